From an optimization exercise on the open Yosys and OpenROAD flow, aimed at small area, a short achievable clock period and few clock cycles; shortcuts taken in it are not production practice.
At most, simulation tests tie the RTL to the original design; equivalence was not proved.
Order is by start time. A run may have started before the one above it ended, and the first run may already hold edits.
The series may have gaps, and a smaller design here may also do less where the tests do not look.
Function not checked in runs 5 to 8, 13 and 22: the RTL went through the layout flow alone.

[config.mk]
export PLATFORM = sky130hd
export DESIGN_NAME = neural
export DESIGN_NICKNAME = neural
export VERILOG_FILES = /design/flow/design.v
export SDC_FILE = /design/flow/constraint.sdc
export NUM_CORES = 4
export LEC_CHECK = 0
export CAP_MARGIN = 20
export CORE_MARGIN = 2
export CORE_UTILIZATION = 40
export SLEW_MARGIN = 20
[constraint.sdc]
create_clock -name core_clock -period 20.0 [get_ports {clk}]
set_input_delay 4.0000 -clock core_clock [delete_from_list [all_inputs] [get_ports {clk}]]
set_output_delay 4.0000 -clock core_clock [all_outputs]
set_load 0.01 [all_outputs]
[design.v]
module neural_control (input logic clk, reset, run_inference, registers_initialized, data_loaded, data_processed, output_written,
                        input logic [7:0] totalLayerNumber,
                        output logic ready, begin_initialize_registers, begin_load_data, begin_process_data, begin_write_output, 
                        output logic [7:0] stage);
logic n_ready, n_begin_initialize_registers, n_begin_load_data, n_begin_process_data, n_begin_write_output;
logic [7:0] n_stage;
typedef enum logic [2:0] {s0 = 3'b000, 
        s1 = 3'b001, 
        s2 = 3'b010,
        s3 = 3'b011,
        s4 = 3'b100, 
          XX = 3'bxxx} state_1;
state_1 present_state, next_state;
always_ff @ (posedge clk, posedge reset)  
  begin
    if (reset)
      present_state <= s0;
    else
      present_state <= next_state;
  end
always_comb begin  
  next_state = XX;
  case (present_state)
    s0 : begin
      if(run_inference)
        next_state = s1;
      else
        next_state = s0;  
    end
    s1 : begin
      if(registers_initialized)
        next_state = s2;
      else
        next_state = s1;  
    end
    s2 : begin
      if(data_loaded)
        next_state = s3;
      else
        next_state = s2;  
    end
    s3 : begin
      if(data_processed)
        if(stage >= totalLayerNumber - 1)
          next_state = s4;
        else
          next_state = s2;
      else
        next_state = s3;  
    end
    s4 : begin
      if(output_written)
        next_state = s0;
      else
        next_state = s4;  
    end
  endcase
end
always_comb begin  
  n_stage = stage;
  n_ready = ready;
  n_begin_initialize_registers = begin_initialize_registers;
  n_begin_load_data = begin_load_data;
  n_begin_process_data = begin_process_data;
  n_begin_write_output = begin_write_output;
  case (next_state)
    s0 : begin
      n_ready = 1;
      n_stage = 0;
      n_begin_write_output = 0;
    end
    s1 : begin
      n_begin_initialize_registers = 1;
      n_ready = 0;
    end
    s2 : begin
      if(registers_initialized || data_processed)
        n_stage = stage + 1;
      n_begin_load_data = 1;
      n_begin_initialize_registers = 0;
      n_begin_process_data = 0;
    end
    s3 : begin
      n_begin_process_data = 1;
      n_begin_load_data = 0;
    end
    s4 : begin
      n_begin_write_output = 1;  
      n_begin_process_data = 0;
		end
  endcase
end
always_ff @ (posedge clk, posedge reset)  
  begin
    if (reset) begin
      stage <= 0;
      ready <= 1;
      begin_initialize_registers <= 0;
      begin_load_data <= 0;
      begin_process_data <= 0;
      begin_write_output <= 0;
    end else begin
      stage <= n_stage;
      ready <= n_ready;
      begin_initialize_registers <= n_begin_initialize_registers;
      begin_load_data <= n_begin_load_data;
      begin_process_data <= n_begin_process_data;
      begin_write_output <= n_begin_write_output;
    end
  end
endmodule
module complete_aux (input logic clk, reset, begin_initialize_registers, begin_load_data, begin_process_data, begin_write_output,
                      input logic [7:0] RAM_rd, stage,
                      output logic registers_initialized, data_loaded, data_processed, output_written, RAM_we, fifo_wr, input_fifo_wr, input_fifo_rd, input_mux, bias, reset_accumulators, output_layer, 
                      output logic [9:0] RAM_address,
                      output logic [7:0] totalLayerNumber, output_mux, fifo_wr_demux,
                      output logic [15:0] fifo_rd,
							 output logic [3:0] shift,
							 output logic [7:0] nodeNumberB);
logic n_registers_initialized, n_data_loaded, n_data_processed, n_output_written, n_RAM_we, n_reset_accumulators, n_output_layer;
logic n_input_mux, n_fifo_wr, n_input_fifo_rd, n_input_fifo_wr, n_bias;
logic [3:0] n_shift;
logic [7:0] n_totalLayerNumber, n_nodeNumberA, nodeNumberA, n_nodeNumberB;
logic [7:0] n_input_counter, input_counter, n_progress_counter, progress_counter;
logic [7:0] n_fifo_wr_ptr, fifo_wr_ptr, n_fifo_wr_demux, n_output_mux;
logic [15:0] n_fifo_rd;
logic [31:0] n_input_ptr, input_ptr, n_data_ptr, data_ptr, n_result_ptr, result_ptr, n_layer_ptr, layer_ptr, n_RAM_address, n_counter, counter;
typedef enum logic [4:0] {s0 = 5'b00000,
        s1 = 5'b00001, 
        s2 = 5'b00010,
        s3 = 5'b00011,
        s4 = 5'b00100, 
        s5 = 5'b00101, 
        s6 = 5'b00110, 
        s7 = 5'b00111, 
        s8 = 5'b01000, 
        s9 = 5'b01001, 
        s10 = 5'b01010, 
        s11 = 5'b01011, 
        s12 = 5'b01100, 
        s13 = 5'b01101, 
        s14 = 5'b01110,
        s15 = 5'b01111,
        s16 = 5'b10000,
        XX = 5'bxxxxx} state_2;
state_2 present_state, next_state;
always_ff @ (posedge clk, posedge reset)  
  begin
    if (reset)
      present_state <= s0;
    else
      present_state <= next_state;
  end
always_comb begin  
  next_state = XX;
  case (present_state)
    s0 : begin
      if(begin_initialize_registers)
        next_state = s1;
      else if(begin_load_data)
        next_state = s3;
      else if(begin_process_data)
        next_state = s12;
      else if(begin_write_output)
        next_state = s15;
      else
        next_state = s0;  
    end
    s1 : begin
      next_state = s2;
    end
    s2 : begin
      next_state = s0;
    end
    s3 : begin
      next_state = s4;
    end
    s4 : begin
      next_state = s5;
    end
    s5 : begin
      next_state = s6;
    end
    s6 : begin
      next_state = s7;
    end
    s7 : begin
      if(counter >= nodeNumberA * nodeNumberB + nodeNumberB)
        if(stage == 1)
          next_state = s8;
        else
          next_state = s9;
      else
        next_state = s7;  
    end
    s8 : begin
      if(input_counter >= nodeNumberA)
        next_state = s10;
      else
        next_state = s8;  
    end
    s9 : begin
      if(input_counter >= nodeNumberA)
        next_state = s10;
      else
        next_state = s9;  
    end
    s10 : begin
      next_state = s11;
    end
	 s11 : begin
      next_state = s0;
    end
    s12 : begin
      if(progress_counter >= nodeNumberB)
        next_state = s13;
      else
        next_state = s12;  
    end
    s13 : begin
      if(progress_counter >= nodeNumberA + nodeNumberB + 2)
        next_state = s14;
      else
        next_state = s13;  
    end
    s14 : begin
      next_state = s0;
    end
    s15 : begin
      next_state = s16;
    end
    s16 : begin
      next_state = s0;
    end
  endcase
end
always_comb begin  
  n_registers_initialized = registers_initialized;
  n_data_loaded = data_loaded;
  n_data_processed = data_processed;
  n_output_written = output_written;
  n_layer_ptr = layer_ptr;
  n_input_ptr = input_ptr;
  n_data_ptr = data_ptr;
  n_result_ptr = result_ptr;
  n_totalLayerNumber = totalLayerNumber;
  n_nodeNumberA = nodeNumberA;
  n_nodeNumberB = nodeNumberB;
  n_shift = shift;
  n_RAM_address = RAM_address;
  n_RAM_we = RAM_we;
  n_counter = counter;
  n_input_counter = input_counter;
  n_progress_counter = progress_counter;
  n_fifo_wr = fifo_wr;
  n_fifo_wr_ptr = fifo_wr_ptr;
  n_input_fifo_wr = input_fifo_wr;
  n_input_mux = input_mux;
  n_bias = bias;
  n_fifo_wr_demux = fifo_wr_demux;
  n_output_mux = output_mux;
  n_fifo_rd = fifo_rd;
  n_input_fifo_rd = input_fifo_rd;
  n_reset_accumulators = reset_accumulators;
  n_output_layer = output_layer;
  case (next_state)
    s0 : begin
      n_registers_initialized = 0;
      n_data_loaded = 0;
      n_data_processed = 0;
      n_output_written = 0;
      n_counter = 0;
      n_progress_counter = 0;
      n_input_counter = 0;
      n_fifo_wr_ptr = 0;
      n_bias = 0;
    end
    s1 : begin
      n_layer_ptr = 32'd0000;
      n_input_ptr = 32'd1015;
      n_result_ptr = 32'd1023;
      n_RAM_address = layer_ptr;
    end
    s2 : begin
      n_totalLayerNumber = RAM_rd;
      n_RAM_address = layer_ptr + 1;
      n_layer_ptr = layer_ptr + 1;
      n_data_ptr = layer_ptr + RAM_rd + 1;
      n_registers_initialized = 1;
    end
    s3 : begin
      n_RAM_address = layer_ptr + 1;
      n_layer_ptr = layer_ptr + 1;
      n_nodeNumberA = RAM_rd;
    end
    s4 : begin
      n_RAM_address = data_ptr;
    end
    s5 : begin
      n_nodeNumberB = RAM_rd;
      n_RAM_address = data_ptr;
      n_data_ptr = data_ptr + 1;
    end
    s6 : begin
      n_data_ptr = data_ptr + 1;
      n_shift = RAM_rd[3:0];
      n_RAM_address = data_ptr;
    end
    s7 : begin
      n_fifo_wr = 1;
      n_RAM_address = data_ptr;
      n_fifo_wr_demux = fifo_wr_ptr;
      n_counter = counter + 1;
      if(fifo_wr_ptr >= nodeNumberB - 1)
        n_fifo_wr_ptr = 0;
      else
        n_fifo_wr_ptr = fifo_wr_ptr + 1;
      if(counter < nodeNumberA * nodeNumberB + nodeNumberB - 1)
        n_data_ptr = data_ptr + 1;
      if(stage == 1 && counter >= nodeNumberA * nodeNumberB + nodeNumberB - 1)
        n_RAM_address = input_ptr;
    end
    s8 : begin
      n_fifo_wr = 0;
      n_input_fifo_wr = 1;
      n_input_mux = 0;
      n_RAM_address = input_ptr + 4;
      n_input_ptr = input_ptr + 4;
      n_input_counter = input_counter + 1;
    end
    s9 : begin
      n_fifo_wr = 0;
      n_input_fifo_wr = 1;
      n_input_mux = 1;
      n_output_mux = input_counter;
      n_input_counter = input_counter + 1;
    end
	 s10 : begin
      n_bias = 1;
    end
    s11 : begin
      n_input_fifo_wr = 0;
      n_data_loaded = 1;
      n_reset_accumulators = 1;
    end
    s12 : begin
	 	n_reset_accumulators = 0;
      n_input_fifo_rd = 1;
      n_fifo_rd = fifo_rd * 2 + 1;
      n_progress_counter = progress_counter + 1;
    end
    s13 : begin
      n_progress_counter = progress_counter + 1;
    end
    s14 : begin
      n_input_fifo_rd = 0;
      n_fifo_rd = 0;
      n_data_processed = 1;
      if(stage < totalLayerNumber - 1)
        n_RAM_address = layer_ptr;
    end
    s15 : begin
	   n_output_layer = 1;
      n_RAM_address = result_ptr;
      n_RAM_we = 1;
    end
    s16 : begin
      n_output_layer = 0;
      n_output_written = 1;
      n_RAM_we = 0;
      n_RAM_address = 32'h0000;
    end
  endcase
end
always_ff @ (posedge clk, posedge reset)  
  begin
    if (reset) begin
      registers_initialized <= 0;
      data_loaded <= 0;
      data_processed <= 0;
      output_written <= 0;
      layer_ptr <= 0;
      input_ptr <= 0;
      data_ptr <= 0;
      result_ptr <= 0;
      totalLayerNumber <= 0;
      nodeNumberA <= 0;
      nodeNumberB <= 0;
      shift <= 0;
      RAM_address <= 0;
      RAM_we <= 0;
      counter <= 0;
      input_counter <= 0;
      progress_counter <= 0;
      fifo_wr <= 0;
      fifo_wr_ptr <= 0;
      input_fifo_wr <= 0;
      input_mux <= 0;
      bias <= 0;
      fifo_wr_demux <= 0;
      output_mux <= 0;
      fifo_rd <= 0;
      input_fifo_rd <= 0;
      reset_accumulators <= 0;
      output_layer <= 0;
    end else begin
      registers_initialized <= n_registers_initialized;
      data_loaded <= n_data_loaded;
      data_processed <= n_data_processed;
      output_written <= n_output_written;
      layer_ptr <= n_layer_ptr;
      input_ptr <= n_input_ptr;
      data_ptr <= n_data_ptr;
      result_ptr <= n_result_ptr;
      totalLayerNumber <= n_totalLayerNumber;
      nodeNumberA <= n_nodeNumberA;
      nodeNumberB <= n_nodeNumberB;
      shift <= n_shift;
      RAM_address <= n_RAM_address;
      RAM_we <= n_RAM_we;
      counter <= n_counter;
      input_counter <= n_input_counter;
      progress_counter <= n_progress_counter;
      fifo_wr <= n_fifo_wr;
      fifo_wr_ptr <= n_fifo_wr_ptr;
      input_fifo_wr <= n_input_fifo_wr;
      input_mux <= n_input_mux;
      bias <= n_bias;
      fifo_wr_demux <= n_fifo_wr_demux;
      output_mux <= n_output_mux;
      fifo_rd <= n_fifo_rd;
      input_fifo_rd <= n_input_fifo_rd;
      reset_accumulators <= n_reset_accumulators;
      output_layer <= n_output_layer;
    end
  end
endmodule
module control_unit(input logic clk, reset, run_inference,
            input logic [7:0] RAM_rd,
            output logic ready,
            output logic RAM_we, fifo_wr, input_fifo_wr, input_fifo_rd, input_mux, bias, reset_accumulators, output_layer, 
            output logic [7:0] output_mux, fifo_wr_demux,
				output logic [3:0] shift,
            output logic [15:0] fifo_rd,
            output logic [9:0] RAM_address,
				output logic [7:0] outputNodeNumber);
  logic begin_initialize_registers, begin_load_data, begin_process_data, begin_write_output, registers_initialized, data_loaded, data_processed, output_written;
  logic [7:0] stage, totalLayerNumber;
  neural_control main(clk, reset, run_inference, registers_initialized, data_loaded, data_processed, output_written, totalLayerNumber,
                        ready, begin_initialize_registers, begin_load_data, begin_process_data, begin_write_output, 
                        stage);
  complete_aux secondary(clk, reset, begin_initialize_registers, begin_load_data, begin_process_data, begin_write_output, RAM_rd, stage,
                        registers_initialized, data_loaded, data_processed, output_written, RAM_we, fifo_wr, input_fifo_wr, input_fifo_rd, input_mux, bias, reset_accumulators, output_layer, 
                        RAM_address, totalLayerNumber, output_mux, fifo_wr_demux, fifo_rd, shift, outputNodeNumber);
endmodule
module fifo (input logic [7:0] data_in,  
              input logic clk, rst, rd, wr,
              output logic empty, full,
              output logic [7:0] fifo_cnt,  
              output logic [7:0] data_out);
  logic [7:0] fifo_ram[31:0];  
  logic [3:0] rd_ptr, wr_ptr;  
  assign empty = (fifo_cnt == 8'h0);
  assign full = (fifo_cnt == 8'h20);
  always @( posedge clk )
    if( rst )
      begin
        wr_ptr <= 0;  
        rd_ptr <= 0;  
        fifo_cnt <= 0;  
        data_out <= 0;
      end
    else
      begin
        if((wr && !full)||(wr && rd && !empty))  
          begin
            fifo_ram[wr_ptr] <= data_in;  
            wr_ptr <= wr_ptr + 1'b1;  
            if (!(rd && !empty)) fifo_cnt <= fifo_cnt + 1'b1;  
          end
        if(rd && !empty)  
          begin
            data_out <= fifo_ram[rd_ptr];
            rd_ptr <= rd_ptr + 1'b1;
            if (!wr) fifo_cnt <= fifo_cnt - 1'b1;
          end
        if(rd && empty)  
          begin
            data_out <= 0;
          end
      end
endmodule
module weight_fifos_16(input logic clk, reset, 
                      input logic [15:0] rd, wr,
                      input logic [7:0] data_in,
                      output logic [15:0] empty, full,
                      output logic [7:0] q0, q1, q2, q3, q4, q5, q6, q7, q8, q9, q10, q11, q12, q13, q14, q15);
	logic fifo_cnt1, fifo_cnt2, fifo_cnt3, fifo_cnt4, fifo_cnt5, fifo_cnt6, fifo_cnt7, fifo_cnt8,
	      fifo_cnt9, fifo_cnt10, fifo_cnt11, fifo_cnt12, fifo_cnt13, fifo_cnt14, fifo_cnt15, fifo_cnt16;
	fifo f1(data_in, clk, reset, rd[0], wr[0], empty[0], full[0], fifo_cnt1, q0);
	fifo f2(data_in, clk, reset, rd[1], wr[1], empty[1], full[1], fifo_cnt2, q1);
	fifo f3(data_in, clk, reset, rd[2], wr[2], empty[2], full[2], fifo_cnt3, q2);
	fifo f4(data_in, clk, reset, rd[3], wr[3], empty[3], full[3], fifo_cnt4, q3);
	fifo f5(data_in, clk, reset, rd[4], wr[4], empty[4], full[4], fifo_cnt5, q4);
	fifo f6(data_in, clk, reset, rd[5], wr[5], empty[5], full[5], fifo_cnt6, q5);
	fifo f7(data_in, clk, reset, rd[6], wr[6], empty[6], full[6], fifo_cnt7, q6);
	fifo f8(data_in, clk, reset, rd[7], wr[7], empty[7], full[7], fifo_cnt8, q7);
	fifo f9(data_in, clk, reset, rd[8], wr[8], empty[8], full[8], fifo_cnt9, q8);
	fifo f10(data_in, clk, reset, rd[9], wr[9], empty[9], full[9], fifo_cnt10, q9);
	fifo f11(data_in, clk, reset, rd[10], wr[10], empty[10], full[10], fifo_cnt11, q10);
	fifo f12(data_in, clk, reset, rd[11], wr[11], empty[11], full[11], fifo_cnt12, q11);
	fifo f13(data_in, clk, reset, rd[12], wr[12], empty[12], full[12], fifo_cnt13, q12);
	fifo f14(data_in, clk, reset, rd[13], wr[13], empty[13], full[13], fifo_cnt14, q13);
	fifo f15(data_in, clk, reset, rd[14], wr[14], empty[14], full[14], fifo_cnt15, q14);
	fifo f16(data_in, clk, reset, rd[15], wr[15], empty[15], full[15], fifo_cnt16, q15);
endmodule
module mult8bitmodule(input logic signed [7:0] xin, w,
                      input logic clk, rst,
                      output logic signed [15:0] result,
                      output logic signed [7:0] xout);
always @(posedge clk)
  if (rst)
    begin
      result <= 0;
      xout <= 0;
    end
  else
    begin
      result <= xin * w;
      xout <= xin;
    end
endmodule
module acc32bitmodule(input logic signed [15:0] zin, 
                      input logic clk, rst, 
                      output logic signed [31:0] accum);
always @(posedge clk)
  begin
    if (rst) accum <= 32'b0;
    else accum <= accum + zin;
  end
endmodule
module vector_unit(input logic signed [7:0] xin, w,
                    input logic clk, rst,
                    output logic signed [31:0] accum,
                    output logic signed [7:0] xout);
  logic [15:0] multOut, accIn;
  mult8bitmodule multiplier1(xin, w, clk, rst, multOut, xout);
  acc32bitmodule accumulator1(accIn, clk, rst, accum);
  assign accIn = multOut;
endmodule
module activation_module(input logic signed [31:0] accumulator,
                          input logic [3:0] shift,
                          input logic output_layer,
                          output logic signed [7:0] result);	
	logic signed [31:0] temp;
	assign temp = (accumulator >>> shift) > -128 ? ((accumulator >>> shift) < 127 ? (accumulator >>> shift) : 127) : -128;
	assign result = (!output_layer) ? ((temp < 0) ? 0 : temp) : temp;
endmodule
module vu_activation(input logic signed [7:0] xin, w,
                      input logic clk, rst,
                      input logic [3:0] shift,
                      input logic output_layer,
                      output logic signed [7:0] xout, 
                      output logic signed [7:0] result);
  logic [31:0] accum_o, accum_i;
  vector_unit single_vector_unit(xin, w, clk, rst, accum_o, xout);
  activation_module single_activation_module(accum_i, shift, output_layer, result);
  assign accum_i = accum_o;
endmodule
module systolic_array(input logic signed [7:0] xin, w1, w2, w3, w4, w5, w6, w7, w8, w9, w10, w11, w12, w13, w14, w15, w16, 
                input logic clk, reset, output_layer,
                input logic [3:0] shift,
                output logic signed [7:0] result0, result1, result2, result3, result4, result5, result6, result7, result8, result9, result10, result11, result12, result13, result14, result15,
                output logic signed [7:0] xout);
  logic [7:0]	x1_2, x2_3, x3_4, x4_5, x5_6, x6_7, x7_8, x8_9, x9_10, x10_11, x11_12, x12_13, x13_14, x14_15, x15_16;
  vu_activation vu1(xin, w1, clk, reset, shift, output_layer, x1_2, result0);
  vu_activation vu2(x1_2, w2, clk, reset, shift, output_layer, x2_3, result1);
  vu_activation vu3(x2_3, w3, clk, reset, shift, output_layer, x3_4, result2);
  vu_activation vu4(x3_4, w4, clk, reset, shift, output_layer, x4_5, result3);
  vu_activation vu5(x4_5, w5, clk, reset, shift, output_layer, x5_6, result4);
  vu_activation vu6(x5_6, w6, clk, reset, shift, output_layer, x6_7, result5);
  vu_activation vu7(x6_7, w7, clk, reset, shift, output_layer, x7_8, result6);
  vu_activation vu8(x7_8, w8, clk, reset, shift, output_layer, x8_9, result7);
  vu_activation vu9(x8_9, w9, clk, reset, shift, output_layer, x9_10, result8);
  vu_activation vu10(x9_10, w10, clk, reset, shift, output_layer, x10_11, result9);
  vu_activation vu11(x10_11, w11, clk, reset, shift, output_layer, x11_12, result10);
  vu_activation vu12(x11_12, w12, clk, reset, shift, output_layer, x12_13, result11);
  vu_activation vu13(x12_13, w13, clk, reset, shift, output_layer, x13_14, result12);
  vu_activation vu14(x13_14, w14, clk, reset, shift, output_layer, x14_15, result13);
  vu_activation vu15(x14_15, w15, clk, reset, shift, output_layer, x15_16, result14);
  vu_activation vu16(x15_16, w16, clk, reset, shift, output_layer, xout, result15);
endmodule
module classifier(input logic signed [7:0] result0, result1, result2, result3, result4, result5, result6, result7, result8, result9, result10, result11, result12, result13, result14, result15,
                  input logic [3:0] outputNodeNumber,
                  output logic [7:0] classification);	
  logic [7:0] result0_en, result1_en, result2_en, result3_en, result4_en, result5_en, result6_en, result7_en, result8_en, result9_en, result10_en, result11_en, result12_en, result13_en, result14_en, result15_en;
  logic [7:0] d1_y, d2_y, d3_y, d4_y, d5_y, d6_y, d7_y, d8_y, c1_y, c2_y, c3_y, c4_y, b1_y, b2_y, a1_y;
  logic [15:0] enabled;
  logic d1_winner, d2_winner, d3_winner, d4_winner, d5_winner, d6_winner, d7_winner, d8_winner, c1_winner, c2_winner, c3_winner, c4_winner, b1_winner, b2_winner;
  logic a, b, c, d;
  decode_enable_nodes decode_enable(outputNodeNumber-1, enabled);
  enable_mux_2 en1(result0, -8'd128, enabled[0], result0_en);
  enable_mux_2 en2(result1, -8'd128, enabled[1], result1_en);
  enable_mux_2 en3(result2, -8'd128, enabled[2], result2_en);
  enable_mux_2 en4(result3, -8'd128, enabled[3], result3_en);
  enable_mux_2 en5(result4, -8'd128, enabled[4], result4_en);
  enable_mux_2 en6(result5, -8'd128, enabled[5], result5_en);
  enable_mux_2 en7(result6, -8'd128, enabled[6], result6_en);
  enable_mux_2 en8(result7, -8'd128, enabled[7], result7_en);
  enable_mux_2 en9(result8, -8'd128, enabled[8], result8_en);
  enable_mux_2 en10(result9, -8'd128, enabled[9], result9_en);
  enable_mux_2 en11(result10, -8'd128, enabled[10], result10_en);
  enable_mux_2 en12(result11, -8'd128, enabled[11], result11_en);
  enable_mux_2 en13(result12, -8'd128, enabled[12], result12_en);
  enable_mux_2 en14(result13, -8'd128, enabled[13], result13_en);
  enable_mux_2 en15(result14, -8'd128, enabled[14], result14_en);
  enable_mux_2 en16(result15, -8'd128, enabled[15], result15_en);
  comparator d1(result0_en, result1_en, d1_y, d1_winner);
  comparator d2(result2_en, result3_en, d2_y, d2_winner);
  comparator d3(result4_en, result5_en, d3_y, d3_winner);
  comparator d4(result6_en, result7_en, d4_y, d4_winner);
  comparator d5(result8_en, result9_en, d5_y, d5_winner);
  comparator d6(result10_en, result11_en, d6_y, d6_winner);
  comparator d7(result12_en, result13_en, d7_y, d7_winner);
  comparator d8(result14_en, result15_en, d8_y, d8_winner);
  comparator c1(d1_y, d2_y, c1_y, c1_winner);
  comparator c2(d3_y, d4_y, c2_y, c2_winner);
  comparator c3(d5_y, d6_y, c3_y, c3_winner);
  comparator c4(d7_y, d8_y, c4_y, c4_winner);
  comparator b1(c1_y, c2_y, b1_y, b1_winner);
  comparator b2(c3_y, c4_y, b2_y, b2_winner);
  comparator a1(b1_y, b2_y, a1_y, a);
  class_mux_2 outputmux2(b1_winner, b2_winner, a, b);
  class_mux_4 outputmux4(c1_winner, c2_winner, c3_winner, c4_winner, {a, b}, c);
  class_mux_8 outputmux8(d1_winner, d2_winner, d3_winner, d4_winner, d5_winner, d6_winner, d7_winner, d8_winner, {a, b, c}, d);
  assign classification = {4'b0, a, b, c, d};
endmodule
module comparator(input logic signed [7:0] a, b,
						output logic signed [7:0] y,
						output logic winner);
	assign y = (a > b) ? a : b;
	assign winner = (a > b) ? 0 : 1;
endmodule
module class_mux_2(input logic a, b, s,
                    output logic y);
	assign y = s ? b : a;
endmodule
module enable_mux_2(input logic signed [7:0] a, b, 
                    input logic s,
                    output logic signed [7:0] y);
	assign y = s ? a : b;
endmodule
module class_mux_4(input logic a, b, c, d,
                    input logic [1:0] s,
						  output logic y);
	always_comb
	begin
		case(s)
			2'b00: y = a;
			2'b01: y = b;
			2'b10: y = c;
			2'b11: y = d;
			default: y = 0;
		endcase
	end
endmodule
module class_mux_8(input logic a, b, c, d, e, f, g, h,
                    input logic [2:0] s,
						        output logic y);
	always_comb
	begin
		case(s)
			3'b000: y = a;
			3'b001: y = b;
			3'b010: y = c;
			3'b011: y = d;
         3'b100: y = e;
			3'b101: y = f;
			3'b110: y = g;
			3'b111: y = h;
			default: y = 0;
		endcase
	end
endmodule
module decode_enable_nodes(input logic [3:0] s,
                    output logic [15:0] enabled);
	always_comb
	begin
		case(s)
			4'b0000: enabled = 16'b0000000000000001;
			4'b0001: enabled = 16'b0000000000000011;
			4'b0010: enabled = 16'b0000000000000111;
			4'b0011: enabled = 16'b0000000000001111;
			4'b0100: enabled = 16'b0000000000011111;
			4'b0101: enabled = 16'b0000000000111111;
			4'b0110: enabled = 16'b0000000001111111;
			4'b0111: enabled = 16'b0000000011111111;
         4'b1000: enabled = 16'b0000000111111111;
			4'b1001: enabled = 16'b0000001111111111;
			4'b1010: enabled = 16'b0000011111111111;
			4'b1011: enabled = 16'b0000111111111111;
			4'b1100: enabled = 16'b0001111111111111;
			4'b1101: enabled = 16'b0011111111111111;
			4'b1110: enabled = 16'b0111111111111111;
			4'b1111: enabled = 16'b1111111111111111;
			default: enabled = 16'b1111111111111111;
		endcase
	end
endmodule
module nn_mux_2(input logic s,
              input logic [7:0] a, b, 
              output logic [7:0] y);
  assign y = s ? b : a;
endmodule
module nn_mux_16(input logic [7:0] d0, d1, d2, d3, d4, d5, d6, d7, d8, d9, d10, d11, d12, d13, d14, d15,
              input logic [3:0] s,
              output logic  [7:0] y);
always_comb
  begin
    case(s)
      4'b0000 : y = d0;
      4'b0001 : y = d1;
      4'b0010 : y = d2;
      4'b0011 : y = d3;
      4'b0100 : y = d4;
      4'b0101 : y = d5;
      4'b0110 : y = d6;
      4'b0111 : y = d7;
      4'b1000 : y = d8;
      4'b1001 : y = d9;
      4'b1010 : y = d10;
      4'b1011 : y = d11;
      4'b1100 : y = d12;
      4'b1101 : y = d13;
      4'b1110 : y = d14;
      default : y = d15;
    endcase
  end
endmodule
module nn_demux_16(output logic [15:0] dout,
                input logic din,
                input logic  [3:0] s);
always_comb 
  begin
  dout = 16'b0;
    case(s)
      4'b0000 : dout[0] = din;
      4'b0001 : dout[1] = din;
      4'b0010 : dout[2] = din;
      4'b0011 : dout[3] = din;
      4'b0100 : dout[4] = din;
      4'b0101 : dout[5] = din;
      4'b0110 : dout[6] = din;
      4'b0111 : dout[7] = din;
      4'b1000 : dout[8] = din;
      4'b1001 : dout[9] = din;
      4'b1010 : dout[10] = din;
      4'b1011 : dout[11] = din;
      4'b1100 : dout[12] = din;
      4'b1101 : dout[13] = din;
      4'b1110 : dout[14] = din;
      default : dout[15] = din;
    endcase
  end
endmodule
module neural(input  logic clk, reset, run_inference,
              output logic ready,
              output logic [9:0] RAM_address, 
              output logic [7:0] RAM_wd,
              output logic RAM_we,
              input  logic [7:0] RAM_rd);
  logic fifo_wr, reset_accumulators;	
  logic [7:0] bias_data, input_data, output_data, input_mux, output_mux, y, fifo_wr_demux, xin;
  logic [3:0] shift;
  logic [7:0] w1, w2, w3, w4, w5, w6, w7, w8, w9, w10, w11, w12, w13, w14, w15, w16;
  logic [7:0] d0, d1, d2, d3, d4, d5, d6, d7, d8, d9, d10, d11, d12, d13, d14, d15;
  logic [15:0] fifo_rd, dout;
  logic [7:0] partial_classification, outputNodeNumber;
  logic input_fifo_wr, input_fifo_rd, bias, output_layer, empty_w, full_w, empty, full, fifo_cnt, xout;
  control_unit control(clk, reset, run_inference, RAM_rd, ready, RAM_we, fifo_wr, input_fifo_wr, input_fifo_rd, input_mux, bias, reset_accumulators, output_layer, 
                        output_mux, fifo_wr_demux, shift, fifo_rd, RAM_address, outputNodeNumber);
  weight_fifos_16 weight_fifos(clk, reset, fifo_rd, dout, RAM_rd, empty_w, full_w, w1, w2, w3, w4, w5, w6, w7, w8, w9, w10, w11, w12, w13, w14, w15, w16);
  fifo input_fifo(y, clk, reset, input_fifo_rd, input_fifo_wr, empty, full, fifo_cnt, xin);
  systolic_array systolic_vector_array(xin, w1, w2, w3, w4, w5, w6, w7, w8, w9, w10, w11, w12, w13, w14, w15, w16, 
                                        clk, reset_accumulators, output_layer, shift,
                                        d0, d1, d2, d3, d4, d5, d6, d7, d8, d9, d10, d11, d12, d13, d14, d15,
                                        xout);
  classifier output_classifier(d0, d1, d2, d3, d4, d5, d6, d7, d8, d9, d10, d11, d12, d13, d14, d15, outputNodeNumber, RAM_wd);
  nn_mux_2 input_multiplexer(input_mux, RAM_rd, output_data, input_data);
  nn_mux_2 bias_multiplexer(bias, input_data, bias_data, y);
  nn_mux_16 output_multiplexer(d0, d1, d2, d3, d4, d5, d6, d7, d8, d9, d10, d11, d12, d13, d14, d15, output_mux, output_data);
  nn_demux_16 fifo_wr_demultiplexer(dout, fifo_wr, fifo_wr_demux);
  assign bias_data = 8'h05;
endmodule
[run.sh]
#!/bin/bash
# synth_recipe.tcl (not shown) runs the flow's synth.tcl, then flattens the netlist and writes it again
# the make line also repeats each setting of config.mk as NAME=value (left out here)
make -C /OpenROAD-flow-scripts/flow DESIGN_CONFIG=/design/flow/config.mk WORK_HOME=/design/flow/orfs CLKGATE_MAP_FILE= SYNTH_SCRIPT=/design/flow/synth_recipe.tcl finish
==> flow_summary.toml, run 1 <==
[placement]
gpl.final_weighted_congestion = 0.984
preCtsSetupSlack_ns = 1.64
placement.cell_area_um2 = 245000
place.port_buffers = 26
place.detailed.hpwl_mm = 504

[synth]
post_synth_design_cell_area_um2 = 237000
ys_top_cells_by_area = "sky130_fd_sc_hd__edfxtp_1 (28%), sky130_fd_sc_hd__mux4_2 (11%), sky130_fd_sc_hd__dfxtp_1 (11%), sky130_fd_sc_hd__fa_1 (7.9%), sky130_fd_sc_hd__ha_1 (7.4%)"
yosys_warnings = 36
synth_area_per_cell_um2 = 11.4
ys_ff_latch = 3651
synth.largest_area_cell = "sky130_fd_sc_hd__edfxtp_1"
synth.lib_cells_used.distinct = 124
dominantRegCellSynth = "sky130_fd_sc_hd__edfxtp_1"
asyncSetResetFlopFracSynth_pct = 4.90
synth_largest_type_area_fraction_pct = 27.6
synthesis.instances = 20700
synth_common_cells = "sky130_fd_sc_hd__edfxtp_1 (2176), sky130_fd_sc_hd__nor2_1 (2007), sky130_fd_sc_hd__inv_1 (1495)"
number_of_flops_mapped_to_enable_cells_by_yosys = 2176
post-synth-top-count-cell = "sky130_fd_sc_hd__edfxtp_1"
synth-seq-area-share_pct = 40.5

[die]
floorplan.die.width_um = 773
placement_rows = 282
top_level_port_count = 31
fp.dieH_um = 773
initial_core_util_pct = 40.1
coreArea_um2 = 589000
fp.dieArea_um2 = 597000

[cells_and_area]
sequential_cell_area_um2 = 95800
finalInstanceArea_um2 = 259000
multi_input_comb_area_um2 = 131000
finish.net_count = 22900
layout.filler_cells = 54300
post_route_cells_drive_above_1_share_pct = 12.2
area_delta_synth_final_pct = 9.44

[critical_path]
cpPeakStageDelay_ns = 0.80
setup.worst_path.end_class = "output pin"
worst-r2r-setup-slack_ns = 9.91
worstSetupStartpoint = "control.secondary.shift[0]"
cp_slowest_cell = "sky130_fd_sc_hd__dfrtp_4"
worstRegToRegCells = 31
reg2reg_from = "control.secondary.nodeNumberB[2]"
path_common_cell = "sky130_fd_sc_hd__o21a_1"
critical_path_arrival_ns = 15.23
reg2reg_to = "control.secondary.RAM_address[1]"
critPathLaunchType = "flop"
setup.worst_path.end = "RAM_wd[1]"
cp_max_fo = 88
cp_data_required_time_ns = 16.00
timing.setup.critical_path_class = "reg -> out"

[sta]
fin_crit_sh_pct = 96.2
timing.final.hold_violations = 0
clock-skew-final_ns = 0.121
finalSetupViolations = 0
fmax_mhz = 52.0
max_slew_margin_pct = 18.4
unrepaired_setup_endpoints_after_global_routing = "no"
worstMarginPinSlew_ns = 1.22
final_count_of_pins_violating_max_slew = 0
setup_tns_ns = 0
final_critical_path_time_including_i_o_delays_and_setup_ns = 19.23
pnr_worst_setup_slack_ns = 0.770

[global_routing]
grt_most_used_layer = "met2"
grt_pass1_vias = 162000
global_route.overflow_total = 0
met3_usage_pct = 3.58
globalRouteTotalUtil_pct = 22.5
grt_antenna_before_repair = 47
grt_pass1_wl_mm = 1040
largest_net_degree_at_the_start_of_global_routing = 163
met2_usage_pct = 35.7
gr-usage-met1_pct = 31.3

[detailed_routing]
route.detailed.drc = 0
drt_wl_total_mm = 690
detail-route-antenna-nets = 0
routed-via-count = 164000
drt_iter0_markers = 14600
detailedRoute.firstPassIterationCount = 9
post_drt_via_cell_ratio = 5.69
wire_per_inst_um = 24.0

[cts]
cts_sinks = 3651
clk_transition_reported_paths_ns = 0.07
clock_tree_from_tritoncts = "done"
cts-buffers-inserted = 403
cts_htree_levels = 5
cts_max_path_buffers = 4
cts_root_buf = "sky130_fd_sc_hd__clkbuf_16"
worstSkewPairLatency_ns = 1.07

[flow_run]
max_cap_violations = 0

[outcome]
status = "finished clean"

[hold_path]
min_path_type = "reg -> reg"
[cell families after synthesis]
| group | count (synthesis) | share of synthesized area (%) |
|---|---|---|
| simple gates | 6261 | 13.0 |
| flops | 3651 | 40.5 |
| compound gates | 3303 | 9.12 |
| buf+inv | 2391 | 4.38 |
| fa+ha+maj | 2340 | 15.3 |
| mux | 1817 | 14.2 |
| xor+xnor | 932 | 3.45 |
| other cells | 1 | 0.00159 |
[layout make-up]
type	count	share of cell area, %
multi-input combinational	14700	50.5
clock buffer	570	4.45
timing repair buffer	326	1.13
clock inverter	188	0.893
antenna	98	0.0947
inverter	1499	2.18
tap	7810	3.78
sequential	3651	37.0
[stage by stage]
step,cells,hold WS [ns],util [%]
detailed placement,27900,0.454,41.5
global route,28800,0.480,43.9
finish,28800,0.461,43.9
global placement,27900,0.448,41.5
CTS,28700,0.467,43.9
floorplan,20700,0.427,-
[timing repair]
action                     CTS  global route
hold buffers                 0             0
buffers inserted             0             1
setup endpoints to repair    0             3
gates resized for setup      0             7
[cell usage in the layout, fill, tap and decap left out, types with 311 or more instances in the layout]
cell                        instances
sky130_fd_sc_hd__a21oi_1          833
sky130_fd_sc_hd__and2_1           730
sky130_fd_sc_hd__clkbuf_16        413
sky130_fd_sc_hd__dfxtp_1         1272
sky130_fd_sc_hd__edfxtp_1        2176
sky130_fd_sc_hd__fa_1             935
sky130_fd_sc_hd__ha_1            1404
sky130_fd_sc_hd__inv_1           1490
sky130_fd_sc_hd__mux2i_1          393
sky130_fd_sc_hd__mux4_2          1171
sky130_fd_sc_hd__nand2_1         1275
sky130_fd_sc_hd__nand3_1          311
sky130_fd_sc_hd__nor2_1          2002
sky130_fd_sc_hd__nor2b_1          504
sky130_fd_sc_hd__nor3_1           366
sky130_fd_sc_hd__o21ai_0          672
sky130_fd_sc_hd__xnor2_1          564
sky130_fd_sc_hd__xor2_1           368
[per-layer routing]
layer	vias up	wire length, um
met5	-	29
met4	4	25800
met3	1098	46600
met2	5492	315000
met1	82200	303000
li1	75000	-
[worst min path at each step]
stage                                        start                              to  depth (start not counted)
floorplan           control.secondary.input_ptr[0]  control.secondary.input_ptr[0]                          1
global placement    control.secondary.input_ptr[0]  control.secondary.input_ptr[0]                          1
detailed placement  control.secondary.input_ptr[0]  control.secondary.input_ptr[0]                          1
CTS                 control.secondary.input_ptr[0]  control.secondary.input_ptr[0]                          1
global route        control.secondary.input_ptr[0]  control.secondary.input_ptr[0]                          1
finish              control.secondary.input_ptr[0]  control.secondary.input_ptr[0]                          1
[worst max-delay path, delay by kind of cell (launching register included)]
kind / cells / cell delay (ns)
adders and majority gates: 5 / 1.42
muxes: 3 / 1.15
and+or+nand+nor: 11 / 2.55
AOI/OAI and AO/OA: 33 / 6.71
buffers and inverters: 4 / 1.35
DFF: 1 / 0.80
Testbench counts, summed over its fixed seeds: cycles 56,125.
Power of run 1 is not shown: the default activity estimate is doubtful for this run.
==> run 2: changes to the inputs <==
==> design.v (replaced) <==
module neural(input  logic clk, reset, run_inference,
              output logic ready,
              output logic [9:0] RAM_address,
              output logic [7:0] RAM_wd,
              output logic RAM_we,
              input  logic [7:0] RAM_rd);
  localparam logic [2:0] K_NONE = 3'd0, K_N0 = 3'd1, K_L = 3'd2, K_N1 = 3'd3,
                         K_NS = 3'd4, K_SH = 3'd5, K_IN = 3'd6, K_MAC = 3'd7;
  localparam logic [2:0] S_IDLE = 3'd0, S_INP = 3'd1, S_NODE = 3'd2,
                         S_SWITCH = 3'd3, S_DONE = 3'd4, S_WR = 3'd5, S_WE = 3'd6;
  logic [2:0]  st;
  logic [3:0]  icnt;           
  logic [3:0]  A;              
  logic [4:0]  B;              
  logic [4:0]  Bn;             
  logic [2:0]  Lr;             
  logic [2:0]  s;              
  logic [9:0]  colbase;        
  logic [9:0]  nxtP;           
  logic        rb;             
  logic [4:0]  nj;             
  logic        ph;             
  logic [14:0] abv;            
  logic        shpend;         
  logic        nspend;         
  logic        nsdone;         
  logic [3:0]  wc0, wc1;       
  logic [2:0]  dk;
  logic [4:0]  dr;             
  logic        dfirst, dlast, dbias, dfin, dn0, doutl, drb, dendl;
  logic [2:0]  pk, rk, mk, ck;
  logic [3:0]  pr, rr;
  logic        pfirst, rfirst, mfirst, cfirst;
  logic        plast, rlast, mlast, clast, vlast;
  logic        pbias, rbias, pfin, rfin;
  logic        pn0, rn0, mn0, cn0, vn0;
  logic        poutl, routl, moutl, coutl, voutl;
  logic        prb, rrb, mrb, crb, vrb;
  logic        pendl, rendl, mendl, cendl, vendl;
  logic        vmac;
  logic [7:0]  X [0:14];
  logic [6:0]  Y [0:14];
  logic signed [7:0]  wq, xq;
  logic signed [15:0] pq;
  logic signed [18:0] acc;
  logic [3:0]  sh_n, sh_cur;
  logic signed [7:0] mx;
  logic [3:0]  idx;
  logic        gt;
  wire start = (st == S_IDLE) && run_inference;
  logic [3:0]  wcr;
  logic [14:0] nz, known, amask, me, cnd, low, rest;
  logic [3:0]  lowk;
  logic        lowknown;
  always_comb begin
    wcr = rb ? wc1 : wc0;
    for (int k = 0; k < 15; k++) begin
      nz[k]    = rb ? (Y[k] != 7'd0) : (X[k] != 8'd0);
      known[k] = (k < wcr);
      amask[k] = (k < A);
      me[k]    = amask[k] & (known[k] ? nz[k] : 1'b1);
    end
    cnd  = ph ? (me & abv) : me;
    low  = cnd & (~cnd + 15'd1);
    rest = cnd & (cnd - 15'd1);
    lowk = 4'd0;
    for (int k = 14; k >= 0; k--) if (low[k]) lowk = 4'(k);
    lowknown = |(low & known);
  end
  wire outl    = (s == Lr - 3'd1);
  wire shneed  = shpend && (s < Lr - 3'd1);
  wire lastnode = (nj == B);    
  always_ff @(posedge clk or posedge reset) begin
    if (reset) begin
      st <= S_IDLE; icnt <= 4'd0; s <= 3'd0; rb <= 1'b0; nj <= 5'd0; ph <= 1'b0;
      shpend <= 1'b0; nspend <= 1'b0; nsdone <= 1'b0; wc0 <= 4'd0; wc1 <= 4'd0;
      dk <= K_NONE; dr <= 5'd0; dfirst <= 1'b0; dlast <= 1'b0; dbias <= 1'b0;
      dfin <= 1'b0; dn0 <= 1'b0; doutl <= 1'b0; drb <= 1'b0; dendl <= 1'b0;
      A <= 4'd0; B <= 5'd0; Bn <= 5'd0; Lr <= 3'd0; colbase <= 10'd0; nxtP <= 10'd0;
      abv <= 15'd0;
      ready <= 1'b1; RAM_we <= 1'b0; RAM_wd <= 8'd0; RAM_address <= 10'd2;
      pk <= K_NONE; rk <= K_NONE; mk <= K_NONE; ck <= K_NONE; vmac <= 1'b0;
      pr <= 4'd0; rr <= 4'd0;
      pfirst <= 1'b0; rfirst <= 1'b0; mfirst <= 1'b0; cfirst <= 1'b0;
      plast <= 1'b0; rlast <= 1'b0; mlast <= 1'b0; clast <= 1'b0; vlast <= 1'b0;
      pbias <= 1'b0; rbias <= 1'b0; pfin <= 1'b0; rfin <= 1'b0;
      pn0 <= 1'b0; rn0 <= 1'b0; mn0 <= 1'b0; cn0 <= 1'b0; vn0 <= 1'b0;
      poutl <= 1'b0; routl <= 1'b0; moutl <= 1'b0; coutl <= 1'b0; voutl <= 1'b0;
      prb <= 1'b0; rrb <= 1'b0; mrb <= 1'b0; crb <= 1'b0; vrb <= 1'b0;
      pendl <= 1'b0; rendl <= 1'b0; mendl <= 1'b0; cendl <= 1'b0; vendl <= 1'b0;
      sh_n <= 4'd0; sh_cur <= 4'd0; mx <= -8'sd128; idx <= 4'd0; gt <= 1'b0;
    end else begin
      dk <= K_NONE; dfirst <= 1'b0; dlast <= 1'b0; dbias <= 1'b0; dfin <= 1'b0;
      dn0 <= 1'b0; doutl <= outl; drb <= rb; dendl <= 1'b0;
      case (st)
        S_IDLE: if (run_inference) begin
          dk <= K_L; st <= S_INP; icnt <= 4'd0; wc0 <= 4'd0; nsdone <= 1'b0;
          s <= 3'd1; rb <= 1'b0; wc1 <= 4'd0; nj <= 5'd0; ph <= 1'b0; shpend <= 1'b1;
          ready <= 1'b0; mx <= -8'sd128; idx <= 4'd0; gt <= 1'b0;
        end
        S_INP: begin
          if (!nsdone && icnt == 4'd1) begin
            dk <= K_NS; nspend <= 1'b1; nsdone <= 1'b1;
          end else if (icnt == 4'd0 || icnt < A) begin
            dk <= K_IN; dr <= {1'b0, icnt}; icnt <= icnt + 4'd1;
            if (nsdone && icnt + 4'd1 == A) st <= S_NODE;
          end else st <= S_NODE;
        end
        S_NODE: begin
          if (shneed && nj != 5'd0) begin
            dk <= K_SH; dr <= {1'b0, A} + 5'd1; shpend <= 1'b0;
          end else if (!ph) begin
            dk <= K_MAC; dr <= {1'b0, A}; dfirst <= 1'b1; dbias <= 1'b1;
            dlast <= (cnd == 15'd0); dn0 <= (nj == 5'd0);
            dendl <= (nj + 5'd1 == B);
            colbase <= (nj == 5'd0) ? nxtP : colbase + 10'd1;
            nj <= nj + 5'd1;
            abv <= 15'h7fff;
            if (cnd == 15'd0) begin
              if (nj + 5'd1 == B) st <= outl ? S_DONE : S_SWITCH;
            end else ph <= 1'b1;
          end else if (cnd == 15'd0) begin
            dk <= K_MAC; dfin <= 1'b1; dlast <= 1'b1; dn0 <= (nj == 5'd1);
            dendl <= lastnode; ph <= 1'b0;
            if (lastnode) st <= outl ? S_DONE : S_SWITCH;
          end else if (lowknown) begin
            dk <= K_MAC; dr <= {1'b0, lowk}; dlast <= (rest == 15'd0);
            dn0 <= (nj == 5'd1); dendl <= lastnode && (rest == 15'd0);
            abv <= rest;
            if (rest == 15'd0) begin
              ph <= 1'b0;
              if (lastnode) st <= outl ? S_DONE : S_SWITCH;
            end
          end
          if (!shneed) shpend <= 1'b0;
        end
        S_SWITCH: begin
          if (shneed) begin
            dk <= K_SH; dr <= {1'b0, A} + 5'd1; shpend <= 1'b0;
          end else if (!nspend) begin
            s <= s + 3'd1; A <= B[3:0]; B <= Bn; rb <= ~rb; nj <= 5'd0; ph <= 1'b0;
            if (rb) wc1 <= 4'd0; else wc0 <= 4'd0;
            st <= S_NODE;
            if (s + 3'd2 < Lr) begin    
              dk <= K_NS; nspend <= 1'b1; shpend <= 1'b1;
            end else shpend <= 1'b0;
          end
        end
        default: ;
      endcase
      pk <= dk; pr <= dr[3:0]; pfirst <= dfirst; plast <= dlast; pbias <= dbias;
      pfin <= dfin; pn0 <= dn0; poutl <= doutl; prb <= drb; pendl <= dendl;
      case (dk)
        K_L:   RAM_address <= 10'd0;
        K_NS:  RAM_address <= {7'd0, s} + 10'd2;
        K_IN:  RAM_address <= {8'(dr[3:0] - 4'd3) , 2'b11};
        K_MAC, K_SH: RAM_address <= colbase + 10'(dr * B);
        default: ;
      endcase
      if (dk == K_SH) nxtP <= colbase + 10'(dr * B) + 10'd1;
      rk <= pk; rr <= pr; rfirst <= pfirst; rlast <= plast; rbias <= pbias;
      rfin <= pfin; rn0 <= pn0; routl <= poutl; rrb <= prb; rendl <= pendl;
      if (start) begin
        RAM_address <= 10'd1; pk <= K_N0; rk <= K_N1;
      end
      mk <= rk; mfirst <= rfirst; mlast <= rlast; mn0 <= rn0; moutl <= routl;
      mrb <= rrb; mendl <= rendl;
      case (rk)
        K_N0: A <= RAM_rd[3:0];
        K_L:  begin Lr <= RAM_rd[2:0]; nxtP <= {2'b0, RAM_rd} + 10'd2; end
        K_N1: B <= RAM_rd[4:0];
        K_NS: begin nspend <= 1'b0; if (Lr != 3'd2) Bn <= RAM_rd[4:0]; end
        K_IN: wc0 <= wc0 + 4'd1;
        default: ;
      endcase
      ck <= mk; cfirst <= mfirst; clast <= mlast; cn0 <= mn0; coutl <= moutl;
      crb <= mrb; cendl <= mendl;
      if (mk == K_SH || (mk == K_NS && Lr == 3'd2)) sh_n <= wq[3:0];
      vmac <= (ck == K_MAC); vlast <= clast; vn0 <= cn0; voutl <= coutl;
      vrb <= crb; vendl <= cendl;
      if (vmac && vlast) begin
        if (vn0) sh_cur <= sh_n;
        if (voutl) begin
          if (y8 >= mx) begin mx <= y8; idx <= vrb ? wc0 : wc1; end
          if (y8 != -8'sd128) gt <= 1'b1;
        end
        if (vrb) wc0 <= wc0 + 4'd1; else wc1 <= wc1 + 4'd1;
        if (voutl && vendl) st <= S_WR;
      end
      if (st == S_WR) begin
        RAM_we <= 1'b1; RAM_address <= 10'd1023; RAM_wd <= {4'd0, gt ? idx : 4'd15};
        st <= S_WE;
      end
      if (st == S_WE) begin
        RAM_we <= 1'b0; RAM_address <= 10'd2; ready <= 1'b1; st <= S_IDLE;
      end
    end
  end
  always_ff @(posedge clk) begin
    wq <= RAM_rd;
    xq <= rbias ? 8'sd5 : rfin ? 8'sd0 : (rrb ? {1'b0, Y[rr]} : X[rr]);
    pq <= wq * xq;
    if (ck == K_MAC) acc <= cfirst ? 19'(pq) : acc + 19'(pq);
  end
  wire [3:0] sh_use = vn0 ? sh_n : sh_cur;
  wire signed [18:0] shv = acc >>> sh_use;
  wire signed [7:0] y8 = (shv > 19'sd127) ? 8'sd127 : (shv < -19'sd128) ? -8'sd128 : shv[7:0];
  wire [6:0] y7 = y8[7] ? 7'd0 : y8[6:0];
  wire hw = vmac && vlast && !voutl;
  always_ff @(posedge clk) begin
    for (int k = 0; k < 15; k++) begin
      if (rk == K_IN && wc0 == 4'(k)) X[k] <= RAM_rd;
      else if (hw && vrb && wc0 == 4'(k)) X[k] <= {1'b0, y7};
      if (hw && !vrb && wc1 == 4'(k)) Y[k] <= y7;
    end
  end
endmodule
==> run 2 against run 1 <==
  * Worst hold slack got worse by 0.12 ns
  * Still clean on timing, DRC and antenna
  * Via count fell by 87%
  * Critical path depth fell by 48
  * Final area fell by 89%
  * Largest cell class unchanged
  * Non-clock buffer count fell by 253
  * Worst setup slack improved by 13 ns
  * Die area fell by 88%
  * Global-route usage rose by 1.7 points
  * Register-to-register slack improved by 4.3 ns
  * Critical endpoint is now A[0]
  * Wire length fell by 88%
==> flow_summary.toml, run 2 <==
[synth]
synthesis.instances = 2622
synth_area_per_cell_um2 = 10.2
number_of_flops_mapped_to_enable_cells_by_yosys = 244
asyncSetResetFlopFracSynth_pct = 40.0
synth_largest_type_area_fraction_pct = 27.4
dominantRegCellSynth = "sky130_fd_sc_hd__edfxtp_1"
yosys_warnings = 3
ys_top_cells_by_area = "sky130_fd_sc_hd__edfxtp_1 (27%), sky130_fd_sc_hd__dfrtp_1 (17%), sky130_fd_sc_hd__fa_1 (5.5%), sky130_fd_sc_hd__ha_1 (5.0%), sky130_fd_sc_hd__nand2_1 (4.6%)"
synth.lib_cells_used.distinct = 85
post_synth_design_cell_area_um2 = 26800
synth-seq-area-share_pct = 47.0
synth_common_cells = "sky130_fd_sc_hd__nand2_1 (325), sky130_fd_sc_hd__edfxtp_1 (244), sky130_fd_sc_hd__dfrtp_1 (181)"
post-synth-top-count-cell = "sky130_fd_sc_hd__nand2_1"
synth.largest_area_cell = "sky130_fd_sc_hd__edfxtp_1"
ys_ff_latch = 460

[cells_and_area]
area_delta_synth_final_pct = 11.2
post_route_cells_drive_above_1_share_pct = 7.56
largest_register_ffs = 120
antennaDiodeCount = 0
final_cell_mix = "sky130_fd_sc_hd__nand2_1 (325), sky130_fd_sc_hd__edfxtp_1 (244), sky130_fd_sc_hd__dfrtp_1 (180), sky130_fd_sc_hd__nor2_1 (171), sky130_fd_sc_hd__inv_1 (143)"
layout.cells.most_common = "sky130_fd_sc_hd__nand2_1"
layout.filler_cells = 6106
multi_input_comb_area_um2 = 13100
sequential_cell_area_um2 = 12600
finish.net_count = 2796
layout_top_registers = "X (120), Y (105), acc (19)"
regMostFlops = "X"

[critical_path]
cp_slowest_cell = "sky130_fd_sc_hd__nand3_1"
worstSetupStartpoint = "run_inference"
worstRegToRegCells = 23
reg2reg_from = "vn0"
cp_top_family = "simple AND/OR/NAND/NOR gates"
cpPeakStageDelay_ns = 0.54
critical_path_arrival_ns = 6.62
critical_path.n_buffers_inverters = 1
cp_data_required_time_ns = 20.46
setup.worst_path.end_class = "flop"
cp_num_cells = 8
cp_max_fo = 11
critPathLaunchType = "primary input"
worstPathCellList = "clkdlybuf4s50_1 > nor2b_1 > nand2b_1 > o31a_1 > nor2_1 > nand3_1 > mux2i_1 > o21ai_0"
timing.setup.critical_path_class = "in -> reg"

[hold_path]
hold_path_depth = 0
hp-start = "mendl"
min_path_type = "reg -> reg"

[cts]
clock_tree_from_tritoncts = "done"
cts_root_buf = "sky130_fd_sc_hd__clkbuf_16"
cts_htree_levels = 2
cts_sinks = 460
post_cts_buffers = 0
cts-buffers-inserted = 53
clk_transition_reported_paths_ns = 0.06
cts.repair.resized = 0
ctsHoldBuffers = 0
worstSkewPairLatency_ns = 0.61
cts_max_path_buffers = 3

[sta]
fmax_mhz = 162
final_critical_path_time_including_i_o_delays_and_setup_ns = 6.16
worstMarginPinSlew_ns = 1.12
holdWs_ns = 0.340
fin_crit_sh_pct = 30.8
max_slew_margin_pct = 25.2
clock-skew-final_ns = 0.0219
timing.final.hold_violations = 0
pnr_worst_setup_slack_ns = 13.84
final_count_of_pins_violating_max_slew = 0
setup_tns_ns = 0
unrepaired_setup_endpoints_after_global_routing = "no"
finalSetupViolations = 0

[die]
floorplan.die.width_um = 263
placement_rows = 94
coreArea_um2 = 66000
fp.dieH_um = 263
fp.dieArea_um2 = 69000
initial_core_util_pct = 40.6
top_level_port_count = 31

[global_routing]
grt_antenna_before_repair = 3
grt_pass1_vias = 20700
largest_net_degree_at_the_start_of_global_routing = 131
globalRouteTotalUtil_pct = 24.1
global_route.overflow_total = 0
grt_pass1_wl_mm = 128

[placement]
place.port_buffers = 26
place.detailed.hpwl_mm = 60.9
preCtsSetupSlack_ns = 13.27
gpl.final_weighted_congestion = 1.01

[detailed_routing]
detail-route-antenna-nets = 0
drt_iter0_markers = 2466
post_drt_via_cell_ratio = 6.06
drt_wl_total_mm = 84.0
wire_per_inst_um = 23.9
route.detailed.drc = 0
detailedRoute.firstPassIterationCount = 10
routed-via-count = 21300

[flow_run]
max_cap_violations = 0

[outcome]
status = "finished clean"
-- run 2: cell types whose count changed after synthesis, moves of 544 or more --
| cell | change |
|---|---|
| sky130_fd_sc_hd__ha_1 | -1297 |
| sky130_fd_sc_hd__inv_1 | -1351 |
| sky130_fd_sc_hd__mux4_2 | -1166 |
| sky130_fd_sc_hd__nand2_1 | -950 |
| sky130_fd_sc_hd__a21oi_1 | -722 |
| sky130_fd_sc_hd__o21ai_0 | -544 |
| sky130_fd_sc_hd__fa_1 | -862 |
| sky130_fd_sc_hd__dfxtp_1 | -1264 |
| sky130_fd_sc_hd__and2_1 | -642 |
| sky130_fd_sc_hd__nor2_1 | -1833 |
| sky130_fd_sc_hd__edfxtp_1 | -1932 |
-- run 2: layer usage --
metal | global-route usage (%) | part of all wire (%)
met1 | 33.9 | 42
met3 | 4.51 | 9.5
met4 | 7.16 | 3.0
met5 | 0 | 0.049
met2 | 38.0 | 45
-- run 2: logic make-up (layout without fill, tap and decap cells) --
| group | after synthesis | count (layout) | synth area share (%) |
|---|---|---|---|
| AOI/OAI and AO/OA | 615 | 615 | 15.7 |
| xor gates and xnor gates | 71 | 71 | 2.32 |
| adders and majority gates | 181 | 181 | 10.5 |
| buffers and inverters | 292 | 313 | 4.30 |
| DFF | 460 | 460 | 47.0 |
| muxes | 85 | 85 | 3.51 |
| other | 1 | 4 | 0.0140 |
| and+or+nand+nor | 917 | 917 | 16.6 |
-- run 2: area by class of cell --
class | instances | area share (%)
Timing Repair Buffer | 73 | 2.04
Sequential cell | 460 | 42.3
Tap cell | 864 | 3.63
Clock inverter | 28 | 0.972
Clock buffer | 68 | 5.04
Inverter | 144 | 1.84
Multi-Input combinational cell | 1873 | 44.2
-- run 2: per-stage QoR --
step / util [%] / cell area, um2 / std cells
5_1_grt: 45.1 / 29700 / 3510
3_5_place_dp: 42.4 / 28000 / 3414
6_report: 45.1 / 29700 / 3510
3_3_place_gp: 42.4 / 28000 / 3414
4_1_cts: 45.1 / 29800 / 3510
2_1_floorplan: - / 26800 / 2625
-- run 2: final timing paths --
path,endpoint,slack [ns]
hold reg to reg,cendl,0.34
hold / removal,cendl,0.34
setup / recovery,A[0],13.84
max in group asynchronous,rrb,14.74
setup reg to reg,mx[3],14.22
min in group asynchronous,colbase[9],3.93
Testbench counts for the RTL of run 2, summed over its fixed seeds: cycles 33,206.
Power of run 2 is not shown: the default activity estimate is doubtful for this run.
==> run 3: changes to the inputs <==
==> design.v (replaced) <==
module neural(input  logic clk, reset, run_inference,
              output logic ready,
              output logic [9:0] RAM_address,
              output logic [7:0] RAM_wd,
              output logic RAM_we,
              input  logic [7:0] RAM_rd);
  localparam logic [2:0] K_NONE = 3'd0, K_ZERO = 3'd1, K_NS = 3'd2, K_SH = 3'd3,
                         K_IN = 3'd4, K_MAC = 3'd5;
  localparam logic [2:0] S_IDLE = 3'd0, S_INP = 3'd1, S_NODE = 3'd2,
                         S_SWITCH = 3'd3, S_DONE = 3'd4, S_WE = 3'd5;
  logic [2:0]  st;
  logic [1:0]  hc;             
  logic [2:0]  dk, pk, rk, mk;
  logic        vmac;
  logic [3:0]  icnt;           
  logic [3:0]  A;              
  logic [4:0]  B;              
  logic [4:0]  Bn;             
  logic [2:0]  Lr;             
  logic [2:0]  s;              
  logic [9:0]  colbase;        
  logic [9:0]  nxtP;           
  logic        rb;             
  logic [4:0]  nj;             
  logic        ph;             
  logic [14:0] abv;            
  logic        shpend;         
  logic        nspend;         
  logic        nsdone;         
  logic [3:0]  wc0, wc1;       
  logic [4:0]  dr;             
  logic        dbias, dfin, dlast, drb, doutl, dendl;
  logic [3:0]  pr, rr;
  logic        pbias, pfin, plast, prb, poutl, pendl;
  logic        rbias, rfin, rlast, rrb, routl, rendl;
  logic        mbias, mlast, mrb, moutl, mendl;
  logic        vlast, vrb, voutl, vendl;
  logic [7:0]  X [0:14];
  logic [6:0]  Y [0:14];
  logic signed [7:0]  wq, xq;
  logic signed [18:0] acc;
  wire  signed [15:0] prod = wq * xq;
  logic [3:0]  sh;
  logic signed [7:0] mx;
  logic [3:0]  idx;
  logic [3:0]  wcr;
  logic [14:0] nz, known, amask, me, cnd, low, rest;
  logic [3:0]  lowk;
  logic        lowknown;
  always_comb begin
    wcr = rb ? wc1 : wc0;
    known = 15'(~(16'hffff << wcr));       
    amask = 15'(~(16'hffff << A));         
    for (int k = 0; k < 15; k++) begin
      nz[k]    = rb ? (Y[k] != 7'd0) : (X[k] != 8'd0);
      me[k]    = amask[k] & (~known[k] | nz[k]);
    end
    cnd  = ph ? (me & abv) : me;
    low  = cnd & (~cnd + 15'd1);
    rest = cnd & ~low;
    lowk = 4'd0;
    for (int k = 0; k < 15; k++) if (low[k]) lowk = lowk | 4'(k);
    lowknown = |(low & known);
  end
  wire hidden  = (s < Lr - 3'd1);
  wire shneed  = shpend && hidden;
  wire lastnode = (nj == B);    
  logic [2:0]  n_st, n_dk;
  logic [3:0]  n_icnt, n_A, n_wc0, n_wc1;
  logic [4:0]  n_B, n_nj, n_dr;
  logic [2:0]  n_s;
  logic [9:0]  n_colbase;
  logic        n_rb, n_ph, n_shpend, n_nspend, n_nsdone;
  logic [14:0] n_abv;
  logic        n_dbias, n_dfin, n_dlast, n_drb, n_doutl, n_dendl;
  logic        n_ready, n_we;
  logic [9:0]  n_addr;
  logic [7:0]  n_wd;
  logic [22:0] ae;
  logic [14:0] a1;
  logic [10:0] a2;
  logic [8:0]  a3;
  logic [7:0]  r8;
  logic        ovf;
  logic [15:0] shm;
  logic signed [7:0] y8;
  logic [6:0]  y7;
  always_comb begin
    ae = {{4{acc[18]}}, acc};
    for (int i = 0; i < 15; i++) a1[i] = sh[3] ? ae[i+8] : ae[i];
    for (int i = 0; i < 11; i++) a2[i] = sh[2] ? a1[i+4] : a1[i];
    for (int i = 0; i < 9; i++)  a3[i] = sh[1] ? a2[i+2] : a2[i];
    for (int i = 0; i < 8; i++)  r8[i] = sh[0] ? a3[i+1] : a3[i];
    shm = 16'hffff << sh;                  
    ovf = |((acc[17:7] ^ {11{acc[18]}}) & shm[10:0]);
    y8 = ovf ? (acc[18] ? 8'sh80 : 8'sh7f) : r8;
    y7 = acc[18] ? 7'd0 : (ovf ? 7'h7f : r8[6:0]);
  end
  wire [3:0] vj = vrb ? wc0 : wc1;
  wire ge = (y8 >= mx);
  wire signed [7:0] mx_n = ge ? y8 : mx;
  wire [3:0] idx_n = ge ? vj : idx;
  wire vdo = vmac && vlast;
  always_comb begin
    n_st = st; n_dk = K_NONE; n_icnt = icnt; n_A = A; n_B = B; n_s = s;
    n_nj = nj; n_dr = {1'b0, lowk}; n_colbase = colbase; n_rb = rb; n_ph = ph;
    n_shpend = shpend; n_nspend = nspend; n_nsdone = nsdone; n_abv = abv;
    n_wc0 = wc0; n_wc1 = wc1;
    n_dbias = 1'b0; n_dfin = 1'b0; n_dlast = 1'b0; n_drb = rb; n_doutl = ~hidden;
    n_dendl = 1'b0;
    n_ready = ready; n_we = 1'b0; n_addr = RAM_address;
    n_wd = {4'd0, (mx_n == -8'sd128) ? 4'd15 : idx_n};
    case (st)
      S_IDLE: if (run_inference) begin
        n_dk = K_ZERO; n_st = S_INP; n_icnt = 4'd0; n_wc0 = 4'd0; n_nsdone = 1'b0;
        n_s = 3'd1; n_rb = 1'b0; n_wc1 = 4'd0; n_nj = 5'd0; n_ph = 1'b0; n_shpend = 1'b1;
        n_ready = 1'b0; n_addr = 10'd1;
      end
      S_INP: begin
        if (!nsdone && icnt == 4'd1) begin
          n_dk = K_NS; n_nspend = 1'b1; n_nsdone = 1'b1;
        end else if (icnt == 4'd0 || icnt < A) begin
          n_dk = K_IN; n_dr = {1'b0, icnt}; n_icnt = icnt + 4'd1;
          if (nsdone && icnt + 4'd1 == A) n_st = S_NODE;
        end else n_st = S_NODE;
      end
      S_NODE: begin
        if (s == 3'd1 && nj == 5'd0) n_colbase = {7'd0, Lr} + 10'd2;
        if (shneed && nj == 5'd0) begin
          n_dk = K_SH; n_dr = {1'b0, A} + 5'd1; n_shpend = 1'b0;
        end else if (!ph) begin
          n_dk = K_MAC; n_dr = {1'b0, A}; n_dbias = 1'b1; n_dlast = (cnd == 15'd0);
          n_dendl = (nj + 5'd1 == B);
          if (nj != 5'd0) n_colbase = colbase + 10'd1;
          n_nj = nj + 5'd1;
          n_abv = 15'h7fff;
          if (cnd == 15'd0) begin
            if (nj + 5'd1 == B) n_st = hidden ? S_SWITCH : S_DONE;
          end else n_ph = 1'b1;
        end else if (cnd == 15'd0) begin
          n_dk = K_MAC; n_dfin = 1'b1; n_dlast = 1'b1; n_dendl = lastnode; n_ph = 1'b0;
          if (lastnode) n_st = hidden ? S_SWITCH : S_DONE;
        end else if (lowknown) begin
          n_dk = K_MAC; n_dr = {1'b0, lowk}; n_dlast = (rest == 15'd0);
          n_dendl = lastnode && (rest == 15'd0);
          n_abv = rest;
          if (rest == 15'd0) begin
            n_ph = 1'b0;
            if (lastnode) n_st = hidden ? S_SWITCH : S_DONE;
          end
        end
      end
      S_SWITCH: if (!nspend) begin
        n_s = s + 3'd1; n_A = B[3:0]; n_B = Bn; n_rb = ~rb; n_nj = 5'd0; n_ph = 1'b0;
        n_colbase = nxtP;
        if (rb) n_wc1 = 4'd0; else n_wc0 = 4'd0;
        n_st = S_NODE;
        if (s + 3'd2 < Lr) begin    
          n_dk = K_NS; n_nspend = 1'b1; n_shpend = 1'b1;
        end else begin
          n_shpend = 1'b0;
          n_dk = K_MAC; n_dr = {1'b0, B[3:0]}; n_dbias = 1'b1; n_drb = ~rb; n_doutl = 1'b1;
          n_dendl = (Bn == 5'd1);
          n_nj = 5'd1; n_ph = 1'b1; n_abv = 15'h7fff;
        end
      end
      S_WE: begin
        n_ready = 1'b1; n_addr = 10'd2; n_st = S_IDLE;
      end
      default: ;
    endcase
    case (dk)
      K_ZERO: n_addr = 10'd0;
      K_NS:   n_addr = {7'd0, s} + 10'd2;
      K_IN:   n_addr = {8'(dr[3:0] - 4'd3), 2'b11};
      K_MAC, K_SH: n_addr = colbase + 10'(dr * B);
      default: ;
    endcase
    if (rk == K_IN) n_wc0 = n_wc0 + 4'd1;
    if (vdo) begin
      if (vrb) n_wc0 = wc0 + 4'd1; else n_wc1 = wc1 + 4'd1;
      if (voutl && vendl) begin
        n_we = 1'b1; n_addr = 10'd1023;
        n_st = S_WE;
      end
    end
  end
  always_ff @(posedge clk or posedge reset) begin
    if (reset) begin
      st <= S_IDLE; hc <= 2'd0; dk <= K_NONE; pk <= K_NONE; rk <= K_NONE; mk <= K_NONE;
      vmac <= 1'b0; ready <= 1'b1; RAM_we <= 1'b0; RAM_address <= 10'd2;
    end else begin
      st <= n_st; dk <= n_dk; pk <= dk; rk <= pk; mk <= rk; vmac <= (mk == K_MAC);
      hc <= (st == S_IDLE && run_inference) ? 2'd1 : (hc == 2'd0) ? 2'd0 : hc + 2'd1;
      ready <= n_ready; RAM_we <= n_we; RAM_address <= n_addr;
    end
  end
  always_ff @(posedge clk) begin
    icnt <= n_icnt; A <= n_A; B <= n_B; s <= n_s; nj <= n_nj; dr <= n_dr;
    colbase <= n_colbase; rb <= n_rb; ph <= n_ph; shpend <= n_shpend;
    nspend <= n_nspend; nsdone <= n_nsdone; abv <= n_abv; wc0 <= n_wc0; wc1 <= n_wc1;
    RAM_wd <= n_wd;
    dbias <= n_dbias; dfin <= n_dfin; dlast <= n_dlast; drb <= n_drb; doutl <= n_doutl;
    dendl <= n_dendl;
    pr <= dr[3:0]; pbias <= dbias; pfin <= dfin; plast <= dlast; prb <= drb;
    poutl <= doutl; pendl <= dendl;
    if (dk == K_SH) nxtP <= colbase + 10'(dr * B) + 10'd1;
    rr <= pr; rbias <= pbias; rfin <= pfin; rlast <= plast; rrb <= prb;
    routl <= poutl; rendl <= pendl;
    case (hc)
      2'd1: B <= RAM_rd[4:0];
      2'd2: A <= RAM_rd[3:0];
      2'd3: Lr <= RAM_rd[2:0];
      default: ;
    endcase
    if (rk == K_NS) begin nspend <= 1'b0; Bn <= RAM_rd[4:0]; end
    wq <= RAM_rd;
    xq <= rbias ? 8'sd5 : (rfin || rk != K_MAC) ? 8'sd0 : (rrb ? {1'b0, Y[rr]} : X[rr]);
    mbias <= rbias && rk == K_MAC; mlast <= rlast; mrb <= rrb; moutl <= routl; mendl <= rendl;
    acc <= (mbias ? 19'sd0 : acc) + prod;
    if (mk == K_SH || (mk == K_NS && Lr == 3'd2)) sh <= wq[3:0];
    vlast <= mlast; vrb <= mrb; voutl <= moutl; vendl <= mendl;
    if (vdo && voutl) begin mx <= mx_n; idx <= idx_n; end
    if (st == S_IDLE) begin mx <= -8'sd128; idx <= 4'd0; end
  end
  wire inw = (rk == K_IN);
  wire hw  = vdo && !voutl;
  wire [7:0] xwd = inw ? RAM_rd : {1'b0, y7};
  always_ff @(posedge clk) begin
    for (int k = 0; k < 15; k++) begin
      if ((inw || (hw && vrb)) && wc0 == 4'(k)) X[k] <= xwd;
      if (hw && !vrb && wc1 == 4'(k)) Y[k] <= y7;
    end
  end
endmodule
==> run 3 against run 2 <==
  * Worst setup slack gained 0.24 ns
  * Sequential cell count shrank 33
  * Synthesized area shrank 12%
  * First-iteration DRC count shrank 21%
  * Maximum frequency grew 4.1%
  * Critical path depth grew 9
  * Register-to-register slack lost 0.14 ns
  * Via count shrank 20%
==> flow_summary.toml, run 3 <==
[outcome]
status = "finished clean"

[synth]
dominantRegCellSynth = "sky130_fd_sc_hd__edfxtp_1"
synth.lib_cells_used.distinct = 88
synth.largest_area_cell = "sky130_fd_sc_hd__edfxtp_1"
synthesis.instances = 2059
ys_top_cells_by_area = "sky130_fd_sc_hd__edfxtp_1 (38%), sky130_fd_sc_hd__fa_1 (8.6%), sky130_fd_sc_hd__dfxtp_1 (8.5%), sky130_fd_sc_hd__ha_1 (5.7%), sky130_fd_sc_hd__dfrtp_1 (3.0%)"
synth_common_cells = "sky130_fd_sc_hd__edfxtp_1 (297), sky130_fd_sc_hd__nand2_1 (170), sky130_fd_sc_hd__inv_1 (146)"
synth-seq-area-share_pct = 49.5
ys_ff_latch = 427
synth_area_per_cell_um2 = 11.5
asyncSetResetFlopFracSynth_pct = 7.03
yosys_warnings = 3
post_synth_design_cell_area_um2 = 23600
synth_largest_type_area_fraction_pct = 37.8
post-synth-top-count-cell = "sky130_fd_sc_hd__edfxtp_1"
number_of_flops_mapped_to_enable_cells_by_yosys = 297

[critical_path]
timing.setup.critical_path_class = "reg -> reg"
cp_max_fo = 12
setup.worst_path.end_class = "flop"
critPathLaunchType = "flop"
cp_data_required_time_ns = 20.52
critical_path_arrival_ns = 6.44
worst-r2r-setup-slack_ns = 14.08

[flow_run]
max_cap_violations = 0

[sta]
fmax_mhz = 169
timing.final.hold_violations = 0
finalSetupViolations = 0
worstMarginPinSlew_ns = 1.19
max_slew_margin_pct = 19.3
final_critical_path_time_including_i_o_delays_and_setup_ns = 5.92
setup_tns_ns = 0
clock-skew-final_ns = 0.0188
unrepaired_setup_endpoints_after_global_routing = "no"
fin_crit_sh_pct = 29.6
final_count_of_pins_violating_max_slew = 0

[hold_path]
min_path_type = "reg -> reg"

[detailed_routing]
route.detailed.drc = 0
drt_wl_total_mm = 68.6
routed-via-count = 16900
detail-route-antenna-nets = 0
post_drt_via_cell_ratio = 5.85
detailedRoute.firstPassIterationCount = 7
drt_iter0_markers = 1955
wire_per_inst_um = 23.7

[cts]
clk_transition_reported_paths_ns = 0.07
ctsHoldBuffers = 0
clock_tree_from_tritoncts = "done"
worstSkewPairLatency_ns = 0.60
post_cts_buffers = 0
cts_max_path_buffers = 3
cts_root_buf = "sky130_fd_sc_hd__clkbuf_16"
cts-buffers-inserted = 47
cts.repair.resized = 0
cts_htree_levels = 2
cts_sinks = 427

[die]
floorplan.die.width_um = 247
fp.dieArea_um2 = 60900
placement_rows = 89
initial_core_util_pct = 40.2
fp.dieH_um = 247
top_level_port_count = 31
coreArea_um2 = 58700

[cells_and_area]
layout_top_registers = "X (120), Y (105), acc (19)"
antennaDiodeCount = 0
multi_input_comb_area_um2 = 11100
sequential_cell_area_um2 = 11700
final_cell_mix = "sky130_fd_sc_hd__edfxtp_1 (297), sky130_fd_sc_hd__nand2_1 (170), sky130_fd_sc_hd__inv_1 (146), sky130_fd_sc_hd__nor2_1 (130), sky130_fd_sc_hd__ha_1 (107)"
layout.filler_cells = 5370
post_layout_nonfiller_instances = 2897
area_delta_synth_final_pct = 11.9
regMostFlops = "X"
largest_register_ffs = 120
layout.cells.most_common = "sky130_fd_sc_hd__edfxtp_1"
post_route_cells_drive_above_1_share_pct = 8.57
finish.net_count = 2304

[placement]
placed_cells = 2809
place.detailed.hpwl_mm = 50.8
gpl.final_weighted_congestion = 0.923
place.port_buffers = 26

[global_routing]
global_route.overflow_total = 0
globalRouteTotalUtil_pct = 22.8
largest_net_degree_at_the_start_of_global_routing = 55
grt_antenna_before_repair = 0
grt_pass1_vias = 17100
grt_pass1_wl_mm = 105
[run 3: layer usage]
layer	share of wire [%]	track usage [%]	vias up	routed length, um
met5	0	0	-	0
met4	4.1	9.18	0	2800
met3	7.9	3.71	131	5420
met2	45	35.3	757	30800
met1	43	32.0	8458	29500
li1	-	-	7593	-
[run 3: worst max-delay path, stage by stage (launching register included)]
cell	delay [ns]
sky130_fd_sc_hd__dfxtp_1	0.52
sky130_fd_sc_hd__and2_1	0.69
sky130_fd_sc_hd__fa_1	0.56
sky130_fd_sc_hd__fa_1	0.49
sky130_fd_sc_hd__fa_1	0.56
sky130_fd_sc_hd__fa_1	0.43
sky130_fd_sc_hd__fa_1	0.44
sky130_fd_sc_hd__ha_1	0.33
sky130_fd_sc_hd__a21oi_1	0.23
sky130_fd_sc_hd__o21bai_1	0.09
sky130_fd_sc_hd__a21oi_1	0.22
sky130_fd_sc_hd__o21bai_1	0.09
sky130_fd_sc_hd__a21oi_1	0.22
sky130_fd_sc_hd__o21ai_0	0.16
sky130_fd_sc_hd__o41ai_1	0.43
sky130_fd_sc_hd__o21bai_1	0.10
sky130_fd_sc_hd__a21oi_1	0.18
sky130_fd_sc_hd__xnor2_1	0.13
[run 3: stage by stage]
stage	hold slack [ns]	util [%]	setup slack, ns	area [um2]
after floorplan	0.310	-	14.48	23600
final	0.327	45.0	14.08	26400
after detailed placement	0.312	42.2	13.58	24700
after CTS	0.321	45.0	14.06	26400
after global placement	0.310	42.2	13.54	24700
after global routing	0.332	45.0	13.65	26400
[run 3: path summary, 6_finish.rpt]
| kind | to | from | depth (start not counted) |
|---|---|---|---|
| worst max-delay path | acc[18] | xq[0] | 17 |
| worst min-delay path | rendl | pendl | 0 |
| worst max register to register | acc[18] | xq[0] | 17 |
| worst min register to register | rendl | pendl | 0 |
| max in group asynchronous | RAM_address[1] | reset | 3 |
| min in group asynchronous | RAM_address[8] | reset | 3 |
[run 3: layout make-up]
cell class                      count  share of cell area (%)
Tap cell                          773                    3.67
Multi-Input combinational cell   1407                    42.0
Timing Repair Buffer               54                    1.78
Clock buffer                       60                    5.12
Inverter                          148                    2.11
Clock inverter                     28                    1.08
Sequential cell                   427                    44.2
[run 3: cell families (layout without fill, tap and decap cells)]
kind of cell               count (synthesis)  in the layout  synth area share (%)
xor gates and xnor gates                  62             62                  2.30
buffers and inverters                    228            290                  3.82
AOI/OAI and AO/OA                        397            397                  12.0
DFF                                      427            427                  49.5
adders and majority gates                210            210                  14.3
other                                      1              4                0.0159
and+or+nand+nor                          673            673                  14.8
muxes                                     61             61                  3.25
Testbench counts for the RTL of run 3, summed over its fixed seeds: cycles 32,526.
Power of run 3 is not shown: the default activity estimate is doubtful for this run.
==> run 4: changes to the inputs <==
--- a/design.v
+++ b/design.v
@@ -34,12 +34,20 @@
   logic        pbias, pfin, plast, prb, poutl, pendl;
   logic        rbias, rfin, rlast, rrb, routl, rendl;
   logic        mbias, mlast, mrb, moutl, mendl;
+  logic        cbias, clast, crb, coutl, cendl;
+  logic [2:0]  ck;
   logic        vlast, vrb, voutl, vendl;
   logic [7:0]  X [0:14];
   logic [6:0]  Y [0:14];
   logic signed [7:0]  wq, xq;
   logic signed [18:0] acc;
-  wire  signed [15:0] prod = wq * xq;
+  logic [15:0] pp [0:7];
+  logic signed [15:0] pq;
+  always_comb
+    for (int i = 0; i < 8; i++) begin
+      pp[i] = '0;
+      for (int j = 0; j < 8; j++) pp[i][i+j] = (wq[j] & xq[i]) ^ ((i == 7) ^ (j == 7));
+    end
   logic [3:0]  sh;
   logic signed [7:0] mx;
   logic [3:0]  idx;
@@ -109,12 +117,14 @@
     n_dbias = 1'b0; n_dfin = 1'b0; n_dlast = 1'b0; n_drb = rb; n_doutl = ~hidden;
     n_dendl = 1'b0;
     n_ready = ready; n_we = 1'b0; n_addr = RAM_address;
-    n_wd = {4'd0, (mx_n == -8'sd128) ? 4'd15 : idx_n};
+    n_wd = {4'd0, (mx == -8'sd128 && y8 == -8'sd128) ? 4'd15 : idx_n};
     case (st)
-      S_IDLE: if (run_inference) begin
-        n_dk = K_ZERO; n_st = S_INP; n_icnt = 4'd0; n_wc0 = 4'd0; n_nsdone = 1'b0;
+      S_IDLE: begin
+        n_icnt = 4'd0; n_wc0 = 4'd0; n_nsdone = 1'b0;
         n_s = 3'd1; n_rb = 1'b0; n_wc1 = 4'd0; n_nj = 5'd0; n_ph = 1'b0; n_shpend = 1'b1;
-        n_ready = 1'b0; n_addr = 10'd1;
+        if (run_inference) begin
+          n_dk = K_ZERO; n_st = S_INP; n_ready = 1'b0; n_addr = 10'd1;
+        end
       end
       S_INP: begin
         if (!nsdone && icnt == 4'd1) begin
@@ -188,9 +198,10 @@
   always_ff @(posedge clk or posedge reset) begin
     if (reset) begin
       st <= S_IDLE; hc <= 2'd0; dk <= K_NONE; pk <= K_NONE; rk <= K_NONE; mk <= K_NONE;
+      ck <= K_NONE;
       vmac <= 1'b0; ready <= 1'b1; RAM_we <= 1'b0; RAM_address <= 10'd2;
     end else begin
-      st <= n_st; dk <= n_dk; pk <= dk; rk <= pk; mk <= rk; vmac <= (mk == K_MAC);
+      st <= n_st; dk <= n_dk; pk <= dk; rk <= pk; mk <= rk; ck <= mk; vmac <= (ck == K_MAC);
       hc <= (st == S_IDLE && run_inference) ? 2'd1 : (hc == 2'd0) ? 2'd0 : hc + 2'd1;
       ready <= n_ready; RAM_we <= n_we; RAM_address <= n_addr;
     end
@@ -215,11 +226,14 @@
     endcase
     if (rk == K_NS) begin nspend <= 1'b0; Bn <= RAM_rd[4:0]; end
     wq <= RAM_rd;
-    xq <= rbias ? 8'sd5 : (rfin || rk != K_MAC) ? 8'sd0 : (rrb ? {1'b0, Y[rr]} : X[rr]);
+    xq <= rbias ? 8'sd5 : (rk == K_SH || rk == K_NS) ? 8'sd1 : (rfin || rk != K_MAC) ? 8'sd0 :
+          (rrb ? {1'b0, Y[rr]} : X[rr]);
     mbias <= rbias && rk == K_MAC; mlast <= rlast; mrb <= rrb; moutl <= routl; mendl <= rendl;
-    acc <= (mbias ? 19'sd0 : acc) + prod;
-    if (mk == K_SH || (mk == K_NS && Lr == 3'd2)) sh <= wq[3:0];
-    vlast <= mlast; vrb <= mrb; voutl <= moutl; vendl <= mendl;
+    pq <= pp[0] + pp[1] + pp[2] + pp[3] + pp[4] + pp[5] + pp[6] + pp[7] + 16'h8100;
+    cbias <= mbias; clast <= mlast; crb <= mrb; coutl <= moutl; cendl <= mendl;
+    acc <= (cbias ? 19'sd0 : acc) + 19'(pq);
+    if (ck == K_SH || (ck == K_NS && Lr == 3'd2)) sh <= pq[3:0];
+    vlast <= clast; vrb <= crb; voutl <= coutl; vendl <= cendl;
     if (vdo && voutl) begin mx <= mx_n; idx <= idx_n; end
     if (st == S_IDLE) begin mx <= -8'sd128; idx <= 4'd0; end
   end
==> flow/run.sh (new file) <==
#!/bin/bash
# The standard layout, with faster port buffers than buffer_ports picks by default.
set -euo pipefail
export BUFFER_PORTS_ARGS="-buffer_cell sky130_fd_sc_hd__buf_4"
bash standard.sh > make_finish.log 2>&1
==> standard.sh (new file) <==
#!/bin/bash
# synth_recipe.tcl (not shown) runs the flow's synth.tcl, then flattens the netlist and writes it again
# the make line also repeats each setting of config.mk as NAME=value (left out here)
make -C /OpenROAD-flow-scripts/flow DESIGN_CONFIG=/design/flow/config.mk WORK_HOME=/design/flow/orfs CLKGATE_MAP_FILE= SYNTH_SCRIPT=/design/flow/synth_recipe.tcl "${@:-finish}"
removed: run.sh
==> run 4 against run 3 <==
  * Maximum frequency is 8.1% higher
  * Sequential cell count is 24 higher
  * Critical path depth is 3 higher
  * Clock-buffer cell count is 1 higher
  * Via count is 2.5% higher
  * Die area is 0.65% lower
  * Clock skew is 0.013 ns higher
  * Final area is 0.68% lower
==> flow_summary.toml, run 4 <==
[critical_path]
cp_data_required_time_ns = 20.47
critPathLaunchType = "flop"
critical_path_arrival_ns = 5.94
timing.setup.critical_path_class = "reg -> reg"
cp_max_fo = 31
setup.worst_path.end_class = "flop"

[sta]
holdWs_ns = 0.321
max_slew_margin_pct = 24.5
finalSetupViolations = 0
fin_crit_sh_pct = 27.4
final_critical_path_time_including_i_o_delays_and_setup_ns = 5.47
fmax_mhz = 183
clock-skew-final_ns = 0.0320
final_count_of_pins_violating_max_slew = 0
worstMarginPinSlew_ns = 1.13
setup_tns_ns = 0
unrepaired_setup_endpoints_after_global_routing = "no"
timing.final.hold_violations = 0

[detailed_routing]
drt_iter0_markers = 1916
route.detailed.drc = 0
post_drt_via_cell_ratio = 5.87
top_signal_layer_used = "met4"
routed-via-count = 17400
met1_length_mm = 28.6
detail-route-antenna-nets = 0
met3_length_mm = 5.35
detailroute.wirelength.met2_mm = 31.0
drt_wl_total_mm = 67.3
wire_per_inst_um = 22.7
detailedRoute.firstPassIterationCount = 7

[synth]
synth_adder_area_share_pct = 10.8
synth_area_per_cell_um2 = 11.0
synth_xor_area_share_pct = 2.50
synth_largest_type_area_fraction_pct = 38.1
synth.lib_cells_used.distinct = 87
synthesis.instances = 2124
synth.area.mux_share_pct = 2.49
synth.largest_area_cell = "sky130_fd_sc_hd__edfxtp_1"
asyncSetResetFlopFracSynth_pct = 7.32
area_share_of_and_or_nand_nor_cells_after_synthesis_pct = 16.2
ys_top_cells_by_area = "sky130_fd_sc_hd__edfxtp_1 (38%), sky130_fd_sc_hd__dfxtp_1 (10%), sky130_fd_sc_hd__ha_1 (6.0%), sky130_fd_sc_hd__fa_1 (4.8%), sky130_fd_sc_hd__dfrtp_1 (3.3%)"
synth-seq-area-share_pct = 51.9
synth_compound_area_share_pct = 12.6
dominantRegCellSynth = "sky130_fd_sc_hd__edfxtp_1"
synth_top_family_by_area = "simple AND/OR/NAND/NOR gates"
synth_common_cells = "sky130_fd_sc_hd__edfxtp_1 (297), sky130_fd_sc_hd__nand2_1 (199), sky130_fd_sc_hd__nor2_1 (185)"
post-synth-top-count-cell = "sky130_fd_sc_hd__edfxtp_1"
number_of_flops_mapped_to_enable_cells_by_yosys = 297
ys_ff_latch = 451
post_synth_design_cell_area_um2 = 23400
yosys_warnings = 4

[cells_and_area]
final_cell_mix = "sky130_fd_sc_hd__edfxtp_1 (297), sky130_fd_sc_hd__nand2_1 (199), sky130_fd_sc_hd__nor2_1 (179), sky130_fd_sc_hd__dfxtp_1 (121), sky130_fd_sc_hd__inv_1 (117)"
layout.cells.most_common = "sky130_fd_sc_hd__edfxtp_1"
finish.net_count = 2333
antennaDiodeCount = 0
post_layout_nonfiller_instances = 2959
largest_register_ffs = 120
layout_top_registers = "X (120), Y (105), acc (19)"
area_delta_synth_final_pct = 11.8
regMostFlops = "X"
post_route_cells_drive_above_1_share_pct = 8.93

[die]
fp.dieArea_um2 = 60500
placement_rows = 88
coreArea_um2 = 57800
floorplan.die.width_um = 246
fp.dieH_um = 246
initial_core_util_pct = 40.5
top_level_port_count = 31

[placement]
place.detailed.hpwl_mm = 49.7
placed_cells = 2867
place.port_buffers = 26
gpl.final_weighted_congestion = 0.941

[global_routing]
grt_antenna_before_repair = 0
global_route.overflow_total = 0
grt_pass1_vias = 17200
globalRouteTotalUtil_pct = 22.4
largest_net_degree_at_the_start_of_global_routing = 55
grt_pass1_wl_mm = 104

[cts]
cts_root_buf = "sky130_fd_sc_hd__clkbuf_16"
cts-buffers-inserted = 49
clock_tree_from_tritoncts = "done"
cts.repair.resized = 0
post_cts_buffers = 0
cts_sinks = 451
cts_max_path_buffers = 3
cts_htree_levels = 2
clk_transition_reported_paths_ns = 0.06
ctsHoldBuffers = 0
worstSkewPairLatency_ns = 0.60

[outcome]
status = "finished clean"

[flow_run]
max_cap_violations = 0

[hold_path]
min_path_type = "reg -> reg"
run 4: changes by cell type after synthesis, moves of 11 or more:
cell | previous run | this run
sky130_fd_sc_hd__nor2b_1 | 34 | 45
sky130_fd_sc_hd__nor3_1 | 35 | 46
sky130_fd_sc_hd__nor2_1 | 135 | 185
sky130_fd_sc_hd__nand2_1 | 170 | 199
sky130_fd_sc_hd__o21ai_0 | 49 | 71
sky130_fd_sc_hd__fa_1 | 101 | 56
sky130_fd_sc_hd__dfxtp_1 | 100 | 121
sky130_fd_sc_hd__and2_1 | 67 | 54
sky130_fd_sc_hd__inv_1 | 146 | 117
sky130_fd_sc_hd__nand2b_1 | 35 | 24
run 4: cell type report:
class	instances	area [um2]
Multi-Input combinational cell	1476	10500
Clock buffer	61	1360
Fill cell	5347	31600
Inverter	117	439
Clock inverter	30	364
Tap cell	765	957
Timing Repair Buffer	59	443
Sequential cell	451	12200
run 4: path summary, 6_finish.rpt:
check	startpoint	to	slack (ns)	cells after the start
max	acc[18]	mx[7]	14.53	20
min	crb	vrb	0.32	0
max reg2reg	acc[18]	mx[7]	14.53	20
min reg2reg	crb	vrb	0.32	0
max in group asynchronous	reset	RAM_address[1]	16.16	3
min in group asynchronous	reset	mk[0]	3.50	3
run 4: cell families after synthesis:
family	Yosys count
other	1
adder cells (fa/ha/maj)	168
buffers and inverters	200
AO/OA/AOI/OAI	420
multiplexers	54
flip-flops	451
XOR/XNOR	67
AND/OR/NAND/NOR	763
run 4: critical path, cell delays in order (launching register included):
cell                       delay (ns)
sky130_fd_sc_hd__dfxtp_1         0.99
sky130_fd_sc_hd__and4_1          0.33
sky130_fd_sc_hd__mux2i_1         0.08
sky130_fd_sc_hd__a22oi_1         0.18
sky130_fd_sc_hd__a32oi_1         0.11
sky130_fd_sc_hd__a21oi_1         0.64
sky130_fd_sc_hd__nor2b_1         0.25
sky130_fd_sc_hd__nor2_1          0.24
sky130_fd_sc_hd__inv_1           0.07
sky130_fd_sc_hd__ha_1            0.26
sky130_fd_sc_hd__nand2b_1        0.14
sky130_fd_sc_hd__a21o_1          0.17
sky130_fd_sc_hd__a21o_1          0.17
sky130_fd_sc_hd__a21o_1          0.17
sky130_fd_sc_hd__a21o_1          0.17
sky130_fd_sc_hd__a21oi_1         0.15
sky130_fd_sc_hd__nor2b_1         0.07
sky130_fd_sc_hd__o221ai_1        0.55
sky130_fd_sc_hd__buf_4           0.32
sky130_fd_sc_hd__mux2i_1         0.21
sky130_fd_sc_hd__nand2_1         0.08
run 4: stage by stage:
| stage | setup WS [ns] | area, um2 | utilization (%) |
|---|---|---|---|
| floorplan | 15.28 | 23400 | - |
| detailed placement | 14.59 | 24500 | 42.3 |
| global placement | 14.79 | 24500 | 42.3 |
| global route | 14.00 | 26200 | 45.3 |
| CTS | 14.56 | 26200 | 45.3 |
| finish | 14.53 | 26200 | 45.3 |
run 4: per-layer routing:
metal | GRT usage (%) | vias up
met2 | 35.8 | 785
met4 | 8.20 | 0
li1 | - | 7874
met5 | 0 | -
met3 | 3.43 | 123
met1 | 30.6 | 8585
Testbench counts for the RTL of run 4, summed over its fixed seeds: cycles 32,920.
Power of run 4 is not shown: the default activity estimate is doubtful for this run.
==> run 5: changes to the inputs <==
--- a/design.v
+++ b/design.v
@@ -105,9 +105,12 @@
     y7 = acc[18] ? 7'd0 : (ovf ? 7'h7f : r8[6:0]);
   end
   wire [3:0] vj = vrb ? wc0 : wc1;
-  wire ge = (y8 >= mx);
-  wire signed [7:0] mx_n = ge ? y8 : mx;
-  wire [3:0] idx_n = ge ? vj : idx;
+  logic signed [7:0] yq;
+  logic [3:0]  wj;
+  logic        wv, wend;
+  wire ge = (yq >= mx);
+  wire signed [7:0] mx_n = ge ? yq : mx;
+  wire [3:0] idx_n = ge ? wj : idx;
   wire vdo = vmac && vlast;
   always_comb begin
     n_st = st; n_dk = K_NONE; n_icnt = icnt; n_A = A; n_B = B; n_s = s;
@@ -117,7 +120,7 @@
     n_dbias = 1'b0; n_dfin = 1'b0; n_dlast = 1'b0; n_drb = rb; n_doutl = ~hidden;
     n_dendl = 1'b0;
     n_ready = ready; n_we = 1'b0; n_addr = RAM_address;
-    n_wd = {4'd0, (mx == -8'sd128 && y8 == -8'sd128) ? 4'd15 : idx_n};
+    n_wd = {4'd0, (mx == -8'sd128 && yq == -8'sd128) ? 4'd15 : idx_n};
     case (st)
       S_IDLE: begin
         n_icnt = 4'd0; n_wc0 = 4'd0; n_nsdone = 1'b0;
@@ -189,19 +192,20 @@
     if (rk == K_IN) n_wc0 = n_wc0 + 4'd1;
     if (vdo) begin
       if (vrb) n_wc0 = wc0 + 4'd1; else n_wc1 = wc1 + 4'd1;
-      if (voutl && vendl) begin
-        n_we = 1'b1; n_addr = 10'd1023;
-        n_st = S_WE;
-      end
+    end
+    if (wend) begin
+      n_we = 1'b1; n_addr = 10'd1023;
+      n_st = S_WE;
     end
   end
   always_ff @(posedge clk or posedge reset) begin
     if (reset) begin
       st <= S_IDLE; hc <= 2'd0; dk <= K_NONE; pk <= K_NONE; rk <= K_NONE; mk <= K_NONE;
-      ck <= K_NONE;
+      ck <= K_NONE; wv <= 1'b0; wend <= 1'b0;
       vmac <= 1'b0; ready <= 1'b1; RAM_we <= 1'b0; RAM_address <= 10'd2;
     end else begin
       st <= n_st; dk <= n_dk; pk <= dk; rk <= pk; mk <= rk; ck <= mk; vmac <= (ck == K_MAC);
+      wv <= vdo && voutl; wend <= vdo && voutl && vendl;
       hc <= (st == S_IDLE && run_inference) ? 2'd1 : (hc == 2'd0) ? 2'd0 : hc + 2'd1;
       ready <= n_ready; RAM_we <= n_we; RAM_address <= n_addr;
     end
@@ -234,7 +238,8 @@
     acc <= (cbias ? 19'sd0 : acc) + 19'(pq);
     if (ck == K_SH || (ck == K_NS && Lr == 3'd2)) sh <= pq[3:0];
     vlast <= clast; vrb <= crb; voutl <= coutl; vendl <= cendl;
-    if (vdo && voutl) begin mx <= mx_n; idx <= idx_n; end
+    yq <= y8; wj <= vj;
+    if (wv) begin mx <= mx_n; idx <= idx_n; end
     if (st == S_IDLE) begin mx <= -8'sd128; idx <= 4'd0; end
   end
   wire inw = (rk == K_IN);
==> run 5 against run 4 <==
  * Synthesized area increased by 2.7%
  * First-iteration DRC count up 4.7%
  * Register-to-register slack improved by 0.81 ns
  * Non-clock buffer count is 11 lower
  * Global-route usage is 0.18 points lower
  * Core utilization hardly changed
  * Sequential cell count rose by 14
  * Synthesized cell count is 0.66% higher
  * Critical endpoint is now ready
  * Highest routed layer unchanged
==> flow_summary.toml, run 5 <==
[sta]
finalSetupViolations = 0
worstMarginPinSlew_ns = 1.20
clock-skew-final_ns = 0.0307
fin_crit_sh_pct = 26.3
timing.final.hold_violations = 0
max_slew_margin_pct = 19.8
fmax_mhz = 190
setup_tns_ns = 0
unrepaired_setup_endpoints_after_global_routing = "no"
final_count_of_pins_violating_max_slew = 0
final_critical_path_time_including_i_o_delays_and_setup_ns = 5.26

[cts]
cts-buffers-inserted = 50
post_cts_buffers = 0
cts_sinks = 465
cts_root_buf = "sky130_fd_sc_hd__clkbuf_16"
clk_transition_reported_paths_ns = 0.06
worstSkewPairLatency_ns = 0.61
ctsHoldBuffers = 0
cts_max_path_buffers = 3
cts_htree_levels = 2
clock_tree_from_tritoncts = "done"
cts.repair.resized = 0

[detailed_routing]
drt_wl_total_mm = 69.6
routed-via-count = 17600
detail-route-antenna-nets = 0
route.detailed.drc = 0
post_drt_via_cell_ratio = 5.93
detailedRoute.firstPassIterationCount = 7
drt_iter0_markers = 2007
wire_per_inst_um = 23.5

[synth]
number_of_flops_mapped_to_enable_cells_by_yosys = 297
synth.area.mux_share_pct = 2.83
post-synth-top-count-cell = "sky130_fd_sc_hd__edfxtp_1"
yosys_warnings = 4
post_synth_design_cell_area_um2 = 24100
dominantRegCellSynth = "sky130_fd_sc_hd__edfxtp_1"
synth_common_cells = "sky130_fd_sc_hd__edfxtp_1 (297), sky130_fd_sc_hd__nand2_1 (189), sky130_fd_sc_hd__nor2_1 (166)"
area_share_of_and_or_nand_nor_cells_after_synthesis_pct = 15.9
asyncSetResetFlopFracSynth_pct = 7.53
synth_area_per_cell_um2 = 11.3
synth_compound_area_share_pct = 12.7
synth_adder_area_share_pct = 10.5
synth_top_family_by_area = "simple AND/OR/NAND/NOR gates"
synth.largest_area_cell = "sky130_fd_sc_hd__edfxtp_1"
synth_largest_type_area_fraction_pct = 37.1
ys_ff_latch = 465
synthesis.instances = 2138
synth_xor_area_share_pct = 2.37
synth-seq-area-share_pct = 51.8
ys_top_cells_by_area = "sky130_fd_sc_hd__edfxtp_1 (37%), sky130_fd_sc_hd__dfxtp_1 (11%), sky130_fd_sc_hd__ha_1 (5.8%), sky130_fd_sc_hd__fa_1 (4.7%), sky130_fd_sc_hd__dfrtp_1 (3.4%)"
synth.lib_cells_used.distinct = 100

[die]
coreArea_um2 = 59200
floorplan.die.width_um = 249
placement_rows = 89
initial_core_util_pct = 40.6
fp.dieArea_um2 = 62100
fp.dieH_um = 249
top_level_port_count = 31

[critical_path]
cp_top_family = "flip-flops"
cpPeakStageDelay_ns = 0.54
cp_slowest_cell = "sky130_fd_sc_hd__dfstp_2"
timing.setup.critical_path_class = "reg -> out"
critPathLaunchType = "flop"
critical_path_arrival_ns = 1.26
worstRegToRegCells = 19
cp_num_cells = 1
critical_path.n_buffers_inverters = 1
cp_data_required_time_ns = 16.00
setup.worst_path.end_class = "output pin"
cp_max_fo = 3
worstPathCellList = "buf_4"

[flow_run]
max_cap_violations = 0

[cells_and_area]
multi_input_comb_area_um2 = 10800
post_route_cells_drive_above_1_share_pct = 10.7
area_delta_synth_final_pct = 11.5
final_cell_mix = "sky130_fd_sc_hd__edfxtp_1 (297), sky130_fd_sc_hd__nand2_1 (189), sky130_fd_sc_hd__nor2_1 (159), sky130_fd_sc_hd__dfxtp_1 (133), sky130_fd_sc_hd__inv_1 (133)"
finish.net_count = 2329
layout_top_registers = "X (120), Y (105), acc (19)"
layout.filler_cells = 5428
sequential_cell_area_um2 = 12500
regMostFlops = "X"
largest_register_ffs = 120
layout.cells.most_common = "sky130_fd_sc_hd__edfxtp_1"

[hold_path]
hold_path_depth = 0
min_path_type = "reg -> reg"

[global_routing]
global_route.overflow_total = 0
grt_pass1_vias = 17300
largest_net_degree_at_the_start_of_global_routing = 51
grt_pass1_wl_mm = 106
grt_antenna_before_repair = 2
globalRouteTotalUtil_pct = 22.2

[outcome]
status = "finished clean"

[placement]
place.detailed.hpwl_mm = 50.5
place.port_buffers = 26
gpl.final_weighted_congestion = 0.942
-- run 5: changes by cell type in the layout (fill, tap and decap cells not counted), sizes merged, moves of 7 or more --
cell / previous run / this run
nor2: 185 / 167
buf: 58 / 48
o211ai: 10 / 3
dfxtp: 121 / 133
a21oi: 88 / 73
inv: 120 / 137
o311ai: 1 / 9
-- run 5: logic make-up after synthesis --
kind of cell    after synthesis
xor+xnor                     65
simple gates                742
buf+inv                     225
flops                       465
compound gates              414
fa+ha+maj                   168
mux                          58
other cells                   1
-- run 5: layer usage --
metal / up-vias / share of wire, % / track usage [%]
li1: 7877 / - / -
met1: 8694 / 42 / 29.5
met2: 825 / 45 / 35.3
met3: 181 / 8.5 / 4.51
met4: 0 / 4.3 / 9.31
met5: - / 0 / 0
-- run 5: area by class of cell --
| class | instances | share of cell area [%] |
|---|---|---|
| antenna | 1 | 0.00933 |
| clock inverter | 37 | 1.63 |
| sequential | 465 | 46.4 |
| multi-input combinational | 1451 | 40.1 |
| clock buffer | 57 | 5.04 |
| inverter | 134 | 1.87 |
| timing repair buffer | 48 | 1.34 |
| tap | 773 | 3.60 |
-- run 5: worst paths after layout --
check	end	start	slack (ns)
worst max-delay path	ready	ready	14.74
worst min-delay path	vendl	cendl	0.30
worst max register to register	pq[15]	wq[5]	15.34
worst min register to register	vendl	cendl	0.30
max in group asynchronous	ready	reset	16.14
min in group asynchronous	RAM_address[6]	reset	3.49
-- run 5: stage by stage --
stage	cells	hold slack, ns	setup WS [ns]	instance area (um2)	utilization, %
finish	2966	0.305	14.74	26800	45.3
global route	2965	0.310	14.70	26800	45.3
detailed placement	2871	0.312	14.52	25000	42.3
CTS	2965	0.303	14.70	26800	45.3
global placement	2871	0.310	14.62	25000	42.3
floorplan	2141	0.310	14.61	24100	-
Power of run 5 is not shown: the default activity estimate is doubtful for this run.
==> run 6: changes to the inputs <==
--- a/design.v
+++ b/design.v
@@ -4,15 +4,15 @@
               output logic [7:0] RAM_wd,
               output logic RAM_we,
               input  logic [7:0] RAM_rd);
-  localparam logic [2:0] K_NONE = 3'd0, K_ZERO = 3'd1, K_NS = 3'd2, K_SH = 3'd3,
+  localparam logic [2:0] K_NONE = 3'd0, K_TWO = 3'd1, K_NS = 3'd2, K_SH = 3'd3,
                          K_IN = 3'd4, K_MAC = 3'd5;
   localparam logic [2:0] S_IDLE = 3'd0, S_INP = 3'd1, S_NODE = 3'd2,
                          S_SWITCH = 3'd3, S_DONE = 3'd4, S_WE = 3'd5;
   logic [2:0]  st;
+  logic        busy;           
   logic [1:0]  hc;             
   logic [2:0]  dk, pk, rk, mk;
   logic        vmac;
-  logic [3:0]  icnt;           
   logic [3:0]  A;              
   logic [4:0]  B;              
   logic [4:0]  Bn;             
@@ -23,7 +23,8 @@
   logic        rb;             
   logic [4:0]  nj;             
   logic        ph;             
-  logic [14:0] abv;            
+  logic [3:0]  pos;            
+  logic        rowd;           
   logic        shpend;         
   logic        nspend;         
   logic        nsdone;         
@@ -52,7 +53,7 @@
   logic signed [7:0] mx;
   logic [3:0]  idx;
   logic [3:0]  wcr;
-  logic [14:0] nz, known, amask, me, cnd, low, rest;
+  logic [14:0] nz, known, amask, me, above, cnd, low, rest;
   logic [3:0]  lowk;
   logic        lowknown;
   always_comb begin
@@ -63,25 +64,28 @@
       nz[k]    = rb ? (Y[k] != 7'd0) : (X[k] != 8'd0);
       me[k]    = amask[k] & (~known[k] | nz[k]);
     end
-    cnd  = ph ? (me & abv) : me;
+    above = rowd ? 15'(16'hfffe << pos) : 15'h7fff;    
+    cnd  = ph ? (me & above) : me;
     low  = cnd & (~cnd + 15'd1);
     rest = cnd & ~low;
     lowk = 4'd0;
     for (int k = 0; k < 15; k++) if (low[k]) lowk = lowk | 4'(k);
     lowknown = |(low & known);
   end
+  assign ready = ~busy;
   wire hidden  = (s < Lr - 3'd1);
   wire shneed  = shpend && hidden;
   wire lastnode = (nj == B);    
   logic [2:0]  n_st, n_dk;
-  logic [3:0]  n_icnt, n_A, n_wc0, n_wc1;
+  logic [3:0]  n_A, n_wc0, n_wc1;
   logic [4:0]  n_B, n_nj, n_dr;
   logic [2:0]  n_s;
   logic [9:0]  n_colbase;
   logic        n_rb, n_ph, n_shpend, n_nspend, n_nsdone;
-  logic [14:0] n_abv;
+  logic [3:0]  n_pos;
+  logic        n_rowd;
   logic        n_dbias, n_dfin, n_dlast, n_drb, n_doutl, n_dendl;
-  logic        n_ready, n_we;
+  logic        n_busy, n_we;
   logic [9:0]  n_addr;
   logic [7:0]  n_wd;
   logic [22:0] ae;
@@ -113,29 +117,29 @@
   wire [3:0] idx_n = ge ? wj : idx;
   wire vdo = vmac && vlast;
   always_comb begin
-    n_st = st; n_dk = K_NONE; n_icnt = icnt; n_A = A; n_B = B; n_s = s;
+    n_st = st; n_dk = K_NONE; n_A = A; n_B = B; n_s = s;
     n_nj = nj; n_dr = {1'b0, lowk}; n_colbase = colbase; n_rb = rb; n_ph = ph;
-    n_shpend = shpend; n_nspend = nspend; n_nsdone = nsdone; n_abv = abv;
+    n_shpend = shpend; n_nspend = nspend; n_nsdone = nsdone; n_pos = pos; n_rowd = rowd;
     n_wc0 = wc0; n_wc1 = wc1;
     n_dbias = 1'b0; n_dfin = 1'b0; n_dlast = 1'b0; n_drb = rb; n_doutl = ~hidden;
     n_dendl = 1'b0;
-    n_ready = ready; n_we = 1'b0; n_addr = RAM_address;
+    n_busy = busy; n_we = 1'b0; n_addr = RAM_address;
     n_wd = {4'd0, (mx == -8'sd128 && yq == -8'sd128) ? 4'd15 : idx_n};
     case (st)
       S_IDLE: begin
-        n_icnt = 4'd0; n_wc0 = 4'd0; n_nsdone = 1'b0;
+        n_wc0 = 4'd0; n_nsdone = 1'b0;
         n_s = 3'd1; n_rb = 1'b0; n_wc1 = 4'd0; n_nj = 5'd0; n_ph = 1'b0; n_shpend = 1'b1;
         if (run_inference) begin
-          n_dk = K_ZERO; n_st = S_INP; n_ready = 1'b0; n_addr = 10'd1;
+          n_dk = K_TWO; n_st = S_INP; n_busy = 1'b1; n_addr = 10'd1;
         end
       end
       S_INP: begin
-        if (!nsdone && icnt == 4'd1) begin
+        if (!nsdone && nj == 5'd1) begin
           n_dk = K_NS; n_nspend = 1'b1; n_nsdone = 1'b1;
-        end else if (icnt == 4'd0 || icnt < A) begin
-          n_dk = K_IN; n_dr = {1'b0, icnt}; n_icnt = icnt + 4'd1;
-          if (nsdone && icnt + 4'd1 == A) n_st = S_NODE;
-        end else n_st = S_NODE;
+        end else if (nj == 5'd0 || nj[3:0] < A) begin
+          n_dk = K_IN; n_dr = nj; n_nj = nj + 5'd1;
+          if (nsdone && nj[3:0] + 4'd1 == A) begin n_st = S_NODE; n_nj = 5'd0; end
+        end else begin n_st = S_NODE; n_nj = 5'd0; end
       end
       S_NODE: begin
         if (s == 3'd1 && nj == 5'd0) n_colbase = {7'd0, Lr} + 10'd2;
@@ -146,7 +150,7 @@
           n_dendl = (nj + 5'd1 == B);
           if (nj != 5'd0) n_colbase = colbase + 10'd1;
           n_nj = nj + 5'd1;
-          n_abv = 15'h7fff;
+          n_rowd = 1'b0;
           if (cnd == 15'd0) begin
             if (nj + 5'd1 == B) n_st = hidden ? S_SWITCH : S_DONE;
           end else n_ph = 1'b1;
@@ -156,7 +160,7 @@
         end else if (lowknown) begin
           n_dk = K_MAC; n_dr = {1'b0, lowk}; n_dlast = (rest == 15'd0);
           n_dendl = lastnode && (rest == 15'd0);
-          n_abv = rest;
+          n_pos = lowk; n_rowd = 1'b1;
           if (rest == 15'd0) begin
             n_ph = 1'b0;
             if (lastnode) n_st = hidden ? S_SWITCH : S_DONE;
@@ -174,16 +178,16 @@
           n_shpend = 1'b0;
           n_dk = K_MAC; n_dr = {1'b0, B[3:0]}; n_dbias = 1'b1; n_drb = ~rb; n_doutl = 1'b1;
           n_dendl = (Bn == 5'd1);
-          n_nj = 5'd1; n_ph = 1'b1; n_abv = 15'h7fff;
+          n_nj = 5'd1; n_ph = 1'b1; n_rowd = 1'b0;
         end
       end
       S_WE: begin
-        n_ready = 1'b1; n_addr = 10'd2; n_st = S_IDLE;
+        n_busy = 1'b0; n_addr = 10'd0; n_st = S_IDLE;
       end
       default: ;
     endcase
     case (dk)
-      K_ZERO: n_addr = 10'd0;
+      K_TWO:  n_addr = 10'd2;
       K_NS:   n_addr = {7'd0, s} + 10'd2;
       K_IN:   n_addr = {8'(dr[3:0] - 4'd3), 2'b11};
       K_MAC, K_SH: n_addr = colbase + 10'(dr * B);
@@ -202,18 +206,18 @@
     if (reset) begin
       st <= S_IDLE; hc <= 2'd0; dk <= K_NONE; pk <= K_NONE; rk <= K_NONE; mk <= K_NONE;
       ck <= K_NONE; wv <= 1'b0; wend <= 1'b0;
-      vmac <= 1'b0; ready <= 1'b1; RAM_we <= 1'b0; RAM_address <= 10'd2;
+      vmac <= 1'b0; busy <= 1'b0; RAM_we <= 1'b0; RAM_address <= 10'd0;
     end else begin
       st <= n_st; dk <= n_dk; pk <= dk; rk <= pk; mk <= rk; ck <= mk; vmac <= (ck == K_MAC);
       wv <= vdo && voutl; wend <= vdo && voutl && vendl;
       hc <= (st == S_IDLE && run_inference) ? 2'd1 : (hc == 2'd0) ? 2'd0 : hc + 2'd1;
-      ready <= n_ready; RAM_we <= n_we; RAM_address <= n_addr;
+      busy <= n_busy; RAM_we <= n_we; RAM_address <= n_addr;
     end
   end
   always_ff @(posedge clk) begin
-    icnt <= n_icnt; A <= n_A; B <= n_B; s <= n_s; nj <= n_nj; dr <= n_dr;
+    A <= n_A; B <= n_B; s <= n_s; nj <= n_nj; dr <= n_dr;
     colbase <= n_colbase; rb <= n_rb; ph <= n_ph; shpend <= n_shpend;
-    nspend <= n_nspend; nsdone <= n_nsdone; abv <= n_abv; wc0 <= n_wc0; wc1 <= n_wc1;
+    nspend <= n_nspend; nsdone <= n_nsdone; pos <= n_pos; rowd <= n_rowd; wc0 <= n_wc0; wc1 <= n_wc1;
     RAM_wd <= n_wd;
     dbias <= n_dbias; dfin <= n_dfin; dlast <= n_dlast; drb <= n_drb; doutl <= n_doutl;
     dendl <= n_dendl;
@@ -223,9 +227,9 @@
     rr <= pr; rbias <= pbias; rfin <= pfin; rlast <= plast; rrb <= prb;
     routl <= poutl; rendl <= pendl;
     case (hc)
-      2'd1: B <= RAM_rd[4:0];
+      2'd1: Lr <= RAM_rd[2:0];
       2'd2: A <= RAM_rd[3:0];
-      2'd3: Lr <= RAM_rd[2:0];
+      2'd3: B <= RAM_rd[4:0];
       default: ;
     endcase
     if (rk == K_NS) begin nspend <= 1'b0; Bn <= RAM_rd[4:0]; end
--- a/config.mk
+++ b/config.mk
@@ -7,5 +7,8 @@
 export LEC_CHECK = 0
 export CAP_MARGIN = 20
 export CORE_MARGIN = 2
-export CORE_UTILIZATION = 40
+export CORE_UTILIZATION = 60
+export CTS_BUF_LIST = sky130_fd_sc_hd__clkbuf_8
+export CTS_CLUSTER_DIAMETER = 50
+export CTS_CLUSTER_SIZE = 16
 export SLEW_MARGIN = 20
==> run 6 against run 5 <==
  * Final area is 6.5% lower
  * Wire length shrank 7.6%
  * Clock skew up 0.012 ns
  * Highest routed layer unchanged
  * Still clean
  * Worst setup slack better by 0.032 ns
  * First-iteration DRC count is 0.50% higher
  * Critical path type unchanged
==> flow_summary.toml, run 6 <==
[sta]
worstMarginPinSlew_ns = 1.24
max_slew_margin_pct = 16.3
setup_tns_ns = 0
finalSetupViolations = 0
unrepaired_setup_endpoints_after_global_routing = "no"
final_critical_path_time_including_i_o_delays_and_setup_ns = 5.22
final_count_of_pins_violating_max_slew = 0
clock-skew-final_ns = 0.0424
fmax_mhz = 191
timing.final.hold_violations = 0
fin_crit_sh_pct = 26.1

[detailed_routing]
routed-via-count = 17100
met3_length_mm = 6.32
detail-route-antenna-nets = 0
detailedRoute.firstPassIterationCount = 9
route.detailed.drc = 0
drt_wl_total_mm = 64.3
drt_iter0_markers = 2017
met1_length_mm = 26.9
wire_per_inst_um = 24.3
post_drt_via_cell_ratio = 6.46
detailroute.wirelength.met2_mm = 29.3
top_signal_layer_used = "met4"

[global_routing]
globalRouteTotalUtil_pct = 32.3
grt_pass1_wl_mm = 99.0
grt_pass1_vias = 16800
global_route.overflow_total = 0
largest_net_degree_at_the_start_of_global_routing = 56
grt_antenna_before_repair = 0

[critical_path]
reg2reg_to = "pq[15]"
critical_path.n_buffers_inverters = 1
cpPeakStageDelay_ns = 0.40
worstSetupStartpoint = "RAM_address[3]"
worst-r2r-setup-slack_ns = 15.16
cp_top_family = "flip-flops"
setup.worst_path.end = "RAM_address[3]"
cp_max_fo = 2
cp_slowest_cell = "sky130_fd_sc_hd__dfrtp_1"
critPathLaunchType = "flop"
cp_num_cells = 1
reg2reg_from = "wq[5]"
worstRegToRegCells = 19
cp_data_required_time_ns = 16.00
critical_path_arrival_ns = 1.22
worstPathCellList = "buf_4"
timing.setup.critical_path_class = "reg -> out"
setup.worst_path.end_class = "output pin"

[placement]
place.port_buffers = 26
place.detailed.hpwl_mm = 47.0
gpl.final_weighted_congestion = 0.974

[synth]
yosys_warnings = 4
synth_top_family_by_area = "simple AND/OR/NAND/NOR gates"
synth_xor_area_share_pct = 2.49
synth_adder_area_share_pct = 10.8
asyncSetResetFlopFracSynth_pct = 7.76
synth-seq-area-share_pct = 51.9
ys_ff_latch = 451
synth_area_per_cell_um2 = 11.2
synthesis.instances = 2074
number_of_flops_mapped_to_enable_cells_by_yosys = 283
synth.lib_cells_used.distinct = 98
ys_top_cells_by_area = "sky130_fd_sc_hd__edfxtp_1 (37%), sky130_fd_sc_hd__dfxtp_1 (11%), sky130_fd_sc_hd__ha_1 (5.9%), sky130_fd_sc_hd__fa_1 (4.8%), sky130_fd_sc_hd__dfrtp_1 (3.8%)"
post_synth_design_cell_area_um2 = 23200
synth.area.mux_share_pct = 2.79
area_share_of_and_or_nand_nor_cells_after_synthesis_pct = 15.9
dominantRegCellSynth = "sky130_fd_sc_hd__edfxtp_1"
post-synth-top-count-cell = "sky130_fd_sc_hd__edfxtp_1"
synth_largest_type_area_fraction_pct = 36.6
synth_common_cells = "sky130_fd_sc_hd__edfxtp_1 (283), sky130_fd_sc_hd__nor2_1 (181), sky130_fd_sc_hd__nand2_1 (167)"
synth.largest_area_cell = "sky130_fd_sc_hd__edfxtp_1"
synth_compound_area_share_pct = 12.8

[die]
floorplan.die.width_um = 201
placement_rows = 72
initial_core_util_pct = 60.5
top_level_port_count = 31
fp.dieArea_um2 = 40300
coreArea_um2 = 38400
fp.dieH_um = 201

[cts]
clock_tree_from_tritoncts = "done"
clk_transition_reported_paths_ns = 0.10
cts_root_buf = "sky130_fd_sc_hd__clkbuf_8"
post_cts_buffers = 0
worstSkewPairLatency_ns = 0.69
cts_htree_levels = 2
cts_sinks = 451
ctsHoldBuffers = 0
cts_max_path_buffers = 3
cts-buffers-inserted = 49
cts.repair.resized = 0

[cells_and_area]
layout_top_registers = "X (120), Y (105), acc (19)"
final_cell_mix = "sky130_fd_sc_hd__edfxtp_1 (283), sky130_fd_sc_hd__nor2_1 (171), sky130_fd_sc_hd__nand2_1 (167), sky130_fd_sc_hd__dfxtp_1 (133), sky130_fd_sc_hd__inv_1 (114)"
finish.net_count = 2267
layout.cells.most_common = "sky130_fd_sc_hd__edfxtp_1"
area_delta_synth_final_pct = 8.12
regMostFlops = "X"
antennaDiodeCount = 0
post_route_cells_drive_above_1_share_pct = 9.16
layout.filler_cells = 3066
largest_register_ffs = 120
multi_input_comb_area_um2 = 10500
sequential_cell_area_um2 = 12000

[flow_run]
max_cap_violations = 0

[outcome]
status = "finished clean"

[hold_path]
min_path_type = "reg -> reg"
-- run 6: cell types whose count changed in the layout (fill, tap and decap cells not counted), moves of 12 or more --
cell	before	now
sky130_fd_sc_hd__nor2_1	159	171
sky130_fd_sc_hd__edfxtp_1	297	283
sky130_fd_sc_hd__clkbuf_16	53	0
sky130_fd_sc_hd__inv_1	133	114
sky130_fd_sc_hd__clkbuf_8	1	51
sky130_fd_sc_hd__nand2_1	189	167
-- run 6: kinds of logic after synthesis --
logic type / count (synthesis)
fa+ha+maj: 167
other cells: 1
xor+xnor: 66
simple gates: 731
flops: 451
compound gates: 414
buf+inv: 190
mux: 54
-- run 6: metal layers --
metal | track usage, % | vias up
li1 | - | 7702
met1 | 45.9 | 8380
met2 | 50.6 | 879
met3 | 6.83 | 146
met4 | 9.13 | 0
met5 | 0 | -
-- run 6: worst min-delay path by stage --
stage / start / end / cells after the start
floorplan: mbias / cbias / 0
global placement: mendl / cendl / 0
detailed placement: moutl / coutl / 0
CTS: moutl / coutl / 0
global route: mendl / cendl / 0
finish: coutl / voutl / 0
-- run 6: metrics by stage --
step / setup slack (ns) / hold slack, ns / utilization (%) / instance area, um2 / cells
after global routing: 14.72 / 0.342 / 65.4 / 25100 / 2647
after detailed placement: 14.54 / 0.312 / 62.3 / 23900 / 2556
final: 14.78 / 0.329 / 65.4 / 25100 / 2647
after CTS: 14.74 / 0.334 / 65.2 / 25000 / 2646
after global placement: 14.60 / 0.310 / 62.3 / 23900 / 2556
after floorplan: 14.68 / 0.310 / - / 23200 / 2077
-- run 6: layout make-up --
type                            instances  area share [%]
Clock buffer                           51            2.80
Sequential cell                       451            48.0
Tap cell                              518            2.58
Clock inverter                         39            1.75
Multi-Input combinational cell       1436            42.0
Timing Repair Buffer                   45            1.35
Inverter                              107            1.60
-- run 6: worst register-to-register path, cell delays in order (launching register included) --
cell and delay (ns):
sky130_fd_sc_hd__dfxtp_1 0.40, sky130_fd_sc_hd__and2_1 0.21, sky130_fd_sc_hd__fa_1 0.54, sky130_fd_sc_hd__inv_1 0.06, sky130_fd_sc_hd__fa_1 0.53, sky130_fd_sc_hd__inv_1 0.07, sky130_fd_sc_hd__fa_1 0.49, sky130_fd_sc_hd__ha_1 0.31
sky130_fd_sc_hd__ha_1 0.23, sky130_fd_sc_hd__fa_1 0.41, sky130_fd_sc_hd__a21o_1 0.20, sky130_fd_sc_hd__a21oi_1 0.22, sky130_fd_sc_hd__o21bai_1 0.09, sky130_fd_sc_hd__a21oi_1 0.23, sky130_fd_sc_hd__nor2b_1 0.08, sky130_fd_sc_hd__o21a_1 0.18
sky130_fd_sc_hd__o21ai_0 0.16, sky130_fd_sc_hd__nand2b_1 0.07, sky130_fd_sc_hd__a21oi_1 0.17, sky130_fd_sc_hd__xnor2_1 0.13
Power of run 6 is not shown: the default activity estimate is doubtful for this run.
==> run 7: changes to the inputs <==
==> config.mk (replaced) <==
export PLATFORM = sky130hd
export DESIGN_NAME = neural
export DESIGN_NICKNAME = neural
export VERILOG_FILES = /design/flow/design.v
export SDC_FILE = /design/flow/constraint.sdc
export NUM_CORES = 4
export LEC_CHECK = 0
export CAP_MARGIN = 20
export CORE_MARGIN = 2
export CORE_UTILIZATION = 40
export CTS_BUF_LIST = sky130_fd_sc_hd__clkbuf_16
export CTS_CLUSTER_DIAMETER = 80
export CTS_CLUSTER_SIZE = 24
export SLEW_MARGIN = 20
==> run 7 against run 6 <==
  * Still clean on timing, DRC and antenna
  * Clock skew decreased by 0.0026 ns
  * Synthesized area unchanged
  * Wire length decreased by 0.27%
  * Non-clock buffer count increased by 2
  * Core utilization decreased by 22 points
  * Largest cell class unchanged
==> flow_summary.toml, run 7 <==
[cts]
ctsHoldBuffers = 0
cts_htree_levels = 1
worstSkewPairLatency_ns = 0.61
cts_root_buf = "sky130_fd_sc_hd__clkbuf_16"
clk_transition_reported_paths_ns = 0.10
clock_tree_from_tritoncts = "done"
post_cts_buffers = 0
cts_max_path_buffers = 3
cts_sinks = 451
cts.repair.resized = 0
cts-buffers-inserted = 25

[global_routing]
grt_pass1_vias = 16300
met2_usage_pct = 34.4
gr-usage-met1_pct = 28.8
largest_net_degree_at_the_start_of_global_routing = 56
met3_usage_pct = 4.36
grt_most_used_layer = "met2"
global_route.overflow_total = 0
grt_antenna_before_repair = 0
globalRouteTotalUtil_pct = 21.2
grt_pass1_wl_mm = 97.9

[synth]
synth_top_family_by_area = "simple AND/OR/NAND/NOR gates"
synthesis.instances = 2074
asyncSetResetFlopFracSynth_pct = 7.76
synth.area.mux_share_pct = 2.79
synth.largest_area_cell = "sky130_fd_sc_hd__edfxtp_1"
synth_compound_area_share_pct = 12.8
post_synth_design_cell_area_um2 = 23200
area_share_of_and_or_nand_nor_cells_after_synthesis_pct = 15.9
post-synth-top-count-cell = "sky130_fd_sc_hd__edfxtp_1"
synth_xor_area_share_pct = 2.49
ys_top_cells_by_area = "sky130_fd_sc_hd__edfxtp_1 (37%), sky130_fd_sc_hd__dfxtp_1 (11%), sky130_fd_sc_hd__ha_1 (5.9%), sky130_fd_sc_hd__fa_1 (4.8%), sky130_fd_sc_hd__dfrtp_1 (3.8%)"
synth-seq-area-share_pct = 51.9
synth_area_per_cell_um2 = 11.2
number_of_flops_mapped_to_enable_cells_by_yosys = 283
synth_common_cells = "sky130_fd_sc_hd__edfxtp_1 (283), sky130_fd_sc_hd__nor2_1 (181), sky130_fd_sc_hd__nand2_1 (167)"
synth_adder_area_share_pct = 10.8
synth_largest_type_area_fraction_pct = 36.6
ys_ff_latch = 451
dominantRegCellSynth = "sky130_fd_sc_hd__edfxtp_1"
yosys_warnings = 4
synth.lib_cells_used.distinct = 98

[sta]
setup_tns_ns = 0
fmax_mhz = 194
timing.final.hold_violations = 0
clock-skew-final_ns = 0.0398
unrepaired_setup_endpoints_after_global_routing = "no"
worstMarginPinSlew_ns = 1.13
final_count_of_pins_violating_max_slew = 0
finalSetupViolations = 0
fin_crit_sh_pct = 25.8
final_critical_path_time_including_i_o_delays_and_setup_ns = 5.16
max_slew_margin_pct = 24.3
holdWs_ns = 0.314

[placement]
place.port_buffers = 26
placement.cell_area_um2 = 24200
place.detailed.hpwl_mm = 47.5
gpl.final_weighted_congestion = 0.946

[cells_and_area]
layout.filler_cells = 5420
finalInstanceArea_um2 = 25100
antennaDiodeCount = 0
finish.net_count = 2245
area_delta_synth_final_pct = 7.94
layout.cells.most_common = "sky130_fd_sc_hd__edfxtp_1"
final_cell_mix = "sky130_fd_sc_hd__edfxtp_1 (283), sky130_fd_sc_hd__nor2_1 (172), sky130_fd_sc_hd__nand2_1 (167), sky130_fd_sc_hd__dfxtp_1 (133), sky130_fd_sc_hd__inv_1 (115)"
post_route_cells_drive_above_1_share_pct = 7.33
regMostFlops = "X"
layout_top_registers = "X (120), Y (105), acc (19)"
largest_register_ffs = 120

[die]
placement_rows = 88
initial_core_util_pct = 40.4
floorplan.die.width_um = 245
top_level_port_count = 31
fp.dieH_um = 245
fp.dieArea_um2 = 60000
coreArea_um2 = 57500

[critical_path]
cp_top_family = "flip-flops"
critical_path_arrival_ns = 1.16
cp_slowest_cell = "sky130_fd_sc_hd__dfrtp_1"
cpPeakStageDelay_ns = 0.38
critPathLaunchType = "flop"
worstPathCellList = "inv_1 > buf_4"
critical_path.n_buffers_inverters = 2
setup.worst_path.end_class = "output pin"
cp_max_fo = 2
timing.setup.critical_path_class = "reg -> out"
cp_data_required_time_ns = 16.00

[detailed_routing]
drt_iter0_markers = 1633
detailedRoute.firstPassIterationCount = 6
drt_wl_total_mm = 64.1
detail-route-antenna-nets = 0
wire_per_inst_um = 22.5
post_drt_via_cell_ratio = 5.86
route.detailed.drc = 0
routed-via-count = 16700

[hold_path]
min_path_type = "reg -> reg"

[flow_run]
max_cap_violations = 0

[outcome]
status = "finished clean"
-- run 7: cell counts after synthesis --
Identical to the previous run, type by type.
-- run 7: per-layer routing --
layer,part of all wire (%),routed length (um),vias to the layer above
li1,-,-,7639
met1,43,27500,8258
met2,46,29800,700
met3,7.8,5020,112
met4,2.9,1850,0
met5,0,0,-
-- run 7: cell type report --
type,count,area [um2],share of cell area (%)
Clock buffer,26,651,2.60
Clock inverter,20,151,0.604
Inverter,107,402,1.60
Multi-Input combinational cell,1436,10500,41.9
Sequential cell,451,12000,48.0
Tap cell,765,957,3.82
Timing Repair Buffer,47,353,1.41
-- run 7: through the flow --
step           util, %  std cells  setup WS (ns)
6_report          43.6       2852          14.84
3_5_place_dp      42.1       2806          14.59
3_3_place_gp      42.1       2806          14.60
2_1_floorplan        -       2077          14.68
5_1_grt           43.6       2852          14.79
4_1_cts           43.5       2852          14.82
-- run 7: kinds of logic (layout without fill, tap and decap cells) --
group / count (synthesis) / in the layout
AND/OR/NAND/NOR: 731 / 731
flip-flops: 451 / 451
AO/OA/AOI/OAI: 414 / 414
buffers and inverters: 190 / 200
adder cells (fa/ha/maj): 167 / 167
XOR/XNOR: 66 / 66
multiplexers: 54 / 54
other: 1 / 4
-- run 7: worst register-to-register path, delay by kind of cell, from the launching register on --
| kind | cells | cell delay [ns] |
|---|---|---|
| and+or+nand+nor | 3 | 0.36 |
| AOI/OAI and AO/OA | 7 | 1.23 |
| DFF | 1 | 0.40 |
| adders and majority gates | 6 | 2.50 |
| xor gates and xnor gates | 1 | 0.13 |
| buffers and inverters | 2 | 0.12 |
-- run 7: final timing paths --
| check | from | end | slack (ns) | depth (start not counted) |
|---|---|---|---|---|
| max in group asynchronous | reset | RAM_address[9] | 16.17 | 3 |
| max reg2reg | wq[5] | pq[15] | 15.19 | 19 |
| max | busy | ready | 14.84 | 2 |
| min reg2reg | mlast | clast | 0.31 | 0 |
| min | mlast | clast | 0.31 | 0 |
| min in group asynchronous | reset | wend | 3.48 | 3 |
Power of run 7 is not shown: the default activity estimate is doubtful for this run.
==> run 8: changes to the inputs <==
--- a/design.v
+++ b/design.v
@@ -35,15 +35,12 @@
   logic        pbias, pfin, plast, prb, poutl, pendl;
   logic        rbias, rfin, rlast, rrb, routl, rendl;
   logic        mbias, mlast, mrb, moutl, mendl;
-  logic        cbias, clast, crb, coutl, cendl;
-  logic [2:0]  ck;
   logic        vlast, vrb, voutl, vendl;
   logic [7:0]  X [0:14];
   logic [6:0]  Y [0:14];
   logic signed [7:0]  wq, xq;
   logic signed [18:0] acc;
-  logic [15:0] pp [0:7];
-  logic signed [15:0] pq;
+  logic [18:0] pp [0:7];
   always_comb
     for (int i = 0; i < 8; i++) begin
       pp[i] = '0;
@@ -73,6 +70,7 @@
     lowknown = |(low & known);
   end
   assign ready = ~busy;
+  wire start = (st == S_IDLE) && run_inference;
   wire hidden  = (s < Lr - 3'd1);
   wire shneed  = shpend && hidden;
   wire lastnode = (nj == B);    
@@ -129,9 +127,6 @@
       S_IDLE: begin
         n_wc0 = 4'd0; n_nsdone = 1'b0;
         n_s = 3'd1; n_rb = 1'b0; n_wc1 = 4'd0; n_nj = 5'd0; n_ph = 1'b0; n_shpend = 1'b1;
-        if (run_inference) begin
-          n_dk = K_TWO; n_st = S_INP; n_busy = 1'b1; n_addr = 10'd1;
-        end
       end
       S_INP: begin
         if (!nsdone && nj == 5'd1) begin
@@ -205,13 +200,13 @@
   always_ff @(posedge clk or posedge reset) begin
     if (reset) begin
       st <= S_IDLE; hc <= 2'd0; dk <= K_NONE; pk <= K_NONE; rk <= K_NONE; mk <= K_NONE;
-      ck <= K_NONE; wv <= 1'b0; wend <= 1'b0;
+      wv <= 1'b0; wend <= 1'b0;
       vmac <= 1'b0; busy <= 1'b0; RAM_we <= 1'b0; RAM_address <= 10'd0;
     end else begin
-      st <= n_st; dk <= n_dk; pk <= dk; rk <= pk; mk <= rk; ck <= mk; vmac <= (ck == K_MAC);
+      st <= start ? S_INP : n_st; dk <= start ? K_TWO : n_dk; pk <= dk; rk <= pk; mk <= rk; vmac <= (mk == K_MAC);
       wv <= vdo && voutl; wend <= vdo && voutl && vendl;
-      hc <= (st == S_IDLE && run_inference) ? 2'd1 : (hc == 2'd0) ? 2'd0 : hc + 2'd1;
-      busy <= n_busy; RAM_we <= n_we; RAM_address <= n_addr;
+      hc <= start ? 2'd1 : (hc == 2'd0) ? 2'd0 : hc + 2'd1;
+      busy <= start | n_busy; RAM_we <= n_we; RAM_address <= start ? 10'd1 : n_addr;
     end
   end
   always_ff @(posedge clk) begin
@@ -234,14 +229,13 @@
     endcase
     if (rk == K_NS) begin nspend <= 1'b0; Bn <= RAM_rd[4:0]; end
     wq <= RAM_rd;
-    xq <= rbias ? 8'sd5 : (rk == K_SH || rk == K_NS) ? 8'sd1 : (rfin || rk != K_MAC) ? 8'sd0 :
+    xq <= rbias ? 8'sd5 : (rfin || rk != K_MAC) ? 8'sd0 :
           (rrb ? {1'b0, Y[rr]} : X[rr]);
     mbias <= rbias && rk == K_MAC; mlast <= rlast; mrb <= rrb; moutl <= routl; mendl <= rendl;
-    pq <= pp[0] + pp[1] + pp[2] + pp[3] + pp[4] + pp[5] + pp[6] + pp[7] + 16'h8100;
-    cbias <= mbias; clast <= mlast; crb <= mrb; coutl <= moutl; cendl <= mendl;
-    acc <= (cbias ? 19'sd0 : acc) + 19'(pq);
-    if (ck == K_SH || (ck == K_NS && Lr == 3'd2)) sh <= pq[3:0];
-    vlast <= clast; vrb <= crb; voutl <= coutl; vendl <= cendl;
+    acc <= (mbias ? 19'sd0 : acc) + pp[0] + pp[1] + pp[2] + pp[3] + pp[4] + pp[5] + pp[6] + pp[7]
+           + 19'h78100;
+    if (mk == K_SH || (mk == K_NS && Lr == 3'd2)) sh <= wq[3:0];
+    vlast <= mlast; vrb <= mrb; voutl <= moutl; vendl <= mendl;
     yq <= y8; wj <= vj;
     if (wv) begin mx <= mx_n; idx <= idx_n; end
     if (st == S_IDLE) begin mx <= -8'sd128; idx <= 4'd0; end
==> run 8 against run 7 <==
  * Clock skew shrank 0.018 ns
  * Register-to-register slack lost 0.66 ns
  * Critical path type is now reg -> reg
  * Non-clock buffer count grew 5
  * First-iteration DRC count grew 16%
  * Critical path depth grew 17
  * Die area shrank 2.7%
  * Synthesized cell count shrank 2.5%
  * Maximum frequency shrank 5.8%
  * Highest routed layer unchanged
  * Still clean on timing, DRC and antenna
  * Sequential cell count shrank 24
  * Wire length grew 1.2%
  * Cell count shrank 1.8%
  * Via count shrank 1.3%
==> flow_summary.toml, run 8 <==
[outcome]
status = "finished clean"

[cts]
cts_max_path_buffers = 3
cts.repair.resized = 0
clk_transition_reported_paths_ns = 0.10
cts_sinks = 427
cts-buffers-inserted = 26
cts_htree_levels = 1
worstSkewPairLatency_ns = 0.59
post_cts_buffers = 0
ctsHoldBuffers = 0
clock_tree_from_tritoncts = "done"
cts_root_buf = "sky130_fd_sc_hd__clkbuf_16"

[placement]
gpl.final_weighted_congestion = 0.934
place.port_buffers = 26
placement.cell_area_um2 = 23700
preCtsSetupSlack_ns = 14.49
place.detailed.hpwl_mm = 48.7

[sta]
finalSetupViolations = 0
final_count_of_pins_violating_max_slew = 0
fin_crit_sh_pct = 27.4
pnr_worst_setup_slack_ns = 14.53
max_slew_margin_pct = 38.7
clock-skew-final_ns = 0.0214
fmax_mhz = 183
final_critical_path_time_including_i_o_delays_and_setup_ns = 5.47
timing.final.hold_violations = 0
unrepaired_setup_endpoints_after_global_routing = "no"
setup_tns_ns = 0
worstMarginPinSlew_ns = 0.910

[cells_and_area]
layout_top_registers = "X (120), Y (105), acc (19)"
finish.net_count = 2212
layout.filler_cells = 5217
finalCoreUtilization_pct = 43.8
area_delta_synth_final_pct = 8.69
final_cell_mix = "sky130_fd_sc_hd__edfxtp_1 (283), sky130_fd_sc_hd__nand2_1 (183), sky130_fd_sc_hd__nor2_1 (177), sky130_fd_sc_hd__inv_1 (124), sky130_fd_sc_hd__dfxtp_1 (112)"
regMostFlops = "X"
largest_register_ffs = 120
layout.cells.most_common = "sky130_fd_sc_hd__edfxtp_1"
finalInstanceArea_um2 = 24500
post_route_cells_drive_above_1_share_pct = 7.63
antennaDiodeCount = 0

[synth]
yosys_warnings = 4
synth.lib_cells_used.distinct = 89
ys_top_cells_by_area = "sky130_fd_sc_hd__edfxtp_1 (38%), sky130_fd_sc_hd__dfxtp_1 (9.9%), sky130_fd_sc_hd__fa_1 (5.9%), sky130_fd_sc_hd__ha_1 (5.9%), sky130_fd_sc_hd__dfrtp_1 (3.5%)"
asyncSetResetFlopFracSynth_pct = 7.49
synthesis.instances = 2023
synth.largest_area_cell = "sky130_fd_sc_hd__edfxtp_1"
post_synth_design_cell_area_um2 = 22600
synth_common_cells = "sky130_fd_sc_hd__edfxtp_1 (283), sky130_fd_sc_hd__nand2_1 (183), sky130_fd_sc_hd__nor2_1 (178)"
synth_largest_type_area_fraction_pct = 37.6
number_of_flops_mapped_to_enable_cells_by_yosys = 283
synth-seq-area-share_pct = 51.1
ys_ff_latch = 427
dominantRegCellSynth = "sky130_fd_sc_hd__edfxtp_1"
synth_area_per_cell_um2 = 11.2
post-synth-top-count-cell = "sky130_fd_sc_hd__edfxtp_1"

[die]
coreArea_um2 = 56100
top_level_port_count = 31
placement_rows = 87
floorplan.die.width_um = 242
initial_core_util_pct = 40.3
fp.dieArea_um2 = 58400
fp.dieH_um = 242

[critical_path]
timing.setup.critical_path_class = "reg -> reg"
cp_data_required_time_ns = 20.51
setup.worst_path.end_class = "flop"
critical_path_arrival_ns = 5.98
critPathLaunchType = "flop"
cp_max_fo = 19

[detailed_routing]
drt_iter0_markers = 1889
route.detailed.drc = 0
routed-via-count = 16500
wire_per_inst_um = 23.2
detailedRoute.firstPassIterationCount = 7
drt_wl_total_mm = 64.9
post_drt_via_cell_ratio = 5.89
detail-route-antenna-nets = 0

[global_routing]
globalRouteTotalUtil_pct = 21.8
grt_antenna_before_repair = 0
grt_pass1_wl_mm = 98.8
grt_pass1_vias = 16400
largest_net_degree_at_the_start_of_global_routing = 45
global_route.overflow_total = 0

[flow_run]
max_cap_violations = 0

[hold_path]
min_path_type = "reg -> reg"
run 8: changes by cell type after synthesis, sizes merged, moves of 6 or more:
cell | previous run | this run
a21oi | 82 | 75
buf | 22 | 14
dfxtp | 133 | 112
fa | 56 | 67
inv | 107 | 120
mux2 | 15 | 21
nand2 | 167 | 183
nand3 | 68 | 49
nor2b | 39 | 22
o21ai | 69 | 59
xnor2 | 48 | 35
run 8: kinds of logic after synthesis:
group | count (synthesis) | share of synthesized area, %
flops | 427 | 51.1
other cells | 1 | 0.0166
simple gates | 708 | 15.7
xor+xnor | 55 | 2.13
fa+ha+maj | 176 | 11.9
compound gates | 399 | 12.6
mux | 59 | 3.06
buf+inv | 198 | 3.40
run 8: layout make-up:
cell class	instances	area, um2	share of cell area (%)
Clock buffer	29	726	2.96
Clock inverter	16	150	0.612
Inverter	120	450	1.84
Multi-Input combinational cell	1401	10300	42.1
Sequential cell	427	11500	47.0
Tap cell	756	946	3.85
Timing Repair Buffer	52	390	1.59
run 8: worst paths after layout:
path,startpoint,endpoint,slack (ns),cells after the start
min in group asynchronous,reset,dk[2],3.49,3
min reg2reg,rlast,mlast,0.31,0
max,mbias,acc[18],14.53,19
max reg2reg,mbias,acc[18],14.53,19
max in group asynchronous,reset,RAM_address[9],16.22,3
min,rlast,mlast,0.31,0
run 8: through the flow:
stage,hold WS (ns),instances
after floorplan,0.310,2026
after global placement,0.310,2756
after detailed placement,0.312,2756
after CTS,0.311,2801
after global routing,0.317,2801
final,0.313,2801
run 8: per-layer routing:
metal  track usage [%]  share of wire [%]
met4              7.20                3.3
met1              28.5                 41
met3              3.85                7.8
met5                 0                  0
met2              36.7                 48
run 8: critical path, cell delays in order, from the launching register on:
cell	delay, ns
sky130_fd_sc_hd__dfxtp_1	0.75
sky130_fd_sc_hd__nor2b_1	0.16
sky130_fd_sc_hd__fa_1	0.57
sky130_fd_sc_hd__inv_1	0.06
sky130_fd_sc_hd__fa_1	0.53
sky130_fd_sc_hd__inv_1	0.05
sky130_fd_sc_hd__fa_1	0.43
sky130_fd_sc_hd__ha_1	0.28
sky130_fd_sc_hd__ha_1	0.23
sky130_fd_sc_hd__fa_1	0.47
sky130_fd_sc_hd__a21o_1	0.18
sky130_fd_sc_hd__a21oi_1	0.21
sky130_fd_sc_hd__o21bai_1	0.09
sky130_fd_sc_hd__a21oi_1	0.23
sky130_fd_sc_hd__o21bai_1	0.12
sky130_fd_sc_hd__a211oi_1	0.32
sky130_fd_sc_hd__o21ai_0	0.18
sky130_fd_sc_hd__a31o_2	0.25
sky130_fd_sc_hd__a21oi_1	0.18
sky130_fd_sc_hd__xnor2_1	0.13
Power of run 8 is not shown: the default activity estimate is doubtful for this run.
==> run 9: changes to the inputs <==
--- a/design.v
+++ b/design.v
@@ -35,12 +35,15 @@
   logic        pbias, pfin, plast, prb, poutl, pendl;
   logic        rbias, rfin, rlast, rrb, routl, rendl;
   logic        mbias, mlast, mrb, moutl, mendl;
+  logic        cbias, clast, crb, coutl, cendl;
+  logic [2:0]  ck;
   logic        vlast, vrb, voutl, vendl;
   logic [7:0]  X [0:14];
   logic [6:0]  Y [0:14];
   logic signed [7:0]  wq, xq;
   logic signed [18:0] acc;
-  logic [18:0] pp [0:7];
+  logic [15:0] pp [0:7];
+  logic signed [15:0] pq;
   always_comb
     for (int i = 0; i < 8; i++) begin
       pp[i] = '0;
@@ -200,10 +203,10 @@
   always_ff @(posedge clk or posedge reset) begin
     if (reset) begin
       st <= S_IDLE; hc <= 2'd0; dk <= K_NONE; pk <= K_NONE; rk <= K_NONE; mk <= K_NONE;
-      wv <= 1'b0; wend <= 1'b0;
+      ck <= K_NONE; wv <= 1'b0; wend <= 1'b0;
       vmac <= 1'b0; busy <= 1'b0; RAM_we <= 1'b0; RAM_address <= 10'd0;
     end else begin
-      st <= start ? S_INP : n_st; dk <= start ? K_TWO : n_dk; pk <= dk; rk <= pk; mk <= rk; vmac <= (mk == K_MAC);
+      st <= start ? S_INP : n_st; dk <= start ? K_TWO : n_dk; pk <= dk; rk <= pk; mk <= rk; ck <= mk; vmac <= (ck == K_MAC);
       wv <= vdo && voutl; wend <= vdo && voutl && vendl;
       hc <= start ? 2'd1 : (hc == 2'd0) ? 2'd0 : hc + 2'd1;
       busy <= start | n_busy; RAM_we <= n_we; RAM_address <= start ? 10'd1 : n_addr;
@@ -229,13 +232,14 @@
     endcase
     if (rk == K_NS) begin nspend <= 1'b0; Bn <= RAM_rd[4:0]; end
     wq <= RAM_rd;
-    xq <= rbias ? 8'sd5 : (rfin || rk != K_MAC) ? 8'sd0 :
+    xq <= rbias ? 8'sd5 : (rk == K_SH || rk == K_NS) ? 8'sd1 : (rfin || rk != K_MAC) ? 8'sd0 :
           (rrb ? {1'b0, Y[rr]} : X[rr]);
     mbias <= rbias && rk == K_MAC; mlast <= rlast; mrb <= rrb; moutl <= routl; mendl <= rendl;
-    acc <= (mbias ? 19'sd0 : acc) + pp[0] + pp[1] + pp[2] + pp[3] + pp[4] + pp[5] + pp[6] + pp[7]
-           + 19'h78100;
-    if (mk == K_SH || (mk == K_NS && Lr == 3'd2)) sh <= wq[3:0];
-    vlast <= mlast; vrb <= mrb; voutl <= moutl; vendl <= mendl;
+    pq <= pp[0] + pp[1] + pp[2] + pp[3] + pp[4] + pp[5] + pp[6] + pp[7] + 16'h8100;
+    cbias <= mbias; clast <= mlast; crb <= mrb; coutl <= moutl; cendl <= mendl;
+    acc <= (cbias ? 19'sd0 : acc) + 19'(pq);
+    if (ck == K_SH || (ck == K_NS && Lr == 3'd2)) sh <= pq[3:0];
+    vlast <= clast; vrb <= crb; voutl <= coutl; vendl <= cendl;
     yq <= y8; wj <= vj;
     if (wv) begin mx <= mx_n; idx <= idx_n; end
     if (st == S_IDLE) begin mx <= -8'sd128; idx <= 4'd0; end
==> run 9 against run 8 <==
  * Still clean on timing, DRC and antenna
  * Die area is 2.5% higher
  * Via count up 1.0%
  * Cell count increased by 2.2%
  * Largest cell class unchanged
  * Highest routed layer unchanged
==> flow_summary.toml, run 9 <==
[synth]
number_of_flops_mapped_to_enable_cells_by_yosys = 283
synth.lib_cells_used.distinct = 92
synth_common_cells = "sky130_fd_sc_hd__edfxtp_1 (283), sky130_fd_sc_hd__nand2_1 (188), sky130_fd_sc_hd__nor2_1 (171)"
asyncSetResetFlopFracSynth_pct = 7.76
synth-seq-area-share_pct = 52.0
dominantRegCellSynth = "sky130_fd_sc_hd__edfxtp_1"
post_synth_design_cell_area_um2 = 23200
post-synth-top-count-cell = "sky130_fd_sc_hd__edfxtp_1"
synth_area_per_cell_um2 = 11.1
synth.largest_area_cell = "sky130_fd_sc_hd__edfxtp_1"
synthesis.instances = 2081
ys_top_cells_by_area = "sky130_fd_sc_hd__edfxtp_1 (37%), sky130_fd_sc_hd__dfxtp_1 (11%), sky130_fd_sc_hd__ha_1 (5.9%), sky130_fd_sc_hd__fa_1 (4.8%), sky130_fd_sc_hd__dfrtp_1 (3.8%)"
yosys_warnings = 4
ys_ff_latch = 451
synth_largest_type_area_fraction_pct = 36.7

[cts]
worstSkewPairLatency_ns = 0.59
ctsHoldBuffers = 0
cts_max_path_buffers = 3
cts.repair.resized = 0
cts_htree_levels = 1
clock_tree_from_tritoncts = "done"
cts_root_buf = "sky130_fd_sc_hd__clkbuf_16"
post_cts_buffers = 0
clk_transition_reported_paths_ns = 0.09
cts-buffers-inserted = 26
cts_sinks = 451

[cells_and_area]
post_layout_nonfiller_instances = 2864
regMostFlops = "X"
final_cell_mix = "sky130_fd_sc_hd__edfxtp_1 (283), sky130_fd_sc_hd__nand2_1 (188), sky130_fd_sc_hd__nor2_1 (164), sky130_fd_sc_hd__dfxtp_1 (133), sky130_fd_sc_hd__inv_1 (118)"
layout_top_registers = "X (120), Y (105), acc (19)"
antennaDiodeCount = 0
finish.net_count = 2256
post_route_cells_drive_above_1_share_pct = 7.53
largest_register_ffs = 120
layout.cells.most_common = "sky130_fd_sc_hd__edfxtp_1"
area_delta_synth_final_pct = 7.88

[global_routing]
global_route.overflow_total = 0
globalRouteTotalUtil_pct = 21.4
grt_pass1_vias = 16400
met3_usage_pct = 3.19
met2_usage_pct = 35.5
gr-usage-met1_pct = 29.2
grt_most_used_layer = "met2"
largest_net_degree_at_the_start_of_global_routing = 56
grt_antenna_before_repair = 1
grt_pass1_wl_mm = 98.8

[sta]
final_count_of_pins_violating_max_slew = 0
unrepaired_setup_endpoints_after_global_routing = "no"
timing.final.hold_violations = 0
setup_tns_ns = 0
fmax_mhz = 194
fin_crit_sh_pct = 25.8
finalSetupViolations = 0
max_slew_margin_pct = 24.3
final_critical_path_time_including_i_o_delays_and_setup_ns = 5.16
clock-skew-final_ns = 0.0236
worstMarginPinSlew_ns = 1.13

[critical_path]
cp_max_fo = 3
setup.worst_path.end_class = "output pin"
timing.setup.critical_path_class = "reg -> out"
cp_data_required_time_ns = 16.00
critPathLaunchType = "flop"
critical_path_arrival_ns = 1.16

[flow_run]
max_cap_violations = 0

[outcome]
status = "finished clean"

[die]
fp.dieArea_um2 = 59800
floorplan.die.width_um = 245
top_level_port_count = 31
placement_rows = 88
initial_core_util_pct = 40.3
coreArea_um2 = 57500
fp.dieH_um = 245

[detailed_routing]
route.detailed.drc = 0
detail-route-antenna-nets = 0
post_drt_via_cell_ratio = 5.82
drt_iter0_markers = 1810
detailedRoute.firstPassIterationCount = 6
wire_per_inst_um = 22.4
drt_wl_total_mm = 64.2
routed-via-count = 16700

[placement]
gpl.final_weighted_congestion = 0.937
place.port_buffers = 26
placed_cells = 2816
place.detailed.hpwl_mm = 47.8

[hold_path]
min_path_type = "reg -> reg"
[run 9: cell type report]
cell class	instances	area [um2]
inverters	110	413
fillers	5424	32500
multi-input cells	1440	10400
well taps	765	957
flip-flops and latches	451	12000
clock buffers	26	651
repair buffers	50	375
clock inverters	22	169
[run 9: per-layer routing]
layer,routed length (um),vias up
met5,0,-
met2,30200,707
li1,-,7597
met1,26900,8254
met4,1750,0
met3,5400,105
[run 9: worst max-delay path, stage by stage (launching register included)]
cell	delay, ns
sky130_fd_sc_hd__dfrtp_1	0.40
sky130_fd_sc_hd__inv_1	0.06
sky130_fd_sc_hd__buf_4	0.11
[run 9: cells by family (layout without fill, tap and decap cells)]
| group | after synthesis | in the layout | share of synthesized area [%] |
|---|---|---|---|
| compound gates | 402 | 402 | 12.3 |
| fa+ha+maj | 169 | 169 | 10.9 |
| other cells | 1 | 4 | 0.0162 |
| flops | 451 | 451 | 52.0 |
| buf+inv | 193 | 208 | 3.46 |
| simple gates | 750 | 750 | 16.2 |
| xor+xnor | 63 | 63 | 2.38 |
| mux | 52 | 52 | 2.70 |
[run 9: metrics by stage]
step	setup slack (ns)	hold WS [ns]	instance area [um2]	utilization [%]
2_1_floorplan	14.89	0.310	23200	-
3_3_place_gp	14.61	0.310	24100	42.0
3_5_place_dp	14.54	0.312	24100	42.0
4_1_cts	14.81	0.327	25000	43.4
5_1_grt	14.79	0.337	25000	43.5
6_report	14.84	0.327	25000	43.5
[run 9: path summary, 6_finish.rpt]
| check | from | endpoint | slack [ns] | cells past startpoint |
|---|---|---|---|---|
| max | busy | ready | 14.84 | 2 |
| min | rendl | mendl | 0.33 | 0 |
| max reg2reg | wq[7] | pq[15] | 15.23 | 18 |
| min reg2reg | rendl | mendl | 0.33 | 0 |
| max in group asynchronous | reset | dk[1] | 16.18 | 3 |
| min in group asynchronous | reset | ck[0] | 3.50 | 3 |
Testbench counts for the RTL of run 9, summed over its fixed seeds: cycles 33,160.
Power of run 9 is not shown: the default activity estimate is doubtful for this run.
==> run 10: changes to the inputs <==
--- a/design.v
+++ b/design.v
@@ -9,7 +9,6 @@
   localparam logic [2:0] S_IDLE = 3'd0, S_INP = 3'd1, S_NODE = 3'd2,
                          S_SWITCH = 3'd3, S_DONE = 3'd4, S_WE = 3'd5;
   logic [2:0]  st;
-  logic        busy;           
   logic [1:0]  hc;             
   logic [2:0]  dk, pk, rk, mk;
   logic        vmac;
@@ -72,8 +71,7 @@
     for (int k = 0; k < 15; k++) if (low[k]) lowk = lowk | 4'(k);
     lowknown = |(low & known);
   end
-  assign ready = ~busy;
-  wire start = (st == S_IDLE) && run_inference;
+  wire start = ready && run_inference;
   wire hidden  = (s < Lr - 3'd1);
   wire shneed  = shpend && hidden;
   wire lastnode = (nj == B);    
@@ -86,7 +84,7 @@
   logic [3:0]  n_pos;
   logic        n_rowd;
   logic        n_dbias, n_dfin, n_dlast, n_drb, n_doutl, n_dendl;
-  logic        n_busy, n_we;
+  logic        n_ready, n_we;
   logic [9:0]  n_addr;
   logic [7:0]  n_wd;
   logic [22:0] ae;
@@ -124,10 +122,11 @@
     n_wc0 = wc0; n_wc1 = wc1;
     n_dbias = 1'b0; n_dfin = 1'b0; n_dlast = 1'b0; n_drb = rb; n_doutl = ~hidden;
     n_dendl = 1'b0;
-    n_busy = busy; n_we = 1'b0; n_addr = RAM_address;
+    n_ready = ready; n_we = 1'b0; n_addr = RAM_address;
     n_wd = {4'd0, (mx == -8'sd128 && yq == -8'sd128) ? 4'd15 : idx_n};
     case (st)
       S_IDLE: begin
+        n_ready = 1'b1;
         n_wc0 = 4'd0; n_nsdone = 1'b0;
         n_s = 3'd1; n_rb = 1'b0; n_wc1 = 4'd0; n_nj = 5'd0; n_ph = 1'b0; n_shpend = 1'b1;
       end
@@ -180,7 +179,7 @@
         end
       end
       S_WE: begin
-        n_busy = 1'b0; n_addr = 10'd0; n_st = S_IDLE;
+        n_ready = 1'b1; n_addr = 10'd0; n_st = S_IDLE;
       end
       default: ;
     endcase
@@ -204,12 +203,12 @@
     if (reset) begin
       st <= S_IDLE; hc <= 2'd0; dk <= K_NONE; pk <= K_NONE; rk <= K_NONE; mk <= K_NONE;
       ck <= K_NONE; wv <= 1'b0; wend <= 1'b0;
-      vmac <= 1'b0; busy <= 1'b0; RAM_we <= 1'b0; RAM_address <= 10'd0;
+      vmac <= 1'b0; ready <= 1'b0; RAM_we <= 1'b0; RAM_address <= 10'd0;
     end else begin
       st <= start ? S_INP : n_st; dk <= start ? K_TWO : n_dk; pk <= dk; rk <= pk; mk <= rk; ck <= mk; vmac <= (ck == K_MAC);
       wv <= vdo && voutl; wend <= vdo && voutl && vendl;
       hc <= start ? 2'd1 : (hc == 2'd0) ? 2'd0 : hc + 2'd1;
-      busy <= start | n_busy; RAM_we <= n_we; RAM_address <= start ? 10'd1 : n_addr;
+      ready <= !start && n_ready; RAM_we <= n_we; RAM_address <= start ? 10'd1 : n_addr;
     end
   end
   always_ff @(posedge clk) begin
==> run 10 against run 9 <==
  * Final area grew 0.38%
  * Synthesized cell count grew 0.77%
  * Sequential share of layout area shrank 0.18 points
  * Core utilization grew 0.25 points
  * Maximum frequency shrank 0.32%
  * Clock skew grew 0.0034 ns
  * Critical path depth shrank 1
==> flow_summary.toml, run 10 <==
[outcome]
status = "finished clean"

[cells_and_area]
layout.cells.most_common = "sky130_fd_sc_hd__edfxtp_1"
layout_top_registers = "X (120), Y (105), acc (19)"
post_layout_nonfiller_instances = 2878
regMostFlops = "X"
largest_register_ffs = 120
final_cell_mix = "sky130_fd_sc_hd__edfxtp_1 (283), sky130_fd_sc_hd__nand2_1 (211), sky130_fd_sc_hd__nor2_1 (173), sky130_fd_sc_hd__dfxtp_1 (132), sky130_fd_sc_hd__inv_1 (119)"
antennaDiodeCount = 0
finish.net_count = 2269
finalCoreUtilization_pct = 43.7
area_delta_synth_final_pct = 8.45
post_route_cells_drive_above_1_share_pct = 7.52

[detailed_routing]
drt_wl_total_mm = 63.3
wire_per_inst_um = 22.0
drt_iter0_markers = 1713
detail-route-antenna-nets = 0
routed-via-count = 16600
post_drt_via_cell_ratio = 5.77
detailedRoute.firstPassIterationCount = 9
route.detailed.drc = 0

[critical_path]
timing.setup.critical_path_class = "reg -> out"
worstPathCellList = "buf_4"
cp_data_required_time_ns = 16.00
worst-r2r-setup-slack_ns = 15.40
cp_top_family = "flip-flops"
critical_path_arrival_ns = 1.18
critical_path.n_buffers_inverters = 1
cp_max_fo = 2
critPathLaunchType = "flop"
setup.worst_path.end_class = "output pin"
cpPeakStageDelay_ns = 0.42
cp_slowest_cell = "sky130_fd_sc_hd__dfrtp_1"

[sta]
pnr_worst_setup_slack_ns = 14.82
timing.final.hold_violations = 0
max_slew_margin_pct = 17.8
clock-skew-final_ns = 0.0270
finalSetupViolations = 0
final_critical_path_time_including_i_o_delays_and_setup_ns = 5.18
fmax_mhz = 193
final_count_of_pins_violating_max_slew = 0
fin_crit_sh_pct = 25.9
worstMarginPinSlew_ns = 1.22
unrepaired_setup_endpoints_after_global_routing = "no"
setup_tns_ns = 0

[cts]
cts.repair.resized = 0
cts-buffers-inserted = 27
cts_max_path_buffers = 3
ctsHoldBuffers = 0
cts_htree_levels = 1
cts_sinks = 451
cts_root_buf = "sky130_fd_sc_hd__clkbuf_16"
post_cts_buffers = 0
clk_transition_reported_paths_ns = 0.10
clock_tree_from_tritoncts = "done"
worstSkewPairLatency_ns = 0.61

[global_routing]
grt_antenna_before_repair = 1
globalRouteTotalUtil_pct = 20.9
global_route.overflow_total = 0
grt_pass1_vias = 16000
grt_pass1_wl_mm = 96.6
largest_net_degree_at_the_start_of_global_routing = 51

[synth]
synth_largest_type_area_fraction_pct = 36.8
synth.largest_area_cell = "sky130_fd_sc_hd__edfxtp_1"
synth_area_per_cell_um2 = 11.0
yosys_warnings = 4
asyncSetResetFlopFracSynth_pct = 7.76
synth_common_cells = "sky130_fd_sc_hd__edfxtp_1 (283), sky130_fd_sc_hd__nand2_1 (211), sky130_fd_sc_hd__nor2_1 (175)"
post_synth_design_cell_area_um2 = 23100
number_of_flops_mapped_to_enable_cells_by_yosys = 283
ys_ff_latch = 451
post-synth-top-count-cell = "sky130_fd_sc_hd__edfxtp_1"
synth-seq-area-share_pct = 52.1
ys_top_cells_by_area = "sky130_fd_sc_hd__edfxtp_1 (37%), sky130_fd_sc_hd__dfxtp_1 (12%), sky130_fd_sc_hd__ha_1 (6.0%), sky130_fd_sc_hd__fa_1 (4.8%), sky130_fd_sc_hd__dfrtp_1 (3.8%)"
synth.lib_cells_used.distinct = 86
dominantRegCellSynth = "sky130_fd_sc_hd__edfxtp_1"
synthesis.instances = 2097

[die]
initial_core_util_pct = 40.3
fp.dieArea_um2 = 59700
floorplan.die.width_um = 244
fp.dieH_um = 244
placement_rows = 88
top_level_port_count = 31
coreArea_um2 = 57400

[placement]
gpl.final_weighted_congestion = 0.958
place.detailed.hpwl_mm = 46.8
place.port_buffers = 26
preCtsSetupSlack_ns = 14.47
placed_cells = 2828

[hold_path]
min_path_type = "reg -> reg"

[flow_run]
max_cap_violations = 0
==> run 10: cell types whose count changed after synthesis, moves of 6 or more <==
cell / delta
sky130_fd_sc_hd__nand2b_1: -8
sky130_fd_sc_hd__clkbuf_1: +7
sky130_fd_sc_hd__nor3_1: -8
sky130_fd_sc_hd__a21oi_1: +14
sky130_fd_sc_hd__nand2_1: +23
sky130_fd_sc_hd__o21ai_0: -10
sky130_fd_sc_hd__o22ai_1: +6
==> run 10: logic make-up (layout without fill, tap and decap cells) <==
group	count (synthesis)	in the layout	synth area share, %
xor+xnor	64	64	2.42
other cells	1	4	0.0162
buf+inv	194	207	3.33
mux	49	49	2.52
compound gates	412	412	12.5
simple gates	758	758	16.3
fa+ha+maj	168	168	10.9
flops	451	451	52.1
==> run 10: through the flow <==
| step | hold WS [ns] | instance area (um2) |
|---|---|---|
| CTS | 0.331 | 25000 |
| global placement | 0.311 | 24100 |
| detailed placement | 0.312 | 24200 |
| finish | 0.328 | 25100 |
| global route | 0.332 | 25100 |
| floorplan | 0.310 | 23100 |
==> run 10: cell type report <==
| class | count | area (um2) |
|---|---|---|
| well taps | 765 | 957 |
| repair buffers | 48 | 360 |
| inverters | 109 | 409 |
| flip-flops and latches | 451 | 12000 |
| clock inverters | 23 | 221 |
| multi-input cells | 1455 | 10400 |
| clock buffers | 27 | 676 |
| fillers | 5322 | 32300 |
==> run 10: worst paths after layout <==
| kind | startpoint | end | depth (start not counted) |
|---|---|---|---|
| max | RAM_address[0] | RAM_address[0] | 1 |
| min | mlast | clast | 0 |
| max reg2reg | wq[3] | pq[15] | 19 |
| min reg2reg | mlast | clast | 0 |
| max in group asynchronous | reset | hc[0] | 3 |
| min in group asynchronous | reset | wend | 3 |
==> run 10: routing by layer <==
metal / vias to the layer above / share of wire (%) / global-route usage [%]
li1: 7640 / - / -
met1: 8077 / 42 / 28.8
met2: 788 / 45 / 33.4
met3: 94 / 9.9 / 4.87
met4: 2 / 2.3 / 5.20
met5: - / 0.021 / 0
Testbench counts for the RTL of run 10, summed over its fixed seeds: cycles 33,160.
Power of run 10 is not shown: the default activity estimate is doubtful for this run.
==> run 11: changes to the inputs <==
--- a/config.mk
+++ b/config.mk
@@ -7,8 +7,8 @@
 export LEC_CHECK = 0
 export CAP_MARGIN = 20
 export CORE_MARGIN = 2
-export CORE_UTILIZATION = 40
+export CORE_UTILIZATION = 70
 export CTS_BUF_LIST = sky130_fd_sc_hd__clkbuf_16
-export CTS_CLUSTER_DIAMETER = 80
-export CTS_CLUSTER_SIZE = 24
+export CTS_CLUSTER_DIAMETER = 60
+export CTS_CLUSTER_SIZE = 30
 export SLEW_MARGIN = 20
==> run 11 against run 10 <==
  * Critical path type unchanged
  * First-iteration DRC count is 56% higher
  * Still clean on timing, DRC and antenna
  * Register-to-register slack got worse by 0.08 ns
  * Worst hold slack lost 0.018 ns
  * Synthesized area is the same
==> flow_summary.toml, run 11 <==
[detailed_routing]
wire_per_inst_um = 23.7
detailedRoute.firstPassIterationCount = 8
route.detailed.drc = 0
drt_iter0_markers = 2675
detail-route-antenna-nets = 0
drt_wl_total_mm = 61.0
routed-via-count = 17300
post_drt_via_cell_ratio = 6.71

[critical_path]
cp_slowest_cell = "sky130_fd_sc_hd__dfrtp_1"
cpPeakStageDelay_ns = 0.41
worstPathCellList = "buf_4"
setup.worst_path.end_class = "output pin"
critical_path.n_buffers_inverters = 1
cp_data_required_time_ns = 16.00
cp_max_fo = 2
timing.setup.critical_path_class = "reg -> out"
critical_path_arrival_ns = 1.09
critPathLaunchType = "flop"
cp_top_family = "flip-flops"

[cells_and_area]
finish.net_count = 2282
post_route_cells_drive_above_1_share_pct = 8.26
largest_register_ffs = 120
layout.cells.most_common = "sky130_fd_sc_hd__edfxtp_1"
regMostFlops = "X"
area_delta_synth_final_pct = 8.26
final_cell_mix = "sky130_fd_sc_hd__edfxtp_1 (283), sky130_fd_sc_hd__nand2_1 (211), sky130_fd_sc_hd__nor2_1 (174), sky130_fd_sc_hd__dfxtp_1 (133)"
layout_top_registers = "X (120), Y (105), acc (19)"

[cts]
cts-buffers-inserted = 34
post_cts_buffers = 0
cts.repair.resized = 0
cts_htree_levels = 2
ctsHoldBuffers = 0
cts_max_path_buffers = 3
clk_transition_reported_paths_ns = 0.08
worstSkewPairLatency_ns = 0.55
cts_root_buf = "sky130_fd_sc_hd__clkbuf_16"
cts_sinks = 451
clock_tree_from_tritoncts = "done"

[synth]
dominantRegCellSynth = "sky130_fd_sc_hd__edfxtp_1"
ys_top_cells_by_area = "sky130_fd_sc_hd__edfxtp_1 (37%), sky130_fd_sc_hd__dfxtp_1 (12%), sky130_fd_sc_hd__ha_1 (6.0%), sky130_fd_sc_hd__fa_1 (4.8%), sky130_fd_sc_hd__dfrtp_1 (3.8%)"
post-synth-top-count-cell = "sky130_fd_sc_hd__edfxtp_1"
synth.largest_area_cell = "sky130_fd_sc_hd__edfxtp_1"
synth-seq-area-share_pct = 52.1
yosys_warnings = 4
asyncSetResetFlopFracSynth_pct = 7.76
synth_area_per_cell_um2 = 11.0
synth.lib_cells_used.distinct = 86
post_synth_design_cell_area_um2 = 23100
number_of_flops_mapped_to_enable_cells_by_yosys = 283
synth_largest_type_area_fraction_pct = 36.8
synth_common_cells = "sky130_fd_sc_hd__edfxtp_1 (283), sky130_fd_sc_hd__nand2_1 (211), sky130_fd_sc_hd__nor2_1 (175)"
synthesis.instances = 2097
ys_ff_latch = 451

[global_routing]
grt_pass1_wl_mm = 93.0
global_route.overflow_total = 0
globalRouteTotalUtil_pct = 36.0
grt_pass1_vias = 16300
largest_net_degree_at_the_start_of_global_routing = 52
grt_antenna_before_repair = 0

[sta]
pnr_worst_setup_slack_ns = 14.91
max_slew_margin_pct = 34.1
timing.final.hold_violations = 0
setup_tns_ns = 0
final_critical_path_time_including_i_o_delays_and_setup_ns = 5.10
fin_crit_sh_pct = 25.5
clock-skew-final_ns = 0.0295
worstMarginPinSlew_ns = 0.985
fmax_mhz = 196
finalSetupViolations = 0
holdWs_ns = 0.310
final_count_of_pins_violating_max_slew = 0
unrepaired_setup_endpoints_after_global_routing = "no"

[die]
top_level_port_count = 31
fp.dieArea_um2 = 34500
floorplan.die.width_um = 186
placement_rows = 66
fp.dieH_um = 186
coreArea_um2 = 32500
initial_core_util_pct = 71.1

[placement]
preCtsSetupSlack_ns = 14.46
gpl.final_weighted_congestion = 0.987
place.port_buffers = 26
place.detailed.hpwl_mm = 44.7

[flow_run]
max_cap_violations = 0

[hold_path]
min_path_type = "reg -> reg"

[outcome]
status = "finished clean"
## run 11: cell count changes in the layout (fill, tap and decap cells not counted), moves of 2 or more
cell / change
sky130_fd_sc_hd__bufinv_16: +2
sky130_fd_sc_hd__inv_6: +2
sky130_fd_sc_hd__buf_4: +5
sky130_fd_sc_hd__clkinv_8: -2
sky130_fd_sc_hd__inv_8: +2
sky130_fd_sc_hd__inv_12: +2
sky130_fd_sc_hd__clkbuf_16: +10
sky130_fd_sc_hd__nor2b_4: -4
sky130_fd_sc_hd__o41ai_1: +2
sky130_fd_sc_hd__o41ai_2: -2
sky130_fd_sc_hd__inv_1: -9
sky130_fd_sc_hd__inv_16: +2
sky130_fd_sc_hd__nor2b_1: +5
sky130_fd_sc_hd__clkinv_4: +4
## run 11: path summary, 6_finish.rpt
check	from	end	slack, ns	cells past startpoint
worst max-delay path	RAM_address[0]	RAM_address[0]	14.91	1
worst min-delay path	pr[2]	rr[2]	0.31	0
worst max register to register	xq[5]	pq[15]	15.32	20
worst min register to register	pr[2]	rr[2]	0.31	0
max in group asynchronous	reset	RAM_address[8]	16.07	3
min in group asynchronous	reset	ck[0]	3.58	3
## run 11: metrics by stage
| stage | instances | util [%] | cell area (um2) |
|---|---|---|---|
| after global placement | 2510 | 72.9 | 23700 |
| after floorplan | 2100 | - | 23100 |
| after global routing | 2573 | 76.9 | 25000 |
| final | 2574 | 76.9 | 25000 |
| after detailed placement | 2510 | 73.0 | 23700 |
| after CTS | 2572 | 76.9 | 25000 |
## run 11: metal layers
layer  share of wire [%]  vias to the layer above  track usage (%)
li1                    -                     7662                -
met4                 3.8                        0             12.8
met5                   0                        -                0
met3                  13                      182             9.37
met2                  44                     1090             55.1
met1                  39                     8334             50.1
## run 11: logic make-up (layout without fill, tap and decap cells)
family                     after synthesis  after routing  share of synthesized area (%)
DFF                                    451            451                           52.1
AOI/OAI and AO/OA                      412            412                           12.5
buffers and inverters                  194            225                           3.33
xor gates and xnor gates                64             64                           2.42
other                                    1              5                         0.0162
muxes                                   49             49                           2.52
adders and majority gates              168            168                           10.9
and+or+nand+nor                        758            758                           16.3
## run 11: layout make-up
type | instances | area [um2]
Sequential cell | 451 | 12000
Multi-Input combinational cell | 1455 | 10400
Fill cell | 2160 | 7510
Clock buffer | 37 | 926
Tap cell | 442 | 553
Inverter | 109 | 409
Timing Repair Buffer | 54 | 403
Clock inverter | 25 | 343
Antenna cell | 1 | 2.50
Power of run 11 is not shown: the default activity estimate is doubtful for this run.
==> run 12: changes to the inputs <==
--- a/config.mk
+++ b/config.mk
@@ -9,6 +9,6 @@
 export CORE_MARGIN = 2
 export CORE_UTILIZATION = 70
 export CTS_BUF_LIST = sky130_fd_sc_hd__clkbuf_16
-export CTS_CLUSTER_DIAMETER = 60
-export CTS_CLUSTER_SIZE = 30
+export CTS_CLUSTER_DIAMETER = 50
+export CTS_CLUSTER_SIZE = 40
 export SLEW_MARGIN = 20
==> run 12 against run 11 <==
  * Clock-buffer cell count grew 4
  * Core utilization grew 0.42 points
  * Clock skew shrank 0.0032 ns
  * Critical path depth is the same
  * Global-route usage shrank 0.088 points
  * Register-to-register slack is essentially flat
  * Worst setup slack lost 0.017 ns
  * Worst hold slack gained 0.011 ns
==> flow_summary.toml, run 12 <==
[synth]
dominantRegCellSynth = "sky130_fd_sc_hd__edfxtp_1"
synth_common_cells = "sky130_fd_sc_hd__edfxtp_1 (283), sky130_fd_sc_hd__nand2_1 (211), sky130_fd_sc_hd__nor2_1 (175)"
synth_top_family_by_area = "simple AND/OR/NAND/NOR gates"
synth_compound_area_share_pct = 12.5
post-synth-top-count-cell = "sky130_fd_sc_hd__edfxtp_1"
synth_largest_type_area_fraction_pct = 36.8
synth.largest_area_cell = "sky130_fd_sc_hd__edfxtp_1"
ys_top_cells_by_area = "sky130_fd_sc_hd__edfxtp_1 (37%), sky130_fd_sc_hd__dfxtp_1 (12%), sky130_fd_sc_hd__ha_1 (6.0%), sky130_fd_sc_hd__fa_1 (4.8%), sky130_fd_sc_hd__dfrtp_1 (3.8%)"
synth-seq-area-share_pct = 52.1
ys_ff_latch = 451
synth.area.mux_share_pct = 2.52
synthesis.instances = 2097
synth_area_per_cell_um2 = 11.0
number_of_flops_mapped_to_enable_cells_by_yosys = 283
post_synth_design_cell_area_um2 = 23100
asyncSetResetFlopFracSynth_pct = 7.76
area_share_of_and_or_nand_nor_cells_after_synthesis_pct = 16.3
synth_adder_area_share_pct = 10.9
synth.lib_cells_used.distinct = 86
yosys_warnings = 4
synth_xor_area_share_pct = 2.42

[detailed_routing]
detailedRoute.firstPassIterationCount = 7
drt_wl_total_mm = 61.2
routed-via-count = 17400
post_drt_via_cell_ratio = 6.73
route.detailed.drc = 0
drt_iter0_markers = 2470
detail-route-antenna-nets = 0
wire_per_inst_um = 23.7

[cells_and_area]
multi_input_comb_area_um2 = 10400
post_route_cells_drive_above_1_share_pct = 8.56
largest_register_ffs = 120
sequential_cell_area_um2 = 12000
layout_top_registers = "X (120), Y (105), acc (19)"
finalCoreUtilization_pct = 77.3
finish.net_count = 2286
regMostFlops = "X"
final_cell_mix = "sky130_fd_sc_hd__edfxtp_1 (283), sky130_fd_sc_hd__nand2_1 (211), sky130_fd_sc_hd__nor2_1 (174), sky130_fd_sc_hd__dfxtp_1 (133), sky130_fd_sc_hd__inv_1 (112)"
layout.filler_cells = 2142
layout.cells.most_common = "sky130_fd_sc_hd__edfxtp_1"
antennaDiodeCount = 0
area_delta_synth_final_pct = 8.85

[sta]
final_count_of_pins_violating_max_slew = 0
clock-skew-final_ns = 0.0262
worstMarginPinSlew_ns = 1.00
unrepaired_setup_endpoints_after_global_routing = "no"
fin_crit_sh_pct = 25.6
finalSetupViolations = 0
setup_tns_ns = 0
max_slew_margin_pct = 32.8
final_critical_path_time_including_i_o_delays_and_setup_ns = 5.11
fmax_mhz = 196
timing.final.hold_violations = 0

[critical_path]
critPathLaunchType = "flop"
cp_max_fo = 2
worstRegToRegCells = 20
cp_slowest_cell = "sky130_fd_sc_hd__dfrtp_1"
worstSetupStartpoint = "RAM_address[0]"
timing.setup.critical_path_class = "reg -> out"
cp_data_required_time_ns = 16.00
reg2reg_from = "xq[5]"
worstPathCellList = "buf_4"
critical_path.n_buffers_inverters = 1
setup.worst_path.end_class = "output pin"
cp_num_cells = 1
cpPeakStageDelay_ns = 0.41
cp_top_family = "flip-flops"
critical_path_arrival_ns = 1.11

[cts]
cts_sinks = 451
cts.repair.resized = 0
clock_tree_from_tritoncts = "done"
cts_root_buf = "sky130_fd_sc_hd__clkbuf_16"
clk_transition_reported_paths_ns = 0.08
ctsHoldBuffers = 0
cts_htree_levels = 2
post_cts_buffers = 0
cts_max_path_buffers = 3
cts-buffers-inserted = 38
worstSkewPairLatency_ns = 0.56

[die]
placement_rows = 66
fp.dieH_um = 186
floorplan.die.width_um = 186
top_level_port_count = 31
coreArea_um2 = 32500
initial_core_util_pct = 71.1
fp.dieArea_um2 = 34500

[global_routing]
largest_net_degree_at_the_start_of_global_routing = 52
grt_antenna_before_repair = 1
global_route.overflow_total = 0
grt_pass1_vias = 16500
globalRouteTotalUtil_pct = 35.9
grt_pass1_wl_mm = 93.0

[placement]
place.detailed.hpwl_mm = 44.7
gpl.final_weighted_congestion = 0.987
place.port_buffers = 26

[flow_run]
max_cap_violations = 0

[hold_path]
min_path_type = "reg -> reg"
hold_path_depth = 0
hp-start = "pr[2]"

[outcome]
status = "finished clean"
[run 12: cell count changes in the layout (fill, tap and decap cells not counted), moves of 2 or more]
cell                        delta
sky130_fd_sc_hd__inv_1         +2
sky130_fd_sc_hd__clkinv_4      -3
sky130_fd_sc_hd__clkbuf_16     +4
sky130_fd_sc_hd__inv_12        +2
sky130_fd_sc_hd__clkinv_8      +5
sky130_fd_sc_hd__bufinv_16     -2
[run 12: area by class of cell]
| class | instances | area share, % |
|---|---|---|
| Clock buffer | 41 | 4.08 |
| Clock inverter | 29 | 1.52 |
| Inverter | 109 | 1.63 |
| Multi-Input combinational cell | 1455 | 41.2 |
| Sequential cell | 451 | 47.8 |
| Tap cell | 442 | 2.20 |
| Timing Repair Buffer | 54 | 1.60 |
[run 12: worst paths after layout]
kind	end	slack, ns
worst max register to register	pq[15]	15.32
worst min register to register	rr[2]	0.32
max in group asynchronous	ready	16.08
worst max-delay path	RAM_address[0]	14.89
min in group asynchronous	wv	3.58
worst min-delay path	rr[2]	0.32
[run 12: layer usage]
metal	track usage (%)	vias to the layer above	routed length (um)
met3	9.16	195	7960
met5	0	-	0
met1	50.0	8319	23800
li1	-	7676	-
met2	54.8	1170	27100
met4	13.4	0	2420
[run 12: metrics by stage]
stage	hold slack, ns	area [um2]	std cells	setup slack [ns]
after floorplan	0.310	23100	2100	14.49
after global placement	0.310	23700	2510	14.53
after detailed placement	0.312	23700	2510	14.46
after CTS	0.313	25100	2580	14.88
after global routing	0.312	25200	2581	14.86
final	0.321	25200	2581	14.89
[run 12: kinds of logic (layout without fill, tap and decap cells)]
logic type | Yosys count | count (layout)
adders and majority gates | 168 | 168
xor gates and xnor gates | 64 | 64
AOI/OAI and AO/OA | 412 | 412
buffers and inverters | 194 | 233
other | 1 | 4
muxes | 49 | 49
and+or+nand+nor | 758 | 758
DFF | 451 | 451
Power of run 12 is not shown: the default activity estimate is doubtful for this run.
==> run 13: changes to the inputs <==
--- a/design.v
+++ b/design.v
@@ -11,7 +11,6 @@
   logic [2:0]  st;
   logic [1:0]  hc;             
   logic [2:0]  dk, pk, rk, mk;
-  logic        vmac;
   logic [3:0]  A;              
   logic [4:0]  B;              
   logic [4:0]  Bn;             
@@ -36,11 +35,11 @@
   logic        mbias, mlast, mrb, moutl, mendl;
   logic        cbias, clast, crb, coutl, cendl;
   logic [2:0]  ck;
-  logic        vlast, vrb, voutl, vendl;
   logic [7:0]  X [0:14];
   logic [6:0]  Y [0:14];
   logic signed [7:0]  wq, xq;
   logic signed [18:0] acc;
+  logic signed [18:0] acc_n;      
   logic [15:0] pp [0:7];
   logic signed [15:0] pq;
   always_comb
@@ -87,6 +86,7 @@
   logic        n_ready, n_we;
   logic [9:0]  n_addr;
   logic [7:0]  n_wd;
+  assign acc_n = (cbias ? 19'sd0 : acc) + 19'(pq);
   logic [22:0] ae;
   logic [14:0] a1;
   logic [10:0] a2;
@@ -97,24 +97,24 @@
   logic signed [7:0] y8;
   logic [6:0]  y7;
   always_comb begin
-    ae = {{4{acc[18]}}, acc};
+    ae = {{4{acc_n[18]}}, acc_n};
     for (int i = 0; i < 15; i++) a1[i] = sh[3] ? ae[i+8] : ae[i];
     for (int i = 0; i < 11; i++) a2[i] = sh[2] ? a1[i+4] : a1[i];
     for (int i = 0; i < 9; i++)  a3[i] = sh[1] ? a2[i+2] : a2[i];
     for (int i = 0; i < 8; i++)  r8[i] = sh[0] ? a3[i+1] : a3[i];
     shm = 16'hffff << sh;                  
-    ovf = |((acc[17:7] ^ {11{acc[18]}}) & shm[10:0]);
-    y8 = ovf ? (acc[18] ? 8'sh80 : 8'sh7f) : r8;
-    y7 = acc[18] ? 7'd0 : (ovf ? 7'h7f : r8[6:0]);
-  end
-  wire [3:0] vj = vrb ? wc0 : wc1;
+    ovf = |((acc_n[17:7] ^ {11{acc_n[18]}}) & shm[10:0]);
+    y8 = ovf ? (acc_n[18] ? 8'sh80 : 8'sh7f) : r8;
+    y7 = acc_n[18] ? 7'd0 : (ovf ? 7'h7f : r8[6:0]);
+  end
+  wire [3:0] vj = crb ? wc0 : wc1;
   logic signed [7:0] yq;
   logic [3:0]  wj;
   logic        wv, wend;
   wire ge = (yq >= mx);
   wire signed [7:0] mx_n = ge ? yq : mx;
   wire [3:0] idx_n = ge ? wj : idx;
-  wire vdo = vmac && vlast;
+  wire vdo = (ck == K_MAC) && clast;    
   always_comb begin
     n_st = st; n_dk = K_NONE; n_A = A; n_B = B; n_s = s;
     n_nj = nj; n_dr = {1'b0, lowk}; n_colbase = colbase; n_rb = rb; n_ph = ph;
@@ -192,7 +192,7 @@
     endcase
     if (rk == K_IN) n_wc0 = n_wc0 + 4'd1;
     if (vdo) begin
-      if (vrb) n_wc0 = wc0 + 4'd1; else n_wc1 = wc1 + 4'd1;
+      if (crb) n_wc0 = wc0 + 4'd1; else n_wc1 = wc1 + 4'd1;
     end
     if (wend) begin
       n_we = 1'b1; n_addr = 10'd1023;
@@ -203,10 +203,10 @@
     if (reset) begin
       st <= S_IDLE; hc <= 2'd0; dk <= K_NONE; pk <= K_NONE; rk <= K_NONE; mk <= K_NONE;
       ck <= K_NONE; wv <= 1'b0; wend <= 1'b0;
-      vmac <= 1'b0; ready <= 1'b0; RAM_we <= 1'b0; RAM_address <= 10'd0;
+      ready <= 1'b0; RAM_we <= 1'b0; RAM_address <= 10'd0;
     end else begin
-      st <= start ? S_INP : n_st; dk <= start ? K_TWO : n_dk; pk <= dk; rk <= pk; mk <= rk; ck <= mk; vmac <= (ck == K_MAC);
-      wv <= vdo && voutl; wend <= vdo && voutl && vendl;
+      st <= start ? S_INP : n_st; dk <= start ? K_TWO : n_dk; pk <= dk; rk <= pk; mk <= rk; ck <= mk;
+      wv <= vdo && coutl; wend <= vdo && coutl && cendl;
       hc <= start ? 2'd1 : (hc == 2'd0) ? 2'd0 : hc + 2'd1;
       ready <= !start && n_ready; RAM_we <= n_we; RAM_address <= start ? 10'd1 : n_addr;
     end
@@ -236,20 +236,19 @@
     mbias <= rbias && rk == K_MAC; mlast <= rlast; mrb <= rrb; moutl <= routl; mendl <= rendl;
     pq <= pp[0] + pp[1] + pp[2] + pp[3] + pp[4] + pp[5] + pp[6] + pp[7] + 16'h8100;
     cbias <= mbias; clast <= mlast; crb <= mrb; coutl <= moutl; cendl <= mendl;
-    acc <= (cbias ? 19'sd0 : acc) + 19'(pq);
+    acc <= acc_n;
     if (ck == K_SH || (ck == K_NS && Lr == 3'd2)) sh <= pq[3:0];
-    vlast <= clast; vrb <= crb; voutl <= coutl; vendl <= cendl;
     yq <= y8; wj <= vj;
     if (wv) begin mx <= mx_n; idx <= idx_n; end
     if (st == S_IDLE) begin mx <= -8'sd128; idx <= 4'd0; end
   end
   wire inw = (rk == K_IN);
-  wire hw  = vdo && !voutl;
+  wire hw  = vdo && !coutl;
   wire [7:0] xwd = inw ? RAM_rd : {1'b0, y7};
   always_ff @(posedge clk) begin
     for (int k = 0; k < 15; k++) begin
-      if ((inw || (hw && vrb)) && wc0 == 4'(k)) X[k] <= xwd;
-      if (hw && !vrb && wc1 == 4'(k)) Y[k] <= y7;
+      if ((inw || (hw && crb)) && wc0 == 4'(k)) X[k] <= xwd;
+      if (hw && !crb && wc1 == 4'(k)) Y[k] <= y7;
     end
   end
 endmodule
--- a/config.mk
+++ b/config.mk
@@ -7,8 +7,8 @@
 export LEC_CHECK = 0
 export CAP_MARGIN = 20
 export CORE_MARGIN = 2
-export CORE_UTILIZATION = 70
+export CORE_UTILIZATION = 40
 export CTS_BUF_LIST = sky130_fd_sc_hd__clkbuf_16
-export CTS_CLUSTER_DIAMETER = 50
-export CTS_CLUSTER_SIZE = 40
+export CTS_CLUSTER_DIAMETER = 80
+export CTS_CLUSTER_SIZE = 24
 export SLEW_MARGIN = 20
==> run 13 against run 12 <==
  * First-iteration DRC count shrank 21%
  * Sequential cell count shrank 5
  * Global-route usage shrank 14 points
  * Critical endpoint is now Y[1][6]
==> flow_summary.toml, run 13 <==
[hold_path]
hold_path_depth = 0
timing.hold.worst_endpoint = "mendl"
min_path_type = "reg -> reg"
hp-start = "rendl"

[sta]
finalSetupViolations = 0
timing.final.hold_violations = 0
unrepaired_setup_endpoints_after_global_routing = "no"
clock-skew-final_ns = 0.0286
worstMarginPinSlew_ns = 1.10
fmax_mhz = 179
final_critical_path_time_including_i_o_delays_and_setup_ns = 5.59
max_slew_margin_pct = 26.2
setup_tns_ns = 0
fin_crit_sh_pct = 28.0
final_count_of_pins_violating_max_slew = 0

[detailed_routing]
wire_per_inst_um = 22.9
drt_wl_total_mm = 68.2
routed-via-count = 17700
route.detailed.drc = 0
detailedRoute.firstPassIterationCount = 6
drt_iter0_markers = 1945
detail-route-antenna-nets = 0
post_drt_via_cell_ratio = 5.96

[global_routing]
largest_net_degree_at_the_start_of_global_routing = 52
global_route.overflow_total = 0
globalRouteTotalUtil_pct = 22.2
grt_pass1_wl_mm = 105
grt_pass1_vias = 17400
grt_antenna_before_repair = 0

[cts]
clock_tree_from_tritoncts = "done"
cts_htree_levels = 1
ctsHoldBuffers = 0
cts-buffers-inserted = 27
cts_max_path_buffers = 3
cts_root_buf = "sky130_fd_sc_hd__clkbuf_16"
cts_sinks = 446
clk_transition_reported_paths_ns = 0.09
cts.repair.resized = 0
worstSkewPairLatency_ns = 0.63
post_cts_buffers = 0

[placement]
placed_cells = 2923
gpl.final_weighted_congestion = 0.957
place.detailed.hpwl_mm = 50.9
placement.cell_area_um2 = 24700
place.port_buffers = 26

[synth]
synth_largest_type_area_fraction_pct = 35.9
synthesis.instances = 2180
synth_area_per_cell_um2 = 10.9
ys_top_cells_by_area = "sky130_fd_sc_hd__edfxtp_1 (36%), sky130_fd_sc_hd__dfxtp_1 (11%), sky130_fd_sc_hd__ha_1 (5.8%), sky130_fd_sc_hd__fa_1 (4.7%), sky130_fd_sc_hd__dfrtp_1 (3.6%)"
post-synth-top-count-cell = "sky130_fd_sc_hd__edfxtp_1"
synth_common_cells = "sky130_fd_sc_hd__edfxtp_1 (283), sky130_fd_sc_hd__nor2_1 (190), sky130_fd_sc_hd__nand2_1 (185)"
ys_ff_latch = 446
synth.largest_area_cell = "sky130_fd_sc_hd__edfxtp_1"
synth.lib_cells_used.distinct = 110
dominantRegCellSynth = "sky130_fd_sc_hd__edfxtp_1"
synth-seq-area-share_pct = 50.4
yosys_warnings = 4
asyncSetResetFlopFracSynth_pct = 7.62
post_synth_design_cell_area_um2 = 23700
number_of_flops_mapped_to_enable_cells_by_yosys = 283

[critical_path]
worst-r2r-setup-slack_ns = 14.41
worstRegToRegCells = 13
cp_slowest_cell = "sky130_fd_sc_hd__dfxtp_1"
critPathLaunchType = "flop"
setup.worst_path.end_class = "flop"
critical_path_arrival_ns = 5.83
cpPeakStageDelay_ns = 0.83
cp_max_fo = 20
reg2reg_from = "cbias"
timing.setup.critical_path_class = "reg -> reg"
cp_data_required_time_ns = 20.24
worstPathCellList = "nor2b_1 > ha_1 > a21o_1 > nor4_1 > a21oi_1 > o211a_1 > a211oi_4 > inv_2 > a2111o_1 > a22oi_2 > a41oi_4 > or4_4 > and2_1"
reg2reg_to = "Y[1][6]"

[die]
fp.dieArea_um2 = 61200
placement_rows = 89
top_level_port_count = 31
fp.dieH_um = 247
coreArea_um2 = 58800
initial_core_util_pct = 40.3
floorplan.die.width_um = 247

[cells_and_area]
area_delta_synth_final_pct = 8.06
finish.net_count = 2356
largest_register_ffs = 120
regMostFlops = "X"
post_route_cells_drive_above_1_share_pct = 7.68
post_layout_nonfiller_instances = 2974
finalInstanceArea_um2 = 25600
layout_top_registers = "X (120), Y (105), acc (19)"
final_cell_mix = "sky130_fd_sc_hd__edfxtp_1 (283), sky130_fd_sc_hd__nor2_1 (188), sky130_fd_sc_hd__nand2_1 (185), sky130_fd_sc_hd__dfxtp_1 (129), sky130_fd_sc_hd__inv_1 (116)"
layout.cells.most_common = "sky130_fd_sc_hd__edfxtp_1"
layout.filler_cells = 5506

[flow_run]
max_cap_violations = 0

[outcome]
status = "finished clean"
[run 13: cell count changes after synthesis, sizes merged, moves of 8 or more]
cell,previous run,this run
o211ai,9,19
or2,22,12
nor3,45,61
a21oi,92,105
nor2b,47,34
nor2,175,190
nand4,21,29
nand2,211,185
[run 13: worst max-delay path by stage]
stage,startpoint,endpoint,slack (ns),cells past startpoint
CTS,cbias,Y[1][6],14.45,15
global route,cbias,Y[2][6],14.15,15
global placement,run_inference,RAM_address[1],14.44,5
detailed placement,run_inference,RAM_address[5],14.39,5
floorplan,run_inference,RAM_address[0],14.33,4
finish,cbias,Y[1][6],14.41,13
[run 13: per-stage QoR]
| stage | setup WS (ns) | utilization (%) | hold WS [ns] |
|---|---|---|---|
| after floorplan | 14.33 | - | 0.310 |
| after global placement | 14.44 | 41.9 | 0.310 |
| after detailed placement | 14.39 | 42.0 | 0.312 |
| after CTS | 14.45 | 43.5 | 0.315 |
| after global routing | 14.15 | 43.5 | 0.328 |
| final | 14.41 | 43.5 | 0.318 |
[run 13: cells by family after synthesis]
kind of cell / after synthesis / synth area share, %
muxes: 41 / 1.92
other: 1 / 0.0158
buffers and inverters: 205 / 3.74
and+or+nand+nor: 770 / 16.3
DFF: 446 / 50.4
xor gates and xnor gates: 60 / 2.22
adders and majority gates: 167 / 10.6
AOI/OAI and AO/OA: 490 / 14.9
[run 13: per-layer routing]
layer / share of wire (%) / GRT usage (%) / wire [um]
met3: 7.7 / 3.01 / 5220
met4: 3.1 / 6.69 / 2140
met2: 47 / 36.4 / 31900
met5: 0 / 0 / 0
met1: 42 / 30.6 / 28900
[run 13: final cells by class]
class,count,area (um2),area share (%)
diodes,1,2.50,0.00978
clock buffers,28,701,2.74
clock inverters,22,221,0.865
inverters,114,429,1.68
multi-input cells,1532,10900,42.6
flip-flops and latches,446,11900,46.6
well taps,773,967,3.78
repair buffers,58,435,1.70
[run 13: critical path: cells and delay by family, from the launching register on]
kind | cells | cell delay (ns)
AND/OR/NAND/NOR | 4 | 1.50
flip-flops | 1 | 0.83
buffers and inverters | 1 | 0.34
AO/OA/AOI/OAI | 7 | 2.15
adder cells (fa/ha/maj) | 1 | 0.38
Power of run 13 is not shown: the default activity estimate is doubtful for this run.
==> run 14: changes to the inputs <==
==> design.v: back to that of run 10 <==
--- a/config.mk
+++ b/config.mk
@@ -8,7 +8,7 @@
 export CAP_MARGIN = 20
 export CORE_MARGIN = 2
 export CORE_UTILIZATION = 40
-export CTS_BUF_LIST = sky130_fd_sc_hd__clkbuf_16
-export CTS_CLUSTER_DIAMETER = 80
-export CTS_CLUSTER_SIZE = 24
+export CTS_BUF_LIST = sky130_fd_sc_hd__clkbuf_8
+export CTS_CLUSTER_DIAMETER = 60
+export CTS_CLUSTER_SIZE = 16
 export SLEW_MARGIN = 20
==> run 14 against run 13 <==
  * Final area shrank 2.1%
  * Critical path type is now reg -> out
  * Critical endpoint is now RAM_address[0]
  * Worst hold slack better by 0.0043 ns
  * Die area shrank 2.4%
  * Non-clock buffer count is 10 lower
  * First-iteration DRC count fell by 13%
  * Clock-buffer cell count is 16 higher
  * Synthesized area is 2.4% lower
  * Wire length is 6.8% lower
  * Register-to-register slack better by 0.93 ns
==> flow_summary.toml, run 14 <==
[outcome]
status = "finished clean"

[cts]
cts_root_buf = "sky130_fd_sc_hd__clkbuf_8"
cts_sinks = 451
cts.repair.resized = 0
post_cts_buffers = 0
cts_max_path_buffers = 3
ctsHoldBuffers = 0
clk_transition_reported_paths_ns = 0.10
worstSkewPairLatency_ns = 0.67
cts-buffers-inserted = 43
cts_htree_levels = 2
clock_tree_from_tritoncts = "done"

[synth]
synth_adder_area_share_pct = 10.9
number_of_flops_mapped_to_enable_cells_by_yosys = 283
ys_top_cells_by_area = "sky130_fd_sc_hd__edfxtp_1 (37%), sky130_fd_sc_hd__dfxtp_1 (12%), sky130_fd_sc_hd__ha_1 (6.0%), sky130_fd_sc_hd__fa_1 (4.8%), sky130_fd_sc_hd__dfrtp_1 (3.8%)"
ys_ff_latch = 451
area_share_of_and_or_nand_nor_cells_after_synthesis_pct = 16.3
synth_compound_area_share_pct = 12.5
synth_largest_type_area_fraction_pct = 36.8
post-synth-top-count-cell = "sky130_fd_sc_hd__edfxtp_1"
dominantRegCellSynth = "sky130_fd_sc_hd__edfxtp_1"
synth.largest_area_cell = "sky130_fd_sc_hd__edfxtp_1"
synth-seq-area-share_pct = 52.1
asyncSetResetFlopFracSynth_pct = 7.76
yosys_warnings = 4
synth_area_per_cell_um2 = 11.0
post_synth_design_cell_area_um2 = 23100
synth_top_family_by_area = "simple AND/OR/NAND/NOR gates"
synth_common_cells = "sky130_fd_sc_hd__edfxtp_1 (283), sky130_fd_sc_hd__nand2_1 (211), sky130_fd_sc_hd__nor2_1 (175)"
synthesis.instances = 2097
synth_xor_area_share_pct = 2.42
synth.area.mux_share_pct = 2.52
synth.lib_cells_used.distinct = 86

[sta]
setup_tns_ns = 0
holdWs_ns = 0.323
fin_crit_sh_pct = 26.3
finalSetupViolations = 0
max_slew_margin_pct = 19.4
fmax_mhz = 190
timing.final.hold_violations = 0
final_critical_path_time_including_i_o_delays_and_setup_ns = 5.26
worstMarginPinSlew_ns = 1.19
clock-skew-final_ns = 0.0608
final_count_of_pins_violating_max_slew = 0
pnr_worst_setup_slack_ns = 14.74
unrepaired_setup_endpoints_after_global_routing = "no"

[die]
fp.dieH_um = 244
fp.dieArea_um2 = 59700
placement_rows = 88
coreArea_um2 = 57400
initial_core_util_pct = 40.3
top_level_port_count = 31
floorplan.die.width_um = 244

[cells_and_area]
post_route_cells_drive_above_1_share_pct = 8.78
layout_top_registers = "X (120), Y (105), acc (19)"
layout.filler_cells = 5344
final_cell_mix = "sky130_fd_sc_hd__edfxtp_1 (283), sky130_fd_sc_hd__nand2_1 (211), sky130_fd_sc_hd__nor2_1 (173), sky130_fd_sc_hd__dfxtp_1 (132), sky130_fd_sc_hd__inv_1 (118)"
antennaDiodeCount = 0
post_layout_nonfiller_instances = 2906
largest_register_ffs = 120
regMostFlops = "X"
layout.cells.most_common = "sky130_fd_sc_hd__edfxtp_1"
area_delta_synth_final_pct = 8.36
finish.net_count = 2285

[critical_path]
critical_path_arrival_ns = 1.26
worstPathCellList = "buf_4"
worst-r2r-setup-slack_ns = 15.34
cp_max_fo = 2
cpPeakStageDelay_ns = 0.43
timing.setup.critical_path_class = "reg -> out"
cp_top_family = "flip-flops"
critPathLaunchType = "flop"
critical_path.n_buffers_inverters = 1
cp_data_required_time_ns = 16.00
setup.worst_path.end_class = "output pin"
cp_slowest_cell = "sky130_fd_sc_hd__dfrtp_1"

[detailed_routing]
drt_iter0_markers = 1688
post_drt_via_cell_ratio = 5.72
route.detailed.drc = 0
wire_per_inst_um = 21.9
detail-route-antenna-nets = 0
routed-via-count = 16600
drt_wl_total_mm = 63.5
detailedRoute.firstPassIterationCount = 7

[global_routing]
global_route.overflow_total = 0
globalRouteTotalUtil_pct = 21.1
grt_pass1_vias = 16100
grt_pass1_wl_mm = 97.2
grt_antenna_before_repair = 1
largest_net_degree_at_the_start_of_global_routing = 51

[placement]
placed_cells = 2828
preCtsSetupSlack_ns = 14.47
place.detailed.hpwl_mm = 46.8
place.port_buffers = 26
gpl.final_weighted_congestion = 0.958

[flow_run]
max_cap_violations = 0

[hold_path]
min_path_type = "reg -> reg"
[run 14: cell types whose count changed after synthesis, sizes merged, moves of 7 or more]
cell / before / now
nor2: 190 / 175
nor4: 49 / 42
a21oi: 105 / 92
nand3: 63 / 56
nand4: 29 / 21
nor3: 61 / 45
o21a: 21 / 14
o211ai: 19 / 9
nand2: 185 / 211
or2: 12 / 22
nor2b: 34 / 47
mux2i: 23 / 30
[run 14: cell type report]
| cell class | instances | area [um2] | area share [%] |
|---|---|---|---|
| clock buffers | 44 | 606 | 2.42 |
| clock inverters | 34 | 270 | 1.08 |
| inverters | 109 | 409 | 1.63 |
| multi-input cells | 1455 | 10400 | 41.6 |
| flip-flops and latches | 451 | 12000 | 48.0 |
| well taps | 765 | 957 | 3.82 |
| repair buffers | 48 | 360 | 1.44 |
[run 14: metal layers]
metal | share of wire, % | global-route usage [%] | wire [um] | vias up
li1 | - | - | - | 7684
met1 | 42 | 28.8 | 26800 | 8112
met2 | 46 | 33.4 | 29000 | 725
met3 | 9.7 | 5.54 | 6170 | 97
met4 | 2.5 | 5.70 | 1570 | 2
met5 | 0.020 | 0 | 13 | -
[run 14: worst register-to-register path, cell delays in order, from the launching register on]
cell,delay [ns]
sky130_fd_sc_hd__dfxtp_1,0.54
sky130_fd_sc_hd__and2_1,0.21
sky130_fd_sc_hd__fa_1,0.42
sky130_fd_sc_hd__inv_1,0.08
sky130_fd_sc_hd__fa_1,0.44
sky130_fd_sc_hd__fa_1,0.54
sky130_fd_sc_hd__inv_1,0.05
sky130_fd_sc_hd__fa_1,0.49
sky130_fd_sc_hd__ha_1,0.35
sky130_fd_sc_hd__a21oi_1,0.16
sky130_fd_sc_hd__nor2_1,0.05
sky130_fd_sc_hd__nor2_1,0.15
sky130_fd_sc_hd__o21bai_1,0.08
sky130_fd_sc_hd__a21oi_1,0.21
sky130_fd_sc_hd__nor2b_1,0.07
sky130_fd_sc_hd__o21a_1,0.16
sky130_fd_sc_hd__nor2_1,0.16
sky130_fd_sc_hd__o21bai_1,0.08
sky130_fd_sc_hd__a21oi_1,0.17
sky130_fd_sc_hd__xnor2_1,0.13
[run 14: logic make-up (layout without fill, tap and decap cells)]
| family | after synthesis | in the layout |
|---|---|---|
| AND/OR/NAND/NOR | 758 | 758 |
| flip-flops | 451 | 451 |
| AO/OA/AOI/OAI | 412 | 412 |
| buffers and inverters | 194 | 235 |
| adder cells (fa/ha/maj) | 168 | 168 |
| XOR/XNOR | 64 | 64 |
| multiplexers | 49 | 49 |
| other | 1 | 4 |
[run 14: path summary, 6_finish.rpt]
path                       cells past startpoint           start             end
max                                            1  RAM_address[0]  RAM_address[0]
min                                            0           coutl           voutl
max reg2reg                                   19           wq[3]          pq[15]
min reg2reg                                    0           coutl           voutl
max in group asynchronous                      3           reset           dk[1]
min in group asynchronous                      3           reset           ck[1]
[run 14: stage by stage]
step	util (%)	instance area, um2
2_1_floorplan	-	23100
3_3_place_gp	42.1	24100
3_5_place_dp	42.1	24200
4_1_cts	43.6	25000
5_1_grt	43.7	25100
6_report	43.7	25100
Testbench counts for the RTL of run 14, summed over its fixed seeds: cycles 33,160.
Power of run 14 is not shown: the default activity estimate is doubtful for this run.
==> run 15: changes to the inputs <==
--- a/config.mk
+++ b/config.mk
@@ -8,7 +8,7 @@
 export CAP_MARGIN = 20
 export CORE_MARGIN = 2
 export CORE_UTILIZATION = 40
-export CTS_BUF_LIST = sky130_fd_sc_hd__clkbuf_8
-export CTS_CLUSTER_DIAMETER = 60
-export CTS_CLUSTER_SIZE = 16
+export CTS_BUF_LIST = sky130_fd_sc_hd__clkbuf_16
+export CTS_CLUSTER_DIAMETER = 100
+export CTS_CLUSTER_SIZE = 30
 export SLEW_MARGIN = 20
==> run 15 against run 14 <==
  * Sequential share of layout area increased by 0.39 points
  * Worst setup slack gained 0.11 ns
  * Synthesized area is the same
  * Still clean on timing, DRC and antenna
  * Critical endpoint unchanged
  * Core utilization decreased by 0.35 points
  * Critical path depth unchanged
  * Register-to-register slack improved by 0.05 ns
  * Via count shrank 0.76%
  * Largest cell class unchanged
==> flow_summary.toml, run 15 <==
[outcome]
status = "finished clean"

[global_routing]
largest_net_degree_at_the_start_of_global_routing = 51
grt_pass1_wl_mm = 96.3
grt_antenna_before_repair = 1
global_route.overflow_total = 0
globalRouteTotalUtil_pct = 20.8
grt_pass1_vias = 15900

[detailed_routing]
wire_per_inst_um = 22.0
post_drt_via_cell_ratio = 5.76
detailedRoute.firstPassIterationCount = 6
drt_wl_total_mm = 62.9
detail-route-antenna-nets = 0
drt_iter0_markers = 1683
routed-via-count = 16500
route.detailed.drc = 0

[synth]
ys_top_cells_by_area = "sky130_fd_sc_hd__edfxtp_1 (37%), sky130_fd_sc_hd__dfxtp_1 (12%), sky130_fd_sc_hd__ha_1 (6.0%), sky130_fd_sc_hd__fa_1 (4.8%), sky130_fd_sc_hd__dfrtp_1 (3.8%)"
post_synth_design_cell_area_um2 = 23100
post-synth-top-count-cell = "sky130_fd_sc_hd__edfxtp_1"
synth_largest_type_area_fraction_pct = 36.8
number_of_flops_mapped_to_enable_cells_by_yosys = 283
ys_ff_latch = 451
synth-seq-area-share_pct = 52.1
asyncSetResetFlopFracSynth_pct = 7.76
dominantRegCellSynth = "sky130_fd_sc_hd__edfxtp_1"
yosys_warnings = 4
synth_area_per_cell_um2 = 11.0
synth.largest_area_cell = "sky130_fd_sc_hd__edfxtp_1"
synth.lib_cells_used.distinct = 86
synthesis.instances = 2097
synth_common_cells = "sky130_fd_sc_hd__edfxtp_1 (283), sky130_fd_sc_hd__nand2_1 (211), sky130_fd_sc_hd__nor2_1 (175)"

[placement]
place.port_buffers = 26
gpl.final_weighted_congestion = 0.958
place.detailed.hpwl_mm = 46.8

[critical_path]
cp_top_family = "flip-flops"
cp_max_fo = 2
critPathLaunchType = "flop"
cpPeakStageDelay_ns = 0.43
cp_slowest_cell = "sky130_fd_sc_hd__dfrtp_1"
cp_data_required_time_ns = 16.00
critical_path.n_buffers_inverters = 1
timing.setup.critical_path_class = "reg -> out"
critical_path_arrival_ns = 1.15
worstPathCellList = "buf_4"
setup.worst_path.end_class = "output pin"

[cts]
cts.repair.resized = 0
cts_htree_levels = 1
cts_sinks = 451
cts-buffers-inserted = 21
ctsHoldBuffers = 0
worstSkewPairLatency_ns = 0.58
cts_root_buf = "sky130_fd_sc_hd__clkbuf_16"
clock_tree_from_tritoncts = "done"
clk_transition_reported_paths_ns = 0.11
cts_max_path_buffers = 3
post_cts_buffers = 0

[sta]
finalSetupViolations = 0
fin_crit_sh_pct = 25.8
worstMarginPinSlew_ns = 1.21
max_slew_margin_pct = 18.3
final_count_of_pins_violating_max_slew = 0
fmax_mhz = 194
clock-skew-final_ns = 0.0289
unrepaired_setup_endpoints_after_global_routing = "no"
timing.final.hold_violations = 0
final_critical_path_time_including_i_o_delays_and_setup_ns = 5.15
setup_tns_ns = 0

[cells_and_area]
post_route_cells_drive_above_1_share_pct = 7.23
layout.cells.most_common = "sky130_fd_sc_hd__edfxtp_1"
largest_register_ffs = 120
finish.net_count = 2263
area_delta_synth_final_pct = 7.50
antennaDiodeCount = 0
final_cell_mix = "sky130_fd_sc_hd__edfxtp_1 (283), sky130_fd_sc_hd__nand2_1 (211), sky130_fd_sc_hd__nor2_1 (173), sky130_fd_sc_hd__dfxtp_1 (132), sky130_fd_sc_hd__inv_1 (114)"
regMostFlops = "X"
layout_top_registers = "X (120), Y (105), acc (19)"

[die]
fp.dieH_um = 244
placement_rows = 88
coreArea_um2 = 57400
fp.dieArea_um2 = 59700
floorplan.die.width_um = 244
initial_core_util_pct = 40.3
top_level_port_count = 31

[hold_path]
min_path_type = "reg -> reg"

[flow_run]
max_cap_violations = 0
## run 15: cell counts after synthesis
Identical to the previous run, type by type.
## run 15: kinds of logic (layout without fill, tap and decap cells)
family / after synthesis / in the layout / synth area share [%]
compound gates: 412 / 412 / 12.5
buf+inv: 194 / 195 / 3.33
xor+xnor: 64 / 64 / 2.42
other cells: 1 / 4 / 0.0162
flops: 451 / 451 / 52.1
fa+ha+maj: 168 / 168 / 10.9
simple gates: 758 / 758 / 16.3
mux: 49 / 49 / 2.52
## run 15: path summary, 6_finish.rpt
| path | startpoint | to | slack [ns] | cells after the start |
|---|---|---|---|---|
| min | dlast | plast | 0.33 | 0 |
| max in group asynchronous | reset | dk[0] | 16.11 | 3 |
| min reg2reg | dlast | plast | 0.33 | 0 |
| max reg2reg | wq[3] | pq[15] | 15.39 | 19 |
| max | RAM_address[0] | RAM_address[0] | 14.85 | 1 |
| min in group asynchronous | reset | RAM_address[4] | 3.53 | 3 |
## run 15: per-stage QoR
stage               setup WS [ns]  hold slack, ns  area (um2)  instances  utilization, %
finish                      14.85           0.329       24900       2866            43.3
global route                14.80           0.335       24900       2866            43.3
CTS                         14.83           0.330       24800       2866            43.3
detailed placement          14.47           0.312       24200       2828            42.1
global placement            14.50           0.311       24100       2828            42.1
floorplan                   14.49           0.310       23100       2100               -
## run 15: layout make-up
cell class	instances	area (um2)
fill	5356	32500
sequential	451	12000
multi-input combinational	1455	10400
tap	765	957
clock buffer	21	526
inverter	109	409
timing repair buffer	48	360
clock inverter	17	150
## run 15: layer usage
metal,global-route usage [%],vias up,wire (um)
met1,28.8,8077,26800
met2,33.5,708,28800
met3,4.66,88,5830
met4,4.81,2,1490
li1,-,7619,-
met5,0,-,13
Power of run 15 is not shown: the default activity estimate is doubtful for this run.
==> run 16: changes to the inputs <==
--- a/config.mk
+++ b/config.mk
@@ -7,7 +7,7 @@
 export LEC_CHECK = 0
 export CAP_MARGIN = 20
 export CORE_MARGIN = 2
-export CORE_UTILIZATION = 40
+export CORE_UTILIZATION = 50
 export CTS_BUF_LIST = sky130_fd_sc_hd__clkbuf_16
 export CTS_CLUSTER_DIAMETER = 100
 export CTS_CLUSTER_SIZE = 30
==> run 16 against run 15 <==
  * Final area decreased by 0.91%
  * Die area fell by 20%
  * Sequential cell count unchanged
  * First-iteration DRC count up 29%
  * Clock skew up 0.011 ns
  * Synthesized area unchanged
  * Clock-buffer cell count is 1 higher
  * Core utilization rose by 11 points
  * Critical endpoint is now ready
==> flow_summary.toml, run 16 <==
[synth]
dominantRegCellSynth = "sky130_fd_sc_hd__edfxtp_1"
synthesis.instances = 2097
post-synth-top-count-cell = "sky130_fd_sc_hd__edfxtp_1"
synth.largest_area_cell = "sky130_fd_sc_hd__edfxtp_1"
ys_ff_latch = 451
ys_top_cells_by_area = "sky130_fd_sc_hd__edfxtp_1 (37%), sky130_fd_sc_hd__dfxtp_1 (12%), sky130_fd_sc_hd__ha_1 (6.0%), sky130_fd_sc_hd__fa_1 (4.8%), sky130_fd_sc_hd__dfrtp_1 (3.8%)"
synth.lib_cells_used.distinct = 86
post_synth_design_cell_area_um2 = 23100
asyncSetResetFlopFracSynth_pct = 7.76
yosys_warnings = 4
synth_common_cells = "sky130_fd_sc_hd__edfxtp_1 (283), sky130_fd_sc_hd__nand2_1 (211), sky130_fd_sc_hd__nor2_1 (175)"
number_of_flops_mapped_to_enable_cells_by_yosys = 283
synth_area_per_cell_um2 = 11.0
synth-seq-area-share_pct = 52.1
synth_largest_type_area_fraction_pct = 36.8

[sta]
final_count_of_pins_violating_max_slew = 0
fin_crit_sh_pct = 25.8
setup_tns_ns = 0
fmax_mhz = 194
worstMarginPinSlew_ns = 1.15
finalSetupViolations = 0
max_slew_margin_pct = 22.8
clock-skew-final_ns = 0.0403
timing.final.hold_violations = 0
unrepaired_setup_endpoints_after_global_routing = "no"
final_critical_path_time_including_i_o_delays_and_setup_ns = 5.17

[detailed_routing]
route.detailed.drc = 0
drt_iter0_markers = 2168
wire_per_inst_um = 23.7
routed-via-count = 16700
detailedRoute.firstPassIterationCount = 6
detail-route-antenna-nets = 0
post_drt_via_cell_ratio = 6.16
drt_wl_total_mm = 64.2

[outcome]
status = "finished clean"

[cells_and_area]
regMostFlops = "X"
layout.cells.most_common = "sky130_fd_sc_hd__edfxtp_1"
antennaDiodeCount = 0
layout_top_registers = "X (120), Y (105), acc (19)"
final_cell_mix = "sky130_fd_sc_hd__edfxtp_1 (283), sky130_fd_sc_hd__nand2_1 (211), sky130_fd_sc_hd__nor2_1 (173), sky130_fd_sc_hd__dfxtp_1 (133), sky130_fd_sc_hd__inv_1 (118)"
multi_input_comb_area_um2 = 10400
sequential_cell_area_um2 = 12000
largest_register_ffs = 120
area_delta_synth_final_pct = 6.52
layout.filler_cells = 4013
post_route_cells_drive_above_1_share_pct = 6.89
finish.net_count = 2269

[cts]
cts_sinks = 451
cts_htree_levels = 1
cts.repair.resized = 0
worstSkewPairLatency_ns = 0.59
cts-buffers-inserted = 20
ctsHoldBuffers = 0
clock_tree_from_tritoncts = "done"
cts_root_buf = "sky130_fd_sc_hd__clkbuf_16"
clk_transition_reported_paths_ns = 0.12
post_cts_buffers = 0
cts_max_path_buffers = 3

[die]
coreArea_um2 = 45500
fp.dieArea_um2 = 48000
fp.dieH_um = 219
initial_core_util_pct = 50.8
top_level_port_count = 31
floorplan.die.width_um = 219
placement_rows = 78

[global_routing]
grt_pass1_wl_mm = 97.7
largest_net_degree_at_the_start_of_global_routing = 52
global_route.overflow_total = 0
globalRouteTotalUtil_pct = 27.0
grt_pass1_vias = 16100
grt_antenna_before_repair = 0

[critical_path]
worstPathCellList = "buf_4"
cp_max_fo = 3
cp_top_family = "flip-flops"
cp_data_required_time_ns = 16.00
cp_slowest_cell = "sky130_fd_sc_hd__dfrtp_1"
critPathLaunchType = "flop"
critical_path_arrival_ns = 1.17
setup.worst_path.end_class = "output pin"
timing.setup.critical_path_class = "reg -> out"
critical_path.n_buffers_inverters = 1
cpPeakStageDelay_ns = 0.43

[placement]
place.detailed.hpwl_mm = 47.5
place.port_buffers = 26
gpl.final_weighted_congestion = 0.962

[hold_path]
min_path_type = "reg -> reg"

[flow_run]
max_cap_violations = 0
## run 16: cell counts after synthesis
No cell type changed its count.
## run 16: worst paths after layout
path / start / end / slack (ns) / cells after the start
worst max-delay path: ready / ready / 14.83 / 1
min in group asynchronous: reset / RAM_address[1] / 3.51 / 3
worst max register to register: wq[7] / pq[15] / 15.32 / 18
worst min register to register: mbias / cbias / 0.32 / 0
max in group asynchronous: reset / hc[1] / 16.14 / 3
worst min-delay path: mbias / cbias / 0.32 / 0
## run 16: per-layer routing
metal / vias to the layer above / global-route usage [%] / wire length (um)
met5: - / 0 / 0
met4: 0 / 7.75 / 1810
met3: 100 / 6.65 / 6450
met2: 753 / 40.3 / 27800
met1: 8160 / 39.0 / 28100
li1: 7643 / - / -
## run 16: layout make-up
cell class                      count  area share [%]
Multi-Input combinational cell   1455            42.1
Clock buffer                       22            2.24
Sequential cell                   451            48.9
Tap cell                          600            3.05
Clock inverter                     14           0.417
Timing Repair Buffer               55            1.69
Inverter                          109            1.66
## run 16: cells by family (layout without fill, tap and decap cells)
logic type | count (synthesis) | in the layout | share of synthesized area (%)
flip-flops | 451 | 451 | 52.1
adder cells (fa/ha/maj) | 168 | 168 | 10.9
AO/OA/AOI/OAI | 412 | 412 | 12.5
buffers and inverters | 194 | 200 | 3.33
multiplexers | 49 | 49 | 2.52
other | 1 | 4 | 0.0162
XOR/XNOR | 64 | 64 | 2.42
AND/OR/NAND/NOR | 758 | 758 | 16.3
## run 16: stage by stage
step	area [um2]	std cells	worst slack, ns	util [%]	hold WS [ns]
finish	24600	2706	14.83	54.2	0.323
CTS	24600	2705	14.45	54.1	0.314
global placement	24000	2669	13.90	52.7	0.310
floorplan	23100	2100	14.49	-	0.310
detailed placement	24000	2669	13.85	52.7	0.312
global route	24600	2706	14.65	54.2	0.332
Power of run 16 is not shown: the default activity estimate is doubtful for this run.
==> run 17: changes to the inputs <==
--- a/config.mk
+++ b/config.mk
@@ -7,8 +7,9 @@
 export LEC_CHECK = 0
 export CAP_MARGIN = 20
 export CORE_MARGIN = 2
-export CORE_UTILIZATION = 50
+export CORE_UTILIZATION = 40
 export CTS_BUF_LIST = sky130_fd_sc_hd__clkbuf_16
 export CTS_CLUSTER_DIAMETER = 100
 export CTS_CLUSTER_SIZE = 30
+export GPL_TIMING_DRIVEN = 0
 export SLEW_MARGIN = 20
==> run 17 against run 16 <==
  * Still clean
  * Maximum frequency shrank 2.8%
  * Worst hold slack got worse by 0.0049 ns
  * Non-clock buffer count increased by 67
  * Critical path depth rose by 7
  * Clock-buffer cell count is 3 higher
  * Cell count is 8.9% higher
  * Final area rose by 2.9%
  * Synthesized area is the same
  * Register-to-register slack about the same
  * Critical path type is now in -> reg
  * Critical endpoint is now RAM_address[4]
  * Largest cell class unchanged
==> flow_summary.toml, run 17 <==
[critical_path]
cp_num_cells = 8
cpPeakStageDelay_ns = 0.53
timing.setup.critical_path_class = "in -> reg"
reg2reg_to = "pq[15]"
critical_path_arrival_ns = 5.83
setup.worst_path.end = "RAM_address[4]"
setup.worst_path.end_class = "flop"
worst-r2r-setup-slack_ns = 15.33
cp_top_family = "buffers and inverters"
reg2reg_from = "wq[6]"
critPathLaunchType = "primary input"
cp_max_fo = 9
critical_path.n_buffers_inverters = 3
worstPathCellList = "buf_4 > and2_1 > clkbuf_1 > or2_2 > a211oi_1 > buf_2 > nand2_1 > o21ai_0"
cp_slowest_cell = "sky130_fd_sc_hd__a211oi_1"
cp_data_required_time_ns = 20.51
worstRegToRegCells = 19
worstSetupStartpoint = "run_inference"

[cells_and_area]
layout.filler_cells = 5281
multi_input_comb_area_um2 = 10400
finish.net_count = 2340
layout.cells.most_common = "sky130_fd_sc_hd__edfxtp_1"
regMostFlops = "X"
final_cell_mix = "sky130_fd_sc_hd__edfxtp_1 (283), sky130_fd_sc_hd__nand2_1 (211), sky130_fd_sc_hd__nor2_1 (175), sky130_fd_sc_hd__dfxtp_1 (133), sky130_fd_sc_hd__inv_1 (114)"
sequential_cell_area_um2 = 12000
largest_register_ffs = 120
post_route_cells_drive_above_1_share_pct = 7.24
antennaDiodeCount = 0
layout_top_registers = "X (120), Y (105), acc (19)"
area_delta_synth_final_pct = 9.66

[hold_path]
min_path_type = "reg -> reg"
hp-start = "mendl"

[die]
top_level_port_count = 31
initial_core_util_pct = 40.3
placement_rows = 88
fp.dieH_um = 244
coreArea_um2 = 57400
fp.dieArea_um2 = 59700
floorplan.die.width_um = 244

[placement]
place.detailed.hpwl_mm = 51.6
place.port_buffers = 26
gpl.final_weighted_congestion = 0.978

[sta]
worstMarginPinSlew_ns = 1.20
finalSetupViolations = 0
final_count_of_pins_violating_max_slew = 0
max_slew_margin_pct = 19.1
setup_tns_ns = 0
clock-skew-final_ns = 0.0428
unrepaired_setup_endpoints_after_global_routing = "no"
timing.final.hold_violations = 0
fin_crit_sh_pct = 26.6
fmax_mhz = 188
final_critical_path_time_including_i_o_delays_and_setup_ns = 5.31

[cts]
ctsHoldBuffers = 0
cts.repair.resized = 0
post_cts_buffers = 0
worstSkewPairLatency_ns = 0.60
cts_root_buf = "sky130_fd_sc_hd__clkbuf_16"
cts-buffers-inserted = 24
clk_transition_reported_paths_ns = 0.12
cts_htree_levels = 1
cts_sinks = 451
cts_max_path_buffers = 3
clock_tree_from_tritoncts = "done"

[detailed_routing]
detail-route-antenna-nets = 0
detailedRoute.firstPassIterationCount = 7
wire_per_inst_um = 22.8
route.detailed.drc = 0
routed-via-count = 17000
drt_iter0_markers = 2231
post_drt_via_cell_ratio = 5.78
drt_wl_total_mm = 67.3

[synth]
synth.lib_cells_used.distinct = 86
post-synth-top-count-cell = "sky130_fd_sc_hd__edfxtp_1"
synth.largest_area_cell = "sky130_fd_sc_hd__edfxtp_1"
ys_ff_latch = 451
synth_common_cells = "sky130_fd_sc_hd__edfxtp_1 (283), sky130_fd_sc_hd__nand2_1 (211), sky130_fd_sc_hd__nor2_1 (175)"
synth-seq-area-share_pct = 52.1
synth_largest_type_area_fraction_pct = 36.8
synthesis.instances = 2097
ys_top_cells_by_area = "sky130_fd_sc_hd__edfxtp_1 (37%), sky130_fd_sc_hd__dfxtp_1 (12%), sky130_fd_sc_hd__ha_1 (6.0%), sky130_fd_sc_hd__fa_1 (4.8%), sky130_fd_sc_hd__dfrtp_1 (3.8%)"
number_of_flops_mapped_to_enable_cells_by_yosys = 283
dominantRegCellSynth = "sky130_fd_sc_hd__edfxtp_1"
post_synth_design_cell_area_um2 = 23100
yosys_warnings = 4
synth_area_per_cell_um2 = 11.0
asyncSetResetFlopFracSynth_pct = 7.76

[global_routing]
grt_pass1_wl_mm = 102
globalRouteTotalUtil_pct = 22.3
grt_antenna_before_repair = 2
grt_pass1_vias = 16600
largest_net_degree_at_the_start_of_global_routing = 32
global_route.overflow_total = 0

[outcome]
status = "finished clean"

[flow_run]
max_cap_violations = 0
[run 17: metal layers]
metal	vias to the layer above	GRT usage [%]	share of wire, %
met1	8365	31.5	44
li1	7761	-	-
met5	-	0	0
met4	0	6.96	3.3
met2	755	35.6	45
met3	145	3.03	7.6
[run 17: worst reg2reg max path: cells and delay by family, from the launching register on]
family / cells / cell delay, ns
and+or+nand+nor: 5 / 0.56
buffers and inverters: 2 / 0.34
DFF: 1 / 0.31
xor gates and xnor gates: 1 / 0.13
adders and majority gates: 5 / 2.38
AOI/OAI and AO/OA: 6 / 0.91
[run 17: final cells by class]
type                    instances  share of cell area (%)
flip-flops and latches        451                    47.5
multi-input cells            1455                    40.9
well taps                     765                    3.78
clock buffers                  25                    2.47
inverters                     109                    1.61
plain buffers                  85                    1.42
repair buffers                 37                    1.26
clock inverters                19                    1.05
[run 17: cells by family after synthesis]
group	share of synthesized area, %
AO/OA/AOI/OAI	12.5
flip-flops	52.1
other	0.0162
AND/OR/NAND/NOR	16.3
multiplexers	2.52
adder cells (fa/ha/maj)	10.9
buffers and inverters	3.33
XOR/XNOR	2.42
[run 17: stage by stage]
| step | hold slack, ns | util (%) | setup slack (ns) | instances | instance area, um2 |
|---|---|---|---|---|---|
| 2_1_floorplan | 0.310 | - | 14.49 | 2100 | 23100 |
| 3_3_place_gp | 0.310 | 42.3 | 13.80 | 2891 | 24300 |
| 4_1_cts | 0.305 | 44.2 | 14.63 | 2946 | 25300 |
| 3_5_place_dp | 0.312 | 42.6 | 14.01 | 2902 | 24400 |
| 5_1_grt | 0.304 | 44.2 | 14.50 | 2946 | 25400 |
| 6_report | 0.318 | 44.2 | 14.69 | 2946 | 25400 |
[run 17: worst min path at each step]
| stage | endpoint | slack (ns) | cells after the start |
|---|---|---|---|
| CTS | cendl | 0.30 | 0 |
| global placement | voutl | 0.31 | 0 |
| global route | cendl | 0.30 | 0 |
| finish | cendl | 0.32 | 0 |
| floorplan | cbias | 0.31 | 0 |
| detailed placement | rendl | 0.31 | 0 |
Power of run 17 is not shown: the default activity estimate is doubtful for this run.
==> run 18: changes to the inputs <==
==> flow/run.sh (replaced) <==
#!/bin/bash
# The standard layout, with faster port buffers than buffer_ports picks by default
# and a two-level clock tree (root buffer, then leaf buffers).
set -euo pipefail
export BUFFER_PORTS_ARGS="-buffer_cell sky130_fd_sc_hd__buf_4"
export CTS_ARGS="-sink_clustering_enable -repair_clock_nets -sink_clustering_size 30 -sink_clustering_max_diameter 100 -buf_list sky130_fd_sc_hd__clkbuf_16 -sink_clustering_levels 1"
bash standard.sh > make_finish.log 2>&1
--- a/config.mk
+++ b/config.mk
@@ -11,5 +11,4 @@
 export CTS_BUF_LIST = sky130_fd_sc_hd__clkbuf_16
 export CTS_CLUSTER_DIAMETER = 100
 export CTS_CLUSTER_SIZE = 30
-export GPL_TIMING_DRIVEN = 0
 export SLEW_MARGIN = 20
==> run 18 against run 17 <==
  * Register-to-register slack better by 0.06 ns
  * Synthesized area unchanged
  * Synthesized cell count unchanged
  * Worst setup slack better by 0.16 ns
  * Worst hold slack better by 0.011 ns
  * Global-route usage down 1.5 points
==> flow_summary.toml, run 18 <==
[cells_and_area]
layout_top_registers = "X (120), Y (105), acc (19)"
antennaDiodeCount = 0
layout.cells.most_common = "sky130_fd_sc_hd__edfxtp_1"
sequential_cell_area_um2 = 12000
finish.net_count = 2263
multi_input_comb_area_um2 = 10400
area_delta_synth_final_pct = 7.50
layout.filler_cells = 5356
final_cell_mix = "sky130_fd_sc_hd__edfxtp_1 (283), sky130_fd_sc_hd__nand2_1 (211), sky130_fd_sc_hd__nor2_1 (173), sky130_fd_sc_hd__dfxtp_1 (132), sky130_fd_sc_hd__inv_1 (114)"
regMostFlops = "X"
post_route_cells_drive_above_1_share_pct = 7.23
largest_register_ffs = 120

[hold_path]
min_path_type = "reg -> reg"
hp-start = "dlast"
hold_path_depth = 0
timing.hold.worst_endpoint = "plast"

[placement]
gpl.final_weighted_congestion = 0.958
place.port_buffers = 26
place.detailed.hpwl_mm = 46.8
preCtsSetupSlack_ns = 14.47

[synth]
ys_top_cells_by_area = "sky130_fd_sc_hd__edfxtp_1 (37%), sky130_fd_sc_hd__dfxtp_1 (12%), sky130_fd_sc_hd__ha_1 (6.0%), sky130_fd_sc_hd__fa_1 (4.8%), sky130_fd_sc_hd__dfrtp_1 (3.8%)"
dominantRegCellSynth = "sky130_fd_sc_hd__edfxtp_1"
post_synth_design_cell_area_um2 = 23100
synth_common_cells = "sky130_fd_sc_hd__edfxtp_1 (283), sky130_fd_sc_hd__nand2_1 (211), sky130_fd_sc_hd__nor2_1 (175)"
yosys_warnings = 4
ys_ff_latch = 451
number_of_flops_mapped_to_enable_cells_by_yosys = 283
post-synth-top-count-cell = "sky130_fd_sc_hd__edfxtp_1"
asyncSetResetFlopFracSynth_pct = 7.76
synth-seq-area-share_pct = 52.1
synth_area_per_cell_um2 = 11.0
synthesis.instances = 2097
synth_largest_type_area_fraction_pct = 36.8
synth.largest_area_cell = "sky130_fd_sc_hd__edfxtp_1"
synth.lib_cells_used.distinct = 86

[critical_path]
critical_path_arrival_ns = 1.15
critPathLaunchType = "flop"
critical_path.n_buffers_inverters = 1
timing.setup.critical_path_class = "reg -> out"
worstRegToRegCells = 19
cp_data_required_time_ns = 16.00
cp_top_family = "flip-flops"
worstSetupStartpoint = "RAM_address[0]"
reg2reg_from = "wq[3]"
worst-r2r-setup-slack_ns = 15.39
cpPeakStageDelay_ns = 0.43
reg2reg_to = "pq[15]"
setup.worst_path.end_class = "output pin"
worstPathCellList = "buf_4"
cp_max_fo = 2
cp_slowest_cell = "sky130_fd_sc_hd__dfrtp_1"

[sta]
clock-skew-final_ns = 0.0289
fin_crit_sh_pct = 25.8
unrepaired_setup_endpoints_after_global_routing = "no"
worstMarginPinSlew_ns = 1.21
finalSetupViolations = 0
setup_tns_ns = 0
pnr_worst_setup_slack_ns = 14.85
final_critical_path_time_including_i_o_delays_and_setup_ns = 5.15
max_slew_margin_pct = 18.3
fmax_mhz = 194
timing.final.hold_violations = 0
final_count_of_pins_violating_max_slew = 0

[outcome]
status = "finished clean"

[cts]
cts_max_path_buffers = 3
cts_sinks = 451
clock_tree_from_tritoncts = "done"
cts.repair.resized = 0
worstSkewPairLatency_ns = 0.58
post_cts_buffers = 0
ctsHoldBuffers = 0
cts-buffers-inserted = 21
clk_transition_reported_paths_ns = 0.11
cts_root_buf = "sky130_fd_sc_hd__clkbuf_16"
cts_htree_levels = 1

[die]
placement_rows = 88
top_level_port_count = 31
floorplan.die.width_um = 244
fp.dieArea_um2 = 59700
initial_core_util_pct = 40.3
coreArea_um2 = 57400
fp.dieH_um = 244

[detailed_routing]
post_drt_via_cell_ratio = 5.76
drt_wl_total_mm = 62.9
routed-via-count = 16500
detailedRoute.firstPassIterationCount = 6
wire_per_inst_um = 22.0
drt_iter0_markers = 1683
route.detailed.drc = 0
detail-route-antenna-nets = 0

[flow_run]
max_cap_violations = 0

[global_routing]
largest_net_degree_at_the_start_of_global_routing = 51
grt_antenna_before_repair = 1
grt_pass1_vias = 15900
globalRouteTotalUtil_pct = 20.8
global_route.overflow_total = 0
grt_pass1_wl_mm = 96.3
==> run 18: cell counts after synthesis <==
No cell type changed its count.
==> run 18: worst max-delay path by stage <==
stage                     depth (start not counted)             end  slack, ns
after CTS                                         1  RAM_address[0]      14.83
final                                             1  RAM_address[0]      14.85
after detailed placement                          6  RAM_address[0]      14.47
after global routing                              1  RAM_address[0]      14.80
after floorplan                                   5  RAM_address[0]      14.49
after global placement                            6  RAM_address[0]      14.50
==> run 18: cell families after synthesis <==
kind of cell | count (synthesis) | synth area share [%]
AO/OA/AOI/OAI | 412 | 12.5
XOR/XNOR | 64 | 2.42
adder cells (fa/ha/maj) | 168 | 10.9
buffers and inverters | 194 | 3.33
flip-flops | 451 | 52.1
multiplexers | 49 | 2.52
other | 1 | 0.0162
AND/OR/NAND/NOR | 758 | 16.3
==> run 18: metrics by stage <==
stage          std cells  hold WS, ns  instance area, um2  utilization (%)
3_5_place_dp        2828        0.312               24200             42.1
3_3_place_gp        2828        0.311               24100             42.1
6_report            2866        0.329               24900             43.3
5_1_grt             2866        0.335               24900             43.3
4_1_cts             2866        0.330               24800             43.3
2_1_floorplan       2100        0.310               23100                -
==> run 18: routing by layer <==
metal | global-route usage [%] | vias up | share of wire [%]
li1 | - | 7619 | -
met4 | 4.81 | 2 | 2.4
met5 | 0 | - | 0.021
met1 | 28.8 | 8077 | 43
met2 | 33.5 | 708 | 46
met3 | 4.66 | 88 | 9.3
==> run 18: final cells by class <==
type | instances | share of cell area [%]
Timing Repair Buffer | 48 | 1.45
Multi-Input combinational cell | 1455 | 41.9
Clock buffer | 21 | 2.11
Sequential cell | 451 | 48.4
Tap cell | 765 | 3.85
Clock inverter | 17 | 0.604
Inverter | 109 | 1.65
Power of run 18 is not shown: the default activity estimate is doubtful for this run.
==> run 19: changes to the inputs <==
==> flow/run.sh (replaced) <==
#!/bin/bash
# The standard layout, with faster port buffers than buffer_ports picks by default
# and a clock tree without buffers along its trunk (root buffer, then leaf buffers).
set -euo pipefail
export BUFFER_PORTS_ARGS="-buffer_cell sky130_fd_sc_hd__buf_4"
export CTS_ARGS="-sink_clustering_enable -repair_clock_nets -sink_clustering_size 30 -sink_clustering_max_diameter 100 -buf_list sky130_fd_sc_hd__clkbuf_16 -distance_between_buffers 1000 -branching_point_buffers_distance 1000"
bash standard.sh > make_finish.log 2>&1
==> run 19 against run 18 <==
  * Synthesized cell count unchanged
  * Cell count unchanged
  * Core utilization unchanged
  * Sequential cell count unchanged
  * Register-to-register slack about the same
==> flow_summary.toml, run 19 <==
[cts]
clk_transition_reported_paths_ns = 0.11
cts_sinks = 451
clock_tree_from_tritoncts = "done"
post_cts_buffers = 0
worstSkewPairLatency_ns = 0.58
cts_htree_levels = 1
cts.repair.resized = 0
cts-buffers-inserted = 21
cts_root_buf = "sky130_fd_sc_hd__clkbuf_16"
cts_max_path_buffers = 3
ctsHoldBuffers = 0

[critical_path]
critical_path.n_buffers_inverters = 1
cp_top_family = "flip-flops"
critPathLaunchType = "flop"
reg2reg_from = "wq[3]"
cpPeakStageDelay_ns = 0.43
cp_max_fo = 2
worstRegToRegCells = 19
timing.setup.critical_path_class = "reg -> out"
worstPathCellList = "buf_4"
setup.worst_path.end_class = "output pin"
worst-r2r-setup-slack_ns = 15.39
cp_slowest_cell = "sky130_fd_sc_hd__dfrtp_1"
critical_path_arrival_ns = 1.15
cp_data_required_time_ns = 16.00
reg2reg_to = "pq[15]"

[placement]
place.detailed.hpwl_mm = 46.8
place.port_buffers = 26
gpl.final_weighted_congestion = 0.958
preCtsSetupSlack_ns = 14.47

[die]
placement_rows = 88
coreArea_um2 = 57400
initial_core_util_pct = 40.3
fp.dieH_um = 244
fp.dieArea_um2 = 59700
top_level_port_count = 31
floorplan.die.width_um = 244

[sta]
finalSetupViolations = 0
max_slew_margin_pct = 18.3
unrepaired_setup_endpoints_after_global_routing = "no"
fin_crit_sh_pct = 25.8
final_count_of_pins_violating_max_slew = 0
setup_tns_ns = 0
worstMarginPinSlew_ns = 1.21
timing.final.hold_violations = 0
clock-skew-final_ns = 0.0289
final_critical_path_time_including_i_o_delays_and_setup_ns = 5.15
fmax_mhz = 194
pnr_worst_setup_slack_ns = 14.85

[synth]
ys_ff_latch = 451
synth.lib_cells_used.distinct = 86
post_synth_design_cell_area_um2 = 23100
synth.largest_area_cell = "sky130_fd_sc_hd__edfxtp_1"
synthesis.instances = 2097
asyncSetResetFlopFracSynth_pct = 7.76
dominantRegCellSynth = "sky130_fd_sc_hd__edfxtp_1"
synth_area_per_cell_um2 = 11.0
synth_top_family_by_area = "simple AND/OR/NAND/NOR gates"
synth_compound_area_share_pct = 12.5
yosys_warnings = 4
area_share_of_and_or_nand_nor_cells_after_synthesis_pct = 16.3
synth_largest_type_area_fraction_pct = 36.8
ys_top_cells_by_area = "sky130_fd_sc_hd__edfxtp_1 (37%), sky130_fd_sc_hd__dfxtp_1 (12%), sky130_fd_sc_hd__ha_1 (6.0%), sky130_fd_sc_hd__fa_1 (4.8%), sky130_fd_sc_hd__dfrtp_1 (3.8%)"
post-synth-top-count-cell = "sky130_fd_sc_hd__edfxtp_1"
synth_adder_area_share_pct = 10.9
synth.area.mux_share_pct = 2.52
synth-seq-area-share_pct = 52.1
synth_common_cells = "sky130_fd_sc_hd__edfxtp_1 (283), sky130_fd_sc_hd__nand2_1 (211), sky130_fd_sc_hd__nor2_1 (175)"
number_of_flops_mapped_to_enable_cells_by_yosys = 283
synth_xor_area_share_pct = 2.42

[detailed_routing]
routed-via-count = 16500
detailroute.wirelength.met2_mm = 28.8
detailedRoute.firstPassIterationCount = 6
post_drt_via_cell_ratio = 5.76
drt_iter0_markers = 1683
detail-route-antenna-nets = 0
route.detailed.drc = 0
wire_per_inst_um = 22.0
met3_length_mm = 5.83
drt_wl_total_mm = 62.9
met1_length_mm = 26.8
top_signal_layer_used = "met5"

[cells_and_area]
regMostFlops = "X"
layout.cells.most_common = "sky130_fd_sc_hd__edfxtp_1"
area_delta_synth_final_pct = 7.50
antennaDiodeCount = 0
final_cell_mix = "sky130_fd_sc_hd__edfxtp_1 (283), sky130_fd_sc_hd__nand2_1 (211), sky130_fd_sc_hd__nor2_1 (173), sky130_fd_sc_hd__dfxtp_1 (132), sky130_fd_sc_hd__inv_1 (114)"
post_route_cells_drive_above_1_share_pct = 7.23
largest_register_ffs = 120
layout.filler_cells = 5356
layout_top_registers = "X (120), Y (105), acc (19)"
finish.net_count = 2263

[outcome]
status = "finished clean"

[hold_path]
hp-start = "dlast"
timing.hold.worst_endpoint = "plast"
hold_path_depth = 0
min_path_type = "reg -> reg"

[global_routing]
grt_antenna_before_repair = 1
grt_pass1_vias = 15900
global_route.overflow_total = 0
globalRouteTotalUtil_pct = 20.8
largest_net_degree_at_the_start_of_global_routing = 51
grt_pass1_wl_mm = 96.3

[flow_run]
max_cap_violations = 0
run 19: cell counts in the layout (fill, tap and decap cells not counted):
Identical to the previous run, type by type.
run 19: worst max-delay path by stage:
stage	cells past startpoint	slack, ns	start	to
3_3_place_gp	6	14.50	run_inference	RAM_address[0]
6_report	1	14.85	RAM_address[0]	RAM_address[0]
4_1_cts	1	14.83	RAM_address[0]	RAM_address[0]
5_1_grt	1	14.80	RAM_address[0]	RAM_address[0]
3_5_place_dp	6	14.47	run_inference	RAM_address[0]
2_1_floorplan	5	14.49	run_inference	RAM_address[0]
run 19: area by class of cell:
type                       count  area, um2  share of cell area, %
timing repair buffer          48        360                   1.45
clock buffer                  21        526                   2.11
inverter                     109        409                   1.65
sequential                   451      12000                   48.4
tap                          765        957                   3.85
clock inverter                17        150                  0.604
multi-input combinational   1455      10400                   41.9
run 19: per-layer routing:
layer,vias to the layer above,track usage [%]
li1,7619,-
met1,8077,28.8
met2,708,33.5
met3,88,4.66
met4,2,4.81
met5,-,0
run 19: logic make-up after synthesis:
logic type / Yosys count
and+or+nand+nor: 758
DFF: 451
AOI/OAI and AO/OA: 412
buffers and inverters: 194
adders and majority gates: 168
xor gates and xnor gates: 64
muxes: 49
other: 1
run 19: through the flow:
stage,util (%),instances,area (um2),hold slack (ns)
6_report,43.3,2866,24900,0.329
5_1_grt,43.3,2866,24900,0.335
4_1_cts,43.3,2866,24800,0.330
3_5_place_dp,42.1,2828,24200,0.312
3_3_place_gp,42.1,2828,24100,0.311
2_1_floorplan,-,2100,23100,0.310
Power of run 19 is not shown: the default activity estimate is doubtful for this run.
==> run 20: changes to the inputs <==
--- a/design.v
+++ b/design.v
@@ -34,20 +34,24 @@
   logic        pbias, pfin, plast, prb, poutl, pendl;
   logic        rbias, rfin, rlast, rrb, routl, rendl;
   logic        mbias, mlast, mrb, moutl, mendl;
-  logic        cbias, clast, crb, coutl, cendl;
-  logic [2:0]  ck;
   logic        vlast, vrb, voutl, vendl;
   logic [7:0]  X [0:14];
   logic [6:0]  Y [0:14];
-  logic signed [7:0]  wq, xq;
+  logic signed [7:0]  wq;
+  logic signed [7:0]  xr;          
+  logic [3:0]  bone, btwo, bneg;   
   logic signed [18:0] acc;
-  logic [15:0] pp [0:7];
-  logic signed [15:0] pq;
-  always_comb
-    for (int i = 0; i < 8; i++) begin
-      pp[i] = '0;
-      for (int j = 0; j < 8; j++) pp[i][i+j] = (wq[j] & xq[i]) ^ ((i == 7) ^ (j == 7));
-    end
+  logic signed [9:0] bpp [0:3];
+  logic [18:0] bnegs;
+  always_comb begin
+    bnegs = '0;
+    for (int i = 0; i < 4; i++) begin
+      logic signed [9:0] mag;
+      mag = bone[i] ? 10'(wq) : btwo[i] ? (10'(wq) <<< 1) : 10'sd0;
+      bpp[i] = bneg[i] ? ~mag : mag;
+      bnegs[2*i] = bneg[i];
+    end
+  end
   logic [3:0]  sh;
   logic signed [7:0] mx;
   logic [3:0]  idx;
@@ -87,6 +91,8 @@
   logic        n_ready, n_we;
   logic [9:0]  n_addr;
   logic [7:0]  n_wd;
+  assign xr = rbias ? 8'sd5 : (rfin || rk != K_MAC) ? 8'sd0 : (rrb ? {1'b0, Y[rr]} : X[rr]);
+  wire [8:0] xr9 = {xr, 1'b0};
   logic [22:0] ae;
   logic [14:0] a1;
   logic [10:0] a2;
@@ -202,10 +208,10 @@
   always_ff @(posedge clk or posedge reset) begin
     if (reset) begin
       st <= S_IDLE; hc <= 2'd0; dk <= K_NONE; pk <= K_NONE; rk <= K_NONE; mk <= K_NONE;
-      ck <= K_NONE; wv <= 1'b0; wend <= 1'b0;
+      wv <= 1'b0; wend <= 1'b0;
       vmac <= 1'b0; ready <= 1'b0; RAM_we <= 1'b0; RAM_address <= 10'd0;
     end else begin
-      st <= start ? S_INP : n_st; dk <= start ? K_TWO : n_dk; pk <= dk; rk <= pk; mk <= rk; ck <= mk; vmac <= (ck == K_MAC);
+      st <= start ? S_INP : n_st; dk <= start ? K_TWO : n_dk; pk <= dk; rk <= pk; mk <= rk; vmac <= (mk == K_MAC);
       wv <= vdo && voutl; wend <= vdo && voutl && vendl;
       hc <= start ? 2'd1 : (hc == 2'd0) ? 2'd0 : hc + 2'd1;
       ready <= !start && n_ready; RAM_we <= n_we; RAM_address <= start ? 10'd1 : n_addr;
@@ -231,14 +237,16 @@
     endcase
     if (rk == K_NS) begin nspend <= 1'b0; Bn <= RAM_rd[4:0]; end
     wq <= RAM_rd;
-    xq <= rbias ? 8'sd5 : (rk == K_SH || rk == K_NS) ? 8'sd1 : (rfin || rk != K_MAC) ? 8'sd0 :
-          (rrb ? {1'b0, Y[rr]} : X[rr]);
+    for (int i = 0; i < 4; i++) begin
+      bone[i] <= xr9[2*i+1] ^ xr9[2*i];
+      btwo[i] <= (xr9[2*i+2] & ~xr9[2*i+1] & ~xr9[2*i]) | (~xr9[2*i+2] & xr9[2*i+1] & xr9[2*i]);
+      bneg[i] <= xr9[2*i+2];
+    end
     mbias <= rbias && rk == K_MAC; mlast <= rlast; mrb <= rrb; moutl <= routl; mendl <= rendl;
-    pq <= pp[0] + pp[1] + pp[2] + pp[3] + pp[4] + pp[5] + pp[6] + pp[7] + 16'h8100;
-    cbias <= mbias; clast <= mlast; crb <= mrb; coutl <= moutl; cendl <= mendl;
-    acc <= (cbias ? 19'sd0 : acc) + 19'(pq);
-    if (ck == K_SH || (ck == K_NS && Lr == 3'd2)) sh <= pq[3:0];
-    vlast <= clast; vrb <= crb; voutl <= coutl; vendl <= cendl;
+    acc <= (mbias ? 19'sd0 : acc) + 19'(bpp[0]) + (19'(bpp[1]) <<< 2) + (19'(bpp[2]) <<< 4)
+           + (19'(bpp[3]) <<< 6) + bnegs;
+    if (mk == K_SH || (mk == K_NS && Lr == 3'd2)) sh <= wq[3:0];
+    vlast <= mlast; vrb <= mrb; voutl <= moutl; vendl <= mendl;
     yq <= y8; wj <= vj;
     if (wv) begin mx <= mx_n; idx <= idx_n; end
     if (st == S_IDLE) begin mx <= -8'sd128; idx <= 4'd0; end
==> flow/run.sh (replaced) <==
#!/bin/bash
# The standard layout, with faster port buffers than buffer_ports picks by default.
set -euo pipefail
export BUFFER_PORTS_ARGS="-buffer_cell sky130_fd_sc_hd__buf_4"
bash standard.sh > make_finish.log 2>&1
==> run 20 against run 19 <==
  * Still clean
  * Synthesized cell count fell by 4.2%
  * Clock skew shrank 0.0028 ns
  * Synthesized area shrank 1.9%
  * Worst setup slack gained 0.011 ns
  * Core utilization is 0.17 points lower
  * Cell count decreased by 3.6%
  * Register-to-register slack worse by 0.44 ns
  * First-iteration DRC count up 16%
  * Maximum frequency increased by 0.22%
  * Highest routed layer is now met4
==> flow_summary.toml, run 20 <==
[global_routing]
global_route.overflow_total = 0
grt_pass1_wl_mm = 98.0
grt_antenna_before_repair = 0
grt_pass1_vias = 16200
globalRouteTotalUtil_pct = 21.5
largest_net_degree_at_the_start_of_global_routing = 57

[synth]
asyncSetResetFlopFracSynth_pct = 7.42
synth_largest_type_area_fraction_pct = 37.5
synth_area_per_cell_um2 = 11.3
synth-seq-area-share_pct = 51.3
number_of_flops_mapped_to_enable_cells_by_yosys = 283
ys_top_cells_by_area = "sky130_fd_sc_hd__edfxtp_1 (37%), sky130_fd_sc_hd__dfxtp_1 (10%), sky130_fd_sc_hd__ha_1 (5.3%), sky130_fd_sc_hd__fa_1 (4.9%), sky130_fd_sc_hd__dfrtp_1 (3.5%)"
yosys_warnings = 4
synth_common_cells = "sky130_fd_sc_hd__edfxtp_1 (283), sky130_fd_sc_hd__nor2_1 (155), sky130_fd_sc_hd__nand2_1 (128)"
post-synth-top-count-cell = "sky130_fd_sc_hd__edfxtp_1"
synthesis.instances = 2009
dominantRegCellSynth = "sky130_fd_sc_hd__edfxtp_1"
ys_ff_latch = 431
synth.largest_area_cell = "sky130_fd_sc_hd__edfxtp_1"
post_synth_design_cell_area_um2 = 22700
synth.lib_cells_used.distinct = 91

[cells_and_area]
final_cell_mix = "sky130_fd_sc_hd__edfxtp_1 (283), sky130_fd_sc_hd__nor2_1 (154), sky130_fd_sc_hd__nand2_1 (128), sky130_fd_sc_hd__dfxtp_1 (116), sky130_fd_sc_hd__inv_1 (116)"
post_route_cells_drive_above_1_share_pct = 7.27
layout.cells.most_common = "sky130_fd_sc_hd__edfxtp_1"
regMostFlops = "X"
finish.net_count = 2158
layout_top_registers = "X (120), Y (105), acc (19)"
antennaDiodeCount = 0
largest_register_ffs = 120
area_delta_synth_final_pct = 6.91

[critical_path]
cpPeakStageDelay_ns = 0.43
critical_path_arrival_ns = 1.14
cp_slowest_cell = "sky130_fd_sc_hd__dfrtp_1"
cp_data_required_time_ns = 16.00
critical_path.n_buffers_inverters = 1
cp_top_family = "flip-flops"
worstPathCellList = "buf_4"
timing.setup.critical_path_class = "reg -> out"
cp_max_fo = 4
setup.worst_path.end_class = "output pin"
critPathLaunchType = "flop"

[sta]
fin_crit_sh_pct = 25.7
fmax_mhz = 194
timing.final.hold_violations = 0
unrepaired_setup_endpoints_after_global_routing = "no"
worstMarginPinSlew_ns = 1.13
holdWs_ns = 0.328
max_slew_margin_pct = 24.3
clock-skew-final_ns = 0.0261
setup_tns_ns = 0
finalSetupViolations = 0
final_count_of_pins_violating_max_slew = 0
final_critical_path_time_including_i_o_delays_and_setup_ns = 5.14

[cts]
clock_tree_from_tritoncts = "done"
cts_root_buf = "sky130_fd_sc_hd__clkbuf_16"
worstSkewPairLatency_ns = 0.56
cts_max_path_buffers = 3
clk_transition_reported_paths_ns = 0.11
post_cts_buffers = 0
cts.repair.resized = 0
cts_sinks = 431
cts-buffers-inserted = 19
cts_htree_levels = 1
ctsHoldBuffers = 0

[hold_path]
min_path_type = "reg -> reg"

[detailed_routing]
wire_per_inst_um = 23.1
route.detailed.drc = 0
detailedRoute.firstPassIterationCount = 7
drt_wl_total_mm = 63.7
drt_iter0_markers = 1945
routed-via-count = 16400
post_drt_via_cell_ratio = 5.93
detail-route-antenna-nets = 0

[flow_run]
max_cap_violations = 0

[placement]
place.port_buffers = 26
gpl.final_weighted_congestion = 0.937
place.detailed.hpwl_mm = 47.7

[die]
initial_core_util_pct = 40.4
floorplan.die.width_um = 242
fp.dieH_um = 242
top_level_port_count = 31
placement_rows = 87
coreArea_um2 = 56200
fp.dieArea_um2 = 58600

[outcome]
status = "finished clean"
-- run 20: area by class of cell --
class,instances,area [um2]
Fill cell,5348,31900
Multi-Input combinational cell,1382,10300
Inverter,111,417
Clock buffer,20,500
Clock inverter,13,87.6
Timing Repair Buffer,50,375
Tap cell,756,946
Sequential cell,431,11600
-- run 20: final timing paths --
path                               from              to  slack [ns]  depth (start not counted)
worst max-delay path              ready           ready       14.86                          1
worst min-delay path                mrb             vrb        0.33                          0
worst max register to register  bone[2]         acc[17]       14.95                         18
worst min register to register      mrb             vrb        0.33                          0
max in group asynchronous         reset  RAM_address[5]       16.18                          3
min in group asynchronous         reset          RAM_we        3.52                          3
-- run 20: cells by family after synthesis --
group | after synthesis | share of synthesized area (%)
XOR/XNOR | 101 | 3.90
AND/OR/NAND/NOR | 608 | 13.8
flip-flops | 431 | 51.3
buffers and inverters | 199 | 3.53
adder cells (fa/ha/maj) | 152 | 10.2
multiplexers | 63 | 3.27
AO/OA/AOI/OAI | 454 | 14.0
other | 1 | 0.0165
-- run 20: through the flow --
step / area [um2] / utilization, % / setup slack, ns / std cells
after floorplan: 22700 / - / 14.80 / 2012
after global placement: 23600 / 42.1 / 14.39 / 2730
after detailed placement: 23600 / 42.1 / 14.33 / 2730
after CTS: 24200 / 43.1 / 14.83 / 2763
after global routing: 24200 / 43.2 / 14.57 / 2763
final: 24200 / 43.2 / 14.86 / 2763
-- run 20: worst register-to-register path, cell delays in order (launching register included) --
cell and delay (ns):
sky130_fd_sc_hd__dfxtp_1 0.43, sky130_fd_sc_hd__nor2b_1 0.43, sky130_fd_sc_hd__a22oi_1 0.15, sky130_fd_sc_hd__xor2_1 0.19, sky130_fd_sc_hd__fa_1 0.56, sky130_fd_sc_hd__inv_1 0.05
sky130_fd_sc_hd__fa_1 0.49, sky130_fd_sc_hd__fa_1 0.42, sky130_fd_sc_hd__ha_1 0.33, sky130_fd_sc_hd__a21o_1 0.18, sky130_fd_sc_hd__a21oi_1 0.22, sky130_fd_sc_hd__o21bai_1 0.09
sky130_fd_sc_hd__a21oi_1 0.23, sky130_fd_sc_hd__o21bai_1 0.12, sky130_fd_sc_hd__a211oi_1 0.34, sky130_fd_sc_hd__o21ai_0 0.19, sky130_fd_sc_hd__a31o_2 0.26, sky130_fd_sc_hd__a21oi_1 0.17
sky130_fd_sc_hd__xnor2_1 0.14
-- run 20: layer usage --
layer	vias to the layer above	global-route usage (%)	part of all wire [%]
met4	0	6.94	3.3
li1	7384	-	-
met1	8101	29.7	42
met5	-	0	0
met2	799	35.5	47
met3	112	2.47	8.0
Testbench counts for the RTL of run 20, summed over its fixed seeds: cycles 32,766.
Power of run 20 is not shown: the default activity estimate is doubtful for this run.
==> run 21: changes to the inputs <==
--- a/config.mk
+++ b/config.mk
@@ -9,6 +9,6 @@
 export CORE_MARGIN = 2
 export CORE_UTILIZATION = 40
 export CTS_BUF_LIST = sky130_fd_sc_hd__clkbuf_16
-export CTS_CLUSTER_DIAMETER = 100
-export CTS_CLUSTER_SIZE = 30
+export CTS_CLUSTER_DIAMETER = 80
+export CTS_CLUSTER_SIZE = 24
 export SLEW_MARGIN = 20
==> run 21 against run 20 <==
  * Synthesized cell count unchanged
  * Critical path depth unchanged
  * Cell count increased by 0.47%
==> flow_summary.toml, run 21 <==
[cells_and_area]
regMostFlops = "X"
layout.cells.most_common = "sky130_fd_sc_hd__edfxtp_1"
multi_input_comb_area_um2 = 10300
layout.filler_cells = 5334
area_delta_synth_final_pct = 7.87
final_cell_mix = "sky130_fd_sc_hd__edfxtp_1 (283), sky130_fd_sc_hd__nor2_1 (154), sky130_fd_sc_hd__nand2_1 (128), sky130_fd_sc_hd__dfxtp_1 (116), sky130_fd_sc_hd__inv_1 (114)"
antennaDiodeCount = 0
finish.net_count = 2165
layout_top_registers = "X (120), Y (105), acc (19)"
largest_register_ffs = 120
sequential_cell_area_um2 = 11600
post_route_cells_drive_above_1_share_pct = 7.97

[flow_run]
max_cap_violations = 0

[detailed_routing]
post_drt_via_cell_ratio = 5.89
routed-via-count = 16400
drt_iter0_markers = 1869
route.detailed.drc = 0
wire_per_inst_um = 23.0
detailedRoute.firstPassIterationCount = 8
detail-route-antenna-nets = 0
drt_wl_total_mm = 63.8

[sta]
timing.final.hold_violations = 0
clock-skew-final_ns = 0.0327
fin_crit_sh_pct = 25.9
setup_tns_ns = 0
final_count_of_pins_violating_max_slew = 0
max_slew_margin_pct = 24.4
finalSetupViolations = 0
final_critical_path_time_including_i_o_delays_and_setup_ns = 5.17
worstMarginPinSlew_ns = 1.13
fmax_mhz = 193
unrepaired_setup_endpoints_after_global_routing = "no"

[critical_path]
cp_max_fo = 4
worstPathCellList = "buf_4"
critPathLaunchType = "flop"
setup.worst_path.end_class = "output pin"
reg2reg_to = "acc[17]"
cpPeakStageDelay_ns = 0.43
reg2reg_from = "bone[2]"
timing.setup.critical_path_class = "reg -> out"
worstSetupStartpoint = "ready"
worstRegToRegCells = 18
critical_path_arrival_ns = 1.17
worst-r2r-setup-slack_ns = 14.98
cp_data_required_time_ns = 16.00
critical_path.n_buffers_inverters = 1
cp_top_family = "flip-flops"
cp_slowest_cell = "sky130_fd_sc_hd__dfrtp_1"
cp_num_cells = 1

[placement]
place.port_buffers = 26
gpl.final_weighted_congestion = 0.937
place.detailed.hpwl_mm = 47.7

[synth]
synth_area_per_cell_um2 = 11.3
ys_ff_latch = 431
synth_common_cells = "sky130_fd_sc_hd__edfxtp_1 (283), sky130_fd_sc_hd__nor2_1 (155), sky130_fd_sc_hd__nand2_1 (128)"
yosys_warnings = 4
synth.largest_area_cell = "sky130_fd_sc_hd__edfxtp_1"
synth-seq-area-share_pct = 51.3
synth.lib_cells_used.distinct = 91
synthesis.instances = 2009
number_of_flops_mapped_to_enable_cells_by_yosys = 283
post-synth-top-count-cell = "sky130_fd_sc_hd__edfxtp_1"
ys_top_cells_by_area = "sky130_fd_sc_hd__edfxtp_1 (37%), sky130_fd_sc_hd__dfxtp_1 (10%), sky130_fd_sc_hd__ha_1 (5.3%), sky130_fd_sc_hd__fa_1 (4.9%), sky130_fd_sc_hd__dfrtp_1 (3.5%)"
asyncSetResetFlopFracSynth_pct = 7.42
post_synth_design_cell_area_um2 = 22700
synth_largest_type_area_fraction_pct = 37.5
dominantRegCellSynth = "sky130_fd_sc_hd__edfxtp_1"

[cts]
ctsHoldBuffers = 0
post_cts_buffers = 0
cts_root_buf = "sky130_fd_sc_hd__clkbuf_16"
cts-buffers-inserted = 25
cts.repair.resized = 0
cts_htree_levels = 1
worstSkewPairLatency_ns = 0.59
cts_sinks = 431
cts_max_path_buffers = 3
clk_transition_reported_paths_ns = 0.10
clock_tree_from_tritoncts = "done"

[hold_path]
timing.hold.worst_endpoint = "rr[3]"
hold_path_depth = 0
min_path_type = "reg -> reg"
hp-start = "pr[3]"

[global_routing]
grt_pass1_vias = 16300
globalRouteTotalUtil_pct = 21.7
global_route.overflow_total = 0
grt_antenna_before_repair = 0
grt_pass1_wl_mm = 98.3
largest_net_degree_at_the_start_of_global_routing = 57

[die]
fp.dieArea_um2 = 58600
top_level_port_count = 31
initial_core_util_pct = 40.4
coreArea_um2 = 56200
floorplan.die.width_um = 242
placement_rows = 87
fp.dieH_um = 242

[outcome]
status = "finished clean"
-- run 21: cell count changes in the layout (fill, tap and decap cells not counted), sizes merged --
cell | before | now
clkinv | 5 | 11
buf | 50 | 51
clkbuf | 20 | 26
-- run 21: area by class of cell --
class | instances | area share, %
Timing Repair Buffer | 51 | 1.57
Tap cell | 756 | 3.87
Multi-Input combinational cell | 1382 | 42.1
Sequential cell | 431 | 47.5
Clock inverter | 19 | 0.604
Inverter | 111 | 1.70
Clock buffer | 26 | 2.66
-- run 21: kinds of logic (layout without fill, tap and decap cells) --
logic type      after synthesis  after routing  synth area share [%]
simple gates                608            608                  13.8
compound gates              454            454                  14.0
flops                       431            431                  51.3
buf+inv                     199            207                  3.53
fa+ha+maj                   152            152                  10.2
xor+xnor                    101            101                  3.90
mux                          63             63                  3.27
other cells                   1              4                0.0165
-- run 21: how the worst max path moves through the flow --
stage,end,slack (ns)
2_1_floorplan,RAM_address[0],14.80
3_5_place_dp,RAM_address[0],14.33
3_3_place_gp,RAM_address[0],14.39
5_1_grt,acc[17],14.60
4_1_cts,ready,14.79
6_report,ready,14.83
-- run 21: metrics by stage --
| stage | area [um2] | instances | utilization [%] | worst slack (ns) | hold WS (ns) |
|---|---|---|---|---|---|
| 3_5_place_dp | 23600 | 2730 | 42.1 | 14.33 | 0.312 |
| 4_1_cts | 24400 | 2775 | 43.5 | 14.79 | 0.333 |
| 2_1_floorplan | 22700 | 2012 | - | 14.80 | 0.310 |
| 3_3_place_gp | 23600 | 2730 | 42.1 | 14.39 | 0.310 |
| 5_1_grt | 24500 | 2776 | 43.5 | 14.60 | 0.340 |
| 6_report | 24500 | 2776 | 43.5 | 14.83 | 0.318 |
-- run 21: layer usage --
metal | vias to the layer above | part of all wire [%] | track usage [%]
met5 | - | 0 | 0
met4 | 0 | 3.6 | 7.35
met3 | 118 | 7.9 | 3.07
met2 | 785 | 46 | 35.3
met1 | 8048 | 42 | 29.7
li1 | 7413 | - | -
Power of run 21 is not shown: the default activity estimate is doubtful for this run.
==> run 22: changes to the inputs <==
--- a/design.v
+++ b/design.v
@@ -114,12 +114,10 @@
     y7 = acc[18] ? 7'd0 : (ovf ? 7'h7f : r8[6:0]);
   end
   wire [3:0] vj = vrb ? wc0 : wc1;
-  logic signed [7:0] yq;
-  logic [3:0]  wj;
-  logic        wv, wend;
-  wire ge = (yq >= mx);
-  wire signed [7:0] mx_n = ge ? yq : mx;
-  wire [3:0] idx_n = ge ? wj : idx;
+  wire ge = ovf ? (~acc[18] | (mx == -8'sh80)) : ($signed(r8) >= mx);
+  wire signed [7:0] mx_n = ge ? y8 : mx;
+  wire [3:0] idx_n = ge ? vj : idx;
+  wire y8min = ovf ? acc[18] : (r8 == 8'h80);    
   wire vdo = vmac && vlast;
   always_comb begin
     n_st = st; n_dk = K_NONE; n_A = A; n_B = B; n_s = s;
@@ -129,7 +127,7 @@
     n_dbias = 1'b0; n_dfin = 1'b0; n_dlast = 1'b0; n_drb = rb; n_doutl = ~hidden;
     n_dendl = 1'b0;
     n_ready = ready; n_we = 1'b0; n_addr = RAM_address;
-    n_wd = {4'd0, (mx == -8'sd128 && yq == -8'sd128) ? 4'd15 : idx_n};
+    n_wd = {4'd0, (mx == -8'sd128 && y8min) ? 4'd15 : idx_n};
     case (st)
       S_IDLE: begin
         n_ready = 1'b1;
@@ -200,7 +198,7 @@
     if (vdo) begin
       if (vrb) n_wc0 = wc0 + 4'd1; else n_wc1 = wc1 + 4'd1;
     end
-    if (wend) begin
+    if (vdo && voutl && vendl) begin
       n_we = 1'b1; n_addr = 10'd1023;
       n_st = S_WE;
     end
@@ -208,11 +206,9 @@
   always_ff @(posedge clk or posedge reset) begin
     if (reset) begin
       st <= S_IDLE; hc <= 2'd0; dk <= K_NONE; pk <= K_NONE; rk <= K_NONE; mk <= K_NONE;
-      wv <= 1'b0; wend <= 1'b0;
       vmac <= 1'b0; ready <= 1'b0; RAM_we <= 1'b0; RAM_address <= 10'd0;
     end else begin
       st <= start ? S_INP : n_st; dk <= start ? K_TWO : n_dk; pk <= dk; rk <= pk; mk <= rk; vmac <= (mk == K_MAC);
-      wv <= vdo && voutl; wend <= vdo && voutl && vendl;
       hc <= start ? 2'd1 : (hc == 2'd0) ? 2'd0 : hc + 2'd1;
       ready <= !start && n_ready; RAM_we <= n_we; RAM_address <= start ? 10'd1 : n_addr;
     end
@@ -247,8 +243,7 @@
            + (19'(bpp[3]) <<< 6) + bnegs;
     if (mk == K_SH || (mk == K_NS && Lr == 3'd2)) sh <= wq[3:0];
     vlast <= mlast; vrb <= mrb; voutl <= moutl; vendl <= mendl;
-    yq <= y8; wj <= vj;
-    if (wv) begin mx <= mx_n; idx <= idx_n; end
+    if (vdo && voutl) begin mx <= mx_n; idx <= idx_n; end
     if (st == S_IDLE) begin mx <= -8'sd128; idx <= 4'd0; end
   end
   wire inw = (rk == K_IN);
--- a/config.mk
+++ b/config.mk
@@ -9,6 +9,6 @@
 export CORE_MARGIN = 2
 export CORE_UTILIZATION = 40
 export CTS_BUF_LIST = sky130_fd_sc_hd__clkbuf_16
-export CTS_CLUSTER_DIAMETER = 80
-export CTS_CLUSTER_SIZE = 24
+export CTS_CLUSTER_DIAMETER = 100
+export CTS_CLUSTER_SIZE = 30
 export SLEW_MARGIN = 20
==> run 22 against run 21 <==
  * Worst setup slack improved by 0.029 ns
  * Core utilization decreased by 0.28 points
  * Critical path depth unchanged
  * Wire length grew 3.8%
  * Non-clock buffer count is 1 higher
==> flow_summary.toml, run 22 <==
[global_routing]
grt_antenna_before_repair = 0
grt_pass1_wl_mm = 100
global_route.overflow_total = 0
grt_pass1_vias = 16400
globalRouteTotalUtil_pct = 22.3
largest_net_degree_at_the_start_of_global_routing = 50

[die]
fp.dieArea_um2 = 58700
initial_core_util_pct = 40.3
coreArea_um2 = 56300
top_level_port_count = 31
placement_rows = 87
floorplan.die.width_um = 242
fp.dieH_um = 242

[placement]
gpl.final_weighted_congestion = 0.912
preCtsSetupSlack_ns = 14.89
place.detailed.hpwl_mm = 49.5
place.port_buffers = 26
placement.cell_area_um2 = 23600

[critical_path]
critical_path.n_buffers_inverters = 1
worstPathCellList = "buf_4"
cp_data_required_time_ns = 16.00
cpPeakStageDelay_ns = 0.42
timing.setup.critical_path_class = "reg -> out"
cp_slowest_cell = "sky130_fd_sc_hd__dfrtp_1"
worst-r2r-setup-slack_ns = 14.96
critical_path_arrival_ns = 1.14
setup.worst_path.end_class = "output pin"
cp_top_family = "flip-flops"
cp_max_fo = 4
critPathLaunchType = "flop"

[synth]
number_of_flops_mapped_to_enable_cells_by_yosys = 283
synth_largest_type_area_fraction_pct = 37.4
asyncSetResetFlopFracSynth_pct = 7.19
synth_common_cells = "sky130_fd_sc_hd__edfxtp_1 (283), sky130_fd_sc_hd__nand2_1 (172), sky130_fd_sc_hd__nor2_1 (161)"
dominantRegCellSynth = "sky130_fd_sc_hd__edfxtp_1"
synth-seq-area-share_pct = 49.9
ys_ff_latch = 417
ys_top_cells_by_area = "sky130_fd_sc_hd__edfxtp_1 (37%), sky130_fd_sc_hd__dfxtp_1 (9.2%), sky130_fd_sc_hd__ha_1 (5.3%), sky130_fd_sc_hd__fa_1 (4.9%), sky130_fd_sc_hd__dfrtp_1 (3.3%)"
synth.lib_cells_used.distinct = 99
synth.largest_area_cell = "sky130_fd_sc_hd__edfxtp_1"
post_synth_design_cell_area_um2 = 22700
yosys_warnings = 4
post-synth-top-count-cell = "sky130_fd_sc_hd__edfxtp_1"
synthesis.instances = 2053
synth_area_per_cell_um2 = 11.1

[cells_and_area]
finish.net_count = 2200
finalInstanceArea_um2 = 24300
post_route_cells_drive_above_1_share_pct = 8.28
regMostFlops = "X"
layout_top_registers = "X (120), Y (105), acc (19)"
largest_register_ffs = 120
final_cell_mix = "sky130_fd_sc_hd__edfxtp_1 (283), sky130_fd_sc_hd__nand2_1 (172), sky130_fd_sc_hd__nor2_1 (153), sky130_fd_sc_hd__inv_1 (120), sky130_fd_sc_hd__dfxtp_1 (104)"
antennaDiodeCount = 0
layout.cells.most_common = "sky130_fd_sc_hd__edfxtp_1"
area_delta_synth_final_pct = 7.25

[cts]
cts_htree_levels = 1
worstSkewPairLatency_ns = 0.58
cts-buffers-inserted = 21
cts_root_buf = "sky130_fd_sc_hd__clkbuf_16"
post_cts_buffers = 0
cts_max_path_buffers = 3
cts_sinks = 417
clock_tree_from_tritoncts = "done"
clk_transition_reported_paths_ns = 0.12
ctsHoldBuffers = 0
cts.repair.resized = 0

[flow_run]
max_cap_violations = 0

[sta]
setup_tns_ns = 0
timing.final.hold_violations = 0
final_count_of_pins_violating_max_slew = 0
fmax_mhz = 194
max_slew_margin_pct = 22.8
finalSetupViolations = 0
fin_crit_sh_pct = 25.7
pnr_worst_setup_slack_ns = 14.86
unrepaired_setup_endpoints_after_global_routing = "no"
final_critical_path_time_including_i_o_delays_and_setup_ns = 5.14
clock-skew-final_ns = 0.0484
worstMarginPinSlew_ns = 1.15

[detailed_routing]
met3_length_mm = 5.69
post_drt_via_cell_ratio = 5.94
met1_length_mm = 27.5
route.detailed.drc = 0
detailroute.wirelength.met2_mm = 30.5
drt_wl_total_mm = 66.3
routed-via-count = 16700
detailedRoute.firstPassIterationCount = 6
detail-route-antenna-nets = 0
wire_per_inst_um = 23.6
top_signal_layer_used = "met4"
drt_iter0_markers = 2002

[outcome]
status = "finished clean"

[hold_path]
min_path_type = "reg -> reg"
## run 22: changes by cell type in the layout (fill, tap and decap cells not counted), moves of 7 or more
cell / delta
sky130_fd_sc_hd__a221oi_1: +7
sky130_fd_sc_hd__nor2_2: +7
sky130_fd_sc_hd__mux2_2: -7
sky130_fd_sc_hd__a21oi_1: -8
sky130_fd_sc_hd__a22oi_1: -8
sky130_fd_sc_hd__nand3_1: +10
sky130_fd_sc_hd__dfxtp_1: -12
sky130_fd_sc_hd__nand4_1: +11
sky130_fd_sc_hd__and2_1: -10
sky130_fd_sc_hd__nand2_1: +44
sky130_fd_sc_hd__o211ai_1: +10
## run 22: final cells by class
type / count / area (um2)
clock inverter: 17 / 170
clock buffer: 21 / 526
inverter: 116 / 435
fill: 5287 / 31900
tap: 756 / 946
sequential: 417 / 11300
multi-input combinational: 1429 / 10500
timing repair buffer: 52 / 390
## run 22: worst paths after layout
path | from | depth (start not counted) | end
setup / recovery | ready | 1 | ready
hold / removal | mrb | 0 | vrb
setup reg to reg | bone[2] | 18 | acc[17]
hold reg to reg | mrb | 0 | vrb
max in group asynchronous | reset | 2 | RAM_address[7]
min in group asynchronous | reset | 2 | mk[1]
## run 22: kinds of logic after synthesis
family,Yosys count,share of synthesized area (%)
AO/OA/AOI/OAI,439,13.8
flip-flops,417,49.9
buffers and inverters,210,3.86
XOR/XNOR,103,3.97
AND/OR/NAND/NOR,676,15.3
other,1,0.0165
adder cells (fa/ha/maj),152,10.2
multiplexers,55,2.93
## run 22: layer usage
metal	global-route usage (%)	up-vias
met3	4.97	124
met1	30.1	8235
li1	-	7546
met4	7.66	0
met5	0	-
met2	35.4	764
## run 22: per-stage QoR
step	std cells	util, %	hold slack, ns
2_1_floorplan	2056	-	0.310
3_3_place_gp	2770	42.0	0.311
3_5_place_dp	2770	42.0	0.312
4_1_cts	2808	43.2	0.324
5_1_grt	2808	43.3	0.339
6_report	2808	43.3	0.311
Power of run 22 is not shown: the default activity estimate is doubtful for this run.
==> run 23: changes to the inputs <==
--- a/design.v
+++ b/design.v
@@ -114,7 +114,8 @@
     y7 = acc[18] ? 7'd0 : (ovf ? 7'h7f : r8[6:0]);
   end
   wire [3:0] vj = vrb ? wc0 : wc1;
-  wire ge = ovf ? (~acc[18] | (mx == -8'sh80)) : ($signed(r8) >= mx);
+  wire signed [7:0] r8s = r8;
+  wire ge = ovf ? (~acc[18] | (mx == -8'sh80)) : (r8s >= mx);
   wire signed [7:0] mx_n = ge ? y8 : mx;
   wire [3:0] idx_n = ge ? vj : idx;
   wire y8min = ovf ? acc[18] : (r8 == 8'h80);    
==> run 23 against run 22 <==
  * Sequential share of layout area did not move
  * Synthesized area did not move
  * Still clean on timing, DRC and antenna
  * Critical path type unchanged
  * Clock skew did not move
  * Worst hold slack did not move
  * Wire length did not move
  * Global-route usage did not move
==> flow_summary.toml, run 23 <==
[synth]
number_of_flops_mapped_to_enable_cells_by_yosys = 283
synth-seq-area-share_pct = 49.9
synthesis.instances = 2053
synth_area_per_cell_um2 = 11.1
synth_compound_area_share_pct = 13.8
synth_common_cells = "sky130_fd_sc_hd__edfxtp_1 (283), sky130_fd_sc_hd__nand2_1 (172), sky130_fd_sc_hd__nor2_1 (161)"
synth_xor_area_share_pct = 3.97
dominantRegCellSynth = "sky130_fd_sc_hd__edfxtp_1"
ys_top_cells_by_area = "sky130_fd_sc_hd__edfxtp_1 (37%), sky130_fd_sc_hd__dfxtp_1 (9.2%), sky130_fd_sc_hd__ha_1 (5.3%), sky130_fd_sc_hd__fa_1 (4.9%), sky130_fd_sc_hd__dfrtp_1 (3.3%)"
area_share_of_and_or_nand_nor_cells_after_synthesis_pct = 15.3
synth.area.mux_share_pct = 2.93
asyncSetResetFlopFracSynth_pct = 7.19
synth_top_family_by_area = "simple AND/OR/NAND/NOR gates"
synth_adder_area_share_pct = 10.2
post-synth-top-count-cell = "sky130_fd_sc_hd__edfxtp_1"
post_synth_design_cell_area_um2 = 22700
ys_ff_latch = 417
synth.lib_cells_used.distinct = 99
synth.largest_area_cell = "sky130_fd_sc_hd__edfxtp_1"
synth_largest_type_area_fraction_pct = 37.4
yosys_warnings = 4

[critical_path]
cp_slowest_cell = "sky130_fd_sc_hd__dfrtp_1"
critical_path_arrival_ns = 1.14
cp_top_family = "flip-flops"
critPathLaunchType = "flop"
setup.worst_path.end_class = "output pin"
cp_data_required_time_ns = 16.00
timing.setup.critical_path_class = "reg -> out"
cp_max_fo = 4
critical_path.n_buffers_inverters = 1
worstPathCellList = "buf_4"
cpPeakStageDelay_ns = 0.42

[sta]
clock-skew-final_ns = 0.0484
setup_tns_ns = 0
fin_crit_sh_pct = 25.7
timing.final.hold_violations = 0
final_count_of_pins_violating_max_slew = 0
finalSetupViolations = 0
max_slew_margin_pct = 22.8
fmax_mhz = 194
worstMarginPinSlew_ns = 1.15
final_critical_path_time_including_i_o_delays_and_setup_ns = 5.14
unrepaired_setup_endpoints_after_global_routing = "no"

[cts]
cts_htree_levels = 1
post_cts_buffers = 0
cts.repair.resized = 0
worstSkewPairLatency_ns = 0.58
ctsHoldBuffers = 0
cts_root_buf = "sky130_fd_sc_hd__clkbuf_16"
cts_max_path_buffers = 3
clk_transition_reported_paths_ns = 0.12
cts_sinks = 417
cts-buffers-inserted = 21
clock_tree_from_tritoncts = "done"

[outcome]
status = "finished clean"

[cells_and_area]
regMostFlops = "X"
post_route_cells_drive_above_1_share_pct = 8.28
antennaDiodeCount = 0
final_cell_mix = "sky130_fd_sc_hd__edfxtp_1 (283), sky130_fd_sc_hd__nand2_1 (172), sky130_fd_sc_hd__nor2_1 (153), sky130_fd_sc_hd__inv_1 (120), sky130_fd_sc_hd__dfxtp_1 (104)"
sequential_cell_area_um2 = 11300
layout.cells.most_common = "sky130_fd_sc_hd__edfxtp_1"
layout_top_registers = "X (120), Y (105), acc (19)"
largest_register_ffs = 120
area_delta_synth_final_pct = 7.25
finish.net_count = 2200
multi_input_comb_area_um2 = 10500
layout.filler_cells = 5287

[detailed_routing]
routed-via-count = 16700
detail-route-antenna-nets = 0
met3_length_mm = 5.69
route.detailed.drc = 0
detailroute.wirelength.met2_mm = 30.5
top_signal_layer_used = "met4"
detailedRoute.firstPassIterationCount = 6
post_drt_via_cell_ratio = 5.94
met1_length_mm = 27.5
wire_per_inst_um = 23.6
drt_iter0_markers = 2002
drt_wl_total_mm = 66.3

[die]
fp.dieH_um = 242
initial_core_util_pct = 40.3
fp.dieArea_um2 = 58700
top_level_port_count = 31
coreArea_um2 = 56300
placement_rows = 87
floorplan.die.width_um = 242

[placement]
place.detailed.hpwl_mm = 49.5
gpl.final_weighted_congestion = 0.912
place.port_buffers = 26

[global_routing]
grt_pass1_wl_mm = 100
globalRouteTotalUtil_pct = 22.3
grt_antenna_before_repair = 0
global_route.overflow_total = 0
largest_net_degree_at_the_start_of_global_routing = 50
grt_pass1_vias = 16400

[hold_path]
min_path_type = "reg -> reg"

[flow_run]
max_cap_violations = 0
## run 23: worst paths after layout
path	cells past startpoint	to	slack, ns	start
max in group asynchronous	2	RAM_address[7]	16.09	reset
worst min-delay path	0	vrb	0.31	mrb
min in group asynchronous	2	mk[1]	3.49	reset
worst max-delay path	1	ready	14.86	ready
worst min register to register	0	vrb	0.31	mrb
worst max register to register	18	acc[17]	14.96	bone[2]
## run 23: cell type report
cell class,count,share of cell area [%]
repair buffers,52,1.60
inverters,116,1.79
well taps,756,3.89
clock inverters,17,0.699
clock buffers,21,2.16
multi-input cells,1429,43.3
flip-flops and latches,417,46.5
## run 23: kinds of logic after synthesis
group | after synthesis
fa+ha+maj | 152
other cells | 1
flops | 417
buf+inv | 210
simple gates | 676
mux | 55
xor+xnor | 103
compound gates | 439
## run 23: worst reg2reg max path, stage by stage (launching register included)
cell                       delay (ns)
sky130_fd_sc_hd__dfxtp_1         0.42
sky130_fd_sc_hd__nor2b_1         0.45
sky130_fd_sc_hd__a22oi_1         0.15
sky130_fd_sc_hd__xor2_1          0.19
sky130_fd_sc_hd__fa_1            0.56
sky130_fd_sc_hd__inv_1           0.05
sky130_fd_sc_hd__fa_1            0.50
sky130_fd_sc_hd__fa_1            0.43
sky130_fd_sc_hd__ha_1            0.33
sky130_fd_sc_hd__a21o_1          0.17
sky130_fd_sc_hd__a21oi_1         0.23
sky130_fd_sc_hd__o21bai_1        0.10
sky130_fd_sc_hd__a21oi_1         0.23
sky130_fd_sc_hd__o21bai_1        0.11
sky130_fd_sc_hd__a211oi_1        0.31
sky130_fd_sc_hd__o21ai_0         0.18
sky130_fd_sc_hd__a31o_2          0.25
sky130_fd_sc_hd__a21oi_1         0.17
sky130_fd_sc_hd__xnor2_1         0.13
## run 23: metrics by stage
stage / cells / area (um2) / setup WS (ns) / hold WS [ns] / utilization, %
6_report: 2808 / 24300 / 14.86 / 0.311 / 43.3
5_1_grt: 2808 / 24300 / 14.62 / 0.339 / 43.3
4_1_cts: 2808 / 24300 / 14.83 / 0.324 / 43.2
3_5_place_dp: 2770 / 23600 / 14.89 / 0.312 / 42.0
3_3_place_gp: 2770 / 23600 / 14.99 / 0.311 / 42.0
2_1_floorplan: 2056 / 22700 / 15.37 / 0.310 / -
## run 23: routing by layer
layer	up-vias	track usage (%)
met4	0	7.66
met2	764	35.4
met5	-	0
met3	124	4.97
li1	7546	-
met1	8235	30.1
Testbench counts for the RTL of run 23, summed over its fixed seeds: cycles 32,526.
Power of run 23 is not shown: the default activity estimate is doubtful for this run.
==> run 24: changes to the inputs <==
--- a/design.v
+++ b/design.v
@@ -144,7 +144,7 @@
         end else begin n_st = S_NODE; n_nj = 5'd0; end
       end
       S_NODE: begin
-        if (s == 3'd1 && nj == 5'd0) n_colbase = {7'd0, Lr} + 10'd2;
+        if (s == 3'd1 && nj == 5'd0) n_colbase = {7'd0, Lr} + 10'd1;
         if (shneed && nj == 5'd0) begin
           n_dk = K_SH; n_dr = {1'b0, A} + 5'd1; n_shpend = 1'b0;
         end else if (!ph) begin
@@ -192,7 +192,7 @@
       K_TWO:  n_addr = 10'd2;
       K_NS:   n_addr = {7'd0, s} + 10'd2;
       K_IN:   n_addr = {8'(dr[3:0] - 4'd3), 2'b11};
-      K_MAC, K_SH: n_addr = colbase + 10'(dr * B);
+      K_MAC, K_SH: n_addr = colbase + 10'(dr * B) + 10'd1;
       default: ;
     endcase
     if (rk == K_IN) n_wc0 = n_wc0 + 4'd1;
@@ -223,7 +223,7 @@
     dendl <= n_dendl;
     pr <= dr[3:0]; pbias <= dbias; pfin <= dfin; plast <= dlast; prb <= drb;
     poutl <= doutl; pendl <= dendl;
-    if (dk == K_SH) nxtP <= colbase + 10'(dr * B) + 10'd1;
+    if (dk == K_SH) nxtP <= colbase + 10'(dr * B) + 10'd1;    
     rr <= pr; rbias <= pbias; rfin <= pfin; rlast <= plast; rrb <= prb;
     routl <= poutl; rendl <= pendl;
     case (hc)
==> run 24 against run 23 <==
  * Synthesized cell count decreased by 1.2%
  * Cell count decreased by 1.0%
  * Core utilization about the same
  * Clock skew decreased by 0.014 ns
  * First-iteration DRC count increased by 4.7%
  * Sequential cell count unchanged
  * Highest routed layer unchanged
==> flow_summary.toml, run 24 <==
[cells_and_area]
post_route_cells_drive_above_1_share_pct = 7.86
largest_register_ffs = 120
finalInstanceArea_um2 = 24200
antennaDiodeCount = 0
area_delta_synth_final_pct = 7.45
regMostFlops = "X"
final_cell_mix = "sky130_fd_sc_hd__edfxtp_1 (283), sky130_fd_sc_hd__nand2_1 (142), sky130_fd_sc_hd__nor2_1 (131), sky130_fd_sc_hd__inv_1 (129), sky130_fd_sc_hd__a21oi_1 (105)"
finalCoreUtilization_pct = 43.2
layout_top_registers = "X (120), Y (105), acc (19)"
layout.cells.most_common = "sky130_fd_sc_hd__edfxtp_1"
finish.net_count = 2172

[synth]
number_of_flops_mapped_to_enable_cells_by_yosys = 283
synth_area_per_cell_um2 = 11.1
synth_largest_type_area_fraction_pct = 37.7
ys_ff_latch = 417
synth-seq-area-share_pct = 50.2
synth_common_cells = "sky130_fd_sc_hd__edfxtp_1 (283), sky130_fd_sc_hd__nand2_1 (142), sky130_fd_sc_hd__nor2_1 (134)"
synthesis.instances = 2028
yosys_warnings = 4
asyncSetResetFlopFracSynth_pct = 7.19
post_synth_design_cell_area_um2 = 22500
synth.largest_area_cell = "sky130_fd_sc_hd__edfxtp_1"
ys_top_cells_by_area = "sky130_fd_sc_hd__edfxtp_1 (38%), sky130_fd_sc_hd__dfxtp_1 (9.2%), sky130_fd_sc_hd__ha_1 (5.2%), sky130_fd_sc_hd__fa_1 (5.1%), sky130_fd_sc_hd__dfrtp_1 (3.3%)"
post-synth-top-count-cell = "sky130_fd_sc_hd__edfxtp_1"
dominantRegCellSynth = "sky130_fd_sc_hd__edfxtp_1"
synth.lib_cells_used.distinct = 101

[critical_path]
setup.worst_path.end_class = "output pin"
reg2reg_to = "idx[0]"
critical_path.n_buffers_inverters = 1
cpPeakStageDelay_ns = 0.43
worst-r2r-setup-slack_ns = 15.09
timing.setup.critical_path_class = "reg -> out"
reg2reg_from = "sh[2]"
cp_data_required_time_ns = 16.00
worstPathCellList = "buf_4"
cp_top_family = "flip-flops"
cp_max_fo = 4
cp_slowest_cell = "sky130_fd_sc_hd__dfrtp_1"
worstRegToRegCells = 16
critical_path_arrival_ns = 1.15
critPathLaunchType = "flop"

[sta]
final_count_of_pins_violating_max_slew = 0
fmax_mhz = 194
max_slew_margin_pct = 21.3
unrepaired_setup_endpoints_after_global_routing = "no"
worstMarginPinSlew_ns = 1.18
fin_crit_sh_pct = 25.7
timing.final.hold_violations = 0
clock-skew-final_ns = 0.0342
setup_tns_ns = 0
final_critical_path_time_including_i_o_delays_and_setup_ns = 5.15
finalSetupViolations = 0

[detailed_routing]
post_drt_via_cell_ratio = 5.94
detail-route-antenna-nets = 0
routed-via-count = 16500
wire_per_inst_um = 23.3
drt_iter0_markers = 2096
route.detailed.drc = 0
drt_wl_total_mm = 64.8
detailedRoute.firstPassIterationCount = 8

[global_routing]
global_route.overflow_total = 0
globalRouteTotalUtil_pct = 22.4
largest_net_degree_at_the_start_of_global_routing = 56
grt_pass1_wl_mm = 98.2
grt_antenna_before_repair = 0
grt_pass1_vias = 16000

[hold_path]
hold_path_depth = 0
hp-start = "pendl"
min_path_type = "reg -> reg"
timing.hold.worst_endpoint = "rendl"

[outcome]
status = "finished clean"

[cts]
cts_root_buf = "sky130_fd_sc_hd__clkbuf_16"
cts_max_path_buffers = 3
clk_transition_reported_paths_ns = 0.10
worstSkewPairLatency_ns = 0.57
clock_tree_from_tritoncts = "done"
cts.repair.resized = 0
post_cts_buffers = 0
cts_htree_levels = 1
cts-buffers-inserted = 21
ctsHoldBuffers = 0
cts_sinks = 417

[die]
coreArea_um2 = 56100
fp.dieH_um = 241
floorplan.die.width_um = 241
initial_core_util_pct = 40.2
placement_rows = 87
top_level_port_count = 31
fp.dieArea_um2 = 58300

[placement]
place.port_buffers = 26
gpl.final_weighted_congestion = 0.946
place.detailed.hpwl_mm = 48.6
placement.cell_area_um2 = 23500

[flow_run]
max_cap_violations = 0
==> run 24: cell types whose count changed after synthesis, moves of 14 or more <==
cell / previous run / this run
sky130_fd_sc_hd__a221oi_1: 21 / 7
sky130_fd_sc_hd__a22oi_1: 80 / 96
sky130_fd_sc_hd__o21ai_0: 67 / 82
sky130_fd_sc_hd__a21oi_1: 87 / 106
sky130_fd_sc_hd__nor2_1: 161 / 134
sky130_fd_sc_hd__nand2_1: 172 / 142
==> run 24: area by class of cell <==
type	instances	area [um2]
clock buffer	21	526
clock inverter	16	174
fill	5217	31800
inverter	125	469
multi-input combinational	1393	10400
sequential	417	11300
tap	756	946
timing repair buffer	52	390
==> run 24: how the worst max path moves through the flow <==
stage,startpoint,to,slack (ns),depth (start not counted)
after global placement,run_inference,RAM_address[8],14.54,7
final,ready,ready,14.85,1
after CTS,ready,ready,14.83,1
after floorplan,run_inference,RAM_address[0],14.91,5
after detailed placement,run_inference,RAM_address[0],14.51,6
after global routing,sh[2],idx[3],14.60,18
==> run 24: kinds of logic after synthesis <==
group                      count (synthesis)  synth area share, %
buffers and inverters                    221                 3.88
xor gates and xnor gates                  93                 3.61
DFF                                      417                 50.2
AOI/OAI and AO/OA                        481                 14.8
adders and majority gates                152                 10.3
other                                      1               0.0166
and+or+nand+nor                          605                 14.0
muxes                                     58                 3.11
==> run 24: stage by stage <==
| step | hold slack, ns | setup slack (ns) | instances |
|---|---|---|---|
| after floorplan | 0.310 | 14.91 | 2031 |
| after global placement | 0.311 | 14.54 | 2743 |
| after detailed placement | 0.312 | 14.51 | 2743 |
| after CTS | 0.338 | 14.83 | 2780 |
| after global routing | 0.344 | 14.60 | 2780 |
| final | 0.334 | 14.85 | 2780 |
==> run 24: routing by layer <==
layer / up-vias / part of all wire, % / global-route usage [%] / routed length [um]
li1: 7497 / - / - / -
met1: 8153 / 42 / 30.2 / 27100
met2: 723 / 46 / 35.9 / 30000
met3: 128 / 8.4 / 4.58 / 5430
met4: 0 / 3.6 / 7.52 / 2340
met5: - / 0 / 0 / 0
Testbench counts for the RTL of run 24, summed over its fixed seeds: cycles 32,526.
Power of run 24 is not shown: the default activity estimate is doubtful for this run.
==> run 25: changes to the inputs <==
--- a/design.v
+++ b/design.v
@@ -207,7 +207,7 @@
   always_ff @(posedge clk or posedge reset) begin
     if (reset) begin
       st <= S_IDLE; hc <= 2'd0; dk <= K_NONE; pk <= K_NONE; rk <= K_NONE; mk <= K_NONE;
-      vmac <= 1'b0; ready <= 1'b0; RAM_we <= 1'b0; RAM_address <= 10'd0;
+      vmac <= 1'b0; ready <= 1'b1; RAM_we <= 1'b0; RAM_address <= 10'd0;
     end else begin
       st <= start ? S_INP : n_st; dk <= start ? K_TWO : n_dk; pk <= dk; rk <= pk; mk <= rk; vmac <= (mk == K_MAC);
       hc <= start ? 2'd1 : (hc == 2'd0) ? 2'd0 : hc + 2'd1;
==> run 25 against run 24 <==
  * Worst setup slack got worse by 0.12 ns
  * Cell count unchanged
  * Largest cell class unchanged
  * Register-to-register slack about the same
  * Sequential cell count unchanged
  * Clock-buffer cell count unchanged
  * Non-clock buffer count increased by 1
  * Critical path type unchanged
  * Highest routed layer unchanged
  * Still clean
  * Clock skew decreased by 0.0014 ns
  * Synthesized area about the same
  * Synthesized cell count unchanged
==> flow_summary.toml, run 25 <==
[synth]
synth.lib_cells_used.distinct = 102
synth_area_per_cell_um2 = 11.1
asyncSetResetFlopFracSynth_pct = 7.19
synth_largest_type_area_fraction_pct = 37.7
yosys_warnings = 4
synthesis.instances = 2028
synth.largest_area_cell = "sky130_fd_sc_hd__edfxtp_1"
synth-seq-area-share_pct = 50.3
post-synth-top-count-cell = "sky130_fd_sc_hd__edfxtp_1"
ys_ff_latch = 417
post_synth_design_cell_area_um2 = 22600
dominantRegCellSynth = "sky130_fd_sc_hd__edfxtp_1"
synth_common_cells = "sky130_fd_sc_hd__edfxtp_1 (283), sky130_fd_sc_hd__nand2_1 (142), sky130_fd_sc_hd__nor2_1 (134)"
number_of_flops_mapped_to_enable_cells_by_yosys = 283
ys_top_cells_by_area = "sky130_fd_sc_hd__edfxtp_1 (38%), sky130_fd_sc_hd__dfxtp_1 (9.2%), sky130_fd_sc_hd__ha_1 (5.2%), sky130_fd_sc_hd__fa_1 (5.1%), sky130_fd_sc_hd__dfrtp_1 (3.2%)"

[cells_and_area]
regMostFlops = "X"
final_cell_mix = "sky130_fd_sc_hd__edfxtp_1 (283), sky130_fd_sc_hd__nand2_1 (142), sky130_fd_sc_hd__inv_1 (130), sky130_fd_sc_hd__nor2_1 (130), sky130_fd_sc_hd__a21oi_1 (105)"
layout.cells.most_common = "sky130_fd_sc_hd__edfxtp_1"
multi_input_comb_area_um2 = 10400
layout.filler_cells = 5237
layout_top_registers = "X (120), Y (105), acc (19)"
antennaDiodeCount = 0
sequential_cell_area_um2 = 11300
post_route_cells_drive_above_1_share_pct = 7.95
area_delta_synth_final_pct = 7.36
finish.net_count = 2172
largest_register_ffs = 120

[critical_path]
cp_num_cells = 1
cpPeakStageDelay_ns = 0.57
critPathLaunchType = "flop"
worstRegToRegCells = 17
critical_path_arrival_ns = 1.26
critical_path.n_buffers_inverters = 1
setup.worst_path.end_class = "output pin"
timing.setup.critical_path_class = "reg -> out"
cp_data_required_time_ns = 16.00
worstPathCellList = "buf_4"
cp_top_family = "flip-flops"
cp_slowest_cell = "sky130_fd_sc_hd__dfstp_2"
cp_max_fo = 4

[detailed_routing]
drt_wl_total_mm = 65.2
detail-route-antenna-nets = 0
wire_per_inst_um = 23.4
post_drt_via_cell_ratio = 5.93
detailedRoute.firstPassIterationCount = 7
routed-via-count = 16500
route.detailed.drc = 0
drt_iter0_markers = 1954

[sta]
unrepaired_setup_endpoints_after_global_routing = "no"
final_critical_path_time_including_i_o_delays_and_setup_ns = 5.26
finalSetupViolations = 0
fin_crit_sh_pct = 26.3
max_slew_margin_pct = 27.2
final_count_of_pins_violating_max_slew = 0
timing.final.hold_violations = 0
fmax_mhz = 190
worstMarginPinSlew_ns = 1.09
clock-skew-final_ns = 0.0328
setup_tns_ns = 0

[hold_path]
hold_path_depth = 0
min_path_type = "reg -> reg"

[global_routing]
grt_pass1_wl_mm = 99.0
grt_pass1_vias = 16300
largest_net_degree_at_the_start_of_global_routing = 56
globalRouteTotalUtil_pct = 22.5
global_route.overflow_total = 0
grt_antenna_before_repair = 1

[die]
fp.dieArea_um2 = 58300
floorplan.die.width_um = 241
fp.dieH_um = 241
initial_core_util_pct = 40.2
placement_rows = 87
top_level_port_count = 31
coreArea_um2 = 56100

[cts]
post_cts_buffers = 0
worstSkewPairLatency_ns = 0.58
ctsHoldBuffers = 0
cts_root_buf = "sky130_fd_sc_hd__clkbuf_16"
cts.repair.resized = 0
clk_transition_reported_paths_ns = 0.12
cts_max_path_buffers = 3
cts_htree_levels = 1
clock_tree_from_tritoncts = "done"
cts-buffers-inserted = 20
cts_sinks = 417

[flow_run]
max_cap_violations = 0

[placement]
gpl.final_weighted_congestion = 0.932
place.detailed.hpwl_mm = 48.7
place.port_buffers = 26

[outcome]
status = "finished clean"
run 25: area by class of cell:
| cell class | count | share of cell area, % |
|---|---|---|
| sequential | 417 | 46.8 |
| multi-input combinational | 1393 | 43.0 |
| tap | 756 | 3.91 |
| clock buffer | 21 | 2.17 |
| inverter | 125 | 1.94 |
| timing repair buffer | 53 | 1.64 |
| clock inverter | 15 | 0.579 |
run 25: cell families after synthesis:
family	share of synthesized area (%)
xor+xnor	3.61
compound gates	14.8
simple gates	14.0
buf+inv	3.88
flops	50.3
mux	3.11
fa+ha+maj	10.3
other cells	0.0166
run 25: metal layers:
layer  share of wire [%]  wire [um]  global-route usage [%]
met3                 8.6       5600                    3.75
met5                   0          0                       0
met2                  46      30100                    36.5
met4                 3.5       2290                    7.88
met1                  42      27200                    30.4
run 25: metrics by stage:
| step | instance area [um2] | util [%] | hold slack (ns) | setup WS (ns) | std cells |
|---|---|---|---|---|---|
| global route | 24200 | 43.2 | 0.340 | 14.66 | 2780 |
| finish | 24200 | 43.2 | 0.333 | 14.74 | 2780 |
| global placement | 23500 | 42.0 | 0.310 | 14.54 | 2744 |
| floorplan | 22600 | - | 0.310 | 14.91 | 2031 |
| detailed placement | 23500 | 42.0 | 0.312 | 14.50 | 2744 |
| CTS | 24200 | 43.2 | 0.339 | 14.71 | 2780 |
run 25: final timing paths:
kind                       start              to  slack (ns)
max in group asynchronous  reset  RAM_address[7]       16.10
min in group asynchronous  reset           st[0]        3.49
max                        ready           ready       14.74
min reg2reg                dbias           pbias        0.33
max reg2reg                sh[2]          idx[1]       15.10
min                        dbias           pbias        0.33
Testbench counts for the RTL of run 25, summed over its fixed seeds: cycles 32,526.
Power of run 25 is not shown: the default activity estimate is doubtful for this run.

==> what the ideal ports hide <==
Ports are ideal in the flow. The routed layouts listed here were re-timed in OpenROAD. Step 1: set_driving_cell puts a clkbuf_16 on clk and a buf_2 on each other input, an assumption about the parent block. Step 2, shift: input delay + t, output delay - t, t = (earliest + latest rising clock arrival at the registers) / 2. This alone moves slack from input paths to output paths. Slacks: ideal ports / drivers / drivers and shift; pairs: ideal ports / drivers.
run | t, ns | setup slack, ns | worst setup path after step 2 | clock arrival spread, ns
run 1 | 1.143 | 0.770 / 0.629 / 1.773 | register to output | 0.129 / 0.129
run 2 | 0.654 | 13.841 / 13.867 / 13.213 | input to register | 0.023 / 0.022
run 3 | 0.649 | 14.084 / 14.084 / 13.530 | input to register | 0.021 / 0.020
run 4 | 0.651 | 14.528 / 14.528 / 14.528 | register to register | 0.038 / 0.038
run 5 | 0.655 | 14.744 / 14.685 / 14.548 | input to register | 0.031 / 0.031
run 6 | 0.726 | 14.775 / 14.722 / 14.564 | input to register | 0.043 / 0.043
run 7 | 0.649 | 14.845 / 14.785 / 14.540 | input to register | 0.040 / 0.039
run 8 | 0.635 | 14.527 / 14.527 / 14.431 | input to register | 0.024 / 0.024
run 9 | 0.644 | 14.837 / 14.773 / 14.513 | input to register | 0.024 / 0.024
run 10 | 0.653 | 14.820 / 14.760 / 14.483 | input to register | 0.029 / 0.029
run 11 | 0.592 | 14.905 / 14.851 / 14.432 | input to register | 0.030 / 0.030
run 12 | 0.600 | 14.888 / 14.830 / 14.441 | input to register | 0.028 / 0.028
run 13 | 0.674 | 14.406 / 14.406 / 14.406 | register to register | 0.037 / 0.037
run 14 | 0.692 | 14.741 / 14.688 / 14.509 | input to register | 0.061 / 0.061
run 15 | 0.623 | 14.847 / 14.788 / 14.445 | input to register | 0.029 / 0.029
run 16 | 0.627 | 14.834 / 14.775 / 14.263 | input to register | 0.040 / 0.040
run 17 | 0.641 | 14.685 / 14.723 / 14.082 | input to register | 0.044 / 0.043
run 18 | 0.623 | 14.847 / 14.788 / 14.445 | input to register | 0.029 / 0.029
run 19 | 0.623 | 14.847 / 14.788 / 14.445 | input to register | 0.029 / 0.029
run 20 | 0.611 | 14.858 / 14.796 / 14.657 | input to register | 0.029 / 0.029
run 21 | 0.641 | 14.826 / 14.760 / 14.667 | input to register | 0.033 / 0.033
run 22 | 0.622 | 14.855 / 14.793 / 14.959 | register to register | 0.052 / 0.052
run 23 | 0.622 | 14.855 / 14.793 / 14.959 | register to register | 0.052 / 0.052
run 24 | 0.619 | 14.853 / 14.792 / 14.497 | input to register | 0.036 / 0.036
run 25 | 0.621 | 14.738 / 14.680 / 14.502 | input to register | 0.033 / 0.033
After both steps every run listed still meets setup and hold. For run 2, which loses most, drivers alone change the setup slack by +0.026 ns; drivers and shift together by -0.628 ns.
